Context: an optimization exercise on an open-source flow, tuned for small area and a short achievable clock period. The choices shown serve that exercise and are no tape-out recipe. At most, simulation tests tie the RTL to the original design; equivalence was not proved. The runs stand in the order in which they began. Some may have run side by side, so a run need not build on the results above it, and the first need not be the original design. Not every run is shown, and edits may drop behaviour that the tests do not exercise. No functional check of the RTL was part of runs 3 to 7, 10 to 14, 16, 19, 20, 26 and 29. Power figures rest on the tool's default switching activity, not on a simulated workload.

==> design/flow/design.v <==
`timescale 1ns/1ps
module pifo_reg
#(
    parameter L2_REG_WIDTH = 4,
    parameter RANK_WIDTH = 16,
    parameter META_WIDTH = 12
)
(
    input                       rst,
    input                       clk,
    output reg                  full,
    input                       insert,
    input [RANK_WIDTH-1:0]      rank_in,
    input [META_WIDTH-1:0]      meta_in,
    output reg                  valid_out,
    input                       remove,
    output [RANK_WIDTH-1:0]     rank_out,
    output [META_WIDTH-1:0]     meta_out,
    output reg                  max_valid_out,
    output [RANK_WIDTH-1:0]     max_rank_out,
    output [META_WIDTH-1:0]     max_meta_out,
    output reg [L2_REG_WIDTH:0] num_entries,
    output reg                  empty
);
    localparam REG_WIDTH = 2**L2_REG_WIDTH;
    reg [RANK_WIDTH-1:0] rank[0:REG_WIDTH-1];
    reg [META_WIDTH-1:0] meta[0:REG_WIDTH-1];
    reg valid[0:REG_WIDTH-1];
    wire [L2_REG_WIDTH-1:0] idx;
    wire [L2_REG_WIDTH-1:0] max_idx;
    reg insert_ltch;
    reg calc_min_max;
    integer i;
    reg [RANK_WIDTH-1:0] rank_in_ltch;
    reg [META_WIDTH-1:0] meta_in_ltch;
    wire [2*REG_WIDTH*RANK_WIDTH-1:0]   t_min_rank;
    wire [2*REG_WIDTH*META_WIDTH-1:0]   t_min_meta;
    wire [2*REG_WIDTH*L2_REG_WIDTH-1:0] t_min_idx;
    wire [2*REG_WIDTH*RANK_WIDTH-1:0]   t_max_rank;
    wire [2*REG_WIDTH*META_WIDTH-1:0]   t_max_meta;
    wire [2*REG_WIDTH*L2_REG_WIDTH-1:0] t_max_idx;
    wire [2*REG_WIDTH-1:0]              t_valid;
    assign t_min_rank[RANK_WIDTH-1:0]     = {RANK_WIDTH{1'b0}};
    assign t_min_meta[META_WIDTH-1:0]     = {META_WIDTH{1'b0}};
    assign t_min_idx[L2_REG_WIDTH-1:0]    = {L2_REG_WIDTH{1'b0}};
    assign t_max_rank[RANK_WIDTH-1:0]     = {RANK_WIDTH{1'b0}};
    assign t_max_meta[META_WIDTH-1:0]     = {META_WIDTH{1'b0}};
    assign t_max_idx[L2_REG_WIDTH-1:0]    = {L2_REG_WIDTH{1'b0}};
    assign t_valid[0]                     = 1'b0;
    genvar g;
    generate
        for (g = 0; g < REG_WIDTH; g = g + 1) begin : leaves
            assign t_min_rank[(REG_WIDTH+g)*RANK_WIDTH +: RANK_WIDTH]     = rank[g];
            assign t_min_meta[(REG_WIDTH+g)*META_WIDTH +: META_WIDTH]     = meta[g];
            assign t_min_idx[(REG_WIDTH+g)*L2_REG_WIDTH +: L2_REG_WIDTH]  = g;
            assign t_max_rank[(REG_WIDTH+g)*RANK_WIDTH +: RANK_WIDTH]     = rank[g];
            assign t_max_meta[(REG_WIDTH+g)*META_WIDTH +: META_WIDTH]     = meta[g];
            assign t_max_idx[(REG_WIDTH+g)*L2_REG_WIDTH +: L2_REG_WIDTH]  = g;
            assign t_valid[REG_WIDTH+g]                                   = valid[g];
        end
        for (g = 1; g < REG_WIDTH; g = g + 1) begin : nodes
            wire [RANK_WIDTH-1:0] lmin = t_min_rank[(2*g)*RANK_WIDTH +: RANK_WIDTH];
            wire [RANK_WIDTH-1:0] rmin = t_min_rank[(2*g+1)*RANK_WIDTH +: RANK_WIDTH];
            wire [RANK_WIDTH-1:0] lmax = t_max_rank[(2*g)*RANK_WIDTH +: RANK_WIDTH];
            wire [RANK_WIDTH-1:0] rmax = t_max_rank[(2*g+1)*RANK_WIDTH +: RANK_WIDTH];
            wire lv = t_valid[2*g];
            wire rv = t_valid[2*g+1];
            wire sel_min_l = ((lmin <= rmin) && lv && rv) || (lv && !rv);
            wire sel_max_l = ((lmax >  rmax) && lv && rv) || (lv && !rv);
            assign t_min_rank[g*RANK_WIDTH +: RANK_WIDTH] = sel_min_l ? lmin : rmin;
            assign t_min_meta[g*META_WIDTH +: META_WIDTH] = sel_min_l ?
                t_min_meta[(2*g)*META_WIDTH +: META_WIDTH] : t_min_meta[(2*g+1)*META_WIDTH +: META_WIDTH];
            assign t_min_idx[g*L2_REG_WIDTH +: L2_REG_WIDTH] = sel_min_l ?
                t_min_idx[(2*g)*L2_REG_WIDTH +: L2_REG_WIDTH] : t_min_idx[(2*g+1)*L2_REG_WIDTH +: L2_REG_WIDTH];
            assign t_max_rank[g*RANK_WIDTH +: RANK_WIDTH] = sel_max_l ? lmax : rmax;
            assign t_max_meta[g*META_WIDTH +: META_WIDTH] = sel_max_l ?
                t_max_meta[(2*g)*META_WIDTH +: META_WIDTH] : t_max_meta[(2*g+1)*META_WIDTH +: META_WIDTH];
            assign t_max_idx[g*L2_REG_WIDTH +: L2_REG_WIDTH] = sel_max_l ?
                t_max_idx[(2*g)*L2_REG_WIDTH +: L2_REG_WIDTH] : t_max_idx[(2*g+1)*L2_REG_WIDTH +: L2_REG_WIDTH];
            assign t_valid[g] = lv | rv;
        end
    endgenerate
    assign rank_out     = t_min_rank[RANK_WIDTH +: RANK_WIDTH];
    assign meta_out     = t_min_meta[META_WIDTH +: META_WIDTH];
    assign idx          = t_min_idx[L2_REG_WIDTH +: L2_REG_WIDTH];
    assign max_rank_out = t_max_rank[RANK_WIDTH +: RANK_WIDTH];
    assign max_meta_out = t_max_meta[META_WIDTH +: META_WIDTH];
    assign max_idx      = t_max_idx[L2_REG_WIDTH +: L2_REG_WIDTH];
    always @(posedge clk)
    begin
        if (rst)
        begin
            valid_out <= 1'b0;
            max_valid_out <= 1'b0;
        end
        else
        begin
            if (insert == 1'b1 || remove == 1'b1)
            begin
                valid_out <= 1'b0;
                max_valid_out <= 1'b0;
            end
            if (calc_min_max == 1'b1)
                if (num_entries > 0)
                begin
                    valid_out <= 1'b1;
                    max_valid_out <= 1'b1;
                end
        end
    end
    always @(posedge clk)
    begin
        if (rst)
        begin
            for (i = 0; i < REG_WIDTH; i=i+1)
                valid[i] <= 1'b0;
        end
        else if (remove == 1'b1 && num_entries > 0)
        begin
            for (i = 1; i < REG_WIDTH; i=i+1)
                if (i > idx)
                    valid[i-1] <= valid[i];
            valid[num_entries-1] <= 0;
        end
        else if (insert == 1'b1 || insert_ltch == 1'b1)
        begin
            if (num_entries < REG_WIDTH)
                valid[num_entries[L2_REG_WIDTH-1:0]] <= 1;
        end
    end
    always @(posedge clk)
    begin
        if (rst)
        begin
            num_entries <= 0;
            calc_min_max <= 0;
            insert_ltch <= 0;
            empty <= 1'b0;
            full <= 1'b0;
        end
        else 
        begin
            calc_min_max <= 0;
            if (remove == 1'b1 && num_entries > 0)
            begin
                for (i = 1; i < REG_WIDTH; i=i+1)
                    if (i > idx)
                    begin
                        rank[i-1] <= rank[i];
                        meta[i-1] <= meta[i];
                    end
                if (num_entries == 1)
                    empty <= 1'b1;
                full <= (insert == 0) ? 1'b0 : full;
                num_entries <= num_entries - 1;
                calc_min_max <= 1;
                insert_ltch <= insert;
                rank_in_ltch <= rank_in;
                meta_in_ltch <= meta_in;
            end
            else if (insert == 1'b1 || insert_ltch == 1'b1)
            begin
                if (num_entries < REG_WIDTH)
                begin
                    rank[num_entries[L2_REG_WIDTH-1:0]] <= (insert) ? rank_in : rank_in_ltch;
                    meta[num_entries[L2_REG_WIDTH-1:0]] <= (insert) ? meta_in : meta_in_ltch;
                    if (num_entries == REG_WIDTH-1)
                        full <= 1'b1;
                    else
                        full <= 1'b0;
                    num_entries <= num_entries + 1;
                end
                else
                begin
                    if (insert) begin
                        if (rank_in < max_rank_out) begin
                            rank[max_idx] <= rank_in;
                            meta[max_idx] <= meta_in;
                        end
                    end
                    else begin
                        if (rank_in_ltch < max_rank_out) begin
                            rank[max_idx] <= rank_in_ltch;
                            meta[max_idx] <= meta_in_ltch;
                        end
                    end
                    full <= 1'b1;
                end
                empty <= 1'b0;
                calc_min_max <= 1;
                insert_ltch <= 0;
            end
        end
    end
endmodule
==> design/flow/run.sh <==
#!/bin/bash
# synth_recipe.tcl (not shown) runs the flow's synth.tcl, then flattens the netlist and writes it again
# the make line also repeats each setting of config.mk as NAME=value (left out here)
make -C /OpenROAD-flow-scripts/flow DESIGN_CONFIG=/design/flow/config.mk WORK_HOME=/design/flow/orfs CLKGATE_MAP_FILE= SYNTH_SCRIPT=/design/flow/synth_recipe.tcl finish
==> design/flow/config.mk <==
export PLATFORM = sky130hd
export DESIGN_NAME = pifo_reg
export DESIGN_NICKNAME = pifo_reg
export VERILOG_FILES = /design/flow/design.v
export SDC_FILE = /design/flow/constraint.sdc
export NUM_CORES = 4
export LEC_CHECK = 0
export CAP_MARGIN = 20
export CORE_MARGIN = 2
export CORE_UTILIZATION = 40
export SLEW_MARGIN = 20
==> design/flow/constraint.sdc <==
create_clock -name core_clock -period 16.0 [get_ports {clk}]
set_input_delay 3.2000 -clock core_clock [delete_from_list [all_inputs] [get_ports {clk}]]
set_output_delay 3.2000 -clock core_clock [all_outputs]
set_load 0.01 [all_outputs]
==> results of run 1 <==
## flip-flops by register name, indices dropped and copies added, names as in the netlist
name / flops
num_entries: 5
rank_in_ltch: 16
insert_ltch: 1
calc_min_max: 1
max_valid_out: 1
valid: 16
empty: 1
meta_in_ltch: 12
meta: 192
full: 1
rank: 256
valid_out: 1
## metrics by stage
stage	instances	util, %	instance area (um2)	worst slack, ns
global route	5551	46.01	47480	-0.03246
CTS	5522	45.50	46960	0.05354
global placement	5393	43.12	44500	-0.2413
detailed placement	5394	43.15	44530	-0.1639
floorplan	4040	-	41550	1.252
finish	5551	46.01	47480	0.4643
## logic make-up after synthesis
kind of cell    count (synthesis)  share of synthesized area, %
flops                         503                         36.06
xor+xnor                        8                        0.1686
buf+inv                       535                         5.207
fa+ha+maj                     378                         11.37
compound gates                862                         13.55
mux                           868                         23.45
simple gates                  886                         10.18
## worst min path at each step
| stage | start | end | cells after the start |
|---|---|---|---|
| after floorplan | calc_min_max | max_valid_out | 2 |
| after global placement | max_valid_out | max_valid_out | 2 |
| after detailed placement | max_valid_out | max_valid_out | 2 |
| after CTS | max_valid_out | max_valid_out | 2 |
| after global routing | max_valid_out | max_valid_out | 2 |
| final | max_valid_out | max_valid_out | 2 |
## cell type report
cell class	instances	share of cell area (%)
clock inverter	38	1.051
clock buffer	82	3.739
inverter	310	2.467
sequential	503	31.56
multi-input combinational	3002	52.90
timing repair buffer	236	4.649
tap	1380	3.637
## metal layers
metal,vias to the layer above,routed length [um],GRT usage (%)
li1,15250,-,-
met1,15990,64090,36.92
met2,1151,60980,39.35
met3,174,10460,4.457
met4,2,3515,6.641
met5,-,11,0
## tightest hold or removal path, stage by stage, from the launching register on
cell and delay [ns]:
dfxtp_1 0.31, nand2_1 0.05, a21oi_1 0.05
## synthesized netlist by cell type (all sizes together) (62+ instances only)
cell / n / area share (%)
a211oi: 73 / 1.3
a21o: 73 / 1.3
a21oi: 248 / 3.0
buf: 78 / 1.1
clkbuf: 147 / 1.3
edfxtp: 491 / 35
ha: 376 / 11
inv: 308 / 2.8
mux2: 567 / 16
mux2i: 301 / 7.3
nand2: 302 / 2.7
nand3: 67 / 0.81
nand4: 62 / 0.95
nor2: 210 / 1.9
nor2b: 80 / 1.2
o21a: 74 / 1.3
o21ai: 161 / 1.9
## repair_timing
item,in CTS,in global routing
endpoints found under the hold margin,0,0
cloned,0,0
buffers inserted,8,28
endpoints found under the setup margin,57,640
pin swaps,3,8
gates resized for setup,23,61
==> flow_summary_export.csv, run 1 <==
group,metric,value,unit
critical_path,cp_num_buf_inv,10,
global_route,grt_pass1_wl,206.5,mm
die,fp.dieH,326.3,um
layout,nets,4528,
cts,clock-root-buffer,"clkbuf_16",
layout,fill_cells,9561,
routing,routed_wl,139.1,mm
critical_path,path_class,"flop to primary output",
timing,fmax,0.06437,GHz
routing,first_pass_iters,5,
timing,tightestPinTransition,1.149,ns
critical_path,cp_data_required_time,12.80,ns
logic_synthesis,synth_nets,4448,
timing,setup_viol,0,
critical_path,cp_slowest_stage_delay,0.63,ns
cts,cts_tree,"yes",
logic_synthesis,synth_area,41550,um2
routing,drtIter0Drc,3060,
timing,finalSetupTns,0,ns
global_route,grt_usage,25.54,%
layout,final_common_cell,"edfxtp_1",
placed_design,hpwlAfterDp,108.9,mm
placed_design,portBuffers,96,
critical_path,arrival,12.34,ns
logic_synthesis,ys.flop_type,"edfxtp_1",
routing,drc,0,
cts,clk_pin_slew,0.06,ns
timing,period_minus_slack,15.54,ns
timing,relSlewSlack,22.76,%
logic_synthesis,ys_async_sr_fraction,0,%
layout,syn_to_final_growth,14.27,%
layout,drive_gt1_share,21.77,%
logic_synthesis,syn_inst,4040,
status,status,"timing/DRC/antenna clean",
min_path,hold_class,"flop to flop",
critical_path,path_delay_family,"compound AO/OA/AOI/OAI gates",
critical_path,crit_path_end_kind,"primary output",
timing,finalClockSkew,0.03910,ns
die,rows,118,
critical_path,crit_start,"rank[12][13]",
logic_synthesis,synth_edf_count,491,
timing,drv_slew,0,
critical_path,r2r-end,"meta[13][6]",
cts,h-tree-depth,3,
die,die-area,106500,um2
critical_path,reg2reg_depth,60,
layout,final_cell_mix,"edfxtp_1, mux2_2, ha_1, inv_1, nand2_1",
job,max_cap_violations,0,
die,start_util,40.26,%
logic_synthesis,ys_ff_latch,503,
cts,ctsHoldBuffers,0,
global_route,grt_pass1_vias,31210,
die,ios,97,
timing,period_share,97.10,%
global_route,grt_max_degree,54,
timing,hold_viol_final,0,
layout,multiInputGateArea,25120,um2
routing,routedWlPerCell,25.05,um
cts,clk_latency,0.65,ns
layout,diodes,0,
timing,hold_ws,0.4602,ns
routing,dr_total_vias,32560,
global_route,grt_antenna_before_repair,6,
placed_design,place_congestion,1.007,
critical_path,startpoint_type,"flop",
logic_synthesis,ys_types,90,
critical_path,cp.depth,47,
critical_path,reg2reg_slack,0.65,ns
cts,clockBufferDepth,3,
routing,routed_via_density,5.866,
critical_path,endpoint,"max_meta_out[7]",
logic_synthesis,synth.avg_cell_area,10.28,um2
cts,cts.sink_count,503,
critical_path,critPathSlowestCell,"or4_4",
die,core,103200,um2
die,die_x,326.3,um
routing,antenna_left,0,
critical_path,reg2reg_from,"rank[12][13]",
logic_synthesis,synth-seq-area-share,36.06,%
logic_synthesis,synth_warnings,1,
layout,regArea,14980,um2
cts,cts_made_buffers,67,
global_route,grt_overflow,0,
timing,rsz0062_at_grt,"true",
critical_path,crit_fanout,38,
Power of run 1 is left out: the tool's default activity adds up to more than one toggle a clock period on the data nets, which glitch-free logic cannot reach.
==> run 2, diff against run 1 <==
==> design/flow/design.v (replaced) <==
`timescale 1ns/1ps
module pifo_reg
#(
    parameter L2_REG_WIDTH = 4,
    parameter RANK_WIDTH = 16,
    parameter META_WIDTH = 12
)
(
    input                       rst,
    input                       clk,
    output reg                  full,
    input                       insert,
    input [RANK_WIDTH-1:0]      rank_in,
    input [META_WIDTH-1:0]      meta_in,
    output reg                  valid_out,
    input                       remove,
    output [RANK_WIDTH-1:0]     rank_out,
    output [META_WIDTH-1:0]     meta_out,
    output reg                  max_valid_out,
    output [RANK_WIDTH-1:0]     max_rank_out,
    output [META_WIDTH-1:0]     max_meta_out,
    output reg [L2_REG_WIDTH:0] num_entries,
    output reg                  empty
);
    localparam N  = 2**L2_REG_WIDTH;
    localparam RW = RANK_WIDTH;
    localparam MW = META_WIDTH;
    localparam SW = L2_REG_WIDTH;
    reg [RW-1:0] rank [0:N-1];
    reg [MW-1:0] meta [0:N-1];
    reg [SW-1:0] slot [0:N-1];
    reg [RW-1:0] max_rank;
    reg [MW-1:0] max_meta;
    reg          insert_ltch;
    reg          calc_min_max;
    reg [RW-1:0] rank_in_ltch;
    reg [MW-1:0] meta_in_ltch;
    wire nz      = |num_entries;
    wire do_rem  = remove & nz;
    wire do_ins  = ~do_rem & (insert | insert_ltch);
    wire is_full = num_entries[SW];
    wire [RW-1:0] new_rank = insert ? rank_in : rank_in_ltch;
    wire [MW-1:0] new_meta = insert ? meta_in : meta_in_ltch;
    wire [SW-1:0] new_slot = is_full ? slot[N-1] : num_entries[SW-1:0];
    wire [N-1:0] c;
    wire [N-1:0] ld;    
    wire [N-1:0] up;    
    genvar g;
    generate
        for (g = 0; g < N; g = g + 1) begin : cmp
            wire v  = num_entries > g;
            wire sg = is_full & (slot[g] > slot[N-1]);
            assign c[g] = ~v | (rank[g] > new_rank) | ((rank[g] == new_rank) & sg);
            if (g == 0) begin : p0
                assign ld[g] = c[g];
                assign up[g] = 1'b0;
            end else begin : pn
                assign ld[g] = c[g] & ~c[g-1];
                assign up[g] = c[g-1];
            end
        end
    endgenerate
    integer i;
    always @(posedge clk) begin
        if (do_rem) begin
            for (i = 0; i < N-1; i = i + 1) begin
                rank[i] <= rank[i+1];
                meta[i] <= meta[i+1];
                slot[i] <= slot[i+1] - (slot[i+1] > slot[0]);
            end
        end else if (do_ins) begin
            for (i = 0; i < N; i = i + 1) begin
                if (ld[i]) begin
                    rank[i] <= new_rank;
                    meta[i] <= new_meta;
                    slot[i] <= new_slot;
                end else if (up[i]) begin
                    rank[i] <= rank[i-1];
                    meta[i] <= meta[i-1];
                    slot[i] <= slot[i-1];
                end
            end
        end
    end
    always @(posedge clk) begin
        if (do_ins) begin
            if (is_full) begin
                if (c[N-1]) begin
                    if (c[N-2]) begin
                        max_rank <= rank[N-2];
                        max_meta <= meta[N-2];
                    end else begin
                        max_rank <= new_rank;
                        max_meta <= new_meta;
                    end
                end
            end else if (num_entries == 0 || !c[num_entries[SW-1:0]-1'b1]) begin
                max_rank <= new_rank;
                max_meta <= new_meta;
            end
        end
    end
    assign rank_out     = rank[0];
    assign meta_out     = meta[0];
    assign max_rank_out = max_rank;
    assign max_meta_out = max_meta;
    always @(posedge clk) begin
        if (rst) begin
            valid_out <= 1'b0;
            max_valid_out <= 1'b0;
        end else begin
            if (insert | remove) begin
                valid_out <= 1'b0;
                max_valid_out <= 1'b0;
            end
            if (calc_min_max & nz) begin
                valid_out <= 1'b1;
                max_valid_out <= 1'b1;
            end
        end
    end
    always @(posedge clk) begin
        if (rst) begin
            num_entries <= 0;
            calc_min_max <= 0;
            insert_ltch <= 0;
            empty <= 1'b0;
            full <= 1'b0;
        end else begin
            calc_min_max <= 0;
            if (do_rem) begin
                if (num_entries == 1)
                    empty <= 1'b1;
                if (!insert)
                    full <= 1'b0;
                num_entries <= num_entries - 1'b1;
                calc_min_max <= 1;
                insert_ltch <= insert;
            end else if (do_ins) begin
                if (!is_full) begin
                    full <= (num_entries == N-1);
                    num_entries <= num_entries + 1'b1;
                end else
                    full <= 1'b1;
                empty <= 1'b0;
                calc_min_max <= 1;
                insert_ltch <= 0;
            end
        end
    end
    always @(posedge clk) begin
        if (do_rem) begin
            rank_in_ltch <= rank_in;
            meta_in_ltch <= meta_in;
        end
    end
endmodule
==> run 2 against run 1 <==
Register-to-register slack better by 9.5 ns. Setup slack better by 6.7 ns. Global-route usage fell by 3.6 points. Area after synthesis down 9.0%. Synthesized cell count down 7.8%. Non-clock buffer count is 88 lower. Cell area down 11%. Core utilization decreased by 0.70 points. Cell count decreased by 9.4%. Via count fell by 12%. Sequential cell count rose by 75. Critical endpoint is now max_meta[4]. Highest routed layer unchanged.
==> flow_summary_export.csv, run 2 <==
group,metric,value,unit
global_route,grt_antenna_before_repair,1,
timing,hold_viol_final,0,
timing,hold_ws,0.5215,ns
critical_path,startpoint_type,"input port",
layout,largest_reg_flops,256,
global_route,grt_pass1_wl,167.5,mm
placed_design,postPlaceCellArea,39910,um2
cts,clockBufferDepth,3,
routing,wl_met3,5.190,mm
critical_path,reg2reg_slack,10.10,ns
logic_synthesis,ys_async_sr_fraction,0,%
layout,final_cell_mix,"nand2_1, edfxtp_1, o21ai_0, ha_1, mux2i_1",
logic_synthesis,ys_types,79,
die,ios,97,
timing,rsz0062_at_grt,"false",
layout,top_register,"rank",
timing,period_share,55.33,%
layout,final_common_cell,"nand2_1",
routing,antenna_left,0,
logic_synthesis,syn_inst,3725,
global_route,grt_max_degree,272,
timing,tightestPinTransition,1.196,ns
critical_path,cpMostUsedCell,"buf_4",
routing,dr.max_layer_used,"met5",
routing,routedWlPerCell,21.52,um
routing,first_pass_iters,5,
logic_synthesis,ys_ff_latch,578,
critical_path,cp_num_buf_inv,4,
layout,final_area,42350,um2
cts,cts.sink_count,578,
timing,setup_viol,0,
layout,drive_gt1_share,7.289,%
logic_synthesis,synth-seq-area-share,45.65,%
logic_synthesis,yosys-top-cells-count,"nand2_1, edfxtp_1, o21ai_0",
logic_synthesis,ys.flop_type,"edfxtp_1",
critical_path,crit_path_end_kind,"flop",
critical_path,crit_path_cell_trace,"buf_2 -> buf_4 -> mux2i_1 -> clkinv_1 -> ha_1 -> nand2b_1 -> a2111oi_0 -> nor4_1 -> o32ai_2 -> nand2_1 -> o211a_1 -> o32ai_1 -> a41o_1 -> buf_4",
timing,fmax,0.1130,GHz
critical_path,cp_slowest_stage_delay,1.02,ns
layout,top_regs,"rank x256, meta x192, slot x64",
die,start_util,40.44,%
critical_path,arrival,9.13,ns
timing,finalSetupTns,0,ns
placed_design,dp_slack,6.453,ns
logic_synthesis,synth.avg_cell_area,10.15,um2
layout,fill_cells,8882,
cts,ctsHoldBuffers,0,
cts,clk_latency,0.63,ns
critical_path,critPathSlowestCell,"clkinv_1",
logic_synthesis,synth_top_area_cell,"edfxtp_1",
status,status,"timing/DRC/antenna clean",
placed_design,portBuffers,96,
global_route,grt_pass1_vias,28480,
logic_synthesis,synth_edf_count,568,
timing,drv_slew,0,
logic_synthesis,netlist.area_leader.share,45.12,%
cts,cts_tree,"yes",
timing,finalWorstSetupSlack,7.147,ns
critical_path,crit_fanout,33,
layout,multiInputGateArea,19410,um2
die,rows,112,
global_route,grt_overflow,0,
critical_path,path_class,"input port to flop",
timing,period_minus_slack,8.853,ns
critical_path,path_delay_family,"buffers and inverters",
die,die-area,96980,um2
cts,h-tree-depth,3,
routing,drc,0,
layout,diodes,0,
placed_design,hpwlAfterDp,76.70,mm
logic_synthesis,synth_warnings,4,
timing,relSlewSlack,20.27,%
placed_design,place_congestion,0.8873,
routing,drtIter0Drc,2357,
routing,routed_via_density,5.703,
die,fp.dieH,311.4,um
min_path,hold_class,"flop to flop",
layout,nets,4157,
cts,cts_made_buffers,72,
cts,clk_pin_slew,0.05,ns
logic_synthesis,synth_area,37800,um2
global_route,grt_usage,21.93,%
die,core,93470,um2
timing,finalClockSkew,0.02691,ns
logic_synthesis,synthTopCellsByArea,"edfxtp_1, ha_1, mux2i_1",
cts,post-cts-setup-buffer-count,0,
logic_synthesis,yosysMostFrequentCell,"nand2_1",
die,die_x,311.4,um
routing,routed_wl,108.2,mm
layout,syn_to_final_growth,12.02,%
layout,regArea,17260,um2
critical_path,cp_data_required_time,16.27,ns
job,max_cap_violations,0,
logic_synthesis,synth_nets,4163,
cts,clock-root-buffer,"clkbuf_16",
routing,dr_wl_met2,51.88,mm
routing,dr_total_vias,28670,
cts,post_cts_resized,0,
routing,met1Wirelength,48.67,mm
run 2: cell type report:
class | count | area share [%]
Multi-Input combinational cell | 2834 | 45.84
Sequential cell | 578 | 40.75
Clock buffer | 87 | 4.488
Tap cell | 1254 | 3.705
Timing Repair Buffer | 148 | 3.389
Clock inverter | 41 | 1.055
Inverter | 85 | 0.7712
run 2: kinds of logic after synthesis:
group	Yosys count	synth area share, %
AO/OA/AOI/OAI	992	14.60
XOR/XNOR	36	0.8341
adder cells (fa/ha/maj)	406	13.44
buffers and inverters	313	3.621
flip-flops	578	45.65
multiplexers	381	10.31
AND/OR/NAND/NOR	1019	11.55
run 2: final timing paths:
check / start / to / cells past startpoint
max: insert / max_meta[4] / 14
min: meta[15][6] / meta[14][6] / 2
max reg2reg: rank_in_ltch[0] / max_meta[4] / 12
min reg2reg: meta[15][6] / meta[14][6] / 2
run 2: worst reg2reg max path, cell delays in order, from the launching register on:
cell	delay [ns]
edfxtp_1	0.37
mux2i_1	0.73
clkinv_1	1.02
ha_1	0.63
nand2b_1	0.15
a2111oi_0	0.41
nor4_1	0.12
o32ai_2	0.56
nand2_1	0.15
o211a_1	0.16
o32ai_1	0.57
a41o_1	0.27
buf_4	0.37
run 2: per-layer routing:
metal  track usage [%]  up-vias
met3             2.815      136
li1                  -    13780
met1             29.64    14060
met2             36.74      689
met5                 0        -
met4             6.379        2
run 2: through the flow:
stage | instances | utilization [%]
3_3_place_gp | 4896 | 42.67
6_report | 5027 | 45.31
2_1_floorplan | 3725 | -
5_1_grt | 5027 | 45.31
4_1_cts | 5025 | 45.21
3_5_place_dp | 4897 | 42.70
Power of run 2 is not shown: the default activity estimate is doubtful for this run.
==> run 3, diff against run 2 <==
--- a/design/flow/design.v
+++ b/design/flow/design.v
@@ -26,9 +26,22 @@
     localparam RW = RANK_WIDTH;
     localparam MW = META_WIDTH;
     localparam SW = L2_REG_WIDTH;
-    reg [RW-1:0] rank [0:N-1];
-    reg [MW-1:0] meta [0:N-1];
-    reg [SW-1:0] slot [0:N-1];
+    localparam EW = RW + MW + SW;       
+    function automatic gt_tree(input [RW-1:0] a, input [RW-1:0] b, input cin);
+        reg [RW-1:0] g, e;
+        integer w, k;
+        begin
+            g = a & ~b;
+            e = ~(a ^ b);
+            for (w = RW; w > 1; w = w / 2)
+                for (k = 0; k < w / 2; k = k + 1) begin
+                    g[k] = g[2*k+1] | (e[2*k+1] & g[2*k]);
+                    e[k] = e[2*k+1] & e[2*k];
+                end
+            gt_tree = g[0] | (e[0] & cin);
+        end
+    endfunction
+    reg [EW-1:0] ent [0:N-1];
     reg [RW-1:0] max_rank;
     reg [MW-1:0] max_meta;
     reg          insert_ltch;
@@ -41,67 +54,54 @@
     wire is_full = num_entries[SW];
     wire [RW-1:0] new_rank = insert ? rank_in : rank_in_ltch;
     wire [MW-1:0] new_meta = insert ? meta_in : meta_in_ltch;
-    wire [SW-1:0] new_slot = is_full ? slot[N-1] : num_entries[SW-1:0];
+    wire [SW-1:0] s_max    = ent[N-1][RW+MW +: SW];
+    wire [SW-1:0] new_slot = is_full ? s_max : num_entries[SW-1:0];
+    wire [EW-1:0] new_ent  = {new_slot, new_meta, new_rank};
+    wire [N-1:0] v;
     wire [N-1:0] c;
-    wire [N-1:0] ld;    
-    wire [N-1:0] up;    
     genvar g;
     generate
         for (g = 0; g < N; g = g + 1) begin : cmp
-            wire v  = num_entries > g;
-            wire sg = is_full & (slot[g] > slot[N-1]);
-            assign c[g] = ~v | (rank[g] > new_rank) | ((rank[g] == new_rank) & sg);
-            if (g == 0) begin : p0
-                assign ld[g] = c[g];
-                assign up[g] = 1'b0;
-            end else begin : pn
-                assign ld[g] = c[g] & ~c[g-1];
-                assign up[g] = c[g-1];
-            end
+            wire [SW-1:0] sl = ent[g][RW+MW +: SW];
+            wire sg = is_full & (sl > s_max);
+            assign v[g] = num_entries > g;
+            assign c[g] = ~v[g] | gt_tree(ent[g][RW-1:0], new_rank, sg);
         end
     endgenerate
+    wire [N-1:0] ld, up, hold;
+    wire         dn = do_rem;
+    assign ld   = {N{do_ins}} & c & ~{c[N-2:0], 1'b0};
+    assign up   = {N{do_ins}} & {c[N-2:0], 1'b0};
+    assign hold = ~(ld | up | {N{dn}});
     integer i;
+    reg [EW-1:0] nxt_up, nxt_dn;
     always @(posedge clk) begin
-        if (do_rem) begin
-            for (i = 0; i < N-1; i = i + 1) begin
-                rank[i] <= rank[i+1];
-                meta[i] <= meta[i+1];
-                slot[i] <= slot[i+1] - (slot[i+1] > slot[0]);
-            end
-        end else if (do_ins) begin
-            for (i = 0; i < N; i = i + 1) begin
-                if (ld[i]) begin
-                    rank[i] <= new_rank;
-                    meta[i] <= new_meta;
-                    slot[i] <= new_slot;
-                end else if (up[i]) begin
-                    rank[i] <= rank[i-1];
-                    meta[i] <= meta[i-1];
-                    slot[i] <= slot[i-1];
-                end
-            end
+        for (i = 0; i < N; i = i + 1) begin
+            nxt_up = (i > 0) ? ent[i-1] : {EW{1'b0}};
+            if (i < N-1) begin
+                nxt_dn = ent[i+1];
+                nxt_dn[RW+MW +: SW] = ent[i+1][RW+MW +: SW] - (ent[i+1][RW+MW +: SW] > ent[0][RW+MW +: SW]);
+            end else
+                nxt_dn = {EW{1'b0}};
+            ent[i] <= ({EW{ld[i]}}   & new_ent)
+                    | ({EW{up[i]}}   & nxt_up)
+                    | ({EW{dn}}      & nxt_dn)
+                    | ({EW{hold[i]}} & ent[i]);
         end
     end
+    wire max_new = do_ins & (is_full ? (c[N-1] & ~c[N-2]) : ~|(c & v));
+    wire max_sec = do_ins & is_full & c[N-2];
     always @(posedge clk) begin
-        if (do_ins) begin
-            if (is_full) begin
-                if (c[N-1]) begin
-                    if (c[N-2]) begin
-                        max_rank <= rank[N-2];
-                        max_meta <= meta[N-2];
-                    end else begin
-                        max_rank <= new_rank;
-                        max_meta <= new_meta;
-                    end
-                end
-            end else if (num_entries == 0 || !c[num_entries[SW-1:0]-1'b1]) begin
-                max_rank <= new_rank;
-                max_meta <= new_meta;
-            end
+        if (max_new) begin
+            max_rank <= new_rank;
+            max_meta <= new_meta;
+        end else if (max_sec) begin
+            max_rank <= ent[N-2][RW-1:0];
+            max_meta <= ent[N-2][RW +: MW];
         end
     end
-    assign rank_out     = rank[0];
-    assign meta_out     = meta[0];
+    assign rank_out     = ent[0][RW-1:0];
+    assign meta_out     = ent[0][RW +: MW];
     assign max_rank_out = max_rank;
     assign max_meta_out = max_meta;
     always @(posedge clk) begin
==> run 3 against run 2 <==
Still clean on timing, DRC and antenna. Hold slack worse by 0.067 ns. Die area decreased by 11%. Register-to-register slack worse by 0.26 ns. Non-clock buffer count up 16. Sequential cell count stayed put. First-iteration DRC count rose by 85%. Count of clock-buffer cells in the layout is 12 higher. Global-route usage is 5.4 points higher. Wire length rose by 11%. Setup slack worse by 0.34 ns. Cell count is 5.0% lower. Largest cell class unchanged.
==> flow_summary_export.csv, run 3 <==
group,metric,value,unit
status,status,"timing/DRC/antenna clean",
routing,routedWlPerCell,25.23,um
job,max_cap_violations,0,
critical_path,crit_path_end_kind,"flop",
layout,top_regs,"ent x512, max_rank x16, rank_in_ltch x16",
cts,clockBufferDepth,3,
layout,top_register,"ent",
logic_synthesis,ys_ff_latch,578,
critical_path,startpoint_type,"input port",
die,die_x,293.6,um
cts,post_cts_resized,0,
timing,period_minus_slack,9.195,ns
pwr,p_int,4.818,mW
critical_path,arrival,9.44,ns
pwr,p_comb_share,48.2,%
timing,finalClockSkew,0.02913,ns
layout,syn_to_final_growth,12.73,%
global_route,grt_overflow,0,
logic_synthesis,yosysMostFrequentCell,"nand2_1",
global_route,grt_antenna_before_repair,1,
pwr,power.density,231.5,nW/um2
timing,drv_slew,0,
layout,largest_reg_flops,512,
logic_synthesis,synth_top_area_cell,"dfxtp_1",
timing,finalWorstSetupSlack,6.805,ns
cts,clk_pin_slew,0.06,ns
cts,clk_latency,0.64,ns
global_route,grt_pass1_wl,182.0,mm
die,die-area,86180,um2
routing,drtIter0Drc,4366,
pwr,power,8.754,mW
logic_synthesis,netlist.area_leader.share,31.16,%
logic_synthesis,synth_area,33540,um2
global_route,grt_pass1_vias,28580,
die,ios,97,
critical_path,cp_data_required_time,16.25,ns
cts,ctsHoldBuffers,0,
routing,dr_total_vias,30780,
placed_design,place_congestion,0.9649,
pwr,p_clk_share,18.4,%
logic_synthesis,ys_async_sr_fraction,0,%
layout,final_cell_mix,"nand2_1, dfxtp_1, ha_1, a222oi_1, a221o_1",
logic_synthesis,synth-seq-area-share,36.17,%
layout,nets,4077,
timing,hold_viol_final,0,
placed_design,dp_slack,6.309,ns
logic_synthesis,synth_edf_count,56,
logic_synthesis,synth.avg_cell_area,9.087,um2
die,fp.dieH,293.6,um
logic_synthesis,synth_nets,4128,
pwr,p_leak,16.70,nW
global_route,grt_max_degree,172,
routing,antenna_left,0,
pwr,seqPwrFrac,33.4,%
cts,post-cts-setup-buffer-count,0,
placed_design,hpwlAfterDp,81.76,mm
critical_path,path_class,"input port to flop",
cts,cts_tree,"yes",
logic_synthesis,yosys-top-cells-count,"nand2_1, dfxtp_1, ha_1",
timing,setup_viol,0,
cts,h-tree-depth,3,
critical_path,crit_fanout,45,
die,rows,106,
die,start_util,40.27,%
pwr,p_sw,3.936,mW
logic_synthesis,syn_inst,3691,
routing,routed_via_density,6.447,
layout,diodes,0,
routing,first_pass_iters,12,
timing,hold_ws,0.4548,ns
cts,cts_made_buffers,68,
routing,routed_wl,120.5,mm
placed_design,portBuffers,96,
timing,tightestPinTransition,1.164,ns
die,core,83290,um2
cts,clock-root-buffer,"clkbuf_16",
layout,final_util,45.39,%
layout,drive_gt1_share,7.091,%
timing,fmax,0.1088,GHz
timing,rsz0062_at_grt,"false",
logic_synthesis,synthTopCellsByArea,"dfxtp_1, ha_1, a222oi_1",
layout,final_common_cell,"nand2_1",
pwr,swShare,44.96,%
logic_synthesis,ys_types,79,
global_route,grt_usage,27.31,%
critical_path,reg2reg_slack,9.84,ns
pwr,irDropWorstVdd,0.1018,mV
min_path,hold_class,"flop to flop",
logic_synthesis,ys.flop_type,"dfxtp_1",
cts,cts.sink_count,578,
timing,finalSetupTns,0,ns
timing,period_share,57.47,%
routing,drc,0,
timing,relSlewSlack,22.14,%
logic_synthesis,synth_warnings,2,
run 3: logic make-up (layout without fill, tap and decap cells):
| family | after synthesis | in the layout | synth area share, % |
|---|---|---|---|
| simple gates | 1189 | 1189 | 15.45 |
| compound gates | 1033 | 1033 | 25.76 |
| flops | 578 | 578 | 36.17 |
| fa+ha+maj | 405 | 405 | 15.11 |
| buf+inv | 385 | 389 | 4.492 |
| mux | 69 | 69 | 2.179 |
| xor+xnor | 32 | 32 | 0.8357 |
run 3: power by group through the flow:
stage                     sequential, mW  clock [mW]  combinational (mW)
after detailed placement            2.93           0                4.16
final                               2.92        1.61                4.22
after global routing                3.00        1.69                4.71
after floorplan                     2.66           0                2.89
after CTS                           2.90        1.64                4.18
after global placement              2.92           0                4.10
run 3: worst paths after layout:
check	start	to	cells after the start
worst max-delay path	insert	max_rank[15]	15
worst max register to register	rank_in_ltch[3]	max_rank[15]	13
worst min-delay path	ent[1][20]	ent[1][20]	2
worst min register to register	ent[1][20]	ent[1][20]	2
run 3: worst max-delay path, cell delays in order:
cell and delay, ns:
buf_2 0.07, buf_4 0.56, mux2_2 0.56, inv_1 0.65
ha_1 0.39, a211o_1 0.29, a31oi_1 0.30, nor3_1 0.10
nor4bb_1 0.89, o2111ai_1 0.23, a211o_1 0.34, nor4_4 0.26
buf_4 0.54, nand2b_1 0.20, a31oi_4 0.79
run 3: metrics by stage:
stage	cells	area (um2)
after detailed placement	4650	35490
after global placement	4650	35490
after CTS	4775	37800
after global routing	4775	37810
after floorplan	3691	33540
final	4775	37810
run 3: final cells by class:
| cell class | count | area (um2) |
|---|---|---|
| flip-flops and latches | 578 | 12130 |
| well taps | 1080 | 1351 |
| inverters | 100 | 382.9 |
| repair buffers | 164 | 1479 |
| multi-input cells | 2728 | 20160 |
| fillers | 7980 | 45480 |
| clock inverters | 26 | 281.5 |
| clock buffers | 99 | 2023 |
run 3: layer usage:
layer	track usage (%)	routed length, um
met1	36.64	51520
met5	0	0
met4	9.955	3966
met3	4.523	9898
met2	44.09	55080
==> run 4, diff against run 3 <==
--- a/design/flow/config.mk
+++ b/design/flow/config.mk
@@ -5,6 +5,7 @@
 export SDC_FILE = /design/flow/constraint.sdc
 export NUM_CORES = 4
 export LEC_CHECK = 0
+export ABC_CLOCK_PERIOD_IN_PS = 4000
 export CAP_MARGIN = 20
 export CORE_MARGIN = 2
 export CORE_UTILIZATION = 40
==> run 4 against run 3 <==
Largest cell class unchanged. Register-to-register slack barely moved. Via count did not move. Die area stayed put. Sequential power barely moved. Count of clock-buffer cells in the layout unchanged. Sequential share of layout area did not move. Area after synthesis unchanged. Clock skew did not move. Core utilization unchanged. Combinational power about the same. Clock power is essentially flat.
==> flow_summary_export.csv, run 4 <==
group,metric,value,unit
critical_path,reg2reg_slack,9.84,ns
global_route,grt_usage,27.31,%
cts,post_cts_resized,0,
die,ios,97,
routing,routed_via_density,6.447,
logic_synthesis,synth_edf_count,56,
pwr,power.density,231.5,nW/um2
routing,drtIter0Drc,4366,
min_path,holdPathStages,2,
timing,fmax,0.1088,GHz
cts,h-tree-depth,3,
pwr,p_clk_share,18.4,%
pwr,p_sw,3.936,mW
timing,relSlewSlack,22.14,%
logic_synthesis,synth_top_family_by_area,"compound AO/OA/AOI/OAI gates",
critical_path,cp_slowest_stage_delay,0.89,ns
routing,drc,0,
routing,routedWlPerCell,25.23,um
logic_synthesis,synth_compound_gate_area_share,25.76,%
placed_design,dp_slack,6.309,ns
critical_path,path_delay_family,"compound AO/OA/AOI/OAI gates",
logic_synthesis,netlist.area_leader.share,31.16,%
placed_design,portBuffers,96,
critical_path,critPathSlowestCell,"nor4bb_1",
timing,finalWorstSetupSlack,6.805,ns
critical_path,arrival,9.44,ns
cts,clockBufferDepth,3,
logic_synthesis,synthTopCellsByArea,"dfxtp_1, ha_1, a222oi_1",
critical_path,cp_num_buf_inv,4,
layout,nets,4077,
die,fp.dieH,293.6,um
layout,diodes,0,
logic_synthesis,yosysMostFrequentCell,"nand2_1",
pwr,swShare,44.96,%
layout,multiInputGateArea,20160,um2
logic_synthesis,synthMuxAreaShare,2.179,%
timing,finalClockSkew,0.02913,ns
critical_path,reg2reg_depth,13,
placed_design,place_congestion,0.9649,
logic_synthesis,yosys-top-cells-count,"nand2_1, dfxtp_1, ha_1",
timing,setup_viol,0,
logic_synthesis,synth-simple-area-share,15.45,%
global_route,grt_pass1_vias,28580,
pwr,seqPwrFrac,33.4,%
logic_synthesis,synth_top_area_cell,"dfxtp_1",
global_route,grt_pass1_wl,182.0,mm
timing,drv_slew,0,
job,max_cap_violations,0,
global_route,grt_max_degree,172,
timing,hold_ws,0.4548,ns
layout,final_cell_mix,"nand2_1, dfxtp_1, ha_1, a222oi_1, a221o_1",
cts,cts.sink_count,578,
critical_path,crit_path_end_kind,"flop",
cts,cts_made_buffers,68,
die,start_util,40.27,%
status,status,"timing/DRC/antenna clean",
pwr,power,8.754,mW
layout,top_register,"ent",
routing,antenna_left,0,
critical_path,r2r-end,"max_rank[15]",
cts,clock-root-buffer,"clkbuf_16",
die,rows,106,
logic_synthesis,ys_async_sr_fraction,0,%
timing,tightestPinTransition,1.164,ns
pwr,p_comb_share,48.2,%
layout,drive_gt1_share,7.091,%
timing,finalSetupTns,0,ns
cts,ctsHoldBuffers,0,
pwr,p_int,4.818,mW
placed_design,hpwlAfterDp,81.76,mm
critical_path,reg2reg_from,"rank_in_ltch[3]",
logic_synthesis,syn_inst,3691,
cts,post-cts-setup-buffer-count,0,
critical_path,path_class,"input port to flop",
logic_synthesis,synth_warnings,2,
logic_synthesis,synth.avg_cell_area,9.087,um2
timing,hold_viol_final,0,
pwr,p_leak,16.70,nW
routing,dr_total_vias,30780,
cts,cts_tree,"yes",
logic_synthesis,synth_area,33540,um2
pwr,irDropWorstVdd,0.1018,mV
routing,first_pass_iters,12,
critical_path,cp_data_required_time,16.25,ns
min_path,hold_path_end,"ent[1][20]",
critical_path,crit_fanout,45,
critical_path,crit_path_cell_trace,"buf_2 -> buf_4 -> mux2_2 -> inv_1 -> ha_1 -> a211o_1 -> a31oi_1 -> nor3_1 -> nor4bb_1 -> o2111ai_1 -> a211o_1 -> nor4_4 -> buf_4 -> nand2b_1 -> a31oi_4",
timing,period_share,57.47,%
layout,regArea,12130,um2
logic_synthesis,ys.flop_type,"dfxtp_1",
logic_synthesis,synth_nets,4128,
die,die-area,86180,um2
layout,fill_cells,7980,
routing,routed_wl,120.5,mm
min_path,hold_class,"flop to flop",
global_route,grt_antenna_before_repair,1,
min_path,min_from,"ent[1][20]",
cts,clk_latency,0.64,ns
layout,largest_reg_flops,512,
critical_path,startpoint_type,"input port",
cts,clk_pin_slew,0.06,ns
layout,syn_to_final_growth,12.73,%
global_route,grt_overflow,0,
logic_synthesis,ys_ff_latch,578,
timing,period_minus_slack,9.195,ns
layout,final_common_cell,"nand2_1",
logic_synthesis,synth_xor_area_share,0.8357,%
die,die_x,293.6,um
logic_synthesis,synth_fa_ha_area_share,15.11,%
timing,rsz0062_at_grt,"false",
die,core,83290,um2
logic_synthesis,ys_types,79,
logic_synthesis,synth-seq-area-share,36.17,%
layout,top_regs,"ent x512, max_rank x16, rank_in_ltch x16",
-- run 4: cell counts in the layout (fill, tap and decap cells not counted) --
No cell type changed its count.
-- run 4: how the worst max path moves through the flow --
stage | cells past startpoint | end | slack [ns] | startpoint
4_1_cts | 15 | max_rank[15] | 6.94 | insert
5_1_grt | 15 | max_rank[15] | 6.54 | insert
3_3_place_gp | 15 | max_meta[1] | 6.45 | insert
3_5_place_dp | 15 | max_meta[2] | 6.31 | insert
2_1_floorplan | 13 | max_meta[0] | 7.57 | insert
6_report | 15 | max_rank[15] | 6.81 | insert
-- run 4: worst min-delay path, stage by stage (launching register included) --
cell,delay [ns]
dfxtp_1,0.32
nand2_1,0.05
nand2_1,0.04
-- run 4: layer usage --
| layer | global-route usage, % | wire length [um] | share of wire, % | vias up |
|---|---|---|---|---|
| met5 | 0 | 0 | 0 | - |
| met4 | 9.955 | 3966 | 3.3 | 0 |
| met3 | 4.523 | 9898 | 8.2 | 206 |
| met2 | 44.09 | 55080 | 46 | 1303 |
| met1 | 36.64 | 51520 | 43 | 14940 |
| li1 | - | - | - | 14330 |
-- run 4: stage by stage --
stage          std cells  utilization, %  cell area [um2]
6_report            4775           45.39            37810
5_1_grt             4775           45.39            37810
4_1_cts             4775           45.38            37800
3_5_place_dp        4650           42.61            35490
3_3_place_gp        4650           42.61            35490
2_1_floorplan       3691               -            33540
-- run 4: power by group through the flow --
| stage | combinational (mW) | clock (mW) | sequential [mW] |
|---|---|---|---|
| finish | 4.22 | 1.61 | 2.92 |
| global route | 4.71 | 1.69 | 3.00 |
| CTS | 4.18 | 1.64 | 2.90 |
| detailed placement | 4.16 | 0 | 2.93 |
| global placement | 4.10 | 0 | 2.92 |
| floorplan | 2.89 | 0 | 2.66 |
-- run 4: cells by family after synthesis --
family / after synthesis
mux: 69
fa+ha+maj: 405
simple gates: 1189
compound gates: 1033
buf+inv: 385
flops: 578
xor+xnor: 32
-- run 4: area by class of cell --
class	instances	share of cell area [%]
multi-input cells	2728	53.32
flip-flops and latches	578	32.09
clock buffers	99	5.351
repair buffers	164	3.912
well taps	1080	3.574
inverters	100	1.013
clock inverters	26	0.7446
==> run 5, diff against run 4 <==
==> design/flow/design.v (replaced) <==
`timescale 1ns/1ps
module pifo_reg
#(
    parameter L2_REG_WIDTH = 4,
    parameter RANK_WIDTH = 16,
    parameter META_WIDTH = 12
)
(
    input                       rst,
    input                       clk,
    output reg                  full,
    input                       insert,
    input [RANK_WIDTH-1:0]      rank_in,
    input [META_WIDTH-1:0]      meta_in,
    output reg                  valid_out,
    input                       remove,
    output [RANK_WIDTH-1:0]     rank_out,
    output [META_WIDTH-1:0]     meta_out,
    output reg                  max_valid_out,
    output [RANK_WIDTH-1:0]     max_rank_out,
    output [META_WIDTH-1:0]     max_meta_out,
    output reg [L2_REG_WIDTH:0] num_entries,
    output reg                  empty
);
    localparam N  = 2**L2_REG_WIDTH;
    localparam RW = RANK_WIDTH;
    localparam MW = META_WIDTH;
    localparam SW = L2_REG_WIDTH;
    localparam DW = RW + MW;            
    localparam EW = DW + SW;            
    function automatic gt_tree(input [RW-1:0] a, input [RW-1:0] b, input cin);
        reg [RW-1:0] g, e;
        integer w, k;
        begin
            g = a & ~b;
            e = ~(a ^ b);
            for (w = RW; w > 1; w = w / 2)
                for (k = 0; k < w / 2; k = k + 1) begin
                    g[k] = g[2*k+1] | (e[2*k+1] & g[2*k]);
                    e[k] = e[2*k+1] & e[2*k];
                end
            gt_tree = g[0] | (e[0] & cin);
        end
    endfunction
    reg [EW-1:0] ent [0:N-1];
    reg [DW-1:0] max_d;
    reg          op_ins, op_rep, op_rem;
    reg [DW-1:0] p_d;
    reg [N-1:0]  c;       
    reg          cm;      
    reg          insert_ltch;
    reg          calc_min_max;
    wire          op_any = op_ins | op_rep;
    wire [N-1:0]  ld   = {N{op_any}} & c & ~{c[N-2:0], 1'b0};
    wire [N-1:0]  up   = {N{op_any}} & {c[N-2:0], 1'b0};
    wire [N-1:0]  hold = ~(ld | up | {N{op_rem}});
    wire [SW-1:0] s_top    = ent[N-1][DW +: SW];
    wire [SW-1:0] new_slot = op_rep ? s_top : (num_entries[SW-1:0] - 1'b1);
    wire [EW-1:0] new_ent  = {new_slot, p_d};
    reg [EW-1:0] cur [0:N-1];
    reg [EW-1:0] nxt_up, nxt_dn;
    integer i;
    always @(*) begin
        for (i = 0; i < N; i = i + 1) begin
            nxt_up = (i > 0) ? ent[i-1] : {EW{1'b0}};
            if (i < N-1) begin
                nxt_dn = ent[i+1];
                nxt_dn[DW +: SW] = ent[i+1][DW +: SW] - (ent[i+1][DW +: SW] > ent[0][DW +: SW]);
            end else
                nxt_dn = {EW{1'b0}};
            cur[i] = ({EW{ld[i]}}   & new_ent)
                   | ({EW{up[i]}}   & nxt_up)
                   | ({EW{op_rem}}  & nxt_dn)
                   | ({EW{hold[i]}} & ent[i]);
        end
    end
    wire max_new = op_ins ? ~cm : (op_rep & c[N-1] & ~c[N-2]);
    wire max_sec = op_rep & c[N-2];
    wire max_keep = ~(max_new | max_sec);
    wire [DW-1:0] cur_max = ({DW{max_new}}  & p_d)
                          | ({DW{max_sec}}  & ent[N-2][DW-1:0])
                          | ({DW{max_keep}} & max_d);
    assign rank_out     = cur[0][RW-1:0];
    assign meta_out     = cur[0][RW +: MW];
    assign max_rank_out = cur_max[RW-1:0];
    assign max_meta_out = cur_max[RW +: MW];
    always @(posedge clk) begin
        for (i = 0; i < N; i = i + 1)
            ent[i] <= cur[i];
        max_d <= cur_max;
    end
    wire nz      = |num_entries;
    wire is_full = num_entries[SW];
    wire do_rem  = remove & nz;
    wire do_ins  = ~do_rem & (insert | insert_ltch);
    wire [SW-1:0] cs_top = cur[N-1][DW +: SW];
    wire          rep_ok = is_full & ~remove;
    wire [N-1:0]  c_in;
    genvar g;
    generate
        for (g = 0; g < N; g = g + 1) begin : cmp
            wire v  = num_entries > g;
            wire sg = rep_ok & (cur[g][DW +: SW] > cs_top);
            assign c_in[g] = ~v | gt_tree(cur[g][RW-1:0], rank_in, sg);
        end
    endgenerate
    wire cm_in = nz & gt_tree(cur_max[RW-1:0], rank_in, 1'b0);
    always @(posedge clk) begin
        if (insert) begin
            p_d <= {meta_in, rank_in};
            c   <= c_in;
            cm  <= cm_in;
        end else begin
            c   <= {1'b1, c[N-1:1]};
            cm  <= cm & nz;
        end
    end
    always @(posedge clk) begin
        if (rst) begin
            op_ins <= 1'b0;
            op_rep <= 1'b0;
            op_rem <= 1'b0;
        end else begin
            op_ins <= do_ins & ~is_full;
            op_rep <= do_ins & is_full;
            op_rem <= do_rem;
        end
    end
    always @(posedge clk) begin
        if (rst) begin
            valid_out <= 1'b0;
            max_valid_out <= 1'b0;
        end else begin
            if (insert | remove) begin
                valid_out <= 1'b0;
                max_valid_out <= 1'b0;
            end
            if (calc_min_max & nz) begin
                valid_out <= 1'b1;
                max_valid_out <= 1'b1;
            end
        end
    end
    always @(posedge clk) begin
        if (rst) begin
            num_entries <= 0;
            calc_min_max <= 0;
            insert_ltch <= 0;
            empty <= 1'b0;
            full <= 1'b0;
        end else begin
            calc_min_max <= 0;
            if (do_rem) begin
                if (num_entries == 1)
                    empty <= 1'b1;
                if (!insert)
                    full <= 1'b0;
                num_entries <= num_entries - 1'b1;
                calc_min_max <= 1;
                insert_ltch <= insert;
            end else if (do_ins) begin
                if (!is_full) begin
                    full <= (num_entries == N-1);
                    num_entries <= num_entries + 1'b1;
                end else
                    full <= 1'b1;
                empty <= 1'b0;
                calc_min_max <= 1;
                insert_ltch <= 0;
            end
        end
    end
endmodule
--- a/design/flow/config.mk
+++ b/design/flow/config.mk
@@ -5,7 +5,6 @@
 export SDC_FILE = /design/flow/constraint.sdc
 export NUM_CORES = 4
 export LEC_CHECK = 0
-export ABC_CLOCK_PERIOD_IN_PS = 4000
 export CAP_MARGIN = 20
 export CORE_MARGIN = 2
 export CORE_UTILIZATION = 40
==> run 5 against run 4 <==
Cell count is 1.8% higher. Maximum frequency rose by 35%. Sequential power decreased by 7.9%. Sequential share of layout area increased by 0.47 points. Critical endpoint is now rank_out[3]. First-iteration DRC count down 7.4%. Via count shrank 3.4%. Clock power rose by 5%. Non-clock buffer count rose by 31. Combinational power fell by 4%. Area after synthesis is 0.65% higher. Largest power group unchanged. Cell area down 0.44%.
==> flow_summary_export.csv, run 5 <==
group,metric,value,unit
die,core,83560,um2
logic_synthesis,syn_inst,3793,
critical_path,crit_path_cell_trace,"or2_1 -> buf_4 -> and2_2 -> buf_4 -> nor2_2 -> buf_4 -> nand2_1 -> nand2_1 -> clkdlybuf4s50_1",
critical_path,reg2reg_depth,14,
logic_synthesis,ys.flop_type,"dfxtp_1",
placed_design,hpwlAfterDp,77.64,mm
logic_synthesis,yosysMostFrequentCell,"nand2_1",
critical_path,arrival,3.59,ns
routing,drtIter0Drc,4043,
die,ios,97,
cts,clockBufferDepth,3,
logic_synthesis,synth_area,33760,um2
timing,period_share,42.43,%
layout,finalNonFillerCells,4859,
timing,tightestPinTransition,1.261,ns
layout,syn_to_final_growth,11.51,%
critical_path,cp_num_buf_inv,4,
layout,fill_cells,8042,
logic_synthesis,synth_nets,4250,
logic_synthesis,netlist.area_leader.share,33.80,%
critical_path,cp_data_required_time,12.80,ns
job,max_cap_violations,0,
timing,relSlewSlack,13.78,%
critical_path,endpoint,"rank_out[3]",
die,fp.dieH,294.5,um
cts,h-tree-depth,3,
cts,ctsHoldBuffers,0,
routing,dr_total_vias,29720,
routing,antenna_left,0,
timing,rsz0062_at_grt,"false",
cts,cts.sink_count,598,
timing,hold_viol_final,0,
routing,routed_via_density,6.117,
critical_path,cp.depth,9,
timing,finalClockSkew,0.02306,ns
layout,final_area,37640,um2
pwr,irDropWorstVdd,0.1084,mV
layout,drive_gt1_share,7.065,%
routing,drc,0,
logic_synthesis,yosys-top-cells-count,"nand2_1, dfxtp_1, a222oi_1",
logic_synthesis,synth.avg_cell_area,8.900,um2
cts,clk_pin_slew,0.06,ns
status,status,"timing/DRC/antenna clean",
logic_synthesis,synth_top_area_cell,"dfxtp_1",
global_route,grt_overflow,0,
cts,cts_made_buffers,72,
placed_design,dp_cells,4727,
die,rows,106,
layout,top_regs,"ent x512, max_d x28, p_d x28",
layout,diodes,0,
critical_path,crit_start,"op_rep",
cts,post-cts-setup-buffer-count,0,
layout,final_common_cell,"nand2_1",
routing,first_pass_iters,13,
layout,top_register,"ent",
logic_synthesis,synth_warnings,3,
layout,largest_reg_flops,512,
global_route,grt_pass1_wl,163.7,mm
pwr,p_int,4.764,mW
placed_design,place_congestion,0.8646,
pwr,swShare,43.59,%
critical_path,r2r-end,"c[4]",
logic_synthesis,ys_types,78,
global_route,grt_max_degree,82,
timing,period_minus_slack,6.789,ns
routing,routedWlPerCell,21.49,um
critical_path,path_delay_family,"buffers and inverters",
min_path,hold_class,"flop to flop",
pwr,p_comb_share,48.1,%
placed_design,postPlaceCellArea,35200,um2
layout,final_cell_mix,"nand2_1, dfxtp_1, a222oi_1, ha_1, inv_1",
cts,cts_tree,"yes",
die,die_x,294.5,um
cts,clock-root-buffer,"clkbuf_16",
critical_path,reg2reg_slack,10.17,ns
timing,setup_viol,0,
critical_path,startpoint_type,"flop",
logic_synthesis,ys_ff_latch,598,
logic_synthesis,ys_async_sr_fraction,0,%
pwr,p_sw,3.681,mW
cts,post_cts_resized,0,
logic_synthesis,synth-seq-area-share,36.29,%
logic_synthesis,synthTopCellsByArea,"dfxtp_1, ha_1, a222oi_1",
critical_path,reg2reg_from,"op_rem",
timing,finalSetupTns,0,ns
critical_path,path_class,"flop to primary output",
timing,drv_slew,0,
cts,clk_latency,0.62,ns
pwr,seqPwrFrac,31.8,%
critical_path,crit_path_end_kind,"primary output",
critical_path,critPathSlowestCell,"dfxtp_1",
logic_synthesis,synth_edf_count,28,
die,start_util,40.40,%
placed_design,portBuffers,96,
timing,fmax,0.1473,GHz
critical_path,cpMostUsedCell,"buf_4",
global_route,grt_usage,23.47,%
pwr,p_leak,17.20,nW
layout,nets,4178,
global_route,grt_pass1_vias,29070,
critical_path,crit_fanout,64,
critical_path,cp_slowest_stage_delay,0.71,ns
die,die-area,86730,um2
global_route,grt_antenna_before_repair,1,
routing,routed_wl,104.4,mm
pwr,power.density,224.3,nW/um2
pwr,p_clk_share,20.0,%
[run 5: cell count changes in the layout (fill, tap and decap cells not counted), sizes merged, moves of 31 or more]
| cell | previous run | this run |
|---|---|---|
| buf | 69 | 100 |
| nor3 | 84 | 24 |
| inv | 101 | 140 |
| nand2 | 800 | 996 |
| a221o | 153 | 16 |
| a222oi | 333 | 464 |
| mux2i | 40 | 2 |
| dfxtp | 522 | 570 |
| a22o | 84 | 2 |
| o21ai | 112 | 74 |
[run 5: worst min-delay path by stage]
stage,from,to,slack [ns],cells past startpoint
global placement,ent[13][23],ent[13][23],0.46,2
CTS,ent[5][23],ent[5][23],0.47,2
finish,ent[5][23],ent[5][23],0.47,2
floorplan,ent[10][16],ent[10][16],0.43,2
detailed placement,ent[5][23],ent[5][23],0.46,2
global route,ent[1][17],ent[1][17],0.49,2
[run 5: routing by layer]
| metal | global-route usage [%] | share of wire [%] | vias to the layer above | routed length (um) |
|---|---|---|---|---|
| li1 | - | - | 14370 | - |
| met1 | 29.21 | 42 | 14260 | 43810 |
| met2 | 42.42 | 51 | 876 | 53010 |
| met3 | 2.760 | 4.8 | 216 | 5003 |
| met4 | 6.608 | 2.5 | 0 | 2587 |
| met5 | 0 | 0 | - | 0 |
[run 5: final cells by class]
| type | instances | area (um2) | share of cell area, % |
|---|---|---|---|
| multi-input cells | 2718 | 19380 | 51.48 |
| well taps | 1080 | 1351 | 3.590 |
| inverters | 136 | 510.5 | 1.356 |
| clock inverters | 22 | 259.0 | 0.6880 |
| repair buffers | 195 | 1699 | 4.514 |
| flip-flops and latches | 598 | 12260 | 32.56 |
| clock buffers | 110 | 2188 | 5.813 |
[run 5: power by group through the flow]
| stage | clock, mW | sequential, mW | combinational [mW] |
|---|---|---|---|
| floorplan | 0 | 2.45 | 3.02 |
| global placement | 0 | 2.72 | 3.96 |
| detailed placement | 0 | 2.72 | 4.02 |
| CTS | 1.73 | 2.69 | 4.05 |
| global route | 1.79 | 2.75 | 4.61 |
| finish | 1.69 | 2.69 | 4.06 |
[run 5: cells by family (layout without fill, tap and decap cells)]
| family | count (synthesis) | after routing | synth area share [%] |
|---|---|---|---|
| flip-flops | 598 | 598 | 36.29 |
| XOR/XNOR | 33 | 33 | 0.8562 |
| buffers and inverters | 477 | 463 | 6.653 |
| adder cells (fa/ha/maj) | 425 | 425 | 15.75 |
| multiplexers | 2 | 2 | 0.05931 |
| AO/OA/AOI/OAI | 960 | 960 | 23.89 |
| AND/OR/NAND/NOR | 1298 | 1298 | 16.49 |
[run 5: worst min-delay path, delay by kind of cell (launching register included)]
family	cells	cell delay, ns
DFF	1	0.33
and+or+nand+nor	2	0.10
[run 5: stage by stage]
| step | worst slack (ns) | power [mW] | hold WS (ns) | util [%] |
|---|---|---|---|---|
| after floorplan | 10.99 | 5.469 | 0.4345 | - |
| after global placement | 9.921 | 6.679 | 0.4604 | 42.12 |
| after detailed placement | 9.882 | 6.738 | 0.4605 | 42.12 |
| after CTS | 9.213 | 8.464 | 0.4701 | 45.05 |
| after global routing | 8.973 | 9.144 | 0.4905 | 45.05 |
| final | 9.211 | 8.445 | 0.4692 | 45.05 |
==> run 6, diff against run 5 <==
==> design/flow/config.mk (replaced) <==
export PLATFORM = sky130hd
export DESIGN_NAME = pifo_reg
export DESIGN_NICKNAME = pifo_reg
export VERILOG_FILES = /design/flow/design.v
export SDC_FILE = /design/flow/constraint.sdc
export NUM_CORES = 4
export LEC_CHECK = 0
export CAP_MARGIN = 50
export CORE_MARGIN = 2
export CORE_UTILIZATION = 55
export SLEW_MARGIN = 70
==> run 6 against run 5 <==
Still clean. Sequential power barely moved. Critical path depth did not move. Global-route usage up 8.2 points. Clock power decreased by 5%. Sequential cell count is the same. Non-clock buffer count increased by 41. Core utilization up 18 points. Register-to-register slack improved by 0.82 ns. Wire length shrank 0.35%. Combinational power increased by 5.7%. Critical path type unchanged. Critical endpoint is now meta_out[5].
==> flow_summary_export.csv, run 6 <==
group,metric,value,unit
status,status,"timing/DRC/antenna clean",
logic_synthesis,synth_warnings,3,
cts,post_cts_resized,0,
die,start_util,55.82,%
placed_design,place_congestion,0.8907,
timing,finalClockSkew,0.01564,ns
pwr,seqPwrFrac,31.3,%
routing,routed_via_density,6.702,
critical_path,crit_fanout,63,
cts,cts_tree,"yes",
die,fp.dieH,251.7,um
logic_synthesis,yosysMostFrequentCell,"nand2_1",
timing,tightestPinTransition,0.4789,ns
routing,routedWlPerCell,22.66,um
logic_synthesis,synth_edf_count,28,
layout,drive_gt1_share,8.587,%
cts,h-tree-depth,3,
logic_synthesis,synth.avg_cell_area,8.900,um2
logic_synthesis,synth_nets,4250,
timing,finalSetupTns,0,ns
global_route,grt_usage,31.67,%
critical_path,cp_data_required_time,12.80,ns
pwr,p_sw,3.751,mW
die,core,60470,um2
pwr,p_leak,17.41,nW
timing,period_minus_slack,6.593,ns
cts,clock-root-buffer,"clkbuf_16",
global_route,grt_overflow,0,
layout,nets,4216,
routing,routed_wl,104.0,mm
layout,top_regs,"ent x512, max_d x28, p_d x28",
timing,finalWorstSetupSlack,9.407,ns
critical_path,reg2reg_depth,16,
placed_design,hpwlAfterDp,77.51,mm
cts,post-cts-setup-buffer-count,0,
timing,relSlewSlack,67.88,%
layout,final_cell_mix,"nand2_1, dfxtp_1, a222oi_1, ha_1, inv_1",
pwr,p_comb_share,50.0,%
cts,clk_pin_slew,0.06,ns
critical_path,reg2reg_slack,10.99,ns
pwr,p_int,4.826,mW
logic_synthesis,ys_types,78,
logic_synthesis,syn_inst,3793,
global_route,grt_antenna_before_repair,1,
global_route,grt_pass1_vias,30550,
logic_synthesis,ys_async_sr_fraction,0,%
die,die-area,63380,um2
pwr,swShare,43.73,%
critical_path,r2r-end,"c[14]",
routing,drc,0,
logic_synthesis,ys_ff_latch,598,
cts,cts.sink_count,598,
layout,final_common_cell,"nand2_1",
global_route,grt_max_degree,84,
logic_synthesis,synthTopCellsByArea,"dfxtp_1, ha_1, a222oi_1",
min_path,holdPathStages,2,
cts,clockBufferDepth,3,
routing,dr_total_vias,30780,
die,rows,90,
critical_path,arrival,3.39,ns
min_path,hold_path_end,"ent[3][24]",
logic_synthesis,yosys-top-cells-count,"nand2_1, dfxtp_1, a222oi_1",
logic_synthesis,synth_area,33760,um2
critical_path,startpoint_type,"flop",
min_path,min_from,"ent[3][24]",
routing,drtIter0Drc,4062,
cts,clk_latency,0.61,ns
layout,final_area,37920,um2
timing,setup_viol,0,
global_route,grt_pass1_wl,163.4,mm
layout,finalNonFillerCells,4592,
routing,first_pass_iters,17,
layout,largest_reg_flops,512,
pwr,p_clk_share,18.7,%
die,die_x,251.7,um
cts,cts_made_buffers,69,
layout,top_register,"ent",
cts,ctsHoldBuffers,0,
critical_path,path_class,"flop to primary output",
placed_design,dp_slack,10.14,ns
routing,antenna_left,0,
timing,fmax,0.1517,GHz
timing,drv_slew,0,
timing,hold_viol_final,0,
critical_path,crit_path_end_kind,"primary output",
placed_design,portBuffers,96,
die,ios,97,
critical_path,reg2reg_from,"op_rem",
pwr,power.density,226.2,nW/um2
logic_synthesis,netlist.area_leader.share,33.80,%
timing,rsz0062_at_grt,"false",
pwr,power,8.577,mW
placed_design,dp_cells,4457,
layout,syn_to_final_growth,12.34,%
logic_synthesis,synth-seq-area-share,36.29,%
placed_design,postPlaceCellArea,35260,um2
pwr,irDropWorstVdd,0.1111,mV
min_path,hold_class,"flop to flop",
job,max_cap_violations,0,
timing,period_share,41.20,%
logic_synthesis,synth_top_area_cell,"dfxtp_1",
logic_synthesis,ys.flop_type,"dfxtp_1",
[run 6: layout make-up]
cell class / instances / area (um2)
fill: 5032 / 22550
antenna: 2 / 5.005
tap: 782 / 978.4
sequential: 598 / 12270
multi-input combinational: 2718 / 19580
clock buffer: 102 / 2043
inverter: 136 / 523.0
clock inverter: 18 / 217.7
timing repair buffer: 236 / 2307
[run 6: per-stage QoR]
stage	utilization (%)	hold slack [ns]
6_report	62.71	0.4648
5_1_grt	62.71	0.4837
4_1_cts	62.04	0.4656
3_5_place_dp	58.30	0.4551
3_3_place_gp	57.51	0.4577
2_1_floorplan	-	0.4345
[run 6: worst max-delay path by stage]
stage                      from              end  slack, ns  cells past startpoint
CTS                      op_rem      meta_out[5]       9.48                      8
floorplan           rank_in[13]             c[3]      10.99                      7
global route             op_rem      meta_out[4]       9.29                      9
detailed placement       op_rem     meta_out[11]      10.14                      8
finish                   op_rem      meta_out[5]       9.41                      9
global placement         op_rep  max_rank_out[0]       9.58                      5
[run 6: power by group through the flow]
stage                     Clock [mW]  Combinational (mW)  Sequential, mW
after global routing            1.68                4.79            2.74
after CTS                       1.62                4.15            2.67
final                           1.60                4.29            2.69
after detailed placement           0                4.12            2.70
after global placement             0                3.79            2.71
after floorplan                    0                3.02            2.45
[run 6: critical path, stage by stage (launching register included)]
cell	delay, ns
dfxtp_4	0.54
buf_16	0.20
buf_16	0.16
buf_12	0.19
buf_16	0.30
buf_8	0.30
buf_12	0.25
a22oi_1	0.12
nand2_1	0.10
clkdlybuf4s50_1	0.54
[run 6: per-layer routing]
| layer | track usage, % | vias to the layer above | share of wire, % |
|---|---|---|---|
| met2 | 55.56 | 1307 | 50 |
| met5 | 0 | - | 0 |
| met3 | 3.755 | 281 | 6.4 |
| li1 | - | 14410 | - |
| met1 | 39.86 | 14780 | 41 |
| met4 | 11.82 | 0 | 3.4 |
[run 6: logic make-up after synthesis]
family          share of synthesized area [%]
simple gates                            16.49
compound gates                          23.89
flops                                   36.29
buf+inv                                 6.653
fa+ha+maj                               15.75
xor+xnor                               0.8562
mux                                   0.05931
==> run 7, diff against run 6 <==
==> design/flow/flow/run.sh (new file) <==
#!/bin/bash
# Standard ORFS layout, with timing repair aiming well below the clock period.
set -euo pipefail
bash standard.sh SETUP_SLACK_MARGIN=11 TNS_END_PERCENT=100 finish > standard_flow.log 2>&1
==> design/flow/standard.sh (new file) <==
#!/bin/bash
# synth_recipe.tcl (not shown) runs the flow's synth.tcl, then flattens the netlist and writes it again
# the make line also repeats each setting of config.mk as NAME=value (left out here)
make -C /OpenROAD-flow-scripts/flow DESIGN_CONFIG=/design/flow/config.mk WORK_HOME=/design/flow/orfs CLKGATE_MAP_FILE= SYNTH_SCRIPT=/design/flow/synth_recipe.tcl "${@:-finish}"
==> design/flow/config.mk (replaced) <==
export PLATFORM = sky130hd
export DESIGN_NAME = pifo_reg
export DESIGN_NICKNAME = pifo_reg
export VERILOG_FILES = /design/flow/design.v
export SDC_FILE = /design/flow/constraint.sdc
export NUM_CORES = 4
export LEC_CHECK = 0
export CAP_MARGIN = 20
export CORE_MARGIN = 2
export CORE_UTILIZATION = 40
export SLEW_MARGIN = 20
removed: design/flow/run.sh
==> run 7 against run 6 <==
Critical endpoint is now max_d[25]. Maximum frequency grew 18%. Area after synthesis is the same. Clock power grew 9%. Wire length grew 6.0%. Sequential power is essentially flat. Highest routed layer is now met5. Critical path depth grew 33. Combinational power grew 6.5%. Die area grew 37%.
==> flow_summary_export.csv, run 7 <==
group,metric,value,unit
critical_path,cp_num_buf_inv,39,
global_route,grt_overflow,0,
logic_synthesis,synth_top_area_cell,"dfxtp_1",
timing,relSlewSlack,41.27,%
global_route,grt_pass1_wl,170.8,mm
routing,routed_wl,110.3,mm
cts,clk_pin_slew,0.06,ns
pwr,swShare,43.13,%
cts,cts_made_buffers,73,
routing,routedWlPerCell,21.98,um
logic_synthesis,synthTopCellsByArea,"dfxtp_1, ha_1, a222oi_1",
timing,finalSetupTns,0,ns
timing,drv_slew,0,
routing,drtIter0Drc,4007,
timing,fmax,0.1786,GHz
layout,regArea,12280,um2
die,ios,97,
layout,nets,4337,
logic_synthesis,ys_async_sr_fraction,0,%
cts,clockBufferDepth,3,
pwr,p_int,5.126,mW
logic_synthesis,ys.flop_type,"dfxtp_1",
die,die_x,294.5,um
critical_path,path_class,"flop to flop",
die,die-area,86730,um2
layout,final_cell_mix,"nand2_1, dfxtp_1, a222oi_1, ha_1, buf_4",
routing,drc,0,
pwr,p_clk_share,19.3,%
critical_path,path_delay_family,"buffers and inverters",
timing,period_minus_slack,5.601,ns
global_route,grt_pass1_vias,29770,
min_path,hold_class,"flop to flop",
layout,diodes,0,
timing,tightestPinTransition,0.8743,ns
timing,rsz0062_at_grt,"true",
pwr,p_leak,18.35,nW
critical_path,cp_data_required_time,16.51,ns
pwr,irDropWorstVdd,0.1019,mV
status,status,"timing/DRC/antenna clean",
critical_path,crit_path_end_kind,"flop",
critical_path,startpoint_type,"flop",
layout,syn_to_final_growth,18.18,%
logic_synthesis,yosys-top-cells-count,"nand2_1, dfxtp_1, a222oi_1",
job,max_cap_violations,0,
cts,cts.sink_count,598,
placed_design,postPlaceCellArea,35170,um2
cts,cts_tree,"yes",
timing,finalClockSkew,0.02715,ns
logic_synthesis,netlist.area_leader.share,33.80,%
die,rows,106,
logic_synthesis,ys_ff_latch,598,
layout,drive_gt1_share,14.83,%
cts,clk_latency,0.63,ns
pwr,p_sw,3.887,mW
critical_path,cp_slowest_stage_delay,0.36,ns
logic_synthesis,synth.avg_cell_area,8.900,um2
logic_synthesis,synth_nets,4250,
logic_synthesis,ys_types,78,
pwr,seqPwrFrac,30.0,%
placed_design,portBuffers,96,
global_route,grt_usage,24.63,%
routing,routed_via_density,6.100,
critical_path,crit_fanout,4,
cts,clock-root-buffer,"clkbuf_16",
pwr,p_comb_share,50.7,%
cts,h-tree-depth,3,
die,core,83560,um2
layout,top_register,"ent",
logic_synthesis,synth_warnings,3,
logic_synthesis,yosysMostFrequentCell,"nand2_1",
routing,dr_total_vias,30620,
die,start_util,40.40,%
timing,period_share,35.00,%
routing,first_pass_iters,10,
placed_design,place_congestion,0.8575,
placed_design,hpwlAfterDp,77.04,mm
global_route,grt_max_degree,151,
layout,top_regs,"ent x512, max_d x28, p_d x28",
layout,largest_reg_flops,512,
critical_path,arrival,6.11,ns
global_route,grt_antenna_before_repair,2,
timing,setup_viol,0,
critical_path,cpMostUsedCell,"buf_4",
layout,fill_cells,7891,
layout,final_area,39890,um2
routing,antenna_left,0,
logic_synthesis,synth_edf_count,28,
critical_path,critPathSlowestCell,"dfxtp_4",
logic_synthesis,synth_area,33760,um2
logic_synthesis,synth-seq-area-share,36.29,%
pwr,power.density,225.9,nW/um2
logic_synthesis,syn_inst,3793,
layout,multiInputGateArea,19850,um2
die,fp.dieH,294.5,um
timing,hold_viol_final,0,
layout,final_common_cell,"nand2_1",
run 7: cell counts after synthesis:
Identical to the previous run, type by type.
run 7: layout make-up:
class	instances	share of cell area, %
inverters	136	1.333
flip-flops and latches	598	30.78
multi-input cells	2718	49.75
repair buffers	353	8.487
clock inverters	30	1.032
well taps	1080	3.387
clock buffers	104	5.231
run 7: worst register-to-register path, delay by kind of cell (launching register included):
family | cells | cell delay [ns]
flops | 1 | 0.36
buf+inv | 39 | 4.58
compound gates | 2 | 0.37
simple gates | 1 | 0.16
run 7: layer usage:
layer,global-route usage (%),part of all wire [%]
met1,31.23,42
met2,43.13,50
met3,2.873,5.2
met4,8.400,3.0
met5,0,0.0091
run 7: what timing repair did:
| item | CTS | global route |
|---|---|---|
| pin swaps | 17 | 26 |
| gates resized for setup | 330 | 146 |
| hold buffers | 0 | 0 |
| setup buffers | 130 | 26 |
| endpoints found under the setup margin | 74 | 73 |
| cloned | 8 | 1 |
run 7: final timing paths:
check               endpoint  cells past startpoint        from  slack (ns)
setup / recovery   max_d[25]                     42      op_rep       10.40
hold / removal    ent[1][18]                      2  ent[1][18]        0.46
setup reg to reg   max_d[25]                     42      op_rep       10.40
hold reg to reg   ent[1][18]                      2  ent[1][18]        0.46
run 7: cells by family (layout without fill, tap and decap cells):
group / Yosys count / in the layout / synth area share (%)
simple gates: 1298 / 1298 / 16.49
compound gates: 960 / 960 / 23.89
flops: 598 / 598 / 36.29
buf+inv: 477 / 623 / 6.653
fa+ha+maj: 425 / 425 / 15.75
xor+xnor: 33 / 33 / 0.8562
mux: 2 / 2 / 0.05931
run 7: power groups by stage:
stage,clock (mW),combinational [mW],sequential (mW)
after detailed placement,0,4.02,2.72
after floorplan,0,3.02,2.45
after global placement,0,3.95,2.72
after global routing,1.82,5.14,2.77
final,1.74,4.57,2.70
after CTS,1.77,4.36,2.70
run 7: stage by stage:
stage / util [%] / setup slack, ns / hold WS [ns] / total power [mW] / instances
after floorplan: - / 11.04 / 0.4345 / 5.470 / 3793
after global placement: 42.09 / 9.600 / 0.4603 / 6.675 / 4720
after detailed placement: 42.09 / 9.551 / 0.4578 / 6.737 / 4720
after CTS: 47.04 / 10.42 / 0.4658 / 8.831 / 4992
after global routing: 47.75 / 10.27 / 0.4905 / 9.728 / 5019
final: 47.75 / 10.40 / 0.4649 / 9.013 / 5019
==> run 8, diff against run 7 <==
--- a/design/flow/design.v
+++ b/design/flow/design.v
@@ -44,19 +44,16 @@
     endfunction
     reg [EW-1:0] ent [0:N-1];
     reg [DW-1:0] max_d;
-    reg          op_ins, op_rep, op_rem;
     reg [DW-1:0] p_d;
+    reg [SW-1:0] p_slot;
     reg [N-1:0]  c;       
     reg          cm;      
+    reg [N-1:0]  ld, up, hold;
+    reg          op_rem;
+    reg          max_new, max_sec, max_keep;
     reg          insert_ltch;
     reg          calc_min_max;
-    wire          op_any = op_ins | op_rep;
-    wire [N-1:0]  ld   = {N{op_any}} & c & ~{c[N-2:0], 1'b0};
-    wire [N-1:0]  up   = {N{op_any}} & {c[N-2:0], 1'b0};
-    wire [N-1:0]  hold = ~(ld | up | {N{op_rem}});
-    wire [SW-1:0] s_top    = ent[N-1][DW +: SW];
-    wire [SW-1:0] new_slot = op_rep ? s_top : (num_entries[SW-1:0] - 1'b1);
-    wire [EW-1:0] new_ent  = {new_slot, p_d};
+    wire [EW-1:0] new_ent  = {p_slot, p_d};
     reg [EW-1:0] cur [0:N-1];
     reg [EW-1:0] nxt_up, nxt_dn;
     integer i;
@@ -74,9 +71,6 @@
                    | ({EW{hold[i]}} & ent[i]);
         end
     end
-    wire max_new = op_ins ? ~cm : (op_rep & c[N-1] & ~c[N-2]);
-    wire max_sec = op_rep & c[N-2];
-    wire max_keep = ~(max_new | max_sec);
     wire [DW-1:0] cur_max = ({DW{max_new}}  & p_d)
                           | ({DW{max_sec}}  & ent[N-2][DW-1:0])
                           | ({DW{max_keep}} & max_d);
@@ -105,26 +99,27 @@
         end
     endgenerate
     wire cm_in = nz & gt_tree(cur_max[RW-1:0], rank_in, 1'b0);
+    wire [N-1:0] c_nx  = insert ? c_in : {1'b1, c[N-1:1]};
+    wire         cm_nx = insert ? cm_in : (cm & nz);
+    wire         go_ins = do_ins & ~rst;
+    wire         go_rem = do_rem & ~rst;
+    wire [N-1:0] ld_nx  = {N{go_ins}} & c_nx & ~{c_nx[N-2:0], 1'b0};
+    wire [N-1:0] up_nx  = {N{go_ins}} & {c_nx[N-2:0], 1'b0};
+    wire mn_nx = go_ins & (is_full ? (c_nx[N-1] & ~c_nx[N-2]) : ~cm_nx);
+    wire ms_nx = go_ins & is_full & c_nx[N-2];
     always @(posedge clk) begin
-        if (insert) begin
+        if (insert)
             p_d <= {meta_in, rank_in};
-            c   <= c_in;
-            cm  <= cm_in;
-        end else begin
-            c   <= {1'b1, c[N-1:1]};
-            cm  <= cm & nz;
-        end
-    end
-    always @(posedge clk) begin
-        if (rst) begin
-            op_ins <= 1'b0;
-            op_rep <= 1'b0;
-            op_rem <= 1'b0;
-        end else begin
-            op_ins <= do_ins & ~is_full;
-            op_rep <= do_ins & is_full;
-            op_rem <= do_rem;
-        end
+        c  <= c_nx;
+        cm <= cm_nx;
+        p_slot   <= is_full ? cs_top : num_entries[SW-1:0];
+        ld       <= ld_nx;
+        up       <= up_nx;
+        hold     <= ~(ld_nx | up_nx | {N{go_rem}});
+        op_rem   <= go_rem;
+        max_new  <= mn_nx;
+        max_sec  <= ms_nx;
+        max_keep <= ~(mn_nx | ms_nx);
     end
     always @(posedge clk) begin
         if (rst) begin
==> run 8 against run 7 <==
Maximum frequency rose by 7.3%. Count of clock-buffer cells in the layout up 14. Setup slack better by 0.38 ns. Combinational power shrank 4%. Critical path depth down 36. Area after synthesis increased by 1.9%. Core utilization increased by 2.6 points. Clock skew decreased by 0.0047 ns. Sequential power is 2% higher. Sequential share of layout area is 0.22 points higher.
==> flow_summary_export.csv, run 8 <==
group,metric,value,unit
global_route,use_met2,43.34,%
critical_path,reg2reg_slack,10.99,ns
layout,largest_reg_flops,512,
global_route,grt_pass1_vias,31700,
layout,nets,4455,
cts,cts_tree,"yes",
timing,drv_slew,0,
timing,period_share,32.61,%
logic_synthesis,synth_nets,4208,
die,core,85150,um2
placed_design,portBuffers,96,
critical_path,cp_data_required_time,12.80,ns
critical_path,cpMostUsedCell,"buf_6",
critical_path,reg2reg_depth,31,
critical_path,crit_fanout,4,
timing,fmax,0.1917,GHz
layout,final_common_cell,"a22oi_1",
critical_path,r2r-end,"ld[1]",
logic_synthesis,yosys-top-cells-count,"a22oi_1, dfxtp_1, nand2_1",
pwr,seqPwrFrac,30.9,%
logic_synthesis,ys_types,78,
routing,drtIter0Drc,2735,
min_path,min_from,"max_d[26]",
critical_path,critPathSlowestCell,"dfxtp_4",
routing,routed_wl,113.9,mm
job,max_cap_violations,0,
global_route,grt_max_degree,119,
global_route,grt_antenna_before_repair,1,
timing,finalSetupTns,0,ns
global_route,use_met3,2.826,%
layout,top_regs,"ent x512, max_d x28, p_d x28",
die,die_x,297.3,um
routing,first_pass_iters,6,
global_route,top_usage_layer,"met2",
timing,rsz0062_at_grt,"true",
cts,clock-root-buffer,"clkbuf_16",
global_route,grt_overflow,0,
timing,finalClockSkew,0.02244,ns
routing,antenna_left,0,
timing,setup_viol,0,
logic_synthesis,synth.avg_cell_area,9.171,um2
pwr,p_leak,19.24,nW
global_route,grt_usage,24.84,%
cts,clk_pin_slew,0.06,ns
pwr,swShare,41.03,%
layout,finalNonFillerCells,5206,
logic_synthesis,ys_async_sr_fraction,0,%
placed_design,hpwlAfterDp,74.22,mm
pwr,power.density,208.0,nW/um2
logic_synthesis,synth_edf_count,28,
layout,drive_gt1_share,17.58,%
routing,routedWlPerCell,21.88,um
logic_synthesis,ys.flop_type,"dfxtp_1",
critical_path,startpoint_type,"flop",
logic_synthesis,ys_ff_latch,648,
critical_path,cp_slowest_stage_delay,0.38,ns
critical_path,crit_path_cell_trace,"buf_6 -> buf_16 -> a222oi_1 -> inv_1 -> buf_6 -> buf_6",
die,fp.dieH,297.3,um
timing,period_minus_slack,5.217,ns
cts,clk_latency,0.63,ns
cts,h-tree-depth,3,
global_route,grt_pass1_wl,177.5,mm
logic_synthesis,syn_inst,3752,
timing,tightestPinTransition,0.9189,ns
cts,cts_made_buffers,76,
cts,cts.sink_count,648,
die,die-area,88380,um2
global_route,grt_util_met1,30.49,%
logic_synthesis,synth_top_area_cell,"dfxtp_1",
die,start_util,40.41,%
critical_path,arrival,2.02,ns
timing,hold_viol_final,0,
layout,fill_cells,8179,
pwr,p_int,5.254,mW
status,status,"timing/DRC/antenna clean",
critical_path,crit_path_end_kind,"primary output",
min_path,holdPathStages,2,
pwr,irDropWorstVdd,0.1368,mV
logic_synthesis,yosysMostFrequentCell,"a22oi_1",
routing,drc,0,
routing,dr_total_vias,30990,
die,ios,97,
layout,top_register,"ent",
min_path,hold_path_end,"max_d[26]",
cts,clockBufferDepth,3,
logic_synthesis,netlist.area_leader.share,36.07,%
routing,routed_via_density,5.953,
logic_synthesis,synth_warnings,3,
pwr,p_sw,3.656,mW
pwr,p_clk_share,19.9,%
logic_synthesis,synthTopCellsByArea,"dfxtp_1, a22oi_1, ha_1",
placed_design,place_congestion,0.8550,
critical_path,path_class,"flop to primary output",
layout,final_cell_mix,"a22oi_1, dfxtp_1, nand2_1, ha_1, buf_4",
placed_design,dp_cells,4762,
layout,syn_to_final_growth,24.49,%
die,rows,107,
min_path,hold_class,"flop to flop",
pwr,p_comb_share,49.1,%
logic_synthesis,synth_area,34410,um2
logic_synthesis,synth-seq-area-share,38.51,%
timing,relSlewSlack,38.74,%
critical_path,reg2reg_from,"p_d[14]",
run 8: cell count changes in the layout (fill, tap and decap cells not counted), moves of 27 or more:
cell | before | now
a22oi_1 | 33 | 787
nand2_2 | 31 | 2
nand2_1 | 941 | 486
o21ai_0 | 59 | 115
ha_1 | 424 | 397
dfxtp_1 | 560 | 610
buf_6 | 77 | 111
inv_1 | 123 | 168
o211ai_1 | 36 | 9
buf_12 | 12 | 44
a222oi_1 | 464 | 117
buf_4 | 186 | 225
run 8: timing repair:
action	in CTS	in global routing
endpoints found under the setup margin	127	100
cloned	8	0
setup buffers	259	36
pin swaps	73	67
hold buffers	0	0
gates resized for setup	393	190
run 8: through the flow:
stage / power [mW] / hold WS, ns / util, % / worst slack, ns / cell area, um2
after detailed placement: 6.377 / 0.4462 / 42.74 / 9.140 / 36390
after floorplan: 5.261 / 0.4265 / - / 10.81 / 34670
after global routing: 9.622 / 0.4792 / 50.31 / 10.66 / 42830
after global placement: 6.299 / 0.4437 / 42.73 / 9.225 / 36380
after CTS: 8.603 / 0.4643 / 49.12 / 10.79 / 41820
final: 8.910 / 0.4639 / 50.31 / 10.78 / 42840
run 8: worst max-delay path by stage:
stage | from | to
2_1_floorplan | rank_in[1] | hold[15]
3_3_place_gp | rank_in[14] | hold[2]
3_5_place_dp | rank_in[9] | hold[2]
4_1_cts | p_d[21] | meta_out[5]
5_1_grt | ld[0] | rank_out[15]
6_report | ld[0] | rank_out[15]
run 8: critical path, delay by kind of cell (launching register included):
kind	cells	cell delay, ns
DFF	1	0.38
buffers and inverters	5	0.66
AOI/OAI and AO/OA	1	0.35
run 8: routing by layer:
layer  share of wire [%]  vias to the layer above  wire, um
met2                  49                      779     55820
li1                    -                    14920         -
met1                  42                    15090     47650
met5                   0                        -         0
met4                 5.0                        0      5731
met3                 4.1                      204      4693
run 8: power groups by stage:
stage | sequential [mW] | combinational [mW] | clock, mW
final | 2.75 | 4.38 | 1.78
after global routing | 2.83 | 4.92 | 1.88
after CTS | 2.75 | 4.05 | 1.81
after detailed placement | 2.79 | 3.59 | 0
after global placement | 2.79 | 3.51 | 0
after floorplan | 2.61 | 2.65 | 0
run 8: kinds of logic (layout without fill, tap and decap cells):
logic type | Yosys count | in the layout | share of synthesized area (%)
flops | 648 | 648 | 38.51
other cells | 0 | 1 | 0
mux | 1 | 1 | 0.02909
fa+ha+maj | 424 | 424 | 15.42
compound gates | 1368 | 1368 | 29.40
buf+inv | 502 | 811 | 5.869
xor+xnor | 32 | 32 | 0.8145
simple gates | 777 | 777 | 9.956
run 8: area by class of cell:
class / count / area, um2 / area share [%]
flip-flops and latches: 648 / 13280 / 31.00
clock inverters: 22 / 221.5 / 0.5170
diodes: 1 / 2.502 / 0.005842
multi-input cells: 2602 / 20010 / 46.71
repair buffers: 484 / 4807 / 11.22
clock buffers: 118 / 2325 / 5.427
well taps: 1144 / 1431 / 3.342
inverters: 187 / 763.2 / 1.782
==> run 9, diff against run 8 <==
--- a/design/flow/config.mk
+++ b/design/flow/config.mk
@@ -5,6 +5,7 @@
 export SDC_FILE = /design/flow/constraint.sdc
 export NUM_CORES = 4
 export LEC_CHECK = 0
+export ABC_AREA = 1
 export CAP_MARGIN = 20
 export CORE_MARGIN = 2
 export CORE_UTILIZATION = 40
==> run 9 against run 8 <==
Still clean. Non-clock buffer count is 187 lower. Wire length is 11% higher. Clock power hardly changed. Cell area is 2.4% lower. Core utilization is 2.8 points lower. Hold slack worse by 0.014 ns. Combinational power is 17% lower. Via count is 8.1% higher. Area after synthesis is 3.2% higher. Largest power group unchanged.
==> flow_summary_export.csv, run 9 <==
group,metric,value,unit
timing,rsz0062_at_grt,"true",
routing,routedWlPerCell,21.27,um
critical_path,startpoint_type,"flop",
layout,finalNonFillerCells,5920,
logic_synthesis,synth_top_area_cell,"dfxtp_1",
layout,final_common_cell,"nand2_1",
cts,clock-root-buffer,"clkbuf_16",
logic_synthesis,synth_area,35500,um2
cts,ctsHoldBuffers,0,
timing,hold_viol_final,0,
routing,dr_total_vias,33500,
cts,cts_made_buffers,75,
routing,routed_wl,125.9,mm
pwr,power.density,194.0,nW/um2
timing,tightestPinTransition,1.077,ns
routing,drc,0,
global_route,top_usage_layer,"met2",
critical_path,crit_path_end_kind,"primary output",
cts,cts.sink_count,648,
placed_design,hpwlAfterDp,91.86,mm
global_route,grt_antenna_before_repair,2,
layout,drive_gt1_share,10.29,%
logic_synthesis,yosysMostFrequentCell,"nand2_1",
layout,final_cell_mix,"nand2_1, dfxtp_1, inv_1, a21oi_1, o21ai_0",
cts,h-tree-depth,3,
timing,setup_viol,0,
die,fp.dieH,301.9,um
routing,routed_via_density,5.658,
routing,drtIter0Drc,2567,
global_route,grt_overflow,0,
logic_synthesis,synth-seq-area-share,37.34,%
cts,clk_latency,0.64,ns
logic_synthesis,yosys-top-cells-count,"nand2_1, dfxtp_1, inv_1",
die,die-area,91140,um2
logic_synthesis,synth_nets,5041,
logic_synthesis,ys_async_sr_fraction,0,%
routing,first_pass_iters,5,
layout,final_util,47.47,%
logic_synthesis,synth.avg_cell_area,7.742,um2
timing,period_minus_slack,5.221,ns
timing,fmax,0.1915,GHz
global_route,use_met2,44.78,%
logic_synthesis,synthTopCellsByArea,"dfxtp_1, ha_1, nand2_1",
routing,antenna_left,0,
placed_design,place_congestion,0.8835,
timing,relSlewSlack,28.21,%
layout,syn_to_final_growth,17.82,%
pwr,irDropWorstVdd,0.09609,mV
layout,top_register,"ent",
critical_path,path_class,"flop to primary output",
die,ios,97,
die,die_x,301.9,um
logic_synthesis,ys_ff_latch,648,
die,rows,109,
global_route,use_met3,3.440,%
global_route,grt_usage,26.90,%
placed_design,portBuffers,96,
logic_synthesis,synth_edf_count,28,
global_route,grt_pass1_wl,189.4,mm
timing,finalClockSkew,0.01926,ns
status,status,"timing/DRC/antenna clean",
cts,clk_pin_slew,0.06,ns
critical_path,arrival,2.02,ns
timing,drv_slew,0,
logic_synthesis,netlist.area_leader.share,34.97,%
layout,top_regs,"ent x512, max_d x28, p_d x28",
critical_path,cp_data_required_time,12.80,ns
critical_path,crit_fanout,14,
global_route,grt_util_met1,35.90,%
logic_synthesis,ys_types,53,
layout,fill_cells,8690,
die,core,88100,um2
min_path,hold_class,"flop to flop",
job,max_cap_violations,0,
global_route,grt_pass1_vias,32450,
global_route,grt_max_degree,103,
placed_design,dp_cells,5646,
timing,finalSetupTns,0,ns
cts,clockBufferDepth,3,
logic_synthesis,syn_inst,4585,
layout,nets,5150,
logic_synthesis,ys.flop_type,"dfxtp_1",
logic_synthesis,synth_warnings,3,
die,start_util,40.29,%
pwr,p_leak,18.24,nW
layout,largest_reg_flops,512,
cts,cts_tree,"yes",
timing,period_share,32.63,%
## run 9: cell count changes after synthesis, moves of 77 or more
cell      before  now
inv_1        185  561
o21ai_0      123  446
nor2_1        86  188
a22oi_1      787    6
a222oi_1     117    0
clkbuf_1     271  194
o22ai_1       10  377
a21oi_1      126  515
nand2_1      490  725
## run 9: critical path, stage by stage (launching register included)
cell and delay [ns]:
dfxtp_4 0.41, buf_12 0.18, nand2_1 0.09, nand3_1 0.15, clkdlybuf4s50_1 0.57
## run 9: path summary, 6_finish.rpt
kind	endpoint	cells past startpoint	slack, ns	from
max reg2reg	hold[6]	19	11.89	ent[0][29]
min	valid_out	2	0.45	calc_min_max
min reg2reg	valid_out	2	0.45	calc_min_max
max	max_rank_out[10]	4	10.78	max_keep
## run 9: layer usage
layer	up-vias	part of all wire, %
li1	16280	-
met1	15950	44
met2	1049	46
met3	218	6.2
met4	0	3.6
met5	-	0
## run 9: power by group
| part | switching [mW] | total (mW) | internal (mW) | leakage [nW] |
|---|---|---|---|---|
| logic | 2.23 | 3.64 | 1.41 | 11.6 |
| registers | 0.388 | 2.68 | 2.29 | 5.42 |
| clock network | 0.731 | 1.80 | 1.06 | 1.24 |
## run 9: repair_timing
action / 4_1_cts / 5_1_grt
gates cloned: 6 / 1
pin swaps: 27 / 17
setup buffers: 115 / 14
gates resized for setup: 220 / 78
endpoints found under the setup margin: 92 / 96
## run 9: cell families (layout without fill, tap and decap cells)
kind of cell | Yosys count | in the layout | share of synthesized area, %
AOI/OAI and AO/OA | 1540 | 1540 | 25.19
and+or+nand+nor | 1119 | 1119 | 13.04
buffers and inverters | 852 | 1019 | 9.440
DFF | 648 | 648 | 37.34
adders and majority gates | 424 | 424 | 14.95
xor gates and xnor gates | 2 | 2 | 0.04936
other | 0 | 3 | 0
## run 9: layout make-up
class / count / area, um2 / area share (%)
repair buffers: 297 / 2989 / 7.147
well taps: 1165 / 1458 / 3.485
repair inverters: 2 / 17.52 / 0.04188
clock buffers: 113 / 2233 / 5.340
flip-flops and latches: 648 / 13280 / 31.75
diodes: 3 / 7.507 / 0.01795
inverters: 585 / 2371 / 5.669
multi-input cells: 3085 / 19150 / 45.80
clock inverters: 22 / 310.3 / 0.7420
## run 9: through the flow
stage	hold WS (ns)	cell area (um2)	power (mW)	setup slack, ns
after global placement	0.4430	37270	6.041	10.22
final	0.4501	41820	8.113	10.78
after CTS	0.4529	41490	8.039	10.77
after detailed placement	0.4376	37270	6.102	10.17
after floorplan	0.4247	35500	5.026	11.15
after global routing	0.4775	41820	8.758	10.71
==> run 10, diff against run 9 <==
--- a/design/flow/design.v
+++ b/design/flow/design.v
@@ -115,11 +115,11 @@
         p_slot   <= is_full ? cs_top : num_entries[SW-1:0];
         ld       <= ld_nx;
         up       <= up_nx;
-        hold     <= ~(ld_nx | up_nx | {N{go_rem}});
+        hold     <= ~(({N{go_ins}} & c_nx) | {N{go_rem}});
         op_rem   <= go_rem;
         max_new  <= mn_nx;
         max_sec  <= ms_nx;
-        max_keep <= ~(mn_nx | ms_nx);
+        max_keep <= ~(go_ins & (is_full ? c_nx[N-1] : ~cm_nx));
     end
     always @(posedge clk) begin
         if (rst) begin
==> run 10 against run 9 <==
Synthesized cell count fell by 0.85%. Still clean. Non-clock buffer count grew 13. Critical path depth is 3 higher. Clock skew increased by 0.0063 ns. Core utilization is 0.18 points higher.
==> flow_summary_export.csv, run 10 <==
group,metric,value,unit
status,status,"timing/DRC/antenna clean",
routing,dr_total_vias,33540,
cts,cts_tree,"yes",
critical_path,cp_data_required_time,12.80,ns
timing,fmax,0.1974,GHz
routing,drtIter0Drc,2750,
layout,final_area,41980,um2
die,start_util,40.17,%
placed_design,dp_cells,5601,
pwr,power,8.275,mW
critical_path,reg2reg_slack,11.99,ns
die,die-area,90880,um2
global_route,grt_pass1_vias,32580,
placed_design,place_congestion,0.9006,
routing,routed_via_density,5.689,
die,rows,109,
logic_synthesis,ys_types,45,
layout,drive_gt1_share,10.57,%
critical_path,crit_start,"op_rem",
die,die_x,301.5,um
layout,nets,5128,
critical_path,path_class,"flop to primary output",
layout,top_regs,"ent x512, max_d x28, p_d x28",
logic_synthesis,ys_ff_latch,648,
logic_synthesis,yosys-top-cells-count,"nand2_1, dfxtp_1, a21oi_1",
layout,final_util,47.65,%
cts,h-tree-depth,3,
cts,cts_made_buffers,75,
cts,clk_pin_slew,0.06,ns
layout,finalNonFillerCells,5896,
die,ios,97,
global_route,grt_overflow,0,
global_route,grt_usage,27.13,%
job,max_cap_violations,0,
pwr,p_leak,18.63,nW
critical_path,crit_fanout,5,
timing,finalClockSkew,0.02552,ns
critical_path,startpoint_type,"flop",
timing,hold_viol_final,0,
routing,drc,0,
min_path,hold_class,"flop to flop",
layout,largest_reg_flops,512,
routing,routed_wl,127.2,mm
timing,finalSetupTns,0,ns
layout,syn_to_final_growth,18.60,%
logic_synthesis,netlist.area_leader.share,35.07,%
die,fp.dieH,301.5,um
cts,clock-root-buffer,"clkbuf_16",
cts,clockBufferDepth,3,
critical_path,reg2reg_depth,20,
logic_synthesis,yosysMostFrequentCell,"nand2_1",
logic_synthesis,ys_async_sr_fraction,0,%
pwr,power.density,197.1,nW/um2
cts,cts.sink_count,648,
critical_path,r2r-end,"ld[2]",
placed_design,postPlaceCellArea,37040,um2
placed_design,portBuffers,96,
global_route,grt_max_degree,98,
global_route,grt_pass1_wl,190.5,mm
logic_synthesis,synth_warnings,3,
logic_synthesis,synth_top_area_cell,"dfxtp_1",
cts,clk_latency,0.64,ns
logic_synthesis,synthTopCellsByArea,"dfxtp_1, ha_1, a21oi_1",
timing,rsz0062_at_grt,"true",
timing,tightestPinTransition,1.146,ns
critical_path,endpoint,"rank_out[1]",
critical_path,arrival,1.87,ns
timing,relSlewSlack,22.80,%
logic_synthesis,ys.flop_type,"dfxtp_1",
critical_path,crit_path_end_kind,"primary output",
routing,routedWlPerCell,21.57,um
routing,antenna_left,0,
routing,first_pass_iters,5,
logic_synthesis,syn_inst,4546,
layout,final_cell_mix,"nand2_1, dfxtp_1, a21oi_1, inv_1, o21ai_0",
critical_path,reg2reg_from,"ent[0][29]",
logic_synthesis,synth.avg_cell_area,7.785,um2
timing,period_minus_slack,5.066,ns
layout,top_register,"ent",
timing,setup_viol,0,
timing,period_share,31.66,%
pwr,irDropWorstVdd,0.09181,mV
placed_design,hpwlAfterDp,90.32,mm
global_route,grt_antenna_before_repair,3,
die,core,88100,um2
timing,drv_slew,0,
logic_synthesis,synth_nets,5002,
logic_synthesis,synth-seq-area-share,37.44,%
layout,diodes,0,
logic_synthesis,synth_edf_count,28,
logic_synthesis,synth_area,35390,um2
layout,final_common_cell,"nand2_1",
[run 10: cell families (layout without fill, tap and decap cells)]
family / after synthesis / in the layout / synth area share [%]
AO/OA/AOI/OAI: 1583 / 1583 / 25.68
AND/OR/NAND/NOR: 1051 / 1051 / 12.25
buffers and inverters: 837 / 1022 / 9.566
flip-flops: 648 / 648 / 37.44
adder cells (fa/ha/maj): 424 / 424 / 14.99
XOR/XNOR: 3 / 3 / 0.07425
[run 10: cell type report]
cell class / instances / area (um2)
sequential: 648 / 13280
timing repair buffer: 310 / 3286
timing repair inverter: 4 / 35.03
fill: 8709 / 46130
clock buffer: 117 / 2310
inverter: 572 / 2310
tap: 1165 / 1458
multi-input combinational: 3061 / 19090
clock inverter: 19 / 207.7
[run 10: timing repair]
action                                  4_1_cts  5_1_grt
cloned                                       11        3
setup buffers                               118       27
hold buffers                                  0        0
pin swaps                                    12       30
endpoints found under the setup margin      108      104
gates resized for setup                     270      102
[run 10: metrics by stage]
step                hold WS [ns]  setup WS, ns
floorplan                 0.4194         11.33
global placement          0.4452         9.984
detailed placement        0.4475         10.02
CTS                       0.4605         10.81
global route              0.4771         10.86
finish                    0.4531         10.93
[run 10: critical path, cell delays in order, from the launching register on]
cell and delay (ns):
dfxtp_4 0.40, buf_12 0.14, buf_16 0.14, buf_12 0.14, nand2_2 0.05, o211ai_1 0.09
buf_4 0.16, buf_6 0.11
[run 10: how the worst min path moves through the flow]
stage | startpoint | to | slack, ns | cells past startpoint
2_1_floorplan | calc_min_max | max_valid_out | 0.42 | 2
3_3_place_gp | ent[15][25] | ent[15][25] | 0.45 | 2
3_5_place_dp | ent[15][19] | ent[15][19] | 0.45 | 2
4_1_cts | max_d[16] | max_d[16] | 0.46 | 2
5_1_grt | calc_min_max | max_valid_out | 0.48 | 2
6_report | max_d[22] | max_d[22] | 0.45 | 2
[run 10: layer usage]
layer / share of wire, % / up-vias / GRT usage [%]
met4: 4.3 / 2 / 10.95
met5: 0.020 / - / 0
met3: 5.6 / 234 / 3.350
met1: 44 / 16000 / 35.72
met2: 46 / 1069 / 44.99
li1: - / 16240 / -
[run 10: where the power goes]
part	internal, mW	switching, mW	total, mW
Sequential	2.32	0.418	2.74
Clock	1.04	0.733	1.78
Combinational	1.49	2.27	3.76
==> run 11, diff against run 10 <==
--- a/design/flow/config.mk
+++ b/design/flow/config.mk
@@ -8,5 +8,6 @@
 export ABC_AREA = 1
 export CAP_MARGIN = 20
 export CORE_MARGIN = 2
-export CORE_UTILIZATION = 40
+export CORE_UTILIZATION = 50
+export CTS_BUF_LIST = sky130_fd_sc_hd__clkbuf_4 sky130_fd_sc_hd__clkbuf_8
 export SLEW_MARGIN = 20
==> run 11 against run 10 <==
Still clean. Power is 0.64% lower. Core utilization rose by 11 points. Sequential power barely moved. Clock power barely moved. Wire length down 3.0%. Global-route usage rose by 5.4 points.
==> flow_summary_export.csv, run 11 <==
group,metric,value,unit
routing,dr_total_vias,33470,
die,ios,97,
cts,cts_made_buffers,117,
routing,routed_via_density,5.843,
layout,top_register,"ent",
layout,syn_to_final_growth,16.54,%
critical_path,path_class,"flop to primary output",
layout,largest_reg_flops,512,
cts,clockBufferDepth,3,
critical_path,crit_fanout,6,
status,status,"timing/DRC/antenna clean",
logic_synthesis,ys_async_sr_fraction,0,%
layout,drive_gt1_share,11.91,%
timing,rsz0062_at_grt,"true",
timing,drv_slew,0,
layout,final_cell_mix,"nand2_1, dfxtp_1, a21oi_1, inv_1, o21ai_0",
critical_path,r2r-end,"ld[1]",
critical_path,startpoint_type,"flop",
timing,finalSetupTns,0,ns
logic_synthesis,synth_nets,5002,
layout,final_common_cell,"nand2_1",
min_path,hold_path_end,"max_valid_out",
logic_synthesis,synth_top_area_cell,"dfxtp_1",
global_route,grt_max_degree,170,
critical_path,reg2reg_depth,20,
critical_path,reg2reg_from,"ent[0][29]",
timing,fmax,0.1880,GHz
pwr,irDropWorstVdd,0.09894,mV
die,start_util,50.54,%
min_path,holdPathStages,2,
logic_synthesis,synthTopCellsByArea,"dfxtp_1, ha_1, a21oi_1",
logic_synthesis,yosys-top-cells-count,"nand2_1, dfxtp_1, a21oi_1",
cts,cts_tree,"yes",
routing,routedWlPerCell,21.53,um
logic_synthesis,syn_inst,4546,
cts,clock-root-buffer,"clkbuf_8",
die,core,70030,um2
placed_design,dp_cells,5379,
pwr,power.density,199.3,nW/um2
die,die_x,270.1,um
timing,hold_viol_final,0,
cts,clk_pin_slew,0.07,ns
layout,nets,5141,
timing,finalClockSkew,0.02399,ns
timing,period_share,33.25,%
logic_synthesis,synth-seq-area-share,37.44,%
routing,antenna_left,0,
placed_design,dp_slack,10.18,ns
global_route,grt_pass1_vias,32330,
global_route,grt_usage,32.51,%
logic_synthesis,synth_edf_count,28,
timing,period_minus_slack,5.320,ns
timing,setup_viol,0,
cts,clk_latency,0.75,ns
critical_path,reg2reg_slack,11.88,ns
pwr,power,8.222,mW
logic_synthesis,synth_area,35390,um2
layout,fill_cells,6605,
timing,finalWorstSetupSlack,10.68,ns
critical_path,arrival,2.12,ns
min_path,min_from,"calc_min_max",
global_route,grt_pass1_wl,185.8,mm
timing,hold_ws,0.4474,ns
logic_synthesis,synth.avg_cell_area,7.785,um2
die,die-area,72930,um2
global_route,grt_antenna_before_repair,1,
layout,regArea,13290,um2
min_path,hold_class,"flop to flop",
timing,relSlewSlack,19.83,%
die,fp.dieH,270.1,um
layout,top_regs,"ent x512, max_d x28, p_d x28",
pwr,p_leak,18.35,nW
layout,multiInputGateArea,19020,um2
logic_synthesis,ys.flop_type,"dfxtp_1",
logic_synthesis,synth_warnings,3,
routing,routed_wl,123.3,mm
routing,first_pass_iters,6,
placed_design,place_congestion,0.9039,
global_route,grt_overflow,0,
logic_synthesis,ys_types,45,
job,max_cap_violations,0,
logic_synthesis,netlist.area_leader.share,35.07,%
logic_synthesis,ys_ff_latch,648,
critical_path,cp_data_required_time,12.80,ns
timing,tightestPinTransition,1.201,ns
logic_synthesis,yosysMostFrequentCell,"nand2_1",
cts,h-tree-depth,3,
placed_design,portBuffers,96,
routing,drc,0,
cts,ctsHoldBuffers,0,
layout,finalNonFillerCells,5728,
routing,drtIter0Drc,2462,
cts,cts.sink_count,648,
die,rows,97,
critical_path,crit_path_end_kind,"primary output",
placed_design,hpwlAfterDp,88.80,mm
## run 11: area by class of cell
| class | count | share of cell area, % |
|---|---|---|
| multi-input combinational | 3061 | 46.10 |
| sequential | 648 | 32.23 |
| timing repair buffer | 282 | 6.662 |
| clock buffer | 202 | 6.058 |
| inverter | 572 | 5.651 |
| tap | 940 | 2.852 |
| clock inverter | 19 | 0.3671 |
| timing repair inverter | 3 | 0.07584 |
| antenna | 1 | 0.006067 |
## run 11: logic make-up after synthesis
logic type,synth area share [%]
compound gates,25.68
xor+xnor,0.07425
fa+ha+maj,14.99
buf+inv,9.566
flops,37.44
simple gates,12.25
## run 11: power by group
group | total, mW | internal, mW | switching [mW] | leakage (nW)
logic | 3.74 | 1.45 | 2.29 | 11.5
clock network | 1.75 | 0.996 | 0.749 | 1.42
registers | 2.74 | 2.32 | 0.412 | 5.46
total | 8.22 | 4.77 | 3.45 | 18.3
## run 11: worst max-delay path by stage
stage	start	endpoint	cells past startpoint	slack [ns]
2_1_floorplan	rank_in[15]	hold[14]	13	11.33
3_3_place_gp	rank_in[15]	hold[14]	14	10.27
3_5_place_dp	rank_in[15]	hold[14]	14	10.18
4_1_cts	ld[0]	rank_out[9]	6	10.67
5_1_grt	ld[0]	rank_out[9]	6	10.62
6_report	ld[0]	rank_out[9]	6	10.68
## run 11: worst max-delay path: stages, from the launching register on
cell and delay (ns):
dfxtp_4 0.36, buf_12 0.11, clkinvlp_4 0.12, buf_12 0.16, buf_16 0.15, o211ai_1 0.27
buf_2 0.19
## run 11: what timing repair did
item,in CTS,in global routing
endpoints found under the setup margin,62,88
setup buffers,92,28
resized for setup,302,50
gates cloned,5,2
pin swaps,18,8
## run 11: per-stage QoR
step / cell area (um2) / util, %
after global routing: 41250 / 58.90
after detailed placement: 36780 / 52.51
after floorplan: 35390 / -
after global placement: 36780 / 52.51
final: 41250 / 58.90
after CTS: 40790 / 58.25
## run 11: per-layer routing
metal / vias to the layer above / GRT usage, % / routed length [um]
li1: 16290 / - / -
met1: 15920 / 42.65 / 54210
met2: 1011 / 55.11 / 57750
met3: 245 / 3.930 / 6797
met4: 0 / 11.35 / 4592
met5: - / 0 / 0
==> run 12, diff against run 11 <==
==> design/flow/flow/run.sh (replaced) <==
#!/bin/bash
# Standard ORFS layout, with plain buffers on the ports and timing repair
# aiming well below the clock period.
set -euo pipefail
bash standard.sh SETUP_SLACK_MARGIN=11 TNS_END_PERCENT=100 \
  "BUFFER_PORTS_ARGS=-buffer_cell sky130_fd_sc_hd__buf_4" finish > standard_flow.log 2>&1
--- a/design/flow/config.mk
+++ b/design/flow/config.mk
@@ -8,6 +8,5 @@
 export ABC_AREA = 1
 export CAP_MARGIN = 20
 export CORE_MARGIN = 2
-export CORE_UTILIZATION = 50
-export CTS_BUF_LIST = sky130_fd_sc_hd__clkbuf_4 sky130_fd_sc_hd__clkbuf_8
+export CORE_UTILIZATION = 40
 export SLEW_MARGIN = 20
==> run 12 against run 11 <==
Still clean. Count of clock-buffer cells in the layout fell by 89. Die area rose by 25%. Via count fell by 1.3%. Synthesized cell count did not move. Non-clock buffer count fell by 55. First-iteration DRC count rose by 14%. Area after synthesis did not move. Power fell by 0.68%. Clock power barely moved. Critical path type unchanged. Largest power group unchanged.
==> flow_summary_export.csv, run 12 <==
group,metric,value,unit
pwr,power.density,202.6,nW/um2
logic_synthesis,ys.flop_type,"dfxtp_1",
logic_synthesis,synth_area,35390,um2
timing,finalClockSkew,0.01945,ns
routing,drtIter0Drc,2807,
cts,ctsHoldBuffers,0,
global_route,grt_antenna_before_repair,1,
logic_synthesis,synth_top_area_cell,"dfxtp_1",
layout,top_regs,"ent x512, max_d x28, p_d x28",
timing,tightestPinTransition,1.051,ns
die,die-area,90880,um2
logic_synthesis,synthTopCellsByArea,"dfxtp_1, ha_1, a21oi_1",
layout,regArea,13280,um2
global_route,grt_max_degree,94,
logic_synthesis,synth_edf_count,28,
logic_synthesis,syn_inst,4546,
placed_design,hpwlAfterDp,90.40,mm
timing,finalWorstSetupSlack,10.83,ns
timing,period_share,32.29,%
logic_synthesis,ys_ff_latch,648,
cts,cts_made_buffers,74,
cts,clk_pin_slew,0.06,ns
status,status,"timing/DRC/antenna clean",
logic_synthesis,synth_nets,5002,
layout,final_util,45.75,%
logic_synthesis,netlist.area_leader.share,35.07,%
routing,drc,0,
layout,drive_gt1_share,9.087,%
logic_synthesis,synth_warnings,3,
cts,clk_latency,0.63,ns
timing,finalSetupTns,0,ns
routing,routed_via_density,5.685,
logic_synthesis,synth.avg_cell_area,7.785,um2
timing,setup_viol,0,
logic_synthesis,ys_types,45,
die,ios,97,
critical_path,path_class,"flop to primary output",
die,fp.dieH,301.5,um
die,core,88100,um2
global_route,grt_pass1_wl,186.1,mm
timing,drv_slew,0,
logic_synthesis,yosys-top-cells-count,"nand2_1, dfxtp_1, a21oi_1",
global_route,grt_usage,26.30,%
layout,fill_cells,8837,
placed_design,portBuffers,96,
cts,clockBufferDepth,3,
job,max_cap_violations,0,
timing,relSlewSlack,29.91,%
timing,period_minus_slack,5.166,ns
placed_design,dp_slack,10.52,ns
timing,rsz0062_at_grt,"true",
cts,h-tree-depth,3,
routing,dr_total_vias,33030,
pwr,p_leak,17.81,nW
routing,antenna_left,0,
layout,top_register,"ent",
logic_synthesis,ys_async_sr_fraction,0,%
min_path,hold_class,"flop to flop",
timing,hold_viol_final,0,
routing,routed_wl,121.9,mm
cts,clock-root-buffer,"clkbuf_16",
global_route,grt_pass1_vias,32060,
die,start_util,40.17,%
cts,cts.sink_count,648,
logic_synthesis,synth-seq-area-share,37.44,%
layout,multiInputGateArea,18900,um2
layout,final_cell_mix,"nand2_1, dfxtp_1, a21oi_1, inv_1, o21ai_0",
critical_path,startpoint_type,"flop",
critical_path,cp_data_required_time,12.80,ns
layout,final_common_cell,"nand2_1",
cts,cts_tree,"yes",
placed_design,place_congestion,0.8782,
layout,syn_to_final_growth,13.89,%
timing,hold_ws,0.4585,ns
routing,routedWlPerCell,20.98,um
pwr,irDropWorstVdd,0.1122,mV
layout,largest_reg_flops,512,
critical_path,crit_fanout,30,
critical_path,crit_path_end_kind,"primary output",
die,rows,109,
layout,nets,5041,
global_route,grt_overflow,0,
critical_path,arrival,1.97,ns
logic_synthesis,yosysMostFrequentCell,"nand2_1",
die,die_x,301.5,um
routing,first_pass_iters,6,
timing,fmax,0.1936,GHz
[run 12: cell counts after synthesis]
Identical to the previous run, type by type.
[run 12: path summary, 6_finish.rpt]
check                  start           end  slack, ns  depth (start not counted)
setup / recovery       ld[0]  rank_out[12]      10.83                          6
setup reg to reg  ent[0][29]         ld[2]      11.93                         20
hold reg to reg    max_d[17]     max_d[17]       0.46                          2
hold / removal     max_d[17]     max_d[17]       0.46                          2
[run 12: final cells by class]
class                           count  area share, %
Multi-Input combinational cell   3061          46.89
Sequential cell                   648          32.94
Inverter                          572          5.646
Clock buffer                      113          5.379
Timing Repair Buffer              227          4.740
Tap cell                         1165          3.616
Clock inverter                     22         0.7636
Timing Repair inverter              1        0.02173
Antenna cell                        1       0.006208
[run 12: routing by layer]
layer / share of wire [%] / GRT usage [%] / wire length, um / vias up
met3: 5.5 / 2.860 / 6755 / 193
met1: 45 / 35.69 / 54780 / 15810
met5: 0 / 0 / 0 / -
met2: 46 / 43.41 / 55820 / 959
li1: - / - / - / 16070
met4: 3.7 / 8.911 / 4540 / 0
[run 12: worst max-delay path: stages, from the launching register on]
cell,delay (ns)
dfxtp_4,0.36
buf_12,0.12
clkinvlp_4,0.10
buf_12,0.18
o211ai_1,0.24
buf_4,0.16
buf_4,0.12
[run 12: power breakdown]
group	switching (mW)	internal (mW)	leakage, nW
Sequential	0.418	2.32	5.46
Combinational	2.23	1.43	11.1
Clock	0.733	1.04	1.21
[run 12: what timing repair did]
action                     in CTS  in global routing
gates cloned                    3                  0
pin swaps                      17                  5
setup buffers                  64                  6
setup endpoints to repair      50                 41
gates resized for setup        67                 12
[run 12: through the flow]
step / power (mW) / cell area [um2] / instances
6_report: 8.166 / 40310 / 5810
5_1_grt: 8.850 / 40310 / 5809
4_1_cts: 8.122 / 40150 / 5803
3_5_place_dp: 6.237 / 36790 / 5601
3_3_place_gp: 6.157 / 36790 / 5601
2_1_floorplan: 5.197 / 35390 / 4546
[run 12: cells by family after synthesis]
kind of cell	count (synthesis)	synth area share, %
flip-flops	648	37.44
XOR/XNOR	3	0.07425
adder cells (fa/ha/maj)	424	14.99
AND/OR/NAND/NOR	1051	12.25
AO/OA/AOI/OAI	1583	25.68
buffers and inverters	837	9.566
==> run 13, diff against run 12 <==
==> design/flow/flow/run.sh (replaced) <==
#!/bin/bash
# Standard ORFS layout, with plain buffers on the ports and timing repair
# aiming well below the clock period.
set -euo pipefail
bash standard.sh SETUP_SLACK_MARGIN=12 TNS_END_PERCENT=100 \
  "BUFFER_PORTS_ARGS=-buffer_cell sky130_fd_sc_hd__buf_4" finish > standard_flow.log 2>&1
==> run 13 against run 12 <==
Global-route usage up 3.1 points. Highest routed layer unchanged. Largest power group unchanged. Area after synthesis unchanged. Hold slack worse by 0.014 ns. Core utilization up 7.3 points. Register-to-register slack worse by 0.86 ns. Die area unchanged. Via count up 7.4%. Power up 13%. Non-clock buffer count up 285. Synthesized cell count unchanged. Clock skew up 0.0086 ns.
==> flow_summary_export.csv, run 13 <==
group,metric,value,unit
routing,drtIter0Drc,2704,
critical_path,arrival,1.83,ns
cts,h-tree-depth,3,
layout,top_register,"ent",
cts,clockBufferDepth,3,
pwr,power.density,197.3,nW/um2
layout,final_common_cell,"dfxtp_1",
die,rows,109,
critical_path,reg2reg_depth,37,
critical_path,crit_fanout,2,
global_route,grt_pass1_wl,204.7,mm
routing,routed_wl,141.4,mm
global_route,grt_pass1_vias,35060,
routing,dr_total_vias,35470,
timing,hold_viol_final,0,
die,start_util,40.17,%
logic_synthesis,yosysMostFrequentCell,"nand2_1",
critical_path,startpoint_type,"flop",
layout,drive_gt1_share,22.35,%
cts,clk_latency,0.64,ns
critical_path,cp_data_required_time,12.80,ns
cts,clk_pin_slew,0.06,ns
pwr,power,9.218,mW
global_route,grt_max_degree,91,
placed_design,hpwlAfterDp,90.23,mm
layout,fill_cells,8086,
logic_synthesis,netlist.area_leader.share,35.07,%
job,max_cap_violations,0,
pwr,irDropWorstVdd,0.08823,mV
logic_synthesis,ys_types,45,
logic_synthesis,yosys-top-cells-count,"nand2_1, dfxtp_1, a21oi_1",
layout,top_regs,"ent x512, max_d x28, p_d x28",
layout,final_cell_mix,"dfxtp_1, nand2_1, a21oi_1, inv_1, o21ai_0",
timing,tightestPinTransition,1.133,ns
layout,syn_to_final_growth,32.03,%
critical_path,crit_path_end_kind,"primary output",
timing,period_share,31.41,%
critical_path,path_class,"flop to primary output",
routing,antenna_left,0,
min_path,hold_path_end,"max_valid_out",
layout,largest_reg_flops,512,
cts,cts.sink_count,648,
timing,drv_slew,0,
cts,cts_tree,"yes",
global_route,grt_antenna_before_repair,2,
die,die-area,90880,um2
die,core,88100,um2
die,ios,97,
layout,final_util,53.04,%
pwr,p_leak,20.24,nW
timing,relSlewSlack,24.49,%
placed_design,dp_slack,10.41,ns
logic_synthesis,synthTopCellsByArea,"dfxtp_1, ha_1, a21oi_1",
timing,finalWorstSetupSlack,10.97,ns
logic_synthesis,ys_async_sr_fraction,0,%
logic_synthesis,syn_inst,4546,
timing,finalClockSkew,0.02809,ns
status,status,"timing/DRC/antenna clean",
global_route,grt_overflow,0,
logic_synthesis,synth_warnings,3,
timing,rsz0062_at_grt,"true",
cts,clock-root-buffer,"clkbuf_16",
logic_synthesis,synth_nets,5002,
timing,fmax,0.1990,GHz
logic_synthesis,ys.flop_type,"dfxtp_1",
critical_path,reg2reg_from,"max_keep",
min_path,holdPathStages,2,
critical_path,reg2reg_slack,11.07,ns
timing,hold_ws,0.4441,ns
logic_synthesis,synth_top_area_cell,"dfxtp_1",
die,die_x,301.5,um
timing,period_minus_slack,5.026,ns
die,fp.dieH,301.5,um
placed_design,portBuffers,96,
routing,first_pass_iters,5,
logic_synthesis,synth_area,35390,um2
placed_design,place_congestion,0.8946,
routing,routedWlPerCell,23.15,um
routing,drc,0,
logic_synthesis,synth_edf_count,28,
routing,routed_via_density,5.808,
logic_synthesis,synth.avg_cell_area,7.785,um2
logic_synthesis,ys_ff_latch,648,
global_route,grt_usage,29.39,%
layout,nets,5337,
timing,finalSetupTns,0,ns
min_path,min_from,"calc_min_max",
logic_synthesis,synth-seq-area-share,37.44,%
critical_path,r2r-end,"max_d[25]",
min_path,hold_class,"flop to flop",
timing,setup_viol,0,
cts,cts_made_buffers,77,
[run 13: cell families after synthesis]
logic type / count (synthesis) / synth area share [%]
fa+ha+maj: 424 / 14.99
xor+xnor: 3 / 0.07425
simple gates: 1051 / 12.25
compound gates: 1583 / 25.68
flops: 648 / 37.44
buf+inv: 837 / 9.566
[run 13: critical path, cell delays in order (launching register included)]
cell and delay (ns):
edfxtp_1 0.46, clkinvlp_4 0.24, o211ai_1 0.32, buf_4 0.18
[run 13: how the worst max path moves through the flow]
stage	start	to	slack (ns)
floorplan	rank_in[15]	max_new	11.36
global placement	op_rem	rank_out[13]	10.42
detailed placement	op_rem	rank_out[13]	10.41
CTS	p_d[16]	meta_out[0]	10.91
global route	max_keep	max_d[25]	10.97
finish	p_d[16]	meta_out[0]	10.97
[run 13: stage by stage]
| stage | cells | cell area, um2 |
|---|---|---|
| floorplan | 4546 | 35820 |
| global placement | 5596 | 36990 |
| detailed placement | 5597 | 37000 |
| CTS | 6036 | 44970 |
| global route | 6105 | 46730 |
| finish | 6106 | 46730 |
[run 13: area by class of cell]
type	instances	area, um2	share of cell area [%]
multi-input cells	3062	21470	45.94
flip-flops and latches	648	13300	28.46
repair buffers	512	5466	11.70
inverters	572	2367	5.066
clock buffers	119	2349	5.026
well taps	1165	1458	3.119
clock inverters	19	221.5	0.4739
repair inverters	8	98.84	0.2115
diodes	1	2.502	0.005355
[run 13: power by group]
| group | total [mW] | leakage, nW | switching, mW | internal [mW] |
|---|---|---|---|---|
| sequential | 2.77 | 5.47 | 0.442 | 2.33 |
| combinational | 4.63 | 13.5 | 2.66 | 1.97 |
| clock | 1.82 | 1.27 | 0.741 | 1.07 |
[run 13: metal layers]
metal	GRT usage, %	vias up	part of all wire [%]
li1	-	16670	-
met1	34.96	16950	39
met2	49.58	1388	47
met3	3.537	463	5.8
met4	20.05	0	8.0
met5	0	-	0
[run 13: repair_timing]
item	4_1_cts	5_1_grt
resized for setup	537	248
endpoints found under the hold margin	0	0
pin swaps	161	149
buffers inserted	278	65
endpoints found under the setup margin	137	133
hold buffers	0	0
gates cloned	23	4
==> run 14, diff against run 13 <==
--- a/design/flow/design.v
+++ b/design/flow/design.v
@@ -50,6 +50,7 @@
     reg          cm;      
     reg [N-1:0]  ld, up, hold;
     reg          op_rem;
+    reg          op_rem0;     
     reg          max_new, max_sec, max_keep;
     reg          insert_ltch;
     reg          calc_min_max;
@@ -67,7 +68,7 @@
                 nxt_dn = {EW{1'b0}};
             cur[i] = ({EW{ld[i]}}   & new_ent)
                    | ({EW{up[i]}}   & nxt_up)
-                   | ({EW{op_rem}}  & nxt_dn)
+                   | ({EW{(i == 0) ? op_rem0 : op_rem}} & nxt_dn)
                    | ({EW{hold[i]}} & ent[i]);
         end
     end
@@ -103,6 +104,7 @@
     wire         cm_nx = insert ? cm_in : (cm & nz);
     wire         go_ins = do_ins & ~rst;
     wire         go_rem = do_rem & ~rst;
+    wire         go_rem0 = go_rem & (num_entries != 1);
     wire [N-1:0] ld_nx  = {N{go_ins}} & c_nx & ~{c_nx[N-2:0], 1'b0};
     wire [N-1:0] up_nx  = {N{go_ins}} & {c_nx[N-2:0], 1'b0};
     wire mn_nx = go_ins & (is_full ? (c_nx[N-1] & ~c_nx[N-2]) : ~cm_nx);
@@ -115,8 +117,9 @@
         p_slot   <= is_full ? cs_top : num_entries[SW-1:0];
         ld       <= ld_nx;
         up       <= up_nx;
-        hold     <= ~(({N{go_ins}} & c_nx) | {N{go_rem}});
+        hold     <= ~(({N{go_ins}} & c_nx) | {{(N-1){go_rem}}, go_rem0});
         op_rem   <= go_rem;
+        op_rem0  <= go_rem0;
         max_new  <= mn_nx;
         max_sec  <= ms_nx;
         max_keep <= ~(go_ins & (is_full ? c_nx[N-1] : ~cm_nx));
==> design/flow/flow/run.sh (replaced) <==
#!/bin/bash
# Standard ORFS layout, with plain buffers on the ports and timing repair
# aiming well below the clock period.
set -euo pipefail
bash standard.sh SETUP_SLACK_MARGIN=11 TNS_END_PERCENT=100 \
  "BUFFER_PORTS_ARGS=-buffer_cell sky130_fd_sc_hd__buf_4" finish > standard_flow.log 2>&1
==> run 14 against run 13 <==
Clock power decreased by 3%. Still clean. Wire length decreased by 12%. Via count decreased by 6.9%. Largest cell class unchanged. Power decreased by 11%.
==> flow_summary_export.csv, run 14 <==
group,metric,value,unit
critical_path,crit_path_end_kind,"primary output",
cts,clk_latency,0.63,ns
logic_synthesis,synthTopCellsByArea,"dfxtp_1, ha_1, a21oi_1",
routing,routed_via_density,5.681,
pwr,p_leak,17.86,nW
critical_path,path_class,"flop to primary output",
placed_design,portBuffers,96,
cts,h-tree-depth,3,
layout,top_register,"ent",
global_route,grt_usage,26.94,%
logic_synthesis,synth.avg_cell_area,7.801,um2
global_route,grt_pass1_wl,190.9,mm
pwr,power,8.248,mW
cts,clockBufferDepth,3,
timing,hold_ws,0.4513,ns
logic_synthesis,synth-seq-area-share,37.53,%
global_route,grt_max_degree,144,
die,fp.dieH,301.4,um
cts,cts_tree,"yes",
routing,routedWlPerCell,21.47,um
routing,routed_wl,124.7,mm
layout,final_common_cell,"nand2_1",
timing,rsz0062_at_grt,"true",
critical_path,arrival,1.84,ns
critical_path,startpoint_type,"flop",
die,core,87970,um2
layout,final_cell_mix,"nand2_1, dfxtp_1, a21oi_1, inv_1, o21ai_0",
timing,drv_slew,0,
timing,relSlewSlack,23.20,%
timing,finalClockSkew,0.03691,ns
die,ios,97,
min_path,hold_class,"flop to flop",
logic_synthesis,ys_types,42,
job,max_cap_violations,0,
logic_synthesis,syn_inst,4534,
timing,tightestPinTransition,1.140,ns
logic_synthesis,synth_warnings,3,
placed_design,place_congestion,0.9028,
logic_synthesis,netlist.area_leader.share,35.15,%
layout,syn_to_final_growth,14.27,%
die,start_util,40.21,%
layout,nets,5043,
logic_synthesis,yosysMostFrequentCell,"nand2_1",
global_route,grt_overflow,0,
pwr,irDropWorstVdd,0.09592,mV
cts,clk_pin_slew,0.06,ns
critical_path,cp_data_required_time,12.80,ns
timing,hold_viol_final,0,
routing,first_pass_iters,5,
logic_synthesis,yosys-top-cells-count,"nand2_1, dfxtp_1, inv_1",
die,die-area,90820,um2
layout,largest_reg_flops,512,
cts,clock-root-buffer,"clkbuf_16",
timing,period_minus_slack,5.038,ns
logic_synthesis,synth_edf_count,28,
timing,fmax,0.1985,GHz
routing,drtIter0Drc,2421,
global_route,grt_pass1_vias,32670,
logic_synthesis,synth_area,35370,um2
timing,period_share,31.49,%
routing,antenna_left,0,
routing,dr_total_vias,33010,
logic_synthesis,ys_async_sr_fraction,0,%
timing,setup_viol,0,
global_route,grt_antenna_before_repair,0,
cts,ctsHoldBuffers,0,
timing,finalSetupTns,0,ns
cts,cts_made_buffers,78,
logic_synthesis,ys_ff_latch,649,
placed_design,hpwlAfterDp,91.59,mm
pwr,power.density,204.1,nW/um2
status,status,"timing/DRC/antenna clean",
layout,top_regs,"ent x512, max_d x28, p_d x28",
die,rows,109,
logic_synthesis,ys.flop_type,"dfxtp_1",
routing,drc,0,
critical_path,crit_fanout,2,
die,die_x,301.4,um
logic_synthesis,synth_top_area_cell,"dfxtp_1",
cts,cts.sink_count,649,
layout,diodes,0,
logic_synthesis,synth_nets,4990,
layout,drive_gt1_share,9.559,%
## run 14: through the flow
step	area (um2)	std cells	setup WS, ns	utilization (%)
3_3_place_gp	36810	5590	10.52	41.84
4_1_cts	40190	5796	10.92	45.69
6_report	40420	5810	10.96	45.95
3_5_place_dp	36840	5591	10.54	41.88
2_1_floorplan	35370	4534	11.32	-
5_1_grt	40420	5810	10.95	45.95
## run 14: cell type report
class | instances | area, um2
multi-input combinational | 3037 | 18910
fill | 8737 | 47550
sequential | 649 | 13290
timing repair buffer | 236 | 1942
inverter | 584 | 2325
tap | 1165 | 1458
timing repair inverter | 1 | 7.507
clock buffer | 107 | 2203
clock inverter | 31 | 280.3
## run 14: kinds of logic (layout without fill, tap and decap cells)
kind of cell / count (synthesis) / count (layout) / share of synthesized area [%]
and+or+nand+nor: 1040 / 1040 / 12.16
xor gates and xnor gates: 3 / 3 / 0.07430
DFF: 649 / 649 / 37.53
buffers and inverters: 848 / 959 / 9.569
AOI/OAI and AO/OA: 1570 / 1570 / 25.67
adders and majority gates: 424 / 424 / 15.00
## run 14: final timing paths
check                    from           to  slack [ns]  cells past startpoint
setup / recovery       p_d[0]  rank_out[0]       10.96                      3
hold / removal    ent[15][23]  ent[14][23]        0.45                      2
setup reg to reg       op_rem        ld[8]       11.78                     15
hold reg to reg   ent[15][23]  ent[14][23]        0.45                      2
## run 14: critical path, stage by stage (launching register included)
cell and delay (ns):
edfxtp_1 0.53, clkinvlp_4 0.29, o221ai_4 0.27, buf_6 0.14
## run 14: repair_timing
item | in CTS | in global routing
setup endpoints to repair | 56 | 27
pin swaps | 13 | 10
setup buffers | 66 | 14
gates resized for setup | 76 | 16
cloned | 1 | 0
## run 14: metal layers
layer | global-route usage (%) | vias up | part of all wire (%)
met4 | 11.32 | 0 | 4.4
met2 | 46.18 | 890 | 48
li1 | - | 16050 | -
met5 | 0 | - | 0
met3 | 3.429 | 216 | 4.7
met1 | 34.00 | 15850 | 43
## run 14: report_power, final
part / leakage (nW) / internal, mW / switching [mW]
clock: 1.23 / 1.03 / 0.735
sequential: 5.47 / 2.33 / 0.427
combinational: 11.2 / 1.43 / 2.29
==> run 15, diff against run 14 <==
--- a/design/flow/design.v
+++ b/design/flow/design.v
@@ -48,13 +48,17 @@
     reg [SW-1:0] p_slot;
     reg [N-1:0]  c;       
     reg          cm;      
-    reg [N-1:0]  ld, up, hold;
-    reg          op_rem;
-    reg          op_rem0;     
+    reg          op_any;      
+    reg          op_rem;      
+    reg          ld0, dn0, hold0;
     reg          max_new, max_sec, max_keep;
     reg          insert_ltch;
     reg          calc_min_max;
     wire [EW-1:0] new_ent  = {p_slot, p_d};
+    wire [N-1:0] ld   = {{(N-1){op_any}} & c[N-1:1] & ~c[N-2:0], ld0};
+    wire [N-1:0] up   = {{(N-1){op_any}} & c[N-2:0], 1'b0};
+    wire [N-1:0] dn   = {{(N-1){op_rem}}, dn0};
+    wire [N-1:0] hold = {~(({(N-1){op_any}} & c[N-1:1]) | {(N-1){op_rem}}), hold0};
     reg [EW-1:0] cur [0:N-1];
     reg [EW-1:0] nxt_up, nxt_dn;
     integer i;
@@ -68,7 +72,7 @@
                 nxt_dn = {EW{1'b0}};
             cur[i] = ({EW{ld[i]}}   & new_ent)
                    | ({EW{up[i]}}   & nxt_up)
-                   | ({EW{(i == 0) ? op_rem0 : op_rem}} & nxt_dn)
+                   | ({EW{dn[i]}}     & nxt_dn)
                    | ({EW{hold[i]}} & ent[i]);
         end
     end
@@ -105,8 +109,6 @@
     wire         go_ins = do_ins & ~rst;
     wire         go_rem = do_rem & ~rst;
     wire         go_rem0 = go_rem & (num_entries != 1);
-    wire [N-1:0] ld_nx  = {N{go_ins}} & c_nx & ~{c_nx[N-2:0], 1'b0};
-    wire [N-1:0] up_nx  = {N{go_ins}} & {c_nx[N-2:0], 1'b0};
     wire mn_nx = go_ins & (is_full ? (c_nx[N-1] & ~c_nx[N-2]) : ~cm_nx);
     wire ms_nx = go_ins & is_full & c_nx[N-2];
     always @(posedge clk) begin
@@ -115,11 +117,11 @@
         c  <= c_nx;
         cm <= cm_nx;
         p_slot   <= is_full ? cs_top : num_entries[SW-1:0];
-        ld       <= ld_nx;
-        up       <= up_nx;
-        hold     <= ~(({N{go_ins}} & c_nx) | {{(N-1){go_rem}}, go_rem0});
+        op_any   <= go_ins;
         op_rem   <= go_rem;
-        op_rem0  <= go_rem0;
+        ld0      <= go_ins & c_nx[0];
+        dn0      <= go_rem0;
+        hold0    <= ~((go_ins & c_nx[0]) | go_rem0);
         max_new  <= mn_nx;
         max_sec  <= ms_nx;
         max_keep <= ~(go_ins & (is_full ? c_nx[N-1] : ~cm_nx));
==> run 15 against run 14 <==
Area after synthesis shrank 1.4%. Core utilization down 0.30 points. Still clean. Global-route usage fell by 1.8 points. Combinational power shrank 9.7%. Die area decreased by 1.3%. Setup slack worse by 0.021 ns. Wire length is 7.3% lower. Cell area shrank 2.2%. Cell count fell by 1.3%.
==> flow_summary_export.csv, run 15 <==
group,metric,value,unit
logic_synthesis,synth_edf_count,28,
timing,setup_viol,0,
pwr,irDropWorstVdd,0.1029,mV
global_route,grt_pass1_vias,31870,
die,ios,97,
routing,drtIter0Drc,2267,
logic_synthesis,synth_xor_area_share,0.02511,%
critical_path,arrival,1.86,ns
critical_path,r2r-end,"c[7]",
die,core,86620,um2
critical_path,startpoint_type,"flop",
routing,routed_wl,115.6,mm
cts,h-tree-depth,3,
timing,tightestPinTransition,1.061,ns
critical_path,path_class,"flop to primary output",
logic_synthesis,yosysMostFrequentCell,"nand2_1",
job,max_cap_violations,0,
cts,ctsHoldBuffers,0,
die,start_util,40.28,%
cts,cts_made_buffers,72,
die,rows,108,
logic_synthesis,synth_compound_gate_area_share,21.52,%
critical_path,cpMostUsedCell,"buf_4",
logic_synthesis,synth_top_area_cell,"dfxtp_1",
placed_design,place_congestion,0.9067,
critical_path,reg2reg_slack,11.33,ns
logic_synthesis,synthMuxAreaShare,0,%
logic_synthesis,syn_inst,4480,
logic_synthesis,synth_fa_ha_area_share,15.21,%
cts,clk_latency,0.63,ns
global_route,grt_antenna_before_repair,0,
routing,drc,0,
timing,fmax,0.1977,GHz
timing,relSlewSlack,29.22,%
critical_path,reg2reg_from,"op_rem",
logic_synthesis,ys_types,57,
critical_path,critPathSlowestCell,"dfxtp_4",
logic_synthesis,ys.flop_type,"dfxtp_1",
layout,final_cell_mix,"nand2_1, dfxtp_1, ha_1, o2111ai_1, a21oi_1",
timing,period_share,31.62,%
routing,dr_total_vias,32630,
logic_synthesis,netlist.area_leader.share,33.23,%
routing,first_pass_iters,7,
logic_synthesis,yosys-top-cells-count,"nand2_1, dfxtp_1, ha_1",
timing,drv_slew,0,
layout,top_regs,"ent x512, max_d x28, p_d x28",
critical_path,cp_data_required_time,12.80,ns
critical_path,crit_start,"ld0",
critical_path,crit_path_end_kind,"primary output",
cts,cts_tree,"yes",
cts,clk_pin_slew,0.06,ns
critical_path,crit_fanout,4,
pwr,p_leak,16.72,nW
global_route,grt_max_degree,90,
global_route,grt_pass1_wl,179.9,mm
logic_synthesis,synth-seq-area-share,35.64,%
layout,nets,4981,
logic_synthesis,ys_async_sr_fraction,0,%
logic_synthesis,synth-simple-area-share,20.50,%
cts,clock-root-buffer,"clkbuf_16",
logic_synthesis,synth_warnings,3,
critical_path,endpoint,"rank_out[8]",
timing,rsz0062_at_grt,"true",
cts,clockBufferDepth,3,
global_route,grt_usage,25.17,%
global_route,grt_overflow,0,
critical_path,reg2reg_depth,16,
placed_design,hpwlAfterDp,85.99,mm
logic_synthesis,synthTopCellsByArea,"dfxtp_1, nand2_1, ha_1",
critical_path,cp_num_buf_inv,4,
critical_path,path_delay_family,"buffers and inverters",
critical_path,crit_path_cell_trace,"buf_4 -> clkinvlp_4 -> buf_4 -> o211ai_1 -> buf_4",
critical_path,cp_slowest_stage_delay,0.36,ns
die,fp.dieH,299.3,um
die,die-area,89590,um2
cts,cts.sink_count,607,
min_path,hold_class,"flop to flop",
routing,routed_via_density,5.688,
min_path,min_from,"max_d[16]",
pwr,power,7.810,mW
timing,finalClockSkew,0.02353,ns
placed_design,portBuffers,96,
die,die_x,299.3,um
routing,routedWlPerCell,20.15,um
critical_path,cp.depth,5,
logic_synthesis,ys_ff_latch,607,
layout,drive_gt1_share,10.57,%
status,status,"timing/DRC/antenna clean",
logic_synthesis,synth_top_family_by_area,"compound AO/OA/AOI/OAI gates",
logic_synthesis,synth_nets,4936,
pwr,power.density,197.5,nW/um2
routing,antenna_left,0,
layout,syn_to_final_growth,13.34,%
timing,hold_viol_final,0,
logic_synthesis,synth.avg_cell_area,7.787,um2
logic_synthesis,synth_area,34890,um2
layout,largest_reg_flops,512,
timing,finalSetupTns,0,ns
layout,final_common_cell,"nand2_1",
layout,top_register,"ent",
timing,period_minus_slack,5.059,ns
==> run 15: metal layers <==
layer | wire [um] | part of all wire [%] | vias up | global-route usage [%]
met4 | 4011 | 3.5 | 0 | 7.964
li1 | - | - | 15910 | -
met1 | 52180 | 45 | 15630 | 33.60
met3 | 5801 | 5.0 | 200 | 3.196
met2 | 53620 | 46 | 886 | 42.21
met5 | 0 | 0 | - | 0
==> run 15: per-stage QoR <==
step / instances / utilization [%] / setup WS [ns] / instance area, um2 / hold WS (ns)
after floorplan: 4480 / - / 11.31 / 34890 / 0.4345
after global placement: 5522 / 41.79 / 10.57 / 36190 / 0.4492
after detailed placement: 5522 / 41.79 / 10.51 / 36190 / 0.4488
after CTS: 5714 / 45.30 / 10.92 / 39240 / 0.4620
after global routing: 5736 / 45.65 / 10.89 / 39540 / 0.4859
final: 5737 / 45.65 / 10.94 / 39540 / 0.4576
==> run 15: how the worst min path moves through the flow <==
| stage | endpoint | slack [ns] | cells after the start |
|---|---|---|---|
| floorplan | max_valid_out | 0.43 | 2 |
| global placement | ent[14][16] | 0.45 | 2 |
| detailed placement | max_d[16] | 0.45 | 2 |
| CTS | max_d[16] | 0.46 | 2 |
| global route | max_d[16] | 0.49 | 2 |
| finish | max_d[16] | 0.46 | 2 |
==> run 15: report_power, final <==
group / switching, mW / leakage [nW] / internal [mW] / total (mW)
Sequential: 0.524 / 5.12 / 2.21 / 2.73
Clock: 0.679 / 1.20 / 1.03 / 1.71
Combinational: 2.01 / 10.4 / 1.35 / 3.36
==> run 15: what timing repair did <==
action	4_1_cts	5_1_grt
buffers inserted	61	21
gates resized for setup	41	18
gates cloned	1	1
pin swaps	16	9
hold endpoints to repair	0	0
endpoints found under the setup margin	51	33
==> run 15: cell families after synthesis <==
| logic type | Yosys count |
|---|---|
| buffers and inverters | 570 |
| adder cells (fa/ha/maj) | 424 |
| XOR/XNOR | 1 |
| AO/OA/AOI/OAI | 1093 |
| flip-flops | 607 |
| AND/OR/NAND/NOR | 1785 |
==> run 15: cell type report <==
| type | instances | area [um2] |
|---|---|---|
| Clock inverter | 13 | 197.7 |
| Timing Repair inverter | 1 | 7.507 |
| Inverter | 300 | 1221 |
| Sequential cell | 607 | 12450 |
| Timing Repair Buffer | 240 | 1964 |
| Multi-Input combinational cell | 3303 | 20010 |
| Clock buffer | 117 | 2237 |
| Tap cell | 1155 | 1445 |
| Fill cell | 8686 | 47080 |
| Antenna cell | 1 | 2.502 |
==> run 15: tightest hold or removal path, cell delays in order (launching register included) <==
cell and delay (ns):
dfxtp_1 0.30, nand2_1 0.05, nand3_1 0.07
==> run 16, diff against run 15 <==
--- a/design/flow/design.v
+++ b/design/flow/design.v
@@ -47,7 +47,6 @@
     reg [DW-1:0] p_d;
     reg [SW-1:0] p_slot;
     reg [N-1:0]  c;       
-    reg          cm;      
     reg          op_any;      
     reg          op_rem;      
     reg          ld0, dn0, hold0;
@@ -95,17 +94,17 @@
     wire [SW-1:0] cs_top = cur[N-1][DW +: SW];
     wire          rep_ok = is_full & ~remove;
     wire [N-1:0]  c_in;
+    wire [N-1:0]  vld;
     genvar g;
     generate
         for (g = 0; g < N; g = g + 1) begin : cmp
-            wire v  = num_entries > g;
             wire sg = rep_ok & (cur[g][DW +: SW] > cs_top);
-            assign c_in[g] = ~v | gt_tree(cur[g][RW-1:0], rank_in, sg);
+            assign vld[g]  = num_entries > g;
+            assign c_in[g] = ~vld[g] | gt_tree(cur[g][RW-1:0], rank_in, sg);
         end
     endgenerate
-    wire cm_in = nz & gt_tree(cur_max[RW-1:0], rank_in, 1'b0);
     wire [N-1:0] c_nx  = insert ? c_in : {1'b1, c[N-1:1]};
-    wire         cm_nx = insert ? cm_in : (cm & nz);
+    wire         cm_nx = |(c_nx & vld);
     wire         go_ins = do_ins & ~rst;
     wire         go_rem = do_rem & ~rst;
     wire         go_rem0 = go_rem & (num_entries != 1);
@@ -115,7 +114,6 @@
         if (insert)
             p_d <= {meta_in, rank_in};
         c  <= c_nx;
-        cm <= cm_nx;
         p_slot   <= is_full ? cs_top : num_entries[SW-1:0];
         op_any   <= go_ins;
         op_rem   <= go_rem;
--- a/design/flow/config.mk
+++ b/design/flow/config.mk
@@ -8,5 +8,6 @@
 export ABC_AREA = 1
 export CAP_MARGIN = 20
 export CORE_MARGIN = 2
-export CORE_UTILIZATION = 40
+export CORE_UTILIZATION = 55
+export CTS_CLUSTER_SIZE = 30
 export SLEW_MARGIN = 20
==> run 16 against run 15 <==
Count of clock-buffer cells in the layout shrank 13. Sequential share of layout area shrank 0.86 points. Register-to-register slack lost 0.04 ns. Critical path depth grew 1. Area after synthesis grew 0.13%. Die area shrank 27%. Cell area grew 2.6%. Sequential cell count shrank 1. Non-clock buffer count grew 60. Clock power shrank 7%. Critical endpoint is now meta_out[11]. Via count grew 8.0%. First-iteration DRC count grew 70%.
==> flow_summary_export.csv, run 16 <==
group,metric,value,unit
logic_synthesis,synth_edf_count,28,
logic_synthesis,ys_types,45,
placed_design,dp_slack,9.917,ns
die,start_util,55.48,%
layout,fill_cells,5744,
layout,top_regs,"ent x512, max_d x28, p_d x28",
routing,drc,0,
logic_synthesis,ys.flop_type,"dfxtp_1",
logic_synthesis,synth.avg_cell_area,7.443,um2
critical_path,endpoint,"meta_out[11]",
cts,clockBufferDepth,3,
min_path,hold_class,"flop to flop",
global_route,grt_overflow,0,
global_route,grt_pass1_vias,33060,
pwr,p_sw,3.438,mW
critical_path,startpoint_type,"flop",
layout,multiInputGateArea,20580,um2
pwr,irDropWorstVdd,0.1173,mV
die,core,62970,um2
die,rows,92,
logic_synthesis,synth_area,34930,um2
logic_synthesis,yosys-top-cells-count,"nand2_1, dfxtp_1, ha_1",
cts,clk_pin_slew,0.06,ns
die,fp.dieH,256.0,um
global_route,grt_antenna_before_repair,2,
cts,clock-root-buffer,"clkbuf_16",
critical_path,path_class,"flop to primary output",
pwr,p_int,4.475,mW
routing,first_pass_iters,6,
layout,largest_reg_flops,512,
logic_synthesis,synth-seq-area-share,35.53,%
timing,period_minus_slack,5.069,ns
global_route,grt_usage,40.65,%
timing,tightestPinTransition,1.125,ns
layout,drive_gt1_share,12.43,%
status,status,"timing/DRC/antenna clean",
timing,finalSetupTns,0,ns
routing,dr_total_vias,35250,
critical_path,cp_data_required_time,12.80,ns
critical_path,reg2reg_slack,11.29,ns
die,die_x,256.0,um
timing,hold_viol_final,0,
die,die-area,65550,um2
global_route,grt_max_degree,111,
pwr,p_comb_share,45.8,%
layout,nets,5237,
layout,top_register,"ent",
pwr,swShare,43.45,%
placed_design,dp_cells,5430,
cts,cts.sink_count,606,
layout,regArea,12430,um2
routing,routed_via_density,6.186,
min_path,min_from,"ent[15][25]",
critical_path,reg2reg_from,"op_rem",
pwr,p_leak,17.66,nW
placed_design,hpwlAfterDp,90.18,mm
logic_synthesis,synth_warnings,3,
timing,setup_viol,0,
routing,antenna_left,0,
global_route,grt_pass1_wl,204.3,mm
routing,routedWlPerCell,24.06,um
timing,fmax,0.1973,GHz
critical_path,reg2reg_depth,21,
cts,clk_latency,0.63,ns
critical_path,arrival,1.87,ns
placed_design,portBuffers,96,
critical_path,r2r-end,"max_new",
layout,finalNonFillerCells,5698,
min_path,holdPathStages,2,
logic_synthesis,ys_ff_latch,606,
timing,finalClockSkew,0.01986,ns
cts,cts_tree,"yes",
cts,ctsHoldBuffers,0,
critical_path,crit_fanout,5,
logic_synthesis,syn_inst,4693,
critical_path,crit_start,"ld0",
logic_synthesis,ys_async_sr_fraction,0,%
logic_synthesis,synth_nets,5134,
pwr,p_clk_share,20.1,%
logic_synthesis,yosysMostFrequentCell,"nand2_1",
timing,period_share,31.68,%
layout,syn_to_final_growth,16.12,%
pwr,power.density,195.1,nW/um2
critical_path,crit_path_end_kind,"primary output",
placed_design,place_congestion,0.9681,
logic_synthesis,netlist.area_leader.share,33.12,%
routing,drtIter0Drc,3856,
layout,final_common_cell,"nand2_1",
die,ios,97,
logic_synthesis,synthTopCellsByArea,"dfxtp_1, nand2_1, ha_1",
pwr,seqPwrFrac,34.1,%
job,max_cap_violations,0,
cts,cts_made_buffers,71,
timing,rsz0062_at_grt,"true",
cts,h-tree-depth,3,
routing,routed_wl,137.1,mm
timing,drv_slew,0,
layout,final_cell_mix,"nand2_1, dfxtp_1, ha_1, o2111ai_1, inv_1",
logic_synthesis,synth_top_area_cell,"dfxtp_1",
timing,finalWorstSetupSlack,10.93,ns
timing,relSlewSlack,24.93,%
==> run 16: per-layer routing <==
| metal | vias up | global-route usage (%) | wire length, um |
|---|---|---|---|
| met5 | - | 0 | 13 |
| met4 | 2 | 20.37 | 8069 |
| met3 | 375 | 7.298 | 13290 |
| met2 | 1867 | 61.94 | 58200 |
| met1 | 16600 | 55.33 | 57510 |
| li1 | 16400 | - | - |
==> run 16: logic make-up (layout without fill, tap and decap cells) <==
group | count (synthesis) | in the layout | share of synthesized area (%)
other | 0 | 2 | 0
AOI/OAI and AO/OA | 912 | 912 | 18.48
and+or+nand+nor | 2123 | 2123 | 23.89
xor gates and xnor gates | 1 | 1 | 0.02508
buffers and inverters | 642 | 799 | 7.425
DFF | 606 | 606 | 35.53
adders and majority gates | 409 | 409 | 14.65
==> run 16: how the worst min path moves through the flow <==
| stage | endpoint |
|---|---|
| floorplan | max_valid_out |
| global placement | max_d[5] |
| detailed placement | max_d[26] |
| CTS | max_valid_out |
| global route | max_valid_out |
| finish | ent[15][25] |
==> run 16: layout make-up <==
| class | instances | area share, % |
|---|---|---|
| clock inverter | 23 | 0.4935 |
| multi-input combinational | 3445 | 50.73 |
| sequential | 606 | 30.63 |
| tap | 846 | 2.610 |
| clock buffer | 104 | 4.985 |
| antenna | 2 | 0.01234 |
| timing repair buffer | 300 | 6.746 |
| inverter | 372 | 3.794 |
==> run 16: metrics by stage <==
stage,hold slack (ns),cell area [um2],util [%],power [mW]
2_1_floorplan,0.4264,34930,-,4.918
3_3_place_gp,0.4401,36080,57.29,5.955
3_5_place_dp,0.4450,36080,57.29,6.014
4_1_cts,0.4581,39680,63.01,7.703
5_1_grt,0.4756,40560,64.41,8.491
6_report,0.4543,40560,64.42,7.912
==> run 16: power by group through the flow <==
stage / sequential [mW] / clock, mW / combinational, mW
2_1_floorplan: 2.54 / 0 / 2.38
3_3_place_gp: 2.71 / 0 / 3.25
3_5_place_dp: 2.71 / 0 / 3.30
4_1_cts: 2.68 / 1.60 / 3.43
5_1_grt: 2.77 / 1.65 / 4.07
6_report: 2.70 / 1.59 / 3.62
==> run 16: repair_timing <==
action,in CTS,in global routing
setup buffers,111,24
setup endpoints to repair,57,32
pin swaps,16,53
cloned,0,3
resized for setup,74,123
==> run 16: critical path, cell delays in order, from the launching register on <==
cell	delay, ns
dfxtp_2	0.35
clkinvlp_4	0.13
buf_8	0.16
buf_6	0.13
o211ai_1	0.17
buf_4	0.18
buf_4	0.12
==> run 17, diff against run 16 <==
--- a/design/flow/design.v
+++ b/design/flow/design.v
@@ -47,6 +47,7 @@
     reg [DW-1:0] p_d;
     reg [SW-1:0] p_slot;
     reg [N-1:0]  c;       
+    reg          cm;      
     reg          op_any;      
     reg          op_rem;      
     reg          ld0, dn0, hold0;
@@ -94,17 +95,17 @@
     wire [SW-1:0] cs_top = cur[N-1][DW +: SW];
     wire          rep_ok = is_full & ~remove;
     wire [N-1:0]  c_in;
-    wire [N-1:0]  vld;
     genvar g;
     generate
         for (g = 0; g < N; g = g + 1) begin : cmp
+            wire v  = num_entries > g;
             wire sg = rep_ok & (cur[g][DW +: SW] > cs_top);
-            assign vld[g]  = num_entries > g;
-            assign c_in[g] = ~vld[g] | gt_tree(cur[g][RW-1:0], rank_in, sg);
+            assign c_in[g] = ~v | gt_tree(cur[g][RW-1:0], rank_in, sg);
         end
     endgenerate
+    wire cm_in = nz & gt_tree(cur_max[RW-1:0], rank_in, 1'b0);
     wire [N-1:0] c_nx  = insert ? c_in : {1'b1, c[N-1:1]};
-    wire         cm_nx = |(c_nx & vld);
+    wire         cm_nx = insert ? cm_in : (cm & nz);
     wire         go_ins = do_ins & ~rst;
     wire         go_rem = do_rem & ~rst;
     wire         go_rem0 = go_rem & (num_entries != 1);
@@ -114,6 +115,7 @@
         if (insert)
             p_d <= {meta_in, rank_in};
         c  <= c_nx;
+        cm <= cm_nx;
         p_slot   <= is_full ? cs_top : num_entries[SW-1:0];
         op_any   <= go_ins;
         op_rem   <= go_rem;
==> run 17 against run 16 <==
Still clean. Cell count shrank 5.2%. Sequential power is 1% higher. Non-clock buffer count down 81. Power decreased by 3.1%. Wire length is 16% lower. Global-route usage down 6.4 points. Clock skew increased by 0.0071 ns.
==> flow_summary_export.csv, run 17 <==
group,metric,value,unit
cts,cts.sink_count,607,
critical_path,startpoint_type,"flop",
pwr,swShare,41.49,%
placed_design,portBuffers,96,
critical_path,crit_fanout,3,
routing,drc,0,
placed_design,place_congestion,0.8988,
placed_design,hpwlAfterDp,83.21,mm
timing,finalWorstSetupSlack,11.00,ns
logic_synthesis,ys.flop_type,"dfxtp_1",
logic_synthesis,synth_top_area_cell,"dfxtp_1",
logic_synthesis,yosys-top-cells-count,"nand2_1, dfxtp_1, ha_1",
global_route,grt_usage,34.25,%
min_path,holdPathStages,2,
layout,drive_gt1_share,9.767,%
cts,clk_latency,0.63,ns
logic_synthesis,ys_ff_latch,607,
logic_synthesis,synth_area,34890,um2
timing,tightestPinTransition,1.036,ns
logic_synthesis,synth_nets,4936,
global_route,grt_max_degree,87,
pwr,irDropWorstVdd,0.1208,mV
layout,final_common_cell,"nand2_1",
job,max_cap_violations,0,
cts,clk_pin_slew,0.06,ns
logic_synthesis,syn_inst,4480,
critical_path,arrival,1.80,ns
status,status,"timing/DRC/antenna clean",
global_route,grt_overflow,0,
timing,drv_slew,0,
logic_synthesis,synthTopCellsByArea,"dfxtp_1, nand2_1, ha_1",
die,ios,97,
critical_path,crit_path_end_kind,"primary output",
timing,finalSetupTns,0,ns
die,start_util,55.51,%
die,rows,92,
routing,routed_wl,115.0,mm
cts,cts_tree,"yes",
die,fp.dieH,255.9,um
critical_path,path_class,"flop to primary output",
critical_path,r2r-end,"c[13]",
layout,nets,4958,
routing,antenna_left,0,
layout,top_regs,"ent x512, max_d x28, p_d x28",
min_path,hold_class,"flop to flop",
layout,fill_cells,5982,
placed_design,dp_cells,5219,
critical_path,reg2reg_slack,11.26,ns
cts,clock-root-buffer,"clkbuf_16",
logic_synthesis,synth_warnings,3,
pwr,p_int,4.487,mW
routing,drtIter0Drc,2638,
pwr,p_sw,3.182,mW
layout,finalNonFillerCells,5402,
cts,cts_made_buffers,71,
logic_synthesis,ys_types,57,
timing,hold_viol_final,0,
pwr,power,7.670,mW
die,die-area,65460,um2
layout,largest_reg_flops,512,
cts,h-tree-depth,3,
layout,diodes,0,
layout,top_register,"ent",
timing,fmax,0.2002,GHz
timing,setup_viol,0,
logic_synthesis,synth.avg_cell_area,7.787,um2
timing,period_share,31.22,%
pwr,seqPwrFrac,35.7,%
critical_path,reg2reg_depth,16,
pwr,p_comb_share,43.2,%
pwr,power.density,197.9,nW/um2
cts,ctsHoldBuffers,0,
cts,clockBufferDepth,3,
placed_design,dp_slack,10.55,ns
global_route,grt_antenna_before_repair,1,
layout,final_cell_mix,"nand2_1, dfxtp_1, ha_1, o2111ai_1, a21oi_1",
die,core,62850,um2
timing,period_minus_slack,4.995,ns
routing,routed_via_density,6.051,
logic_synthesis,yosysMostFrequentCell,"nand2_1",
layout,syn_to_final_growth,11.10,%
logic_synthesis,synth_edf_count,28,
critical_path,reg2reg_from,"op_rem",
layout,final_util,61.67,%
logic_synthesis,netlist.area_leader.share,33.23,%
global_route,grt_pass1_vias,31570,
routing,dr_total_vias,32690,
critical_path,cp_data_required_time,12.80,ns
min_path,min_from,"max_d[18]",
logic_synthesis,ys_async_sr_fraction,0,%
timing,rsz0062_at_grt,"true",
pwr,p_leak,16.56,nW
logic_synthesis,synth-seq-area-share,35.64,%
routing,first_pass_iters,5,
pwr,p_clk_share,21.1,%
timing,relSlewSlack,30.91,%
min_path,hold_path_end,"max_d[18]",
routing,routedWlPerCell,21.30,um
global_route,grt_pass1_wl,178.2,mm
timing,finalClockSkew,0.02700,ns
die,die_x,255.9,um
## run 17: cell count changes in the layout (fill, tap and decap cells not counted), moves of 30 or more
cell / previous run / this run
nor2_1: 205 / 172
a21oi_1: 195 / 279
buf_4: 252 / 200
inv_1: 318 / 253
ha_1: 394 / 424
nand2_1: 1682 / 1436
o21ai_0: 151 / 242
## run 17: worst max-delay path by stage
| stage | startpoint | end | slack (ns) | depth (start not counted) |
|---|---|---|---|---|
| after detailed placement | rank_in[15] | c[8] | 10.55 | 11 |
| after global placement | rank_in[15] | max_new | 10.57 | 12 |
| after floorplan | rank_in[15] | max_new | 11.31 | 10 |
| after CTS | p_d[15] | rank_out[15] | 10.96 | 3 |
| after global routing | p_d[27] | meta_out[11] | 10.97 | 4 |
| final | p_d[12] | rank_out[12] | 11.00 | 3 |
## run 17: repair_timing
item                       CTS  global route
buffers inserted            40            15
pin swaps                   12            12
setup endpoints to repair   50            46
gates cloned                 0             1
gates resized for setup     29            19
## run 17: area by class of cell
| type | count | area [um2] | area share [%] |
|---|---|---|---|
| clock buffer | 120 | 2226 | 5.743 |
| multi-input combinational | 3303 | 20010 | 51.63 |
| clock inverter | 7 | 52.55 | 0.1356 |
| inverter | 300 | 1194 | 3.080 |
| tap | 846 | 1059 | 2.731 |
| timing repair buffer | 219 | 1775 | 4.581 |
| sequential | 607 | 12440 | 32.10 |
## run 17: kinds of logic after synthesis
logic type | share of synthesized area (%)
AOI/OAI and AO/OA | 21.52
xor gates and xnor gates | 0.02511
DFF | 35.64
buffers and inverters | 7.112
adders and majority gates | 15.21
and+or+nand+nor | 20.50
## run 17: stage by stage
stage               hold slack (ns)  cell area (um2)
detailed placement           0.4438            35850
CTS                          0.4588            38550
floorplan                    0.4345            34890
global placement             0.4409            35850
global route                 0.4893            38760
finish                       0.4548            38760
## run 17: power groups by stage
stage               Sequential (mW)  Clock [mW]  Combinational, mW
floorplan                      2.58           0               2.40
global placement               2.75           0               3.16
detailed placement             2.75           0               3.20
CTS                            2.73        1.64               3.25
global route                   2.81        1.70               3.79
finish                         2.74        1.62               3.31
## run 17: worst max-delay path: stages (launching register included)
cell and delay, ns:
edfxtp_1 0.48, clkinvlp_4 0.20, o211ai_1 0.31, buf_4 0.18
## run 17: metal layers
metal	wire [um]	GRT usage (%)	up-vias	share of wire (%)
li1	-	-	15870	-
met1	49230	44.74	15490	43
met2	53640	57.31	1061	47
met3	6838	3.823	258	5.9
met4	5318	14.90	2	4.6
met5	10	0	-	0.0087
==> run 18, diff against run 17 <==
==> design/flow/flow/run.sh (replaced) <==
#!/bin/bash
# Standard ORFS layout, with plain buffers on the ports and timing repair
# aiming well below the clock period.
set -euo pipefail
bash standard.sh SETUP_SLACK_MARGIN=11.3 TNS_END_PERCENT=100 \
  "BUFFER_PORTS_ARGS=-buffer_cell sky130_fd_sc_hd__buf_4" finish > standard_flow.log 2>&1
==> run 18 against run 17 <==
Still clean. Maximum frequency increased by 0.13%. Global-route usage increased by 2.0 points. Sequential power about the same. Clock skew increased by 0.0046 ns. Count of clock-buffer cells in the layout unchanged. Highest routed layer unchanged.
==> flow_summary_export.csv, run 18 <==
group,metric,value,unit
status,status,"timing/DRC/antenna clean",
timing,setup_viol,0,
timing,hold_viol_final,0,
logic_synthesis,synth.avg_cell_area,7.787,um2
logic_synthesis,netlist.area_leader.share,33.23,%
die,die_x,255.9,um
layout,nets,5141,
placed_design,dp_slack,10.55,ns
layout,largest_reg_flops,512,
critical_path,path_delay_family,"flip-flops",
die,start_util,55.51,%
cts,clk_latency,0.63,ns
routing,routed_via_density,6.095,
cts,clock-root-buffer,"clkbuf_16",
timing,period_minus_slack,4.989,ns
logic_synthesis,ys.flop_type,"dfxtp_1",
critical_path,startpoint_type,"flop",
logic_synthesis,synth_warnings,3,
logic_synthesis,yosysMostFrequentCell,"nand2_1",
logic_synthesis,ys_async_sr_fraction,0,%
die,die-area,65460,um2
die,rows,92,
layout,multiInputGateArea,20620,um2
critical_path,crit_fanout,2,
layout,final_cell_mix,"nand2_1, dfxtp_1, ha_1, o2111ai_1, a21oi_1",
critical_path,critPathSlowestCell,"edfxtp_1",
logic_synthesis,synth_top_area_cell,"dfxtp_1",
layout,drive_gt1_share,15.68,%
timing,tightestPinTransition,1.032,ns
critical_path,cp_data_required_time,12.80,ns
critical_path,crit_start,"p_d[10]",
pwr,irDropWorstVdd,0.1223,mV
layout,final_common_cell,"nand2_1",
layout,top_register,"ent",
die,fp.dieH,255.9,um
global_route,grt_usage,36.22,%
timing,drv_slew,0,
layout,final_util,66.28,%
global_route,grt_max_degree,87,
logic_synthesis,synth_nets,4936,
logic_synthesis,syn_inst,4480,
job,max_cap_violations,0,
routing,first_pass_iters,7,
cts,clk_pin_slew,0.06,ns
routing,routed_wl,123.9,mm
layout,regArea,12460,um2
min_path,holdPathStages,2,
cts,cts_made_buffers,71,
global_route,grt_pass1_vias,32910,
die,ios,97,
routing,routedWlPerCell,22.19,um
cts,cts_tree,"yes",
timing,period_share,31.18,%
logic_synthesis,synth_area,34890,um2
global_route,grt_pass1_wl,187.1,mm
logic_synthesis,synth-seq-area-share,35.64,%
timing,hold_ws,0.4663,ns
layout,fill_cells,5528,
critical_path,cp_num_buf_inv,2,
critical_path,path_class,"flop to primary output",
global_route,grt_antenna_before_repair,1,
timing,finalClockSkew,0.03162,ns
die,core,62850,um2
critical_path,reg2reg_depth,37,
timing,relSlewSlack,31.22,%
timing,rsz0062_at_grt,"true",
min_path,hold_class,"flop to flop",
global_route,grt_overflow,0,
layout,syn_to_final_growth,19.42,%
min_path,hold_path_end,"ent[1][27]",
timing,finalWorstSetupSlack,11.01,ns
pwr,power.density,194.4,nW/um2
critical_path,crit_path_end_kind,"primary output",
cts,h-tree-depth,3,
placed_design,place_congestion,0.8988,
logic_synthesis,synth_edf_count,28,
timing,fmax,0.2005,GHz
placed_design,portBuffers,96,
pwr,power,8.101,mW
routing,drtIter0Drc,2850,
logic_synthesis,synthTopCellsByArea,"dfxtp_1, nand2_1, ha_1",
critical_path,r2r-end,"max_d[20]",
logic_synthesis,ys_ff_latch,607,
critical_path,crit_path_cell_trace,"clkinvlp_4 -> o211ai_1 -> buf_4",
critical_path,reg2reg_slack,11.04,ns
logic_synthesis,yosys-top-cells-count,"nand2_1, dfxtp_1, ha_1",
layout,top_regs,"ent x512, max_d x28, p_d x28",
critical_path,cp_slowest_stage_delay,0.44,ns
critical_path,reg2reg_from,"max_keep",
cts,clockBufferDepth,3,
layout,diodes,0,
timing,finalSetupTns,0,ns
min_path,min_from,"ent[0][27]",
logic_synthesis,ys_types,57,
routing,dr_total_vias,34040,
pwr,p_leak,18.01,nW
critical_path,arrival,1.79,ns
placed_design,hpwlAfterDp,83.21,mm
cts,cts.sink_count,607,
routing,antenna_left,0,
routing,drc,0,
run 18: per-layer routing:
metal / track usage [%] / vias to the layer above / wire length, um
met2: 60.24 / 1277 / 57600
met5: 0 / - / 10
met4: 19.09 / 2 / 7272
li1: - / 16260 / -
met1: 45.92 / 16160 / 50500
met3: 4.674 / 343 / 8553
run 18: worst reg2reg max path: cells and delay by family, from the launching register on:
family | cells | cell delay [ns]
buf+inv | 35 | 4.34
flops | 1 | 0.40
simple gates | 2 | 0.14
run 18: layout make-up:
| cell class | count | area share, % |
|---|---|---|
| inverters | 300 | 2.994 |
| clock inverters | 7 | 0.1261 |
| repair buffers | 402 | 9.590 |
| clock buffers | 120 | 5.343 |
| well taps | 846 | 2.541 |
| multi-input cells | 3303 | 49.50 |
| flip-flops and latches | 607 | 29.90 |
run 18: logic make-up (layout without fill, tap and decap cells):
kind of cell	Yosys count	in the layout	synth area share [%]
simple gates	1785	1785	20.50
flops	607	607	35.64
buf+inv	570	829	7.112
fa+ha+maj	424	424	15.21
compound gates	1093	1093	21.52
xor+xnor	1	1	0.02511
run 18: how the worst max path moves through the flow:
stage | cells past startpoint | to
after floorplan | 10 | max_new
after detailed placement | 11 | c[8]
after CTS | 4 | meta_out[11]
after global placement | 12 | max_new
after global routing | 37 | max_d[20]
final | 3 | rank_out[10]
run 18: stage by stage:
stage / std cells / cell area [um2]
2_1_floorplan: 4480 / 34890
3_3_place_gp: 5219 / 35850
3_5_place_dp: 5219 / 35850
4_1_cts: 5523 / 40500
5_1_grt: 5585 / 41660
6_report: 5585 / 41660
run 18: timing repair:
item	4_1_cts	5_1_grt
hold buffers	0	0
buffers inserted	170	59
gates resized for setup	205	125
pin swaps	50	43
setup endpoints to repair	74	79
cloned	7	3
run 18: power breakdown:
| part | switching, mW | internal [mW] | leakage, nW |
|---|---|---|---|
| clock | 0.678 | 0.945 | 1.11 |
| combinational | 2.12 | 1.59 | 11.8 |
| sequential | 0.556 | 2.21 | 5.12 |
==> run 19, diff against run 18 <==
--- a/design/flow/design.v
+++ b/design/flow/design.v
@@ -48,17 +48,16 @@
     reg [SW-1:0] p_slot;
     reg [N-1:0]  c;       
     reg          cm;      
-    reg          op_any;      
-    reg          op_rem;      
-    reg          ld0, dn0, hold0;
+    reg [N-1:0]  mv;          
+    reg [N-1:0]  dn;          
+    reg          hold0;       
     reg          max_new, max_sec, max_keep;
     reg          insert_ltch;
     reg          calc_min_max;
     wire [EW-1:0] new_ent  = {p_slot, p_d};
-    wire [N-1:0] ld   = {{(N-1){op_any}} & c[N-1:1] & ~c[N-2:0], ld0};
-    wire [N-1:0] up   = {{(N-1){op_any}} & c[N-2:0], 1'b0};
-    wire [N-1:0] dn   = {{(N-1){op_rem}}, dn0};
-    wire [N-1:0] hold = {~(({(N-1){op_any}} & c[N-1:1]) | {(N-1){op_rem}}), hold0};
+    wire [N-1:0] ld   = mv & ~{mv[N-2:0], 1'b0};
+    wire [N-1:0] up   = {mv[N-2:0], 1'b0};
+    wire [N-1:0] hold = {~(mv[N-1:1] | dn[N-1:1]), hold0};
     reg [EW-1:0] cur [0:N-1];
     reg [EW-1:0] nxt_up, nxt_dn;
     integer i;
@@ -108,7 +107,12 @@
     wire         cm_nx = insert ? cm_in : (cm & nz);
     wire         go_ins = do_ins & ~rst;
     wire         go_rem = do_rem & ~rst;
-    wire         go_rem0 = go_rem & (num_entries != 1);
+    wire [N-1:0] dn_nx;
+    generate
+        for (g = 0; g < N; g = g + 1) begin : dnx
+            assign dn_nx[g] = go_rem & (num_entries > g + 1);
+        end
+    endgenerate
     wire mn_nx = go_ins & (is_full ? (c_nx[N-1] & ~c_nx[N-2]) : ~cm_nx);
     wire ms_nx = go_ins & is_full & c_nx[N-2];
     always @(posedge clk) begin
@@ -117,11 +121,9 @@
         c  <= c_nx;
         cm <= cm_nx;
         p_slot   <= is_full ? cs_top : num_entries[SW-1:0];
-        op_any   <= go_ins;
-        op_rem   <= go_rem;
-        ld0      <= go_ins & c_nx[0];
-        dn0      <= go_rem0;
-        hold0    <= ~((go_ins & c_nx[0]) | go_rem0);
+        mv       <= {N{go_ins}} & c_nx;
+        dn       <= dn_nx;
+        hold0    <= ~((go_ins & c_nx[0]) | dn_nx[0]);
         max_new  <= mn_nx;
         max_sec  <= ms_nx;
         max_keep <= ~(go_ins & (is_full ? c_nx[N-1] : ~cm_nx));
==> design/flow/flow/run.sh (replaced) <==
#!/bin/bash
# Standard ORFS layout, with plain buffers on the ports and timing repair
# aiming well below the clock period.
set -euo pipefail
bash standard.sh SETUP_SLACK_MARGIN=11 TNS_END_PERCENT=100 \
  "BUFFER_PORTS_ARGS=-buffer_cell sky130_fd_sc_hd__buf_4" finish > standard_flow.log 2>&1
==> run 19 against run 18 <==
Still clean. Sequential cell count up 27. Register-to-register slack improved by 0.71 ns. Count of clock-buffer cells in the layout decreased by 10. Via count rose by 0.23%. Area after synthesis increased by 1.5%. Critical path depth is 1 higher. Die area up 1.4%. Synthesized cell count increased by 2.6%. Cell count fell by 0.23%. Non-clock buffer count decreased by 137. Critical endpoint is now meta_out[1]. Largest power group unchanged.
==> flow_summary_export.csv, run 19 <==
group,metric,value,unit
critical_path,path_class,"flop to primary output",
global_route,grt_max_degree,43,
layout,syn_to_final_growth,13.71,%
routing,routed_wl,126.3,mm
logic_synthesis,synth.avg_cell_area,7.700,um2
pwr,p_int,4.790,mW
layout,largest_reg_flops,512,
critical_path,arrival,1.80,ns
routing,antenna_left,0,
layout,finalNonFillerCells,5572,
logic_synthesis,yosysMostFrequentCell,"nand2_1",
timing,setup_viol,0,
die,ios,97,
cts,h-tree-depth,3,
cts,clockBufferDepth,3,
logic_synthesis,synth-seq-area-share,36.65,%
layout,final_area,40250,um2
cts,clock-root-buffer,"clkbuf_16",
logic_synthesis,synthTopCellsByArea,"dfxtp_1, nand2_1, ha_1",
timing,fmax,0.2000,GHz
pwr,irDropWorstVdd,0.1300,mV
timing,relSlewSlack,33.56,%
cts,cts.sink_count,634,
placed_design,dp_cells,5367,
timing,hold_viol_final,0,
layout,multiInputGateArea,20230,um2
cts,cts_tree,"yes",
logic_synthesis,ys_types,50,
logic_synthesis,synthMuxAreaShare,0,%
logic_synthesis,ys.flop_type,"dfxtp_1",
routing,drtIter0Drc,3111,
pwr,seqPwrFrac,36.6,%
die,core,64000,um2
layout,nets,5115,
layout,drive_gt1_share,9.754,%
logic_synthesis,synth_top_area_cell,"dfxtp_1",
logic_synthesis,yosys-top-cells-count,"nand2_1, dfxtp_1, ha_1",
pwr,swShare,41.86,%
routing,drc,0,
logic_synthesis,synth_top_family_by_area,"simple AND/OR/NAND/NOR gates",
routing,routed_via_density,6.123,
job,max_cap_violations,0,
min_path,hold_class,"flop to flop",
layout,top_regs,"ent x512, max_d x28, p_d x28",
pwr,p_comb_share,43.0,%
timing,drv_slew,0,
routing,routedWlPerCell,22.67,um
pwr,p_leak,17.75,nW
global_route,grt_overflow,0,
status,status,"timing/DRC/antenna clean",
placed_design,postPlaceCellArea,36790,um2
logic_synthesis,synth_area,35400,um2
cts,cts_made_buffers,74,
routing,dr_total_vias,34120,
logic_synthesis,ys_ff_latch,634,
logic_synthesis,synth_nets,5053,
cts,ctsHoldBuffers,0,
pwr,p_clk_share,20.4,%
layout,fill_cells,5945,
layout,final_common_cell,"nand2_1",
critical_path,crit_fanout,2,
logic_synthesis,syn_inst,4597,
die,die-area,66410,um2
logic_synthesis,netlist.area_leader.share,34.27,%
placed_design,place_congestion,0.9383,
logic_synthesis,ys_async_sr_fraction,0,%
layout,final_cell_mix,"nand2_1, dfxtp_1, ha_1, o2111ai_1, inv_1",
placed_design,portBuffers,96,
critical_path,startpoint_type,"flop",
global_route,grt_usage,37.36,%
timing,finalClockSkew,0.01688,ns
placed_design,hpwlAfterDp,92.12,mm
global_route,grt_antenna_before_repair,4,
critical_path,cp_data_required_time,12.80,ns
timing,tightestPinTransition,0.9920,ns
timing,rsz0062_at_grt,"true",
timing,finalSetupTns,0,ns
timing,period_minus_slack,5.001,ns
layout,regArea,12980,um2
routing,first_pass_iters,5,
layout,top_register,"ent",
logic_synthesis,synth_xor_area_share,0.07423,%
die,die_x,257.7,um
logic_synthesis,synth_compound_gate_area_share,20.31,%
die,start_util,55.31,%
logic_synthesis,synth_warnings,3,
die,rows,93,
logic_synthesis,synth-simple-area-share,21.25,%
critical_path,crit_path_end_kind,"primary output",
cts,clk_latency,0.61,ns
cts,clk_pin_slew,0.06,ns
die,fp.dieH,257.7,um
pwr,power.density,204.7,nW/um2
pwr,p_sw,3.449,mW
layout,final_util,62.89,%
critical_path,reg2reg_slack,11.75,ns
global_route,grt_pass1_vias,32880,
logic_synthesis,synth_fa_ha_area_share,14.99,%
timing,period_share,31.26,%
global_route,grt_pass1_wl,193.8,mm
timing,hold_ws,0.4445,ns
logic_synthesis,synth_edf_count,28,
## run 19: critical path: stages (launching register included)
cell        delay, ns
edfxtp_1         0.46
clkinvlp_4       0.21
buf_6            0.17
o211ai_1         0.19
buf_4            0.16
## run 19: metrics by stage
| stage | setup slack [ns] | power, mW |
|---|---|---|
| 3_5_place_dp | 9.991 | 6.420 |
| 3_3_place_gp | 9.992 | 6.346 |
| 6_report | 11.00 | 8.239 |
| 4_1_cts | 10.93 | 8.159 |
| 2_1_floorplan | 11.32 | 5.322 |
| 5_1_grt | 10.90 | 8.905 |
## run 19: worst paths after layout
| path | depth (start not counted) | endpoint | from |
|---|---|---|---|
| hold / removal | 2 | max_valid_out | calc_min_max |
| setup reg to reg | 14 | max_new | mv[14] |
| setup / recovery | 4 | meta_out[1] | p_d[17] |
| hold reg to reg | 2 | max_valid_out | calc_min_max |
## run 19: kinds of logic (layout without fill, tap and decap cells)
logic type / after synthesis / after routing
compound gates: 1019 / 1019
simple gates: 1922 / 1922
xor+xnor: 3 / 3
flops: 634 / 634
fa+ha+maj: 424 / 424
buf+inv: 595 / 714
other cells: 0 / 1
## run 19: repair_timing
action,CTS,global route
cloned,1,0
endpoints found under the hold margin,0,0
endpoints found under the setup margin,66,35
buffers inserted,54,14
resized for setup,50,25
pin swaps,7,11
## run 19: layout make-up
class / instances / share of cell area (%)
Clock buffer: 110 / 5.493
Multi-Input combinational cell: 3368 / 50.25
Tap cell: 855 / 2.658
Inverter: 316 / 3.199
Timing Repair Buffer: 265 / 5.726
Clock inverter: 23 / 0.4134
Antenna cell: 1 / 0.006217
Sequential cell: 634 / 32.26
## run 19: power groups by stage
stage | Sequential [mW] | Combinational, mW | Clock [mW]
floorplan | 2.77 | 2.55 | 0
global placement | 3.02 | 3.32 | 0
detailed placement | 3.02 | 3.40 | 0
CTS | 3.00 | 3.47 | 1.69
global route | 3.09 | 4.06 | 1.76
finish | 3.02 | 3.54 | 1.68
## run 19: layer usage
| metal | vias to the layer above | share of wire, % | global-route usage, % | wire length, um |
|---|---|---|---|---|
| met5 | - | 0.029 | 0 | 37 |
| met4 | 6 | 4.1 | 13.97 | 5122 |
| met3 | 296 | 8.2 | 7.587 | 10350 |
| met2 | 1332 | 45 | 60.22 | 56800 |
| met1 | 16270 | 43 | 49.44 | 54030 |
| li1 | 16210 | - | - | - |
==> run 20, diff against run 19 <==
--- a/design/flow/design.v
+++ b/design/flow/design.v
@@ -116,8 +116,7 @@
     wire mn_nx = go_ins & (is_full ? (c_nx[N-1] & ~c_nx[N-2]) : ~cm_nx);
     wire ms_nx = go_ins & is_full & c_nx[N-2];
     always @(posedge clk) begin
-        if (insert)
-            p_d <= {meta_in, rank_in};
+        p_d <= ({DW{insert}} & {meta_in, rank_in}) | ({DW{~insert}} & p_d);
         c  <= c_nx;
         cm <= cm_nx;
         p_slot   <= is_full ? cs_top : num_entries[SW-1:0];
==> run 20 against run 19 <==
Setup slack got worse by 0.034 ns. Via count decreased by 0.46%. First-iteration DRC count increased by 7.1%. Clock power about the same. Cell count decreased by 0.36%. Critical path type unchanged.
==> flow_summary_export.csv, run 20 <==
group,metric,value,unit
die,core,64120,um2
global_route,grt_pass1_vias,32960,
placed_design,hpwlAfterDp,89.38,mm
die,ios,97,
die,fp.dieH,257.8,um
cts,cts_tree,"yes",
critical_path,cpMostUsedCell,"buf_12",
timing,hold_viol_final,0,
timing,rsz0062_at_grt,"true",
global_route,grt_overflow,0,
logic_synthesis,synth-seq-area-share,36.62,%
timing,relSlewSlack,30.17,%
routing,drtIter0Drc,3332,
cts,cts.sink_count,634,
layout,syn_to_final_growth,12.27,%
cts,clockBufferDepth,3,
critical_path,path_class,"flop to primary output",
critical_path,crit_path_end_kind,"primary output",
layout,final_common_cell,"nand2_1",
timing,hold_ws,0.4587,ns
routing,routed_via_density,6.117,
die,die-area,66450,um2
job,max_cap_violations,0,
timing,period_share,31.47,%
routing,drc,0,
layout,top_regs,"ent x512, max_d x28",
logic_synthesis,synth.avg_cell_area,7.699,um2
cts,clk_pin_slew,0.06,ns
timing,fmax,0.1986,GHz
critical_path,cp_data_required_time,12.80,ns
die,die_x,257.8,um
logic_synthesis,synth_nets,5057,
global_route,grt_antenna_before_repair,1,
critical_path,critPathSlowestCell,"dfxtp_4",
logic_synthesis,synth_warnings,3,
placed_design,place_congestion,0.9577,
global_route,grt_usage,37.70,%
logic_synthesis,ys.flop_type,"dfxtp_1",
critical_path,cp_slowest_stage_delay,0.36,ns
placed_design,portBuffers,96,
logic_synthesis,netlist.area_leader.share,34.25,%
critical_path,startpoint_type,"flop",
layout,regArea,12980,um2
logic_synthesis,ys_ff_latch,634,
timing,finalSetupTns,0,ns
routing,first_pass_iters,6,
layout,final_cell_mix,"nand2_1, dfxtp_1, ha_1, o2111ai_1, inv_1",
layout,nets,5100,
timing,drv_slew,0,
routing,routed_wl,128.5,mm
timing,period_minus_slack,5.035,ns
critical_path,arrival,1.83,ns
pwr,p_leak,17.54,nW
cts,clk_latency,0.63,ns
logic_synthesis,synth_top_area_cell,"dfxtp_1",
layout,drive_gt1_share,9.027,%
status,status,"timing/DRC/antenna clean",
cts,clock-root-buffer,"clkbuf_16",
logic_synthesis,ys_types,51,
critical_path,crit_fanout,5,
cts,ctsHoldBuffers,0,
critical_path,crit_path_cell_trace,"buf_12 -> inv_12 -> buf_12 -> o211ai_1 -> buf_4",
min_path,hold_class,"flop to flop",
logic_synthesis,synth_area,35420,um2
logic_synthesis,yosys-top-cells-count,"nand2_1, dfxtp_1, ha_1",
logic_synthesis,syn_inst,4601,
global_route,grt_max_degree,50,
pwr,irDropWorstVdd,0.1228,mV
die,start_util,55.25,%
layout,top_register,"ent",
timing,tightestPinTransition,1.045,ns
logic_synthesis,synth_edf_count,28,
layout,diodes,0,
global_route,grt_pass1_wl,193.8,mm
routing,dr_total_vias,33960,
routing,antenna_left,0,
cts,cts_made_buffers,72,
logic_synthesis,yosysMostFrequentCell,"nand2_1",
layout,fill_cells,5987,
layout,largest_reg_flops,512,
timing,finalClockSkew,0.01890,ns
logic_synthesis,ys_async_sr_fraction,0,%
layout,multiInputGateArea,20130,um2
logic_synthesis,synthTopCellsByArea,"dfxtp_1, nand2_1, ha_1",
routing,routedWlPerCell,23.15,um
cts,h-tree-depth,3,
die,rows,93,
timing,setup_viol,0,
pwr,power.density,206.5,nW/um2
-- run 20: changes by cell type after synthesis, moves of 7 or more --
cell | previous run | this run
nor3_1 | 24 | 14
buf_1 | 14 | 21
a21oi_1 | 224 | 217
clkbuf_1 | 216 | 188
nand2_1 | 1561 | 1603
a22oi_1 | 73 | 40
buf_2 | 16 | 27
o2111ai_1 | 342 | 375
o211ai_1 | 80 | 53
-- run 20: worst paths after layout --
check	start	endpoint	slack, ns	depth (start not counted)
max	mv[0]	rank_out[11]	10.97	5
min	max_d[18]	max_d[18]	0.46	2
max reg2reg	ent[0][29]	hold0	12.09	20
min reg2reg	max_d[18]	max_d[18]	0.46	2
-- run 20: power by group --
group / switching, mW / total, mW / internal, mW
registers: 0.661 / 3.01 / 2.35
logic: 2.10 / 3.54 / 1.43
clock network: 0.697 / 1.66 / 0.967
-- run 20: kinds of logic after synthesis --
group / after synthesis / synth area share, %
compound gates: 977 / 19.62
simple gates: 1968 / 21.80
xor+xnor: 9 / 0.2225
fa+ha+maj: 424 / 14.98
flops: 634 / 36.62
buf+inv: 589 / 6.757
-- run 20: cell type report --
type | count | area share [%]
multi-input combinational | 3378 | 50.61
clock buffer | 104 | 5.238
inverter | 318 | 3.228
clock inverter | 23 | 0.5600
tap | 855 | 2.690
timing repair buffer | 240 | 5.028
sequential | 634 | 32.64
-- run 20: critical path, delay by kind of cell (launching register included) --
family / cells / cell delay (ns)
AO/OA/AOI/OAI: 1 / 0.31
buffers and inverters: 4 / 0.55
flip-flops: 1 / 0.36
-- run 20: what timing repair did --
action,CTS,global route
endpoints found under the setup margin,52,42
buffers inserted,31,13
resized for setup,35,13
pin swaps,20,8
gates cloned,2,2
-- run 20: per-layer routing --
layer	track usage (%)	wire length (um)	vias up	share of wire (%)
li1	-	-	16150	-
met4	17.68	6398	0	5.0
met1	49.21	53900	16050	42
met5	0	0	-	0
met3	7.440	11300	328	8.8
met2	60.07	56930	1431	44
-- run 20: metrics by stage --
step | power, mW | cells | cell area (um2) | util (%) | setup WS, ns
2_1_floorplan | 5.266 | 4601 | 35420 | - | 11.30
3_3_place_gp | 6.334 | 5375 | 36790 | 57.38 | 10.41
3_5_place_dp | 6.381 | 5375 | 36790 | 57.38 | 10.47
4_1_cts | 8.107 | 5535 | 39510 | 61.62 | 10.93
5_1_grt | 8.828 | 5552 | 39770 | 62.03 | 10.90
6_report | 8.211 | 5552 | 39770 | 62.03 | 10.97
==> run 21, diff against run 20 <==
--- a/design/flow/design.v
+++ b/design/flow/design.v
@@ -48,16 +48,17 @@
     reg [SW-1:0] p_slot;
     reg [N-1:0]  c;       
     reg          cm;      
-    reg [N-1:0]  mv;          
-    reg [N-1:0]  dn;          
-    reg          hold0;       
+    reg          op_any;      
+    reg          op_rem;      
+    reg          ld0, dn0, hold0;
     reg          max_new, max_sec, max_keep;
     reg          insert_ltch;
     reg          calc_min_max;
     wire [EW-1:0] new_ent  = {p_slot, p_d};
-    wire [N-1:0] ld   = mv & ~{mv[N-2:0], 1'b0};
-    wire [N-1:0] up   = {mv[N-2:0], 1'b0};
-    wire [N-1:0] hold = {~(mv[N-1:1] | dn[N-1:1]), hold0};
+    wire [N-1:0] ld   = {{(N-1){op_any}} & c[N-1:1] & ~c[N-2:0], ld0};
+    wire [N-1:0] up   = {{(N-1){op_any}} & c[N-2:0], 1'b0};
+    wire [N-1:0] dn   = {{(N-1){op_rem}}, dn0};
+    wire [N-1:0] hold = {~(({(N-1){op_any}} & c[N-1:1]) | {(N-1){op_rem}}), hold0};
     reg [EW-1:0] cur [0:N-1];
     reg [EW-1:0] nxt_up, nxt_dn;
     integer i;
@@ -107,22 +108,20 @@
     wire         cm_nx = insert ? cm_in : (cm & nz);
     wire         go_ins = do_ins & ~rst;
     wire         go_rem = do_rem & ~rst;
-    wire [N-1:0] dn_nx;
-    generate
-        for (g = 0; g < N; g = g + 1) begin : dnx
-            assign dn_nx[g] = go_rem & (num_entries > g + 1);
-        end
-    endgenerate
+    wire         go_rem0 = go_rem & (num_entries != 1);
     wire mn_nx = go_ins & (is_full ? (c_nx[N-1] & ~c_nx[N-2]) : ~cm_nx);
     wire ms_nx = go_ins & is_full & c_nx[N-2];
     always @(posedge clk) begin
-        p_d <= ({DW{insert}} & {meta_in, rank_in}) | ({DW{~insert}} & p_d);
+        if (insert)
+            p_d <= {meta_in, rank_in};
         c  <= c_nx;
         cm <= cm_nx;
         p_slot   <= is_full ? cs_top : num_entries[SW-1:0];
-        mv       <= {N{go_ins}} & c_nx;
-        dn       <= dn_nx;
-        hold0    <= ~((go_ins & c_nx[0]) | dn_nx[0]);
+        op_any   <= go_ins;
+        op_rem   <= go_rem;
+        ld0      <= go_ins & c_nx[0];
+        dn0      <= go_rem0;
+        hold0    <= ~((go_ins & c_nx[0]) | go_rem0);
         max_new  <= mn_nx;
         max_sec  <= ms_nx;
         max_keep <= ~(go_ins & (is_full ? c_nx[N-1] : ~cm_nx));
--- a/design/flow/config.mk
+++ b/design/flow/config.mk
@@ -8,6 +8,6 @@
 export ABC_AREA = 1
 export CAP_MARGIN = 20
 export CORE_MARGIN = 2
-export CORE_UTILIZATION = 55
+export CORE_UTILIZATION = 65
 export CTS_CLUSTER_SIZE = 30
 export SLEW_MARGIN = 20
==> run 21 against run 20 <==
Highest routed layer unchanged. Largest cell class unchanged. Core utilization up 11 points. Sequential share of layout area down 0.30 points. Sequential power down 9.0%. Via count down 1.3%. Largest power group unchanged. Still clean on timing, DRC and antenna. Maximum frequency down 1.3%.
==> flow_summary_export.csv, run 21 <==
group,metric,value,unit
layout,final_common_cell,"nand2_1",
global_route,grt_usage,39.09,%
die,die-area,55540,um2
die,ios,97,
logic_synthesis,yosysMostFrequentCell,"nand2_1",
layout,syn_to_final_growth,10.25,%
cts,cts.sink_count,607,
critical_path,cp_num_buf_inv,2,
critical_path,cp_slowest_stage_delay,0.46,ns
logic_synthesis,ys_ff_latch,607,
logic_synthesis,synth_area,34890,um2
logic_synthesis,synthTopCellsByArea,"dfxtp_1, nand2_1, ha_1",
critical_path,path_class,"flop to primary output",
logic_synthesis,synth.avg_cell_area,7.787,um2
cts,clockBufferDepth,3,
critical_path,startpoint_type,"flop",
timing,fmax,0.1961,GHz
routing,drtIter0Drc,2874,
layout,final_cell_mix,"nand2_1, dfxtp_1, ha_1, o2111ai_1, a21oi_1",
timing,setup_viol,0,
logic_synthesis,ys.flop_type,"dfxtp_1",
timing,period_share,31.87,%
global_route,grt_pass1_wl,174.4,mm
cts,clk_pin_slew,0.06,ns
logic_synthesis,ys_types,57,
pwr,power,7.605,mW
routing,antenna_left,0,
timing,relSlewSlack,27.53,%
min_path,hold_class,"flop to flop",
layout,top_regs,"ent x512, max_d x28, p_d x28",
die,die_x,235.7,um
logic_synthesis,synth_warnings,3,
placed_design,hpwlAfterDp,79.45,mm
global_route,grt_antenna_before_repair,0,
cts,h-tree-depth,3,
critical_path,critPathSlowestCell,"edfxtp_1",
cts,clock-root-buffer,"clkbuf_16",
layout,top_register,"ent",
critical_path,crit_path_end_kind,"primary output",
timing,finalClockSkew,0.02739,ns
critical_path,arrival,1.90,ns
routing,routed_via_density,6.400,
timing,finalWorstSetupSlack,10.90,ns
timing,hold_viol_final,0,
global_route,grt_pass1_vias,32380,
pwr,p_leak,16.47,nW
layout,regArea,12440,um2
timing,drv_slew,0,
timing,rsz0062_at_grt,"true",
placed_design,dp_slack,10.48,ns
status,status,"timing/DRC/antenna clean",
logic_synthesis,yosys-top-cells-count,"nand2_1, dfxtp_1, ha_1",
routing,dr_total_vias,33510,
timing,tightestPinTransition,1.080,ns
cts,cts_tree,"yes",
pwr,power.density,197.7,nW/um2
layout,fill_cells,4334,
die,core,52760,um2
layout,drive_gt1_share,9.872,%
layout,largest_reg_flops,512,
timing,finalSetupTns,0,ns
layout,multiInputGateArea,20000,um2
cts,cts_made_buffers,67,
critical_path,crit_fanout,3,
routing,routed_wl,111.2,mm
logic_synthesis,synth_nets,4936,
cts,ctsHoldBuffers,0,
logic_synthesis,ys_async_sr_fraction,0,%
critical_path,path_delay_family,"flip-flops",
placed_design,portBuffers,96,
logic_synthesis,syn_inst,4480,
global_route,grt_overflow,0,
pwr,irDropWorstVdd,0.1524,mV
routing,routedWlPerCell,21.23,um
job,max_cap_violations,0,
routing,first_pass_iters,8,
layout,nets,4954,
logic_synthesis,synth-seq-area-share,35.64,%
die,start_util,66.12,%
die,rows,84,
critical_path,crit_path_cell_trace,"clkinvlp_4 -> o211ai_1 -> buf_4",
timing,period_minus_slack,5.100,ns
cts,clk_latency,0.63,ns
global_route,grt_max_degree,171,
placed_design,place_congestion,0.9491,
logic_synthesis,synth_edf_count,28,
logic_synthesis,synth_top_area_cell,"dfxtp_1",
die,fp.dieH,235.7,um
critical_path,cp_data_required_time,12.80,ns
routing,drc,0,
logic_synthesis,netlist.area_leader.share,33.23,%
layout,diodes,0,
-- run 21: cell count changes after synthesis, sizes merged, moves of 15 or more --
cell / previous run / this run
o2111ai: 375 / 327
dfxtp: 606 / 579
buf: 83 / 173
a22oi: 40 / 0
clkbuf: 188 / 97
a21oi: 224 / 280
o22ai: 33 / 48
a221oi: 27 / 51
o21ai: 152 / 256
inv: 313 / 297
nand2: 1606 / 1447
nor2: 243 / 203
-- run 21: final cells by class --
| type | count | share of cell area [%] |
|---|---|---|
| inverters | 300 | 3.162 |
| repair buffers | 219 | 4.590 |
| multi-input cells | 3303 | 52.01 |
| clock buffers | 101 | 5.140 |
| well taps | 688 | 2.238 |
| clock inverters | 18 | 0.5172 |
| flip-flops and latches | 607 | 32.34 |
-- run 21: worst paths after layout --
path                                 from  depth (start not counted)           end  slack [ns]
worst max register to register     op_rem                         15       max_new       11.22
worst max-delay path              p_d[15]                          3  rank_out[15]       10.90
worst min-delay path            max_d[18]                          2     max_d[18]        0.46
worst min register to register  max_d[18]                          2     max_d[18]        0.46
-- run 21: worst register-to-register path, stage by stage (launching register included) --
cell and delay [ns]:
dfxtp_4 0.75, buf_4 0.71, buf_4 0.83, nor2_2 0.16, inv_1 0.42, o22ai_1 0.12, a21oi_1 0.14, nand2_1 0.11
ha_1 0.32, nand2_1 0.05, o21ai_0 0.46, nand4_1 0.17, nand4_1 0.10, nand2_1 0.07, a21oi_1 0.18, nor2_2 0.06
-- run 21: repair_timing --
item / in CTS / in global routing
endpoints found under the setup margin: 27 / 33
setup buffers: 37 / 28
pin swaps: 8 / 9
gates resized for setup: 21 / 17
-- run 21: where the power goes --
group          internal (mW)  switching [mW]
combinational           1.33            1.98
clock                  0.905           0.656
sequential              2.21           0.531
-- run 21: logic make-up (layout without fill, tap and decap cells) --
| logic type | count (synthesis) | count (layout) | synth area share, % |
|---|---|---|---|
| compound gates | 1093 | 1093 | 21.52 |
| flops | 607 | 607 | 35.64 |
| xor+xnor | 1 | 1 | 0.02511 |
| simple gates | 1785 | 1785 | 20.50 |
| fa+ha+maj | 424 | 424 | 15.21 |
| buf+inv | 570 | 638 | 7.112 |
-- run 21: per-layer routing --
layer	wire [um]	part of all wire, %	GRT usage [%]
met1	44990	40	49.08
met3	8740	7.9	6.297
met5	0	0	0
met4	5967	5.4	20.73
met2	51460	46	64.66
-- run 21: through the flow --
step                std cells  area, um2  util, %  hold WS [ns]
floorplan                4480      34890        -        0.4345
global placement         5052      35600    67.47        0.4373
detailed placement       5052      35600    67.47        0.4491
CTS                      5208      38130    72.27        0.4604
global route             5236      38460    72.90        0.4884
finish                   5236      38460    72.90        0.4599
==> run 22, diff against run 21 <==
--- a/design/flow/config.mk
+++ b/design/flow/config.mk
@@ -8,6 +8,7 @@
 export ABC_AREA = 1
 export CAP_MARGIN = 20
 export CORE_MARGIN = 2
-export CORE_UTILIZATION = 65
+export CORE_UTILIZATION = 55
+export CTS_CLUSTER_DIAMETER = 80
 export CTS_CLUSTER_SIZE = 30
 export SLEW_MARGIN = 20
==> run 22 against run 21 <==
Still clean on timing, DRC and antenna. Clock power shrank 29%. Global-route usage shrank 5.3 points. Area after synthesis is the same. Cell count grew 1.9%. Sequential cell count is the same. Combinational power is essentially flat. Clock skew shrank 0.0040 ns. Non-clock buffer count shrank 5. Critical path type unchanged. Highest routed layer is now met5.
==> flow_summary_export.csv, run 22 <==
group,metric,value,unit
logic_synthesis,ys.flop_type,"dfxtp_1",
global_route,grt_pass1_wl,176.3,mm
layout,drive_gt1_share,9.022,%
logic_synthesis,yosys-top-cells-count,"nand2_1, dfxtp_1, ha_1",
critical_path,startpoint_type,"flop",
routing,drc,0,
logic_synthesis,synth_top_area_cell,"dfxtp_1",
pwr,power.density,189.3,nW/um2
logic_synthesis,synth_area,34890,um2
pwr,p_sw,3.107,mW
global_route,grt_pass1_vias,31120,
layout,nets,4919,
logic_synthesis,synth.avg_cell_area,7.787,um2
critical_path,reg2reg_depth,16,
pwr,irDropWorstVdd,0.1147,mV
cts,cts.sink_count,607,
pwr,power,7.135,mW
placed_design,portBuffers,96,
cts,clk_latency,0.60,ns
cts,clock-root-buffer,"clkbuf_16",
timing,finalClockSkew,0.02335,ns
timing,hold_viol_final,0,
routing,routed_via_density,6.062,
cts,cts_made_buffers,37,
logic_synthesis,netlist.area_leader.share,33.23,%
timing,rsz0062_at_grt,"true",
routing,first_pass_iters,5,
die,die_x,255.9,um
timing,hold_ws,0.4648,ns
logic_synthesis,ys_ff_latch,607,
routing,dr_total_vias,32340,
routing,antenna_left,0,
global_route,grt_usage,33.80,%
layout,final_cell_mix,"nand2_1, dfxtp_1, ha_1, o2111ai_1, a21oi_1",
critical_path,reg2reg_slack,11.25,ns
critical_path,endpoint,"rank_out[4]",
routing,routed_wl,113.7,mm
timing,period_share,31.25,%
pwr,p_clk_share,15.4,%
cts,clk_pin_slew,0.11,ns
die,fp.dieH,255.9,um
logic_synthesis,synthTopCellsByArea,"dfxtp_1, nand2_1, ha_1",
die,rows,92,
critical_path,path_class,"flop to primary output",
timing,setup_viol,0,
pwr,seqPwrFrac,38.3,%
critical_path,crit_fanout,7,
placed_design,postPlaceCellArea,35850,um2
critical_path,crit_start,"p_d[4]",
min_path,holdPathStages,2,
pwr,p_leak,16.03,nW
critical_path,r2r-end,"c[13]",
logic_synthesis,synth_warnings,3,
logic_synthesis,ys_types,57,
job,max_cap_violations,0,
global_route,grt_antenna_before_repair,1,
global_route,grt_max_degree,87,
layout,syn_to_final_growth,8.030,%
critical_path,cp_data_required_time,12.80,ns
die,start_util,55.51,%
cts,cts_tree,"yes",
logic_synthesis,syn_inst,4480,
timing,tightestPinTransition,1.029,ns
logic_synthesis,synth_nets,4936,
timing,drv_slew,0,
status,status,"timing/DRC/antenna clean",
layout,diodes,0,
layout,largest_reg_flops,512,
timing,relSlewSlack,31.41,%
layout,top_regs,"ent x512, max_d x28, p_d x28",
cts,clockBufferDepth,3,
min_path,hold_class,"flop to flop",
timing,fmax,0.2000,GHz
placed_design,place_congestion,0.8988,
placed_design,hpwlAfterDp,83.21,mm
critical_path,crit_path_end_kind,"primary output",
die,core,62850,um2
routing,routedWlPerCell,21.31,um
pwr,swShare,43.55,%
layout,final_area,37690,um2
cts,h-tree-depth,2,
timing,finalSetupTns,0,ns
die,ios,97,
global_route,grt_overflow,0,
die,die-area,65460,um2
critical_path,arrival,1.80,ns
logic_synthesis,synth_edf_count,28,
pwr,p_int,4.028,mW
logic_synthesis,synth-seq-area-share,35.64,%
layout,top_register,"ent",
routing,drtIter0Drc,2381,
pwr,p_comb_share,46.3,%
logic_synthesis,yosysMostFrequentCell,"nand2_1",
critical_path,reg2reg_from,"op_rem",
logic_synthesis,ys_async_sr_fraction,0,%
timing,period_minus_slack,4.999,ns
layout,final_common_cell,"nand2_1",
run 22: cell counts after synthesis:
Identical to the previous run, type by type.
run 22: cell type report:
class | instances | area [um2]
fill | 6076 | 25160
inverter | 300 | 1197
clock buffer | 42 | 1007
tap | 846 | 1059
clock inverter | 23 | 245.2
sequential | 607 | 12440
timing repair buffer | 214 | 1727
multi-input combinational | 3303 | 20010
run 22: timing repair:
| item | 4_1_cts | 5_1_grt |
|---|---|---|
| setup buffers | 39 | 11 |
| gates cloned | 0 | 1 |
| setup endpoints to repair | 50 | 45 |
| pin swaps | 9 | 11 |
| hold buffers | 0 | 0 |
| gates resized for setup | 29 | 16 |
run 22: kinds of logic after synthesis:
family	count (synthesis)	share of synthesized area, %
AO/OA/AOI/OAI	1093	21.52
XOR/XNOR	1	0.02511
adder cells (fa/ha/maj)	424	15.21
buffers and inverters	570	7.112
flip-flops	607	35.64
AND/OR/NAND/NOR	1785	20.50
run 22: routing by layer:
metal  vias to the layer above  track usage (%)  share of wire, %
met5                         -                0            0.0088
met4                         2            13.22               4.4
met3                       218            3.030               5.6
met2                       995            57.10                47
met1                     15370            44.73                43
li1                      15760                -                 -
run 22: power by group through the flow:
stage          clock, mW  sequential (mW)  combinational, mW
2_1_floorplan          0             2.58               2.40
5_1_grt             1.17             2.81               3.79
3_3_place_gp           0             2.75               3.16
4_1_cts             1.11             2.72               3.25
6_report            1.10             2.73               3.30
3_5_place_dp           0             2.75               3.20
run 22: worst min path at each step:
stage / from / endpoint
final: max_d[21] / max_d[21]
after global routing: max_d[26] / max_d[26]
after CTS: max_d[17] / max_d[17]
after detailed placement: max_d[17] / max_d[17]
after global placement: max_d[24] / max_d[24]
after floorplan: calc_min_max / max_valid_out
run 22: through the flow:
step	worst slack, ns	util [%]	instances
finish	11.00	59.96	5335
global route	10.98	59.96	5335
floorplan	11.31	-	4480
CTS	10.98	59.70	5323
detailed placement	10.55	57.05	5219
global placement	10.57	57.05	5219
run 22: critical path: stages (launching register included):
cell and delay (ns):
edfxtp_1 0.57, inv_4 0.08, buf_12 0.16, o211ai_1 0.21
buf_4 0.16
==> run 23, diff against run 22 <==
--- a/design/flow/config.mk
+++ b/design/flow/config.mk
@@ -10,5 +10,5 @@
 export CORE_MARGIN = 2
 export CORE_UTILIZATION = 55
 export CTS_CLUSTER_DIAMETER = 80
-export CTS_CLUSTER_SIZE = 30
+export CTS_CLUSTER_SIZE = 40
 export SLEW_MARGIN = 20
==> run 23 against run 22 <==
Critical path type unchanged. Still clean on timing, DRC and antenna. Sequential share of layout area stayed put. Largest cell class unchanged. Cell area unchanged. Critical endpoint unchanged. Maximum frequency is the same.
==> flow_summary_export.csv, run 23 <==
group,metric,value,unit
status,status,"timing/DRC/antenna clean",
cts,cts_tree,"yes",
critical_path,critPathSlowestCell,"edfxtp_1",
routing,routedWlPerCell,21.31,um
timing,rsz0062_at_grt,"true",
timing,tightestPinTransition,1.029,ns
layout,final_area,37690,um2
layout,final_common_cell,"nand2_1",
die,die-area,65460,um2
die,rows,92,
routing,drc,0,
critical_path,crit_path_end_kind,"primary output",
critical_path,path_class,"flop to primary output",
layout,final_cell_mix,"nand2_1, dfxtp_1, ha_1, o2111ai_1, a21oi_1",
placed_design,place_congestion,0.8988,
pwr,power.density,189.3,nW/um2
global_route,grt_antenna_before_repair,1,
layout,finalNonFillerCells,5335,
logic_synthesis,synthTopCellsByArea,"dfxtp_1, nand2_1, ha_1",
critical_path,cp_slowest_stage_delay,0.57,ns
critical_path,arrival,1.80,ns
logic_synthesis,yosys-top-cells-count,"nand2_1, dfxtp_1, ha_1",
logic_synthesis,synth_edf_count,28,
timing,period_share,31.25,%
cts,clk_latency,0.60,ns
die,die_x,255.9,um
min_path,hold_class,"flop to flop",
routing,routed_wl,113.7,mm
placed_design,dp_slack,10.55,ns
critical_path,startpoint_type,"flop",
pwr,irDropWorstVdd,0.1147,mV
logic_synthesis,synth.avg_cell_area,7.787,um2
layout,largest_reg_flops,512,
die,fp.dieH,255.9,um
layout,diodes,0,
routing,routed_via_density,6.062,
logic_synthesis,synth_top_area_cell,"dfxtp_1",
cts,h-tree-depth,2,
critical_path,cp_data_required_time,12.80,ns
timing,finalSetupTns,0,ns
global_route,grt_max_degree,87,
logic_synthesis,yosysMostFrequentCell,"nand2_1",
die,core,62850,um2
cts,clock-root-buffer,"clkbuf_16",
timing,finalWorstSetupSlack,11.00,ns
logic_synthesis,ys_async_sr_fraction,0,%
layout,syn_to_final_growth,8.030,%
layout,top_regs,"ent x512, max_d x28, p_d x28",
logic_synthesis,ys_ff_latch,607,
logic_synthesis,ys.flop_type,"dfxtp_1",
global_route,grt_usage,33.80,%
routing,first_pass_iters,5,
logic_synthesis,syn_inst,4480,
pwr,p_leak,16.03,nW
logic_synthesis,ys_types,57,
logic_synthesis,synth_nets,4936,
die,start_util,55.51,%
cts,clk_pin_slew,0.11,ns
global_route,grt_pass1_vias,31120,
routing,drtIter0Drc,2381,
timing,drv_slew,0,
timing,setup_viol,0,
critical_path,crit_fanout,7,
critical_path,reg2reg_slack,11.25,ns
timing,relSlewSlack,31.41,%
job,max_cap_violations,0,
critical_path,crit_path_cell_trace,"inv_4 -> buf_12 -> o211ai_1 -> buf_4",
critical_path,path_delay_family,"flip-flops",
logic_synthesis,synth_warnings,3,
timing,finalClockSkew,0.02335,ns
timing,fmax,0.2000,GHz
cts,cts.sink_count,607,
cts,cts_made_buffers,37,
global_route,grt_pass1_wl,176.3,mm
placed_design,postPlaceCellArea,35850,um2
global_route,grt_overflow,0,
die,ios,97,
critical_path,cp_num_buf_inv,3,
logic_synthesis,netlist.area_leader.share,33.23,%
layout,nets,4919,
timing,hold_viol_final,0,
cts,clockBufferDepth,3,
placed_design,dp_cells,5219,
layout,drive_gt1_share,9.022,%
placed_design,hpwlAfterDp,83.21,mm
logic_synthesis,synth_area,34890,um2
timing,period_minus_slack,4.999,ns
routing,dr_total_vias,32340,
logic_synthesis,synth-seq-area-share,35.64,%
layout,top_register,"ent",
routing,antenna_left,0,
placed_design,portBuffers,96,
[run 23: final cells by class]
cell class,count,area (um2)
flip-flops and latches,607,12440
clock inverters,23,245.2
repair buffers,214,1727
well taps,846,1059
clock buffers,42,1007
multi-input cells,3303,20010
fillers,6076,25160
inverters,300,1197
[run 23: power by group]
| part | internal, mW | switching (mW) |
|---|---|---|
| Clock | 0.494 | 0.608 |
| Combinational | 1.33 | 1.97 |
| Sequential | 2.20 | 0.526 |
| Total | 4.03 | 3.11 |
[run 23: kinds of logic (layout without fill, tap and decap cells)]
family | after synthesis | after routing | share of synthesized area, %
fa+ha+maj | 424 | 424 | 15.21
buf+inv | 570 | 579 | 7.112
flops | 607 | 607 | 35.64
compound gates | 1093 | 1093 | 21.52
xor+xnor | 1 | 1 | 0.02511
simple gates | 1785 | 1785 | 20.50
[run 23: layer usage]
metal	vias to the layer above	wire length, um	GRT usage, %
met4	2	4972	13.22
met1	15370	48980	44.73
met5	-	10	0
li1	15760	-	-
met3	218	6387	3.030
met2	995	53360	57.10
[run 23: timing repair]
item                       4_1_cts  5_1_grt
pin swaps                        9       11
hold buffers                     0        0
gates cloned                     0        1
gates resized for setup         29       16
setup endpoints to repair       50       45
setup buffers                   39       11
[run 23: path summary, 6_finish.rpt]
check             startpoint           to  depth (start not counted)
setup / recovery      p_d[4]  rank_out[4]                          4
hold reg to reg    max_d[21]    max_d[21]                          2
setup reg to reg      op_rem        c[13]                         16
hold / removal     max_d[21]    max_d[21]                          2
[run 23: worst min-delay path: cells and delay by family, from the launching register on]
kind	cells	cell delay [ns]
flip-flops	1	0.32
AND/OR/NAND/NOR	2	0.12
[run 23: through the flow]
step,hold slack (ns),utilization [%],total power [mW]
after floorplan,0.4345,-,4.976
after global placement,0.4409,57.05,5.912
after detailed placement,0.4438,57.05,5.952
after CTS,0.4684,59.70,7.084
after global routing,0.5005,59.96,7.760
final,0.4648,59.96,7.135
==> run 24, diff against run 23 <==
==> design/flow/flow/run.sh (replaced) <==
#!/bin/bash
# Standard ORFS layout, with plain buffers on the ports and timing repair
# aiming well below the clock period.
set -euo pipefail
bash standard.sh SETUP_SLACK_MARGIN=11 TNS_END_PERCENT=50 \
  "BUFFER_PORTS_ARGS=-buffer_cell sky130_fd_sc_hd__buf_4" finish > standard_flow.log 2>&1
--- a/design/flow/config.mk
+++ b/design/flow/config.mk
@@ -10,5 +10,5 @@
 export CORE_MARGIN = 2
 export CORE_UTILIZATION = 55
 export CTS_CLUSTER_DIAMETER = 80
-export CTS_CLUSTER_SIZE = 40
+export CTS_CLUSTER_SIZE = 30
 export SLEW_MARGIN = 20
==> run 24 against run 23 <==
Maximum frequency barely moved. Count of clock-buffer cells in the layout did not move. Clock power barely moved. Sequential cell count did not move. Largest power group unchanged. Largest cell class unchanged.
==> flow_summary_export.csv, run 24 <==
group,metric,value,unit
logic_synthesis,ys_types,57,
layout,final_cell_mix,"nand2_1, dfxtp_1, ha_1, o2111ai_1, a21oi_1",
cts,clockBufferDepth,3,
logic_synthesis,synth_fa_ha_area_share,15.21,%
cts,cts.sink_count,607,
critical_path,path_class,"flop to primary output",
die,die_x,255.9,um
timing,rsz0062_at_grt,"true",
routing,dr_total_vias,32360,
cts,clk_latency,0.60,ns
critical_path,arrival,1.80,ns
logic_synthesis,syn_inst,4480,
logic_synthesis,yosys-top-cells-count,"nand2_1, dfxtp_1, ha_1",
routing,drc,0,
layout,nets,4923,
logic_synthesis,synth_edf_count,28,
logic_synthesis,synth_warnings,3,
placed_design,place_congestion,0.8988,
logic_synthesis,synth-seq-area-share,35.64,%
status,status,"timing/DRC/antenna clean",
logic_synthesis,ys.flop_type,"dfxtp_1",
global_route,grt_usage,33.71,%
pwr,power,7.132,mW
die,rows,92,
logic_synthesis,synth_compound_gate_area_share,21.52,%
timing,relSlewSlack,29.28,%
critical_path,startpoint_type,"flop",
timing,tightestPinTransition,1.061,ns
global_route,grt_pass1_vias,31070,
logic_synthesis,synthMuxAreaShare,0,%
critical_path,reg2reg_depth,16,
critical_path,reg2reg_slack,11.28,ns
die,ios,97,
global_route,grt_antenna_before_repair,1,
timing,fmax,0.2001,GHz
logic_synthesis,synth_area,34890,um2
routing,routedWlPerCell,21.29,um
layout,drive_gt1_share,9.148,%
timing,hold_viol_final,0,
timing,finalClockSkew,0.02176,ns
cts,clk_pin_slew,0.10,ns
timing,finalSetupTns,0,ns
logic_synthesis,synth-simple-area-share,20.50,%
min_path,hold_class,"flop to flop",
routing,antenna_left,0,
logic_synthesis,ys_async_sr_fraction,0,%
cts,cts_made_buffers,37,
routing,first_pass_iters,5,
critical_path,r2r-end,"c[13]",
job,max_cap_violations,0,
routing,routed_wl,113.7,mm
layout,top_register,"ent",
timing,period_minus_slack,4.998,ns
logic_synthesis,yosysMostFrequentCell,"nand2_1",
pwr,irDropWorstVdd,0.1149,mV
critical_path,cp_data_required_time,12.80,ns
logic_synthesis,synthTopCellsByArea,"dfxtp_1, nand2_1, ha_1",
logic_synthesis,synth_top_area_cell,"dfxtp_1",
die,core,62850,um2
die,die-area,65460,um2
layout,largest_reg_flops,512,
critical_path,reg2reg_from,"op_rem",
timing,setup_viol,0,
die,fp.dieH,255.9,um
layout,syn_to_final_growth,8.213,%
cts,h-tree-depth,2,
placed_design,portBuffers,96,
layout,top_regs,"ent x512, max_d x28, p_d x28",
routing,routed_via_density,6.059,
cts,clock-root-buffer,"clkbuf_16",
logic_synthesis,synth.avg_cell_area,7.787,um2
logic_synthesis,synth_nets,4936,
logic_synthesis,synth_xor_area_share,0.02511,%
logic_synthesis,synth_top_family_by_area,"compound AO/OA/AOI/OAI gates",
global_route,grt_overflow,0,
logic_synthesis,netlist.area_leader.share,33.23,%
critical_path,crit_start,"ld0",
routing,drtIter0Drc,2500,
global_route,grt_max_degree,87,
critical_path,crit_path_end_kind,"primary output",
critical_path,crit_fanout,13,
die,start_util,55.51,%
logic_synthesis,ys_ff_latch,607,
global_route,grt_pass1_wl,176.0,mm
layout,final_common_cell,"nand2_1",
critical_path,endpoint,"rank_out[10]",
timing,drv_slew,0,
timing,period_share,31.24,%
cts,cts_tree,"yes",
pwr,power.density,188.9,nW/um2
pwr,p_leak,16.07,nW
placed_design,hpwlAfterDp,83.21,mm
[run 24: cell types whose count changed in the layout (fill, tap and decap cells not counted), sizes merged]
cell      before  now
clkbuf        43   44
inv          287  288
diode          0    1
clkinvlp      17   16
buf          213  216
[run 24: layout make-up]
type | instances | area, um2
antenna | 1 | 2.502
timing repair buffer | 218 | 1794
multi-input combinational | 3303 | 20010
clock buffer | 42 | 1007
fill | 6076 | 25100
tap | 846 | 1059
clock inverter | 23 | 245.2
sequential | 607 | 12440
inverter | 300 | 1194
[run 24: where the power goes]
part | total, mW | switching [mW] | leakage, nW | internal, mW
clock network | 1.10 | 0.608 | 0.621 | 0.494
logic | 3.30 | 1.97 | 10.3 | 1.33
registers | 2.73 | 0.527 | 5.12 | 2.20
[run 24: worst min path at each step]
stage | depth (start not counted) | end | slack [ns] | from
6_report | 2 | max_d[21] | 0.46 | max_d[21]
5_1_grt | 2 | max_d[26] | 0.50 | max_d[26]
4_1_cts | 2 | max_d[17] | 0.47 | max_d[17]
3_5_place_dp | 2 | max_d[17] | 0.44 | max_d[17]
3_3_place_gp | 2 | max_d[24] | 0.44 | max_d[24]
2_1_floorplan | 2 | max_valid_out | 0.43 | calc_min_max
[run 24: worst max-delay path: stages (launching register included)]
cell and delay, ns:
dfxtp_4 0.39, clkinvlp_4 0.13, buf_12 0.17, o211ai_1 0.32
buf_4 0.19
[run 24: logic make-up (layout without fill, tap and decap cells)]
group | after synthesis | in the layout
buf+inv | 570 | 583
compound gates | 1093 | 1093
xor+xnor | 1 | 1
flops | 607 | 607
other cells | 0 | 1
fa+ha+maj | 424 | 424
simple gates | 1785 | 1785
[run 24: what timing repair did]
action	in CTS	in global routing
gates resized for setup	28	23
setup endpoints to repair	50	46
pin swaps	5	11
hold buffers	0	0
setup buffers	32	21
cloned	0	2
[run 24: metrics by stage]
stage | hold slack (ns) | utilization [%] | area, um2 | std cells | setup WS (ns)
2_1_floorplan | 0.4345 | - | 34890 | 4480 | 11.31
3_3_place_gp | 0.4409 | 57.05 | 35850 | 5219 | 10.57
3_5_place_dp | 0.4438 | 57.05 | 35850 | 5219 | 10.55
4_1_cts | 0.4684 | 59.61 | 37460 | 5316 | 10.82
5_1_grt | 0.5005 | 60.06 | 37750 | 5339 | 10.95
6_report | 0.4647 | 60.07 | 37750 | 5340 | 11.00
[run 24: metal layers]
metal  vias up  part of all wire [%]  track usage (%)  routed length [um]
met2       970                    47            57.10               53430
li1      15750                     -                -                   -
met3       228                   5.3            3.179                6008
met5         -                0.0088                0                  10
met1     15400                    43            44.60               49430
met4         2                   4.3            12.67                4834
==> run 25, diff against run 24 <==
==> design/flow/flow/run.sh (replaced) <==
#!/bin/bash
# Standard ORFS layout, with plain buffers on the ports and timing repair
# aiming well below the clock period.
set -euo pipefail
bash standard.sh SETUP_SLACK_MARGIN=10.8 TNS_END_PERCENT=100 \
  "BUFFER_PORTS_ARGS=-buffer_cell sky130_fd_sc_hd__buf_4" finish > standard_flow.log 2>&1
==> run 25 against run 24 <==
Area after synthesis unchanged. Sequential cell count unchanged. Clock power about the same. Synthesized cell count unchanged. Combinational power down 1%. Non-clock buffer count down 24. Via count down 0.68%. Cell area down 0.86%. Hold slack about the same. Power down 0.44%. Die area unchanged. Critical path type unchanged. Critical endpoint is now rank_out[7]. Largest cell class unchanged.
==> flow_summary_export.csv, run 25 <==
group,metric,value,unit
status,status,"timing/DRC/antenna clean",
critical_path,cpMostUsedCell,"buf_4",
logic_synthesis,synthTopCellsByArea,"dfxtp_1, nand2_1, ha_1",
placed_design,postPlaceCellArea,35850,um2
layout,fill_cells,6099,
critical_path,crit_path_end_kind,"primary output",
critical_path,arrival,1.97,ns
cts,clock-root-buffer,"clkbuf_16",
logic_synthesis,synth_area,34890,um2
pwr,p_leak,15.91,nW
global_route,grt_usage,33.35,%
logic_synthesis,yosys-top-cells-count,"nand2_1, dfxtp_1, ha_1",
timing,period_minus_slack,5.171,ns
critical_path,crit_fanout,14,
timing,rsz0062_at_grt,"false",
layout,diodes,0,
die,fp.dieH,255.9,um
placed_design,place_congestion,0.8988,
cts,clockBufferDepth,3,
logic_synthesis,ys_async_sr_fraction,0,%
critical_path,cp_slowest_stage_delay,0.58,ns
placed_design,hpwlAfterDp,83.21,mm
routing,drtIter0Drc,2540,
timing,relSlewSlack,31.88,%
critical_path,reg2reg_depth,16,
min_path,min_from,"max_d[18]",
routing,routed_wl,112.0,mm
logic_synthesis,syn_inst,4480,
layout,multiInputGateArea,20000,um2
layout,finalNonFillerCells,5315,
die,ios,97,
logic_synthesis,ys_types,57,
global_route,grt_pass1_vias,30990,
timing,finalSetupTns,0,ns
cts,h-tree-depth,2,
critical_path,cp_data_required_time,12.80,ns
logic_synthesis,synth_top_area_cell,"dfxtp_1",
layout,regArea,12440,um2
critical_path,reg2reg_from,"op_rem",
critical_path,path_class,"flop to primary output",
cts,cts.sink_count,607,
die,rows,92,
timing,setup_viol,0,
pwr,seqPwrFrac,38.5,%
global_route,grt_overflow,0,
layout,largest_reg_flops,512,
routing,first_pass_iters,5,
routing,drc,0,
min_path,hold_class,"flop to flop",
cts,ctsHoldBuffers,0,
logic_synthesis,synth_warnings,3,
routing,routedWlPerCell,21.07,um
layout,final_area,37430,um2
timing,tightestPinTransition,1.022,ns
timing,finalClockSkew,0.02296,ns
logic_synthesis,synth-seq-area-share,35.64,%
cts,clk_pin_slew,0.11,ns
job,max_cap_violations,0,
pwr,power,7.101,mW
die,die-area,65460,um2
pwr,power.density,189.7,nW/um2
pwr,p_sw,3.098,mW
layout,final_common_cell,"nand2_1",
cts,cts_tree,"yes",
logic_synthesis,ys.flop_type,"dfxtp_1",
global_route,grt_antenna_before_repair,1,
cts,clk_latency,0.61,ns
critical_path,r2r-end,"c[13]",
layout,top_regs,"ent x512, max_d x28, p_d x28",
critical_path,crit_path_cell_trace,"inv_1 -> buf_4 -> o211ai_1 -> buf_4",
critical_path,reg2reg_slack,11.08,ns
routing,antenna_left,0,
pwr,p_int,4.003,mW
timing,drv_slew,0,
logic_synthesis,yosysMostFrequentCell,"nand2_1",
die,die_x,255.9,um
layout,final_cell_mix,"nand2_1, dfxtp_1, ha_1, o2111ai_1, a21oi_1",
pwr,swShare,43.62,%
critical_path,startpoint_type,"flop",
pwr,irDropWorstVdd,0.1156,mV
global_route,grt_pass1_wl,174.7,mm
cts,cts_made_buffers,37,
routing,routed_via_density,6.046,
die,start_util,55.51,%
routing,dr_total_vias,32140,
logic_synthesis,ys_ff_latch,607,
logic_synthesis,netlist.area_leader.share,33.23,%
logic_synthesis,synth_nets,4936,
min_path,holdPathStages,2,
pwr,p_clk_share,15.5,%
layout,nets,4899,
pwr,p_comb_share,46.0,%
placed_design,portBuffers,96,
layout,syn_to_final_growth,7.288,%
die,core,62850,um2
placed_design,dp_cells,5219,
timing,period_share,32.32,%
global_route,grt_max_degree,87,
min_path,hold_path_end,"max_d[18]",
layout,drive_gt1_share,8.481,%
layout,top_register,"ent",
critical_path,critPathSlowestCell,"edfxtp_1",
logic_synthesis,synth_edf_count,28,
logic_synthesis,synth.avg_cell_area,7.787,um2
timing,fmax,0.1934,GHz
timing,hold_viol_final,0,
==> run 25: cell count changes in the layout (fill, tap and decap cells not counted), moves of 2 or more <==
cell | previous run | this run
buf_12 | 5 | 2
buf_4 | 198 | 190
buf_6 | 10 | 2
buf_8 | 3 | 0
clkbuf_16 | 41 | 39
inv_1 | 251 | 257
inv_2 | 27 | 23
==> run 25: final cells by class <==
class / count / share of cell area [%]
clock buffer: 42 / 2.691
clock inverter: 23 / 0.6552
inverter: 300 / 3.172
multi-input combinational: 3303 / 53.45
timing repair buffer: 194 / 3.978
sequential: 607 / 33.23
tap: 846 / 2.828
==> run 25: critical path, delay by kind of cell, from the launching register on <==
kind,cells,cell delay (ns)
DFF,1,0.58
AOI/OAI and AO/OA,1,0.30
buffers and inverters,3,0.47
==> run 25: worst max-delay path by stage <==
stage	start	end	slack, ns
after floorplan	rank_in[15]	max_new	11.31
after global routing	ld0	rank_out[10]	10.80
after detailed placement	rank_in[15]	c[8]	10.55
final	p_d[7]	rank_out[7]	10.83
after global placement	rank_in[15]	max_new	10.57
after CTS	p_d[15]	rank_out[15]	10.71
==> run 25: per-stage QoR <==
step	hold slack (ns)	utilization [%]	setup WS (ns)
2_1_floorplan	0.4345	-	11.31
5_1_grt	0.5005	59.55	10.80
3_5_place_dp	0.4438	57.05	10.55
6_report	0.4644	59.55	10.83
3_3_place_gp	0.4409	57.05	10.57
4_1_cts	0.4684	59.31	10.71
==> run 25: logic make-up after synthesis <==
| family | synth area share, % |
|---|---|
| AOI/OAI and AO/OA | 21.52 |
| xor gates and xnor gates | 0.02511 |
| adders and majority gates | 15.21 |
| buffers and inverters | 7.112 |
| DFF | 35.64 |
| and+or+nand+nor | 20.50 |
==> run 25: what timing repair did <==
item,4_1_cts,5_1_grt
pin swaps,1,4
gates resized for setup,13,5
gates cloned,0,0
setup buffers,15,16
setup endpoints to repair,37,10
==> run 25: per-layer routing <==
| layer | GRT usage, % | vias to the layer above | routed length, um |
|---|---|---|---|
| met4 | 11.66 | 2 | 3970 |
| met1 | 44.52 | 15260 | 48940 |
| li1 | - | 15710 | - |
| met2 | 56.37 | 965 | 52720 |
| met5 | 0 | - | 10 |
| met3 | 3.189 | 200 | 6336 |
==> run 25: power by group through the flow <==
stage	clock, mW	sequential [mW]	combinational [mW]
final	1.10	2.73	3.26
after global routing	1.17	2.81	3.75
after CTS	1.11	2.72	3.22
after detailed placement	0	2.75	3.20
after global placement	0	2.75	3.16
after floorplan	0	2.58	2.40
==> run 26, diff against run 25 <==
--- a/design/flow/design.v
+++ b/design/flow/design.v
@@ -47,7 +47,6 @@
     reg [DW-1:0] p_d;
     reg [SW-1:0] p_slot;
     reg [N-1:0]  c;       
-    reg          cm;      
     reg          op_any;      
     reg          op_rem;      
     reg          ld0, dn0, hold0;
@@ -95,17 +94,17 @@
     wire [SW-1:0] cs_top = cur[N-1][DW +: SW];
     wire          rep_ok = is_full & ~remove;
     wire [N-1:0]  c_in;
+    wire [N-1:0]  vld;
     genvar g;
     generate
         for (g = 0; g < N; g = g + 1) begin : cmp
-            wire v  = num_entries > g;
             wire sg = rep_ok & (cur[g][DW +: SW] > cs_top);
-            assign c_in[g] = ~v | gt_tree(cur[g][RW-1:0], rank_in, sg);
+            assign vld[g]  = num_entries > g;
+            assign c_in[g] = ~vld[g] | gt_tree(cur[g][RW-1:0], rank_in, sg);
         end
     endgenerate
-    wire cm_in = nz & gt_tree(cur_max[RW-1:0], rank_in, 1'b0);
     wire [N-1:0] c_nx  = insert ? c_in : {1'b1, c[N-1:1]};
-    wire         cm_nx = insert ? cm_in : (cm & nz);
+    wire         cm_nx = |(c_nx & vld);
     wire         go_ins = do_ins & ~rst;
     wire         go_rem = do_rem & ~rst;
     wire         go_rem0 = go_rem & (num_entries != 1);
@@ -115,7 +114,6 @@
         if (insert)
             p_d <= {meta_in, rank_in};
         c  <= c_nx;
-        cm <= cm_nx;
         p_slot   <= is_full ? cs_top : num_entries[SW-1:0];
         op_any   <= go_ins;
         op_rem   <= go_rem;
==> design/flow/flow/run.sh (replaced) <==
#!/bin/bash
# Standard ORFS layout, with plain buffers on the ports and timing repair
# aiming well below the clock period.
set -euo pipefail
bash standard.sh SETUP_SLACK_MARGIN=11 TNS_END_PERCENT=100 \
  "BUFFER_PORTS_ARGS=-buffer_cell sky130_fd_sc_hd__buf_4" finish > standard_flow.log 2>&1
==> run 26 against run 25 <==
Cell count grew 6.0%. Critical path depth grew 1. Sequential cell count shrank 1. Highest routed layer is now met4. Critical path type unchanged. Power grew 4.0%.
==> flow_summary_export.csv, run 26 <==
group,metric,value,unit
status,status,"timing/DRC/antenna clean",
cts,h-tree-depth,2,
timing,finalClockSkew,0.02257,ns
global_route,grt_max_degree,111,
global_route,grt_antenna_before_repair,1,
logic_synthesis,ys_types,45,
logic_synthesis,synth_warnings,3,
logic_synthesis,yosysMostFrequentCell,"nand2_1",
critical_path,cp_data_required_time,12.80,ns
logic_synthesis,synthTopCellsByArea,"dfxtp_1, nand2_1, ha_1",
die,fp.dieH,256.0,um
cts,cts_made_buffers,37,
cts,clockBufferDepth,3,
routing,dr_total_vias,34750,
logic_synthesis,ys_async_sr_fraction,0,%
layout,drive_gt1_share,11.11,%
timing,period_minus_slack,5.048,ns
layout,nets,5203,
layout,largest_reg_flops,512,
die,start_util,55.48,%
logic_synthesis,syn_inst,4693,
cts,cts_tree,"yes",
critical_path,path_delay_family,"buffers and inverters",
cts,clk_latency,0.61,ns
pwr,p_leak,17.15,nW
placed_design,place_congestion,0.9681,
placed_design,dp_cells,5430,
layout,final_area,39370,um2
global_route,grt_pass1_wl,201.3,mm
placed_design,dp_slack,9.917,ns
pwr,power.density,187.6,nW/um2
timing,drv_slew,0,
timing,finalWorstSetupSlack,10.95,ns
critical_path,crit_fanout,8,
cts,cts.sink_count,606,
timing,rsz0062_at_grt,"true",
global_route,grt_overflow,0,
routing,first_pass_iters,6,
logic_synthesis,synth_area,34930,um2
layout,top_regs,"ent x512, max_d x28, p_d x28",
layout,finalNonFillerCells,5635,
routing,routed_wl,134.7,mm
die,rows,92,
cts,clock-root-buffer,"clkbuf_16",
critical_path,startpoint_type,"flop",
critical_path,crit_path_cell_trace,"clkinvlp_4 -> buf_8 -> o211ai_1 -> buf_4 -> buf_6",
cts,clk_pin_slew,0.08,ns
critical_path,reg2reg_depth,22,
critical_path,critPathSlowestCell,"dfxtp_2",
pwr,irDropWorstVdd,0.1238,mV
routing,antenna_left,0,
logic_synthesis,ys_ff_latch,606,
pwr,power,7.386,mW
cts,ctsHoldBuffers,0,
timing,period_share,31.55,%
placed_design,postPlaceCellArea,36080,um2
timing,setup_viol,0,
logic_synthesis,ys.flop_type,"dfxtp_1",
placed_design,portBuffers,96,
routing,drtIter0Drc,4010,
logic_synthesis,synth.avg_cell_area,7.443,um2
placed_design,hpwlAfterDp,90.18,mm
critical_path,cp_slowest_stage_delay,0.36,ns
layout,syn_to_final_growth,12.72,%
critical_path,cp.depth,5,
min_path,hold_class,"flop to flop",
die,die_x,256.0,um
die,core,62970,um2
critical_path,path_class,"flop to primary output",
timing,tightestPinTransition,1.132,ns
min_path,holdPathStages,2,
layout,final_cell_mix,"nand2_1, dfxtp_1, ha_1, o2111ai_1, inv_1",
critical_path,crit_path_end_kind,"primary output",
logic_synthesis,synth_top_area_cell,"dfxtp_1",
die,die-area,65550,um2
global_route,grt_pass1_vias,32490,
logic_synthesis,synth_edf_count,28,
die,ios,97,
critical_path,arrival,1.85,ns
timing,relSlewSlack,24.47,%
critical_path,cp_num_buf_inv,4,
logic_synthesis,netlist.area_leader.share,33.12,%
job,max_cap_violations,0,
layout,final_common_cell,"nand2_1",
timing,fmax,0.1981,GHz
timing,finalSetupTns,0,ns
layout,top_register,"ent",
routing,routed_via_density,6.166,
routing,drc,0,
routing,routedWlPerCell,23.90,um
global_route,grt_usage,39.99,%
logic_synthesis,synth-seq-area-share,35.53,%
timing,hold_viol_final,0,
logic_synthesis,synth_nets,5134,
logic_synthesis,yosys-top-cells-count,"nand2_1, dfxtp_1, ha_1",
-- run 26: power breakdown --
| part | total [mW] | internal (mW) | switching, mW |
|---|---|---|---|
| Combinational | 3.56 | 1.38 | 2.18 |
| Clock | 1.13 | 0.490 | 0.639 |
| Sequential | 2.69 | 2.17 | 0.524 |
| Total | 7.39 | 4.04 | 3.35 |
-- run 26: worst register-to-register path: stages (launching register included) --
cell and delay, ns:
dfxtp_4 0.63, buf_8 0.43, buf_12 0.38, buf_8 0.47, nor2_2 0.33, buf_4 0.34
nand2_1 0.11, o2111ai_1 0.16, ha_1 0.34, nand2_1 0.07, nor2_1 0.16, nand2_1 0.17
nor2_2 0.23, nand4_1 0.11, nand4_1 0.15, nand3_1 0.16, nand2_1 0.12, clkinv_1 0.06
nand2_1 0.06, nor2_1 0.04, nand2_1 0.08, nand2_1 0.06, nand2_1 0.06
-- run 26: final timing paths --
kind	startpoint	end	slack [ns]
setup / recovery	ld0	meta_out[5]	10.95
hold / removal	calc_min_max	max_valid_out	0.46
setup reg to reg	op_rem	max_keep	11.24
hold reg to reg	calc_min_max	max_valid_out	0.46
-- run 26: logic make-up (layout without fill, tap and decap cells) --
group,after synthesis,in the layout,share of synthesized area [%]
xor gates and xnor gates,1,1,0.02508
adders and majority gates,409,409,14.65
DFF,606,606,35.53
and+or+nand+nor,2123,2123,23.89
AOI/OAI and AO/OA,912,912,18.48
buffers and inverters,642,737,7.425
other,0,1,0
-- run 26: stage by stage --
| step | util, % | hold WS (ns) |
|---|---|---|
| floorplan | - | 0.4264 |
| global placement | 57.29 | 0.4401 |
| detailed placement | 57.29 | 0.4450 |
| CTS | 61.26 | 0.4614 |
| global route | 62.53 | 0.4799 |
| finish | 62.53 | 0.4614 |
-- run 26: repair_timing --
item                       CTS  global route
gates resized for setup     69            97
cloned                       0             1
setup buffers              106            31
pin swaps                   11            37
setup endpoints to repair   57            28
-- run 26: final cells by class --
type,count,area (um2)
multi-input cells,3445,20390
flip-flops and latches,606,12430
well taps,846,1059
repair buffers,300,2683
clock inverters,24,311.5
inverters,372,1539
fillers,5881,23590
clock buffers,41,960.9
diodes,1,2.502
-- run 26: per-layer routing --
layer,routed length [um],track usage [%],share of wire [%],vias to the layer above
met4,6957,19.20,5.2,0
met2,57820,61.16,43,1796
met3,12950,6.447,9.6,305
met1,56960,55.03,42,16360
met5,0,0,0,-
li1,-,-,-,16290
==> run 27, diff against run 26 <==
--- a/design/flow/design.v
+++ b/design/flow/design.v
@@ -47,6 +47,7 @@
     reg [DW-1:0] p_d;
     reg [SW-1:0] p_slot;
     reg [N-1:0]  c;       
+    reg          cm;      
     reg          op_any;      
     reg          op_rem;      
     reg          ld0, dn0, hold0;
@@ -94,17 +95,17 @@
     wire [SW-1:0] cs_top = cur[N-1][DW +: SW];
     wire          rep_ok = is_full & ~remove;
     wire [N-1:0]  c_in;
-    wire [N-1:0]  vld;
     genvar g;
     generate
         for (g = 0; g < N; g = g + 1) begin : cmp
+            wire v  = num_entries > g;
             wire sg = rep_ok & (cur[g][DW +: SW] > cs_top);
-            assign vld[g]  = num_entries > g;
-            assign c_in[g] = ~vld[g] | gt_tree(cur[g][RW-1:0], rank_in, sg);
+            assign c_in[g] = ~v | gt_tree(cur[g][RW-1:0], rank_in, sg);
         end
     endgenerate
+    wire cm_in = nz & gt_tree(cur_max[RW-1:0], rank_in, 1'b0);
     wire [N-1:0] c_nx  = insert ? c_in : {1'b1, c[N-1:1]};
-    wire         cm_nx = |(c_nx & vld);
+    wire         cm_nx = insert ? cm_in : (cm & nz);
     wire         go_ins = do_ins & ~rst;
     wire         go_rem = do_rem & ~rst;
     wire         go_rem0 = go_rem & (num_entries != 1);
@@ -114,6 +115,7 @@
         if (insert)
             p_d <= {meta_in, rank_in};
         c  <= c_nx;
+        cm <= cm_nx;
         p_slot   <= is_full ? cs_top : num_entries[SW-1:0];
         op_any   <= go_ins;
         op_rem   <= go_rem;
--- a/design/flow/config.mk
+++ b/design/flow/config.mk
@@ -8,7 +8,7 @@
 export ABC_AREA = 1
 export CAP_MARGIN = 20
 export CORE_MARGIN = 2
-export CORE_UTILIZATION = 55
+export CORE_UTILIZATION = 50
 export CTS_CLUSTER_DIAMETER = 80
 export CTS_CLUSTER_SIZE = 30
 export SLEW_MARGIN = 20
==> run 27 against run 26 <==
Still clean on timing, DRC and antenna. Count of clock-buffer cells in the layout decreased by 1. Setup slack improved by 0.035 ns. Synthesized cell count decreased by 4.5%. Wire length decreased by 16%. Clock power about the same. Core utilization decreased by 7.3 points. Die area increased by 9.7%. Sequential power increased by 1%. Critical endpoint is now meta_out[10]. Largest power group unchanged.
==> flow_summary_export.csv, run 27 <==
group,metric,value,unit
timing,tightestPinTransition,0.8794,ns
logic_synthesis,ys.flop_type,"dfxtp_1",
critical_path,arrival,1.81,ns
die,start_util,50.69,%
critical_path,cp_data_required_time,12.80,ns
layout,syn_to_final_growth,8.923,%
placed_design,place_congestion,0.9237,
routing,first_pass_iters,5,
layout,final_common_cell,"nand2_1",
routing,routed_via_density,5.882,
layout,largest_reg_flops,512,
cts,h-tree-depth,2,
logic_synthesis,synthTopCellsByArea,"dfxtp_1, nand2_1, ha_1",
logic_synthesis,netlist.area_leader.share,33.23,%
logic_synthesis,ys_types,57,
cts,cts.sink_count,607,
logic_synthesis,synth_area,34890,um2
cts,clk_pin_slew,0.10,ns
routing,dr_total_vias,32000,
layout,nets,4939,
placed_design,hpwlAfterDp,83.64,mm
placed_design,portBuffers,96,
die,fp.dieH,268.1,um
layout,top_register,"ent",
die,rows,96,
die,die-area,71900,um2
cts,cts_tree,"yes",
critical_path,startpoint_type,"flop",
logic_synthesis,synth_nets,4936,
pwr,power.density,187.5,nW/um2
cts,clock-root-buffer,"clkbuf_16",
global_route,grt_max_degree,138,
routing,antenna_left,0,
min_path,hold_class,"flop to flop",
timing,relSlewSlack,41.23,%
status,status,"timing/DRC/antenna clean",
global_route,grt_antenna_before_repair,0,
global_route,grt_usage,31.29,%
layout,top_regs,"ent x512, max_d x28, p_d x28",
critical_path,crit_path_cell_trace,"clkinvlp_4 -> o211ai_1 -> buf_4",
cts,clk_latency,0.61,ns
timing,fmax,0.1995,GHz
timing,finalClockSkew,0.02716,ns
die,ios,97,
cts,clockBufferDepth,3,
pwr,irDropWorstVdd,0.1048,mV
critical_path,crit_path_end_kind,"primary output",
timing,setup_viol,0,
global_route,grt_pass1_vias,31340,
layout,final_cell_mix,"nand2_1, dfxtp_1, ha_1, o2111ai_1, a21oi_1",
critical_path,critPathSlowestCell,"edfxtp_1",
routing,routed_wl,113.4,mm
timing,period_minus_slack,5.013,ns
timing,hold_viol_final,0,
logic_synthesis,synth_warnings,3,
logic_synthesis,yosys-top-cells-count,"nand2_1, dfxtp_1, ha_1",
layout,drive_gt1_share,9.492,%
timing,finalSetupTns,0,ns
job,max_cap_violations,0,
cts,cts_made_buffers,37,
pwr,p_leak,16.12,nW
logic_synthesis,synth_edf_count,28,
logic_synthesis,ys_ff_latch,607,
timing,rsz0062_at_grt,"true",
global_route,grt_pass1_wl,177.2,mm
logic_synthesis,synth-seq-area-share,35.64,%
critical_path,path_class,"flop to primary output",
die,core,68830,um2
critical_path,crit_fanout,2,
logic_synthesis,synth_top_area_cell,"dfxtp_1",
global_route,grt_overflow,0,
critical_path,cp_slowest_stage_delay,0.52,ns
logic_synthesis,synth.avg_cell_area,7.787,um2
routing,drtIter0Drc,1991,
timing,drv_slew,0,
routing,routedWlPerCell,20.84,um
timing,period_share,31.33,%
timing,hold_ws,0.4669,ns
logic_synthesis,yosysMostFrequentCell,"nand2_1",
logic_synthesis,syn_inst,4480,
layout,diodes,0,
routing,drc,0,
logic_synthesis,ys_async_sr_fraction,0,%
die,die_x,268.1,um
==> run 27: changes by cell type in the layout (fill, tap and decap cells not counted), moves of 16 or more <==
cell / previous run / this run
inv_1: 318 / 250
a21o_1: 16 / 0
a21oi_1: 199 / 279
o21ai_0: 151 / 242
o2111ai_2: 0 / 18
nand2_1: 1698 / 1436
clkinvlp_4: 39 / 20
nand3_1: 77 / 59
nor2_1: 208 / 172
o2111ai_1: 338 / 309
ha_1: 399 / 424
buf_4: 251 / 215
==> run 27: timing repair <==
item                       in CTS  in global routing
hold buffers                    0                  0
setup buffers                  46                 22
pin swaps                      12                  6
resized for setup              27                 17
setup endpoints to repair      48                 35
==> run 27: logic make-up (layout without fill, tap and decap cells) <==
kind of cell / Yosys count / in the layout / share of synthesized area [%]
AO/OA/AOI/OAI: 1093 / 1093 / 21.52
XOR/XNOR: 1 / 1 / 0.02511
adder cells (fa/ha/maj): 424 / 424 / 15.21
buffers and inverters: 570 / 599 / 7.112
flip-flops: 607 / 607 / 35.64
AND/OR/NAND/NOR: 1785 / 1785 / 20.50
==> run 27: worst paths after layout <==
check,start,endpoint,slack [ns],cells past startpoint
max,p_d[26],meta_out[10],10.99,3
min,max_d[19],max_d[19],0.47,2
max reg2reg,op_rem,c[7],11.31,15
min reg2reg,max_d[19],max_d[19],0.47,2
==> run 27: cell type report <==
cell class	count	area, um2
repair buffers	234	1918
fillers	6715	30830
clock buffers	40	979.7
clock inverters	25	286.5
multi-input cells	3303	20000
flip-flops and latches	607	12440
inverters	300	1206
well taps	931	1165
==> run 27: power breakdown <==
group | total [mW] | switching [mW] | leakage [nW] | internal [mW]
sequential | 2.73 | 0.525 | 5.12 | 2.20
combinational | 3.28 | 1.95 | 10.4 | 1.33
clock | 1.11 | 0.633 | 0.623 | 0.480
==> run 27: stage by stage <==
stage               setup WS, ns  utilization, %  total power [mW]  instances  cell area, um2
floorplan                  11.31               -             4.976       4480           34890
global placement           10.50           52.28             5.903       5306           35980
detailed placement         10.45           52.28             5.950       5306           35980
CTS                        10.92           54.75             7.102       5417           37680
global route               10.95           55.21             7.763       5440           38000
finish                     10.99           55.21             7.125       5440           38000
==> run 27: layer usage <==
layer  part of all wire [%]  global-route usage, %  up-vias
met5                      0                      0        -
met4                    4.2                  12.62        0
met3                    4.5                  2.465      157
met2                     47                  53.05      773
met1                     44                  41.22    15260
li1                       -                      -    15810
==> run 27: critical path, delay by kind of cell, from the launching register on <==
kind,cells,cell delay (ns)
AOI/OAI and AO/OA,1,0.26
buffers and inverters,2,0.43
DFF,1,0.52
==> run 28, diff against run 27 <==
--- a/design/flow/config.mk
+++ b/design/flow/config.mk
@@ -8,7 +8,8 @@
 export ABC_AREA = 1
 export CAP_MARGIN = 20
 export CORE_MARGIN = 2
-export CORE_UTILIZATION = 50
+export CORE_UTILIZATION = 55
 export CTS_CLUSTER_DIAMETER = 80
 export CTS_CLUSTER_SIZE = 30
+export GPL_ROUTABILITY_DRIVEN = 0
 export SLEW_MARGIN = 20
==> run 28 against run 27 <==
Critical path depth increased by 1. Die area decreased by 9.0%. Count of clock-buffer cells in the layout increased by 2. Hold slack got worse by 0.0022 ns. Non-clock buffer count decreased by 20. Sequential power about the same. Clock power about the same. Sequential cell count unchanged. Wire length increased by 0.31%. Clock skew decreased by 0.0038 ns. Power increased by 0.15%. Critical path type unchanged. Critical endpoint is now rank_out[4]. Largest power group unchanged.
==> flow_summary_export.csv, run 28 <==
group,metric,value,unit
die,start_util,55.51,%
logic_synthesis,synth.avg_cell_area,7.787,um2
placed_design,portBuffers,96,
cts,cts_made_buffers,37,
layout,top_regs,"ent x512, max_d x28, p_d x28",
die,fp.dieH,255.9,um
cts,ctsHoldBuffers,0,
layout,nets,4919,
logic_synthesis,yosys-top-cells-count,"nand2_1, dfxtp_1, ha_1",
die,ios,97,
timing,drv_slew,0,
pwr,seqPwrFrac,38.3,%
timing,period_minus_slack,4.999,ns
die,die_x,255.9,um
critical_path,crit_path_cell_trace,"inv_4 -> buf_12 -> o211ai_1 -> buf_4",
critical_path,crit_path_end_kind,"primary output",
layout,top_register,"ent",
cts,clock-root-buffer,"clkbuf_16",
critical_path,crit_start,"p_d[4]",
placed_design,dp_cells,5219,
min_path,hold_class,"flop to flop",
logic_synthesis,synth_nets,4936,
logic_synthesis,yosysMostFrequentCell,"nand2_1",
pwr,p_leak,16.03,nW
critical_path,critPathSlowestCell,"edfxtp_1",
critical_path,cp_slowest_stage_delay,0.57,ns
global_route,grt_pass1_vias,31120,
global_route,grt_max_degree,87,
min_path,min_from,"max_d[21]",
logic_synthesis,syn_inst,4480,
timing,fmax,0.2000,GHz
logic_synthesis,synth_warnings,3,
routing,routed_wl,113.7,mm
placed_design,hpwlAfterDp,83.21,mm
die,core,62850,um2
pwr,power,7.135,mW
critical_path,reg2reg_from,"op_rem",
pwr,p_int,4.028,mW
routing,drc,0,
cts,clockBufferDepth,3,
status,status,"timing/DRC/antenna clean",
critical_path,arrival,1.80,ns
pwr,irDropWorstVdd,0.1147,mV
critical_path,startpoint_type,"flop",
logic_synthesis,synthTopCellsByArea,"dfxtp_1, nand2_1, ha_1",
cts,cts_tree,"yes",
routing,routed_via_density,6.062,
timing,finalSetupTns,0,ns
logic_synthesis,synth_top_area_cell,"dfxtp_1",
global_route,grt_antenna_before_repair,1,
layout,fill_cells,6076,
logic_synthesis,synth_edf_count,28,
pwr,swShare,43.55,%
layout,finalNonFillerCells,5335,
routing,dr_total_vias,32340,
global_route,grt_overflow,0,
timing,period_share,31.25,%
logic_synthesis,ys_async_sr_fraction,0,%
layout,regArea,12440,um2
die,die-area,65460,um2
timing,finalClockSkew,0.02335,ns
layout,final_cell_mix,"nand2_1, dfxtp_1, ha_1, o2111ai_1, a21oi_1",
logic_synthesis,netlist.area_leader.share,33.23,%
job,max_cap_violations,0,
timing,rsz0062_at_grt,"true",
cts,h-tree-depth,2,
routing,routedWlPerCell,21.31,um
logic_synthesis,ys.flop_type,"dfxtp_1",
critical_path,crit_fanout,7,
cts,cts.sink_count,607,
timing,relSlewSlack,31.41,%
layout,drive_gt1_share,9.022,%
pwr,power.density,189.3,nW/um2
layout,multiInputGateArea,20010,um2
timing,setup_viol,0,
die,rows,92,
layout,diodes,0,
global_route,grt_pass1_wl,176.3,mm
layout,final_common_cell,"nand2_1",
cts,clk_latency,0.60,ns
critical_path,path_class,"flop to primary output",
global_route,grt_usage,33.80,%
routing,first_pass_iters,5,
routing,antenna_left,0,
pwr,p_sw,3.107,mW
logic_synthesis,ys_types,57,
logic_synthesis,synth_area,34890,um2
pwr,p_clk_share,15.4,%
timing,tightestPinTransition,1.029,ns
layout,largest_reg_flops,512,
layout,syn_to_final_growth,8.030,%
critical_path,cp_data_required_time,12.80,ns
logic_synthesis,ys_ff_latch,607,
pwr,p_comb_share,46.3,%
timing,hold_viol_final,0,
logic_synthesis,synth-seq-area-share,35.64,%
routing,drtIter0Drc,2381,
cts,clk_pin_slew,0.11,ns
## run 28: changes by cell type in the layout (fill, tap and decap cells not counted), moves of 3 or more
cell,change
buf_12,-5
buf_4,-18
buf_6,+3
clkinvlp_4,-3
inv_1,+3
## run 28: area by class of cell
type	count	area share [%]
sequential	607	33.02
timing repair buffer	214	4.582
clock buffer	42	2.673
multi-input combinational	3303	53.09
clock inverter	23	0.6507
inverter	300	3.177
tap	846	2.809
## run 28: logic make-up after synthesis
group | Yosys count | synth area share (%)
AND/OR/NAND/NOR | 1785 | 20.50
AO/OA/AOI/OAI | 1093 | 21.52
flip-flops | 607 | 35.64
buffers and inverters | 570 | 7.112
adder cells (fa/ha/maj) | 424 | 15.21
XOR/XNOR | 1 | 0.02511
## run 28: critical path, delay by kind of cell (launching register included)
kind | cells | cell delay [ns]
DFF | 1 | 0.57
AOI/OAI and AO/OA | 1 | 0.21
buffers and inverters | 3 | 0.40
## run 28: power by group through the flow
stage	registers (mW)	clock network [mW]	logic, mW
floorplan	2.58	0	2.40
global placement	2.75	0	3.16
detailed placement	2.75	0	3.20
CTS	2.72	1.11	3.25
global route	2.81	1.17	3.79
finish	2.73	1.10	3.30
## run 28: per-layer routing
layer  part of all wire [%]  GRT usage [%]  wire length (um)
met5                 0.0088              0                10
met4                    4.4          13.22              4972
met3                    5.6          3.030              6387
met2                     47          57.10             53360
met1                     43          44.73             48980
## run 28: through the flow
stage	hold WS (ns)	cell area [um2]	worst slack (ns)	utilization, %
after CTS	0.4684	37520	10.98	59.70
after global placement	0.4409	35850	10.57	57.05
after global routing	0.5005	37690	10.98	59.96
after detailed placement	0.4438	35850	10.55	57.05
final	0.4648	37690	11.00	59.96
after floorplan	0.4345	34890	11.31	-
## run 28: path summary, 6_finish.rpt
check | end | slack (ns) | depth (start not counted)
worst max-delay path | rank_out[4] | 11.00 | 4
worst min-delay path | max_d[21] | 0.46 | 2
worst max register to register | c[13] | 11.25 | 16
worst min register to register | max_d[21] | 0.46 | 2
## run 28: what timing repair did
action / 4_1_cts / 5_1_grt
cloned: 0 / 1
endpoints found under the setup margin: 50 / 45
pin swaps: 9 / 11
resized for setup: 29 / 16
buffers inserted: 39 / 11
==> run 29, diff against run 28 <==
--- a/design/flow/design.v
+++ b/design/flow/design.v
@@ -28,23 +28,25 @@
     localparam SW = L2_REG_WIDTH;
     localparam DW = RW + MW;            
     localparam EW = DW + SW;            
-    function automatic gt_tree(input [RW-1:0] a, input [RW-1:0] b, input cin);
-        reg [RW-1:0] g, e;
+    function automatic gt_tree(input [RW-1:0] an, input [RW-1:0] b, input cin);
+        reg [RW-1:0] g, l, gn;
         integer w, k;
         begin
-            g = a & ~b;
-            e = ~(a ^ b);
+            g = ~(an | b);
+            l = an & b;
             for (w = RW; w > 1; w = w / 2)
                 for (k = 0; k < w / 2; k = k + 1) begin
-                    g[k] = g[2*k+1] | (e[2*k+1] & g[2*k]);
-                    e[k] = e[2*k+1] & e[2*k];
+                    gn[k] = g[2*k+1] | (~l[2*k+1] & g[2*k]);
+                    l[k]  = l[2*k+1] | (~g[2*k+1] & l[2*k]);
+                    g[k]  = gn[k];
                 end
-            gt_tree = g[0] | (e[0] & cin);
+            gt_tree = g[0] | (~l[0] & cin);
         end
     endfunction
     reg [EW-1:0] ent [0:N-1];
     reg [DW-1:0] max_d;
     reg [DW-1:0] p_d;
+    reg [DW-1:0] p_o;     
     reg [SW-1:0] p_slot;
     reg [N-1:0]  c;       
     reg          cm;      
@@ -55,6 +57,7 @@
     reg          insert_ltch;
     reg          calc_min_max;
     wire [EW-1:0] new_ent  = {p_slot, p_d};
+    wire [EW-1:0] new_ent0 = {p_slot, p_o};
     wire [N-1:0] ld   = {{(N-1){op_any}} & c[N-1:1] & ~c[N-2:0], ld0};
     wire [N-1:0] up   = {{(N-1){op_any}} & c[N-2:0], 1'b0};
     wire [N-1:0] dn   = {{(N-1){op_rem}}, dn0};
@@ -70,18 +73,18 @@
                 nxt_dn[DW +: SW] = ent[i+1][DW +: SW] - (ent[i+1][DW +: SW] > ent[0][DW +: SW]);
             end else
                 nxt_dn = {EW{1'b0}};
-            cur[i] = ({EW{ld[i]}}   & new_ent)
+            cur[i] = ({EW{ld[i]}}   & ((i == 0) ? new_ent0 : new_ent))
                    | ({EW{up[i]}}   & nxt_up)
                    | ({EW{dn[i]}}     & nxt_dn)
                    | ({EW{hold[i]}} & ent[i]);
         end
     end
-    wire [DW-1:0] cur_max = ({DW{max_new}}  & p_d)
+    wire [DW-1:0] cur_max = ({DW{max_new}}  & p_o)
                           | ({DW{max_sec}}  & ent[N-2][DW-1:0])
                           | ({DW{max_keep}} & max_d);
-    assign rank_out     = cur[0][RW-1:0];
+    assign rank_out     = ~cur[0][RW-1:0];
     assign meta_out     = cur[0][RW +: MW];
-    assign max_rank_out = cur_max[RW-1:0];
+    assign max_rank_out = ~cur_max[RW-1:0];
     assign max_meta_out = cur_max[RW +: MW];
     always @(posedge clk) begin
         for (i = 0; i < N; i = i + 1)
@@ -113,7 +116,9 @@
     wire ms_nx = go_ins & is_full & c_nx[N-2];
     always @(posedge clk) begin
         if (insert)
-            p_d <= {meta_in, rank_in};
+            p_d <= {meta_in, ~rank_in};
+        if (insert | ~insert_ltch)
+            p_o <= {meta_in, ~rank_in};
         c  <= c_nx;
         cm <= cm_nx;
         p_slot   <= is_full ? cs_top : num_entries[SW-1:0];
--- a/design/flow/config.mk
+++ b/design/flow/config.mk
@@ -11,5 +11,4 @@
 export CORE_UTILIZATION = 55
 export CTS_CLUSTER_DIAMETER = 80
 export CTS_CLUSTER_SIZE = 30
-export GPL_ROUTABILITY_DRIVEN = 0
 export SLEW_MARGIN = 20
==> run 29 against run 28 <==
Still clean on timing, DRC and antenna. Non-clock buffer count fell by 71. Register-to-register slack got worse by 0.08 ns. Maximum frequency rose by 1.3%. Setup slack improved by 0.064 ns. Critical path depth rose by 1. Sequential cell count rose by 28.
==> flow_summary_export.csv, run 29 <==
group,metric,value,unit
global_route,grt_usage,40.49,%
routing,routed_wl,145.8,mm
pwr,irDropWorstVdd,0.1080,mV
logic_synthesis,synthTopCellsByArea,"dfxtp_1, nand2_1, ha_1",
critical_path,crit_path_cell_trace,"buf_8 -> nand2_1 -> nand3_1 -> inv_1 -> buf_4",
placed_design,portBuffers,96,
cts,clockBufferDepth,3,
pwr,p_sw,3.549,mW
timing,finalClockSkew,0.03034,ns
die,start_util,55.57,%
logic_synthesis,yosys-top-cells-count,"nand2_1, dfxtp_1, inv_1, nor2_1, nand3_1",
min_path,min_from,"calc_min_max",
logic_synthesis,syn_inst,5830,
global_route,grt_overflow,0,
timing,period_share,30.85,%
die,rows,95,
timing,finalWorstSetupSlack,11.06,ns
layout,final_cell_mix,"nand2_1, dfxtp_1, inv_1, nor2_1, nand3_1",
global_route,grt_pass1_wl,217.1,mm
routing,first_pass_iters,7,
pwr,power,7.584,mW
critical_path,crit_fanout,15,
logic_synthesis,netlist.area_leader.share,31.06,%
layout,largest_reg_flops,512,
routing,routedWlPerCell,22.08,um
layout,fill_cells,6678,
logic_synthesis,ys_async_sr_fraction,0,%
global_route,grt_max_degree,155,
logic_synthesis,ys_ff_latch,635,
routing,drc,0,
pwr,swShare,46.80,%
routing,routed_via_density,6.003,
die,die-area,69950,um2
die,ios,97,
die,fp.dieH,264.5,um
logic_synthesis,synthMuxAreaShare,0,%
timing,rsz0062_at_grt,"false",
critical_path,crit_path_end_kind,"primary output",
logic_synthesis,synth_top_family_by_area,"simple AND/OR/NAND/NOR gates",
global_route,grt_pass1_vias,37040,
timing,relSlewSlack,20.81,%
cts,clk_latency,0.63,ns
logic_synthesis,synth.avg_cell_area,6.401,um2
critical_path,cp_data_required_time,12.80,ns
logic_synthesis,synth_area,37320,um2
critical_path,crit_start,"max_new",
logic_synthesis,ys_types,48,
logic_synthesis,synth_edf_count,56,
logic_synthesis,synth-seq-area-share,35.57,%
timing,period_minus_slack,4.936,ns
cts,cts.sink_count,635,
placed_design,hpwlAfterDp,103.0,mm
pwr,p_int,4.034,mW
timing,tightestPinTransition,1.188,ns
critical_path,reg2reg_from,"op_rem",
critical_path,path_delay_family,"flip-flops",
timing,setup_viol,0,
die,die_x,264.5,um
placed_design,dp_slack,10.39,ns
critical_path,startpoint_type,"flop",
logic_synthesis,ys.flop_type,"dfxtp_1",
layout,diodes,0,
cts,h-tree-depth,2,
logic_synthesis,synth_warnings,3,
min_path,hold_class,"flop to flop",
layout,final_common_cell,"nand2_1",
timing,hold_viol_final,0,
logic_synthesis,synth_compound_gate_area_share,11.20,%
logic_synthesis,yosysMostFrequentCell,"nand2_1",
status,status,"timing/DRC/antenna clean",
cts,clk_pin_slew,0.09,ns
logic_synthesis,synth-simple-area-share,39.40,%
timing,drv_slew,0,
critical_path,cp_slowest_stage_delay,0.50,ns
timing,finalSetupTns,0,ns
critical_path,cp_num_buf_inv,3,
routing,drtIter0Drc,4149,
cts,cts_tree,"yes",
pwr,p_comb_share,45.8,%
pwr,p_leak,18.57,nW
pwr,p_clk_share,15.5,%
critical_path,arrival,1.74,ns
pwr,power.density,192.1,nW/um2
die,core,67160,um2
placed_design,place_congestion,0.9880,
job,max_cap_violations,0,
layout,nets,5888,
layout,syn_to_final_growth,5.757,%
critical_path,reg2reg_slack,11.17,ns
timing,hold_ws,0.4493,ns
layout,top_register,"ent",
logic_synthesis,synth_nets,6016,
layout,drive_gt1_share,4.990,%
cts,cts_made_buffers,38,
critical_path,path_class,"flop to primary output",
cts,clock-root-buffer,"clkbuf_16",
global_route,grt_antenna_before_repair,2,
routing,dr_total_vias,39650,
pwr,seqPwrFrac,38.7,%
logic_synthesis,synth_fa_ha_area_share,5.163,%
timing,fmax,0.2026,GHz
routing,antenna_left,0,
logic_synthesis,synth_top_area_cell,"dfxtp_1",
logic_synthesis,synth_xor_area_share,0.02347,%
critical_path,critPathSlowestCell,"dfxtp_4",
-- run 29: path summary, 6_finish.rpt --
check | end | cells after the start
setup reg to reg | c[10] | 15
hold reg to reg | max_valid_out | 2
setup / recovery | max_rank_out[10] | 5
hold / removal | max_valid_out | 2
-- run 29: kinds of logic (layout without fill, tap and decap cells) --
family / count (synthesis) / after routing
and+or+nand+nor: 3631 / 3631
buffers and inverters: 774 / 676
DFF: 635 / 635
AOI/OAI and AO/OA: 635 / 635
xor gates and xnor gates: 1 / 1
adders and majority gates: 154 / 154
-- run 29: power by group through the flow --
stage               Sequential [mW]  Clock, mW  Combinational, mW
floorplan                      2.68          0               2.51
CTS                            2.91       1.18               3.39
detailed placement             2.95          0               3.37
finish                         2.93       1.18               3.47
global route                   2.99       1.23               3.92
global placement               2.95          0               3.29
-- run 29: final cells by class --
class / count / area [um2] / area share [%]
well taps: 873 / 1092 / 2.768
inverters: 463 / 1752 / 4.438
clock buffers: 44 / 1057 / 2.679
flip-flops and latches: 635 / 13290 / 33.67
repair buffers: 143 / 1144 / 2.898
multi-input cells: 4421 / 20850 / 52.83
clock inverters: 26 / 282.8 / 0.7165
-- run 29: metal layers --
metal	wire, um	global-route usage, %	vias up
li1	-	-	18690
met1	56370	49.66	18550
met2	66910	67.53	1968
met3	12540	5.397	437
met4	9973	25.11	2
met5	9	0	-
-- run 29: worst reg2reg max path, cell delays in order, from the launching register on --
cell	delay (ns)
dfxtp_4	0.42
buf_4	0.60
buf_6	0.50
buf_12	0.53
nor2_2	0.62
a21oi_1	0.25
o21ai_0	0.16
ha_1	0.33
nand2_1	0.07
inv_1	0.05
o21ai_0	0.07
a221oi_1	0.80
nand3_1	0.15
nand3_1	0.11
nand2_1	0.05
nand2_1	0.07
-- run 29: repair_timing --
action,4_1_cts,5_1_grt
hold buffers,0,0
endpoints found under the setup margin,44,32
resized for setup,9,10
buffers inserted,3,1
-- run 29: per-stage QoR --
stage	instances	utilization [%]	instance area, um2
after floorplan	5830	-	37320
after global placement	6531	56.60	38010
after detailed placement	6531	56.60	38010
after CTS	6604	58.69	39410
after global routing	6605	58.77	39470
final	6605	58.77	39470
==> run 30, diff against run 29 <==
--- a/design/flow/design.v
+++ b/design/flow/design.v
@@ -28,19 +28,18 @@
     localparam SW = L2_REG_WIDTH;
     localparam DW = RW + MW;            
     localparam EW = DW + SW;            
-    function automatic gt_tree(input [RW-1:0] an, input [RW-1:0] b, input cin);
-        reg [RW-1:0] g, l, gn;
+    function automatic gt_tree(input [RW-1:0] a, input [RW-1:0] b, input cin);
+        reg [RW-1:0] g, e;
         integer w, k;
         begin
-            g = ~(an | b);
-            l = an & b;
+            g = a & ~b;
+            e = ~(a ^ b);
             for (w = RW; w > 1; w = w / 2)
                 for (k = 0; k < w / 2; k = k + 1) begin
-                    gn[k] = g[2*k+1] | (~l[2*k+1] & g[2*k]);
-                    l[k]  = l[2*k+1] | (~g[2*k+1] & l[2*k]);
-                    g[k]  = gn[k];
+                    g[k] = g[2*k+1] | (e[2*k+1] & g[2*k]);
+                    e[k] = e[2*k+1] & e[2*k];
                 end
-            gt_tree = g[0] | (~l[0] & cin);
+            gt_tree = g[0] | (e[0] & cin);
         end
     endfunction
     reg [EW-1:0] ent [0:N-1];
@@ -82,9 +81,9 @@
     wire [DW-1:0] cur_max = ({DW{max_new}}  & p_o)
                           | ({DW{max_sec}}  & ent[N-2][DW-1:0])
                           | ({DW{max_keep}} & max_d);
-    assign rank_out     = ~cur[0][RW-1:0];
+    assign rank_out     = cur[0][RW-1:0];
     assign meta_out     = cur[0][RW +: MW];
-    assign max_rank_out = ~cur_max[RW-1:0];
+    assign max_rank_out = cur_max[RW-1:0];
     assign max_meta_out = cur_max[RW +: MW];
     always @(posedge clk) begin
         for (i = 0; i < N; i = i + 1)
@@ -116,9 +115,9 @@
     wire ms_nx = go_ins & is_full & c_nx[N-2];
     always @(posedge clk) begin
         if (insert)
-            p_d <= {meta_in, ~rank_in};
+            p_d <= {meta_in, rank_in};
         if (insert | ~insert_ltch)
-            p_o <= {meta_in, ~rank_in};
+            p_o <= {meta_in, rank_in};
         c  <= c_nx;
         cm <= cm_nx;
         p_slot   <= is_full ? cs_top : num_entries[SW-1:0];
==> run 30 against run 29 <==
Still clean on timing, DRC and antenna. Power fell by 2.8%. Clock skew is 0.00055 ns higher. Die area down 4.5%. Critical endpoint is now rank_out[1].
==> flow_summary_export.csv, run 30 <==
group,metric,value,unit
die,core,64230,um2
routing,routedWlPerCell,23.54,um
layout,final_common_cell,"nand2_1",
timing,rsz0062_at_grt,"false",
routing,drc,0,
critical_path,reg2reg_slack,11.70,ns
routing,routed_via_density,6.199,
pwr,seqPwrFrac,39.3,%
global_route,grt_overflow,0,
pwr,power.density,193.0,nW/um2
die,rows,93,
cts,clk_pin_slew,0.10,ns
placed_design,place_congestion,0.9448,
global_route,grt_max_degree,177,
cts,clockBufferDepth,3,
pwr,swShare,44.53,%
routing,antenna_left,0,
critical_path,crit_fanout,16,
timing,hold_viol_final,0,
logic_synthesis,synthTopCellsByArea,"dfxtp_1, nand2_1, ha_1",
die,die_x,258.4,um
critical_path,crit_path_end_kind,"primary output",
logic_synthesis,synth-seq-area-share,37.28,%
status,status,"timing/DRC/antenna clean",
cts,clock-root-buffer,"clkbuf_16",
global_route,grt_antenna_before_repair,0,
logic_synthesis,yosys-top-cells-count,"nand2_1, dfxtp_1, ha_1",
cts,cts.sink_count,635,
layout,syn_to_final_growth,7.274,%
die,die-area,66790,um2
job,max_cap_violations,0,
routing,drtIter0Drc,2923,
timing,setup_viol,0,
pwr,p_comb_share,45.0,%
logic_synthesis,yosysMostFrequentCell,"nand2_1",
die,fp.dieH,258.4,um
logic_synthesis,ys_ff_latch,635,
placed_design,postPlaceCellArea,36590,um2
logic_synthesis,ys_async_sr_fraction,0,%
timing,finalSetupTns,0,ns
pwr,p_leak,16.30,nW
layout,top_register,"ent",
routing,routed_wl,126.1,mm
critical_path,path_class,"flop to primary output",
die,ios,97,
timing,finalWorstSetupSlack,11.07,ns
cts,cts_tree,"yes",
logic_synthesis,syn_inst,4529,
routing,first_pass_iters,6,
cts,h-tree-depth,2,
logic_synthesis,synth_nets,4985,
global_route,grt_pass1_wl,190.3,mm
placed_design,portBuffers,96,
global_route,use_met3,3.365,%
logic_synthesis,synth.avg_cell_area,7.861,um2
global_route,top_usage_layer,"met2",
pwr,power,7.373,mW
pwr,p_sw,3.284,mW
min_path,hold_class,"flop to flop",
routing,dr_total_vias,33200,
cts,cts_made_buffers,37,
timing,tightestPinTransition,1.101,ns
timing,relSlewSlack,26.60,%
global_route,use_met2,62.88,%
timing,fmax,0.2030,GHz
pwr,p_clk_share,15.7,%
global_route,grt_pass1_vias,31920,
logic_synthesis,synth_warnings,3,
timing,finalClockSkew,0.03089,ns
logic_synthesis,ys_types,54,
critical_path,startpoint_type,"flop",
logic_synthesis,synth_top_area_cell,"dfxtp_1",
logic_synthesis,synth_edf_count,56,
critical_path,critPathSlowestCell,"dfxtp_4",
layout,final_cell_mix,"nand2_1, dfxtp_1, ha_1, o2111ai_1, inv_1",
layout,nets,4929,
layout,drive_gt1_share,7.202,%
layout,largest_reg_flops,512,
critical_path,cp_slowest_stage_delay,0.50,ns
critical_path,arrival,1.73,ns
pwr,p_int,4.090,mW
logic_synthesis,ys.flop_type,"dfxtp_1",
layout,final_area,38190,um2
die,start_util,55.43,%
placed_design,hpwlAfterDp,91.35,mm
timing,period_minus_slack,4.926,ns
global_route,grt_usage,36.87,%
pwr,irDropWorstVdd,0.1241,mV
logic_synthesis,synth_area,35600,um2
layout,fill_cells,6156,
placed_design,dp_slack,10.42,ns
logic_synthesis,netlist.area_leader.share,32.56,%
global_route,grt_util_met1,46.87,%
critical_path,cp_data_required_time,12.80,ns
cts,clk_latency,0.61,ns
timing,drv_slew,0,
timing,period_share,30.79,%
critical_path,crit_path_cell_trace,"buf_6 -> nand2_1 -> nand3_1 -> buf_4",
## run 30: worst paths after layout
check                    start       endpoint  cells past startpoint
setup / recovery         hold0    rank_out[1]                      4
hold / removal    calc_min_max  max_valid_out                      2
setup reg to reg        op_rem           c[4]                     14
hold reg to reg   calc_min_max  max_valid_out                      2
## run 30: routing by layer
| metal | routed length [um] | vias up |
|---|---|---|
| met5 | 0 | - |
| met4 | 6517 | 0 |
| met3 | 7283 | 305 |
| met2 | 59940 | 1177 |
| met1 | 52310 | 15890 |
| li1 | - | 15830 |
## run 30: what timing repair did
item,4_1_cts,5_1_grt
pin swaps,0,0
hold endpoints to repair,0,0
hold buffers,0,0
buffers inserted,0,19
endpoints found under the setup margin,56,28
resized for setup,12,11
## run 30: per-stage QoR
stage / hold slack, ns / util, % / instances
after floorplan: 0.4262 / - / 4529
after global placement: 0.4400 / 56.97 / 5269
after detailed placement: 0.4337 / 56.97 / 5269
after CTS: 0.4577 / 59.05 / 5334
after global routing: 0.4787 / 59.46 / 5354
final: 0.4557 / 59.46 / 5355
## run 30: cell families (layout without fill, tap and decap cells)
group,Yosys count,after routing,share of synthesized area (%)
flops,635,635,37.28
fa+ha+maj,424,424,14.90
compound gates,1025,1025,19.89
buf+inv,574,544,6.916
simple gates,1868,1868,20.94
xor+xnor,3,3,0.07381
other cells,0,1,0
## run 30: area by class of cell
class	instances	area, um2	area share, %
repair buffers	176	1439	3.767
clock buffers	39	943.4	2.470
multi-input cells	3320	19920	52.16
clock inverters	26	360.3	0.9435
inverters	303	1169	3.060
diodes	1	2.502	0.006552
well taps	855	1070	2.801
flip-flops and latches	635	13290	34.79
## run 30: power groups by stage
stage / clock (mW) / combinational [mW] / sequential (mW)
2_1_floorplan: 0 / 2.37 / 2.68
5_1_grt: 1.22 / 3.76 / 2.96
3_3_place_gp: 0 / 3.21 / 2.91
3_5_place_dp: 0 / 3.25 / 2.91
6_report: 1.15 / 3.32 / 2.90
4_1_cts: 1.17 / 3.27 / 2.88
## run 30: worst max-delay path: cells and delay by family, from the launching register on
family	cells	cell delay [ns]
flip-flops	1	0.50
buffers and inverters	2	0.38
AND/OR/NAND/NOR	2	0.24
==> run 31, diff against run 30 <==
==> design/flow/flow/run.sh (replaced) <==
#!/bin/bash
# Standard ORFS layout, with plain buffers on the ports and timing repair
# aiming well below the clock period.
set -euo pipefail
bash standard.sh SETUP_SLACK_MARGIN=11.3 TNS_END_PERCENT=100 \
  "BUFFER_PORTS_ARGS=-buffer_cell sky130_fd_sc_hd__buf_4" finish > standard_flow.log 2>&1
==> run 31 against run 30 <==
Via count rose by 4.0%. Critical endpoint is now max_rank_out[1]. Cell count rose by 2.1%. Hold slack improved by 0.0020 ns. Sequential power barely moved. Sequential share of layout area fell by 2.3 points. Clock skew rose by 0.0031 ns. Still clean on timing, DRC and antenna. Setup slack improved by 0.069 ns. Largest cell class unchanged.
==> flow_summary_export.csv, run 31 <==
group,metric,value,unit
logic_synthesis,syn_inst,4529,
critical_path,cp_num_buf_inv,3,
critical_path,path_delay_family,"buffers and inverters",
logic_synthesis,synth_fa_ha_area_share,14.90,%
logic_synthesis,synth_xor_area_share,0.07380,%
logic_synthesis,synth_top_family_by_area,"simple AND/OR/NAND/NOR gates",
timing,finalClockSkew,0.03400,ns
logic_synthesis,ys.flop_type,"dfxtp_1",
critical_path,crit_fanout,7,
global_route,grt_usage,38.16,%
routing,first_pass_iters,6,
critical_path,arrival,1.66,ns
die,core,64230,um2
job,max_cap_violations,0,
layout,syn_to_final_growth,14.89,%
logic_synthesis,synth_edf_count,56,
critical_path,reg2reg_slack,11.22,ns
critical_path,r2r-end,"c[0]",
pwr,p_leak,17.92,nW
status,status,"timing/DRC/antenna clean",
placed_design,place_congestion,0.9448,
pwr,power.density,192.2,nW/um2
logic_synthesis,synth_top_area_cell,"dfxtp_1",
timing,hold_viol_final,0,
placed_design,postPlaceCellArea,36590,um2
critical_path,cp.depth,5,
logic_synthesis,synth.avg_cell_area,7.861,um2
layout,final_util,63.68,%
logic_synthesis,synth_nets,4985,
cts,clk_pin_slew,0.11,ns
global_route,grt_max_degree,177,
critical_path,critPathSlowestCell,"dfxtp_4",
routing,routed_via_density,6.313,
logic_synthesis,synth_compound_gate_area_share,19.89,%
cts,clockBufferDepth,3,
die,die-area,66790,um2
logic_synthesis,synth_warnings,3,
cts,h-tree-depth,2,
timing,period_minus_slack,4.857,ns
logic_synthesis,synth_area,35600,um2
die,fp.dieH,258.4,um
layout,nets,5043,
timing,finalSetupTns,0,ns
routing,antenna_left,0,
critical_path,startpoint_type,"flop",
critical_path,crit_path_end_kind,"primary output",
global_route,grt_pass1_vias,32820,
logic_synthesis,ys_types,54,
logic_synthesis,synth-simple-area-share,20.94,%
logic_synthesis,ys_async_sr_fraction,0,%
timing,drv_slew,0,
cts,clock-root-buffer,"clkbuf_16",
layout,final_area,40900,um2
cts,clk_latency,0.62,ns
timing,period_share,30.36,%
placed_design,hpwlAfterDp,91.35,mm
cts,cts_tree,"yes",
pwr,irDropWorstVdd,0.1443,mV
routing,dr_wl_met2,62.64,mm
logic_synthesis,synth-seq-area-share,37.28,%
min_path,hold_class,"flop to flop",
global_route,grt_pass1_wl,196.5,mm
cts,ctsHoldBuffers,0,
min_path,min_from,"calc_min_max",
logic_synthesis,ys_ff_latch,635,
timing,tightestPinTransition,1.099,ns
global_route,grt_antenna_before_repair,0,
layout,largest_reg_flops,512,
logic_synthesis,synthTopCellsByArea,"dfxtp_1, nand2_1, ha_1",
critical_path,cp_slowest_stage_delay,0.41,ns
critical_path,cp_data_required_time,12.80,ns
critical_path,reg2reg_depth,35,
timing,rsz0062_at_grt,"true",
layout,drive_gt1_share,12.92,%
logic_synthesis,yosysMostFrequentCell,"nand2_1",
critical_path,path_class,"flop to primary output",
logic_synthesis,synthMuxAreaShare,0,%
die,rows,93,
timing,finalWorstSetupSlack,11.14,ns
timing,hold_ws,0.4577,ns
routing,drc,0,
timing,fmax,0.2059,GHz
global_route,grt_overflow,0,
routing,wl_met3,8.572,mm
layout,top_register,"ent",
timing,setup_viol,0,
critical_path,crit_path_cell_trace,"buf_12 -> buf_16 -> nand2_4 -> nand3_4 -> buf_6",
routing,drtIter0Drc,3081,
critical_path,reg2reg_from,"ld0",
die,ios,97,
placed_design,portBuffers,96,
timing,relSlewSlack,26.58,%
routing,routedWlPerCell,24.45,um
cts,cts_made_buffers,37,
die,start_util,55.43,%
min_path,holdPathStages,2,
layout,final_cell_mix,"nand2_1, dfxtp_1, ha_1, o2111ai_1, inv_1",
placed_design,dp_slack,10.42,ns
logic_synthesis,netlist.area_leader.share,32.56,%
routing,dr_total_vias,34530,
routing,dr.max_layer_used,"met4",
routing,met1Wirelength,54.77,mm
layout,final_common_cell,"nand2_1",
routing,routed_wl,133.7,mm
cts,cts.sink_count,635,
min_path,hold_path_end,"max_valid_out",
die,die_x,258.4,um
logic_synthesis,yosys-top-cells-count,"nand2_1, dfxtp_1, ha_1",
==> run 31: cell counts after synthesis <==
No cell type changed its count.
==> run 31: stage by stage <==
step / power (mW) / std cells
floorplan: 5.052 / 4529
global placement: 6.121 / 5269
detailed placement: 6.164 / 5269
CTS: 7.539 / 5422
global route: 8.415 / 5468
finish: 7.861 / 5469
==> run 31: how the worst max path moves through the flow <==
stage | startpoint | to | slack [ns]
floorplan | rank_in[11] | max_new | 11.32
global placement | rank_in[13] | hold0 | 10.46
detailed placement | rank_in[15] | hold0 | 10.42
CTS | max_new | max_rank_out[5] | 11.15
global route | max_new | max_rank_out[1] | 11.11
finish | max_new | max_rank_out[1] | 11.14
==> run 31: power by group <==
| group | switching (mW) | internal (mW) |
|---|---|---|
| Clock | 0.658 | 0.502 |
| Combinational | 2.20 | 1.58 |
| Sequential | 0.630 | 2.29 |
| Total | 3.49 | 4.37 |
==> run 31: kinds of logic (layout without fill, tap and decap cells) <==
logic type / count (synthesis) / in the layout
simple gates: 1868 / 1868
compound gates: 1025 / 1025
fa+ha+maj: 424 / 424
flops: 635 / 635
other cells: 0 / 1
buf+inv: 574 / 658
xor+xnor: 3 / 3
==> run 31: cell type report <==
type	instances	area, um2
Inverter	303	1169
Sequential cell	635	13300
Timing Repair Buffer	290	2945
Antenna cell	1	2.502
Clock inverter	26	360.3
Tap cell	855	1070
Fill cell	5746	23330
Clock buffer	39	943.4
Multi-Input combinational cell	3320	21110
==> run 31: worst min-delay path, cell delays in order (launching register included) <==
cell     delay [ns]
dfxtp_1        0.31
nand2_1        0.05
a21oi_1        0.05
==> run 31: metal layers <==
layer / GRT usage, % / vias up
met1: 48.73 / 16610
met4: 19.52 / 0
li1: - / 16060
met5: 0 / -
met3: 3.717 / 383
met2: 64.25 / 1471
==> run 31: repair_timing <==
action | in CTS | in global routing
hold endpoints to repair | 0 | 0
resized for setup | 169 | 202
cloned | 7 | 4
pin swaps | 31 | 38
endpoints found under the setup margin | 77 | 59
buffers inserted | 81 | 40
==> run 32, diff against run 31 <==
--- a/design/flow/design.v
+++ b/design/flow/design.v
@@ -45,7 +45,6 @@
     reg [EW-1:0] ent [0:N-1];
     reg [DW-1:0] max_d;
     reg [DW-1:0] p_d;
-    reg [DW-1:0] p_o;     
     reg [SW-1:0] p_slot;
     reg [N-1:0]  c;       
     reg          cm;      
@@ -56,7 +55,6 @@
     reg          insert_ltch;
     reg          calc_min_max;
     wire [EW-1:0] new_ent  = {p_slot, p_d};
-    wire [EW-1:0] new_ent0 = {p_slot, p_o};
     wire [N-1:0] ld   = {{(N-1){op_any}} & c[N-1:1] & ~c[N-2:0], ld0};
     wire [N-1:0] up   = {{(N-1){op_any}} & c[N-2:0], 1'b0};
     wire [N-1:0] dn   = {{(N-1){op_rem}}, dn0};
@@ -72,13 +70,13 @@
                 nxt_dn[DW +: SW] = ent[i+1][DW +: SW] - (ent[i+1][DW +: SW] > ent[0][DW +: SW]);
             end else
                 nxt_dn = {EW{1'b0}};
-            cur[i] = ({EW{ld[i]}}   & ((i == 0) ? new_ent0 : new_ent))
+            cur[i] = ({EW{ld[i]}}   & new_ent)
                    | ({EW{up[i]}}   & nxt_up)
                    | ({EW{dn[i]}}     & nxt_dn)
                    | ({EW{hold[i]}} & ent[i]);
         end
     end
-    wire [DW-1:0] cur_max = ({DW{max_new}}  & p_o)
+    wire [DW-1:0] cur_max = ({DW{max_new}}  & p_d)
                           | ({DW{max_sec}}  & ent[N-2][DW-1:0])
                           | ({DW{max_keep}} & max_d);
     assign rank_out     = cur[0][RW-1:0];
@@ -116,8 +114,6 @@
     always @(posedge clk) begin
         if (insert)
             p_d <= {meta_in, rank_in};
-        if (insert | ~insert_ltch)
-            p_o <= {meta_in, rank_in};
         c  <= c_nx;
         cm <= cm_nx;
         p_slot   <= is_full ? cs_top : num_entries[SW-1:0];
==> design/flow/flow/run.sh (replaced) <==
#!/bin/bash
# Standard ORFS layout, with plain buffers on the ports and timing repair
# aiming well below the clock period.
set -euo pipefail
bash standard.sh SETUP_SLACK_MARGIN=11.1 TNS_END_PERCENT=100 \
  "BUFFER_PORTS_ARGS=-buffer_cell sky130_fd_sc_hd__buf_4" finish > standard_flow.log 2>&1
==> run 32 against run 31 <==
Still clean on timing, DRC and antenna. Cell count shrank 1.6%. Count of clock-buffer cells in the layout rose by 3. Wire length is 14% lower. Sequential power down 7%. Highest routed layer unchanged.
==> flow_summary_export.csv, run 32 <==
group,metric,value,unit
status,status,"timing/DRC/antenna clean",
global_route,grt_antenna_before_repair,0,
cts,clk_pin_slew,0.10,ns
logic_synthesis,synthTopCellsByArea,"dfxtp_1, nand2_1, ha_1",
critical_path,r2r-end,"c[13]",
routing,routed_wl,114.9,mm
die,die_x,255.9,um
min_path,min_from,"max_d[18]",
timing,fmax,0.2024,GHz
logic_synthesis,synth_nets,4936,
die,rows,92,
cts,clk_latency,0.60,ns
routing,dr_total_vias,32520,
global_route,grt_pass1_wl,178.0,mm
timing,finalWorstSetupSlack,11.06,ns
placed_design,portBuffers,96,
timing,tightestPinTransition,1.004,ns
die,core,62850,um2
logic_synthesis,synth.avg_cell_area,7.787,um2
min_path,hold_class,"flop to flop",
cts,clock-root-buffer,"clkbuf_16",
placed_design,dp_slack,10.55,ns
logic_synthesis,synth_top_area_cell,"dfxtp_1",
placed_design,hpwlAfterDp,83.21,mm
logic_synthesis,ys.flop_type,"dfxtp_1",
global_route,grt_max_degree,87,
critical_path,reg2reg_slack,11.26,ns
pwr,p_leak,16.29,nW
routing,routedWlPerCell,21.34,um
routing,drc,0,
critical_path,cp_data_required_time,12.80,ns
placed_design,dp_cells,5219,
layout,largest_reg_flops,512,
timing,hold_viol_final,0,
cts,clockBufferDepth,3,
critical_path,crit_path_end_kind,"primary output",
global_route,grt_overflow,0,
job,max_cap_violations,0,
cts,h-tree-depth,2,
routing,drtIter0Drc,2354,
die,fp.dieH,255.9,um
timing,relSlewSlack,33.04,%
logic_synthesis,syn_inst,4480,
timing,rsz0062_at_grt,"true",
logic_synthesis,ys_ff_latch,607,
min_path,holdPathStages,2,
routing,first_pass_iters,6,
timing,period_share,30.89,%
logic_synthesis,netlist.area_leader.share,33.23,%
cts,cts_tree,"yes",
layout,nets,4965,
timing,finalSetupTns,0,ns
critical_path,startpoint_type,"flop",
layout,drive_gt1_share,10.32,%
layout,top_register,"ent",
logic_synthesis,synth_edf_count,28,
logic_synthesis,ys_types,57,
layout,final_area,38270,um2
timing,drv_slew,0,
routing,antenna_left,0,
logic_synthesis,synth_warnings,3,
cts,ctsHoldBuffers,0,
layout,finalNonFillerCells,5382,
global_route,grt_pass1_vias,31290,
critical_path,arrival,1.74,ns
critical_path,reg2reg_depth,16,
logic_synthesis,ys_async_sr_fraction,0,%
cts,cts.sink_count,607,
layout,top_regs,"ent x512, max_d x28, p_d x28",
logic_synthesis,yosys-top-cells-count,"nand2_1, dfxtp_1, ha_1",
routing,routed_via_density,6.042,
layout,final_util,60.89,%
min_path,hold_path_end,"max_d[18]",
timing,period_minus_slack,4.942,ns
placed_design,postPlaceCellArea,35850,um2
timing,setup_viol,0,
die,start_util,55.51,%
layout,fill_cells,5995,
layout,syn_to_final_growth,9.691,%
logic_synthesis,yosysMostFrequentCell,"nand2_1",
die,die-area,65460,um2
layout,final_common_cell,"nand2_1",
cts,cts_made_buffers,37,
logic_synthesis,synth_area,34890,um2
critical_path,crit_fanout,2,
die,ios,97,
pwr,power.density,187.5,nW/um2
placed_design,place_congestion,0.8988,
critical_path,path_class,"flop to primary output",
logic_synthesis,synth-seq-area-share,35.64,%
pwr,irDropWorstVdd,0.09052,mV
timing,finalClockSkew,0.02358,ns
critical_path,reg2reg_from,"op_rem",
global_route,grt_usage,34.20,%
layout,final_cell_mix,"nand2_1, dfxtp_1, ha_1, o2111ai_1, a21oi_1",
run 32: changes by cell type after synthesis, sizes merged, moves of 25 or more:
cell | previous run | this run
nand2 | 1501 | 1447
o21ai | 221 | 256
nand3 | 90 | 60
edfxtp | 56 | 28
clkbuf | 124 | 97
o211ai | 20 | 47
buf | 147 | 173
a21oi | 255 | 280
run 32: critical path, stage by stage, from the launching register on:
cell        delay [ns]
edfxtp_1          0.44
clkinvlp_4        0.23
o211ai_1          0.29
buf_4             0.17
run 32: repair_timing:
action	CTS	global route
setup endpoints to repair	56	59
setup buffers	64	33
pin swaps	18	24
cloned	0	0
gates resized for setup	63	22
run 32: area by class of cell:
cell class	instances	area (um2)	share of cell area, %
Antenna cell	1	2.502	0.006539
Clock buffer	42	1007	2.632
Clock inverter	23	245.2	0.6409
Inverter	300	1229	3.211
Multi-Input combinational cell	3303	20030	52.35
Sequential cell	607	12440	32.52
Tap cell	846	1059	2.766
Timing Repair Buffer	260	2247	5.872
run 32: routing by layer:
| metal | track usage (%) | routed length [um] | up-vias |
|---|---|---|---|
| met5 | 0 | 0 | - |
| met4 | 14.20 | 5174 | 0 |
| met3 | 2.971 | 6076 | 200 |
| met2 | 57.99 | 53950 | 961 |
| met1 | 44.82 | 49680 | 15500 |
| li1 | - | - | 15860 |
run 32: logic make-up after synthesis:
| kind of cell | after synthesis | synth area share (%) |
|---|---|---|
| adder cells (fa/ha/maj) | 424 | 15.21 |
| buffers and inverters | 570 | 7.112 |
| XOR/XNOR | 1 | 0.02511 |
| AO/OA/AOI/OAI | 1093 | 21.52 |
| AND/OR/NAND/NOR | 1785 | 20.50 |
| flip-flops | 607 | 35.64 |
run 32: where the power goes:
part | internal (mW) | leakage, nW | total, mW | switching (mW)
clock | 0.494 | 0.621 | 1.10 | 0.608
sequential | 2.20 | 5.12 | 2.73 | 0.525
combinational | 1.36 | 10.6 | 3.34 | 1.99
run 32: through the flow:
step                total power [mW]  hold slack (ns)
floorplan                      4.976           0.4345
detailed placement             5.952           0.4438
CTS                            7.113           0.4684
finish                         7.176           0.4648
global route                   7.802           0.5005
global placement               5.912           0.4409
run 32: worst max path at each step:
stage / startpoint / endpoint / slack (ns) / cells after the start
2_1_floorplan: rank_in[15] / max_new / 11.31 / 10
3_3_place_gp: rank_in[15] / max_new / 10.57 / 12
3_5_place_dp: rank_in[15] / c[8] / 10.55 / 11
4_1_cts: p_d[25] / meta_out[9] / 11.00 / 3
5_1_grt: p_d[27] / meta_out[11] / 10.99 / 4
6_report: p_d[25] / meta_out[9] / 11.06 / 3
==> run 33, diff against run 32 <==
--- a/design/flow/design.v
+++ b/design/flow/design.v
@@ -45,6 +45,7 @@
     reg [EW-1:0] ent [0:N-1];
     reg [DW-1:0] max_d;
     reg [DW-1:0] p_d;
+    reg [DW-1:0] p_o;     
     reg [SW-1:0] p_slot;
     reg [N-1:0]  c;       
     reg          cm;      
@@ -55,6 +56,7 @@
     reg          insert_ltch;
     reg          calc_min_max;
     wire [EW-1:0] new_ent  = {p_slot, p_d};
+    wire [EW-1:0] new_ent0 = {p_slot, p_o};
     wire [N-1:0] ld   = {{(N-1){op_any}} & c[N-1:1] & ~c[N-2:0], ld0};
     wire [N-1:0] up   = {{(N-1){op_any}} & c[N-2:0], 1'b0};
     wire [N-1:0] dn   = {{(N-1){op_rem}}, dn0};
@@ -70,13 +72,13 @@
                 nxt_dn[DW +: SW] = ent[i+1][DW +: SW] - (ent[i+1][DW +: SW] > ent[0][DW +: SW]);
             end else
                 nxt_dn = {EW{1'b0}};
-            cur[i] = ({EW{ld[i]}}   & new_ent)
+            cur[i] = ({EW{ld[i]}}   & ((i == 0) ? new_ent0 : new_ent))
                    | ({EW{up[i]}}   & nxt_up)
                    | ({EW{dn[i]}}     & nxt_dn)
                    | ({EW{hold[i]}} & ent[i]);
         end
     end
-    wire [DW-1:0] cur_max = ({DW{max_new}}  & p_d)
+    wire [DW-1:0] cur_max = ({DW{max_new}}  & p_o)
                           | ({DW{max_sec}}  & ent[N-2][DW-1:0])
                           | ({DW{max_keep}} & max_d);
     assign rank_out     = cur[0][RW-1:0];
@@ -114,6 +116,8 @@
     always @(posedge clk) begin
         if (insert)
             p_d <= {meta_in, rank_in};
+        if (insert | ~insert_ltch)
+            p_o <= {meta_in, rank_in};
         c  <= c_nx;
         cm <= cm_nx;
         p_slot   <= is_full ? cs_top : num_entries[SW-1:0];
==> run 33 against run 32 <==
Critical endpoint is now max_rank_out[3]. Critical path depth up 1. Global-route usage up 2.7 points. Still clean. Cell count down 0.48%. Combinational power about the same. Via count up 2.3%. Non-clock buffer count down 82. Sequential share of layout area up 2.2 points.
==> flow_summary_export.csv, run 33 <==
group,metric,value,unit
min_path,hold_class,"flop to flop",
status,status,"timing/DRC/antenna clean",
logic_synthesis,synth_top_area_cell,"dfxtp_1",
die,die_x,258.4,um
cts,clockBufferDepth,3,
layout,diodes,0,
logic_synthesis,ys_types,54,
timing,fmax,0.2053,GHz
placed_design,hpwlAfterDp,91.35,mm
die,start_util,55.43,%
routing,drtIter0Drc,2863,
logic_synthesis,synthTopCellsByArea,"dfxtp_1, nand2_1, ha_1",
pwr,swShare,44.53,%
pwr,irDropWorstVdd,0.1232,mV
timing,drv_slew,0,
timing,rsz0062_at_grt,"false",
logic_synthesis,synth.avg_cell_area,7.861,um2
routing,routedWlPerCell,23.66,um
global_route,grt_pass1_vias,31970,
cts,cts_made_buffers,37,
die,fp.dieH,258.4,um
routing,routed_wl,126.7,mm
critical_path,cp_slowest_stage_delay,0.38,ns
timing,tightestPinTransition,1.109,ns
routing,routed_via_density,6.213,
layout,largest_reg_flops,512,
critical_path,critPathSlowestCell,"dfxtp_4",
pwr,p_sw,3.287,mW
cts,cts.sink_count,635,
layout,top_register,"ent",
die,ios,97,
critical_path,crit_path_cell_trace,"buf_8 -> nand2_1 -> nand3_1 -> buf_4",
critical_path,startpoint_type,"flop",
layout,nets,4931,
logic_synthesis,ys_ff_latch,635,
timing,period_share,30.45,%
logic_synthesis,synth-seq-area-share,37.28,%
critical_path,arrival,1.67,ns
placed_design,place_congestion,0.9448,
cts,clock-root-buffer,"clkbuf_16",
global_route,grt_usage,36.89,%
layout,final_cell_mix,"nand2_1, dfxtp_1, ha_1, o2111ai_1, inv_1",
logic_synthesis,synth_edf_count,56,
logic_synthesis,yosysMostFrequentCell,"nand2_1",
placed_design,portBuffers,96,
logic_synthesis,synth_area,35600,um2
layout,drive_gt1_share,7.354,%
job,max_cap_violations,0,
pwr,p_int,4.096,mW
layout,syn_to_final_growth,7.513,%
timing,finalSetupTns,0,ns
global_route,grt_pass1_wl,190.4,mm
die,core,64230,um2
pwr,p_comb_share,45.1,%
cts,h-tree-depth,2,
pwr,seqPwrFrac,39.2,%
global_route,grt_max_degree,177,
global_route,grt_overflow,0,
timing,setup_viol,0,
critical_path,path_class,"flop to primary output",
logic_synthesis,yosys-top-cells-count,"nand2_1, dfxtp_1, ha_1",
cts,clk_pin_slew,0.11,ns
cts,cts_tree,"yes",
die,die-area,66790,um2
timing,relSlewSlack,25.89,%
layout,final_common_cell,"nand2_1",
logic_synthesis,synth_warnings,3,
critical_path,crit_fanout,16,
logic_synthesis,ys_async_sr_fraction,0,%
global_route,grt_antenna_before_repair,0,
timing,hold_viol_final,0,
pwr,power.density,192.9,nW/um2
logic_synthesis,netlist.area_leader.share,32.56,%
routing,drc,0,
timing,period_minus_slack,4.871,ns
cts,ctsHoldBuffers,0,
routing,dr_total_vias,33280,
routing,first_pass_iters,6,
logic_synthesis,ys.flop_type,"dfxtp_1",
logic_synthesis,syn_inst,4529,
timing,finalClockSkew,0.03017,ns
timing,hold_ws,0.4566,ns
pwr,p_leak,16.33,nW
die,rows,93,
critical_path,cp_data_required_time,12.80,ns
cts,clk_latency,0.61,ns
pwr,p_clk_share,15.6,%
routing,antenna_left,0,
critical_path,crit_path_end_kind,"primary output",
logic_synthesis,synth_nets,4985,
==> run 33: cell count changes after synthesis, moves of 25 or more <==
cell and delta:
o21ai_0 -36, clkbuf_1 +28, o2111ai_1 +27, buf_2 -25
nand2_1 +56, o211ai_1 -27, nand3_1 +30, edfxtp_1 +28
==> run 33: area by class of cell <==
class                   count  area (um2)
fillers                  6143       25950
multi-input cells        3320       19930
flip-flops and latches    635       13290
repair buffers            178        1513
inverters                 303        1169
well taps                 855        1070
clock buffers              39       943.4
clock inverters            26       360.3
==> run 33: worst paths after layout <==
check | startpoint | endpoint | slack [ns] | cells past startpoint
hold / removal | calc_min_max | max_valid_out | 0.46 | 2
hold reg to reg | calc_min_max | max_valid_out | 0.46 | 2
setup / recovery | max_sec | max_rank_out[3] | 11.13 | 4
setup reg to reg | op_rem | c[4] | 11.69 | 14
==> run 33: stage by stage <==
stage	cell area, um2	setup WS (ns)	cells	util, %	power, mW
final	38280	11.13	5356	59.60	7.383
after global routing	38280	11.10	5356	59.60	7.953
after CTS	38010	11.06	5337	59.17	7.321
after detailed placement	36590	10.42	5269	56.97	6.164
after global placement	36590	10.46	5269	56.97	6.121
after floorplan	35600	11.32	4529	-	5.052
==> run 33: power by group through the flow <==
| stage | clock [mW] | combinational, mW | sequential (mW) |
|---|---|---|---|
| finish | 1.15 | 3.33 | 2.90 |
| global route | 1.22 | 3.78 | 2.96 |
| CTS | 1.17 | 3.28 | 2.87 |
| detailed placement | 0 | 3.25 | 2.91 |
| global placement | 0 | 3.21 | 2.91 |
| floorplan | 0 | 2.37 | 2.68 |
==> run 33: kinds of logic after synthesis <==
logic type | Yosys count | synth area share (%)
and+or+nand+nor | 1868 | 20.94
AOI/OAI and AO/OA | 1025 | 19.89
DFF | 635 | 37.28
buffers and inverters | 574 | 6.916
adders and majority gates | 424 | 14.90
xor gates and xnor gates | 3 | 0.07381
==> run 33: per-layer routing <==
metal  vias to the layer above  GRT usage, %  part of all wire [%]
met5                         -             0                     0
met4                         0         18.14                   5.0
met3                       297         3.345                   6.0
met2                      1234         62.97                    48
met1                     15910         46.86                    41
li1                      15840             -                     -
==> run 33: critical path, delay by kind of cell (launching register included) <==
kind / cells / cell delay, ns
flops: 1 / 0.38
buf+inv: 2 / 0.34
simple gates: 2 / 0.34
==> run 33: repair_timing <==
item / in CTS / in global routing
gates resized for setup: 21 / 13
setup buffers: 3 / 17
setup endpoints to repair: 58 / 31
pin swaps: 0 / 0
cloned: 0 / 1
==> run 34, diff against run 33 <==
==> design/flow/flow/run.sh (replaced) <==
#!/bin/bash
# Standard ORFS layout, with plain buffers on the ports and timing repair
# aiming well below the clock period.
set -euo pipefail
bash standard.sh SETUP_SLACK_MARGIN=11.2 TNS_END_PERCENT=100 \
  "BUFFER_PORTS_ARGS=-buffer_cell sky130_fd_sc_hd__buf_4" finish > standard_flow.log 2>&1
==> run 34 against run 33 <==
Sequential power about the same. Combinational power up 5%. Register-to-register slack about the same. Critical endpoint is now max_rank_out[10].
==> flow_summary_export.csv, run 34 <==
group,metric,value,unit
global_route,grt_pass1_vias,32340,
die,fp.dieH,258.4,um
die,ios,97,
die,core,64230,um2
timing,drv_slew,0,
timing,finalSetupTns,0,ns
routing,drtIter0Drc,3102,
logic_synthesis,ys.flop_type,"dfxtp_1",
cts,cts_made_buffers,37,
critical_path,crit_path_end_kind,"primary output",
logic_synthesis,synth_nets,4985,
status,status,"timing/DRC/antenna clean",
min_path,holdPathStages,2,
timing,hold_viol_final,0,
global_route,grt_usage,37.57,%
critical_path,startpoint_type,"flop",
timing,period_minus_slack,4.853,ns
cts,cts_tree,"yes",
routing,drc,0,
placed_design,place_congestion,0.9448,
critical_path,reg2reg_depth,15,
logic_synthesis,ys_ff_latch,635,
routing,dr_total_vias,33690,
min_path,min_from,"calc_min_max",
logic_synthesis,synth_edf_count,56,
layout,diodes,0,
placed_design,dp_cells,5269,
logic_synthesis,ys_types,54,
logic_synthesis,synth_area,35600,um2
timing,relSlewSlack,26.36,%
routing,routed_via_density,6.253,
cts,cts.sink_count,635,
die,rows,93,
logic_synthesis,ys_async_sr_fraction,0,%
layout,nets,4963,
cts,clk_latency,0.61,ns
global_route,grt_antenna_before_repair,0,
critical_path,critPathSlowestCell,"dfxtp_4",
routing,first_pass_iters,8,
logic_synthesis,synth_top_area_cell,"dfxtp_1",
layout,drive_gt1_share,9.530,%
global_route,grt_max_degree,177,
pwr,power.density,191.9,nW/um2
routing,routedWlPerCell,24.06,um
timing,rsz0062_at_grt,"true",
die,die_x,258.4,um
global_route,grt_pass1_wl,193.6,mm
timing,setup_viol,0,
cts,ctsHoldBuffers,0,
layout,final_cell_mix,"nand2_1, dfxtp_1, ha_1, o2111ai_1, inv_1",
logic_synthesis,netlist.area_leader.share,32.56,%
timing,period_share,30.33,%
layout,largest_reg_flops,512,
cts,clock-root-buffer,"clkbuf_16",
die,start_util,55.43,%
critical_path,crit_path_cell_trace,"buf_12 -> buf_16 -> nand2_4 -> nand3_4 -> buf_6",
timing,tightestPinTransition,1.105,ns
layout,final_common_cell,"nand2_1",
logic_synthesis,synthTopCellsByArea,"dfxtp_1, nand2_1, ha_1",
logic_synthesis,synth.avg_cell_area,7.861,um2
cts,h-tree-depth,2,
critical_path,reg2reg_slack,11.70,ns
logic_synthesis,synth_warnings,3,
critical_path,path_class,"flop to primary output",
routing,routed_wl,129.6,mm
min_path,hold_path_end,"max_valid_out",
logic_synthesis,yosysMostFrequentCell,"nand2_1",
layout,finalNonFillerCells,5388,
pwr,p_leak,16.95,nW
layout,top_register,"ent",
die,die-area,66790,um2
logic_synthesis,syn_inst,4529,
timing,finalClockSkew,0.02753,ns
critical_path,r2r-end,"c[2]",
critical_path,cp_data_required_time,12.80,ns
routing,antenna_left,0,
critical_path,arrival,1.65,ns
layout,syn_to_final_growth,10.49,%
timing,fmax,0.2061,GHz
job,max_cap_violations,0,
cts,clk_pin_slew,0.11,ns
cts,clockBufferDepth,3,
critical_path,cp_slowest_stage_delay,0.44,ns
critical_path,reg2reg_from,"op_any",
logic_synthesis,yosys-top-cells-count,"nand2_1, dfxtp_1, ha_1",
min_path,hold_class,"flop to flop",
pwr,irDropWorstVdd,0.1458,mV
global_route,grt_overflow,0,
logic_synthesis,synth-seq-area-share,37.28,%
placed_design,portBuffers,96,
placed_design,hpwlAfterDp,91.35,mm
critical_path,crit_fanout,7,
-- run 34: per-stage QoR --
step | power [mW] | cell area [um2] | setup slack (ns) | util (%) | hold WS, ns
finish | 7.551 | 39340 | 11.15 | 61.25 | 0.4568
global route | 8.113 | 39340 | 11.13 | 61.25 | 0.4793
CTS | 7.421 | 38820 | 11.14 | 60.44 | 0.4577
detailed placement | 6.164 | 36590 | 10.42 | 56.97 | 0.4337
global placement | 6.121 | 36590 | 10.46 | 56.97 | 0.4400
floorplan | 5.052 | 35600 | 11.32 | - | 0.4262
-- run 34: what timing repair did --
action | CTS | global route
gates resized for setup | 126 | 51
pin swaps | 21 | 12
gates cloned | 4 | 4
setup buffers | 30 | 15
endpoints found under the setup margin | 70 | 62
-- run 34: cell families after synthesis --
kind of cell	share of synthesized area, %
AO/OA/AOI/OAI	19.89
XOR/XNOR	0.07381
adder cells (fa/ha/maj)	14.90
buffers and inverters	6.916
flip-flops	37.28
AND/OR/NAND/NOR	20.94
-- run 34: worst max-delay path by stage --
stage                     start          endpoint  slack, ns  depth (start not counted)
floorplan           rank_in[11]           max_new      11.32                         12
global placement    rank_in[13]             hold0      10.46                         10
detailed placement  rank_in[15]             hold0      10.42                         12
CTS                     max_new   max_rank_out[4]      11.14                          5
global route            max_new  max_rank_out[10]      11.13                          5
finish                  max_new  max_rank_out[10]      11.15                          5
-- run 34: cell type report --
| cell class | instances | area (um2) |
|---|---|---|
| clock inverters | 26 | 360.3 |
| multi-input cells | 3320 | 20510 |
| repair buffers | 210 | 1989 |
| well taps | 855 | 1070 |
| flip-flops and latches | 635 | 13300 |
| fillers | 5993 | 24890 |
| clock buffers | 39 | 943.4 |
| inverters | 303 | 1169 |
-- run 34: routing by layer --
metal	global-route usage [%]	up-vias	wire, um	share of wire, %
met3	3.746	322	8713	6.7
li1	-	15910	-	-
met2	63.74	1368	61000	47
met4	18.69	0	6699	5.2
met1	47.75	16090	53220	41
met5	0	-	0	0
-- run 34: worst max-delay path: cells and delay by family, from the launching register on --
kind | cells | cell delay [ns]
buffers and inverters | 3 | 0.41
flip-flops | 1 | 0.44
AND/OR/NAND/NOR | 2 | 0.17
-- run 34: power breakdown --
part,internal (mW),total (mW),switching [mW]
logic,1.39,3.49,2.09
clock network,0.502,1.16,0.657
registers,2.29,2.90,0.611
total,4.19,7.55,3.36
==> run 35, diff against run 34 <==
==> design/flow/flow/run.sh (replaced) <==
#!/bin/bash
# Standard ORFS layout, with plain buffers on the ports and timing repair
# aiming well below the clock period.
set -euo pipefail
bash standard.sh SETUP_SLACK_MARGIN=11.1 TNS_END_PERCENT=100 \
  "BUFFER_PORTS_ARGS=-buffer_cell sky130_fd_sc_hd__buf_4" finish > standard_flow.log 2>&1
--- a/design/flow/config.mk
+++ b/design/flow/config.mk
@@ -11,4 +11,5 @@
 export CORE_UTILIZATION = 55
 export CTS_CLUSTER_DIAMETER = 80
 export CTS_CLUSTER_SIZE = 30
+export PLACE_DENSITY_LB_ADDON = 0.1
 export SLEW_MARGIN = 20
==> run 35 against run 34 <==
Still clean. Combinational power is 3% lower. Register-to-register slack worse by 0.37 ns. Synthesized cell count stayed put. Non-clock buffer count is 5 lower. Power is 1.9% lower. Critical path depth is 1 lower.
==> flow_summary_export.csv, run 35 <==
group,metric,value,unit
placed_design,dp_cells,5268,
critical_path,cp_num_buf_inv,2,
min_path,hold_class,"flop to flop",
global_route,grt_pass1_wl,199.6,mm
critical_path,path_class,"flop to primary output",
layout,fill_cells,5919,
layout,final_common_cell,"nand2_1",
timing,relSlewSlack,25.84,%
timing,tightestPinTransition,1.111,ns
timing,finalSetupTns,0,ns
critical_path,crit_path_end_kind,"primary output",
logic_synthesis,synthTopCellsByArea,"dfxtp_1, nand2_1, ha_1",
routing,routed_via_density,6.364,
critical_path,cp_data_required_time,12.80,ns
logic_synthesis,yosysMostFrequentCell,"nand2_1",
pwr,irDropWorstVdd,0.1141,mV
logic_synthesis,yosys-top-cells-count,"nand2_1, dfxtp_1, ha_1",
cts,ctsHoldBuffers,0,
critical_path,arrival,1.68,ns
critical_path,crit_fanout,14,
critical_path,cp.depth,4,
global_route,grt_pass1_vias,32990,
global_route,grt_usage,39.09,%
logic_synthesis,synth.avg_cell_area,7.861,um2
pwr,power,7.411,mW
cts,cts_made_buffers,36,
cts,clk_latency,0.63,ns
logic_synthesis,synth_area,35600,um2
logic_synthesis,ys.flop_type,"dfxtp_1",
min_path,holdPathStages,2,
pwr,power.density,191.6,nW/um2
routing,routed_wl,135.1,mm
timing,hold_viol_final,0,
min_path,hold_path_end,"max_valid_out",
critical_path,r2r-end,"max_new",
cts,cts.sink_count,635,
placed_design,portBuffers,96,
routing,dr_total_vias,34260,
logic_synthesis,synth_top_area_cell,"dfxtp_1",
timing,period_minus_slack,4.880,ns
status,status,"timing/DRC/antenna clean",
critical_path,path_delay_family,"flip-flops",
die,ios,97,
critical_path,reg2reg_from,"op_any",
die,die-area,66790,um2
cts,clockBufferDepth,3,
timing,setup_viol,0,
job,max_cap_violations,0,
global_route,grt_max_degree,129,
cts,clk_pin_slew,0.12,ns
routing,drtIter0Drc,3918,
layout,final_cell_mix,"nand2_1, dfxtp_1, ha_1, o2111ai_1, inv_1",
logic_synthesis,synth_warnings,3,
min_path,min_from,"calc_min_max",
critical_path,startpoint_type,"flop",
die,rows,93,
routing,first_pass_iters,6,
critical_path,reg2reg_slack,11.33,ns
die,die_x,258.4,um
logic_synthesis,syn_inst,4529,
layout,finalNonFillerCells,5383,
placed_design,place_congestion,0.9605,
layout,nets,4957,
critical_path,critPathSlowestCell,"dfxtp_4",
timing,finalWorstSetupSlack,11.12,ns
layout,drive_gt1_share,8.350,%
logic_synthesis,synth-seq-area-share,37.28,%
global_route,grt_antenna_before_repair,1,
layout,syn_to_final_growth,8.641,%
logic_synthesis,synth_nets,4985,
logic_synthesis,ys_async_sr_fraction,0,%
critical_path,crit_path_cell_trace,"buf_12 -> nand2_1 -> nand3_1 -> buf_4",
logic_synthesis,ys_types,54,
placed_design,dp_slack,10.08,ns
timing,rsz0062_at_grt,"true",
layout,top_register,"ent",
logic_synthesis,ys_ff_latch,635,
critical_path,cp_slowest_stage_delay,0.41,ns
global_route,grt_overflow,0,
critical_path,reg2reg_depth,16,
timing,finalClockSkew,0.04540,ns
routing,routedWlPerCell,25.09,um
logic_synthesis,synth_edf_count,56,
routing,drc,0,
cts,h-tree-depth,2,
timing,period_share,30.50,%
logic_synthesis,netlist.area_leader.share,32.56,%
layout,largest_reg_flops,512,
die,fp.dieH,258.4,um
timing,drv_slew,0,
pwr,p_leak,16.47,nW
timing,fmax,0.2049,GHz
routing,antenna_left,0,
placed_design,hpwlAfterDp,92.11,mm
die,core,64230,um2
cts,cts_tree,"yes",
die,start_util,55.43,%
cts,clock-root-buffer,"clkbuf_16",
-- run 35: power breakdown --
| part | total, mW | switching, mW | internal, mW |
|---|---|---|---|
| Clock | 1.15 | 0.651 | 0.494 |
| Sequential | 2.88 | 0.585 | 2.29 |
| Combinational | 3.39 | 2.07 | 1.31 |
-- run 35: metal layers --
layer	up-vias	wire length [um]	global-route usage (%)	share of wire [%]
met1	16080	51210	47.65	38
met3	522	12750	6.641	9.4
met5	-	15	0	0.011
li1	15880	-	-	-
met4	2	10830	26.65	8.0
met2	1777	60250	63.33	45
-- run 35: per-stage QoR --
step / area (um2) / utilization (%) / hold slack (ns)
floorplan: 35600 / - / 0.4262
global placement: 36590 / 56.96 / 0.4360
detailed placement: 36590 / 56.96 / 0.4403
CTS: 38330 / 59.67 / 0.4594
global route: 38680 / 60.22 / 0.4794
finish: 38680 / 60.22 / 0.4599
-- run 35: layout make-up --
cell class                      count  area (um2)  area share (%)
Sequential cell                   635       13290           34.36
Antenna cell                        1       2.502        0.006469
Tap cell                          855        1070           2.766
Clock buffer                       39       933.4           2.413
Multi-Input combinational cell   3320       20000           51.70
Clock inverter                     25       340.3          0.8798
Timing Repair Buffer              205        1853           4.791
Inverter                          303        1194           3.086
-- run 35: repair_timing --
item | in CTS | in global routing
endpoints found under the setup margin | 67 | 25
resized for setup | 34 | 25
hold endpoints to repair | 0 | 0
cloned | 0 | 4
buffers inserted | 31 | 15
-- run 35: cells by family after synthesis --
group	Yosys count	share of synthesized area, %
adders and majority gates	424	14.90
buffers and inverters	574	6.916
xor gates and xnor gates	3	0.07381
DFF	635	37.28
AOI/OAI and AO/OA	1025	19.89
and+or+nand+nor	1868	20.94
-- run 35: worst reg2reg max path, delay by kind of cell, from the launching register on --
| family | cells | cell delay, ns |
|---|---|---|
| flip-flops | 1 | 0.63 |
| adder cells (fa/ha/maj) | 1 | 0.36 |
| buffers and inverters | 3 | 1.51 |
| AND/OR/NAND/NOR | 10 | 1.60 |
| AO/OA/AOI/OAI | 2 | 0.45 |
-- run 35: how the worst max path moves through the flow --
stage / start / slack [ns] / end
final: max_new / 11.12 / max_meta_out[10]
after global routing: rank_in[15] / 11.08 / c[6]
after detailed placement: rank_in[14] / 10.08 / c[11]
after floorplan: rank_in[11] / 11.32 / max_new
after CTS: op_rem / 11.03 / c[6]
after global placement: rank_in[13] / 10.05 / c[12]
==> run 36, diff against run 35 <==
--- a/design/flow/config.mk
+++ b/design/flow/config.mk
@@ -8,8 +8,7 @@
 export ABC_AREA = 1
 export CAP_MARGIN = 20
 export CORE_MARGIN = 2
-export CORE_UTILIZATION = 55
+export CORE_UTILIZATION = 60
 export CTS_CLUSTER_DIAMETER = 80
 export CTS_CLUSTER_SIZE = 30
-export PLACE_DENSITY_LB_ADDON = 0.1
 export SLEW_MARGIN = 20
==> run 36 against run 35 <==
Still clean. Power shrank 0.85%. Combinational power shrank 1%. Sequential share of layout area grew 0.58 points. Area after synthesis is the same. Setup slack gained 0.019 ns. Register-to-register slack gained 0.30 ns. Cell count shrank 2.1%. First-iteration DRC count shrank 14%. Sequential power is essentially flat. Critical endpoint is now max_rank_out[3]. Largest power group unchanged. Highest routed layer unchanged.
==> flow_summary_export.csv, run 36 <==
group,metric,value,unit
logic_synthesis,synth_nets,4985,
cts,clock-root-buffer,"clkbuf_16",
logic_synthesis,synth_area,35600,um2
layout,final_cell_mix,"nand2_1, dfxtp_1, ha_1, o2111ai_1, inv_1",
routing,routed_wl,123.9,mm
timing,hold_viol_final,0,
timing,drv_slew,0,
critical_path,cp_data_required_time,12.80,ns
critical_path,arrival,1.66,ns
layout,final_common_cell,"nand2_1",
placed_design,dp_cells,5191,
cts,ctsHoldBuffers,0,
timing,period_minus_slack,4.861,ns
timing,relSlewSlack,27.91,%
die,ios,97,
layout,finalNonFillerCells,5268,
job,max_cap_violations,0,
layout,syn_to_final_growth,6.863,%
die,die-area,61310,um2
timing,finalSetupTns,0,ns
logic_synthesis,ys_ff_latch,635,
routing,routed_via_density,6.418,
critical_path,crit_start,"max_sec",
layout,nets,4925,
timing,period_share,30.38,%
logic_synthesis,yosys-top-cells-count,"nand2_1, dfxtp_1, ha_1",
logic_synthesis,synth_warnings,3,
global_route,grt_overflow,0,
routing,drtIter0Drc,3384,
logic_synthesis,synth.avg_cell_area,7.861,um2
logic_synthesis,synth_edf_count,56,
critical_path,crit_fanout,16,
global_route,grt_antenna_before_repair,1,
timing,fmax,0.2057,GHz
logic_synthesis,synthTopCellsByArea,"dfxtp_1, nand2_1, ha_1",
layout,final_area,38050,um2
routing,routedWlPerCell,23.52,um
cts,clk_latency,0.61,ns
logic_synthesis,synth_top_area_cell,"dfxtp_1",
pwr,irDropWorstVdd,0.1140,mV
routing,dr_total_vias,33810,
routing,first_pass_iters,9,
placed_design,place_congestion,0.9702,
logic_synthesis,yosysMostFrequentCell,"nand2_1",
die,rows,89,
die,fp.dieH,247.6,um
timing,setup_viol,0,
pwr,power.density,193.1,nW/um2
cts,cts_made_buffers,37,
logic_synthesis,ys_async_sr_fraction,0,%
placed_design,portBuffers,96,
critical_path,crit_path_end_kind,"primary output",
global_route,grt_max_degree,179,
cts,cts.sink_count,635,
logic_synthesis,netlist.area_leader.share,32.56,%
global_route,top_usage_layer,"met2",
global_route,use_met2,65.67,%
pwr,power,7.348,mW
cts,h-tree-depth,2,
cts,cts_tree,"yes",
logic_synthesis,ys.flop_type,"dfxtp_1",
logic_synthesis,syn_inst,4529,
placed_design,hpwlAfterDp,89.07,mm
layout,drive_gt1_share,6.987,%
critical_path,reg2reg_from,"op_rem",
cts,clk_pin_slew,0.10,ns
critical_path,reg2reg_slack,11.63,ns
min_path,min_from,"calc_min_max",
timing,tightestPinTransition,1.081,ns
global_route,grt_pass1_wl,185.7,mm
global_route,grt_util_met1,49.71,%
logic_synthesis,synth-seq-area-share,37.28,%
min_path,hold_class,"flop to flop",
critical_path,path_class,"flop to primary output",
critical_path,startpoint_type,"flop",
layout,largest_reg_flops,512,
status,status,"timing/DRC/antenna clean",
placed_design,postPlaceCellArea,36520,um2
global_route,grt_pass1_vias,31730,
global_route,use_met3,4.596,%
routing,antenna_left,0,
die,start_util,60.55,%
cts,clockBufferDepth,3,
timing,finalClockSkew,0.02101,ns
logic_synthesis,ys_types,54,
routing,drc,0,
layout,fill_cells,5281,
die,core,58800,um2
timing,rsz0062_at_grt,"false",
layout,top_register,"ent",
global_route,grt_usage,39.48,%
die,die_x,247.6,um
pwr,p_leak,16.29,nW
run 36: cell counts after synthesis:
Identical to the previous run, type by type.
run 36: worst max-delay path, stage by stage, from the launching register on:
cell	delay [ns]
dfxtp_4	0.36
buf_6	0.16
nand2_1	0.17
nand3_1	0.18
buf_4	0.19
run 36: path summary, 6_finish.rpt:
kind | endpoint | depth (start not counted)
worst min register to register | max_valid_out | 2
worst min-delay path | max_valid_out | 2
worst max-delay path | max_rank_out[3] | 4
worst max register to register | c[12] | 14
run 36: metrics by stage:
stage                     utilization [%]  worst slack [ns]  hold slack, ns
final                               64.71             11.14          0.4468
after global routing                64.71             11.11          0.4660
after CTS                           64.45             11.10          0.4485
after detailed placement            62.10             10.48          0.4376
after global placement              62.10             10.49          0.4367
after floorplan                         -             11.32          0.4262
run 36: per-layer routing:
metal / share of wire, % / up-vias
li1: - / 15840
met3: 8.3 / 412
met1: 39 / 15840
met5: 0.0097 / -
met2: 46 / 1711
met4: 6.4 / 2
run 36: logic make-up after synthesis:
family / share of synthesized area [%]
and+or+nand+nor: 20.94
AOI/OAI and AO/OA: 19.89
DFF: 37.28
buffers and inverters: 6.916
adders and majority gates: 14.90
xor gates and xnor gates: 0.07381
run 36: repair_timing:
action                                  in CTS  in global routing
endpoints found under the setup margin      49                 40
buffers inserted                             5                  5
endpoints found under the hold margin        0                  0
gates cloned                                 0                  1
resized for setup                           14                  9
run 36: area by class of cell:
class	instances	area, um2	area share (%)
antenna	1	2.502	0.006577
clock buffer	39	954.7	2.509
clock inverter	25	285.3	0.7498
inverter	303	1154	3.032
multi-input combinational	3320	19920	52.34
sequential	635	13290	34.93
tap	773	967.2	2.542
timing repair buffer	172	1478	3.884
run 36: report_power, final:
| group | switching, mW | total (mW) | internal (mW) |
|---|---|---|---|
| registers | 0.602 | 2.89 | 2.29 |
| logic | 2.04 | 3.34 | 1.30 |
| clock network | 0.642 | 1.11 | 0.470 |

==> port drivers added, routing unchanged <==
The results above use ideal ports. As a check the final layouts listed here were re-extracted and re-timed, cells and wires unchanged.
Step 1, drivers: a clkbuf_16 drives clk and a buf_2 each remaining input, both assumed.
Step 2, shift: input delay + t, output delay - t, t = (earliest + latest rising clock arrival at the registers) / 2. This alone moves slack from input paths to output paths.
Three values: ideal, step 1, step 2; two values: the first two.
run	t (ns)	setup slack, ns	pins driven straight from the clock port
run 1	0.696	0.464 / 0.395 / 0.648	1
run 2	0.687	7.147 / 7.187 / 6.500	1
run 3	0.693	6.805 / 6.850 / 6.157	1
run 4	0.693	6.805 / 6.850 / 6.157	1
run 5	0.682	9.211 / 9.140 / 9.822	1
run 6	0.669	9.407 / 9.345 / 10.013	1
run 7	0.681	10.399 / 10.334 / 10.348	1
run 8	0.690	10.783 / 10.715 / 10.250	1
run 9	0.694	10.779 / 10.709 / 10.485	1
run 10	0.698	10.934 / 10.861 / 10.508	1
run 11	0.804	10.680 / 10.615 / 10.348	1
run 12	0.693	10.834 / 10.764 / 10.479	1
run 13	0.699	10.974 / 10.900 / 10.746	1
run 14	0.679	10.962 / 10.895 / 10.547	1
run 15	0.681	10.941 / 10.880 / 10.521	1
run 16	0.683	10.931 / 10.863 / 10.417	1
run 17	0.680	11.005 / 10.937 / 10.471	1
run 18	0.679	11.011 / 10.944 / 10.742	1
run 19	0.677	10.999 / 10.928 / 10.376	1
run 20	0.690	10.965 / 10.894 / 10.424	1
run 21	0.677	10.900 / 10.834 / 10.363	1
run 22	0.659	11.000 / 10.934 / 10.532	1
run 23	0.659	11.000 / 10.934 / 10.532	1
run 24	0.662	11.002 / 10.934 / 10.497	1
run 25	0.665	10.829 / 10.759 / 10.489	1
run 26	0.669	10.952 / 10.883 / 10.400	1
run 27	0.664	10.987 / 10.919 / 10.465	1
run 28	0.659	11.000 / 10.934 / 10.532	1
run 29	0.675	11.064 / 10.998 / 10.501	1
run 30	0.668	11.074 / 11.006 / 10.711	1
run 31	0.669	11.143 / 11.073 / 10.633	1
run 32	0.658	11.058 / 10.990 / 10.591	1
run 33	0.667	11.129 / 11.061 / 10.758	1
run 34	0.671	11.147 / 11.078 / 10.752	1
run 35	0.678	11.120 / 11.050 / 10.531	1
run 36	0.666	11.138 / 11.074 / 10.778	1
After both steps every run listed still meets setup and hold.
